Source: an optimization exercise on an open RTL-to-GDS flow (aim: small area and a short achievable clock period). Production flows keep margins and buffers that such runs may drop.
Where RTL was checked, it was by simulation tests only, not by an equivalence proof against the original.
Runs are listed by start time; runs that overlapped did not see each other's results, and the first one shown may already differ from the original design.
Not every run is shown, and edits may drop behaviour that the tests do not exercise.
For runs 2 to 10, 16 to 19, 21, 23, 24, 26 and 37 to 45, only the layout was checked, not whether the RTL still works.
Power figures rest on the tool's default switching activity, not on a simulated workload.

--- design/flow/design.v ---
`timescale 1ns / 1ps
module RISCuva0 ( clk, reset,
 				  progAddress, progData, progReset,
 				  dataIn, dataOut,
				  portAddress, portRead, portWrite,
 				  intReq, intAck );
	input 	clk, reset; 		 
	output [9:0] progAddress; 	 
	input [13:0] progData; 		 
	output progReset; 			 
	input [7:0] dataIn; 		 
	output [7:0] dataOut; 		 
	output [7:0] portAddress; 	 
	output portRead; 			 
	output portWrite; 			 
	input intReq; 				 
	output intAck; 				 
    logic [7:0] dataBus; 					 
	logic [2+9:0] stackValue; 				 
	logic zeroFlag, carryFlag; 				 
	logic [13:0] opCode; 	
	logic [1:0] opA; 
	logic [1:0] opB;
	logic [1:0] opC;
	logic [3:0] rM;
	logic [3:0] rN;
	logic [9:0] immAddr;
	logic [7:0] immData;
	logic [4:0] immPort;
	assign opCode = progData; 	 
	assign opA = opCode[13:12];  
	assign opB = opCode[11:10];  
	assign opC = opCode[ 9: 8];  
	assign rM = opCode[ 7: 4]; 	 
	assign rN = opCode[ 3: 0]; 	 
	assign immAddr = opCode[ 9:0];  
	assign immData = opCode[11:4];  
	assign immPort = opCode[ 8:4];  
    logic MISC, JP, LOAD, ALU, CALL, GOTO, RETS, MOVOUT, RETN, RETI;
	logic DI, EI, FLAG_Z, FLAG_NZ, FLAG_C, FLAG_NC, LOGIX, ARITH;
	logic SHIFT, MOVIN, MOV, XNOR, OR, AND, ADD, ADC, SUB, SBC, ASR;
	logic RRC, ROR, ROL, IND, SEQ, DIR; 
    assign MISC = (opA == 2'b00);
	assign JP = (opA == 2'b01);
	assign LOAD = (opA == 2'b10);
	assign ALU = (opA == 2'b11);
	assign CALL = (opB == 2'b00);
	assign GOTO = (opB == 2'b01);
	assign RETS = (opB == 2'b10);
	assign MOVOUT = (opB == 2'b11);
	assign RETN = (opC == 2'b00);
	assign RETI = (opC == 2'b01);
	assign DI = (opC == 2'b10);
	assign EI = (opC == 2'b11);
	assign FLAG_Z = (opB == 2'b00);
	assign FLAG_NZ = (opB == 2'b01);
	assign FLAG_C = (opB == 2'b10);
	assign FLAG_NC = (opB == 2'b11);
	assign LOGIX = (opB == 2'b00);
	assign ARITH = (opB == 2'b01);
	assign SHIFT = (opB == 2'b10);
	assign MOVIN = (opB == 2'b11);
	assign MOV = (opC == 2'b00);
	assign XNOR = (opC == 2'b01);
	assign OR = (opC == 2'b10);
	assign AND = (opC == 2'b11);
	assign ADD = (opC == 2'b00);
	assign ADC = (opC == 2'b01);
	assign SUB = (opC == 2'b10);
	assign SBC = (opC == 2'b11);
	assign ASR = (opC == 2'b00);
	assign RRC = (opC == 2'b01);
	assign ROR = (opC == 2'b10);
	assign ROL = (opC == 2'b11);
	assign IND = (opC == 2'b00);
	assign SEQ = (opC == 2'b01);
	assign DIR = (opC >= 2'b10); 	
	logic [7:0] registerFile[0:15]; 			 
	always@(posedge clk)
	begin
	    if (reset)
	    begin
	       registerFile[0] <= 0;
	       registerFile[1] <= 1;
	    end   
		else if (LOAD | ALU)
			registerFile[rN] <= dataBus; 	 
	end
	logic [7:0] busN;
	assign busN = registerFile[rN]; 	 
	logic [7:0] busM;
	assign busM = registerFile[rM]; 	 
	logic [7:0] nextPort;
	always@(posedge clk)
	begin
        if (reset)
            nextPort <= 0;
        else if (portRead | portWrite)
            nextPort <= portAddress + 1; 	 
    end
	assign dataOut = busN; 					 
	assign portRead = ALU & MOVIN; 			 
	assign portWrite = MISC & MOVOUT; 		 
	assign portAddress = IND ? busM : 		 
						 SEQ ? nextPort :	 
							   {3'b111,immPort};  
	logic logicCarry;
	assign logicCarry = AND ? 1'b1 : OR ? 1'b0 : carryFlag;
	logic [7:0] logicALU;
	assign logicALU = AND ? busN & busM :
						  OR ?  busN | busM :
						  XNOR ? busN ~^ busM :
									 	 busM ; 
	logic [7:0] arithALU, altM;
	logic arithCarry, x, y, z;
	assign x = ADD ? 1'b0 : ADC ? carryFlag :
			   SUB ? 1'b1 : ~carryFlag;
	assign altM = (SUB | SBC) ? ~busM : busM;
	assign {z, arithALU, y} = {busN, 1'b1} + {altM, x};
	assign arithCarry = (SUB | SBC) ? ~z : z; 
	logic [7:0] shiftALU;
	logic shiftCarry;
	assign {shiftALU, shiftCarry} =
						ASR ? {busN[7], busN} :
						RRC ? {carryFlag, busN} :
						ROR ? {busN[0], busN} :
							  {busN[6:0], busN[7], busN[7]};
	always_comb
	begin
        dataBus = 8'b0;
        dataBus = ((LOAD | MISC) == 1)          ? immData   : dataBus;
        dataBus = (((ALU | JP) & LOGIX) == 1)   ? logicALU  : dataBus;
        dataBus = (((ALU | JP) & ARITH) == 1)   ? arithALU  : dataBus;
        dataBus = (((ALU | JP) & SHIFT) == 1)   ? shiftALU  : dataBus;
        dataBus = (((ALU | JP) & MOVIN) == 1)   ? dataIn    : dataBus;         
	end
	logic userEI, callingIRQ, intAck;
	logic mayIRQ;
	assign mayIRQ = ! (MISC & RETS
				  | MISC & MOVOUT
				  | ALU & MOVIN);
	logic validIRQ;
	assign validIRQ = intReq & ~intAck & userEI & mayIRQ;
	logic [9:0] destIRQ;
	assign destIRQ = callingIRQ ? 10'h001 : 10'h000;
	always@(posedge clk)
	begin
		if (reset) 					 userEI <= 0;
		else if (MISC & RETS & DI)   userEI <= 0;
		else if (MISC & RETS & EI)   userEI <= 1;
		if (reset) 					 intAck <= 0;
		else if (validIRQ) 			 intAck <= 1;
		else if (MISC & RETS & RETI) intAck <= 0;
		if (reset) 					 callingIRQ <= 0;
		else 						 callingIRQ <= validIRQ;
	end
	always@(posedge clk)
	begin
		if (MISC & RETS & RETI) 	 
			{carryFlag,zeroFlag} <= stackValue[11:10];
		else begin
			if (LOAD | ALU)  
				zeroFlag <= (dataBus == 8'h00);
			if (ALU & ~MOVIN)  
				carryFlag <= LOGIX ? logicCarry :
							 SHIFT ? shiftCarry :
									 arithCarry ;
		end
	end
	logic [9:0] PC;
	logic [9:0] nextPC, incrPC;
    logic validFlag;
	assign validFlag = FLAG_Z ?   zeroFlag :
				 	 FLAG_NZ ? ~zeroFlag :
					 FLAG_C ?  carryFlag :
							  ~carryFlag ; 	
	logic onRet;
	assign onRet = MISC & RETS & (RETN | RETI);
	logic onJump;
	assign onJump = MISC & (GOTO | CALL) | JP & validFlag;
	assign incrPC = PC + (callingIRQ ? 0 : 1);
	always_comb
	begin
	   nextPC = 10'b0;
	   nextPC = (!(onRet == 1) | !(onJump == 1))      ? incrPC : nextPC;
	   nextPC = (onRet == 1)                          ? stackValue[9:0]    : nextPC;
       nextPC = (onJump == 1)                         ? immAddr | destIRQ : nextPC;
	end
	always@(posedge clk)
	begin
        if (reset)
            PC <= 0;
        else
            PC <= nextPC;
    end
	assign progAddress = nextPC;
	assign progReset = (reset == 1) ? 1 : validIRQ; 
	logic [3:0] SP;  
	always@(posedge clk)
	begin
		if (reset) 							SP <= 0;
		else if (MISC & CALL) 				SP <= SP + 1;
		else if (MISC & RETS & (RETN|RETI)) SP <= SP - 1;
	end
	logic [3:0] mySP;
	assign mySP = (CALL | GOTO) ? SP : SP - 1;
	logic [2+9:0] stackMem[0:15]; 		 
	always@(posedge clk)
	begin
		if (MISC & CALL)  
			stackMem [mySP] <= {carryFlag, zeroFlag, incrPC};
	end
	assign stackValue = stackMem[mySP]; 
endmodule 	 
--- design/flow/run.sh ---
#!/bin/bash
# synth_recipe.tcl (not shown) runs the flow's synth.tcl, then flattens the netlist and writes it again
# the make line also repeats each setting of config.mk as NAME=value (left out here)
make -C /OpenROAD-flow-scripts/flow DESIGN_CONFIG=/design/flow/config.mk WORK_HOME=/design/flow/orfs CLKGATE_MAP_FILE= SYNTH_SCRIPT=/design/flow/synth_recipe.tcl finish
--- design/flow/config.mk ---
export PLATFORM = sky130hd
export DESIGN_NAME = RISCuva0
export DESIGN_NICKNAME = RISCuva0
export VERILOG_FILES = /design/flow/design.v
export SDC_FILE = /design/flow/constraint.sdc
export NUM_CORES = 4
export LEC_CHECK = 0
export CAP_MARGIN = 20
export CORE_MARGIN = 2
export CORE_UTILIZATION = 40
export SLEW_MARGIN = 20
--- design/flow/constraint.sdc ---
create_clock -name core_clock -period 7.0 [get_ports {clk}]
set_input_delay 1.4000 -clock core_clock [delete_from_list [all_inputs] [get_ports {clk}]]
set_output_delay 1.4000 -clock core_clock [all_outputs]
set_load 0.01 [all_outputs]
==> results.rst, run 1 <==
.. list-table::
   :header-rows: 1

   * - Metric
     - Value
   * - Initial antenna violation count
     - 0
   * - Via density
     - 5.96
   * - Remaining global-route overflow
     - 0
   * - Placement row count
     - 75
   * - FMAX
     - 151 MHz
   * - Number of I/O pins
     - 55
   * - Most common library cells after synthesis
     - 322 x sky130_fd_sc_hd__edfxtp_1, 114 x sky130_fd_sc_hd__mux4_2, 79 x sky130_fd_sc_hd__nor2_1
   * - Routed length per placed instance
     - 26.6 µm
   * - Area overhead of the layout relative to synthesis
     - 17.0%
   * - Largest net degree at the start of global routing
     - 29
   * - Critical register-to-register path startpoint
     - registerFile[12][2]$_DFFE_PP_
   * - Arrival time at the worst endpoint
     - 5.23 ns
   * - Final standard cell count with taps included and fillers excluded
     - 1766
   * - Final hold slack
     - 0.459 ns
   * - Sequential area share after synthesis
     - 60.2%
   * - Post-cts gate resize count
     - 0
   * - WHS Path Cells
     - 2
   * - Nature of the critical path startpoint
     - input pin
   * - Data required time of the worst path
     - 5.60 ns
   * - Yosys reg bits
     - 347
   * - Flop2flop setup slack
     - 2.54 ns
   * - Logic depth of the worst register-to-register path
     - 14
   * - Minimum clock period
     - 6.63 ns
   * - Critical path cell sequence
     - clkdlybuf4s50_1 > xnor2_4 > buf_4 > mux4_2 > mux4_2 > mux2i_1 > mux2i_1 > clkdlybuf4s50_1
   * - Reg-to-reg critical path endpoint
     - zeroFlag$_DFFE_PP_
   * - Worst IR drop on VDD
     - 0.000170 V
   * - Via count of the first global-routing pass
     - 10597
   * - Instance count of the mapped netlist
     - 1103
   * - Number of buffers inserted for hold repair after clock tree synthesis
     - 0
   * - Number of DRC markers after the initial detailed-route iteration
     - 1281
   * - Clock tree from TritonCTS
     - yes
   * - Post-CTS setup buffers
     - 0
   * - Width of the chip
     - 210 µm
   * - Die area
     - 0.0439 mm²
   * - Final layout net count
     - 1252
   * - Share of the clock period used by the worst path after layout
     - 94.7%
   * - Clock Tree Root
     - sky130_fd_sc_hd__clkbuf_16
   * - First-pass GRT wire length
     - 69600 µm
   * - Fin. max-slew vios
     - 0
   * - Clock Tree Buf Depth
     - 3
   * - Starting utilization of the core area
     - 40.4%
   * - Synthesized area
     - 0.0169 mm²
   * - Worst path buffer plus inverter count
     - 3
   * - CP Capture Point
     - progAddress[9]
   * - Kind of cell adding the most delay to the critical path
     - buffers and inverters
   * - Count of input and output buffers
     - 54
   * - Slowest cell on the critical path
     - sky130_fd_sc_hd__xnor2_4
   * - Max_cap viols
     - 0
   * - Number of synthesis warnings
     - 1
   * - Final Routed Wirelength
     - 46900 µm
   * - Clock buffers created by TritonCTS
     - 38
   * - Layout filler cell count
     - 3543
   * - Detailed placement HPWL
     - 31800 µm
   * - Final cell area excluding filler cells
     - 0.0198 mm²
   * - Total cell area at the placement stage
     - 0.0183 mm²
   * - Post-synth EDFFs
     - 322
   * - Clk Latency, worst-skew pair
     - 0.56 ns
   * - Detailed-route via count
     - 10532
   * - Yosys top cell by area
     - sky130_fd_sc_hd__edfxtp_1
   * - Setup CP Type
     - input pin to primary output
   * - Placed cell count
     - 1694
   * - Setup repair after global routing missed its margin
     - false
   * - Count of distinct cell types in the synthesized netlist
     - 71
   * - Classification of the worst-slack hold path
     - flop to flop
   * - Clk sink count
     - 347
   * - Final RePlAce weighted congestion
     - 0.916
   * - Residual DRC
     - 0
   * - Clock transition at path regs
     - 0.06 ns
   * - Top cells by area, synth
     - sky130_fd_sc_hd__edfxtp_1 57%, sky130_fd_sc_hd__mux4_2 15%, sky130_fd_sc_hd__dfxtp_1 3.0%
   * - Slowest cell delay on critical path
     - 0.78 ns
   * - Status
     - complete, no violations
   * - Average size of a mapped cell
     - 15.3 µm²
   * - Die height
     - 210 µm
   * - Number of detailed-route iterations in the first pass
     - 5
   * - Global Route Usage Sum
     - 21.7%
   * - Antenna-violating nets left
     - 0
   * - CTS H-tree depth
     - 2
   * - Actual slew at the worst max-slew pin
     - 1.17 ns
   * - Async S/R FF share, synth
     - 0%
   * - Total area of multi-input combinational cells
     - 0.00637 mm²
   * - CP max FO
     - 21
   * - Setup TNS Final
     - 0 ns
   * - Static power due to leakage
     - 0.00668 µW
   * - Critical path origin
     - progData[11]
   * - Core area
     - 0.0419 mm²
   * - Path length in cells of the critical path
     - 8
   * - Main synth FF type
     - sky130_fd_sc_hd__edfxtp_1
   * - Share of final-layout standard cells stronger than drive strength 1
     - 23.4%
   * - Final Setup Violations
     - 0
   * - Synthesized net count
     - 1159
   * - Power density over the cells
     - 267 mW/mm²
   * - Hold Fails Final Rpt
     - 0
   * - Relative slew slack
     - 21.9%
   * - Most frequently used cell type in the post-synthesis netlist
     - sky130_fd_sc_hd__edfxtp_1
   * - Clock Skew
     - 0.0341 ns
   * - Proportion of netlist area held by the largest area contributor
     - 57.2%
   * - Sequential cell area
     - 0.0102 mm²
   * - Worst setup EP type
     - primary output
==> per-stage QoR <==
| stage | worst slack, ns | power (µW) | utilization (%) |
|---|---|---|---|
| floorplan | 1.77 | 2850 | - |
| global placement | 0.401 | 3080 | 43.7 |
| detailed placement | 0.353 | 3080 | 43.7 |
| CTS | 0.350 | 5300 | 47.1 |
| global route | 0.171 | 5440 | 47.2 |
| finish | 0.373 | 5270 | 47.3 |
==> worst register-to-register path: cells and delay by family, from the launching register on <==
| kind | cells | cell delay [ns] |
|---|---|---|
| muxes | 2 | 0.61 |
| adders and majority gates | 1 | 0.30 |
| and+or+nand+nor | 3 | 0.97 |
| buffers and inverters | 1 | 0.12 |
| DFF | 1 | 0.40 |
| AOI/OAI and AO/OA | 7 | 1.85 |
==> area by class of cell <==
type / count / share of cell area [%]
multi-input combinational: 658 / 32.2
clock inverter: 29 / 2.23
timing repair buffer: 114 / 5.12
tap: 539 / 3.41
inverter: 37 / 0.702
clock buffer: 41 / 4.92
sequential: 347 / 51.4
antenna: 1 / 0.0127
==> cell usage in the layout, fill, tap and decap left out, types with 8 or more instances in the layout <==
cell	synthesis	routed
sky130_fd_sc_hd__a211oi_1	15	15
sky130_fd_sc_hd__ha_1	30	30
sky130_fd_sc_hd__clkbuf_16	0	38
sky130_fd_sc_hd__a22oi_1	16	16
sky130_fd_sc_hd__o22ai_1	8	8
sky130_fd_sc_hd__buf_4	7	56
sky130_fd_sc_hd__mux2i_1	47	47
sky130_fd_sc_hd__a21oi_1	39	38
sky130_fd_sc_hd__mux2_2	13	13
sky130_fd_sc_hd__xnor2_1	22	18
sky130_fd_sc_hd__inv_1	34	34
sky130_fd_sc_hd__o21ai_0	18	18
sky130_fd_sc_hd__a221oi_1	9	9
sky130_fd_sc_hd__edfxtp_1	322	322
sky130_fd_sc_hd__dfxtp_1	25	25
sky130_fd_sc_hd__nor3_1	16	15
sky130_fd_sc_hd__mux4_2	114	114
sky130_fd_sc_hd__nand2_1	58	58
sky130_fd_sc_hd__nand2b_1	16	16
sky130_fd_sc_hd__nor2b_1	26	26
sky130_fd_sc_hd__bufinv_16	0	9
sky130_fd_sc_hd__clkdlybuf4s50_1	0	50
sky130_fd_sc_hd__nand3_1	18	18
sky130_fd_sc_hd__o211ai_1	9	9
sky130_fd_sc_hd__nor2_1	79	74
==> routing by layer <==
metal | up-vias | GRT usage [%] | share of wire, %
li1 | 4569 | - | -
met4 | 0 | 7.68 | 3.2
met5 | - | 0 | 0
met3 | 92 | 4.65 | 7.7
met2 | 476 | 34.4 | 47
met1 | 5395 | 29.8 | 42
==> sequential cells by signal, summed over array words and instances (netlist names) <==
| register | cells |
|---|---|
| PC | 10 |
| SP | 4 |
| callingIRQ | 1 |
| carryFlag | 1 |
| intAck | 1 |
| nextPort | 8 |
| registerFile | 128 |
| stackMem | 192 |
| userEI | 1 |
| zeroFlag | 1 |
==> power by group <==
| part | internal, µW | switching, µW | leakage, µW |
|---|---|---|---|
| Sequential | 2330 | 17.1 | 0.00313 |
| Clock | 1360 | 866 | 0.000663 |
| Combinational | 297 | 405 | 0.00289 |
| Total | 3980 | 1290 | 0.00668 |
==> worst min-delay path by stage <==
stage / start / to
5_1_grt: nextPort[0]$_SDFFE_PP0P_ / nextPort[0]$_SDFFE_PP0P_
2_1_floorplan: nextPort[1]$_SDFFE_PP0P_ / nextPort[1]$_SDFFE_PP0P_
6_report: nextPort[0]$_SDFFE_PP0P_ / nextPort[0]$_SDFFE_PP0P_
3_5_place_dp: nextPort[0]$_SDFFE_PP0P_ / nextPort[0]$_SDFFE_PP0P_
4_1_cts: nextPort[0]$_SDFFE_PP0P_ / nextPort[0]$_SDFFE_PP0P_
3_3_place_gp: nextPort[0]$_SDFFE_PP0P_ / nextPort[0]$_SDFFE_PP0P_
==> cell families after synthesis <==
kind of cell	share of synthesized area, %
AOI/OAI and AO/OA	6.17
xor gates and xnor gates	1.80
adders and majority gates	2.34
buffers and inverters	2.77
DFF	60.2
muxes	19.0
and+or+nand+nor	7.73
==> run 2: changes to the inputs <==
==> design/flow/design.v (replaced) <==
`timescale 1ns / 1ps
module RISCuva0 ( clk, reset,
                  progAddress, progData, progReset,
                  dataIn, dataOut,
                  portAddress, portRead, portWrite,
                  intReq, intAck );
    input        clk, reset;
    output [9:0] progAddress;
    input [13:0] progData;
    output       progReset;
    input  [7:0] dataIn;
    output [7:0] dataOut;
    output [7:0] portAddress;
    output       portRead;
    output       portWrite;
    input        intReq;
    output       intAck;
    wire [1:0] opA = progData[13:12];
    wire [1:0] opB = progData[11:10];
    wire [1:0] opC = progData[9:8];
    wire [3:0] rM  = progData[7:4];
    wire [3:0] rN  = progData[3:0];
    wire [9:0] immAddr = progData[9:0];
    wire [7:0] immData = progData[11:4];
    wire MISC = (opA == 2'b00);
    wire JP   = (opA == 2'b01);
    wire LOAD = (opA == 2'b10);
    wire ALU  = (opA == 2'b11);
    wire rets    = MISC & (opB == 2'b10);
    wire onRet   = rets & ~opC[1];               
    wire isRETI  = rets & (opC == 2'b01);
    wire isDI    = rets & (opC == 2'b10);
    wire isEI    = rets & (opC == 2'b11);
    wire isCALL  = MISC & (opB == 2'b00);
    wire writeRF = opA[1];                       
    logic [7:0]  rf [0:15];
    logic [11:0] stackMem [0:15];
    logic [3:0]  SP;
    logic [9:0]  PC;
    logic [7:0]  nextPort;
    logic        zeroFlag, carryFlag;
    logic        userEI, intAckR, callingIRQ;
    wire [7:0] busN = rf[rN];
    wire [7:0] busM = rf[rM];
    assign portRead  = ALU & (opB == 2'b11);
    assign portWrite = MISC & (opB == 2'b11);
    assign dataOut   = busN;
    assign portAddress = (opC == 2'b00) ? busM :
                         (opC == 2'b01) ? nextPort : {3'b111, progData[8:4]};
    assign intAck = intAckR;
    logic [7:0] logicALU;
    logic       logicCarry;
    always_comb
        case (opC)
            2'b00: begin logicALU = busM;           logicCarry = carryFlag; end
            2'b01: begin logicALU = busN ~^ busM;   logicCarry = carryFlag; end
            2'b10: begin logicALU = busN | busM;    logicCarry = 1'b0;      end
            default: begin logicALU = busN & busM;  logicCarry = 1'b1;      end
        endcase
    wire       isSub = opC[1];
    wire [7:0] altM  = isSub ? ~busM : busM;
    wire       cin   = opC[0] ? (isSub ? ~carryFlag : carryFlag) : isSub;
    wire [8:0] sum   = {1'b0, busN} + {1'b0, altM} + {8'b0, cin};
    wire [7:0] arithALU   = sum[7:0];
    wire       arithCarry = isSub ? ~sum[8] : sum[8];
    wire [7:0] hx = busN ^ altM;
    wire [7:0] ho = busN | altM;
    wire       arithZero = ~(hx[0] ^ cin) & ((hx[7:1] ^ ho[6:0]) == 7'b0);
    logic [7:0] shiftALU;
    logic       shiftCarry;
    always_comb
        case (opC)
            2'b00: {shiftALU, shiftCarry} = {busN[7], busN};
            2'b01: {shiftALU, shiftCarry} = {carryFlag, busN};
            2'b10: {shiftALU, shiftCarry} = {busN[0], busN};
            default: {shiftALU, shiftCarry} = {busN[6:0], busN[7], busN[7]};
        endcase
    logic [7:0] aluRes;
    logic       aluZero;
    always_comb
        case (opB)
            2'b00: begin aluRes = logicALU; aluZero = (logicALU == 8'h00); end
            2'b01: begin aluRes = arithALU; aluZero = arithZero;            end
            2'b10: begin aluRes = shiftALU; aluZero = (shiftALU == 8'h00); end
            default: begin aluRes = dataIn; aluZero = (dataIn == 8'h00);    end
        endcase
    wire [7:0] dataBus  = opA[0] ? aluRes  : immData;
    wire       dataZero = opA[0] ? aluZero : (immData == 8'h00);
    always @(posedge clk)
        for (int i = 0; i < 16; i++)
            if (reset && i < 2)
                rf[i] <= (i == 1) ? 8'd1 : 8'd0;
            else if (~reset && writeRF && rN == i)
                rf[i] <= dataBus;
    always @(posedge clk)
        if (reset)
            nextPort <= 8'd0;
        else if (portRead | portWrite)
            nextPort <= portAddress + 8'd1;
    wire mayIRQ   = ~(rets | portWrite | portRead);
    wire validIRQ = intReq & ~intAckR & userEI & mayIRQ;
    always @(posedge clk) begin
        if (reset)     userEI <= 1'b0;
        else if (isDI) userEI <= 1'b0;
        else if (isEI) userEI <= 1'b1;
        if (reset)         intAckR <= 1'b0;
        else if (validIRQ) intAckR <= 1'b1;
        else if (isRETI)   intAckR <= 1'b0;
        if (reset) callingIRQ <= 1'b0;
        else       callingIRQ <= validIRQ;
    end
    wire [3:0]  SPm1     = SP - 4'd1;
    wire [11:0] stackTop = stackMem[SPm1];
    always @(posedge clk)
        if (isRETI)
            {carryFlag, zeroFlag} <= stackTop[11:10];
        else begin
            if (writeRF)
                zeroFlag <= dataZero;
            if (ALU & (opB != 2'b11))
                carryFlag <= (opB == 2'b00) ? logicCarry :
                             (opB == 2'b10) ? shiftCarry : arithCarry;
        end
    logic validFlag;
    always_comb
        case (opB)
            2'b00: validFlag =  zeroFlag;
            2'b01: validFlag = ~zeroFlag;
            2'b10: validFlag =  carryFlag;
            default: validFlag = ~carryFlag;
        endcase
    wire       onJump = (MISC & ~opB[1]) | (JP & validFlag);
    wire [9:0] incrPC = callingIRQ ? PC : PC + 10'd1;
    wire [9:0] nextPC = onJump ? {immAddr[9:1], immAddr[0] | callingIRQ} :
                        onRet  ? stackTop[9:0] : incrPC;
    always @(posedge clk)
        if (reset) PC <= 10'd0;
        else       PC <= nextPC;
    assign progAddress = nextPC;
    assign progReset   = reset | validIRQ;
    always @(posedge clk)
        if (reset)       SP <= 4'd0;
        else if (isCALL) SP <= SP + 4'd1;
        else if (onRet)  SP <= SPm1;
    always @(posedge clk)
        if (isCALL)
            stackMem[SP] <= {carryFlag, zeroFlag, incrPC};
endmodule
--- a/design/flow/config.mk
+++ b/design/flow/config.mk
@@ -9,3 +9,4 @@
 export CORE_MARGIN = 2
 export CORE_UTILIZATION = 40
+export SETUP_SLACK_MARGIN = 3.0
 export SLEW_MARGIN = 20
==> run 2 against run 1 <==
Synthesized area up 4.9%; final area up 26%; total power up 5.1%; still clean; global-route usage up 6.1 points.
==> results.rst, run 2 <==
.. list-table::
   :header-rows: 1

   * - Metric
     - Value
   * - Status
     - complete, no violations
   * - Number of I/O pins
     - 55 (unchanged)
   * - Layout filler cell count
     - 3504 (-1.1%)
   * - Count of input and output buffers
     - 54 (unchanged)
   * - Placed cell count
     - 1977 (+17%)
   * - Routed length per placed instance
     - 28.7 µm (+8.0%)
   * - Leading cell type in the layout, fill and taps excluded
     - sky130_fd_sc_hd__edfxtp_1
   * - Count of distinct cell types in the synthesized netlist
     - 100 (+41%)
   * - Sequential cell area
     - 0.0100 mm² (-1.5%)
   * - Most common library cells after synthesis
     - 306 x sky130_fd_sc_hd__edfxtp_1, 99 x sky130_fd_sc_hd__nor2_1, 75 x sky130_fd_sc_hd__nand2_1
   * - Share of final-layout standard cells stronger than drive strength 1
     - 44.4% (+21 points)
   * - Starting utilization of the core area
     - 40.3% (-0.044 points)
   * - Worst path buffer plus inverter count
     - 5 (+2)
   * - Final Setup Violations
     - 0 (unchanged)
   * - Sequential area share after synthesis
     - 56.5% (-3.7 points)
   * - Sequential fraction of design power
     - 42.1% (-2.4 points)
   * - Die height
     - 215 µm (+2.4%)
   * - Antenna-violating nets left
     - 0 (unchanged)
   * - Max_cap viols
     - 0 (unchanged)
   * - Count of antenna diodes in the layout
     - 0 (-1)
   * - CTS H-tree depth
     - 2 (unchanged)
   * - Number of synthesis warnings
     - 2 (+1)
   * - Average size of a mapped cell
     - 12.9 µm² (-16%)
   * - Classification of the worst-slack hold path
     - flop to flop
   * - Basic-gate share of the synthesized area counting and, or, nand and nor cells
     - 11.0% (+3.3 points)
   * - Clock Tree Buf Depth
     - 3 (unchanged)
   * - Area overhead of the layout relative to synthesis
     - 41.0%
   * - Number of buffers inserted for hold repair after clock tree synthesis
     - 0 (unchanged)
   * - Die area
     - 0.0460 mm² (+4.8%)
   * - Fraction of power spent switching nets
     - 27.8% (+3.4 points)
   * - Yosys reg bits
     - 347 (unchanged)
   * - Final Routed Wirelength
     - 65800 µm (+40%)
   * - Internal power component
     - 4000 µW (+0.32%)
   * - Register ranked first by flip-flop count
     - stackMem
   * - Via count of the first global-routing pass
     - 14385 (+36%)
   * - Number of DRC markers after the initial detailed-route iteration
     - 1703 (+33%)
   * - Share of the clock period used by the worst path after layout
     - 66.6% (-28 points)
   * - Main synth FF type
     - sky130_fd_sc_hd__edfxtp_1
   * - Critical path cell sequence
     - buf_12 > clkinvlp_4 > buf_6 > buf_6 > o21ai_2 > a21o_1 > a21oi_2 > o32a_4 > xnor2_4 > fa_2 > fa_2 > nor2b_4 > o21a_1 > nand2_2 > o31ai_4 > mux2_4 > a2111oi_4 > buf_6 > nor3_4
   * - Kind of cell adding the most delay to the critical path
     - compound AO/OA/AOI/OAI gates
   * - Clock Skew
     - 0.0377 ns (+0.00357 ns)
   * - Residual DRC
     - 0 (unchanged)
   * - Setup CP Type
     - input pin to flop
   * - Post-synth EDFFs
     - 306 (-5.0%)
   * - Instance count of the mapped netlist
     - 1369 (+24%)
   * - Placement Setup Slack
     - 0.666 ns (+0.314 ns)
   * - Net load switching power
     - 1540 µW (+20%)
   * - Compound-gate portion of the synthesized area
     - 11.6% (+5.4 points)
   * - Combinational family with the most area after synthesis
     - multiplexers
   * - Largest register FFs
     - 192 (unchanged)
   * - Final layout net count
     - 1737 (+39%)
   * - Final standard cell count with taps included and fillers excluded
     - 2294 (+30%)
   * - Share of power burned in the clock network
     - 34.6% (-7.6 points)
   * - Worst setup EP type
     - flop
   * - FMAX
     - 214 MHz (+42%)
   * - Total area of multi-input combinational cells
     - 0.00879 mm² (+38%)
   * - Core area
     - 0.0439 mm² (+5.0%)
   * - Actual slew at the worst max-slew pin
     - 1.30 ns (+0.130 ns)
   * - Combinational share of power
     - 23.3% (+10 points)
   * - Final core utilization
     - 56.9% (+9.7 points)
   * - Largest net degree at the start of global routing
     - 40 (+38%)
   * - Arrival time at the worst endpoint
     - 4.91 ns (-0.32 ns)
   * - Clock tree from TritonCTS
     - yes
   * - Fraction of synthesized area in multiplexers
     - 12.4% (-6.7 points)
   * - Initial antenna violation count
     - 0 (unchanged)
   * - Most frequently used cell type in the post-synthesis netlist
     - sky130_fd_sc_hd__edfxtp_1
   * - Detailed-route via count
     - 14347 (+36%)
   * - Placement row count
     - 77 (+2.7%)
   * - Adder-Cell Fraction of Synth Area
     - 2.63% (+0.29 points)
   * - Clock Tree Root
     - sky130_fd_sc_hd__clkbuf_16
   * - Width of the chip
     - 215 µm (+2.4%)
   * - Slowest cell on the critical path
     - sky130_fd_sc_hd__fa_2
   * - Most used cell along the critical path
     - sky130_fd_sc_hd__buf_6
   * - Synthesized area
     - 0.0177 mm² (+4.9%)
   * - Async S/R FF share, synth
     - 0% (unchanged)
   * - Top cells by area, synth
     - sky130_fd_sc_hd__edfxtp_1 52%, sky130_fd_sc_hd__mux4_2 8.8%, sky130_fd_sc_hd__dfxtp_1 4.6%
   * - Power density over the cells
     - 222 mW/mm² (-17%)
   * - Clk sink count
     - 347 (unchanged)
   * - Static power due to leakage
     - 0.00888 µW (+33%)
   * - XOR/XNOR share of the synthesized area
     - 2.05% (+0.26 points)
   * - Detailed placement HPWL
     - 37900 µm (+19%)
   * - Clock buffers created by TritonCTS
     - 38 (unchanged)
   * - Clk Latency, worst-skew pair
     - 0.57 ns (about the same)
   * - Global Route Usage Sum
     - 27.8% (+6.1 points)
   * - Worst IR drop on VDD
     - 0.000242 V (+42%)
   * - Setup repair after global routing missed its margin
     - true
   * - Relative slew slack
     - 13.2% (-8.7 points)
   * - Via density
     - 6.25 (+4.9%)
   * - Setup TNS Final
     - 0 ns (unchanged)
   * - Registers with the most flip-flops
     - stackMem: 192 flops, rf: 128 flops, PC: 10 flops
   * - Yosys top cell by area
     - sky130_fd_sc_hd__edfxtp_1
   * - Highest-count cells in the layout ignoring fill and taps
     - 306 x sky130_fd_sc_hd__edfxtp_1, 196 x sky130_fd_sc_hd__buf_4, 76 x sky130_fd_sc_hd__nor2_1, 69 x sky130_fd_sc_hd__mux4_2, 65 x sky130_fd_sc_hd__nand2_1
   * - Synthesized net count
     - 1430 (+23%)
   * - Slowest cell delay on critical path
     - 0.43 ns (-0.35 ns)
   * - Number of detailed-route iterations in the first pass
     - 5 (unchanged)
   * - Clock transition at path regs
     - 0.06 ns (about the same)
   * - First-pass GRT wire length
     - 94700 µm (+36%)
   * - Final setup slack of the worst path
     - 2.34 ns (+1.96 ns)
   * - Final RePlAce weighted congestion
     - 0.982 (+7.3%)
   * - Nature of the critical path startpoint
     - input pin
   * - Data required time of the worst path
     - 7.24 ns (+1.64 ns)
   * - CP max FO
     - 7 (-67%)
   * - Fin. max-slew vios
     - 0 (unchanged)
   * - Remaining global-route overflow
     - 0 (unchanged)
   * - Proportion of netlist area held by the largest area contributor
     - 51.8% (-5.4 points)
   * - Minimum clock period
     - 4.66 ns (-1.96 ns)
   * - Hold Fails Final Rpt
     - 0 (unchanged)
run 2: timing repair:
item,in CTS,in global routing
pin swaps,102,66
buffers inserted,185,41
endpoints found under the setup margin,162,155
gates resized for setup,522,89
cloned,24,1
run 2: path summary, 6_finish.rpt:
| path | start | to | slack (ns) | cells after the start |
|---|---|---|---|---|
| min reg2reg | nextPort[1]$_SDFFE_PP0P_ | nextPort[1]$_SDFFE_PP0P_ | 0.47 | 2 |
| max | progData[6] | rf[8][6]$_DFFE_PP_ | 2.34 | 19 |
| min | nextPort[1]$_SDFFE_PP0P_ | nextPort[1]$_SDFFE_PP0P_ | 0.47 | 2 |
| max reg2reg | rf[2][0]$_DFFE_PP_ | rf[8][6]$_DFFE_PP_ | 2.89 | 15 |
run 2: cell type report:
cell class	count	share of cell area, %
timing repair buffer	359	15.9
timing repair inverter	3	0.0851
sequential	347	40.1
clock inverter	20	0.701
multi-input combinational	872	35.2
inverter	55	1.14
tap	592	2.96
clock buffer	46	4.00
run 2: layer usage:
metal	routed length, µm	vias to the layer above	GRT usage, %	share of wire, %
met5	0	-	0	0
met4	4620	0	17.3	7.0
met3	5500	280	5.83	8.4
met2	30700	856	44.6	47
met1	25000	7245	34.6	38
li1	-	5966	-	-
run 2: stage by stage:
step	hold WS (ns)	power (µW)	area [µm²]
after floorplan	0.432	2930	18300
after global placement	0.446	3180	19300
after detailed placement	0.454	3180	19400
after CTS	0.463	5450	24200
after global routing	0.499	5710	25000
final	0.466	5540	25000
run 2: worst min-delay path: stages (launching register included):
cell	delay, ns
sky130_fd_sc_hd__dfxtp_1	0.31
sky130_fd_sc_hd__nand2_1	0.05
sky130_fd_sc_hd__a21oi_1	0.05
run 2: cell families (layout without fill, tap and decap cells):
group / Yosys count / in the layout
compound gates: 280 / 281
xor+xnor: 39 / 39
fa+ha+maj: 36 / 36
buf+inv: 154 / 483
flops: 347 / 347
mux: 131 / 131
simple gates: 382 / 385
run 2: power groups by stage:
stage / Combinational (µW) / Clock, µW / Sequential (µW)
after floorplan: 564 / 0 / 2370
after global placement: 804 / 0 / 2370
after detailed placement: 810 / 0 / 2370
after CTS: 1180 / 1940 / 2330
after global routing: 1350 / 2020 / 2330
final: 1290 / 1910 / 2330
==> run 3: changes to the inputs <==
--- a/design/flow/config.mk
+++ b/design/flow/config.mk
@@ -9,4 +9,3 @@
 export CORE_MARGIN = 2
 export CORE_UTILIZATION = 40
-export SETUP_SLACK_MARGIN = 3.0
 export SLEW_MARGIN = 20
==> run 3 against run 2 <==
Sequential share of layout area is 9.0 points higher; clock power is 2% higher; synthesized cell count stayed put; routed wire length is 17% lower.
==> results.rst, run 3 <==
.. list-table::
   :header-rows: 1

   * - Metric
     - Value
   * - Status
     - complete, no violations
   * - Yosys top cell by area
     - sky130_fd_sc_hd__edfxtp_1
   * - Async S/R FF share, synth
     - 0% (unchanged)
   * - Final setup slack of the worst path
     - 1.08 ns (-1.25 ns)
   * - Count of input and output buffers
     - 54 (unchanged)
   * - CP max FO
     - 20 (+13)
   * - Slowest cell delay on critical path
     - 0.58 ns (+0.15 ns)
   * - Leading cell type in the layout, fill and taps excluded
     - sky130_fd_sc_hd__edfxtp_1
   * - Startpoint of the lowest-slack hold path
     - nextPort[1]$_SDFFE_PP0P_
   * - Main synth FF type
     - sky130_fd_sc_hd__edfxtp_1
   * - Setup TNS Final
     - 0 ns (unchanged)
   * - Placement Setup Slack
     - 0.803 ns (+0.136 ns)
   * - Fraction of synthesized area in multiplexers
     - 12.4% (unchanged)
   * - Combinational family with the most area after synthesis
     - multiplexers
   * - Number of synthesis warnings
     - 2 (unchanged)
   * - Post-CTS setup buffers
     - 0 (-100%)
   * - Clk sink count
     - 347 (unchanged)
   * - Flop2flop setup slack
     - 2.44 ns (-0.45 ns)
   * - Instance count of the mapped netlist
     - 1369 (unchanged)
   * - Clock Skew
     - 0.0304 ns (-0.00726 ns)
   * - Number of DRC markers after the initial detailed-route iteration
     - 1557 (-8.6%)
   * - Actual slew at the worst max-slew pin
     - 1.07 ns (-0.226 ns)
   * - Clock buffers created by TritonCTS
     - 39 (+2.6%)
   * - Final core utilization
     - 46.5% (-10 points)
   * - Antenna-violating nets left
     - 0 (unchanged)
   * - Final layout net count
     - 1500 (-14%)
   * - Max_cap viols
     - 0 (unchanged)
   * - Clk Latency, worst-skew pair
     - 0.57 ns (about the same)
   * - Residual DRC
     - 0 (unchanged)
   * - Final Setup Violations
     - 0 (unchanged)
   * - Nature of the critical path startpoint
     - input pin
   * - Largest net degree at the start of global routing
     - 53 (+33%)
   * - Final hold slack
     - 0.465 ns (-0.00147 ns)
   * - Worst path buffer plus inverter count
     - 4 (-1)
   * - Slowest cell on the critical path
     - sky130_fd_sc_hd__clkdlybuf4s50_1
   * - Final Routed Wirelength
     - 54900 µm (-17%)
   * - Area overhead of the layout relative to synthesis
     - 15.1%
   * - Setup CP Type
     - input pin to primary output
   * - Static power due to leakage
     - 0.00694 µW (-22%)
   * - Global Route Usage Sum
     - 23.7% (-4.2 points)
   * - WHS Path Cells
     - 2 (unchanged)
   * - Adder-Cell Fraction of Synth Area
     - 2.63% (unchanged)
   * - Layout filler cell count
     - 3959 (+13%)
   * - Most frequently used cell type in the post-synthesis netlist
     - sky130_fd_sc_hd__edfxtp_1
   * - Post-synth EDFFs
     - 306 (unchanged)
   * - Basic-gate share of the synthesized area counting and, or, nand and nor cells
     - 11.0% (unchanged)
   * - Synthesized area
     - 0.0177 mm² (unchanged)
   * - Detailed placement HPWL
     - 37100 µm (-2.2%)
   * - Clock Tree Root
     - sky130_fd_sc_hd__clkbuf_16
   * - Remaining global-route overflow
     - 0 (unchanged)
   * - Compound-gate portion of the synthesized area
     - 11.6% (unchanged)
   * - Width of the chip
     - 215 µm (unchanged)
   * - Logic depth of the worst register-to-register path
     - 15 (unchanged)
   * - Number of buffers inserted for hold repair after clock tree synthesis
     - 0 (unchanged)
   * - Register ranked first by flip-flop count
     - stackMem
   * - Via density
     - 6.10 (-2.5%)
   * - Worst IR drop on VDD
     - 0.000202 V (-16%)
   * - Highest-count cells in the layout ignoring fill and taps
     - 306 x sky130_fd_sc_hd__edfxtp_1, 92 x sky130_fd_sc_hd__nor2_1, 75 x sky130_fd_sc_hd__nand2_1, 72 x sky130_fd_sc_hd__buf_4, 69 x sky130_fd_sc_hd__mux4_2
   * - XOR/XNOR share of the synthesized area
     - 2.05% (unchanged)
   * - Core area
     - 0.0439 mm² (unchanged)
   * - Minimum clock period
     - 5.92 ns (+1.25 ns)
   * - Top cells by area, synth
     - sky130_fd_sc_hd__edfxtp_1 52%, sky130_fd_sc_hd__mux4_2 8.8%, sky130_fd_sc_hd__dfxtp_1 4.6%
   * - Clock transition at path regs
     - 0.06 ns (about the same)
   * - Critical path origin
     - progData[6]
   * - Final RePlAce weighted congestion
     - 0.987 (+0.53%)
   * - Count of antenna diodes in the layout
     - 0 (unchanged)
   * - Number of detailed-route iterations in the first pass
     - 5 (unchanged)
   * - Critical register-to-register path startpoint
     - rf[13][1]$_DFFE_PP_
   * - Starting utilization of the core area
     - 40.3% (unchanged)
   * - Share of final-layout standard cells stronger than drive strength 1
     - 18.4% (-26 points)
   * - Hold Path End
     - nextPort[1]$_SDFFE_PP0P_
   * - Count of distinct cell types in the synthesized netlist
     - 100 (unchanged)
   * - Worst setup EP type
     - primary output
   * - Data required time of the worst path
     - 5.60 ns (-1.64 ns)
   * - Fin. max-slew vios
     - 0 (unchanged)
   * - Clock tree from TritonCTS
     - yes
   * - Post-cts gate resize count
     - 0 (-100%)
   * - Reg-to-reg critical path endpoint
     - rf[5][7]$_DFFE_PP_
   * - Detailed-route via count
     - 12560 (-12%)
   * - Share of the clock period used by the worst path after layout
     - 84.5% (+18 points)
   * - Critical path cell sequence
     - buf_2 > buf_4 > or3b_2 > o22ai_1 > nor4_1 > a31o_2 > o21a_1 > inv_1 > clkdlybuf4s50_1
   * - Relative slew slack
     - 28.2% (+15 points)
   * - Power density over the cells
     - 249 mW/mm² (+12%)
   * - Setup repair after global routing missed its margin
     - false
   * - Die area
     - 0.0460 mm² (unchanged)
   * - Hold Fails Final Rpt
     - 0 (unchanged)
   * - Average size of a mapped cell
     - 12.9 µm² (unchanged)
   * - Registers with the most flip-flops
     - stackMem: 192 flops, rf: 128 flops, PC: 10 flops
   * - Largest register FFs
     - 192 (unchanged)
   * - Placement row count
     - 77 (unchanged)
   * - Routed length per placed instance
     - 26.7 µm (-7.1%)
   * - Synthesized net count
     - 1430 (unchanged)
   * - First-pass GRT wire length
     - 80700 µm (-15%)
   * - Kind of cell adding the most delay to the critical path
     - buffers and inverters
   * - Via count of the first global-routing pass
     - 12226 (-15%)
   * - Arrival time at the worst endpoint
     - 4.52 ns (-0.39 ns)
   * - Clock Tree Buf Depth
     - 3 (unchanged)
   * - Die height
     - 215 µm (unchanged)
   * - Classification of the worst-slack hold path
     - flop to flop
   * - Yosys reg bits
     - 347 (unchanged)
   * - CTS H-tree depth
     - 2 (unchanged)
   * - Proportion of netlist area held by the largest area contributor
     - 51.8% (unchanged)
   * - Sequential area share after synthesis
     - 56.5% (unchanged)
   * - Initial antenna violation count
     - 0 (unchanged)
   * - Number of I/O pins
     - 55 (unchanged)
   * - FMAX
     - 169 MHz (-21%)
   * - Most common library cells after synthesis
     - 306 x sky130_fd_sc_hd__edfxtp_1, 99 x sky130_fd_sc_hd__nor2_1, 75 x sky130_fd_sc_hd__nand2_1
-- run 3: final cells by class --
cell class,instances,area [µm²],area share [%]
repair buffers,128,1100,5.38
clock inverters,22,179,0.877
well taps,592,741,3.63
clock buffers,47,1020,4.98
flip-flops and latches,347,10000,49.1
inverters,55,206,1.01
multi-input cells,868,7160,35.1
-- run 3: how the worst max path moves through the flow --
stage,endpoint,cells past startpoint,slack (ns)
floorplan,rf[10][6]$_DFFE_PP_,16,1.52
global placement,rf[11][6]$_DFFE_PP_,17,0.87
detailed placement,rf[5][7]$_DFFE_PP_,17,0.80
CTS,portAddress[4],9,1.12
global route,rf[15][7]$_DFFE_PP_,17,0.99
finish,portAddress[4],9,1.08
-- run 3: through the flow --
stage                     std cells  instance area [µm²]  total power (µW)
after floorplan                1369                17700              2880
after global placement         1989                19100              3150
after detailed placement       1989                19100              3150
after CTS                      2058                20300              5100
after global routing           2059                20400              5260
final                          2059                20400              5080
-- run 3: kinds of logic after synthesis --
kind of cell             count (synthesis)
AO/OA/AOI/OAI                          280
buffers and inverters                  154
multiplexers                           131
AND/OR/NAND/NOR                        382
flip-flops                             347
adder cells (fa/ha/maj)                 36
XOR/XNOR                                39
-- run 3: worst min-delay path: cells and delay by family, from the launching register on --
kind	cells	cell delay, ns
AO/OA/AOI/OAI	1	0.05
AND/OR/NAND/NOR	1	0.05
flip-flops	1	0.31
-- run 3: layer usage --
metal | routed length, µm | share of wire (%) | global-route usage (%) | vias up
met3 | 4220 | 7.7 | 3.94 | 143
met5 | 0 | 0 | 0 | -
li1 | - | - | - | 5456
met4 | 2690 | 4.9 | 11.4 | 0
met1 | 22600 | 41 | 31.8 | 6341
met2 | 25400 | 46 | 37.4 | 620
-- run 3: report_power, final --
part	internal (µW)	switching, µW
Combinational	315	479
Clock	1110	840
Sequential	2310	17.9
Total	3740	1340
==> run 4: changes to the inputs <==
--- a/design/flow/design.v
+++ b/design/flow/design.v
@@ -61,9 +61,21 @@
     wire [7:0] altM  = isSub ? ~busM : busM;
     wire       cin   = opC[0] ? (isSub ? ~carryFlag : carryFlag) : isSub;
-    wire [8:0] sum   = {1'b0, busN} + {1'b0, altM} + {8'b0, cin};
-    wire [7:0] arithALU   = sum[7:0];
-    wire       arithCarry = isSub ? ~sum[8] : sum[8];
     wire [7:0] hx = busN ^ altM;
     wire [7:0] ho = busN | altM;
+    wire [7:0] g0 = busN & altM;
+    wire [7:0] p0 = hx;
+    wire [7:0] g1, p1, g2, p2, g3, p3;
+    assign g1[0] = g0[0];              assign p1[0] = p0[0];
+    assign g1[7:1] = g0[7:1] | (p0[7:1] & g0[6:0]);
+    assign p1[7:1] = p0[7:1] & p0[6:0];
+    assign g2[1:0] = g1[1:0];          assign p2[1:0] = p1[1:0];
+    assign g2[7:2] = g1[7:2] | (p1[7:2] & g1[5:0]);
+    assign p2[7:2] = p1[7:2] & p1[5:0];
+    assign g3[3:0] = g2[3:0];          assign p3[3:0] = p2[3:0];
+    assign g3[7:4] = g2[7:4] | (p2[7:4] & g2[3:0]);
+    assign p3[7:4] = p2[7:4] & p2[3:0];
+    wire [8:1] c = g3 | (p3 & {8{cin}});
+    wire [7:0] arithALU   = hx ^ {c[7:1], cin};
+    wire       arithCarry = isSub ? ~c[8] : c[8];
     wire       arithZero = ~(hx[0] ^ cin) & ((hx[7:1] ^ ho[6:0]) == 7'b0);
     logic [7:0] shiftALU;
@@ -110,6 +122,6 @@
         else       callingIRQ <= validIRQ;
     end
-    wire [3:0]  SPm1     = SP - 4'd1;
-    wire [11:0] stackTop = stackMem[SPm1];
+    wire [3:0]  SPp1     = SP + 4'd1;
+    wire [11:0] stackTop = stackMem[SP];
     always @(posedge clk)
         if (isRETI)
@@ -140,9 +152,9 @@
     assign progReset   = reset | validIRQ;
     always @(posedge clk)
-        if (reset)       SP <= 4'd0;
-        else if (isCALL) SP <= SP + 4'd1;
-        else if (onRet)  SP <= SPm1;
+        if (reset)       SP <= 4'd15;
+        else if (isCALL) SP <= SPp1;
+        else if (onRet)  SP <= SP - 4'd1;
     always @(posedge clk)
         if (isCALL)
-            stackMem[SP] <= {carryFlag, zeroFlag, incrPC};
+            stackMem[SPp1] <= {carryFlag, zeroFlag, incrPC};
 endmodule
--- a/design/flow/config.mk
+++ b/design/flow/config.mk
@@ -9,3 +9,4 @@
 export CORE_MARGIN = 2
 export CORE_UTILIZATION = 40
+export SETUP_SLACK_MARGIN = 2.6
 export SLEW_MARGIN = 20
==> run 4 against run 3 <==
Register-to-register slack better by 0.65 ns; combinational power up 36%; flip-flop and latch count up 4; sequential share of layout area down 7.0 points; maximum frequency up 28%; clock power up 4%; critical path type unchanged; critical endpoint is now portAddress[2]; largest power group unchanged; highest routed layer unchanged.
==> results.rst, run 4 <==
.. list-table::
   :header-rows: 1

   * - Metric
     - Value
   * - Remaining global-route overflow
     - 0 (unchanged)
   * - Antenna-violating nets left
     - 0 (unchanged)
   * - Hold Fails Final Rpt
     - 0 (unchanged)
   * - Status
     - complete, no violations
   * - Sequential fraction of design power
     - 43.3% (-2.6 points)
   * - Critical path origin
     - progData[5]
   * - Average size of a mapped cell
     - 12.7 µm² (-2.0%)
   * - Synthesized area
     - 0.0178 mm² (+0.47%)
   * - Placement row count
     - 77 (unchanged)
   * - Final Routed Wirelength
     - 65000 µm (+18%)
   * - Setup repair after global routing missed its margin
     - true
   * - Logic depth of the worst register-to-register path
     - 15 (unchanged)
   * - Clock Skew
     - 0.0356 ns (+0.00512 ns)
   * - Overall Power
     - 5480 µW (+7.9%)
   * - Routed length per placed instance
     - 28.7 µm (+7.7%)
   * - Minimum clock period
     - 4.62 ns (-1.30 ns)
   * - Clk Latency, worst-skew pair
     - 0.57 ns (about the same)
   * - Count of distinct cell types in the synthesized netlist
     - 84 (-16%)
   * - Clock Tree Root
     - sky130_fd_sc_hd__clkbuf_16
   * - Setup CP Type
     - input pin to primary output
   * - Nature of the critical path startpoint
     - input pin
   * - Flop2flop setup slack
     - 3.09 ns (+0.65 ns)
   * - Met3 track utilization from global routing
     - 4.59% (+0.64 points)
   * - Combinational share of power
     - 19.7% (+4.1 points)
   * - Synthesized net count
     - 1469 (+2.7%)
   * - CTS H-tree depth
     - 2 (unchanged)
   * - Starting utilization of the core area
     - 40.4% (about the same)
   * - Most common library cells after synthesis
     - 306 x sky130_fd_sc_hd__edfxtp_1, 98 x sky130_fd_sc_hd__nor2_1, 86 x sky130_fd_sc_hd__nand2_1
   * - Fin. max-slew vios
     - 0 (unchanged)
   * - Share of final-layout standard cells stronger than drive strength 1
     - 36.8% (+18 points)
   * - Via count of the first global-routing pass
     - 13671 (+12%)
   * - Met1 usage
     - 36.3% (+4.5 points)
   * - Worst setup EP type
     - primary output
   * - CP max FO
     - 10 (-50%)
   * - Number of I/O pins
     - 55 (unchanged)
   * - Worst IR drop on VDD
     - 0.000212 V (+4.9%)
   * - Final RePlAce weighted congestion
     - 0.972 (-1.5%)
   * - Actual slew at the worst max-slew pin
     - 0.993 ns (-0.0775 ns)
   * - Setup TNS Final
     - 0 ns (unchanged)
   * - Clock transition at path regs
     - 0.06 ns (about the same)
   * - Number of DRC markers after the initial detailed-route iteration
     - 2065 (+33%)
   * - Critical register-to-register path startpoint
     - rf[12][2]$_DFFE_PP_
   * - Yosys top cell by area
     - sky130_fd_sc_hd__edfxtp_1
   * - Count of antenna diodes in the layout
     - 0 (unchanged)
   * - Sequential area share after synthesis
     - 56.7% (+0.19 points)
   * - Largest net degree at the start of global routing
     - 38 (-28%)
   * - Power density over the cells
     - 228 mW/mm² (-8.3%)
   * - Register ranked first by flip-flop count
     - stackMem
   * - Width of the chip
     - 215 µm (+0.23%)
   * - Initial antenna violation count
     - 0 (unchanged)
   * - Global Route Usage Sum
     - 26.4% (+2.8 points)
   * - Via density
     - 6.34 (+4.0%)
   * - Proportion of netlist area held by the largest area contributor
     - 51.6% (-0.24 points)
   * - Highest-count cells in the layout ignoring fill and taps
     - 306 x sky130_fd_sc_hd__edfxtp_1, 162 x sky130_fd_sc_hd__buf_4, 78 x sky130_fd_sc_hd__nand2_1, 74 x sky130_fd_sc_hd__nor2_1, 63 x sky130_fd_sc_hd__mux4_2
   * - Relative slew slack
     - 33.7% (+5.5 points)
   * - Clock Tree Buf Depth
     - 3 (unchanged)
   * - Fraction of met2 tracks used by global routing
     - 40.9% (+3.5 points)
   * - FMAX
     - 217 MHz (+28%)
   * - Clock tree from TritonCTS
     - yes
   * - Instance count of the mapped netlist
     - 1403 (+2.5%)
   * - Number of detailed-route iterations in the first pass
     - 8 (+3)
   * - Die height
     - 215 µm (+0.23%)
   * - Leading cell type in the layout, fill and taps excluded
     - sky130_fd_sc_hd__edfxtp_1
   * - Detailed placement HPWL
     - 37800 µm (+1.8%)
   * - First-pass GRT wire length
     - 91100 µm (+13%)
   * - Final layout net count
     - 1706 (+14%)
   * - Top cells by area, synth
     - sky130_fd_sc_hd__edfxtp_1 52%, sky130_fd_sc_hd__mux4_2 8.0%, sky130_fd_sc_hd__dfxtp_1 5.1%
   * - Async S/R FF share, synth
     - 0% (unchanged)
   * - Data required time of the worst path
     - 5.60 ns (about the same)
   * - Share of the clock period used by the worst path after layout
     - 65.9% (-19 points)
   * - Number of synthesis warnings
     - 2 (unchanged)
   * - Post-synth EDFFs
     - 306 (unchanged)
   * - Internal power component
     - 3950 µW (+5.6%)
   * - Global routing's busiest layer
     - met2
   * - Share of power burned in the clock network
     - 37.0% (-1.4 points)
   * - CP Capture Point
     - portAddress[2]
   * - Detailed-route via count
     - 14345 (+14%)
   * - Net load switching power
     - 1530 µW (+14%)
   * - Largest register FFs
     - 192 (unchanged)
   * - Most frequently used cell type in the post-synthesis netlist
     - sky130_fd_sc_hd__edfxtp_1
   * - Residual DRC
     - 0 (unchanged)
   * - Clk sink count
     - 351 (+1.2%)
   * - Core area
     - 0.0441 mm² (+0.44%)
   * - Static power due to leakage
     - 0.00878 µW (+27%)
   * - Arrival time at the worst endpoint
     - 3.22 ns (-1.30 ns)
   * - Clock buffers created by TritonCTS
     - 39 (unchanged)
   * - Registers with the most flip-flops
     - stackMem: 192 flops, rf: 128 flops, PC: 10 flops
   * - Area overhead of the layout relative to synthesis
     - 34.8%
   * - Classification of the worst-slack hold path
     - flop to flop
   * - Fraction of power spent switching nets
     - 27.9% (+1.5 points)
   * - Max_cap viols
     - 0 (unchanged)
   * - Final Setup Violations
     - 0 (unchanged)
   * - Yosys reg bits
     - 351 (+1.2%)
   * - Count of input and output buffers
     - 54 (unchanged)
   * - Die area
     - 0.0462 mm² (+0.46%)
   * - Final hold slack
     - 0.475 ns (+0.0107 ns)
   * - Main synth FF type
     - sky130_fd_sc_hd__edfxtp_1
   * - Reg-to-reg critical path endpoint
     - rf[0][4]$_SDFFE_PP0P_
-- run 4: cells by family after synthesis --
logic type / after synthesis / synth area share (%)
simple gates: 407 / 12.2
flops: 351 / 56.7
compound gates: 287 / 11.1
buf+inv: 159 / 3.91
mux: 117 / 11.1
xor+xnor: 41 / 2.02
fa+ha+maj: 41 / 2.92
-- run 4: worst max-delay path, cell delays in order --
cell and delay (ns):
sky130_fd_sc_hd__buf_16 0.14, sky130_fd_sc_hd__mux2_2 0.36, sky130_fd_sc_hd__a32o_1 0.26, sky130_fd_sc_hd__nor4_4 0.37, sky130_fd_sc_hd__a21oi_4 0.15, sky130_fd_sc_hd__a221oi_4 0.30, sky130_fd_sc_hd__inv_1 0.09, sky130_fd_sc_hd__buf_6 0.13
-- run 4: power by group through the flow --
stage                     registers (µW)  logic, µW  clock network (µW)
after floorplan                     2400        496                   0
after global placement              2420        722                   0
after detailed placement            2420        723                   0
after CTS                           2370        934                2050
after global routing                2370       1130                2140
final                               2370       1080                2030
-- run 4: final cells by class --
| class | count | area (µm²) |
|---|---|---|
| flip-flops and latches | 351 | 10100 |
| repair inverters | 2 | 15.0 |
| repair buffers | 286 | 3280 |
| fillers | 3630 | 20100 |
| clock inverters | 24 | 213 |
| inverters | 65 | 273 |
| multi-input cells | 895 | 8340 |
| well taps | 592 | 741 |
| clock buffers | 47 | 1050 |
-- run 4: per-stage QoR --
stage	setup WS [ns]	area (µm²)	utilization [%]	instances
floorplan	2.12	18000	-	1403
global placement	1.05	19200	43.4	2010
detailed placement	1.09	19200	43.5	2010
CTS	2.46	22800	51.7	2198
global route	2.35	24000	54.4	2262
finish	2.38	24000	54.4	2262
-- run 4: worst min-delay path by stage --
stage                                   from                  endpoint  slack (ns)  cells past startpoint
finish                  intAckR$_SDFFE_PP0P_      intAckR$_SDFFE_PP0P_        0.48                      2
detailed placement  nextPort[5]$_SDFFE_PP0P_  nextPort[5]$_SDFFE_PP0P_        0.48                      2
CTS                     intAckR$_SDFFE_PP0P_      intAckR$_SDFFE_PP0P_        0.49                      2
floorplan           nextPort[5]$_SDFFE_PP0P_  nextPort[5]$_SDFFE_PP0P_        0.45                      2
global route            intAckR$_SDFFE_PP0P_      intAckR$_SDFFE_PP0P_        0.52                      2
global placement    nextPort[5]$_SDFFE_PP0P_  nextPort[5]$_SDFFE_PP0P_        0.47                      2
-- run 4: routing by layer --
layer	vias to the layer above	wire length, µm
li1	5945	-
met1	7142	25600
met2	990	29100
met3	268	6610
met4	0	3640
met5	-	0
-- run 4: timing repair --
item,in CTS,in global routing
hold endpoints to repair,0,0
hold buffers,0,0
cloned,21,8
resized for setup,379,112
buffers inserted,96,56
pin swaps,59,52
endpoints found under the setup margin,159,128
==> run 5: changes to the inputs <==
--- a/design/flow/config.mk
+++ b/design/flow/config.mk
@@ -9,4 +9,4 @@
 export CORE_MARGIN = 2
 export CORE_UTILIZATION = 40
-export SETUP_SLACK_MARGIN = 2.6
+export SETUP_SLACK_MARGIN = 2.0
 export SLEW_MARGIN = 20
==> run 5 against run 4 <==
Synthesized area is the same; clock power is essentially flat; utilization decreased by 5.9 points; register-to-register slack got worse by 0.30 ns; combinational power shrank 25%; critical path type unchanged.
==> results.rst, run 5 <==
.. list-table::
   :header-rows: 1

   * - Metric
     - Value
   * - Final standard cell count with taps included and fillers excluded
     - 2143 (-5.3%)
   * - Final hold slack
     - 0.475 ns (+0.000113 ns)
   * - Setup repair after global routing missed its margin
     - true
   * - Clock Tree Root
     - sky130_fd_sc_hd__clkbuf_16
   * - Hold Fails Final Rpt
     - 0 (unchanged)
   * - Synthesized net count
     - 1469 (unchanged)
   * - Placed cell count
     - 2026 (+0.80%)
   * - Power density over the cells
     - 244 mW/mm² (+6.8%)
   * - Routed length per placed instance
     - 26.7 µm (-7.1%)
   * - Actual slew at the worst max-slew pin
     - 0.966 ns (-0.0272 ns)
   * - Main synth FF type
     - sky130_fd_sc_hd__edfxtp_1
   * - Share of the clock period used by the worst path after layout
     - 71.5% (+5.5 points)
   * - Detailed placement HPWL
     - 37800 µm (about the same)
   * - Leading cell type in the layout, fill and taps excluded
     - sky130_fd_sc_hd__edfxtp_1
   * - Count of distinct cell types in the synthesized netlist
     - 84 (unchanged)
   * - Final layout net count
     - 1587 (-7.0%)
   * - CP max FO
     - 20 (+10)
   * - Number of I/O pins
     - 55 (unchanged)
   * - Status
     - complete, no violations
   * - Minimum clock period
     - 5.00 ns (+0.387 ns)
   * - Layout filler cell count
     - 3958 (+9.0%)
   * - Global Route Usage Sum
     - 24.4% (-2.1 points)
   * - Share of final-layout standard cells stronger than drive strength 1
     - 22.6% (-14 points)
   * - Final Setup Violations
     - 0 (unchanged)
   * - Yosys top cell by area
     - sky130_fd_sc_hd__edfxtp_1
   * - Async S/R FF share, synth
     - 0% (unchanged)
   * - Total area of multi-input combinational cells
     - 0.00742 mm² (-11%)
   * - Kind of cell adding the most delay to the critical path
     - buffers and inverters
   * - Yosys reg bits
     - 351 (unchanged)
   * - Worst path buffer plus inverter count
     - 4 (+1)
   * - First-pass GRT wire length
     - 84600 µm (-7.2%)
   * - Detailed-route via count
     - 13026 (-9.2%)
   * - Starting utilization of the core area
     - 40.4% (unchanged)
   * - Final RePlAce weighted congestion
     - 0.988 (+1.6%)
   * - Highest-count cells in the layout ignoring fill and taps
     - 306 x sky130_fd_sc_hd__edfxtp_1, 97 x sky130_fd_sc_hd__buf_4, 94 x sky130_fd_sc_hd__nor2_1, 85 x sky130_fd_sc_hd__nand2_1, 63 x sky130_fd_sc_hd__mux4_2
   * - Number of buffers inserted for hold repair after clock tree synthesis
     - 0 (unchanged)
   * - Setup TNS Final
     - 0 ns (unchanged)
   * - Synthesized area
     - 0.0178 mm² (unchanged)
   * - Critical path cell sequence
     - buf_12 > buf_8 > nor2_1 > a21oi_1 > o32a_1 > a31oi_4 > o21ai_2 > inv_1 > clkdlybuf4s50_1
   * - Registers with the most flip-flops
     - stackMem: 192 flops, rf: 128 flops, PC: 10 flops
   * - Max_cap viols
     - 0 (unchanged)
   * - Post-synth EDFFs
     - 306 (unchanged)
   * - Slowest cell delay on critical path
     - 0.55 ns (+0.18 ns)
   * - Nature of the critical path startpoint
     - input pin
   * - Clock Tree Buf Depth
     - 3 (unchanged)
   * - Width of the chip
     - 215 µm (unchanged)
   * - Count of antenna diodes in the layout
     - 0 (unchanged)
   * - Clock tree from TritonCTS
     - yes
   * - Number of detailed-route iterations in the first pass
     - 5 (-3)
   * - Static power due to leakage
     - 0.00763 µW (-13%)
   * - Placement row count
     - 77 (unchanged)
   * - FMAX
     - 200 MHz (-7.7%)
   * - Remaining global-route overflow
     - 0 (unchanged)
   * - Setup CP Type
     - input pin to primary output
   * - Initial antenna violation count
     - 2 (+2)
   * - Clk Latency, worst-skew pair
     - 0.56 ns (about the same)
   * - Die area
     - 0.0462 mm² (unchanged)
   * - Area overhead of the layout relative to synthesis
     - 20.1%
   * - Via density
     - 6.08 (-4.2%)
   * - Classification of the worst-slack hold path
     - flop to flop
   * - Relative slew slack
     - 35.5% (+1.8 points)
   * - Core area
     - 0.0441 mm² (unchanged)
   * - Antenna-violating nets left
     - 0 (unchanged)
   * - Clk sink count
     - 351 (unchanged)
   * - Average size of a mapped cell
     - 12.7 µm² (unchanged)
   * - Most common library cells after synthesis
     - 306 x sky130_fd_sc_hd__edfxtp_1, 98 x sky130_fd_sc_hd__nor2_1, 86 x sky130_fd_sc_hd__nand2_1
   * - Number of DRC markers after the initial detailed-route iteration
     - 1360 (-34%)
   * - Instance count of the mapped netlist
     - 1403 (unchanged)
   * - Most frequently used cell type in the post-synthesis netlist
     - sky130_fd_sc_hd__edfxtp_1
   * - Worst IR drop on VDD
     - 0.000204 V (-3.6%)
   * - Die height
     - 215 µm (unchanged)
   * - Top cells by area, synth
     - sky130_fd_sc_hd__edfxtp_1 52%, sky130_fd_sc_hd__mux4_2 8.0%, sky130_fd_sc_hd__dfxtp_1 5.1%
   * - Slowest cell on the critical path
     - sky130_fd_sc_hd__clkdlybuf4s50_1
   * - Number of synthesis warnings
     - 2 (unchanged)
   * - Data required time of the worst path
     - 5.60 ns (about the same)
   * - Register ranked first by flip-flop count
     - stackMem
   * - Arrival time at the worst endpoint
     - 3.60 ns (+0.38 ns)
   * - Clock transition at path regs
     - 0.05 ns (about the same)
   * - Final Routed Wirelength
     - 57200 µm (-12%)
   * - Largest net degree at the start of global routing
     - 38 (unchanged)
   * - Clock Skew
     - 0.0239 ns (-0.0117 ns)
   * - Sequential cell area
     - 0.0101 mm² (about the same)
   * - Proportion of netlist area held by the largest area contributor
     - 51.6% (unchanged)
   * - Via count of the first global-routing pass
     - 12971 (-5.1%)
   * - Clock buffers created by TritonCTS
     - 38 (-2.6%)
   * - Count of input and output buffers
     - 54 (unchanged)
   * - Residual DRC
     - 0 (unchanged)
   * - Worst setup EP type
     - primary output
   * - CTS H-tree depth
     - 2 (unchanged)
   * - Fin. max-slew vios
     - 0 (unchanged)
   * - Largest register FFs
     - 192 (unchanged)
   * - Sequential area share after synthesis
     - 56.7% (unchanged)
[run 5: cell counts after synthesis]
No cell type changed its count.
[run 5: cells by family after synthesis]
logic type	synth area share (%)
XOR/XNOR	2.02
flip-flops	56.7
AO/OA/AOI/OAI	11.1
buffers and inverters	3.91
AND/OR/NAND/NOR	12.2
multiplexers	11.1
adder cells (fa/ha/maj)	2.92
[run 5: layer usage]
| layer | vias to the layer above | share of wire [%] | track usage (%) |
|---|---|---|---|
| met4 | 2 | 3.9 | 9.36 |
| met1 | 6618 | 42 | 33.1 |
| li1 | 5668 | - | - |
| met5 | - | 0.026 | 0 |
| met3 | 130 | 7.1 | 3.84 |
| met2 | 608 | 47 | 39.6 |
[run 5: repair_timing]
action                                  CTS  global route
endpoints found under the setup margin  121            73
gates resized for setup                 123            48
buffers inserted                         39             3
endpoints found under the hold margin     0             0
cloned                                    4             1
pin swaps                                14             2
[run 5: cell type report]
class	instances	share of cell area (%)
Clock inverter	15	0.947
Clock buffer	55	4.88
Inverter	65	1.24
Timing Repair Buffer	170	7.57
Tap cell	592	3.46
Multi-Input combinational cell	895	34.7
Sequential cell	351	47.2
[run 5: worst min-delay path: stages (launching register included)]
cell and delay, ns:
sky130_fd_sc_hd__dfxtp_1 0.30, sky130_fd_sc_hd__o21ai_0 0.06, sky130_fd_sc_hd__a21oi_1 0.06
[run 5: final timing paths]
| check | depth (start not counted) | slack [ns] | startpoint | endpoint |
|---|---|---|---|---|
| setup / recovery | 9 | 2.00 | progData[5] | portAddress[3] |
| hold reg to reg | 2 | 0.48 | userEI$_SDFFE_PP0P_ | userEI$_SDFFE_PP0P_ |
| setup reg to reg | 15 | 2.79 | rf[4][5]$_DFFE_PP_ | rf[14][7]$_DFFE_PP_ |
| hold / removal | 2 | 0.48 | userEI$_SDFFE_PP0P_ | userEI$_SDFFE_PP0P_ |
[run 5: stage by stage]
stage / cell area, µm² / utilization [%] / total power, µW / setup slack (ns)
finish: 21400 / 48.5 / 5220 / 2.00
global route: 21400 / 48.5 / 5380 / 1.91
CTS: 21100 / 47.9 / 5200 / 1.96
detailed placement: 19200 / 43.5 / 3140 / 0.714
global placement: 19200 / 43.5 / 3140 / 0.746
floorplan: 17900 / - / 2880 / 2.01
[run 5: power breakdown]
part | switching, µW | total, µW | internal (µW)
logic | 490 | 815 | 325
registers | 32.1 | 2370 | 2340
clock network | 861 | 2030 | 1170
total | 1380 | 5220 | 3830
==> run 6: changes to the inputs <==
--- a/design/flow/config.mk
+++ b/design/flow/config.mk
@@ -6,4 +6,5 @@
 export NUM_CORES = 4
 export LEC_CHECK = 0
+export ABC_AREA = 1
 export CAP_MARGIN = 20
 export CORE_MARGIN = 2
==> run 6 against run 5 <==
Sequential power hardly changed; first-iteration DRC count is 6.4% higher; clock skew is 0.011 ns lower; synthesized cell count is 37% higher; critical path depth is 4 higher; critical path type unchanged; largest cell class unchanged; largest power group unchanged.
==> results.rst, run 6 <==
.. list-table::
   :header-rows: 1

   * - Metric
     - Value
   * - Data required time of the worst path
     - 5.60 ns (about the same)
   * - Largest register FFs
     - 192 (unchanged)
   * - Combinational family with the most area after synthesis
     - simple AND/OR/NAND/NOR gates
   * - Via count of the first global-routing pass
     - 14146 (+9.1%)
   * - Sequential cell area
     - 0.0101 mm² (about the same)
   * - Leading cell type in the layout, fill and taps excluded
     - sky130_fd_sc_hd__nand2_1
   * - Initial antenna violation count
     - 0 (-2)
   * - Instance count of the mapped netlist
     - 1925 (+37%)
   * - Worst setup EP type
     - primary output
   * - Global Route Usage Sum
     - 25.3% (+0.88 points)
   * - CTS H-tree depth
     - 2 (unchanged)
   * - Antenna-violating nets left
     - 0 (unchanged)
   * - Overall Power
     - 5070 µW (-2.8%)
   * - Async S/R FF share, synth
     - 0% (unchanged)
   * - Yosys top cell by area
     - sky130_fd_sc_hd__edfxtp_1
   * - Fraction of synthesized area in multiplexers
     - 0% (-11 points)
   * - Clk Latency, worst-skew pair
     - 0.54 ns (-0.02 ns)
   * - Share of the clock period used by the worst path after layout
     - 70.9% (-0.55 points)
   * - Adder-Cell Fraction of Synth Area
     - 2.96% (+0.040 points)
   * - Via density
     - 5.49 (-9.6%)
   * - Kind of cell adding the most delay to the critical path
     - simple AND/OR/NAND/NOR gates
   * - Nature of the critical path startpoint
     - input pin
   * - Arrival time at the worst endpoint
     - 3.56 ns (-0.04 ns)
   * - Proportion of netlist area held by the largest area contributor
     - 52.3% (+0.70 points)
   * - Final standard cell count with taps included and fillers excluded
     - 2646 (+23%)
   * - Critical path cell sequence
     - buf_2 > inv_4 > nand2_2 > nor2_4 > nand2_1 > nand2_1 > nor2_1 > nand2_1 > inv_1 > nand2_1 > nand2_1 > inv_2 > clkdlybuf4s50_1
   * - Reg-to-reg critical path endpoint
     - rf[2][4]$_DFFE_PP_
   * - Sequential area share after synthesis
     - 57.4% (+0.77 points)
   * - Critical register-to-register path startpoint
     - rf[9][1]$_DFFE_PP_
   * - Largest net degree at the start of global routing
     - 97 (+160%)
   * - Routed length per placed instance
     - 21.7 µm (-19%)
   * - Share of final-layout standard cells stronger than drive strength 1
     - 13.6% (-9.0 points)
   * - Core area
     - 0.0432 mm² (-2.2%)
   * - Count of distinct cell types in the synthesized netlist
     - 45 (-46%)
   * - Number of detailed-route iterations in the first pass
     - 7 (+2)
   * - Most common library cells after synthesis
     - 540 x sky130_fd_sc_hd__nand2_1, 306 x sky130_fd_sc_hd__edfxtp_1, 241 x sky130_fd_sc_hd__nor2_1
   * - Status
     - complete, no violations
   * - Clock Tree Root
     - sky130_fd_sc_hd__clkbuf_16
   * - Number of buffers inserted for hold repair after clock tree synthesis
     - 0 (unchanged)
   * - Number of DRC markers after the initial detailed-route iteration
     - 1447 (+6.4%)
   * - Setup repair after global routing missed its margin
     - true
   * - Die height
     - 214 µm (-0.66%)
   * - Flop2flop setup slack
     - 3.44 ns (+0.65 ns)
   * - Hold Path End
     - rf[0][7]$_SDFFE_PP0P_
   * - WHS Path Cells
     - 2 (unchanged)
   * - Setup TNS Final
     - 0 ns (unchanged)
   * - Detailed placement HPWL
     - 39800 µm (+5.5%)
   * - Clk sink count
     - 351 (unchanged)
   * - Post-synth EDFFs
     - 306 (unchanged)
   * - Final RePlAce weighted congestion
     - 1.02 (+3.2%)
   * - Placed cell count
     - 2537 (+25%)
   * - Final Setup Violations
     - 0 (unchanged)
   * - Number of synthesis warnings
     - 2 (unchanged)
   * - Slowest cell delay on critical path
     - 0.54 ns (about the same)
   * - Average size of a mapped cell
     - 9.13 µm² (-28%)
   * - Worst path buffer plus inverter count
     - 5 (+1)
   * - Classification of the worst-slack hold path
     - flop to flop
   * - Registers with the most flip-flops
     - stackMem: 192 flops, rf: 128 flops, PC: 10 flops
   * - Final layout net count
     - 2098 (+32%)
   * - Clock transition at path regs
     - 0.05 ns (about the same)
   * - Final cell area excluding filler cells
     - 0.0209 mm² (-2.4%)
   * - Detailed-route via count
     - 14534 (+12%)
   * - Die area
     - 0.0456 mm² (-1.3%)
   * - First-pass GRT wire length
     - 86000 µm (+1.6%)
   * - Clock Tree Buf Depth
     - 3 (unchanged)
   * - Area overhead of the layout relative to synthesis
     - 18.8%
   * - FMAX
     - 201 MHz (+0.77%)
   * - Max_cap viols
     - 0 (unchanged)
   * - Setup CP Type
     - input pin to primary output
   * - Startpoint of the lowest-slack hold path
     - rf[0][7]$_SDFFE_PP0P_
   * - Count of antenna diodes in the layout
     - 0 (unchanged)
   * - Total cell area at the placement stage
     - 0.0189 mm² (-1.3%)
   * - Layout filler cell count
     - 4126 (+4.2%)
   * - Total area of multi-input combinational cells
     - 0.00710 mm² (-4.4%)
   * - Starting utilization of the core area
     - 40.7% (+0.34 points)
   * - Worst IR drop on VDD
     - 0.000169 V (-17%)
   * - Static power due to leakage
     - 0.00829 µW (+8.7%)
   * - Final Routed Wirelength
     - 57400 µm (+0.42%)
   * - Count of input and output buffers
     - 54 (unchanged)
   * - Top cells by area, synth
     - sky130_fd_sc_hd__edfxtp_1 52%, sky130_fd_sc_hd__nand2_1 12%, sky130_fd_sc_hd__nor2_1 5.1%
   * - Most used cell along the critical path
     - sky130_fd_sc_hd__nand2_1
   * - Clock tree from TritonCTS
     - yes
   * - Number of I/O pins
     - 55 (unchanged)
   * - Compound-gate portion of the synthesized area
     - 9.52% (-1.6 points)
   * - Slowest cell on the critical path
     - sky130_fd_sc_hd__clkdlybuf4s50_1
   * - Placement row count
     - 76 (-1.3%)
   * - XOR/XNOR share of the synthesized area
     - 1.35% (-0.67 points)
   * - Residual DRC
     - 0 (unchanged)
   * - Register ranked first by flip-flop count
     - stackMem
   * - Remaining global-route overflow
     - 0 (unchanged)
   * - Basic-gate share of the synthesized area counting and, or, nand and nor cells
     - 23.8% (+12 points)
   * - Most frequently used cell type in the post-synthesis netlist
     - sky130_fd_sc_hd__nand2_1
   * - Clock buffers created by TritonCTS
     - 38 (unchanged)
   * - Minimum clock period
     - 4.96 ns (-0.0383 ns)
   * - Hold Fails Final Rpt
     - 0 (unchanged)
   * - CP max FO
     - 6 (-70%)
   * - Width of the chip
     - 214 µm (-0.66%)
   * - Fin. max-slew vios
     - 0 (unchanged)
   * - Clock Skew
     - 0.0128 ns (-0.0110 ns)
   * - Main synth FF type
     - sky130_fd_sc_hd__edfxtp_1
   * - Logic depth of the worst register-to-register path
     - 16 (+1)
   * - Actual slew at the worst max-slew pin
     - 1.18 ns (+0.214 ns)
   * - Final core utilization
     - 48.4% (-0.13 points)
   * - Yosys reg bits
     - 351 (unchanged)
   * - Synthesized area
     - 0.0176 mm² (-1.3%)
   * - Highest-count cells in the layout ignoring fill and taps
     - 522 x sky130_fd_sc_hd__nand2_1, 306 x sky130_fd_sc_hd__edfxtp_1, 221 x sky130_fd_sc_hd__nor2_1, 133 x sky130_fd_sc_hd__nand3_1, 131 x sky130_fd_sc_hd__o21ai_0
   * - Power density over the cells
     - 243 mW/mm² (-0.34%)
   * - Relative slew slack
     - 20.9% (-15 points)
   * - Synthesized net count
     - 1991 (+36%)
-- run 6: cell types whose count changed in the layout (fill, tap and decap cells not counted), moves of 17 or more --
cell and delta:
sky130_fd_sc_hd__mux4_2 -63, sky130_fd_sc_hd__nor2_1 +127, sky130_fd_sc_hd__nand2_1 +437, sky130_fd_sc_hd__o22ai_1 +24, sky130_fd_sc_hd__mux2i_1 -36, sky130_fd_sc_hd__xnor2_1 -22
sky130_fd_sc_hd__nor2_4 +35, sky130_fd_sc_hd__nand2_2 +17, sky130_fd_sc_hd__buf_4 -19, sky130_fd_sc_hd__o221ai_1 +20, sky130_fd_sc_hd__o21ai_0 +75, sky130_fd_sc_hd__nand3_1 +97
sky130_fd_sc_hd__inv_1 +72
-- run 6: logic make-up after synthesis --
family | count (synthesis)
xor gates and xnor gates | 27
and+or+nand+nor | 1007
AOI/OAI and AO/OA | 281
adders and majority gates | 41
buffers and inverters | 218
DFF | 351
-- run 6: worst max path at each step --
stage,startpoint,endpoint,slack [ns],cells past startpoint
detailed placement,progData[11],progAddress[6],0.68,12
CTS,progData[7],portAddress[4],1.92,12
finish,progData[2],dataOut[7],2.04,13
global placement,progData[11],progAddress[6],0.71,12
global route,progData[6],portAddress[3],1.97,12
floorplan,progData[2],rf[10][6]$_DFFE_PP_,2.74,22
-- run 6: worst reg2reg max path, cell delays in order, from the launching register on --
cell and delay (ns):
sky130_fd_sc_hd__edfxtp_1 0.43, sky130_fd_sc_hd__nand2_1 0.09, sky130_fd_sc_hd__nand2_1 0.05, sky130_fd_sc_hd__nor2_1 0.29, sky130_fd_sc_hd__nand2_1 0.11, sky130_fd_sc_hd__o21ai_2 0.26, sky130_fd_sc_hd__inv_1 0.15, sky130_fd_sc_hd__ha_1 0.38
sky130_fd_sc_hd__a21o_1 0.18, sky130_fd_sc_hd__inv_1 0.06, sky130_fd_sc_hd__o21a_1 0.10, sky130_fd_sc_hd__nand2_1 0.07, sky130_fd_sc_hd__or2_2 0.27, sky130_fd_sc_hd__nand3_1 0.09, sky130_fd_sc_hd__o2111ai_1 0.12, sky130_fd_sc_hd__nand2_1 0.11
sky130_fd_sc_hd__nand2_1 0.38
-- run 6: metal layers --
metal | wire, µm | global-route usage [%]
met1 | 23400 | 32.2
met2 | 27500 | 42.2
met3 | 3880 | 4.23
met4 | 2660 | 11.6
met5 | 0 | 0
-- run 6: timing repair --
item                       in CTS  in global routing
setup buffers                  29                 11
setup endpoints to repair     139                 86
resized for setup             141                 41
cloned                          0                  0
pin swaps                      20                 17
-- run 6: power breakdown --
group | switching, µW | leakage (µW) | internal, µW
logic | 496 | 0.00455 | 226
registers | 18.8 | 0.00313 | 2330
clock network | 839 | 0.000612 | 1160
-- run 6: per-stage QoR --
step	hold slack [ns]	worst slack (ns)
CTS	0.474	1.92
floorplan	0.450	2.74
global route	0.487	1.97
detailed placement	0.465	0.680
global placement	0.458	0.714
finish	0.473	2.04
-- run 6: final cells by class --
| type | count | share of cell area [%] |
|---|---|---|
| Timing Repair Buffer | 136 | 5.36 |
| Clock buffer | 45 | 4.93 |
| Sequential cell | 351 | 48.3 |
| Clock inverter | 24 | 1.02 |
| Tap cell | 585 | 3.51 |
| Multi-Input combinational cell | 1356 | 34.0 |
| Inverter | 149 | 2.84 |
==> run 7: changes to the inputs <==
==> design/flow/flow/run.sh (new file) <==
#!/bin/bash
# Standard layout, with plain buffers on the ports instead of the delay cells
# buffer_ports picks by default.
set -euo pipefail
bash standard.sh "BUFFER_PORTS_ARGS=-buffer_cell sky130_fd_sc_hd__buf_1" finish > standard.log 2>&1
==> design/flow/standard.sh (new file) <==
#!/bin/bash
# synth_recipe.tcl (not shown) runs the flow's synth.tcl, then flattens the netlist and writes it again
# the make line also repeats each setting of config.mk as NAME=value (left out here)
make -C /OpenROAD-flow-scripts/flow DESIGN_CONFIG=/design/flow/config.mk WORK_HOME=/design/flow/orfs CLKGATE_MAP_FILE= SYNTH_SCRIPT=/design/flow/synth_recipe.tcl "${@:-finish}"
--- a/design/flow/config.mk
+++ b/design/flow/config.mk
@@ -9,5 +9,5 @@
 export CAP_MARGIN = 20
 export CORE_MARGIN = 2
-export CORE_UTILIZATION = 40
+export CORE_UTILIZATION = 50
 export SETUP_SLACK_MARGIN = 2.0
 export SLEW_MARGIN = 20
removed: design/flow/run.sh
==> run 7 against run 6 <==
Still clean on timing, DRC and antenna; critical path type unchanged; first-iteration DRC count shrank 2.2%; sequential share of layout area increased by 2.3 points; register-to-register slack improved by 0.07 ns; critical endpoint is now dataOut[6]; highest routed layer is now met5.
==> results.rst, run 7 <==
.. list-table::
   :header-rows: 1

   * - Metric
     - Value
   * - Antenna-violating nets left
     - 0 (unchanged)
   * - Remaining global-route overflow
     - 0 (unchanged)
   * - Setup repair after global routing missed its margin
     - true
   * - Clock tree from TritonCTS
     - yes
   * - Power density over the cells
     - 251 mW/mm² (+3.4%)
   * - FMAX
     - 196 MHz (-2.7%)
   * - Reg-to-reg critical path endpoint
     - rf[7][5]$_DFFE_PP_
   * - Worst path buffer plus inverter count
     - 4 (-1)
   * - Leading cell type in the layout, fill and taps excluded
     - sky130_fd_sc_hd__nand2_1
   * - Data required time of the worst path
     - 5.60 ns (about the same)
   * - Layout filler cell count
     - 3121 (-24%)
   * - Yosys reg bits
     - 351 (unchanged)
   * - Critical path origin
     - progData[1]
   * - Average size of a mapped cell
     - 9.13 µm² (unchanged)
   * - Relative slew slack
     - 27.4% (+6.6 points)
   * - Clk Latency, worst-skew pair
     - 0.53 ns (about the same)
   * - Status
     - complete, no violations
   * - Routed length per placed instance
     - 23.1 µm (+6.4%)
   * - Registers with the most flip-flops
     - stackMem: 192 flops, rf: 128 flops, PC: 10 flops
   * - Placed cell count
     - 2404 (-5.2%)
   * - Kind of cell adding the most delay to the critical path
     - simple AND/OR/NAND/NOR gates
   * - Largest net degree at the start of global routing
     - 54 (-44%)
   * - Count of input and output buffers
     - 54 (unchanged)
   * - Max_cap viols
     - 0 (unchanged)
   * - Minimum clock period
     - 5.10 ns (+0.138 ns)
   * - Share of final-layout standard cells stronger than drive strength 1
     - 10.4% (-3.2 points)
   * - Logic depth of the worst register-to-register path
     - 19 (+3)
   * - Largest register FFs
     - 192 (unchanged)
   * - Clock Tree Root
     - sky130_fd_sc_hd__clkbuf_16
   * - Number of buffers inserted for hold repair after clock tree synthesis
     - 0 (unchanged)
   * - Final layout net count
     - 2066 (-1.5%)
   * - Highest-count cells in the layout ignoring fill and taps
     - 533 x sky130_fd_sc_hd__nand2_1, 306 x sky130_fd_sc_hd__edfxtp_1, 228 x sky130_fd_sc_hd__nor2_1, 136 x sky130_fd_sc_hd__nand3_1, 134 x sky130_fd_sc_hd__inv_1
   * - Die height
     - 191 µm (-10%)
   * - Async S/R FF share, synth
     - 0% (unchanged)
   * - Placement row count
     - 68 (-11%)
   * - Residual DRC
     - 0 (unchanged)
   * - Path length in cells of the critical path
     - 12 (-1)
   * - Via count of the first global-routing pass
     - 13678 (-3.3%)
   * - Count of distinct cell types in the synthesized netlist
     - 45 (unchanged)
   * - CTS H-tree depth
     - 2 (unchanged)
   * - Post-synth EDFFs
     - 306 (unchanged)
   * - Count of antenna diodes in the layout
     - 0 (unchanged)
   * - Share of the clock period used by the worst path after layout
     - 72.9% (+2.0 points)
   * - Core area
     - 0.0345 mm² (-20%)
   * - Yosys top cell by area
     - sky130_fd_sc_hd__edfxtp_1
   * - Detailed-route via count
     - 14439 (-0.65%)
   * - Classification of the worst-slack hold path
     - flop to flop
   * - Number of synthesis warnings
     - 2 (unchanged)
   * - Synthesized net count
     - 1991 (unchanged)
   * - Top cells by area, synth
     - sky130_fd_sc_hd__edfxtp_1 52%, sky130_fd_sc_hd__nand2_1 12%, sky130_fd_sc_hd__nor2_1 5.1%
   * - Clk sink count
     - 351 (unchanged)
   * - Setup CP Type
     - input pin to primary output
   * - Sequential cell area
     - 0.0101 mm² (about the same)
   * - Area overhead of the layout relative to synthesis
     - 13.4%
   * - Final hold slack
     - 0.472 ns (-0.00132 ns)
   * - Number of I/O pins
     - 55 (unchanged)
   * - Overall Power
     - 5000 µW (-1.4%)
   * - Most used cell along the critical path
     - sky130_fd_sc_hd__nand2_1
   * - Most common library cells after synthesis
     - 540 x sky130_fd_sc_hd__nand2_1, 306 x sky130_fd_sc_hd__edfxtp_1, 241 x sky130_fd_sc_hd__nor2_1
   * - Actual slew at the worst max-slew pin
     - 1.08 ns (-0.0983 ns)
   * - Clock Tree Buf Depth
     - 3 (unchanged)
   * - Clock Skew
     - 0.0137 ns (+0.000863 ns)
   * - Slowest cell delay on critical path
     - 0.41 ns (-0.13 ns)
   * - Static power due to leakage
     - 0.00786 µW (-5.2%)
   * - Worst IR drop on VDD
     - 0.000290 V (+72%)
   * - Fin. max-slew vios
     - 0 (unchanged)
   * - Arrival time at the worst endpoint
     - 3.70 ns (+0.14 ns)
   * - Slowest cell on the critical path
     - sky130_fd_sc_hd__nor2_2
   * - CP Capture Point
     - dataOut[6]
   * - Final Routed Wirelength
     - 57300 µm (-0.11%)
   * - Clock buffers created by TritonCTS
     - 37 (-2.6%)
   * - Flop2flop setup slack
     - 3.51 ns (+0.07 ns)
   * - Hold Fails Final Rpt
     - 0 (unchanged)
   * - Most frequently used cell type in the post-synthesis netlist
     - sky130_fd_sc_hd__nand2_1
   * - Sequential area share after synthesis
     - 57.4% (unchanged)
   * - Setup TNS Final
     - 0 ns (unchanged)
   * - Critical register-to-register path startpoint
     - rf[8][2]$_DFFE_PP_
   * - Final Setup Violations
     - 0 (unchanged)
   * - Die area
     - 0.0367 mm² (-20%)
   * - Via density
     - 5.81 (+5.8%)
   * - Number of detailed-route iterations in the first pass
     - 6 (-1)
   * - CP max FO
     - 9 (+3)
   * - Critical path cell sequence
     - buf_1 > nand2_2 > nor2_2 > nand2_1 > nand2_1 > inv_1 > nand2_1 > nor2_1 > nand2_1 > nand2_1 > inv_1 > buf_1
   * - Number of DRC markers after the initial detailed-route iteration
     - 1415 (-2.2%)
   * - Final standard cell count with taps included and fillers excluded
     - 2484 (-6.1%)
   * - Clock transition at path regs
     - 0.06 ns (about the same)
   * - Detailed placement HPWL
     - 40000 µm (+0.53%)
   * - Total area of multi-input combinational cells
     - 0.00685 mm² (-3.5%)
   * - Starting utilization of the core area
     - 50.9% (+10 points)
   * - Final core utilization
     - 57.7% (+9.3 points)
   * - Global Route Usage Sum
     - 31.2% (+5.9 points)
   * - Register ranked first by flip-flop count
     - stackMem
   * - Main synth FF type
     - sky130_fd_sc_hd__edfxtp_1
   * - Worst setup EP type
     - primary output
   * - Width of the chip
     - 191 µm (-10%)
   * - Synthesized area
     - 0.0176 mm² (unchanged)
   * - Initial antenna violation count
     - 1 (+1)
   * - Instance count of the mapped netlist
     - 1925 (unchanged)
   * - Proportion of netlist area held by the largest area contributor
     - 52.3% (unchanged)
   * - Final RePlAce weighted congestion
     - 1.02 (+0.50%)
   * - First-pass GRT wire length
     - 83400 µm (-2.9%)
   * - Nature of the critical path startpoint
     - input pin
run 7: layer usage:
layer  GRT usage, %  routed length [µm]
met5              0                  12
met4           15.1                2860
met3           4.02                3870
met2           53.6               28000
met1           38.9               22600
run 7: report_power, final:
part / total, µW / leakage, µW / switching (µW) / internal [µW]
Combinational: 673 / 0.00414 / 482 / 191
Sequential: 2350 / 0.00313 / 21.0 / 2330
Clock: 1980 / 0.000592 / 820 / 1160
Total: 5000 / 0.00786 / 1320 / 3680
run 7: worst min-delay path by stage:
| stage | slack [ns] | end | cells past startpoint | from |
|---|---|---|---|---|
| global placement | 0.46 | rf[0][4]$_SDFFE_PP0P_ | 2 | rf[0][4]$_SDFFE_PP0P_ |
| finish | 0.47 | rf[0][1]$_SDFFE_PP0P_ | 2 | rf[0][1]$_SDFFE_PP0P_ |
| floorplan | 0.45 | rf[0][1]$_SDFFE_PP0P_ | 2 | rf[0][1]$_SDFFE_PP0P_ |
| global route | 0.49 | rf[0][5]$_SDFFE_PP0P_ | 2 | rf[0][5]$_SDFFE_PP0P_ |
| CTS | 0.47 | rf[0][1]$_SDFFE_PP0P_ | 2 | rf[0][1]$_SDFFE_PP0P_ |
| detailed placement | 0.46 | rf[0][5]$_SDFFE_PP0P_ | 2 | rf[0][5]$_SDFFE_PP0P_ |
run 7: final cells by class:
class	instances	area share, %
multi-input cells	1357	34.4
repair buffers	104	3.06
well taps	455	2.86
flip-flops and latches	351	50.7
inverters	149	2.87
clock buffers	47	4.99
clock inverters	21	1.12
run 7: metrics by stage:
stage / area (µm²) / worst slack [ns]
after CTS: 19700 / 1.98
after floorplan: 17600 / 2.74
after global placement: 18400 / 1.27
after global routing: 19900 / 1.88
final: 19900 / 1.90
after detailed placement: 18400 / 1.13
run 7: cells by family after synthesis:
family / after synthesis / synth area share [%]
AO/OA/AOI/OAI: 281 / 9.52
AND/OR/NAND/NOR: 1007 / 23.8
buffers and inverters: 218 / 4.91
adder cells (fa/ha/maj): 41 / 2.96
flip-flops: 351 / 57.4
XOR/XNOR: 27 / 1.35
run 7: worst reg2reg max path: stages (launching register included):
cell and delay, ns:
sky130_fd_sc_hd__edfxtp_1 0.45, sky130_fd_sc_hd__o211ai_1 0.24, sky130_fd_sc_hd__nand3_1 0.13, sky130_fd_sc_hd__nor2_1 0.16
sky130_fd_sc_hd__nand2_1 0.14, sky130_fd_sc_hd__nand2_2 0.18, sky130_fd_sc_hd__inv_1 0.11, sky130_fd_sc_hd__ha_1 0.39
sky130_fd_sc_hd__nand2_1 0.11, sky130_fd_sc_hd__inv_1 0.06, sky130_fd_sc_hd__nand2_1 0.05, sky130_fd_sc_hd__nand2_1 0.04
sky130_fd_sc_hd__nor2_1 0.11, sky130_fd_sc_hd__o21ai_1 0.12, sky130_fd_sc_hd__a31oi_1 0.20, sky130_fd_sc_hd__nand2_1 0.07
sky130_fd_sc_hd__nand2_1 0.06, sky130_fd_sc_hd__o21ai_0 0.08, sky130_fd_sc_hd__o21ai_1 0.19, sky130_fd_sc_hd__nand2_2 0.26
run 7: timing repair:
action	CTS	global route
pin swaps	1	0
resized for setup	22	21
setup buffers	3	8
cloned	1	0
endpoints found under the setup margin	101	131
==> run 8: changes to the inputs <==
--- a/design/flow/config.mk
+++ b/design/flow/config.mk
@@ -10,4 +10,6 @@
 export CORE_MARGIN = 2
 export CORE_UTILIZATION = 50
+export CTS_BUF_LIST = sky130_fd_sc_hd__clkbuf_4 sky130_fd_sc_hd__clkbuf_8
+export CTS_CLUSTER_SIZE = 20
 export SETUP_SLACK_MARGIN = 2.0
 export SLEW_MARGIN = 20
==> run 8 against run 7 <==
Critical path depth is 1 higher; setup slack improved by 0.16 ns; first-iteration DRC count increased by 1.3%; critical endpoint unchanged; maximum frequency grew 3.3%; highest routed layer is now met4; final area grew 0.32%; register-to-register slack lost 0.05 ns; total power down 1.1%; global-route usage rose by 0.40 points.
==> results.rst, run 8 <==
.. list-table::
   :header-rows: 1

   * - Metric
     - Value
   * - Fin. max-slew vios
     - 0 (unchanged)
   * - Synthesized net count
     - 1991 (unchanged)
   * - Relative slew slack
     - 26.9% (-0.51 points)
   * - Remaining global-route overflow
     - 0 (unchanged)
   * - Main synth FF type
     - sky130_fd_sc_hd__edfxtp_1
   * - Worst setup EP type
     - primary output
   * - Count of input and output buffers
     - 54 (unchanged)
   * - Initial antenna violation count
     - 0 (-1)
   * - Synthesized area
     - 0.0176 mm² (unchanged)
   * - Clock buffers created by TritonCTS
     - 57 (+54%)
   * - Placement row count
     - 68 (unchanged)
   * - Basic-gate share of the synthesized area counting and, or, nand and nor cells
     - 23.8% (unchanged)
   * - Net load switching power
     - 1330 µW (+0.74%)
   * - Logic depth of the worst register-to-register path
     - 19 (unchanged)
   * - Die height
     - 191 µm (unchanged)
   * - Via count of the first global-routing pass
     - 13756 (+0.57%)
   * - Static power due to leakage
     - 0.00796 µW (+1.3%)
   * - CTS H-tree depth
     - 2 (unchanged)
   * - Slowest cell delay on critical path
     - 0.32 ns (-0.09 ns)
   * - Nature of the critical path startpoint
     - input pin
   * - Registers with the most flip-flops
     - stackMem: 192 flops, rf: 128 flops, PC: 10 flops
   * - Core area
     - 0.0345 mm² (unchanged)
   * - Critical path origin
     - progData[3]
   * - Yosys top cell by area
     - sky130_fd_sc_hd__edfxtp_1
   * - Total cell area at the placement stage
     - 0.0184 mm² (unchanged)
   * - Antenna-violating nets left
     - 0 (unchanged)
   * - Count of distinct cell types in the synthesized netlist
     - 45 (unchanged)
   * - Critical path cell sequence
     - buf_1 > inv_2 > nand2_2 > nor2_2 > nand2_1 > nand2_1 > inv_1 > nand2_1 > nor2_1 > nand2_1 > nand2_1 > inv_1 > buf_1
   * - Clk Latency, worst-skew pair
     - 0.65 ns (+0.12 ns)
   * - Clock Skew
     - 0.0165 ns (+0.00285 ns)
   * - Average size of a mapped cell
     - 9.13 µm² (unchanged)
   * - Width of the chip
     - 191 µm (unchanged)
   * - Largest register FFs
     - 192 (unchanged)
   * - Number of I/O pins
     - 55 (unchanged)
   * - Hold Fails Final Rpt
     - 0 (unchanged)
   * - Final Setup Violations
     - 0 (unchanged)
   * - Number of buffers inserted for hold repair after clock tree synthesis
     - 0 (unchanged)
   * - Instance count of the mapped netlist
     - 1925 (unchanged)
   * - Combinational family with the most area after synthesis
     - simple AND/OR/NAND/NOR gates
   * - Final RePlAce weighted congestion
     - 1.02 (unchanged)
   * - Register ranked first by flip-flop count
     - stackMem
   * - Leading cell type in the layout, fill and taps excluded
     - sky130_fd_sc_hd__nand2_1
   * - Reg-to-reg critical path endpoint
     - rf[4][5]$_DFFE_PP_
   * - Fraction of synthesized area in multiplexers
     - 0% (unchanged)
   * - XOR/XNOR share of the synthesized area
     - 1.35% (unchanged)
   * - Data required time of the worst path
     - 5.60 ns (about the same)
   * - Via density
     - 5.78 (-0.62%)
   * - Die area
     - 0.0367 mm² (unchanged)
   * - Arrival time at the worst endpoint
     - 3.54 ns (-0.16 ns)
   * - Slowest cell on the critical path
     - sky130_fd_sc_hd__nand2_1
   * - Adder-Cell Fraction of Synth Area
     - 2.96% (unchanged)
   * - Residual DRC
     - 0 (unchanged)
   * - Compound-gate portion of the synthesized area
     - 9.52% (unchanged)
   * - Worst IR drop on VDD
     - 0.000164 V (-43%)
   * - Detailed-route via count
     - 14569 (+0.90%)
   * - Routed length per placed instance
     - 22.9 µm (-1.0%)
   * - Classification of the worst-slack hold path
     - flop to flop
   * - Share of final-layout standard cells stronger than drive strength 1
     - 12.8% (+2.4 points)
   * - Top cells by area, synth
     - sky130_fd_sc_hd__edfxtp_1 52%, sky130_fd_sc_hd__nand2_1 12%, sky130_fd_sc_hd__nor2_1 5.1%
   * - Clock Tree Buf Depth
     - 3 (unchanged)
   * - Clock tree from TritonCTS
     - yes
   * - Detailed placement HPWL
     - 40000 µm (unchanged)
   * - Post-synth EDFFs
     - 306 (unchanged)
   * - Largest net degree at the start of global routing
     - 54 (unchanged)
   * - Highest-count cells in the layout ignoring fill and taps
     - 532 x sky130_fd_sc_hd__nand2_1, 306 x sky130_fd_sc_hd__edfxtp_1, 229 x sky130_fd_sc_hd__nor2_1, 136 x sky130_fd_sc_hd__nand3_1, 133 x sky130_fd_sc_hd__inv_1
   * - Clock transition at path regs
     - 0.06 ns (about the same)
   * - Most frequently used cell type in the post-synthesis netlist
     - sky130_fd_sc_hd__nand2_1
   * - Final cell area excluding filler cells
     - 0.0200 mm² (+0.32%)
   * - Max_cap viols
     - 0 (unchanged)
   * - Fraction of power spent switching nets
     - 26.9% (+0.49 points)
   * - First-pass GRT wire length
     - 83800 µm (+0.46%)
   * - Starting utilization of the core area
     - 50.9% (unchanged)
   * - Yosys reg bits
     - 351 (unchanged)
   * - Critical register-to-register path startpoint
     - rf[8][2]$_DFFE_PP_
   * - Minimum clock period
     - 4.94 ns (-0.163 ns)
   * - Share of the clock period used by the worst path after layout
     - 70.6% (-2.3 points)
   * - Startpoint of the lowest-slack hold path
     - rf[0][6]$_SDFFE_PP0P_
   * - Combinational share of power
     - 13.6% (+0.2 points)
   * - Final Routed Wirelength
     - 57600 µm (+0.51%)
   * - Number of DRC markers after the initial detailed-route iteration
     - 1433 (+1.3%)
   * - Proportion of netlist area held by the largest area contributor
     - 52.3% (unchanged)
   * - Async S/R FF share, synth
     - 0% (unchanged)
   * - Status
     - complete, no violations
   * - Area overhead of the layout relative to synthesis
     - 13.7%
   * - Clk sink count
     - 351 (unchanged)
   * - Setup TNS Final
     - 0 ns (unchanged)
   * - Number of synthesis warnings
     - 2 (unchanged)
   * - Power density over the cells
     - 248 mW/mm² (-1.4%)
   * - Number of detailed-route iterations in the first pass
     - 5 (-1)
   * - Flop2flop setup slack
     - 3.46 ns (-0.05 ns)
   * - Most common library cells after synthesis
     - 540 x sky130_fd_sc_hd__nand2_1, 306 x sky130_fd_sc_hd__edfxtp_1, 241 x sky130_fd_sc_hd__nor2_1
   * - Setup CP Type
     - input pin to primary output
   * - Sequential fraction of design power
     - 47.5% (+0.6 points)
   * - Hold Path End
     - rf[0][6]$_SDFFE_PP0P_
   * - Sequential area share after synthesis
     - 57.4% (unchanged)
   * - Setup repair after global routing missed its margin
     - false
   * - Most used cell along the critical path
     - sky130_fd_sc_hd__nand2_1
   * - FMAX
     - 202 MHz (+3.3%)
   * - CP max FO
     - 6 (-3)
   * - Share of power burned in the clock network
     - 38.9% (-0.7 points)
   * - Internal power component
     - 3610 µW (-1.8%)
   * - Clock Tree Root
     - sky130_fd_sc_hd__clkbuf_8
   * - Final hold slack
     - 0.478 ns (+0.00558 ns)
   * - WHS Path Cells
     - 2 (unchanged)
   * - Global Route Usage Sum
     - 31.6% (+0.40 points)
   * - Actual slew at the worst max-slew pin
     - 1.09 ns (+0.00753 ns)
   * - Final layout net count
     - 2085 (+0.92%)
## run 8: cell counts after synthesis
No cell type changed its count.
## run 8: layout make-up
class                           instances  area (µm²)
Fill cell                            3155       14600
Sequential cell                       351       10100
Multi-Input combinational cell       1357        6900
Clock buffer                           90        1090
Timing Repair Buffer                  103         594
Inverter                              149         572
Tap cell                              455         569
Clock inverter                         16         163
Antenna cell                            1        2.50
## run 8: power by group through the flow
stage	registers (µW)	clock network, µW	logic, µW
2_1_floorplan	2380	0	435
3_3_place_gp	2390	0	645
3_5_place_dp	2390	0	648
4_1_cts	2350	1950	654
5_1_grt	2350	2030	741
6_report	2350	1920	673
## run 8: cell families after synthesis
logic type / Yosys count
fa+ha+maj: 41
compound gates: 281
simple gates: 1007
buf+inv: 218
flops: 351
xor+xnor: 27
## run 8: worst max path at each step
stage / to / slack, ns
6_report: dataOut[6] / 2.06
3_5_place_dp: rf[10][5]$_DFFE_PP_ / 1.13
5_1_grt: progAddress[5] / 2.00
2_1_floorplan: rf[10][6]$_DFFE_PP_ / 2.74
3_3_place_gp: rf[4][5]$_DFFE_PP_ / 1.27
4_1_cts: progAddress[5] / 1.98
## run 8: layer usage
layer	vias up	track usage (%)	wire length (µm)
met5	-	0	0
met4	0	17.3	3290
met3	173	4.98	4080
met2	648	53.7	28000
met1	6982	38.5	22300
li1	6766	-	-
## run 8: per-stage QoR
stage | total power, µW | std cells | util (%) | worst slack (ns)
2_1_floorplan | 2820 | 1925 | - | 2.74
3_3_place_gp | 3040 | 2404 | 53.3 | 1.27
3_5_place_dp | 3040 | 2404 | 53.3 | 1.13
4_1_cts | 4950 | 2514 | 57.2 | 1.98
5_1_grt | 5120 | 2521 | 57.8 | 2.00
6_report | 4950 | 2522 | 57.8 | 2.06
## run 8: worst max-delay path: cells and delay by family
kind          cells  cell delay (ns)
buf+inv           5             0.82
simple gates      8             1.30
## run 8: timing repair
action                     CTS  global route
setup buffers                3             7
cloned                       1             0
setup endpoints to repair   98           118
pin swaps                    1             5
gates resized for setup     17            39
==> run 9: changes to the inputs <==
==> design/flow/flow/run.sh (replaced) <==
#!/bin/bash
# Standard layout, except that the ports get plain buffers of a chosen size
# (inputs and outputs separately) instead of the delay cells buffer_ports
# picks by default.
set -euo pipefail
here=$(pwd)
res=$here/orfs/results/sky130hd/RISCuva0/base
bash standard.sh synth floorplan > standard_floorplan.log 2>&1
cat > buffer_ports.tcl <<EOT
read_liberty \$::env(FLOW_HOME)/platforms/sky130hd/lib/sky130_fd_sc_hd__tt_025C_1v80.lib
read_db $res/2_floorplan.odb
read_sdc $res/2_floorplan.sdc
remove_buffers
buffer_ports -inputs -buffer_cell sky130_fd_sc_hd__buf_4
buffer_ports -outputs -buffer_cell sky130_fd_sc_hd__buf_2
write_db $res/2_floorplan.odb
EOT
openroad -no_init -exit buffer_ports.tcl > buffer_ports.log 2>&1
bash standard.sh DONT_BUFFER_PORTS=1 finish > standard_finish.log 2>&1
--- a/design/flow/config.mk
+++ b/design/flow/config.mk
@@ -10,6 +10,4 @@
 export CORE_MARGIN = 2
 export CORE_UTILIZATION = 50
-export CTS_BUF_LIST = sky130_fd_sc_hd__clkbuf_4 sky130_fd_sc_hd__clkbuf_8
-export CTS_CLUSTER_SIZE = 20
 export SETUP_SLACK_MARGIN = 2.0
 export SLEW_MARGIN = 20
==> run 9 against run 8 <==
Critical path type unchanged; still clean on timing, DRC and antenna; combinational power shrank 6.1%; flip-flop and latch count unchanged; total power up 0.67%; critical endpoint is now progAddress[1]; maximum frequency rose by 0.13%; routed wire length down 0.54%; hold slack got worse by 0.0021 ns; critical path depth shrank 5; clock-buffer cell count is 35 lower; register-to-register slack worse by 0.31 ns.
==> results.rst, run 9 <==
.. list-table::
   :header-rows: 1

   * - Metric
     - Value
   * - Final Setup Violations
     - 0 (unchanged)
   * - Hold Fails Final Rpt
     - 0 (unchanged)
   * - Via count of the first global-routing pass
     - 13527 (-1.7%)
   * - Total cell area at the placement stage
     - 0.0182 mm² (-1.2%)
   * - Most used cell along the critical path
     - sky130_fd_sc_hd__inv_1
   * - Most common library cells after synthesis
     - 540 x sky130_fd_sc_hd__nand2_1, 306 x sky130_fd_sc_hd__edfxtp_1, 241 x sky130_fd_sc_hd__nor2_1
   * - Width of the chip
     - 191 µm (unchanged)
   * - Detailed-route via count
     - 14132 (-3.0%)
   * - Leading cell type in the layout, fill and taps excluded
     - sky130_fd_sc_hd__nand2_1
   * - Registers with the most flip-flops
     - stackMem: 192 flops, rf: 128 flops, PC: 10 flops
   * - Number of I/O pins
     - 55 (unchanged)
   * - CP max FO
     - 11 (+5)
   * - Overall Power
     - 4980 µW (+0.67%)
   * - Classification of the worst-slack hold path
     - flop to flop
   * - Yosys top cell by area
     - sky130_fd_sc_hd__edfxtp_1
   * - Static power due to leakage
     - 0.00773 µW (-2.9%)
   * - Antenna-violating nets left
     - 0 (unchanged)
   * - Remaining global-route overflow
     - 0 (unchanged)
   * - Flop2flop setup slack
     - 3.15 ns (-0.31 ns)
   * - Synthesized area
     - 0.0176 mm² (unchanged)
   * - Post-synth EDFFs
     - 306 (unchanged)
   * - Register ranked first by flip-flop count
     - stackMem
   * - Yosys reg bits
     - 351 (unchanged)
   * - Clock transition at path regs
     - 0.06 ns (about the same)
   * - Clk Latency, worst-skew pair
     - 0.57 ns (-0.08 ns)
   * - Final cell area excluding filler cells
     - 0.0195 mm² (-2.6%)
   * - Setup TNS Final
     - 0 ns (unchanged)
   * - Clock Skew
     - 0.0220 ns (+0.00542 ns)
   * - Share of final-layout standard cells stronger than drive strength 1
     - 8.51% (-4.3 points)
   * - Nature of the critical path startpoint
     - input pin
   * - Final setup slack of the worst path
     - 2.07 ns (+0.00653 ns)
   * - Routed length per placed instance
     - 23.7 µm (+3.8%)
   * - Async S/R FF share, synth
     - 0% (unchanged)
   * - Status
     - complete, no violations
   * - Relative slew slack
     - 15.6% (-11 points)
   * - Worst setup EP type
     - primary output
   * - Final layout net count
     - 1998 (-4.2%)
   * - Core area
     - 0.0345 mm² (unchanged)
   * - Data required time of the worst path
     - 5.60 ns (about the same)
   * - Count of antenna diodes in the layout
     - 0 (-1)
   * - Detailed placement HPWL
     - 39000 µm (-2.5%)
   * - Clock buffers created by TritonCTS
     - 38 (-33%)
   * - Clock tree from TritonCTS
     - yes
   * - Max_cap viols
     - 0 (unchanged)
   * - Top cells by area, synth
     - sky130_fd_sc_hd__edfxtp_1 52%, sky130_fd_sc_hd__nand2_1 12%, sky130_fd_sc_hd__nor2_1 5.1%
   * - Count of distinct cell types in the synthesized netlist
     - 45 (unchanged)
   * - Number of DRC markers after the initial detailed-route iteration
     - 1472 (+2.7%)
   * - Initial antenna violation count
     - 0 (unchanged)
   * - Average size of a mapped cell
     - 9.13 µm² (unchanged)
   * - Placement row count
     - 68 (unchanged)
   * - Instance count of the mapped netlist
     - 1925 (unchanged)
   * - Critical path cell sequence
     - inv_1 > nor2_2 > inv_1 > nor2_1 > inv_1 > nor2_2 > o211ai_1 > nand2_1
   * - Number of detailed-route iterations in the first pass
     - 7 (+2)
   * - Clock Tree Root
     - sky130_fd_sc_hd__clkbuf_16
   * - Number of synthesis warnings
     - 2 (unchanged)
   * - Proportion of netlist area held by the largest area contributor
     - 52.3% (unchanged)
   * - Area overhead of the layout relative to synthesis
     - 10.8%
   * - Via density
     - 5.85 (+1.2%)
   * - Actual slew at the worst max-slew pin
     - 1.26 ns (+0.169 ns)
   * - Most frequently used cell type in the post-synthesis netlist
     - sky130_fd_sc_hd__nand2_1
   * - Placement Setup Slack
     - 1.76 ns (+0.632 ns)
   * - Clk sink count
     - 351 (unchanged)
   * - Final Routed Wirelength
     - 57300 µm (-0.54%)
   * - Share of the clock period used by the worst path after layout
     - 70.5% (-0.093 points)
   * - Final hold slack
     - 0.476 ns (-0.00206 ns)
   * - Largest register FFs
     - 192 (unchanged)
   * - Highest-count cells in the layout ignoring fill and taps
     - 540 x sky130_fd_sc_hd__nand2_1, 306 x sky130_fd_sc_hd__edfxtp_1, 239 x sky130_fd_sc_hd__nor2_1, 137 x sky130_fd_sc_hd__inv_1, 136 x sky130_fd_sc_hd__nand3_1
   * - Main synth FF type
     - sky130_fd_sc_hd__edfxtp_1
   * - Residual DRC
     - 0 (unchanged)
   * - Arrival time at the worst endpoint
     - 3.53 ns (about the same)
   * - Synthesized net count
     - 1991 (unchanged)
   * - Power density over the cells
     - 256 mW/mm² (+3.3%)
   * - CTS H-tree depth
     - 2 (unchanged)
   * - Minimum clock period
     - 4.93 ns (-0.00653 ns)
   * - Sequential area share after synthesis
     - 57.4% (unchanged)
   * - Setup CP Type
     - input pin to primary output
   * - Die height
     - 191 µm (unchanged)
   * - Slowest cell on the critical path
     - sky130_fd_sc_hd__nor2_2
   * - Setup repair after global routing missed its margin
     - false
   * - Worst IR drop on VDD
     - 0.000236 V (+43%)
   * - Slowest cell delay on critical path
     - 0.57 ns (+0.25 ns)
   * - Die area
     - 0.0367 mm² (unchanged)
   * - FMAX
     - 203 MHz (+0.13%)
   * - Starting utilization of the core area
     - 50.9% (unchanged)
   * - Count of input and output buffers
     - 0 (-100%)
   * - Global Route Usage Sum
     - 31.3% (-0.23 points)
   * - Fin. max-slew vios
     - 0 (unchanged)
   * - First-pass GRT wire length
     - 83700 µm (-0.17%)
   * - Final RePlAce weighted congestion
     - 0.997 (-2.7%)
   * - Clock Tree Buf Depth
     - 3 (unchanged)
   * - Largest net degree at the start of global routing
     - 65 (+20%)
run 9: cell count changes in the layout (fill, tap and decap cells not counted), moves of 6 or more:
cell / before / now
sky130_fd_sc_hd__nor2_1: 229 / 239
sky130_fd_sc_hd__clkbuf_1: 0 / 13
sky130_fd_sc_hd__clkbuf_2: 6 / 0
sky130_fd_sc_hd__nor2_2: 18 / 25
sky130_fd_sc_hd__buf_4: 48 / 34
sky130_fd_sc_hd__buf_1: 45 / 0
sky130_fd_sc_hd__clkbuf_8: 66 / 3
sky130_fd_sc_hd__nor2_4: 19 / 2
sky130_fd_sc_hd__clkbuf_16: 0 / 39
sky130_fd_sc_hd__nand2_1: 532 / 540
sky130_fd_sc_hd__clkbuf_4: 24 / 1
run 9: cell families (layout without fill, tap and decap cells):
logic type / Yosys count / count (layout) / synth area share [%]
AOI/OAI and AO/OA: 281 / 281 / 9.52
and+or+nand+nor: 1007 / 1008 / 23.8
adders and majority gates: 41 / 41 / 2.96
buffers and inverters: 218 / 254 / 4.91
xor gates and xnor gates: 27 / 27 / 1.35
DFF: 351 / 351 / 57.4
run 9: what timing repair did:
action | CTS | global route
cloned | 0 | 1
setup buffers | 0 | 0
hold endpoints to repair | 0 | 0
setup endpoints to repair | 9 | 30
hold buffers | 0 | 0
gates resized for setup | 1 | 1
pin swaps | 0 | 1
run 9: stage by stage:
step	std cells	util [%]
after floorplan	1925	-
after global placement	2344	52.6
after detailed placement	2344	52.7
after CTS	2414	56.2
after global routing	2417	56.3
final	2417	56.3
run 9: final timing paths:
check,from,to,depth (start not counted)
worst min register to register,userEI$_SDFFE_PP0P_,userEI$_SDFFE_PP0P_,2
worst min-delay path,userEI$_SDFFE_PP0P_,userEI$_SDFFE_PP0P_,2
worst max register to register,rf[8][3]$_DFFE_PP_,rf[15][4]$_DFFE_PP_,15
worst max-delay path,progData[11],progAddress[1],8
run 9: layout make-up:
class,count,area (µm²)
Clock buffer,55,1070
Inverter,149,562
Multi-Input combinational cell,1357,6750
Sequential cell,351,10100
Tap cell,455,569
Timing Repair Buffer,35,263
Fill cell,3139,15100
Clock inverter,15,161
run 9: routing by layer:
layer / up-vias / routed length (µm) / GRT usage, %
met4: 0 / 2850 / 15.0
met3: 173 / 5120 / 6.43
met2: 713 / 26700 / 51.5
met5: - / 0 / 0
met1: 6674 / 22600 / 39.6
li1: 6572 / - / -
run 9: power by group:
part | leakage, µW | switching (µW) | internal, µW
combinational | 0.00400 | 458 | 174
sequential | 0.00313 | 20.5 | 2330
clock | 0.000599 | 824 | 1170
total | 0.00773 | 1300 | 3680
run 9: critical path: cells and delay by family:
| kind | cells | cell delay [ns] |
|---|---|---|
| AO/OA/AOI/OAI | 1 | 0.22 |
| buffers and inverters | 3 | 0.50 |
| AND/OR/NAND/NOR | 4 | 1.42 |
==> run 10: changes to the inputs <==
--- a/design/flow/config.mk
+++ b/design/flow/config.mk
@@ -10,4 +10,7 @@
 export CORE_MARGIN = 2
 export CORE_UTILIZATION = 50
+export CTS_BUF_LIST = sky130_fd_sc_hd__clkbuf_8
+export CTS_CLUSTER_DIAMETER = 50
+export CTS_CLUSTER_SIZE = 16
 export SETUP_SLACK_MARGIN = 2.0
 export SLEW_MARGIN = 20
==> run 10 against run 9 <==
Still clean on timing, DRC and antenna; cell count decreased by 0.41%; register-to-register slack got worse by 0.02 ns; total power shrank 9.9%; utilization down 1.2 points; maximum frequency increased by 0.42%; clock skew rose by 0.016 ns; first-iteration DRC count fell by 0.68%; synthesized cell count is the same; flip-flop and latch count stayed put; critical path type unchanged; largest cell class unchanged; largest power group unchanged.
==> results.rst, run 10 <==
.. list-table::
   :header-rows: 1

   * - Metric
     - Value
   * - Status
     - complete, no violations
   * - Share of the clock period used by the worst path after layout
     - 70.2% (-0.29 points)
   * - Antenna-violating nets left
     - 0 (unchanged)
   * - Hold Path End
     - userEI$_SDFFE_PP0P_
   * - Clock buffers created by TritonCTS
     - 35 (-7.9%)
   * - Critical register-to-register path startpoint
     - rf[8][3]$_DFFE_PP_
   * - FMAX
     - 204 MHz (+0.42%)
   * - WHS Path Cells
     - 2 (unchanged)
   * - Routed length per placed instance
     - 23.8 µm (+0.30%)
   * - Synthesized net count
     - 1991 (unchanged)
   * - Starting utilization of the core area
     - 50.9% (unchanged)
   * - Via count of the first global-routing pass
     - 13458 (-0.51%)
   * - Average size of a mapped cell
     - 9.13 µm² (unchanged)
   * - Setup CP Type
     - input pin to primary output
   * - Flop2flop setup slack
     - 3.13 ns (-0.02 ns)
   * - Setup repair after global routing missed its margin
     - false
   * - Count of antenna diodes in the layout
     - 0 (unchanged)
   * - Leading cell type in the layout, fill and taps excluded
     - sky130_fd_sc_hd__nand2_1
   * - Register ranked first by flip-flop count
     - stackMem
   * - Main synth FF type
     - sky130_fd_sc_hd__edfxtp_1
   * - CTS H-tree depth
     - 2 (unchanged)
   * - Number of detailed-route iterations in the first pass
     - 6 (-1)
   * - Initial antenna violation count
     - 0 (unchanged)
   * - Instance count of the mapped netlist
     - 1925 (unchanged)
   * - Most common library cells after synthesis
     - 540 x sky130_fd_sc_hd__nand2_1, 306 x sky130_fd_sc_hd__edfxtp_1, 241 x sky130_fd_sc_hd__nor2_1
   * - Worst setup EP type
     - primary output
   * - Basic-gate share of the synthesized area counting and, or, nand and nor cells
     - 23.8% (unchanged)
   * - Hold Fails Final Rpt
     - 0 (unchanged)
   * - Arrival time at the worst endpoint
     - 3.51 ns (-0.02 ns)
   * - Post-synth EDFFs
     - 306 (unchanged)
   * - Post-CTS setup buffers
     - 0 (unchanged)
   * - Nature of the critical path startpoint
     - input pin
   * - Number of I/O pins
     - 55 (unchanged)
   * - Highest-count cells in the layout ignoring fill and taps
     - 540 x sky130_fd_sc_hd__nand2_1, 306 x sky130_fd_sc_hd__edfxtp_1, 240 x sky130_fd_sc_hd__nor2_1, 140 x sky130_fd_sc_hd__inv_1, 136 x sky130_fd_sc_hd__nand3_1
   * - Minimum clock period
     - 4.91 ns (-0.0204 ns)
   * - Largest register FFs
     - 192 (unchanged)
   * - Remaining global-route overflow
     - 0 (unchanged)
   * - Synthesized area
     - 0.0176 mm² (unchanged)
   * - Proportion of netlist area held by the largest area contributor
     - 52.3% (unchanged)
   * - Static power due to leakage
     - 0.00752 µW (-2.6%)
   * - Reg-to-reg critical path endpoint
     - rf[15][4]$_DFFE_PP_
   * - Number of DRC markers after the initial detailed-route iteration
     - 1462 (-0.68%)
   * - Top cells by area, synth
     - sky130_fd_sc_hd__edfxtp_1 52%, sky130_fd_sc_hd__nand2_1 12%, sky130_fd_sc_hd__nor2_1 5.1%
   * - Total area of multi-input combinational cells
     - 0.00676 mm² (+0.13%)
   * - Setup TNS Final
     - 0 ns (unchanged)
   * - Clock transition at path regs
     - 0.08 ns (+0.02 ns)
   * - Startpoint of the lowest-slack hold path
     - userEI$_SDFFE_PP0P_
   * - Core area
     - 0.0345 mm² (unchanged)
   * - Number of synthesis warnings
     - 2 (unchanged)
   * - Worst IR drop on VDD
     - 0.000206 V (-13%)
   * - Total cell area at the placement stage
     - 0.0182 mm² (unchanged)
   * - Clk Latency, worst-skew pair
     - 0.59 ns (+0.02 ns)
   * - Die height
     - 191 µm (unchanged)
   * - Classification of the worst-slack hold path
     - flop to flop
   * - Clock Tree Buf Depth
     - 3 (unchanged)
   * - Clock Tree Root
     - sky130_fd_sc_hd__clkbuf_8
   * - Area overhead of the layout relative to synthesis
     - 8.41%
   * - Most frequently used cell type in the post-synthesis netlist
     - sky130_fd_sc_hd__nand2_1
   * - Yosys reg bits
     - 351 (unchanged)
   * - Final hold slack
     - 0.481 ns (+0.00562 ns)
   * - Count of distinct cell types in the synthesized netlist
     - 45 (unchanged)
   * - Overall Power
     - 4490 µW (-9.9%)
   * - Layout filler cell count
     - 3196 (+1.8%)
   * - Placement row count
     - 68 (unchanged)
   * - Data required time of the worst path
     - 5.60 ns (about the same)
   * - Global Route Usage Sum
     - 31.2% (-0.19 points)
   * - Final layout net count
     - 1993 (-0.25%)
   * - Die area
     - 0.0367 mm² (unchanged)
   * - Width of the chip
     - 191 µm (unchanged)
   * - First-pass GRT wire length
     - 83400 µm (-0.35%)
   * - Fraction of synthesized area in multiplexers
     - 0% (unchanged)
   * - Sequential cell area
     - 0.0101 mm² (unchanged)
   * - Detailed-route via count
     - 14081 (-0.36%)
   * - Registers with the most flip-flops
     - stackMem: 192 flops, rf: 128 flops, PC: 10 flops
   * - Clock tree from TritonCTS
     - yes
   * - Power density over the cells
     - 236 mW/mm² (-7.9%)
   * - CP max FO
     - 11 (unchanged)
   * - Clock Skew
     - 0.0384 ns (+0.0165 ns)
   * - Clk sink count
     - 351 (unchanged)
   * - Adder-Cell Fraction of Synth Area
     - 2.96% (unchanged)
   * - Sequential area share after synthesis
     - 57.4% (unchanged)
   * - Fin. max-slew vios
     - 0 (unchanged)
   * - Detailed placement HPWL
     - 39000 µm (unchanged)
   * - Final Routed Wirelength
     - 57200 µm (-0.12%)
   * - Max_cap viols
     - 0 (unchanged)
   * - Yosys top cell by area
     - sky130_fd_sc_hd__edfxtp_1
   * - Combinational family with the most area after synthesis
     - simple AND/OR/NAND/NOR gates
   * - Logic depth of the worst register-to-register path
     - 15 (unchanged)
   * - Relative slew slack
     - 21.2% (+5.5 points)
   * - Async S/R FF share, synth
     - 0% (unchanged)
   * - Number of buffers inserted for hold repair after clock tree synthesis
     - 0 (unchanged)
   * - Final RePlAce weighted congestion
     - 0.997 (unchanged)
   * - Via density
     - 5.85 (about the same)
   * - Residual DRC
     - 0 (unchanged)
   * - Largest net degree at the start of global routing
     - 65 (unchanged)
   * - Actual slew at the worst max-slew pin
     - 1.18 ns (-0.0827 ns)
   * - Final cell area excluding filler cells
     - 0.0190 mm² (-2.1%)
   * - Count of input and output buffers
     - 0 (unchanged)
   * - Share of final-layout standard cells stronger than drive strength 1
     - 8.71% (+0.20 points)
   * - Final Setup Violations
     - 0 (unchanged)
   * - Compound-gate portion of the synthesized area
     - 9.52% (unchanged)
   * - XOR/XNOR share of the synthesized area
     - 1.35% (unchanged)
run 10: changes by cell type in the layout (fill, tap and decap cells not counted), sizes merged:
cell,before,now
clkbuf,56,35
buf,34,33
bufinv,3,7
inv,149,153
clkinvlp,0,6
clkinv,12,10
run 10: area by class of cell:
type                       count  area share [%]
sequential                   351            53.0
multi-input combinational   1357            35.5
clock inverter                27            1.77
tap                          455            2.99
timing repair buffer          33            1.30
clock buffer                  35            2.53
inverter                     149            2.95
run 10: per-stage QoR:
step                      utilization [%]  worst slack [ns]  std cells
after detailed placement             52.7              1.76       2344
final                                55.1              2.09       2407
after floorplan                         -              2.74       1925
after global routing                 55.1              2.01       2407
after CTS                            55.0              2.18       2406
after global placement               52.6              1.73       2344
run 10: what timing repair did:
action                                  in CTS  in global routing
endpoints found under the setup margin       8                  2
gates resized for setup                      1                  0
pin swaps                                    0                  1
gates cloned                                 0                  1
run 10: worst max-delay path, stage by stage:
cell and delay, ns:
sky130_fd_sc_hd__inv_1 0.10, sky130_fd_sc_hd__nor2_2 0.36, sky130_fd_sc_hd__inv_1 0.20, sky130_fd_sc_hd__nor2_1 0.20, sky130_fd_sc_hd__inv_1 0.18, sky130_fd_sc_hd__nor2_2 0.58, sky130_fd_sc_hd__o211ai_1 0.22, sky130_fd_sc_hd__nand2_1 0.25
run 10: logic make-up (layout without fill, tap and decap cells):
logic type,after synthesis,in the layout
XOR/XNOR,27,27
AO/OA/AOI/OAI,281,281
flip-flops,351,351
adder cells (fa/ha/maj),41,41
buffers and inverters,218,244
AND/OR/NAND/NOR,1007,1008
run 10: routing by layer:
metal / share of wire, % / global-route usage, % / vias up
met4: 4.8 / 14.0 / 0
met5: 0 / 0 / -
met3: 8.5 / 5.71 / 147
met1: 40 / 39.8 / 6717
li1: - / - / 6546
met2: 47 / 51.7 / 671
run 10: worst max path at each step:
stage | startpoint | endpoint | cells after the start
final | progData[11] | progAddress[1] | 8
after global routing | progData[0] | rf[4][7]$_DFFE_PP_ | 25
after CTS | progData[11] | progAddress[4] | 9
after detailed placement | progData[1] | rf[15][4]$_DFFE_PP_ | 16
after global placement | progData[1] | rf[12][4]$_DFFE_PP_ | 17
after floorplan | progData[2] | rf[10][6]$_DFFE_PP_ | 22
run 10: power breakdown:
group / internal, µW / switching, µW / leakage (µW)
Clock: 749 / 764 / 0.000405
Sequential: 2320 / 20.5 / 0.00313
Combinational: 173 / 457 / 0.00399
Total: 3250 / 1240 / 0.00752
==> run 11: changes to the inputs <==
--- a/design/flow/design.v
+++ b/design/flow/design.v
@@ -41,6 +41,11 @@
     logic        zeroFlag, carryFlag;
     logic        userEI, intAckR, callingIRQ;
-    wire [7:0] busN = rf[rN];
-    wire [7:0] busM = rf[rM];
+    wire [7:0] busN, busM;
+    RISCuva0_mux16 #(8) muxN (.sel(rN), .d0(rf[0]), .d1(rf[1]), .d2(rf[2]), .d3(rf[3]),
+        .d4(rf[4]), .d5(rf[5]), .d6(rf[6]), .d7(rf[7]), .d8(rf[8]), .d9(rf[9]),
+        .d10(rf[10]), .d11(rf[11]), .d12(rf[12]), .d13(rf[13]), .d14(rf[14]), .d15(rf[15]), .q(busN));
+    RISCuva0_mux16 #(8) muxM (.sel(rM), .d0(rf[0]), .d1(rf[1]), .d2(rf[2]), .d3(rf[3]),
+        .d4(rf[4]), .d5(rf[5]), .d6(rf[6]), .d7(rf[7]), .d8(rf[8]), .d9(rf[9]),
+        .d10(rf[10]), .d11(rf[11]), .d12(rf[12]), .d13(rf[13]), .d14(rf[14]), .d15(rf[15]), .q(busM));
     assign portRead  = ALU & (opB == 2'b11);
     assign portWrite = MISC & (opB == 2'b11);
@@ -88,15 +93,15 @@
             default: {shiftALU, shiftCarry} = {busN[6:0], busN[7], busN[7]};
         endcase
-    logic [7:0] aluRes;
-    logic       aluZero;
+    logic [7:0] otherRes;
     always_comb
-        case (opB)
-            2'b00: begin aluRes = logicALU; aluZero = (logicALU == 8'h00); end
-            2'b01: begin aluRes = arithALU; aluZero = arithZero;            end
-            2'b10: begin aluRes = shiftALU; aluZero = (shiftALU == 8'h00); end
-            default: begin aluRes = dataIn; aluZero = (dataIn == 8'h00);    end
+        case ({opA[0], opB})
+            3'b100:  otherRes = logicALU;
+            3'b110:  otherRes = shiftALU;
+            3'b111:  otherRes = dataIn;
+            default: otherRes = immData;
         endcase
-    wire [7:0] dataBus  = opA[0] ? aluRes  : immData;
-    wire       dataZero = opA[0] ? aluZero : (immData == 8'h00);
+    wire       isArith  = opA[0] & (opB == 2'b01);
+    wire [7:0] dataBus  = isArith ? arithALU  : otherRes;
+    wire       dataZero = isArith ? arithZero : (otherRes == 8'h00);
     always @(posedge clk)
         for (int i = 0; i < 16; i++)
@@ -123,5 +128,9 @@
     end
     wire [3:0]  SPp1     = SP + 4'd1;
-    wire [11:0] stackTop = stackMem[SP];
+    wire [11:0] stackTop;
+    RISCuva0_mux16 #(12) muxS (.sel(SP), .d0(stackMem[0]), .d1(stackMem[1]), .d2(stackMem[2]),
+        .d3(stackMem[3]), .d4(stackMem[4]), .d5(stackMem[5]), .d6(stackMem[6]), .d7(stackMem[7]),
+        .d8(stackMem[8]), .d9(stackMem[9]), .d10(stackMem[10]), .d11(stackMem[11]),
+        .d12(stackMem[12]), .d13(stackMem[13]), .d14(stackMem[14]), .d15(stackMem[15]), .q(stackTop));
     always @(posedge clk)
         if (isRETI)
@@ -159,2 +168,12 @@
             stackMem[SPp1] <= {carryFlag, zeroFlag, incrPC};
 endmodule
+module RISCuva0_mux16 #(parameter W = 8) (
+    input  [3:0]   sel,
+    input  [W-1:0] d0, d1, d2, d3, d4, d5, d6, d7, d8, d9, d10, d11, d12, d13, d14, d15,
+    output [W-1:0] q);
+    wire [W-1:0] a = sel[1] ? (sel[0] ? d3  : d2)  : (sel[0] ? d1  : d0);
+    wire [W-1:0] b = sel[1] ? (sel[0] ? d7  : d6)  : (sel[0] ? d5  : d4);
+    wire [W-1:0] c = sel[1] ? (sel[0] ? d11 : d10) : (sel[0] ? d9  : d8);
+    wire [W-1:0] d = sel[1] ? (sel[0] ? d15 : d14) : (sel[0] ? d13 : d12);
+    assign q = sel[3] ? (sel[2] ? d : c) : (sel[2] ? b : a);
+endmodule
==> run 11 against run 10 <==
Setup slack better by 0.020 ns; clock power is 3% lower; synthesized cell count is 2.1% lower; final area is 2.1% lower; first-iteration DRC count is 20% lower; global-route usage is 2.4 points lower; flip-flop and latch count is 4 lower; sequential power hardly changed; hold slack better by 0.0063 ns; critical endpoint is now portAddress[3]; highest routed layer unchanged.
==> results.rst, run 11 <==
.. list-table::
   :header-rows: 1

   * - Metric
     - Value
   * - Main synth FF type
     - sky130_fd_sc_hd__edfxtp_1
   * - Setup repair after global routing missed its margin
     - false
   * - Share of final-layout standard cells stronger than drive strength 1
     - 7.39% (-1.3 points)
   * - FMAX
     - 204 MHz (+0.42%)
   * - Yosys reg bits
     - 347 (-1.1%)
   * - Minimum clock period
     - 4.89 ns (-0.0203 ns)
   * - Initial antenna violation count
     - 0 (unchanged)
   * - Number of synthesis warnings
     - 3 (+1)
   * - Placement Setup Slack
     - 1.89 ns (+0.126 ns)
   * - Global Route Usage Sum
     - 28.8% (-2.4 points)
   * - Clk sink count
     - 347 (-1.1%)
   * - Clock Tree Root
     - sky130_fd_sc_hd__clkbuf_8
   * - Placement row count
     - 68 (unchanged)
   * - Most frequently used cell type in the post-synthesis netlist
     - sky130_fd_sc_hd__nand2_1
   * - Classification of the worst-slack hold path
     - flop to flop
   * - Area overhead of the layout relative to synthesis
     - 6.64%
   * - Largest net degree at the start of global routing
     - 104 (+60%)
   * - Post-CTS setup buffers
     - 0 (unchanged)
   * - Worst path buffer plus inverter count
     - 1 (-2)
   * - Async S/R FF share, synth
     - 0% (unchanged)
   * - Arrival time at the worst endpoint
     - 3.49 ns (-0.02 ns)
   * - Static power due to leakage
     - 0.00718 µW (-4.6%)
   * - Share of the clock period used by the worst path after layout
     - 69.9% (-0.29 points)
   * - CTS H-tree depth
     - 2 (unchanged)
   * - Count of antenna diodes in the layout
     - 0 (unchanged)
   * - Kind of cell adding the most delay to the critical path
     - simple AND/OR/NAND/NOR gates
   * - First-pass GRT wire length
     - 78300 µm (-6.1%)
   * - Die height
     - 191 µm (-0.23%)
   * - Via density
     - 5.80 (-0.93%)
   * - Top cells by area, synth
     - sky130_fd_sc_hd__edfxtp_1 53%, sky130_fd_sc_hd__nand2_1 9.6%, sky130_fd_sc_hd__nor2_1 5.2%
   * - Sequential area share after synthesis
     - 57.2% (-0.19 points)
   * - Remaining global-route overflow
     - 0 (unchanged)
   * - Synthesized net count
     - 1948 (-2.2%)
   * - Clock Tree Buf Depth
     - 3 (unchanged)
   * - Setup CP Type
     - input pin to primary output
   * - Highest-count cells in the layout ignoring fill and taps
     - 448 x sky130_fd_sc_hd__nand2_1, 306 x sky130_fd_sc_hd__edfxtp_1, 237 x sky130_fd_sc_hd__nor2_1, 161 x sky130_fd_sc_hd__o21ai_0, 147 x sky130_fd_sc_hd__inv_1
   * - Data required time of the worst path
     - 5.60 ns (about the same)
   * - Worst setup EP type
     - primary output
   * - Residual DRC
     - 0 (unchanged)
   * - Detailed-route via count
     - 13539 (-3.8%)
   * - Clock buffers created by TritonCTS
     - 36 (+2.9%)
   * - Instance count of the mapped netlist
     - 1884 (-2.1%)
   * - Number of detailed-route iterations in the first pass
     - 6 (unchanged)
   * - Worst IR drop on VDD
     - 0.000166 V (-20%)
   * - Number of I/O pins
     - 55 (unchanged)
   * - Clock tree from TritonCTS
     - yes
   * - Final layout net count
     - 1917 (-3.8%)
   * - Proportion of netlist area held by the largest area contributor
     - 52.5% (+0.25 points)
   * - Slowest cell on the critical path
     - sky130_fd_sc_hd__inv_1
   * - Most used cell along the critical path
     - sky130_fd_sc_hd__nand2_1
   * - Number of buffers inserted for hold repair after clock tree synthesis
     - 0 (unchanged)
   * - Register ranked first by flip-flop count
     - stackMem
   * - Clk Latency, worst-skew pair
     - 0.59 ns (about the same)
   * - CP max FO
     - 103 (+92)
   * - Final Routed Wirelength
     - 52000 µm (-9.1%)
   * - Critical path cell sequence
     - inv_1 > nand2_1 > nand2_1 > nand2_1 > nand3_1 > nand3_1 > nand2_1 > nand2_1 > nand3_2
   * - Registers with the most flip-flops
     - stackMem: 192 flops, rf: 128 flops, PC: 10 flops
   * - Status
     - complete, no violations
   * - Antenna-violating nets left
     - 0 (unchanged)
   * - Synthesized area
     - 0.0175 mm² (-0.47%)
   * - Largest register FFs
     - 192 (unchanged)
   * - Clock transition at path regs
     - 0.09 ns (about the same)
   * - Width of the chip
     - 191 µm (-0.23%)
   * - Final hold slack
     - 0.487 ns (+0.00626 ns)
   * - Average size of a mapped cell
     - 9.28 µm² (+1.7%)
   * - Relative slew slack
     - 21.2% (+0.088 points)
   * - Post-cts gate resize count
     - 1 (unchanged)
   * - Detailed placement HPWL
     - 33300 µm (-15%)
   * - Power density over the cells
     - 233 mW/mm² (-1.1%)
   * - Count of distinct cell types in the synthesized netlist
     - 45 (unchanged)
   * - Count of input and output buffers
     - 0 (unchanged)
   * - Leading cell type in the layout, fill and taps excluded
     - sky130_fd_sc_hd__nand2_1
   * - Via count of the first global-routing pass
     - 12818 (-4.8%)
   * - Flop2flop setup slack
     - 3.51 ns (+0.38 ns)
   * - Placed cell count
     - 2270 (-3.2%)
   * - Nature of the critical path startpoint
     - input pin
   * - Most common library cells after synthesis
     - 448 x sky130_fd_sc_hd__nand2_1, 306 x sky130_fd_sc_hd__edfxtp_1, 241 x sky130_fd_sc_hd__nor2_1
   * - Layout filler cell count
     - 3125 (-2.2%)
   * - Die area
     - 0.0365 mm² (-0.46%)
   * - Fin. max-slew vios
     - 0 (unchanged)
   * - Clock Skew
     - 0.0318 ns (-0.00665 ns)
   * - Core area
     - 0.0345 mm² (-0.25%)
   * - Final Setup Violations
     - 0 (unchanged)
   * - Final RePlAce weighted congestion
     - 0.912 (-8.5%)
   * - Routed length per placed instance
     - 22.3 µm (-6.3%)
   * - Post-synth EDFFs
     - 306 (unchanged)
   * - Slowest cell delay on critical path
     - 0.85 ns (+0.27 ns)
   * - Final standard cell count with taps included and fillers excluded
     - 2336 (-2.9%)
   * - Number of DRC markers after the initial detailed-route iteration
     - 1170 (-20%)
   * - Final setup slack of the worst path
     - 2.11 ns (+0.0203 ns)
   * - Starting utilization of the core area
     - 50.7% (-0.11 points)
   * - Overall Power
     - 4350 µW (-3.1%)
   * - Actual slew at the worst max-slew pin
     - 1.18 ns (+0.000738 ns)
   * - Max_cap viols
     - 0 (unchanged)
   * - Setup TNS Final
     - 0 ns (unchanged)
   * - Yosys top cell by area
     - sky130_fd_sc_hd__edfxtp_1
   * - Hold Fails Final Rpt
     - 0 (unchanged)
[run 11: cell types whose count changed in the layout (fill, tap and decap cells not counted), moves of 14 or more]
cell / previous run / this run
sky130_fd_sc_hd__o21ai_0: 132 / 161
sky130_fd_sc_hd__o22ai_1: 30 / 16
sky130_fd_sc_hd__nand2_1: 540 / 448
sky130_fd_sc_hd__a21oi_1: 31 / 64
sky130_fd_sc_hd__nand3_1: 136 / 116
sky130_fd_sc_hd__o211ai_1: 27 / 57
[run 11: metal layers]
layer / GRT usage, % / routed length (µm) / up-vias
li1: - / - / 6402
met1: 37.9 / 21400 / 6480
met2: 47.7 / 24800 / 535
met3: 3.56 / 3460 / 122
met4: 13.0 / 2410 / 0
met5: 0 / 0 / -
[run 11: cells by family after synthesis]
| family | after synthesis | synth area share (%) |
|---|---|---|
| and+or+nand+nor | 847 | 19.7 |
| AOI/OAI and AO/OA | 373 | 12.8 |
| DFF | 347 | 57.2 |
| buffers and inverters | 251 | 6.10 |
| adders and majority gates | 39 | 2.83 |
| xor gates and xnor gates | 27 | 1.35 |
[run 11: report_power, final]
| part | leakage (µW) | switching [µW] | total (µW) | internal [µW] |
|---|---|---|---|---|
| logic | 0.00370 | 402 | 561 | 159 |
| clock network | 0.000424 | 774 | 1470 | 693 |
| registers | 0.00306 | 14.8 | 2320 | 2300 |
| total | 0.00718 | 1190 | 4350 | 3150 |
[run 11: worst reg2reg max path: stages (launching register included)]
cell                       delay [ns]
sky130_fd_sc_hd__edfxtp_1        0.39
sky130_fd_sc_hd__nand2_1         0.07
sky130_fd_sc_hd__o21ai_0         0.08
sky130_fd_sc_hd__nand2_1         0.06
sky130_fd_sc_hd__nand3_1         0.21
sky130_fd_sc_hd__nand3_1         0.18
sky130_fd_sc_hd__nand2_1         0.21
sky130_fd_sc_hd__xor2_1          0.21
sky130_fd_sc_hd__ha_1            0.42
sky130_fd_sc_hd__nand4_1         0.16
sky130_fd_sc_hd__or3_1           0.39
sky130_fd_sc_hd__nand2_1         0.14
sky130_fd_sc_hd__nand2_1         0.07
sky130_fd_sc_hd__nand3_1         0.08
sky130_fd_sc_hd__nand3_1         0.21
sky130_fd_sc_hd__inv_1           0.38
[run 11: final timing paths]
kind,startpoint,endpoint,depth (start not counted)
max,progData[4],portAddress[3],9
min,userEI$_SDFFE_PP0P_,userEI$_SDFFE_PP0P_,2
max reg2reg,rf[5][3]$_DFFE_PP_,rf[9][6]$_DFFE_PP_,15
min reg2reg,userEI$_SDFFE_PP0P_,userEI$_SDFFE_PP0P_,2
[run 11: through the flow]
stage	cell area, µm²	util (%)
floorplan	17500	-
global placement	17800	51.6
detailed placement	17800	51.7
CTS	18600	54.1
global route	18600	54.1
finish	18600	54.1
[run 11: area by class of cell]
type	instances	area, µm²	share of cell area [%]
sequential	347	10000	53.7
multi-input combinational	1286	6460	34.7
inverter	154	578	3.10
tap	455	569	3.05
clock buffer	39	537	2.88
clock inverter	27	279	1.50
timing repair buffer	28	210	1.13
==> run 12: changes to the inputs <==
--- a/design/flow/config.mk
+++ b/design/flow/config.mk
@@ -6,5 +6,4 @@
 export NUM_CORES = 4
 export LEC_CHECK = 0
-export ABC_AREA = 1
 export CAP_MARGIN = 20
 export CORE_MARGIN = 2
==> run 12 against run 11 <==
Critical path depth decreased by 4; largest power group unchanged; routed wire length decreased by 20%; cell count fell by 33%; critical path type is now flop to primary output; hold slack gained 0.0077 ns; die area decreased by 3.8%; flip-flop and latch count did not move; utilization unchanged.
==> results.rst, run 12 <==
.. list-table::
   :header-rows: 1

   * - Metric
     - Value
   * - Status
     - complete, no violations
   * - Data required time of the worst path
     - 5.60 ns (about the same)
   * - Reg-to-reg critical path endpoint
     - rf[6][7]$_DFFE_PP_
   * - Final RePlAce weighted congestion
     - 0.857 (-6.0%)
   * - Largest register FFs
     - 192 (unchanged)
   * - Clock transition at path regs
     - 0.08 ns (about the same)
   * - CP Capture Point
     - progAddress[0]
   * - Clk Latency, worst-skew pair
     - 0.56 ns (-0.03 ns)
   * - Async S/R FF share, synth
     - 0% (unchanged)
   * - Die area
     - 0.0351 mm² (-3.8%)
   * - Clk sink count
     - 347 (unchanged)
   * - Final layout net count
     - 1166 (-39%)
   * - Clock Tree Root
     - sky130_fd_sc_hd__clkbuf_8
   * - Share of final-layout standard cells stronger than drive strength 1
     - 22.7% (+15 points)
   * - Minimum clock period
     - 4.70 ns (-0.196 ns)
   * - Final Routed Wirelength
     - 41500 µm (-20%)
   * - CTS H-tree depth
     - 2 (unchanged)
   * - Worst IR drop on VDD
     - 0.000115 V (-31%)
   * - Fin. max-slew vios
     - 0 (unchanged)
   * - Antenna-violating nets left
     - 0 (unchanged)
   * - Nature of the critical path startpoint
     - flop
   * - Most frequently used cell type in the post-synthesis netlist
     - sky130_fd_sc_hd__edfxtp_1
   * - Clock Skew
     - 0.0260 ns (-0.00579 ns)
   * - Leading cell type in the layout, fill and taps excluded
     - sky130_fd_sc_hd__edfxtp_1
   * - Core area
     - 0.0334 mm² (-3.2%)
   * - Setup TNS Final
     - 0 ns (unchanged)
   * - Registers with the most flip-flops
     - stackMem: 192 flops, rf: 128 flops, PC: 10 flops
   * - Synthesized area
     - 0.0168 mm² (-3.8%)
   * - Global Route Usage Sum
     - 24.0% (-4.8 points)
   * - FMAX
     - 213 MHz (+4.2%)
   * - Most common library cells after synthesis
     - 306 x sky130_fd_sc_hd__edfxtp_1, 125 x sky130_fd_sc_hd__mux4_2, 93 x sky130_fd_sc_hd__nor2_1
   * - Placement row count
     - 67 (-1.5%)
   * - First-pass GRT wire length
     - 62700 µm (-20%)
   * - Die height
     - 187 µm (-1.9%)
   * - Top cells by area, synth
     - sky130_fd_sc_hd__edfxtp_1 55%, sky130_fd_sc_hd__mux4_2 17%, sky130_fd_sc_hd__dfxtp_1 4.9%
   * - Width of the chip
     - 187 µm (-1.9%)
   * - Synthesized net count
     - 1170 (-40%)
   * - Instance count of the mapped netlist
     - 1106 (-41%)
   * - Number of detailed-route iterations in the first pass
     - 5 (-1)
   * - Static power due to leakage
     - 0.00606 µW (-16%)
   * - Remaining global-route overflow
     - 0 (unchanged)
   * - Starting utilization of the core area
     - 50.4% (-0.35 points)
   * - Average size of a mapped cell
     - 15.2 µm² (+64%)
   * - Number of buffers inserted for hold repair after clock tree synthesis
     - 0 (unchanged)
   * - Sequential cell area
     - 0.0100 mm² (about the same)
   * - Register ranked first by flip-flop count
     - stackMem
   * - Total area of multi-input combinational cells
     - 0.00635 mm² (-1.8%)
   * - Power density over the cells
     - 229 mW/mm² (-1.7%)
   * - Max_cap viols
     - 0 (unchanged)
   * - Residual DRC
     - 0 (unchanged)
   * - Number of DRC markers after the initial detailed-route iteration
     - 895 (-24%)
   * - Critical register-to-register path startpoint
     - rf[15][2]$_DFFE_PP_
   * - Critical path origin
     - SP[0]$_SDFFE_PP1P_
   * - Post-CTS setup buffers
     - 0 (unchanged)
   * - Flop2flop setup slack
     - 3.04 ns (-0.47 ns)
   * - Highest-count cells in the layout ignoring fill and taps
     - 306 x sky130_fd_sc_hd__edfxtp_1, 125 x sky130_fd_sc_hd__mux4_2, 93 x sky130_fd_sc_hd__nor2_1, 61 x sky130_fd_sc_hd__nand2_1, 48 x sky130_fd_sc_hd__inv_1
   * - Clock tree from TritonCTS
     - yes
   * - Via count of the first global-routing pass
     - 9739 (-24%)
   * - Number of I/O pins
     - 55 (unchanged)
   * - Post-cts gate resize count
     - 0 (-1)
   * - Detailed placement HPWL
     - 27000 µm (-19%)
   * - Post-synth EDFFs
     - 306 (unchanged)
   * - Worst setup EP type
     - primary output
   * - Routed length per placed instance
     - 26.4 µm (+19%)
   * - Setup CP Type
     - flop to primary output
   * - Share of the clock period used by the worst path after layout
     - 67.1% (-2.8 points)
   * - Area overhead of the layout relative to synthesis
     - 7.37%
   * - Detailed-route via count
     - 9786 (-28%)
   * - Setup repair after global routing missed its margin
     - false
   * - Yosys top cell by area
     - sky130_fd_sc_hd__edfxtp_1
   * - Clock Tree Buf Depth
     - 3 (unchanged)
   * - Hold Fails Final Rpt
     - 0 (unchanged)
   * - Count of antenna diodes in the layout
     - 0 (unchanged)
   * - Yosys reg bits
     - 347 (unchanged)
   * - Final hold slack
     - 0.495 ns (+0.00773 ns)
   * - Sequential area share after synthesis
     - 59.5% (+2.3 points)
   * - Arrival time at the worst endpoint
     - 3.30 ns (-0.19 ns)
   * - Clock buffers created by TritonCTS
     - 34 (-5.6%)
   * - Final Setup Violations
     - 0 (unchanged)
   * - Actual slew at the worst max-slew pin
     - 1.15 ns (-0.0273 ns)
   * - Largest net degree at the start of global routing
     - 47 (-55%)
   * - Count of input and output buffers
     - 0 (unchanged)
   * - Number of synthesis warnings
     - 3 (unchanged)
   * - Logic depth of the worst register-to-register path
     - 13 (-2)
   * - Layout filler cell count
     - 2736 (-12%)
   * - Classification of the worst-slack hold path
     - flop to flop
   * - Proportion of netlist area held by the largest area contributor
     - 54.6% (+2.1 points)
   * - Relative slew slack
     - 23.1% (+1.8 points)
   * - Initial antenna violation count
     - 0 (unchanged)
   * - Count of distinct cell types in the synthesized netlist
     - 76 (+69%)
   * - Via density
     - 6.23 (+7.4%)
   * - CP max FO
     - 43 (-58%)
   * - Main synth FF type
     - sky130_fd_sc_hd__edfxtp_1
run 12: cell count changes in the layout (fill, tap and decap cells not counted), sizes merged, moves of 22 or more:
cell / change
nor2: -157
a21oi: -32
a211oi: +22
nand3: -105
nand2: -397
inv: -102
o221ai: -35
o211ai: -53
o21ai: -161
mux4: +127
run 12: report_power, final:
group | internal, µW | switching [µW] | total, µW | leakage [µW]
clock | 577 | 747 | 1320 | 0.000369
sequential | 2310 | 24.5 | 2330 | 0.00312
combinational | 192 | 288 | 480 | 0.00258
total | 3080 | 1060 | 4140 | 0.00606
run 12: how the worst min path moves through the flow:
stage	depth (start not counted)	slack, ns	to	from
final	2	0.50	nextPort[6]$_SDFFE_PP0P_	nextPort[6]$_SDFFE_PP0P_
after global routing	2	0.53	rf[1][4]$_SDFFE_PP0P_	rf[1][4]$_SDFFE_PP0P_
after CTS	2	0.50	nextPort[6]$_SDFFE_PP0P_	nextPort[6]$_SDFFE_PP0P_
after detailed placement	2	0.48	nextPort[6]$_SDFFE_PP0P_	nextPort[6]$_SDFFE_PP0P_
after global placement	2	0.47	nextPort[6]$_SDFFE_PP0P_	nextPort[6]$_SDFFE_PP0P_
after floorplan	2	0.45	nextPort[1]$_SDFFE_PP0P_	nextPort[1]$_SDFFE_PP0P_
run 12: final cells by class:
type | instances | area share [%]
Clock buffer | 35 | 2.67
Multi-Input combinational cell | 640 | 35.1
Inverter | 48 | 0.998
Sequential cell | 347 | 55.5
Clock inverter | 23 | 1.31
Timing Repair Buffer | 31 | 1.31
Tap cell | 448 | 3.10
run 12: through the flow:
step / total power (µW) / cells / util, % / setup slack (ns) / instance area (µm²)
5_1_grt: 4300 / 1572 / 54.1 / 2.02 / 18100
3_3_place_gp: 2850 / 1512 / 51.8 / 2.13 / 17300
6_report: 4140 / 1572 / 54.1 / 2.30 / 18100
4_1_cts: 4170 / 1570 / 53.9 / 2.20 / 18000
2_1_floorplan: 2760 / 1106 / - / 2.28 / 16800
3_5_place_dp: 2860 / 1512 / 51.8 / 2.02 / 17300
run 12: routing by layer:
metal | global-route usage, % | routed length, µm
met1 | 35.4 | 18700
met3 | 4.07 | 2510
met4 | 5.21 | 715
met2 | 37.9 | 19600
met5 | 0 | 0
run 12: cell families (layout without fill, tap and decap cells):
logic type,after synthesis,in the layout,synth area share [%]
compound gates,154,154,6.67
xor+xnor,38,38,1.98
fa+ha+maj,39,39,2.95
buf+inv,119,137,3.17
flops,347,347,59.5
mux,147,147,18.3
simple gates,262,262,7.44
run 12: critical path, stage by stage, from the launching register on:
cell	delay (ns)
sky130_fd_sc_hd__dfxtp_4	0.88
sky130_fd_sc_hd__buf_4	0.45
sky130_fd_sc_hd__mux4_2	0.56
sky130_fd_sc_hd__mux4_2	0.48
sky130_fd_sc_hd__o21ai_0	0.17
sky130_fd_sc_hd__a21oi_1	0.18
==> run 13: changes to the inputs <==
--- a/design/flow/config.mk
+++ b/design/flow/config.mk
@@ -12,4 +12,4 @@
 export CTS_CLUSTER_DIAMETER = 50
 export CTS_CLUSTER_SIZE = 16
-export SETUP_SLACK_MARGIN = 2.0
+export SETUP_SLACK_MARGIN = 2.5
 export SLEW_MARGIN = 20
==> run 13 against run 12 <==
Still clean; routed wire length increased by 2.7%; register-to-register slack improved by 0.04 ns; sequential share of layout area decreased by 0.83 points; global-route usage increased by 0.79 points; total power increased by 4.1%; setup slack improved by 0.25 ns; synthesized area unchanged; first-iteration DRC count decreased by 4.8%; synthesized cell count unchanged; clock skew increased by 0.013 ns; largest power group unchanged.
==> results.rst, run 13 <==
.. list-table::
   :header-rows: 1

   * - Metric
     - Value
   * - Synthesized net count
     - 1170 (unchanged)
   * - Critical path cell sequence
     - mux4_2 > mux4_2 > a211o_1 > o21a_1
   * - Instance count of the mapped netlist
     - 1106 (unchanged)
   * - Synthesized area
     - 0.0168 mm² (unchanged)
   * - Yosys reg bits
     - 347 (unchanged)
   * - Core area
     - 0.0334 mm² (unchanged)
   * - Most used cell along the critical path
     - sky130_fd_sc_hd__mux4_2
   * - Reg-to-reg critical path endpoint
     - rf[7][6]$_DFFE_PP_
   * - Clock Tree Buf Depth
     - 3 (unchanged)
   * - Detailed-route via count
     - 9872 (+0.88%)
   * - Final Setup Violations
     - 0 (unchanged)
   * - Initial antenna violation count
     - 1 (+1)
   * - Clock buffers created by TritonCTS
     - 37 (+8.8%)
   * - Critical path origin
     - progData[4]
   * - Nature of the critical path startpoint
     - input pin
   * - Via count of the first global-routing pass
     - 9812 (+0.75%)
   * - Main synth FF type
     - sky130_fd_sc_hd__edfxtp_1
   * - Via density
     - 6.22 (-0.14%)
   * - Worst path buffer plus inverter count
     - 0 (-1)
   * - Static power due to leakage
     - 0.00618 µW (+1.9%)
   * - Clock Tree Root
     - sky130_fd_sc_hd__clkbuf_8
   * - Number of detailed-route iterations in the first pass
     - 5 (unchanged)
   * - Count of distinct cell types in the synthesized netlist
     - 76 (unchanged)
   * - Net load switching power
     - 1120 µW (+5.3%)
   * - Global Route Usage Sum
     - 24.8% (+0.79 points)
   * - Register ranked first by flip-flop count
     - stackMem
   * - Clock tree from TritonCTS
     - yes
   * - Yosys top cell by area
     - sky130_fd_sc_hd__edfxtp_1
   * - Overall Power
     - 4310 µW (+4.1%)
   * - Antenna-violating nets left
     - 0 (unchanged)
   * - Clock Skew
     - 0.0390 ns (+0.0130 ns)
   * - Setup TNS Final
     - 0 ns (unchanged)
   * - Clk sink count
     - 347 (unchanged)
   * - Compound-gate portion of the synthesized area
     - 6.67% (unchanged)
   * - Leading cell type in the layout, fill and taps excluded
     - sky130_fd_sc_hd__edfxtp_1
   * - Number of buffers inserted for hold repair after clock tree synthesis
     - 0 (unchanged)
   * - Fraction of synthesized area in multiplexers
     - 18.3% (unchanged)
   * - Starting utilization of the core area
     - 50.4% (unchanged)
   * - Minimum clock period
     - 4.45 ns (-0.247 ns)
   * - Largest net degree at the start of global routing
     - 49 (+4.3%)
   * - Placement row count
     - 67 (unchanged)
   * - Fin. max-slew vios
     - 0 (unchanged)
   * - First-pass GRT wire length
     - 63700 µm (+1.6%)
   * - Actual slew at the worst max-slew pin
     - 1.13 ns (-0.0201 ns)
   * - Sequential area share after synthesis
     - 59.5% (unchanged)
   * - Width of the chip
     - 187 µm (unchanged)
   * - Number of DRC markers after the initial detailed-route iteration
     - 852 (-4.8%)
   * - Area overhead of the layout relative to synthesis
     - 9.00%
   * - Relative slew slack
     - 24.4% (+1.3 points)
   * - Post-synth EDFFs
     - 306 (unchanged)
   * - Max_cap viols
     - 0 (unchanged)
   * - Most frequently used cell type in the post-synthesis netlist
     - sky130_fd_sc_hd__edfxtp_1
   * - Combinational share of power
     - 11.7% (about the same)
   * - Flop2flop setup slack
     - 3.08 ns (+0.04 ns)
   * - Classification of the worst-slack hold path
     - flop to flop
   * - Final RePlAce weighted congestion
     - 0.833 (-2.8%)
   * - Adder-Cell Fraction of Synth Area
     - 2.95% (unchanged)
   * - Kind of cell adding the most delay to the critical path
     - multiplexers
   * - Share of power burned in the clock network
     - 34.3% (+2.3 points)
   * - Final Routed Wirelength
     - 42600 µm (+2.7%)
   * - Share of the clock period used by the worst path after layout
     - 63.6% (-3.5 points)
   * - Clk Latency, worst-skew pair
     - 0.60 ns (+0.04 ns)
   * - Setup CP Type
     - input pin to primary output
   * - Logic depth of the worst register-to-register path
     - 12 (-1)
   * - Final layout net count
     - 1175 (+0.77%)
   * - Clock transition at path regs
     - 0.07 ns (about the same)
   * - Number of I/O pins
     - 55 (unchanged)
   * - Share of final-layout standard cells stronger than drive strength 1
     - 25.3% (+2.6 points)
   * - Largest register FFs
     - 192 (unchanged)
   * - Die area
     - 0.0351 mm² (unchanged)
   * - Combinational family with the most area after synthesis
     - multiplexers
   * - Slowest cell on the critical path
     - sky130_fd_sc_hd__mux4_2
   * - CTS H-tree depth
     - 2 (unchanged)
   * - Slowest cell delay on critical path
     - 0.59 ns (-0.29 ns)
   * - Die height
     - 187 µm (unchanged)
   * - Highest-count cells in the layout ignoring fill and taps
     - 306 x sky130_fd_sc_hd__edfxtp_1, 125 x sky130_fd_sc_hd__mux4_2, 91 x sky130_fd_sc_hd__nor2_1, 60 x sky130_fd_sc_hd__nand2_1, 46 x sky130_fd_sc_hd__inv_1
   * - Basic-gate share of the synthesized area counting and, or, nand and nor cells
     - 7.44% (unchanged)
   * - Hold Fails Final Rpt
     - 0 (unchanged)
   * - CP max FO
     - 36 (-16%)
   * - Sequential fraction of design power
     - 54.0% (-2.4 points)
   * - Routed length per placed instance
     - 26.9 µm (+1.6%)
   * - Power density over the cells
     - 235 mW/mm² (+2.5%)
   * - Registers with the most flip-flops
     - stackMem: 192 flops, rf: 128 flops, PC: 10 flops
   * - Async S/R FF share, synth
     - 0% (unchanged)
   * - Top cells by area, synth
     - sky130_fd_sc_hd__edfxtp_1 55%, sky130_fd_sc_hd__mux4_2 17%, sky130_fd_sc_hd__dfxtp_1 4.9%
   * - Internal power component
     - 3190 µW (+3.7%)
   * - Status
     - complete, no violations
   * - Critical register-to-register path startpoint
     - rf[7][0]$_DFFE_PP_
   * - CP Capture Point
     - portAddress[0]
   * - Fraction of power spent switching nets
     - 25.9% (+0.30 points)
   * - Worst IR drop on VDD
     - 0.000144 V (+25%)
   * - Worst setup EP type
     - primary output
   * - Count of input and output buffers
     - 0 (unchanged)
   * - Most common library cells after synthesis
     - 306 x sky130_fd_sc_hd__edfxtp_1, 125 x sky130_fd_sc_hd__mux4_2, 93 x sky130_fd_sc_hd__nor2_1
   * - XOR/XNOR share of the synthesized area
     - 1.98% (unchanged)
   * - Final core utilization
     - 54.9% (+0.82 points)
   * - Average size of a mapped cell
     - 15.2 µm² (unchanged)
   * - Path length in cells of the critical path
     - 4 (-1)
   * - Number of synthesis warnings
     - 3 (unchanged)
   * - Residual DRC
     - 0 (unchanged)
   * - FMAX
     - 225 MHz (+5.5%)
   * - Detailed placement HPWL
     - 27100 µm (+0.43%)
   * - Setup repair after global routing missed its margin
     - false
   * - Arrival time at the worst endpoint
     - 3.05 ns (-0.25 ns)
   * - Proportion of netlist area held by the largest area contributor
     - 54.6% (unchanged)
   * - Data required time of the worst path
     - 5.60 ns (about the same)
   * - Remaining global-route overflow
     - 0 (unchanged)
[run 13: cell counts after synthesis]
Identical to the previous run, type by type.
[run 13: routing by layer]
| metal | share of wire (%) | global-route usage (%) |
|---|---|---|
| met1 | 44 | 36.6 |
| met2 | 46 | 37.9 |
| met3 | 7.4 | 5.08 |
| met4 | 1.9 | 6.48 |
| met5 | 0 | 0 |
[run 13: power by group through the flow]
stage / combinational, µW / clock [µW] / sequential, µW
after floorplan: 406 / 0 / 2370
after global placement: 486 / 0 / 2380
after detailed placement: 491 / 0 / 2380
after CTS: 498 / 1510 / 2330
after global routing: 554 / 1590 / 2330
final: 505 / 1480 / 2320
[run 13: cell type report]
class                           count  area (µm²)
Fill cell                        2735       15000
Sequential cell                   347       10000
Multi-Input combinational cell    640        6420
Tap cell                          448         561
Clock buffer                       40         551
Timing Repair Buffer               37         314
Clock inverter                     27         278
Inverter                           48         185
Antenna cell                        1        2.50
[run 13: through the flow]
stage	setup slack [ns]	area [µm²]	std cells	hold WS [ns]
2_1_floorplan	2.50	16900	1106	0.452
3_3_place_gp	2.21	17400	1515	0.474
3_5_place_dp	2.13	17400	1516	0.486
4_1_cts	2.50	18300	1584	0.502
5_1_grt	2.50	18300	1588	0.517
6_report	2.55	18300	1588	0.495
[run 13: tightest hold or removal path, stage by stage, from the launching register on]
cell	delay [ns]
sky130_fd_sc_hd__dfxtp_1	0.32
sky130_fd_sc_hd__mux2i_1	0.06
sky130_fd_sc_hd__nor2_1	0.08
[run 13: cell families (layout without fill, tap and decap cells)]
kind of cell	count (synthesis)	in the layout
compound gates	154	154
xor+xnor	38	38
fa+ha+maj	39	39
buf+inv	119	152
flops	347	347
mux	147	147
other cells	0	1
simple gates	262	262
[run 13: worst min-delay path by stage]
stage | from | cells after the start | to | slack, ns
2_1_floorplan | nextPort[1]$_SDFFE_PP0P_ | 2 | nextPort[1]$_SDFFE_PP0P_ | 0.45
3_3_place_gp | nextPort[1]$_SDFFE_PP0P_ | 2 | nextPort[1]$_SDFFE_PP0P_ | 0.47
6_report | nextPort[1]$_SDFFE_PP0P_ | 2 | nextPort[1]$_SDFFE_PP0P_ | 0.49
5_1_grt | nextPort[3]$_SDFFE_PP0P_ | 2 | nextPort[3]$_SDFFE_PP0P_ | 0.52
3_5_place_dp | nextPort[6]$_SDFFE_PP0P_ | 2 | nextPort[6]$_SDFFE_PP0P_ | 0.49
4_1_cts | nextPort[6]$_SDFFE_PP0P_ | 2 | nextPort[6]$_SDFFE_PP0P_ | 0.50
[run 13: what timing repair did]
action | in CTS | in global routing
pin swaps | 0 | 0
endpoints found under the setup margin | 10 | 20
resized for setup | 4 | 3
buffers inserted | 1 | 3
==> run 14: changes to the inputs <==
==> design/flow/flow/run.sh (replaced) <==
#!/bin/bash
# The standard layout, with plain buf_2 cells as the port buffers instead of
# the delay cells that buffer_ports picks by default. Each tool's output is
# in standard.log and orfs/logs/.
set -euo pipefail
bash standard.sh "BUFFER_PORTS_ARGS=-buffer_cell sky130_fd_sc_hd__buf_2" finish > standard.log 2>&1
--- a/design/flow/config.mk
+++ b/design/flow/config.mk
@@ -12,4 +12,4 @@
 export CTS_CLUSTER_DIAMETER = 50
 export CTS_CLUSTER_SIZE = 16
-export SETUP_SLACK_MARGIN = 2.5
+export SETUP_SLACK_MARGIN = 2.8
 export SLEW_MARGIN = 20
==> run 14 against run 13 <==
Final area up 12%; global-route usage up 1.7 points; flip-flop and latch count unchanged; cell count up 10%; synthesized cell count unchanged; setup slack worse by 0.17 ns; first-iteration DRC count up 35%; clock-buffer cell count down 2; clock power about the same; routed wire length up 8.9%; non-clock buffer count up 160; critical path type unchanged; critical endpoint is now portAddress[5]; highest routed layer unchanged.
==> results.rst, run 14 <==
.. list-table::
   :header-rows: 1

   * - Metric
     - Value
   * - Status
     - complete, no violations
   * - Placement row count
     - 67 (unchanged)
   * - Fraction of power spent switching nets
     - 27.0% (+1.1 points)
   * - Sequential area share after synthesis
     - 59.5% (unchanged)
   * - Final Setup Violations
     - 0 (unchanged)
   * - Top cells by area, synth
     - sky130_fd_sc_hd__edfxtp_1 55%, sky130_fd_sc_hd__mux4_2 17%, sky130_fd_sc_hd__dfxtp_1 4.9%
   * - Final layout net count
     - 1337 (+14%)
   * - Worst IR drop on VDD
     - 0.000168 V (+17%)
   * - Nature of the critical path startpoint
     - input pin
   * - Final standard cell count with taps included and fillers excluded
     - 1749 (+10%)
   * - Layout filler cell count
     - 2499 (-8.6%)
   * - FMAX
     - 216 MHz (-3.7%)
   * - Relative slew slack
     - 27.7% (+3.3 points)
   * - Setup TNS Final
     - 0 ns (unchanged)
   * - Number of detailed-route iterations in the first pass
     - 5 (unchanged)
   * - Clock tree from TritonCTS
     - yes
   * - Final Routed Wirelength
     - 46400 µm (+8.9%)
   * - Actual slew at the worst max-slew pin
     - 1.08 ns (-0.0486 ns)
   * - Net load switching power
     - 1240 µW (+11%)
   * - Global Route Usage Sum
     - 26.5% (+1.7 points)
   * - Sequential fraction of design power
     - 50.8% (-3.2 points)
   * - Antenna-violating nets left
     - 0 (unchanged)
   * - Overall Power
     - 4580 µW (+6.4%)
   * - Synthesized area
     - 0.0168 mm² (unchanged)
   * - Detailed placement HPWL
     - 28100 µm (+3.5%)
   * - Final cell area excluding filler cells
     - 0.0205 mm² (+12%)
   * - Async S/R FF share, synth
     - 0% (unchanged)
   * - Remaining global-route overflow
     - 0 (unchanged)
   * - Highest-count cells in the layout ignoring fill and taps
     - 306 x sky130_fd_sc_hd__edfxtp_1, 127 x sky130_fd_sc_hd__mux4_2, 109 x sky130_fd_sc_hd__buf_4, 87 x sky130_fd_sc_hd__nor2_1, 54 x sky130_fd_sc_hd__nand2_1
   * - Width of the chip
     - 187 µm (unchanged)
   * - Registers with the most flip-flops
     - stackMem: 192 flops, rf: 128 flops, PC: 10 flops
   * - Setup repair after global routing missed its margin
     - true
   * - Logic depth of the worst register-to-register path
     - 22 (+10)
   * - Classification of the worst-slack hold path
     - flop to flop
   * - Most common library cells after synthesis
     - 306 x sky130_fd_sc_hd__edfxtp_1, 125 x sky130_fd_sc_hd__mux4_2, 93 x sky130_fd_sc_hd__nor2_1
   * - Die height
     - 187 µm (unchanged)
   * - Clock transition at path regs
     - 0.08 ns (about the same)
   * - Initial antenna violation count
     - 0 (-1)
   * - Number of buffers inserted for hold repair after clock tree synthesis
     - 0 (unchanged)
   * - Static power due to leakage
     - 0.00724 µW (+17%)
   * - Yosys top cell by area
     - sky130_fd_sc_hd__edfxtp_1
   * - Starting utilization of the core area
     - 50.4% (unchanged)
   * - Clock Tree Buf Depth
     - 3 (unchanged)
   * - Flop2flop setup slack
     - 3.16 ns (+0.08 ns)
   * - Instance count of the mapped netlist
     - 1106 (unchanged)
   * - Clk Latency, worst-skew pair
     - 0.58 ns (-0.02 ns)
   * - Via count of the first global-routing pass
     - 10830 (+10%)
   * - Via density
     - 6.22 (about the same)
   * - Count of antenna diodes in the layout
     - 0 (-1)
   * - First-pass GRT wire length
     - 68800 µm (+8.0%)
   * - Share of power burned in the clock network
     - 32.5% (-1.8 points)
   * - Number of DRC markers after the initial detailed-route iteration
     - 1149 (+35%)
   * - Largest net degree at the start of global routing
     - 46 (-6.1%)
   * - Post-synth EDFFs
     - 306 (unchanged)
   * - Count of input and output buffers
     - 54 (+54)
   * - Number of synthesis warnings
     - 3 (unchanged)
   * - Data required time of the worst path
     - 5.60 ns (about the same)
   * - CTS H-tree depth
     - 2 (unchanged)
   * - Clock buffers created by TritonCTS
     - 37 (unchanged)
   * - Register ranked first by flip-flop count
     - stackMem
   * - Arrival time at the worst endpoint
     - 3.22 ns (+0.17 ns)
   * - Setup CP Type
     - input pin to primary output
   * - Clock Skew
     - 0.0352 ns (-0.00381 ns)
   * - Area overhead of the layout relative to synthesis
     - 21.8%
   * - Fin. max-slew vios
     - 0 (unchanged)
   * - Synthesized net count
     - 1170 (unchanged)
   * - Die area
     - 0.0351 mm² (unchanged)
   * - Share of final-layout standard cells stronger than drive strength 1
     - 39.4% (+14 points)
   * - Hold Fails Final Rpt
     - 0 (unchanged)
   * - Max_cap viols
     - 0 (unchanged)
   * - Residual DRC
     - 0 (unchanged)
   * - Average size of a mapped cell
     - 15.2 µm² (unchanged)
   * - CP max FO
     - 7 (-81%)
   * - Share of the clock period used by the worst path after layout
     - 66.0% (+2.5 points)
   * - WHS Path Cells
     - 2 (unchanged)
   * - Placed cell count
     - 1567 (+3.4%)
   * - Final core utilization
     - 61.4% (+6.5 points)
   * - Internal power component
     - 3350 µW (+4.9%)
   * - Largest register FFs
     - 192 (unchanged)
   * - Worst setup EP type
     - primary output
   * - Detailed-route via count
     - 10878 (+10%)
   * - Main synth FF type
     - sky130_fd_sc_hd__edfxtp_1
   * - Combinational share of power
     - 16.7% (+5.0 points)
   * - Yosys reg bits
     - 347 (unchanged)
   * - Proportion of netlist area held by the largest area contributor
     - 54.6% (unchanged)
   * - Power density over the cells
     - 224 mW/mm² (-4.8%)
   * - Leading cell type in the layout, fill and taps excluded
     - sky130_fd_sc_hd__edfxtp_1
   * - Minimum clock period
     - 4.62 ns (+0.173 ns)
   * - Clk sink count
     - 347 (unchanged)
   * - Most frequently used cell type in the post-synthesis netlist
     - sky130_fd_sc_hd__edfxtp_1
   * - Total cell area at the placement stage
     - 0.0177 mm² (+1.6%)
   * - Core area
     - 0.0334 mm² (unchanged)
   * - Final RePlAce weighted congestion
     - 0.877 (+5.2%)
   * - Number of I/O pins
     - 55 (unchanged)
   * - Clock Tree Root
     - sky130_fd_sc_hd__clkbuf_8
   * - Routed length per placed instance
     - 26.6 µm (-1.1%)
   * - Count of distinct cell types in the synthesized netlist
     - 76 (unchanged)
[run 14: cell count changes in the layout (fill, tap and decap cells not counted), moves of 6 or more]
cell | before | now
sky130_fd_sc_hd__nand2_1 | 60 | 54
sky130_fd_sc_hd__buf_16 | 0 | 8
sky130_fd_sc_hd__buf_6 | 3 | 24
sky130_fd_sc_hd__buf_4 | 32 | 109
sky130_fd_sc_hd__buf_12 | 2 | 10
sky130_fd_sc_hd__buf_2 | 0 | 35
[run 14: kinds of logic after synthesis]
| logic type | after synthesis | synth area share [%] |
|---|---|---|
| xor+xnor | 38 | 1.98 |
| simple gates | 262 | 7.44 |
| flops | 347 | 59.5 |
| mux | 147 | 18.3 |
| buf+inv | 119 | 3.17 |
| compound gates | 154 | 6.67 |
| fa+ha+maj | 39 | 2.95 |
[run 14: worst paths after layout]
| kind | endpoint | startpoint |
|---|---|---|
| worst min-delay path | intAckR$_SDFFE_PP0P_ | intAckR$_SDFFE_PP0P_ |
| worst max register to register | nextPort[5]$_SDFFE_PP0P_ | rf[10][3]$_DFFE_PP_ |
| worst max-delay path | portAddress[5] | progData[4] |
| worst min register to register | intAckR$_SDFFE_PP0P_ | intAckR$_SDFFE_PP0P_ |
[run 14: layer usage]
metal / part of all wire [%] / GRT usage (%) / vias to the layer above
met2: 45 / 40.3 / 435
met4: 2.4 / 7.30 / 0
met5: 0 / 0 / -
met3: 7.4 / 4.88 / 74
met1: 45 / 39.6 / 5694
li1: - / - / 4675
[run 14: worst max-delay path: stages]
cell and delay, ns:
sky130_fd_sc_hd__buf_16 0.11, sky130_fd_sc_hd__buf_4 0.11, sky130_fd_sc_hd__buf_6 0.08, sky130_fd_sc_hd__mux4_2 0.52, sky130_fd_sc_hd__mux4_2 0.60, sky130_fd_sc_hd__a21oi_4 0.19
sky130_fd_sc_hd__inv_2 0.08, sky130_fd_sc_hd__buf_6 0.12
[run 14: what timing repair did]
| item | in CTS | in global routing |
|---|---|---|
| setup endpoints to repair | 157 | 134 |
| pin swaps | 31 | 27 |
| cloned | 8 | 4 |
| gates resized for setup | 123 | 56 |
| buffers inserted | 72 | 31 |
[run 14: power by group through the flow]
| stage | Combinational, µW | Clock (µW) | Sequential [µW] |
|---|---|---|---|
| 2_1_floorplan | 411 | 0 | 2360 |
| 3_3_place_gp | 557 | 0 | 2380 |
| 3_5_place_dp | 564 | 0 | 2380 |
| 4_1_cts | 698 | 1510 | 2330 |
| 5_1_grt | 818 | 1590 | 2330 |
| 6_report | 765 | 1490 | 2330 |
[run 14: cell type report]
cell class / instances / area [µm²] / area share, %
sequential: 347 / 10000 / 48.9
multi-input combinational: 641 / 6920 / 33.8
tap: 448 / 561 / 2.74
clock inverter: 29 / 319 / 1.56
timing repair buffer: 197 / 1940 / 9.48
inverter: 48 / 205 / 1.00
clock buffer: 38 / 523 / 2.55
timing repair inverter: 1 / 6.26 / 0.0305
[run 14: stage by stage]
step	setup slack, ns	hold WS, ns
3_5_place_dp	1.38	0.467
2_1_floorplan	2.50	0.452
4_1_cts	2.40	0.479
3_3_place_gp	1.48	0.462
6_report	2.38	0.480
5_1_grt	2.34	0.530
==> run 15: changes to the inputs <==
--- a/design/flow/config.mk
+++ b/design/flow/config.mk
@@ -12,4 +12,4 @@
 export CTS_CLUSTER_DIAMETER = 50
 export CTS_CLUSTER_SIZE = 16
-export SETUP_SLACK_MARGIN = 2.8
+export SETUP_SLACK_MARGIN = 2.5
 export SLEW_MARGIN = 20
==> run 15 against run 14 <==
Non-clock buffer count fell by 53; critical endpoint is now portAddress[0]; utilization decreased by 3.3 points; critical path depth down 2; combinational power shrank 15%; highest routed layer unchanged; final area fell by 5.3%; sequential power hardly changed; largest cell class unchanged; clock power is essentially flat; global-route usage is 0.49 points lower.
==> results.rst, run 15 <==
.. list-table::
   :header-rows: 1

   * - Metric
     - Value
   * - Top cells by area, synth
     - sky130_fd_sc_hd__edfxtp_1 55%, sky130_fd_sc_hd__mux4_2 17%, sky130_fd_sc_hd__dfxtp_1 4.9%
   * - Global routing's busiest layer
     - met2
   * - Met3 track utilization from global routing
     - 5.40% (+0.53 points)
   * - Clock tree from TritonCTS
     - yes
   * - Yosys top cell by area
     - sky130_fd_sc_hd__edfxtp_1
   * - Clock buffers created by TritonCTS
     - 39 (+5.4%)
   * - Detailed-route via count
     - 10471 (-3.7%)
   * - Die height
     - 187 µm (unchanged)
   * - Final setup slack of the worst path
     - 2.40 ns (+0.0269 ns)
   * - Critical register-to-register path startpoint
     - rf[15][0]$_DFFE_PP_
   * - Residual DRC
     - 0 (unchanged)
   * - Final Routed Wirelength
     - 45400 µm (-2.3%)
   * - Routed length per placed instance
     - 26.7 µm (+0.62%)
   * - Logic depth of the worst register-to-register path
     - 14 (-36%)
   * - Proportion of netlist area held by the largest area contributor
     - 54.6% (unchanged)
   * - Async S/R FF share, synth
     - 0% (unchanged)
   * - Critical path origin
     - progData[4]
   * - Share of the clock period used by the worst path after layout
     - 65.7% (-0.38 points)
   * - Area overhead of the layout relative to synthesis
     - 15.3%
   * - Sequential cell area
     - 0.0100 mm² (unchanged)
   * - Total area of multi-input combinational cells
     - 0.00657 mm² (-5.0%)
   * - Critical path cell sequence
     - buf_16 > mux4_2 > mux4_2 > a211o_1 > o21a_1 > buf_2
   * - Flop2flop setup slack
     - 3.14 ns (-0.02 ns)
   * - Overall Power
     - 4450 µW (-2.8%)
   * - Via density
     - 6.16 (-0.91%)
   * - Largest net degree at the start of global routing
     - 37 (-20%)
   * - Setup repair after global routing missed its margin
     - true
   * - Classification of the worst-slack hold path
     - flop to flop
   * - Clock Skew
     - 0.0443 ns (+0.00906 ns)
   * - Relative slew slack
     - 29.2% (+1.6 points)
   * - Hold Fails Final Rpt
     - 0 (unchanged)
   * - Max_cap viols
     - 0 (unchanged)
   * - Clock Tree Root
     - sky130_fd_sc_hd__clkbuf_8
   * - Number of DRC markers after the initial detailed-route iteration
     - 1246 (+8.4%)
   * - Setup TNS Final
     - 0 ns (unchanged)
   * - Actual slew at the worst max-slew pin
     - 1.06 ns (-0.0251 ns)
   * - Nature of the critical path startpoint
     - input pin
   * - Remaining global-route overflow
     - 0 (unchanged)
   * - Antenna-violating nets left
     - 0 (unchanged)
   * - Share of final-layout standard cells stronger than drive strength 1
     - 33.1% (-6.3 points)
   * - Count of distinct cell types in the synthesized netlist
     - 76 (unchanged)
   * - Minimum clock period
     - 4.60 ns (-0.0269 ns)
   * - Data required time of the worst path
     - 5.60 ns (about the same)
   * - Core area
     - 0.0334 mm² (unchanged)
   * - Average size of a mapped cell
     - 15.2 µm² (unchanged)
   * - Clock Tree Buf Depth
     - 3 (unchanged)
   * - Power density over the cells
     - 230 mW/mm² (+2.6%)
   * - Count of input and output buffers
     - 54 (unchanged)
   * - Largest register FFs
     - 192 (unchanged)
   * - Slowest cell on the critical path
     - sky130_fd_sc_hd__mux4_2
   * - Final RePlAce weighted congestion
     - 0.902 (+3.0%)
   * - Clk Latency, worst-skew pair
     - 0.59 ns (about the same)
   * - Most frequently used cell type in the post-synthesis netlist
     - sky130_fd_sc_hd__edfxtp_1
   * - Post-synth EDFFs
     - 306 (unchanged)
   * - Count of antenna diodes in the layout
     - 0 (unchanged)
   * - Clk sink count
     - 347 (unchanged)
   * - Arrival time at the worst endpoint
     - 3.20 ns (-0.02 ns)
   * - Number of I/O pins
     - 55 (unchanged)
   * - Status
     - complete, no violations
   * - Placement Setup Slack
     - 1.37 ns (-0.00286 ns)
   * - Clock transition at path regs
     - 0.07 ns (about the same)
   * - Via count of the first global-routing pass
     - 10301 (-4.9%)
   * - Die area
     - 0.0351 mm² (unchanged)
   * - Most used cell along the critical path
     - sky130_fd_sc_hd__mux4_2
   * - First-pass GRT wire length
     - 66600 µm (-3.2%)
   * - Met1 usage
     - 38.9% (-0.72 points)
   * - Synthesized net count
     - 1170 (unchanged)
   * - Sequential area share after synthesis
     - 59.5% (unchanged)
   * - Placement row count
     - 67 (unchanged)
   * - Synthesized area
     - 0.0168 mm² (unchanged)
   * - Initial antenna violation count
     - 0 (unchanged)
   * - Static power due to leakage
     - 0.00677 µW (-6.5%)
   * - CP max FO
     - 5 (-2)
   * - Fraction of met2 tracks used by global routing
     - 39.3% (-1.1 points)
   * - Main synth FF type
     - sky130_fd_sc_hd__edfxtp_1
   * - Most common library cells after synthesis
     - 306 x sky130_fd_sc_hd__edfxtp_1, 125 x sky130_fd_sc_hd__mux4_2, 93 x sky130_fd_sc_hd__nor2_1
   * - Slowest cell delay on critical path
     - 0.57 ns (-0.03 ns)
   * - CP Capture Point
     - portAddress[0]
   * - Placed cell count
     - 1582 (+0.96%)
   * - Highest-count cells in the layout ignoring fill and taps
     - 306 x sky130_fd_sc_hd__edfxtp_1, 125 x sky130_fd_sc_hd__mux4_2, 92 x sky130_fd_sc_hd__nor2_1, 78 x sky130_fd_sc_hd__buf_4, 58 x sky130_fd_sc_hd__nand2_1
   * - Instance count of the mapped netlist
     - 1106 (unchanged)
   * - Final standard cell count with taps included and fillers excluded
     - 1699 (-2.9%)
   * - Width of the chip
     - 187 µm (unchanged)
   * - Yosys reg bits
     - 347 (unchanged)
   * - Worst setup EP type
     - primary output
   * - Register ranked first by flip-flop count
     - stackMem
   * - Final Setup Violations
     - 0 (unchanged)
   * - FMAX
     - 218 MHz (+0.58%)
   * - Reg-to-reg critical path endpoint
     - rf[1][7]$_SDFFE_PP0P_
   * - Leading cell type in the layout, fill and taps excluded
     - sky130_fd_sc_hd__edfxtp_1
   * - Number of detailed-route iterations in the first pass
     - 6 (+1)
   * - Registers with the most flip-flops
     - stackMem: 192 flops, rf: 128 flops, PC: 10 flops
   * - Final layout net count
     - 1285 (-3.9%)
   * - Layout filler cell count
     - 2694 (+7.8%)
   * - Worst IR drop on VDD
     - 0.000174 V (+3.3%)
   * - Starting utilization of the core area
     - 50.4% (unchanged)
   * - Global Route Usage Sum
     - 26.0% (-0.49 points)
   * - Detailed placement HPWL
     - 29700 µm (+5.8%)
   * - Fin. max-slew vios
     - 0 (unchanged)
   * - Setup CP Type
     - input pin to primary output
   * - CTS H-tree depth
     - 2 (unchanged)
   * - Number of synthesis warnings
     - 3 (unchanged)
## run 15: area by class of cell
| type | instances | area share, % |
|---|---|---|
| Sequential cell | 347 | 51.6 |
| Multi-Input combinational cell | 640 | 33.9 |
| Timing Repair Buffer | 144 | 6.10 |
| Tap cell | 448 | 2.89 |
| Clock buffer | 40 | 2.84 |
| Clock inverter | 31 | 1.62 |
| Inverter | 48 | 0.968 |
| Timing Repair inverter | 1 | 0.0387 |
## run 15: critical path: cells and delay by family
family	cells	cell delay, ns
buf+inv	2	0.26
compound gates	2	0.47
mux	2	1.07
## run 15: power by group
part	internal (µW)	leakage (µW)	total [µW]	switching, µW
clock network	663	0.000430	1470	811
logic	266	0.00323	650	384
registers	2310	0.00312	2330	19.4
## run 15: logic make-up after synthesis
kind of cell | count (synthesis) | synth area share (%)
AO/OA/AOI/OAI | 154 | 6.67
XOR/XNOR | 38 | 1.98
adder cells (fa/ha/maj) | 39 | 2.95
buffers and inverters | 119 | 3.17
flip-flops | 347 | 59.5
multiplexers | 147 | 18.3
AND/OR/NAND/NOR | 262 | 7.44
## run 15: how the worst min path moves through the flow
stage          depth (start not counted)                  endpoint                     start
2_1_floorplan                          2  nextPort[1]$_SDFFE_PP0P_  nextPort[1]$_SDFFE_PP0P_
3_3_place_gp                           2  nextPort[1]$_SDFFE_PP0P_  nextPort[1]$_SDFFE_PP0P_
3_5_place_dp                           2      intAckR$_SDFFE_PP0P_      intAckR$_SDFFE_PP0P_
4_1_cts                                2      intAckR$_SDFFE_PP0P_      intAckR$_SDFFE_PP0P_
5_1_grt                                2  nextPort[0]$_SDFFE_PP0P_  nextPort[0]$_SDFFE_PP0P_
6_report                               2  nextPort[6]$_SDFFE_PP0P_  nextPort[6]$_SDFFE_PP0P_
## run 15: what timing repair did
item / CTS / global route
pin swaps: 5 / 10
setup endpoints to repair: 131 / 62
hold buffers: 0 / 0
resized for setup: 57 / 22
gates cloned: 2 / 2
setup buffers: 28 / 14
## run 15: layer usage
metal / vias up / wire length, µm
li1: 4564 / -
met1: 5378 / 20000
met2: 461 / 20600
met3: 68 / 3830
met4: 0 / 995
met5: - / 0
## run 15: stage by stage
step	util [%]	hold slack, ns	area [µm²]
4_1_cts	57.3	0.484	19100
5_1_grt	58.1	0.529	19400
3_5_place_dp	53.1	0.473	17700
2_1_floorplan	-	0.452	16900
6_report	58.1	0.487	19400
3_3_place_gp	53.1	0.465	17700
==> run 16: changes to the inputs <==
--- a/design/flow/design.v
+++ b/design/flow/design.v
@@ -38,12 +38,14 @@
     logic [3:0]  SP;
     logic [9:0]  PC;
-    logic [7:0]  nextPort;
+    logic [7:0]  lastPort;      
     logic        zeroFlag, carryFlag;
     logic        userEI, intAckR, callingIRQ;
+    wire [15:0] selN = 16'd1 << rN;
+    wire [15:0] selM = 16'd1 << rM;
     wire [7:0] busN, busM;
-    RISCuva0_mux16 #(8) muxN (.sel(rN), .d0(rf[0]), .d1(rf[1]), .d2(rf[2]), .d3(rf[3]),
+    RISCuva0_read16 readN (.sel(selN), .d0(rf[0]), .d1(rf[1]), .d2(rf[2]), .d3(rf[3]),
         .d4(rf[4]), .d5(rf[5]), .d6(rf[6]), .d7(rf[7]), .d8(rf[8]), .d9(rf[9]),
         .d10(rf[10]), .d11(rf[11]), .d12(rf[12]), .d13(rf[13]), .d14(rf[14]), .d15(rf[15]), .q(busN));
-    RISCuva0_mux16 #(8) muxM (.sel(rM), .d0(rf[0]), .d1(rf[1]), .d2(rf[2]), .d3(rf[3]),
+    RISCuva0_read16 readM (.sel(selM), .d0(rf[0]), .d1(rf[1]), .d2(rf[2]), .d3(rf[3]),
         .d4(rf[4]), .d5(rf[5]), .d6(rf[6]), .d7(rf[7]), .d8(rf[8]), .d9(rf[9]),
         .d10(rf[10]), .d11(rf[11]), .d12(rf[12]), .d13(rf[13]), .d14(rf[14]), .d15(rf[15]), .q(busM));
@@ -51,4 +53,5 @@
     assign portWrite = MISC & (opB == 2'b11);
     assign dataOut   = busN;
+    wire [7:0] nextPort = lastPort + 8'd1;
     assign portAddress = (opC == 2'b00) ? busM :
                          (opC == 2'b01) ? nextPort : {3'b111, progData[8:4]};
@@ -112,7 +115,7 @@
     always @(posedge clk)
         if (reset)
-            nextPort <= 8'd0;
+            lastPort <= 8'hFF;
         else if (portRead | portWrite)
-            nextPort <= portAddress + 8'd1;
+            lastPort <= portAddress;
     wire mayIRQ   = ~(rets | portWrite | portRead);
     wire validIRQ = intReq & ~intAckR & userEI & mayIRQ;
@@ -178,2 +181,11 @@
     assign q = sel[3] ? (sel[2] ? d : c) : (sel[2] ? b : a);
 endmodule
+module RISCuva0_read16 (
+    input  [15:0] sel,
+    input  [7:0]  d0, d1, d2, d3, d4, d5, d6, d7, d8, d9, d10, d11, d12, d13, d14, d15,
+    output [7:0]  q);
+    assign q = ({8{sel[0]}}  & d0)  | ({8{sel[1]}}  & d1)  | ({8{sel[2]}}  & d2)  | ({8{sel[3]}}  & d3)
+             | ({8{sel[4]}}  & d4)  | ({8{sel[5]}}  & d5)  | ({8{sel[6]}}  & d6)  | ({8{sel[7]}}  & d7)
+             | ({8{sel[8]}}  & d8)  | ({8{sel[9]}}  & d9)  | ({8{sel[10]}} & d10) | ({8{sel[11]}} & d11)
+             | ({8{sel[12]}} & d12) | ({8{sel[13]}} & d13) | ({8{sel[14]}} & d14) | ({8{sel[15]}} & d15);
+endmodule
--- a/design/flow/config.mk
+++ b/design/flow/config.mk
@@ -14,2 +14,4 @@
 export SETUP_SLACK_MARGIN = 2.5
 export SLEW_MARGIN = 20
+export SYNTH_HIERARCHICAL = 1
+export SYNTH_MINIMUM_KEEP_SIZE = 0
==> run 16 against run 15 <==
Setup slack better by 0.043 ns; critical path depth is 5 higher; critical endpoint is now portAddress[3]; sequential power hardly changed; still clean on timing, DRC and antenna; hold slack worse by 0.024 ns; utilization is 0.56 points higher.
==> results.rst, run 16 <==
.. list-table::
   :header-rows: 1

   * - Metric
     - Value
   * - Number of DRC markers after the initial detailed-route iteration
     - 1423 (+14%)
   * - Setup repair after global routing missed its margin
     - true
   * - Sequential area share after synthesis
     - 59.7% (+0.22 points)
   * - Residual DRC
     - 0 (unchanged)
   * - Most used cell along the critical path
     - sky130_fd_sc_hd__buf_12
   * - Antenna-violating nets left
     - 0 (unchanged)
   * - Detailed placement HPWL
     - 31200 µm (+5.0%)
   * - Minimum clock period
     - 4.55 ns (-0.0425 ns)
   * - Status
     - complete, no violations
   * - Setup CP Type
     - input pin to primary output
   * - Largest register FFs
     - 192 (unchanged)
   * - Average size of a mapped cell
     - 13.9 µm² (-8.6%)
   * - Width of the chip
     - 187 µm (-0.18%)
   * - Synthesized net count
     - 1270 (+8.5%)
   * - Number of synthesis warnings
     - 9 (+6)
   * - Via count of the first global-routing pass
     - 10936 (+6.2%)
   * - Slowest cell delay on critical path
     - 0.38 ns (-0.19 ns)
   * - Worst setup EP type
     - primary output
   * - Count of distinct cell types in the synthesized netlist
     - 70 (-7.9%)
   * - Proportion of netlist area held by the largest area contributor
     - 54.8% (+0.20 points)
   * - Setup TNS Final
     - 0 ns (unchanged)
   * - Yosys reg bits
     - 347 (unchanged)
   * - Final Setup Violations
     - 0 (unchanged)
   * - Area overhead of the layout relative to synthesis
     - 16.6%
   * - Critical register-to-register path startpoint
     - rf[4][4]$_DFFE_PP_
   * - Final hold slack
     - 0.463 ns (-0.0237 ns)
   * - Synthesized area
     - 0.0168 mm² (-0.37%)
   * - Instance count of the mapped netlist
     - 1205 (+9.0%)
   * - Nature of the critical path startpoint
     - input pin
   * - Most frequently used cell type in the post-synthesis netlist
     - sky130_fd_sc_hd__edfxtp_1
   * - Overall Power
     - 4500 µW (+1.2%)
   * - Placement Setup Slack
     - 1.25 ns (-0.119 ns)
   * - Via density
     - 6.34 (+2.9%)
   * - Slowest cell on the critical path
     - sky130_fd_sc_hd__nor3_4
   * - Hold Fails Final Rpt
     - 0 (unchanged)
   * - Initial antenna violation count
     - 0 (unchanged)
   * - Count of antenna diodes in the layout
     - 0 (unchanged)
   * - Global Route Usage Sum
     - 26.7% (+0.66 points)
   * - Clock Skew
     - 0.0458 ns (+0.00157 ns)
   * - Actual slew at the worst max-slew pin
     - 1.01 ns (-0.0424 ns)
   * - Clock tree from TritonCTS
     - yes
   * - Placement row count
     - 67 (unchanged)
   * - Final layout net count
     - 1374 (+6.9%)
   * - Share of the clock period used by the worst path after layout
     - 65.0% (-0.61 points)
   * - Highest-count cells in the layout ignoring fill and taps
     - 306 x sky130_fd_sc_hd__edfxtp_1, 91 x sky130_fd_sc_hd__buf_4, 64 x sky130_fd_sc_hd__a22o_1, 63 x sky130_fd_sc_hd__nor2_1, 55 x sky130_fd_sc_hd__nand2_1
   * - Clock buffers created by TritonCTS
     - 37 (-5.1%)
   * - Kind of cell adding the most delay to the critical path
     - simple AND/OR/NAND/NOR gates
   * - Clk sink count
     - 347 (unchanged)
   * - First-pass GRT wire length
     - 69900 µm (+5.0%)
   * - Final setup slack of the worst path
     - 2.45 ns (+0.0425 ns)
   * - Final RePlAce weighted congestion
     - 0.993 (+10%)
   * - Number of I/O pins
     - 55 (unchanged)
   * - FMAX
     - 220 MHz (+0.93%)
   * - Number of buffers inserted for hold repair after clock tree synthesis
     - 0 (unchanged)
   * - Classification of the worst-slack hold path
     - flop to flop
   * - Main synth FF type
     - sky130_fd_sc_hd__edfxtp_1
   * - Largest net degree at the start of global routing
     - 44 (+19%)
   * - Register ranked first by flip-flop count
     - stackMem
   * - Top cells by area, synth
     - sky130_fd_sc_hd__edfxtp_1 55%, sky130_fd_sc_hd__mux4_2 5.4%, sky130_fd_sc_hd__dfxtp_1 4.9%
   * - Post-synth EDFFs
     - 306 (unchanged)
   * - Routed length per placed instance
     - 26.5 µm (-0.88%)
   * - Count of input and output buffers
     - 54 (unchanged)
   * - Die height
     - 187 µm (-0.18%)
   * - Core area
     - 0.0333 mm² (-0.25%)
   * - Leading cell type in the layout, fill and taps excluded
     - sky130_fd_sc_hd__edfxtp_1
   * - Max_cap viols
     - 0 (unchanged)
   * - Worst IR drop on VDD
     - 0.000112 V (-36%)
   * - CP max FO
     - 8 (+3)
   * - Die area
     - 0.0350 mm² (-0.36%)
   * - Arrival time at the worst endpoint
     - 3.15 ns (-0.05 ns)
   * - Most common library cells after synthesis
     - 306 x sky130_fd_sc_hd__edfxtp_1, 92 x sky130_fd_sc_hd__nor2_1, 64 x sky130_fd_sc_hd__a22o_1
   * - Clk Latency, worst-skew pair
     - 0.57 ns (-0.02 ns)
   * - Fin. max-slew vios
     - 0 (unchanged)
   * - Static power due to leakage
     - 0.00700 µW (+3.4%)
   * - CTS H-tree depth
     - 2 (unchanged)
   * - Registers with the most flip-flops
     - stackMem: 192 flops, rf: 128 flops, PC: 10 flops
   * - Clock Tree Buf Depth
     - 3 (unchanged)
   * - Data required time of the worst path
     - 5.60 ns (about the same)
   * - Critical path cell sequence
     - buf_12 > buf_12 > nor3_4 > a22o_1 > a221oi_2 > nand4_1 > nor2_2 > a21oi_1 > nor2_1 > a21oi_2 > buf_2
   * - Async S/R FF share, synth
     - 0% (unchanged)
   * - Clock Tree Root
     - sky130_fd_sc_hd__clkbuf_8
   * - Startpoint of the lowest-slack hold path
     - userEI$_SDFFE_PP0P_
   * - Detailed-route via count
     - 11306 (+8.0%)
   * - Remaining global-route overflow
     - 0 (unchanged)
   * - Worst path buffer plus inverter count
     - 3 (+1)
   * - Power density over the cells
     - 231 mW/mm² (+0.45%)
   * - Number of detailed-route iterations in the first pass
     - 5 (-1)
   * - Starting utilization of the core area
     - 50.3% (-0.061 points)
   * - Relative slew slack
     - 32.4% (+3.1 points)
   * - Share of final-layout standard cells stronger than drive strength 1
     - 30.1% (-3.0 points)
   * - Critical path origin
     - progData[5]
   * - Final Routed Wirelength
     - 47200 µm (+4.0%)
   * - Yosys top cell by area
     - sky130_fd_sc_hd__edfxtp_1
   * - Clock transition at path regs
     - 0.08 ns (about the same)
## run 16: cell type report
class / instances / area, µm²
inverter: 50 / 213
sequential: 347 / 10000
clock buffer: 39 / 537
fill: 2645 / 13700
timing repair buffer: 153 / 1210
clock inverter: 25 / 249
tap: 448 / 561
multi-input combinational: 720 / 6740
## run 16: through the flow
step | util (%) | instance area [µm²] | cells
after floorplan | - | 16900 | 1205
after global placement | 52.1 | 17300 | 1651
after detailed placement | 52.1 | 17400 | 1652
after CTS | 57.4 | 19100 | 1763
after global routing | 58.7 | 19500 | 1782
final | 58.7 | 19500 | 1782
## run 16: worst reg2reg max path: stages, from the launching register on
cell	delay (ns)
sky130_fd_sc_hd__edfxtp_1	0.46
sky130_fd_sc_hd__a22o_1	0.27
sky130_fd_sc_hd__a221oi_1	0.27
sky130_fd_sc_hd__nand4_1	0.13
sky130_fd_sc_hd__buf_4	0.18
sky130_fd_sc_hd__xor2_1	0.26
sky130_fd_sc_hd__inv_1	0.07
sky130_fd_sc_hd__ha_1	0.38
sky130_fd_sc_hd__a21o_1	0.24
sky130_fd_sc_hd__a211oi_2	0.29
sky130_fd_sc_hd__a21oi_4	0.12
sky130_fd_sc_hd__a221oi_4	0.34
sky130_fd_sc_hd__xnor2_1	0.12
sky130_fd_sc_hd__a221o_1	0.30
## run 16: final timing paths
check | endpoint | slack, ns | cells past startpoint
worst max-delay path | portAddress[3] | 2.45 | 11
worst min-delay path | userEI$_SDFFE_PP0P_ | 0.46 | 2
worst max register to register | carryFlag$_DFFE_PP_ | 3.27 | 13
worst min register to register | userEI$_SDFFE_PP0P_ | 0.46 | 2
## run 16: report_power, final
| group | switching (µW) | total [µW] | internal (µW) | leakage (µW) |
|---|---|---|---|---|
| sequential | 26.3 | 2340 | 2310 | 0.00311 |
| clock | 749 | 1400 | 655 | 0.000409 |
| combinational | 458 | 760 | 302 | 0.00348 |
| total | 1230 | 4500 | 3270 | 0.00700 |
## run 16: repair_timing
action                                  in CTS  in global routing
resized for setup                          119                 49
setup buffers                               45                 18
gates cloned                                 2                  1
endpoints found under the setup margin     152                133
pin swaps                                   27                 12
## run 16: cells by family (layout without fill, tap and decap cells)
group / count (synthesis) / in the layout / share of synthesized area, %
AO/OA/AOI/OAI: 270 / 271 / 12.8
flip-flops: 347 / 347 / 59.7
adder cells (fa/ha/maj): 40 / 40 / 3.03
buffers and inverters: 139 / 267 / 4.69
multiplexers: 78 / 78 / 9.13
XOR/XNOR: 41 / 41 / 2.14
AND/OR/NAND/NOR: 290 / 290 / 8.44
## run 16: metal layers
layer	vias up	part of all wire [%]	track usage [%]
met1	5702	45	39.8
met2	531	44	40.4
met4	0	3.4	8.21
met5	-	0	0
li1	4956	-	-
met3	117	7.7	4.32
## run 16: per-module statistics from Yosys, one instance, submodules excluded, a selection
module           cell area, µm²  cells inside
RISCuva0                  13700           927
RISCuva0_read16             778            88
==> run 17: changes to the inputs <==
--- a/design/flow/design.v
+++ b/design/flow/design.v
@@ -132,5 +132,6 @@
     wire [3:0]  SPp1     = SP + 4'd1;
     wire [11:0] stackTop;
-    RISCuva0_mux16 #(12) muxS (.sel(SP), .d0(stackMem[0]), .d1(stackMem[1]), .d2(stackMem[2]),
+    wire [15:0] selS = 16'd1 << SP;
+    RISCuva0_read16 #(12) readS (.sel(selS), .d0(stackMem[0]), .d1(stackMem[1]), .d2(stackMem[2]),
         .d3(stackMem[3]), .d4(stackMem[4]), .d5(stackMem[5]), .d6(stackMem[6]), .d7(stackMem[7]),
         .d8(stackMem[8]), .d9(stackMem[9]), .d10(stackMem[10]), .d11(stackMem[11]),
@@ -171,21 +172,11 @@
             stackMem[SPp1] <= {carryFlag, zeroFlag, incrPC};
 endmodule
-module RISCuva0_mux16 #(parameter W = 8) (
-    input  [3:0]   sel,
+module RISCuva0_read16 #(parameter W = 8) (
+    input  [15:0]  sel,
     input  [W-1:0] d0, d1, d2, d3, d4, d5, d6, d7, d8, d9, d10, d11, d12, d13, d14, d15,
     output [W-1:0] q);
-    wire [W-1:0] a = sel[1] ? (sel[0] ? d3  : d2)  : (sel[0] ? d1  : d0);
-    wire [W-1:0] b = sel[1] ? (sel[0] ? d7  : d6)  : (sel[0] ? d5  : d4);
-    wire [W-1:0] c = sel[1] ? (sel[0] ? d11 : d10) : (sel[0] ? d9  : d8);
-    wire [W-1:0] d = sel[1] ? (sel[0] ? d15 : d14) : (sel[0] ? d13 : d12);
-    assign q = sel[3] ? (sel[2] ? d : c) : (sel[2] ? b : a);
+    assign q = ({W{sel[0]}}  & d0)  | ({W{sel[1]}}  & d1)  | ({W{sel[2]}}  & d2)  | ({W{sel[3]}}  & d3)
+             | ({W{sel[4]}}  & d4)  | ({W{sel[5]}}  & d5)  | ({W{sel[6]}}  & d6)  | ({W{sel[7]}}  & d7)
+             | ({W{sel[8]}}  & d8)  | ({W{sel[9]}}  & d9)  | ({W{sel[10]}} & d10) | ({W{sel[11]}} & d11)
+             | ({W{sel[12]}} & d12) | ({W{sel[13]}} & d13) | ({W{sel[14]}} & d14) | ({W{sel[15]}} & d15);
 endmodule
-module RISCuva0_read16 (
-    input  [15:0] sel,
-    input  [7:0]  d0, d1, d2, d3, d4, d5, d6, d7, d8, d9, d10, d11, d12, d13, d14, d15,
-    output [7:0]  q);
-    assign q = ({8{sel[0]}}  & d0)  | ({8{sel[1]}}  & d1)  | ({8{sel[2]}}  & d2)  | ({8{sel[3]}}  & d3)
-             | ({8{sel[4]}}  & d4)  | ({8{sel[5]}}  & d5)  | ({8{sel[6]}}  & d6)  | ({8{sel[7]}}  & d7)
-             | ({8{sel[8]}}  & d8)  | ({8{sel[9]}}  & d9)  | ({8{sel[10]}} & d10) | ({8{sel[11]}} & d11)
-             | ({8{sel[12]}} & d12) | ({8{sel[13]}} & d13) | ({8{sel[14]}} & d14) | ({8{sel[15]}} & d15);
-endmodule
==> run 17 against run 16 <==
Register-to-register slack improved by 0.10 ns; routed wire length fell by 0.74%; utilization rose by 0.17 points; still clean; global-route usage rose by 0.39 points; synthesized cell count rose by 4.1%; hold slack got worse by 0.0039 ns; non-clock buffer count did not move; sequential share of layout area rose by 1.3 points; maximum frequency fell by 1.6%; clock skew rose by 0.014 ns.
==> results.rst, run 17 <==
.. list-table::
   :header-rows: 1

   * - Metric
     - Value
   * - Status
     - complete, no violations
   * - WHS Path Cells
     - 2 (unchanged)
   * - CP Capture Point
     - portAddress[1]
   * - Basic-gate share of the synthesized area counting and, or, nand and nor cells
     - 9.04% (+0.60 points)
   * - Highest-count cells in the layout ignoring fill and taps
     - 306 x sky130_fd_sc_hd__edfxtp_1, 112 x sky130_fd_sc_hd__a22o_1, 93 x sky130_fd_sc_hd__buf_4, 61 x sky130_fd_sc_hd__nand2_1
   * - Antenna-violating nets left
     - 0 (unchanged)
   * - Critical path origin
     - progData[7]
   * - Number of DRC markers after the initial detailed-route iteration
     - 1305 (-8.3%)
   * - Max_cap viols
     - 0 (unchanged)
   * - Final layout net count
     - 1424 (+3.6%)
   * - Core area
     - 0.0324 mm² (-2.7%)
   * - Clock Tree Root
     - sky130_fd_sc_hd__clkbuf_8
   * - Most used cell along the critical path
     - sky130_fd_sc_hd__buf_4
   * - Clock tree from TritonCTS
     - yes
   * - Internal power component
     - 3190 µW (-2.5%)
   * - Via density
     - 6.36 (+0.23%)
   * - Minimum clock period
     - 4.63 ns (+0.0739 ns)
   * - Nature of the critical path startpoint
     - input pin
   * - Fraction of power spent switching nets
     - 27.7% (+0.34 points)
   * - Die area
     - 0.0341 mm² (-2.4%)
   * - Synthesized net count
     - 1321 (+4.0%)
   * - Via count of the first global-routing pass
     - 11017 (+0.74%)
   * - CP max FO
     - 8 (unchanged)
   * - Detailed-route via count
     - 11618 (+2.8%)
   * - Number of I/O pins
     - 55 (unchanged)
   * - Reg-to-reg critical path endpoint
     - rf[7][6]$_DFFE_PP_
   * - Final Setup Violations
     - 0 (unchanged)
   * - Critical path cell sequence
     - buf_12 > buf_4 > nand2_8 > buf_4 > nor2_4 > a221oi_1 > nand4_1 > buf_4 > mux2i_1 > o21ai_1 > buf_2
   * - Slowest cell delay on critical path
     - 0.38 ns (about the same)
   * - Post-synth EDFFs
     - 306 (unchanged)
   * - Largest register FFs
     - 192 (unchanged)
   * - Yosys reg bits
     - 347 (unchanged)
   * - Remaining global-route overflow
     - 0 (unchanged)
   * - Logic depth of the worst register-to-register path
     - 14 (+1)
   * - First-pass GRT wire length
     - 68100 µm (-2.6%)
   * - Power density over the cells
     - 232 mW/mm² (+0.47%)
   * - Clock buffers created by TritonCTS
     - 37 (unchanged)
   * - Combinational family with the most area after synthesis
     - compound AO/OA/AOI/OAI gates
   * - Classification of the worst-slack hold path
     - flop to flop
   * - Leading cell type in the layout, fill and taps excluded
     - sky130_fd_sc_hd__edfxtp_1
   * - Area overhead of the layout relative to synthesis
     - 16.6% (about the same)
   * - Static power due to leakage
     - 0.00683 µW (-2.4%)
   * - Net load switching power
     - 1220 µW (-0.77%)
   * - Relative slew slack
     - 25.3% (-7.0 points)
   * - Average size of a mapped cell
     - 13.0 µm² (-6.3%)
   * - Most common library cells after synthesis
     - 306 x sky130_fd_sc_hd__edfxtp_1, 112 x sky130_fd_sc_hd__a22o_1, 99 x sky130_fd_sc_hd__a221oi_1
   * - Clk sink count
     - 347 (unchanged)
   * - Final setup slack of the worst path
     - 2.37 ns (-0.0739 ns)
   * - Fin. max-slew vios
     - 0 (unchanged)
   * - Die height
     - 185 µm (-1.2%)
   * - Setup TNS Final
     - 0 ns (unchanged)
   * - Instance count of the mapped netlist
     - 1254 (+4.1%)
   * - Arrival time at the worst endpoint
     - 3.23 ns (+0.08 ns)
   * - Registers with the most flip-flops
     - stackMem: 192 flops, rf: 128 flops, PC: 10 flops
   * - Worst IR drop on VDD
     - 0.000155 V (+39%)
   * - Worst setup EP type
     - primary output
   * - Proportion of netlist area held by the largest area contributor
     - 56.2% (+1.4 points)
   * - Placement Setup Slack
     - 1.37 ns (+0.111 ns)
   * - Number of synthesis warnings
     - 9 (unchanged)
   * - Detailed placement HPWL
     - 31100 µm (-0.23%)
   * - Share of power burned in the clock network
     - 31.6% (+0.4 points)
   * - Setup repair after global routing missed its margin
     - true
   * - Synthesized area
     - 0.0163 mm² (-2.5%)
   * - Clk Latency, worst-skew pair
     - 0.59 ns (+0.02 ns)
   * - Routed length per placed instance
     - 25.6 µm (-3.2%)
   * - Sequential fraction of design power
     - 52.7% (+0.8 points)
   * - Async S/R FF share, synth
     - 0% (unchanged)
   * - Combinational share of power
     - 15.7% (-1.2 points)
   * - Width of the chip
     - 185 µm (-1.2%)
   * - Actual slew at the worst max-slew pin
     - 1.12 ns (+0.102 ns)
   * - Clock transition at path regs
     - 0.08 ns (about the same)
   * - Layout filler cell count
     - 2608 (-1.4%)
   * - Yosys top cell by area
     - sky130_fd_sc_hd__edfxtp_1
   * - Data required time of the worst path
     - 5.60 ns (about the same)
   * - Sequential cell area
     - 0.0100 mm² (about the same)
   * - Clock Tree Buf Depth
     - 3 (unchanged)
   * - Register ranked first by flip-flop count
     - stackMem
   * - Final Routed Wirelength
     - 46900 µm (-0.74%)
   * - Share of final-layout standard cells stronger than drive strength 1
     - 27.1% (-2.9 points)
   * - Path length in cells of the critical path
     - 11 (unchanged)
   * - Count of distinct cell types in the synthesized netlist
     - 64 (-8.6%)
   * - Final hold slack
     - 0.459 ns (-0.00388 ns)
   * - Number of detailed-route iterations in the first pass
     - 5 (unchanged)
   * - Worst path buffer plus inverter count
     - 5 (+2)
   * - Fraction of synthesized area in multiplexers
     - 1.74% (-7.4 points)
   * - Sequential area share after synthesis
     - 61.3% (+1.5 points)
   * - Largest net degree at the start of global routing
     - 50 (+14%)
   * - Total area of multi-input combinational cells
     - 0.00634 mm² (-6.0%)
   * - Setup CP Type
     - input pin to primary output
   * - CTS H-tree depth
     - 2 (unchanged)
   * - Top cells by area, synth
     - sky130_fd_sc_hd__edfxtp_1 56%, sky130_fd_sc_hd__a22o_1 6.0%, sky130_fd_sc_hd__a221oi_1 5.3%
   * - Kind of cell adding the most delay to the critical path
     - buffers and inverters
   * - Slowest cell on the critical path
     - sky130_fd_sc_hd__nor2_4
   * - Compound-gate portion of the synthesized area
     - 17.7% (+4.9 points)
   * - Final RePlAce weighted congestion
     - 0.905 (-8.9%)
   * - Placement row count
     - 66 (-1.5%)
   * - Most frequently used cell type in the post-synthesis netlist
     - sky130_fd_sc_hd__edfxtp_1
   * - Initial antenna violation count
     - 2 (+2)
   * - Hold Fails Final Rpt
     - 0 (unchanged)
   * - XOR/XNOR share of the synthesized area
     - 2.14% (about the same)
   * - Global Route Usage Sum
     - 27.0% (+0.39 points)
   * - Critical register-to-register path startpoint
     - rf[5][2]$_DFFE_PP_
   * - Share of the clock period used by the worst path after layout
     - 66.1% (+1.1 points)
   * - Count of antenna diodes in the layout
     - 0 (unchanged)
   * - FMAX
     - 216 MHz (-1.6%)
   * - Adder-Cell Fraction of Synth Area
     - 3.26% (+0.23 points)
   * - Starting utilization of the core area
     - 50.5% (+0.14 points)
   * - Residual DRC
     - 0 (unchanged)
   * - Main synth FF type
     - sky130_fd_sc_hd__edfxtp_1
   * - Count of input and output buffers
     - 54 (unchanged)
   * - Clock Skew
     - 0.0597 ns (+0.0138 ns)
   * - Flop2flop setup slack
     - 3.37 ns (+0.10 ns)
## run 17: kinds of logic after synthesis
family | Yosys count
AOI/OAI and AO/OA | 358
adders and majority gates | 42
buffers and inverters | 137
DFF | 347
xor gates and xnor gates | 40
and+or+nand+nor | 306
muxes | 24
## run 17: worst reg2reg max path, stage by stage, from the launching register on
cell and delay, ns:
sky130_fd_sc_hd__edfxtp_1 0.40, sky130_fd_sc_hd__a22o_1 0.27, sky130_fd_sc_hd__a221oi_4 0.27, sky130_fd_sc_hd__nand4_1 0.20, sky130_fd_sc_hd__buf_4 0.20, sky130_fd_sc_hd__xor2_1 0.21, sky130_fd_sc_hd__inv_1 0.07, sky130_fd_sc_hd__ha_1 0.34
sky130_fd_sc_hd__a21oi_1 0.21, sky130_fd_sc_hd__a21boi_1 0.13, sky130_fd_sc_hd__a21oi_1 0.26, sky130_fd_sc_hd__nor2_1 0.10, sky130_fd_sc_hd__xnor2_1 0.14, sky130_fd_sc_hd__a21o_2 0.27, sky130_fd_sc_hd__clkinvlp_4 0.25
## run 17: timing repair
item                                    in CTS  in global routing
hold buffers                                 0                  0
setup buffers                               47                 19
endpoints found under the setup margin     149                104
resized for setup                          138                 81
pin swaps                                   26                 32
cloned                                       0                  2
## run 17: area by class of cell
type                       instances  area share, %
inverter                          47           1.02
clock inverter                    29           1.33
timing repair inverter             1         0.0394
timing repair buffer             153           6.13
tap                              442           2.90
multi-input combinational        770           33.3
clock buffer                      38           2.74
sequential                       347           52.6
## run 17: how the worst min path moves through the flow
| stage | from | slack (ns) | endpoint |
|---|---|---|---|
| after detailed placement | userEI$_SDFFE_PP0P_ | 0.45 | userEI$_SDFFE_PP0P_ |
| after floorplan | userEI$_SDFFE_PP0P_ | 0.44 | userEI$_SDFFE_PP0P_ |
| after global placement | userEI$_SDFFE_PP0P_ | 0.45 | userEI$_SDFFE_PP0P_ |
| after global routing | userEI$_SDFFE_PP0P_ | 0.50 | userEI$_SDFFE_PP0P_ |
| after CTS | userEI$_SDFFE_PP0P_ | 0.46 | userEI$_SDFFE_PP0P_ |
| final | userEI$_SDFFE_PP0P_ | 0.46 | userEI$_SDFFE_PP0P_ |
## run 17: modules after synthesis, one instance, submodules excluded, a selection
| module | flip-flops and latches | cell area (µm²) | cells |
|---|---|---|---|
| RISCuva0 | 347 | 13700 | 954 |
| RISCuva0_read16 | 0 | 778 | 88 |
## run 17: power by group through the flow
| stage | Clock, µW | Sequential (µW) | Combinational [µW] |
|---|---|---|---|
| after global placement | 0 | 2370 | 560 |
| final | 1400 | 2330 | 691 |
| after global routing | 1500 | 2330 | 742 |
| after CTS | 1420 | 2330 | 633 |
| after detailed placement | 0 | 2370 | 562 |
| after floorplan | 0 | 2360 | 384 |
## run 17: per-stage QoR
step	cells	power, µW	utilization, %	area, µm²
after floorplan	1254	2750	-	16400
after global placement	1691	2930	51.9	16800
after detailed placement	1692	2930	51.9	16800
after CTS	1806	4380	57.1	18500
after global routing	1827	4570	58.9	19100
final	1827	4410	58.9	19100
## run 17: metal layers
layer	vias up	share of wire (%)	track usage, %
li1	5139	-	-
met3	106	9.2	4.68
met1	5741	45	41.2
met2	630	43	39.2
met4	2	3.0	9.05
met5	-	0.028	0
==> run 18: changes to the inputs <==
--- a/design/flow/config.mk
+++ b/design/flow/config.mk
@@ -6,5 +6,5 @@
 export NUM_CORES = 4
 export LEC_CHECK = 0
-export CAP_MARGIN = 20
+export CAP_MARGIN = 10
 export CORE_MARGIN = 2
 export CORE_UTILIZATION = 50
@@ -12,6 +12,7 @@
 export CTS_CLUSTER_DIAMETER = 50
 export CTS_CLUSTER_SIZE = 16
+export GPL_TIMING_DRIVEN = 0
 export SETUP_SLACK_MARGIN = 2.5
-export SLEW_MARGIN = 20
+export SLEW_MARGIN = 10
 export SYNTH_HIERARCHICAL = 1
 export SYNTH_MINIMUM_KEEP_SIZE = 0
==> run 18 against run 17 <==
Still clean on timing, DRC and antenna; non-clock buffer count grew 63; maximum frequency shrank 2.2%; first-iteration DRC count grew 2.0%; hold slack gained 0.0025 ns; highest routed layer unchanged.
==> results.rst, run 18 <==
.. list-table::
   :header-rows: 1

   * - Metric
     - Value
   * - Antenna-violating nets left
     - 0 (unchanged)
   * - Most frequently used cell type in the post-synthesis netlist
     - sky130_fd_sc_hd__edfxtp_1
   * - Register ranked first by flip-flop count
     - stackMem
   * - Largest register FFs
     - 192 (unchanged)
   * - Count of antenna diodes in the layout
     - 0 (unchanged)
   * - Logic depth of the worst register-to-register path
     - 16 (+2)
   * - Clk Latency, worst-skew pair
     - 0.57 ns (-0.02 ns)
   * - Clock transition at path regs
     - 0.06 ns (-0.02 ns)
   * - Yosys reg bits
     - 347 (unchanged)
   * - Placement row count
     - 66 (unchanged)
   * - Compound-gate portion of the synthesized area
     - 17.7% (unchanged)
   * - First-pass GRT wire length
     - 69200 µm (+1.6%)
   * - Average size of a mapped cell
     - 13.0 µm² (unchanged)
   * - Power density over the cells
     - 224 mW/mm² (-3.2%)
   * - Final RePlAce weighted congestion
     - 0.927 (+2.5%)
   * - Leading cell type in the layout, fill and taps excluded
     - sky130_fd_sc_hd__edfxtp_1
   * - Critical path cell sequence
     - clkbuf_16 > buf_4 > nor3_4 > buf_6 > a22o_1 > a221oi_4 > nand4_1 > nor2_2 > a21oi_2 > or2_4 > buf_6
   * - Starting utilization of the core area
     - 50.5% (unchanged)
   * - Top cells by area, synth
     - sky130_fd_sc_hd__edfxtp_1 56%, sky130_fd_sc_hd__a22o_1 6.0%, sky130_fd_sc_hd__a221oi_1 5.3%
   * - CTS H-tree depth
     - 2 (unchanged)
   * - Slowest cell on the critical path
     - sky130_fd_sc_hd__nand4_1
   * - Global Route Usage Sum
     - 27.3% (+0.24 points)
   * - Final layout net count
     - 1486 (+4.4%)
   * - Clock Skew
     - 0.0427 ns (-0.0170 ns)
   * - Adder-Cell Fraction of Synth Area
     - 3.26% (unchanged)
   * - Main synth FF type
     - sky130_fd_sc_hd__edfxtp_1
   * - Routed length per placed instance
     - 25.0 µm (-2.5%)
   * - Critical register-to-register path startpoint
     - rf[4][0]$_DFFE_PP_
   * - CP max FO
     - 8 (unchanged)
   * - Highest-count cells in the layout ignoring fill and taps
     - 306 x sky130_fd_sc_hd__edfxtp_1, 110 x sky130_fd_sc_hd__a22o_1, 86 x sky130_fd_sc_hd__buf_4, 66 x sky130_fd_sc_hd__nor2_1, 61 x sky130_fd_sc_hd__nand2_1
   * - Count of distinct cell types in the synthesized netlist
     - 64 (unchanged)
   * - Reg-to-reg critical path endpoint
     - rf[10][6]$_DFFE_PP_
   * - Status
     - complete, no violations
   * - Startpoint of the lowest-slack hold path
     - userEI$_SDFFE_PP0P_
   * - Setup TNS Final
     - 0 ns (unchanged)
   * - Proportion of netlist area held by the largest area contributor
     - 56.2% (unchanged)
   * - Sequential area share after synthesis
     - 61.3% (unchanged)
   * - Setup CP Type
     - input pin to primary output
   * - Detailed-route via count
     - 11888 (+2.3%)
   * - Number of buffers inserted for hold repair after clock tree synthesis
     - 0 (unchanged)
   * - Arrival time at the worst endpoint
     - 3.33 ns (+0.10 ns)
   * - Clock Tree Root
     - sky130_fd_sc_hd__clkbuf_8
   * - Fin. max-slew vios
     - 0 (unchanged)
   * - Share of the clock period used by the worst path after layout
     - 67.6% (+1.5 points)
   * - Die height
     - 185 µm (unchanged)
   * - Registers with the most flip-flops
     - stackMem: 192 flops, rf: 128 flops, PC: 10 flops
   * - Core area
     - 0.0324 mm² (unchanged)
   * - Clock tree from TritonCTS
     - yes
   * - Minimum clock period
     - 4.73 ns (+0.104 ns)
   * - Initial antenna violation count
     - 1 (-1)
   * - Clock buffers created by TritonCTS
     - 36 (-2.7%)
   * - Slowest cell delay on critical path
     - 0.29 ns (-0.09 ns)
   * - Clk sink count
     - 347 (unchanged)
   * - Nature of the critical path startpoint
     - input pin
   * - Most used cell along the critical path
     - sky130_fd_sc_hd__buf_6
   * - Number of DRC markers after the initial detailed-route iteration
     - 1331 (+2.0%)
   * - Detailed placement HPWL
     - 32600 µm (+4.9%)
   * - Worst setup EP type
     - primary output
   * - Async S/R FF share, synth
     - 0% (unchanged)
   * - Final Routed Wirelength
     - 47200 µm (+0.68%)
   * - Via count of the first global-routing pass
     - 11241 (+2.0%)
   * - Combinational family with the most area after synthesis
     - compound AO/OA/AOI/OAI gates
   * - Worst IR drop on VDD
     - 0.000177 V (+14%)
   * - Via density
     - 6.30 (-0.93%)
   * - Actual slew at the worst max-slew pin
     - 1.12 ns (+0.00635 ns)
   * - Final standard cell count with taps included and fillers excluded
     - 1887 (+3.3%)
   * - Yosys top cell by area
     - sky130_fd_sc_hd__edfxtp_1
   * - Remaining global-route overflow
     - 0 (unchanged)
   * - Count of input and output buffers
     - 44 (-19%)
   * - Classification of the worst-slack hold path
     - flop to flop
   * - Post-synth EDFFs
     - 306 (unchanged)
   * - Residual DRC
     - 0 (unchanged)
   * - Hold Fails Final Rpt
     - 0 (unchanged)
   * - XOR/XNOR share of the synthesized area
     - 2.14% (unchanged)
   * - Area overhead of the layout relative to synthesis
     - 20.6%
   * - WHS Path Cells
     - 2 (unchanged)
   * - Flop2flop setup slack
     - 3.43 ns (+0.06 ns)
   * - FMAX
     - 211 MHz (-2.2%)
   * - Share of final-layout standard cells stronger than drive strength 1
     - 30.7% (+3.6 points)
   * - Number of synthesis warnings
     - 9 (unchanged)
   * - Largest net degree at the start of global routing
     - 22 (-56%)
   * - Basic-gate share of the synthesized area counting and, or, nand and nor cells
     - 9.04% (unchanged)
   * - Placed cell count
     - 1741 (+2.9%)
   * - Hold Path End
     - userEI$_SDFFE_PP0P_
   * - Most common library cells after synthesis
     - 306 x sky130_fd_sc_hd__edfxtp_1, 112 x sky130_fd_sc_hd__a22o_1, 99 x sky130_fd_sc_hd__a221oi_1
   * - Number of detailed-route iterations in the first pass
     - 6 (+1)
   * - Max_cap viols
     - 0 (unchanged)
   * - Width of the chip
     - 185 µm (unchanged)
   * - Data required time of the worst path
     - 5.60 ns (about the same)
   * - Clock Tree Buf Depth
     - 3 (unchanged)
   * - Relative slew slack
     - 24.9% (-0.43 points)
   * - Setup repair after global routing missed its margin
     - true
   * - Static power due to leakage
     - 0.00722 µW (+5.7%)
   * - Synthesized area
     - 0.0163 mm² (unchanged)
   * - Fraction of synthesized area in multiplexers
     - 1.74% (unchanged)
   * - Synthesized net count
     - 1321 (unchanged)
   * - Number of I/O pins
     - 55 (unchanged)
   * - Instance count of the mapped netlist
     - 1254 (unchanged)
   * - Final Setup Violations
     - 0 (unchanged)
   * - Die area
     - 0.0341 mm² (unchanged)
==> run 18: cell types whose count changed in the layout (fill, tap and decap cells not counted), moves of 8 or more <==
cell	before	now
sky130_fd_sc_hd__a221oi_2	41	59
sky130_fd_sc_hd__and2_1	15	23
sky130_fd_sc_hd__nor2_1	58	66
sky130_fd_sc_hd__clkbuf_1	0	10
sky130_fd_sc_hd__and2_2	9	1
sky130_fd_sc_hd__buf_6	9	43
sky130_fd_sc_hd__a221oi_1	58	41
sky130_fd_sc_hd__buf_2	41	56
sky130_fd_sc_hd__nor2_4	18	3
==> run 18: power breakdown <==
group          switching (µW)  internal, µW
clock network             755           596
logic                     447           297
registers                21.0          2310
total                    1220          3200
==> run 18: per-module statistics from Yosys, one instance, submodules excluded, a selection <==
module	cell area, µm²	flip-flops and latches
RISCuva0_read16	778	0
RISCuva0	13700	347
==> run 18: repair_timing <==
| item | in CTS | in global routing |
|---|---|---|
| setup buffers | 57 | 22 |
| pin swaps | 28 | 28 |
| setup endpoints to repair | 152 | 112 |
| cloned | 1 | 1 |
| resized for setup | 137 | 118 |
==> run 18: worst max path at each step <==
stage                startpoint                   to  slack (ns)  cells after the start
floorplan           progData[7]  carryFlag$_DFFE_PP_        2.52                     18
global placement    progData[7]   rf[6][7]$_DFFE_PP_        0.98                     18
detailed placement  progData[7]   rf[6][7]$_DFFE_PP_        0.93                     18
CTS                 progData[5]       portAddress[0]        2.32                     13
global route        progData[6]       portAddress[0]        2.25                     13
finish              progData[5]       portAddress[7]        2.27                     11
==> run 18: kinds of logic (layout without fill, tap and decap cells) <==
group | count (synthesis) | count (layout)
buffers and inverters | 137 | 328
AND/OR/NAND/NOR | 306 | 306
adder cells (fa/ha/maj) | 42 | 42
flip-flops | 347 | 347
XOR/XNOR | 40 | 40
AO/OA/AOI/OAI | 358 | 358
multiplexers | 24 | 24
==> run 18: layout make-up <==
type	instances	area, µm²
buffer	90	782
clock buffer	37	509
clock inverter	27	229
fill	2569	12700
inverter	47	195
multi-input combinational	770	6510
sequential	347	10000
tap	442	553
timing repair buffer	126	910
timing repair inverter	1	7.51
==> run 18: layer usage <==
| layer | wire (µm) | vias to the layer above | track usage [%] |
|---|---|---|---|
| li1 | - | 5254 | - |
| met1 | 21200 | 5980 | 41.5 |
| met2 | 20600 | 572 | 40.2 |
| met3 | 4110 | 80 | 5.15 |
| met4 | 1240 | 2 | 7.33 |
| met5 | 11 | - | 0 |
==> run 18: per-stage QoR <==
| stage | setup slack [ns] | area (µm²) | util, % | power, µW | hold WS [ns] |
|---|---|---|---|---|---|
| global route | 2.25 | 19700 | 60.9 | 4580 | 0.496 |
| global placement | 0.981 | 17100 | 52.9 | 2940 | 0.450 |
| floorplan | 2.52 | 16400 | - | 2750 | 0.437 |
| detailed placement | 0.933 | 17200 | 53.0 | 2950 | 0.455 |
| CTS | 2.32 | 19000 | 58.6 | 4370 | 0.463 |
| finish | 2.27 | 19700 | 60.9 | 4420 | 0.462 |
==> run 18: worst max-delay path, delay by kind of cell <==
kind | cells | cell delay (ns)
and+or+nand+nor | 4 | 0.81
AOI/OAI and AO/OA | 3 | 0.59
buffers and inverters | 4 | 0.52
==> run 19: changes to the inputs <==
==> design/flow/run.sh (new file) <==
#!/bin/bash
# synth_recipe.tcl (not shown) runs the flow's synth.tcl, then flattens the netlist and writes it again
# the make line also repeats each setting of config.mk as NAME=value (left out here)
make -C /OpenROAD-flow-scripts/flow DESIGN_CONFIG=/design/flow/config.mk WORK_HOME=/design/flow/orfs CLKGATE_MAP_FILE= SYNTH_SCRIPT=/design/flow/synth_recipe.tcl finish
--- a/design/flow/config.mk
+++ b/design/flow/config.mk
@@ -6,5 +6,5 @@
 export NUM_CORES = 4
 export LEC_CHECK = 0
-export CAP_MARGIN = 10
+export CAP_MARGIN = 20
 export CORE_MARGIN = 2
 export CORE_UTILIZATION = 50
@@ -12,7 +12,6 @@
 export CTS_CLUSTER_DIAMETER = 50
 export CTS_CLUSTER_SIZE = 16
-export GPL_TIMING_DRIVEN = 0
 export SETUP_SLACK_MARGIN = 2.5
-export SLEW_MARGIN = 10
+export SLEW_MARGIN = 20
 export SYNTH_HIERARCHICAL = 1
 export SYNTH_MINIMUM_KEEP_SIZE = 0
removed: design/flow/flow/run.sh
removed: design/flow/standard.sh
==> run 19 against run 18 <==
Final area increased by 1.4%; maximum frequency rose by 0.82%; setup slack improved by 0.038 ns; largest power group unchanged; still clean on timing, DRC and antenna; total power rose by 3.9%; utilization up 0.82 points; hold slack gained 0.0024 ns; largest cell class unchanged.
==> results.rst, run 19 <==
.. list-table::
   :header-rows: 1

   * - Metric
     - Value
   * - Area overhead of the layout relative to synthesis
     - 22.3%
   * - Clk Latency, worst-skew pair
     - 0.57 ns (about the same)
   * - Setup TNS Final
     - 0 ns (unchanged)
   * - Hold Fails Final Rpt
     - 0 (unchanged)
   * - Setup CP Type
     - input pin to primary output
   * - Count of distinct cell types in the synthesized netlist
     - 64 (unchanged)
   * - Critical register-to-register path startpoint
     - rf[4][0]$_DFFE_PP_
   * - Fraction of synthesized area in multiplexers
     - 1.74% (unchanged)
   * - Most frequently used cell type in the post-synthesis netlist
     - sky130_fd_sc_hd__edfxtp_1
   * - Adder-Cell Fraction of Synth Area
     - 3.26% (unchanged)
   * - Via count of the first global-routing pass
     - 11212 (-0.26%)
   * - WHS Path Cells
     - 2 (unchanged)
   * - Highest-count cells in the layout ignoring fill and taps
     - 306 x sky130_fd_sc_hd__edfxtp_1, 112 x sky130_fd_sc_hd__a22o_1, 107 x sky130_fd_sc_hd__buf_4, 59 x sky130_fd_sc_hd__nor2_1, 59 x sky130_fd_sc_hd__a221oi_2
   * - Sequential area share after synthesis
     - 61.3% (unchanged)
   * - Sequential fraction of design power
     - 50.7% (-1.9 points)
   * - Largest net degree at the start of global routing
     - 50 (+130%)
   * - Basic-gate share of the synthesized area counting and, or, nand and nor cells
     - 9.04% (unchanged)
   * - Share of final-layout standard cells stronger than drive strength 1
     - 30.1% (-0.66 points)
   * - CP max FO
     - 10 (+2)
   * - Final standard cell count with taps included and fillers excluded
     - 1863 (-1.3%)
   * - Clock Tree Buf Depth
     - 3 (unchanged)
   * - Clock tree from TritonCTS
     - yes
   * - Die area
     - 0.0341 mm² (unchanged)
   * - Synthesized net count
     - 1321 (unchanged)
   * - Share of power burned in the clock network
     - 32.5% (+1.9 points)
   * - Average size of a mapped cell
     - 13.0 µm² (unchanged)
   * - Power density over the cells
     - 230 mW/mm² (+2.5%)
   * - Placed cell count
     - 1703 (-2.2%)
   * - Async S/R FF share, synth
     - 0% (unchanged)
   * - Classification of the worst-slack hold path
     - flop to flop
   * - CTS H-tree depth
     - 2 (unchanged)
   * - Data required time of the worst path
     - 5.60 ns (about the same)
   * - Number of I/O pins
     - 55 (unchanged)
   * - Global Route Usage Sum
     - 28.2% (+0.92 points)
   * - FMAX
     - 213 MHz (+0.82%)
   * - Minimum clock period
     - 4.69 ns (-0.0383 ns)
   * - Detailed placement HPWL
     - 32600 µm (about the same)
   * - Synthesized area
     - 0.0163 mm² (unchanged)
   * - Residual DRC
     - 0 (unchanged)
   * - Net load switching power
     - 1250 µW (+2.4%)
   * - Count of input and output buffers
     - 54 (+23%)
   * - Compound-gate portion of the synthesized area
     - 17.7% (unchanged)
   * - Nature of the critical path startpoint
     - input pin
   * - Fraction of power spent switching nets
     - 27.3% (-0.39 points)
   * - Number of synthesis warnings
     - 9 (unchanged)
   * - Internal power component
     - 3340 µW (+4.4%)
   * - Die height
     - 185 µm (unchanged)
   * - Final RePlAce weighted congestion
     - 0.959 (+3.4%)
   * - Detailed-route via count
     - 12015 (+1.1%)
   * - Final layout net count
     - 1459 (-1.8%)
   * - Static power due to leakage
     - 0.00720 µW (-0.27%)
   * - Worst IR drop on VDD
     - 0.000164 V (-7.6%)
   * - Final Routed Wirelength
     - 48800 µm (+3.6%)
   * - Core area
     - 0.0324 mm² (unchanged)
   * - Logic depth of the worst register-to-register path
     - 15 (-1)
   * - Largest register FFs
     - 192 (unchanged)
   * - Layout filler cell count
     - 2550 (-0.74%)
   * - Clock Tree Root
     - sky130_fd_sc_hd__clkbuf_8
   * - Final setup slack of the worst path
     - 2.31 ns (+0.0383 ns)
   * - Starting utilization of the core area
     - 50.5% (unchanged)
   * - Share of the clock period used by the worst path after layout
     - 67.0% (-0.55 points)
   * - Antenna-violating nets left
     - 0 (unchanged)
   * - Combinational family with the most area after synthesis
     - compound AO/OA/AOI/OAI gates
   * - Yosys reg bits
     - 347 (unchanged)
   * - XOR/XNOR share of the synthesized area
     - 2.14% (unchanged)
   * - Actual slew at the worst max-slew pin
     - 1.07 ns (-0.0533 ns)
   * - Clock buffers created by TritonCTS
     - 36 (unchanged)
   * - Status
     - complete, no violations
   * - Reg-to-reg critical path endpoint
     - rf[4][5]$_DFFE_PP_
   * - Number of DRC markers after the initial detailed-route iteration
     - 1541 (+16%)
   * - Routed length per placed instance
     - 26.2 µm (+4.9%)
   * - Clk sink count
     - 347 (unchanged)
   * - Placement Setup Slack
     - 0.448 ns (-0.484 ns)
   * - Worst setup EP type
     - primary output
   * - Clock Skew
     - 0.0308 ns (-0.0119 ns)
   * - Initial antenna violation count
     - 1 (unchanged)
   * - Width of the chip
     - 185 µm (unchanged)
   * - Final Setup Violations
     - 0 (unchanged)
   * - Proportion of netlist area held by the largest area contributor
     - 56.2% (unchanged)
   * - Clock transition at path regs
     - 0.09 ns (+0.03 ns)
   * - Register ranked first by flip-flop count
     - stackMem
   * - Remaining global-route overflow
     - 0 (unchanged)
   * - Relative slew slack
     - 28.5% (+3.6 points)
   * - Placement row count
     - 66 (unchanged)
   * - Registers with the most flip-flops
     - stackMem: 192 flops, rf: 128 flops, PC: 10 flops
   * - Instance count of the mapped netlist
     - 1254 (unchanged)
   * - Via density
     - 6.45 (+2.4%)
   * - Yosys top cell by area
     - sky130_fd_sc_hd__edfxtp_1
   * - Number of detailed-route iterations in the first pass
     - 6 (unchanged)
   * - Leading cell type in the layout, fill and taps excluded
     - sky130_fd_sc_hd__edfxtp_1
   * - Flop2flop setup slack
     - 3.39 ns (-0.04 ns)
   * - Setup repair after global routing missed its margin
     - true
   * - Max_cap viols
     - 0 (unchanged)
   * - Combinational share of power
     - 16.8% (about the same)
   * - Most common library cells after synthesis
     - 306 x sky130_fd_sc_hd__edfxtp_1, 112 x sky130_fd_sc_hd__a22o_1, 99 x sky130_fd_sc_hd__a221oi_1
   * - Post-synth EDFFs
     - 306 (unchanged)
   * - Fin. max-slew vios
     - 0 (unchanged)
   * - CP Capture Point
     - portAddress[7]
   * - Main synth FF type
     - sky130_fd_sc_hd__edfxtp_1
   * - Critical path origin
     - progData[6]
   * - First-pass GRT wire length
     - 70900 µm (+2.6%)
   * - Top cells by area, synth
     - sky130_fd_sc_hd__edfxtp_1 56%, sky130_fd_sc_hd__a22o_1 6.0%, sky130_fd_sc_hd__a221oi_1 5.3%
   * - Arrival time at the worst endpoint
     - 3.29 ns (-0.04 ns)
[run 19: worst min-delay path by stage]
stage,from,end,slack (ns)
floorplan,userEI$_SDFFE_PP0P_,userEI$_SDFFE_PP0P_,0.44
global placement,userEI$_SDFFE_PP0P_,userEI$_SDFFE_PP0P_,0.45
detailed placement,userEI$_SDFFE_PP0P_,userEI$_SDFFE_PP0P_,0.45
CTS,userEI$_SDFFE_PP0P_,userEI$_SDFFE_PP0P_,0.47
global route,userEI$_SDFFE_PP0P_,userEI$_SDFFE_PP0P_,0.53
finish,userEI$_SDFFE_PP0P_,userEI$_SDFFE_PP0P_,0.46
[run 19: logic make-up (layout without fill, tap and decap cells)]
group | Yosys count | count (layout)
fa+ha+maj | 42 | 42
flops | 347 | 347
xor+xnor | 40 | 40
compound gates | 358 | 358
buf+inv | 137 | 302
other cells | 0 | 1
mux | 24 | 24
simple gates | 306 | 307
[run 19: timing repair]
action / CTS / global route
gates resized for setup: 369 / 80
setup buffers: 64 / 27
setup endpoints to repair: 157 / 99
endpoints found under the hold margin: 0 / 0
pin swaps: 53 / 33
hold buffers: 0 / 0
gates cloned: 2 / 0
[run 19: power groups by stage]
stage	registers [µW]	logic, µW	clock network, µW
detailed placement	2370	608	0
finish	2330	772	1490
floorplan	2360	384	0
global placement	2370	603	0
CTS	2330	713	1510
global route	2330	823	1600
[run 19: per-stage QoR]
stage | hold slack, ns | power (µW) | instance area, µm² | util [%]
finish | 0.464 | 4590 | 20000 | 61.7
global route | 0.528 | 4760 | 20000 | 61.7
CTS | 0.467 | 4550 | 19500 | 60.1
detailed placement | 0.454 | 2980 | 17100 | 53.0
global placement | 0.447 | 2980 | 17100 | 52.9
floorplan | 0.437 | 2750 | 16400 | -
[run 19: final cells by class]
| class | count | area (µm²) | share of cell area (%) |
|---|---|---|---|
| repair buffers | 189 | 1710 | 8.55 |
| clock buffers | 38 | 523 | 2.62 |
| well taps | 442 | 553 | 2.77 |
| flip-flops and latches | 347 | 10000 | 50.1 |
| clock inverters | 28 | 325 | 1.63 |
| diodes | 1 | 2.50 | 0.0125 |
| multi-input cells | 771 | 6640 | 33.3 |
| inverters | 47 | 209 | 1.05 |
[run 19: metal layers]
| layer | part of all wire (%) | routed length (µm) | GRT usage [%] | up-vias |
|---|---|---|---|---|
| met4 | 3.0 | 1470 | 8.60 | 0 |
| met3 | 11 | 5140 | 4.97 | 89 |
| met1 | 44 | 21400 | 43.6 | 5993 |
| met5 | 0 | 0 | 0 | - |
| met2 | 43 | 20800 | 40.5 | 715 |
| li1 | - | - | - | 5218 |
[run 19: per-module statistics from Yosys, one instance, submodules excluded, a selection]
module	flip-flops and latches	area, µm²	cells	copies in the design
RISCuva0_read16	0	778	88	2
RISCuva0	347	13700	954	1
[run 19: critical path: stages]
cell                       delay, ns
sky130_fd_sc_hd__buf_16         0.14
sky130_fd_sc_hd__nand2_4        0.14
sky130_fd_sc_hd__nor2_4         0.09
sky130_fd_sc_hd__a22o_1         0.21
sky130_fd_sc_hd__a221oi_2       0.31
sky130_fd_sc_hd__nand4_1        0.31
sky130_fd_sc_hd__nor2_2         0.23
sky130_fd_sc_hd__a21oi_2        0.06
sky130_fd_sc_hd__or2_4          0.26
sky130_fd_sc_hd__buf_6          0.12
==> run 20: changes to the inputs <==
--- a/design/flow/design.v
+++ b/design/flow/design.v
@@ -38,5 +38,5 @@
     logic [3:0]  SP;
     logic [9:0]  PC;
-    logic [7:0]  lastPort;      
+    logic [7:0]  nextPort;
     logic        zeroFlag, carryFlag;
     logic        userEI, intAckR, callingIRQ;
@@ -53,5 +53,4 @@
     assign portWrite = MISC & (opB == 2'b11);
     assign dataOut   = busN;
-    wire [7:0] nextPort = lastPort + 8'd1;
     assign portAddress = (opC == 2'b00) ? busM :
                          (opC == 2'b01) ? nextPort : {3'b111, progData[8:4]};
@@ -115,7 +114,7 @@
     always @(posedge clk)
         if (reset)
-            lastPort <= 8'hFF;
+            nextPort <= 8'd0;
         else if (portRead | portWrite)
-            lastPort <= portAddress;
+            nextPort <= portAddress + 8'd1;
     wire mayIRQ   = ~(rets | portWrite | portRead);
     wire validIRQ = intReq & ~intAckR & userEI & mayIRQ;
@@ -132,6 +131,5 @@
     wire [3:0]  SPp1     = SP + 4'd1;
     wire [11:0] stackTop;
-    wire [15:0] selS = 16'd1 << SP;
-    RISCuva0_read16 #(12) readS (.sel(selS), .d0(stackMem[0]), .d1(stackMem[1]), .d2(stackMem[2]),
+    RISCuva0_mux16 #(12) muxS (.sel(SP), .d0(stackMem[0]), .d1(stackMem[1]), .d2(stackMem[2]),
         .d3(stackMem[3]), .d4(stackMem[4]), .d5(stackMem[5]), .d6(stackMem[6]), .d7(stackMem[7]),
         .d8(stackMem[8]), .d9(stackMem[9]), .d10(stackMem[10]), .d11(stackMem[11]),
@@ -172,11 +170,21 @@
             stackMem[SPp1] <= {carryFlag, zeroFlag, incrPC};
 endmodule
-module RISCuva0_read16 #(parameter W = 8) (
-    input  [15:0]  sel,
+module RISCuva0_mux16 #(parameter W = 8) (
+    input  [3:0]   sel,
     input  [W-1:0] d0, d1, d2, d3, d4, d5, d6, d7, d8, d9, d10, d11, d12, d13, d14, d15,
     output [W-1:0] q);
-    assign q = ({W{sel[0]}}  & d0)  | ({W{sel[1]}}  & d1)  | ({W{sel[2]}}  & d2)  | ({W{sel[3]}}  & d3)
-             | ({W{sel[4]}}  & d4)  | ({W{sel[5]}}  & d5)  | ({W{sel[6]}}  & d6)  | ({W{sel[7]}}  & d7)
-             | ({W{sel[8]}}  & d8)  | ({W{sel[9]}}  & d9)  | ({W{sel[10]}} & d10) | ({W{sel[11]}} & d11)
-             | ({W{sel[12]}} & d12) | ({W{sel[13]}} & d13) | ({W{sel[14]}} & d14) | ({W{sel[15]}} & d15);
+    wire [W-1:0] a = sel[1] ? (sel[0] ? d3  : d2)  : (sel[0] ? d1  : d0);
+    wire [W-1:0] b = sel[1] ? (sel[0] ? d7  : d6)  : (sel[0] ? d5  : d4);
+    wire [W-1:0] c = sel[1] ? (sel[0] ? d11 : d10) : (sel[0] ? d9  : d8);
+    wire [W-1:0] d = sel[1] ? (sel[0] ? d15 : d14) : (sel[0] ? d13 : d12);
+    assign q = sel[3] ? (sel[2] ? d : c) : (sel[2] ? b : a);
 endmodule
+module RISCuva0_read16 (
+    input  [15:0] sel,
+    input  [7:0]  d0, d1, d2, d3, d4, d5, d6, d7, d8, d9, d10, d11, d12, d13, d14, d15,
+    output [7:0]  q);
+    assign q = ({8{sel[0]}}  & d0)  | ({8{sel[1]}}  & d1)  | ({8{sel[2]}}  & d2)  | ({8{sel[3]}}  & d3)
+             | ({8{sel[4]}}  & d4)  | ({8{sel[5]}}  & d5)  | ({8{sel[6]}}  & d6)  | ({8{sel[7]}}  & d7)
+             | ({8{sel[8]}}  & d8)  | ({8{sel[9]}}  & d9)  | ({8{sel[10]}} & d10) | ({8{sel[11]}} & d11)
+             | ({8{sel[12]}} & d12) | ({8{sel[13]}} & d13) | ({8{sel[14]}} & d14) | ({8{sel[15]}} & d15);
+endmodule
==> design/flow/flow/run.sh (new file) <==
#!/bin/bash
# The standard layout, with plain buf_2 cells as the port buffers instead of
# the delay cells that buffer_ports picks by default. Each tool's output is
# in standard.log and orfs/logs/.
set -euo pipefail
bash standard.sh "BUFFER_PORTS_ARGS=-buffer_cell sky130_fd_sc_hd__buf_2" finish > standard.log 2>&1
==> design/flow/standard.sh (new file) <==
#!/bin/bash
# synth_recipe.tcl (not shown) runs the flow's synth.tcl, then flattens the netlist and writes it again
# the make line also repeats each setting of config.mk as NAME=value (left out here)
make -C /OpenROAD-flow-scripts/flow DESIGN_CONFIG=/design/flow/config.mk WORK_HOME=/design/flow/orfs CLKGATE_MAP_FILE= SYNTH_SCRIPT=/design/flow/synth_recipe.tcl "${@:-finish}"
removed: design/flow/run.sh
==> run 20 against run 19 <==
Total power shrank 3.8%; flip-flop and latch count is the same; first-iteration DRC count is 15% lower; routed wire length fell by 6.0%; critical path type unchanged.
==> results.rst, run 20 <==
.. list-table::
   :header-rows: 1

   * - Metric
     - Value
   * - Highest-count cells in the layout ignoring fill and taps
     - 306 x sky130_fd_sc_hd__edfxtp_1, 97 x sky130_fd_sc_hd__buf_4, 84 x sky130_fd_sc_hd__nor2_1, 64 x sky130_fd_sc_hd__a22o_1, 55 x sky130_fd_sc_hd__nand2_1
   * - Fraction of synthesized area in multiplexers
     - 8.99% (+7.3 points)
   * - Internal power component
     - 3190 µW (-4.7%)
   * - Clock transition at path regs
     - 0.07 ns (-0.02 ns)
   * - Routed length per placed instance
     - 25.6 µm (-2.2%)
   * - Share of power burned in the clock network
     - 31.2% (-1.3 points)
   * - Synthesized net count
     - 1273 (-3.6%)
   * - Worst setup EP type
     - primary output
   * - Yosys reg bits
     - 347 (unchanged)
   * - First-pass GRT wire length
     - 68700 µm (-3.2%)
   * - Adder-Cell Fraction of Synth Area
     - 3.04% (-0.22 points)
   * - Yosys top cell by area
     - sky130_fd_sc_hd__edfxtp_1
   * - Registers with the most flip-flops
     - stackMem: 192 flops, rf: 128 flops, PC: 10 flops
   * - Setup TNS Final
     - 0 ns (unchanged)
   * - Setup CP Type
     - input pin to primary output
   * - Basic-gate share of the synthesized area counting and, or, nand and nor cells
     - 8.24% (-0.81 points)
   * - Combinational share of power
     - 16.0% (-0.8 points)
   * - Initial antenna violation count
     - 1 (unchanged)
   * - Number of synthesis warnings
     - 9 (unchanged)
   * - Clock tree from TritonCTS
     - yes
   * - Die height
     - 187 µm (+1.1%)
   * - Largest register FFs
     - 192 (unchanged)
   * - Most common library cells after synthesis
     - 306 x sky130_fd_sc_hd__edfxtp_1, 92 x sky130_fd_sc_hd__nor2_1, 65 x sky130_fd_sc_hd__a22o_1
   * - Data required time of the worst path
     - 5.60 ns (about the same)
   * - Classification of the worst-slack hold path
     - flop to flop
   * - Sequential area share after synthesis
     - 59.9% (-1.3 points)
   * - Most frequently used cell type in the post-synthesis netlist
     - sky130_fd_sc_hd__edfxtp_1
   * - Register ranked first by flip-flop count
     - stackMem
   * - Synthesized area
     - 0.0167 mm² (+2.3%)
   * - Global Route Usage Sum
     - 26.1% (-2.1 points)
   * - Residual DRC
     - 0 (unchanged)
   * - Nature of the critical path startpoint
     - input pin
   * - Main synth FF type
     - sky130_fd_sc_hd__edfxtp_1
   * - Net load switching power
     - 1230 µW (-1.5%)
   * - Async S/R FF share, synth
     - 0% (unchanged)
   * - Max_cap viols
     - 0 (unchanged)
   * - Number of DRC markers after the initial detailed-route iteration
     - 1314 (-15%)
   * - Area overhead of the layout relative to synthesis
     - 16.0%
   * - Final layout net count
     - 1387 (-4.9%)
   * - Starting utilization of the core area
     - 51.1% (+0.61 points)
   * - Detailed placement HPWL
     - 30400 µm (-6.8%)
   * - Instance count of the mapped netlist
     - 1208 (-3.7%)
   * - Die area
     - 0.0349 mm² (+2.2%)
   * - Count of distinct cell types in the synthesized netlist
     - 76 (+19%)
   * - Placement Setup Slack
     - 1.28 ns (+0.830 ns)
   * - Proportion of netlist area held by the largest area contributor
     - 55.0% (-1.2 points)
   * - Minimum clock period
     - 4.50 ns (-0.192 ns)
   * - Static power due to leakage
     - 0.00697 µW (-3.2%)
   * - Hold Fails Final Rpt
     - 0 (unchanged)
   * - Clock Tree Root
     - sky130_fd_sc_hd__clkbuf_8
   * - Average size of a mapped cell
     - 13.8 µm² (+6.1%)
   * - Power density over the cells
     - 228 mW/mm² (-0.81%)
   * - Setup repair after global routing missed its margin
     - true
   * - Final RePlAce weighted congestion
     - 0.896 (-6.6%)
   * - Detailed-route via count
     - 11303 (-5.9%)
   * - Remaining global-route overflow
     - 0 (unchanged)
   * - Share of the clock period used by the worst path after layout
     - 64.3% (-2.7 points)
   * - Share of final-layout standard cells stronger than drive strength 1
     - 27.8% (-2.2 points)
   * - Antenna-violating nets left
     - 0 (unchanged)
   * - Relative slew slack
     - 27.6% (-0.91 points)
   * - Leading cell type in the layout, fill and taps excluded
     - sky130_fd_sc_hd__edfxtp_1
   * - Via count of the first global-routing pass
     - 10933 (-2.5%)
   * - CTS H-tree depth
     - 2 (unchanged)
   * - Compound-gate portion of the synthesized area
     - 13.2% (-4.5 points)
   * - CP max FO
     - 9 (-1)
   * - XOR/XNOR share of the synthesized area
     - 2.04% (-0.10 points)
   * - Post-synth EDFFs
     - 306 (unchanged)
   * - Count of input and output buffers
     - 54 (unchanged)
   * - FMAX
     - 222 MHz (+4.3%)
   * - Clock Tree Buf Depth
     - 3 (unchanged)
   * - Clock Skew
     - 0.0355 ns (+0.00466 ns)
   * - Worst IR drop on VDD
     - 0.000131 V (-20%)
   * - Number of I/O pins
     - 55 (unchanged)
   * - Placement row count
     - 66 (unchanged)
   * - Final setup slack of the worst path
     - 2.50 ns (+0.192 ns)
   * - Layout filler cell count
     - 2601 (+2.0%)
   * - Number of detailed-route iterations in the first pass
     - 5 (-1)
   * - Clk Latency, worst-skew pair
     - 0.57 ns (about the same)
   * - Via density
     - 6.31 (-2.1%)
   * - Combinational family with the most area after synthesis
     - compound AO/OA/AOI/OAI gates
   * - Final hold slack
     - 0.471 ns (+0.00709 ns)
   * - Total area of multi-input combinational cells
     - 0.00660 mm² (-0.64%)
   * - Fin. max-slew vios
     - 0 (unchanged)
   * - Actual slew at the worst max-slew pin
     - 1.09 ns (+0.0164 ns)
   * - Final Routed Wirelength
     - 45900 µm (-6.0%)
   * - Clk sink count
     - 347 (unchanged)
   * - Largest net degree at the start of global routing
     - 49 (-2.0%)
   * - Clock buffers created by TritonCTS
     - 37 (+2.8%)
   * - Core area
     - 0.0327 mm² (+1.0%)
   * - Final Setup Violations
     - 0 (unchanged)
   * - Sequential cell area
     - 0.0100 mm² (about the same)
   * - Status
     - complete, no violations
   * - Top cells by area, synth
     - sky130_fd_sc_hd__edfxtp_1 55%, sky130_fd_sc_hd__dfxtp_1 4.9%, sky130_fd_sc_hd__mux4_2 4.9%
   * - Arrival time at the worst endpoint
     - 3.10 ns (-0.19 ns)
   * - Fraction of power spent switching nets
     - 27.9% (+0.65 points)
   * - Sequential fraction of design power
     - 52.8% (+2.1 points)
   * - Width of the chip
     - 187 µm (+1.1%)
[run 20: changes by cell type in the layout (fill, tap and decap cells not counted), sizes merged, moves of 8 or more]
cell / change
mux4: +52
a221oi: -48
a22o: -47
a22oi: +23
and2: -13
clkdlybuf4s50: -13
inv: +11
nand4: -11
o21ai: -9
a21oi: +8
dlygate4sd2: -8
[run 20: cells by family after synthesis]
logic type,count (synthesis)
DFF,347
and+or+nand+nor,284
xor gates and xnor gates,39
AOI/OAI and AO/OA,285
muxes,74
adders and majority gates,40
buffers and inverters,139
[run 20: final cells by class]
| type | instances | area share [%] |
|---|---|---|
| sequential | 347 | 51.7 |
| multi-input combinational | 722 | 34.1 |
| timing repair buffer | 161 | 6.32 |
| tap | 442 | 2.85 |
| clock buffer | 38 | 2.70 |
| clock inverter | 26 | 1.23 |
| inverter | 53 | 1.11 |
| antenna | 1 | 0.0129 |
[run 20: power groups by stage]
stage | clock network (µW) | logic [µW] | registers [µW]
global route | 1480 | 762 | 2340
CTS | 1400 | 674 | 2330
finish | 1380 | 708 | 2330
detailed placement | 0 | 599 | 2390
global placement | 0 | 592 | 2380
floorplan | 0 | 420 | 2370
[run 20: final timing paths]
check	slack, ns	end	startpoint	cells past startpoint
min reg2reg	0.47	nextPort[6]$_SDFFE_PP0P_	nextPort[6]$_SDFFE_PP0P_	2
min	0.47	nextPort[6]$_SDFFE_PP0P_	nextPort[6]$_SDFFE_PP0P_	2
max reg2reg	3.36	rf[11][7]$_DFFE_PP_	rf[5][4]$_DFFE_PP_	14
max	2.50	portAddress[0]	progData[6]	12
[run 20: through the flow]
step                      area, µm²  total power, µW  instances  utilization [%]
after global routing          19400             4580       1789             59.2
after detailed placement      17500             2980       1673             53.5
after CTS                     19100             4410       1780             58.3
after floorplan               16900             2790       1208                -
final                         19400             4420       1790             59.3
after global placement        17500             2980       1673             53.5
[run 20: Yosys stat by module (local to each module, per instance), a selection]
module	flops+latches	cells	area, µm²
RISCuva0	347	930	13700
RISCuva0_read16	0	88	778
[run 20: critical path, stage by stage]
cell	delay, ns
sky130_fd_sc_hd__buf_12	0.12
sky130_fd_sc_hd__nand2_2	0.14
sky130_fd_sc_hd__nor2_1	0.07
sky130_fd_sc_hd__buf_4	0.18
sky130_fd_sc_hd__a22o_1	0.21
sky130_fd_sc_hd__a221oi_2	0.19
sky130_fd_sc_hd__nand4_1	0.15
sky130_fd_sc_hd__buf_6	0.17
sky130_fd_sc_hd__mux2i_1	0.12
sky130_fd_sc_hd__o21ai_1	0.07
sky130_fd_sc_hd__buf_4	0.15
sky130_fd_sc_hd__buf_6	0.11
[run 20: repair_timing]
item / CTS / global route
pin swaps: 25 / 14
hold buffers: 0 / 0
setup endpoints to repair: 152 / 109
gates resized for setup: 98 / 49
setup buffers: 43 / 8
[run 20: metal layers]
metal	GRT usage, %	part of all wire, %	vias to the layer above
met1	39.2	45	5752
met5	0	0	-
met2	39.6	45	479
met3	4.80	8.0	69
li1	-	-	5003
met4	5.95	1.9	0
==> run 21: changes to the inputs <==
==> design/flow/design.v: back to that of run 17 <==
--- a/design/flow/config.mk
+++ b/design/flow/config.mk
@@ -12,5 +12,5 @@
 export CTS_CLUSTER_DIAMETER = 50
 export CTS_CLUSTER_SIZE = 16
-export SETUP_SLACK_MARGIN = 2.5
+export SETUP_SLACK_MARGIN = 2.2
 export SLEW_MARGIN = 20
 export SYNTH_HIERARCHICAL = 1
==> run 21 against run 20 <==
Clock power fell by 3%; hold slack got worse by 0.013 ns; routed wire length rose by 1.4%; critical path type unchanged; combinational power fell by 9.6%; highest routed layer unchanged; global-route usage rose by 1.1 points; flip-flop and latch count did not move; critical endpoint is now portAddress[2]; cell count rose by 0.45%; utilization fell by 2.9 points; register-to-register slack got worse by 0.09 ns.
==> results.rst, run 21 <==
.. list-table::
   :header-rows: 1

   * - Metric
     - Value
   * - Critical path origin
     - progData[7]
   * - Yosys reg bits
     - 347 (unchanged)
   * - Synthesized net count
     - 1321 (+3.8%)
   * - Setup TNS Final
     - 0 ns (unchanged)
   * - Flop2flop setup slack
     - 3.27 ns (-0.09 ns)
   * - Final RePlAce weighted congestion
     - 0.905 (+1.0%)
   * - Actual slew at the worst max-slew pin
     - 1.02 ns (-0.0610 ns)
   * - Placement Setup Slack
     - 1.36 ns (+0.0834 ns)
   * - Number of synthesis warnings
     - 9 (unchanged)
   * - Number of detailed-route iterations in the first pass
     - 6 (+1)
   * - Critical register-to-register path startpoint
     - rf[5][0]$_DFFE_PP_
   * - Share of power burned in the clock network
     - 31.2% (about the same)
   * - Count of distinct cell types in the synthesized netlist
     - 64 (-16%)
   * - Max_cap viols
     - 0 (unchanged)
   * - Internal power component
     - 3120 µW (-2.0%)
   * - Sequential cell area
     - 0.0100 mm² (about the same)
   * - Initial antenna violation count
     - 1 (unchanged)
   * - Worst setup EP type
     - primary output
   * - CP max FO
     - 10 (+1)
   * - Clk sink count
     - 347 (unchanged)
   * - Number of DRC markers after the initial detailed-route iteration
     - 1776 (+35%)
   * - First-pass GRT wire length
     - 68300 µm (-0.52%)
   * - Setup CP Type
     - input pin to primary output
   * - Placement row count
     - 66 (unchanged)
   * - Sequential fraction of design power
     - 54.0% (+1.2 points)
   * - Clock tree from TritonCTS
     - yes
   * - Via count of the first global-routing pass
     - 10758 (-1.6%)
   * - Startpoint of the lowest-slack hold path
     - userEI$_SDFFE_PP0P_
   * - Synthesized area
     - 0.0163 mm² (-2.2%)
   * - Average size of a mapped cell
     - 13.0 µm² (-5.8%)
   * - Hold Fails Final Rpt
     - 0 (unchanged)
   * - Clock Tree Root
     - sky130_fd_sc_hd__clkbuf_8
   * - Area overhead of the layout relative to synthesis
     - 11.7%
   * - Instance count of the mapped netlist
     - 1254 (+3.8%)
   * - Core area
     - 0.0324 mm² (-1.0%)
   * - Most frequently used cell type in the post-synthesis netlist
     - sky130_fd_sc_hd__edfxtp_1
   * - Nature of the critical path startpoint
     - input pin
   * - Slowest cell on the critical path
     - sky130_fd_sc_hd__nor2_2
   * - Clock Tree Buf Depth
     - 3 (unchanged)
   * - Final setup slack of the worst path
     - 2.15 ns (-0.348 ns)
   * - Arrival time at the worst endpoint
     - 3.45 ns (+0.35 ns)
   * - Largest register FFs
     - 192 (unchanged)
   * - Yosys top cell by area
     - sky130_fd_sc_hd__edfxtp_1
   * - Antenna-violating nets left
     - 0 (unchanged)
   * - Clock buffers created by TritonCTS
     - 35 (-5.4%)
   * - Net load switching power
     - 1180 µW (-4.0%)
   * - Reg-to-reg critical path endpoint
     - rf[5][6]$_DFFE_PP_
   * - Final hold slack
     - 0.458 ns (-0.0132 ns)
   * - Main synth FF type
     - sky130_fd_sc_hd__edfxtp_1
   * - Power density over the cells
     - 236 mW/mm² (+3.5%)
   * - Placed cell count
     - 1695 (+1.3%)
   * - Residual DRC
     - 0 (unchanged)
   * - Post-synth EDFFs
     - 306 (unchanged)
   * - Static power due to leakage
     - 0.00654 µW (-6.1%)
   * - Sequential area share after synthesis
     - 61.3% (+1.3 points)
   * - Minimum clock period
     - 4.85 ns (+0.348 ns)
   * - Largest net degree at the start of global routing
     - 46 (-6.1%)
   * - Remaining global-route overflow
     - 0 (unchanged)
   * - Clk Latency, worst-skew pair
     - 0.57 ns (about the same)
   * - Worst IR drop on VDD
     - 0.000152 V (+16%)
   * - Classification of the worst-slack hold path
     - flop to flop
   * - Global Route Usage Sum
     - 27.2% (+1.1 points)
   * - CP Capture Point
     - portAddress[2]
   * - Final Routed Wirelength
     - 46600 µm (+1.4%)
   * - Fin. max-slew vios
     - 0 (unchanged)
   * - CTS H-tree depth
     - 2 (unchanged)
   * - Via density
     - 6.42 (+1.6%)
   * - Top cells by area, synth
     - sky130_fd_sc_hd__edfxtp_1 56%, sky130_fd_sc_hd__a22o_1 6.0%, sky130_fd_sc_hd__a221oi_1 5.3%
   * - Async S/R FF share, synth
     - 0% (unchanged)
   * - Most common library cells after synthesis
     - 306 x sky130_fd_sc_hd__edfxtp_1, 112 x sky130_fd_sc_hd__a22o_1, 99 x sky130_fd_sc_hd__a221oi_1
   * - Detailed-route via count
     - 11537 (+2.1%)
   * - Share of the clock period used by the worst path after layout
     - 69.3% (+5.0 points)
   * - Data required time of the worst path
     - 5.60 ns (about the same)
   * - Starting utilization of the core area
     - 50.5% (-0.61 points)
   * - Total area of multi-input combinational cells
     - 0.00588 mm² (-11%)
   * - Routed length per placed instance
     - 25.9 µm (+0.99%)
   * - Clock Skew
     - 0.0346 ns (-0.000879 ns)
   * - Combinational share of power
     - 14.9% (-1.1 points)
   * - Proportion of netlist area held by the largest area contributor
     - 56.2% (+1.2 points)
   * - Clock transition at path regs
     - 0.09 ns (+0.02 ns)
   * - Count of input and output buffers
     - 54 (unchanged)
   * - Status
     - complete, no violations
   * - Layout filler cell count
     - 2747 (+5.6%)
   * - Register ranked first by flip-flop count
     - stackMem
   * - Final standard cell count with taps included and fillers excluded
     - 1798 (+0.45%)
   * - Relative slew slack
     - 31.5% (+3.9 points)
   * - Logic depth of the worst register-to-register path
     - 14 (unchanged)
   * - Die area
     - 0.0341 mm² (-2.2%)
   * - Setup repair after global routing missed its margin
     - true
   * - Registers with the most flip-flops
     - stackMem: 192 flops, rf: 128 flops, PC: 10 flops
   * - Number of I/O pins
     - 55 (unchanged)
   * - Share of final-layout standard cells stronger than drive strength 1
     - 21.2% (-6.6 points)
   * - Critical path cell sequence
     - buf_12 > inv_2 > nand2_4 > nor2_2 > a221oi_2 > nand4_1 > o21ai_1 > o21ai_0 > buf_2
   * - Count of antenna diodes in the layout
     - 0 (-1)
   * - Leading cell type in the layout, fill and taps excluded
     - sky130_fd_sc_hd__edfxtp_1
   * - Final Setup Violations
     - 0 (unchanged)
   * - Highest-count cells in the layout ignoring fill and taps
     - 306 x sky130_fd_sc_hd__edfxtp_1, 112 x sky130_fd_sc_hd__a22o_1, 77 x sky130_fd_sc_hd__buf_4, 76 x sky130_fd_sc_hd__a221oi_1, 66 x sky130_fd_sc_hd__nor2_1
   * - Width of the chip
     - 185 µm (-1.1%)
   * - Die height
     - 185 µm (-1.1%)
   * - Fraction of power spent switching nets
     - 27.5% (-0.42 points)
   * - Final layout net count
     - 1400 (+0.94%)
   * - Slowest cell delay on critical path
     - 0.55 ns (+0.34 ns)
   * - FMAX
     - 206 MHz (-7.2%)
   * - Detailed placement HPWL
     - 31700 µm (+4.2%)
run 21: power groups by stage:
stage / Combinational, µW / Sequential (µW) / Clock, µW
2_1_floorplan: 382 / 2360 / 0
3_3_place_gp: 558 / 2370 / 0
3_5_place_dp: 564 / 2370 / 0
4_1_cts: 603 / 2320 / 1370
5_1_grt: 690 / 2330 / 1440
6_report: 640 / 2330 / 1340
run 21: timing repair:
| action | CTS | global route |
|---|---|---|
| endpoints found under the hold margin | 0 | 0 |
| buffers inserted | 26 | 16 |
| setup endpoints to repair | 80 | 98 |
| gates resized for setup | 54 | 43 |
| pin swaps | 15 | 9 |
| hold buffers | 0 | 0 |
run 21: how the worst min path moves through the flow:
| stage | slack, ns | cells after the start | end |
|---|---|---|---|
| global route | 0.49 | 2 | userEI$_SDFFE_PP0P_ |
| global placement | 0.45 | 2 | userEI$_SDFFE_PP0P_ |
| floorplan | 0.44 | 2 | userEI$_SDFFE_PP0P_ |
| finish | 0.46 | 2 | userEI$_SDFFE_PP0P_ |
| detailed placement | 0.45 | 2 | userEI$_SDFFE_PP0P_ |
| CTS | 0.46 | 2 | userEI$_SDFFE_PP0P_ |
run 21: worst max-delay path: cells and delay by family:
| kind | cells | cell delay [ns] |
|---|---|---|
| compound gates | 3 | 0.72 |
| buf+inv | 3 | 0.47 |
| simple gates | 3 | 0.85 |
run 21: cell families after synthesis:
| group | count (synthesis) | share of synthesized area (%) |
|---|---|---|
| AO/OA/AOI/OAI | 358 | 17.7 |
| XOR/XNOR | 40 | 2.14 |
| adder cells (fa/ha/maj) | 42 | 3.26 |
| buffers and inverters | 137 | 4.82 |
| flip-flops | 347 | 61.3 |
| multiplexers | 24 | 1.74 |
| AND/OR/NAND/NOR | 306 | 9.04 |
run 21: cell type report:
cell class,count,area share [%]
multi-input cells,770,32.2
clock buffers,36,2.72
well taps,442,3.03
repair buffers,132,4.95
flip-flops and latches,347,54.9
inverters,47,0.967
clock inverters,24,1.25
run 21: per-module statistics from Yosys, one instance, submodules excluded, a selection:
module	flops+latches	copies in the design
RISCuva0	347	1
RISCuva0_read16	0	2
run 21: per-layer routing:
metal | routed length [µm] | global-route usage (%) | part of all wire (%) | vias to the layer above
li1 | - | - | - | 5073
met1 | 20900 | 42.3 | 45 | 5773
met2 | 19600 | 38.7 | 42 | 608
met3 | 4890 | 5.19 | 10 | 83
met4 | 1160 | 7.59 | 2.5 | 0
met5 | 0 | 0 | 0 | -
run 21: metrics by stage:
stage	power [µW]	utilization, %	instance area (µm²)
floorplan	2750	-	16300
global placement	2930	52.0	16800
detailed placement	2940	52.0	16800
CTS	4300	55.5	18000
global route	4460	56.4	18200
finish	4310	56.4	18200
==> run 22: changes to the inputs <==
--- a/design/flow/design.v
+++ b/design/flow/design.v
@@ -41,4 +41,6 @@
     logic        zeroFlag, carryFlag;
     logic        userEI, intAckR, callingIRQ;
+    wire [7:0] nextPort = lastPort + 8'd1;
+    wire [7:0] otherPort = (opC == 2'b01) ? nextPort : {3'b111, progData[8:4]};
     wire [15:0] selN = 16'd1 << rN;
     wire [15:0] selM = 16'd1 << rM;
@@ -47,13 +49,11 @@
         .d4(rf[4]), .d5(rf[5]), .d6(rf[6]), .d7(rf[7]), .d8(rf[8]), .d9(rf[9]),
         .d10(rf[10]), .d11(rf[11]), .d12(rf[12]), .d13(rf[13]), .d14(rf[14]), .d15(rf[15]), .q(busN));
-    RISCuva0_read16 readM (.sel(selM), .d0(rf[0]), .d1(rf[1]), .d2(rf[2]), .d3(rf[3]),
+    RISCuva0_read16p readM (.sel(selM), .d0(rf[0]), .d1(rf[1]), .d2(rf[2]), .d3(rf[3]),
         .d4(rf[4]), .d5(rf[5]), .d6(rf[6]), .d7(rf[7]), .d8(rf[8]), .d9(rf[9]),
-        .d10(rf[10]), .d11(rf[11]), .d12(rf[12]), .d13(rf[13]), .d14(rf[14]), .d15(rf[15]), .q(busM));
+        .d10(rf[10]), .d11(rf[11]), .d12(rf[12]), .d13(rf[13]), .d14(rf[14]), .d15(rf[15]), .q(busM),
+        .pass(opC == 2'b00), .other(otherPort), .qp(portAddress));
     assign portRead  = ALU & (opB == 2'b11);
     assign portWrite = MISC & (opB == 2'b11);
     assign dataOut   = busN;
-    wire [7:0] nextPort = lastPort + 8'd1;
-    assign portAddress = (opC == 2'b00) ? busM :
-                         (opC == 2'b01) ? nextPort : {3'b111, progData[8:4]};
     assign intAck = intAckR;
     logic [7:0] logicALU;
@@ -181,2 +181,15 @@
              | ({W{sel[12]}} & d12) | ({W{sel[13]}} & d13) | ({W{sel[14]}} & d14) | ({W{sel[15]}} & d15);
 endmodule
+module RISCuva0_read16p (
+    input  [15:0] sel,
+    input  [7:0]  d0, d1, d2, d3, d4, d5, d6, d7, d8, d9, d10, d11, d12, d13, d14, d15,
+    input         pass,
+    input  [7:0]  other,
+    output [7:0]  q,
+    output [7:0]  qp);
+    assign q = ({8{sel[0]}}  & d0)  | ({8{sel[1]}}  & d1)  | ({8{sel[2]}}  & d2)  | ({8{sel[3]}}  & d3)
+             | ({8{sel[4]}}  & d4)  | ({8{sel[5]}}  & d5)  | ({8{sel[6]}}  & d6)  | ({8{sel[7]}}  & d7)
+             | ({8{sel[8]}}  & d8)  | ({8{sel[9]}}  & d9)  | ({8{sel[10]}} & d10) | ({8{sel[11]}} & d11)
+             | ({8{sel[12]}} & d12) | ({8{sel[13]}} & d13) | ({8{sel[14]}} & d14) | ({8{sel[15]}} & d15);
+    assign qp = pass ? q : other;
+endmodule
--- a/design/flow/config.mk
+++ b/design/flow/config.mk
@@ -12,5 +12,5 @@
 export CTS_CLUSTER_DIAMETER = 50
 export CTS_CLUSTER_SIZE = 16
-export SETUP_SLACK_MARGIN = 2.2
+export SETUP_SLACK_MARGIN = 2.5
 export SLEW_MARGIN = 20
 export SYNTH_HIERARCHICAL = 1
==> run 22 against run 21 <==
Via count is 0.81% higher; global-route usage is 0.94 points higher; hold slack better by 0.0045 ns; clock skew is 0.0034 ns lower; routed wire length is 5.4% higher; synthesized cell count is 1.6% lower; total power is 5.1% higher; first-iteration DRC count is 21% lower; largest cell class unchanged; largest power group unchanged.
==> results.rst, run 22 <==
.. list-table::
   :header-rows: 1

   * - Metric
     - Value
   * - Status
     - complete, no violations
   * - Worst IR drop on VDD
     - 0.000134 V (-12%)
   * - Share of final-layout standard cells stronger than drive strength 1
     - 29.1% (+7.9 points)
   * - Die height
     - 186 µm (+0.58%)
   * - Yosys reg bits
     - 347 (unchanged)
   * - Async S/R FF share, synth
     - 0% (unchanged)
   * - Setup repair after global routing missed its margin
     - true
   * - Flop2flop setup slack
     - 3.42 ns (+0.15 ns)
   * - Data required time of the worst path
     - 5.60 ns (about the same)
   * - Actual slew at the worst max-slew pin
     - 0.943 ns (-0.0810 ns)
   * - Average size of a mapped cell
     - 13.4 µm² (+2.8%)
   * - Main synth FF type
     - sky130_fd_sc_hd__edfxtp_1
   * - Classification of the worst-slack hold path
     - flop to flop
   * - Clk sink count
     - 347 (unchanged)
   * - Placed cell count
     - 1683 (-0.71%)
   * - Final layout net count
     - 1412 (+0.86%)
   * - Proportion of netlist area held by the largest area contributor
     - 55.6% (-0.66 points)
   * - CP Capture Point
     - portAddress[7]
   * - Starting utilization of the core area
     - 50.8% (+0.34 points)
   * - Power density over the cells
     - 234 mW/mm² (-0.96%)
   * - Critical register-to-register path startpoint
     - rf[4][1]$_DFFE_PP_
   * - Number of buffers inserted for hold repair after clock tree synthesis
     - 0 (unchanged)
   * - Initial antenna violation count
     - 0 (-1)
   * - Clk Latency, worst-skew pair
     - 0.59 ns (+0.02 ns)
   * - Setup TNS Final
     - 0 ns (unchanged)
   * - Hold Fails Final Rpt
     - 0 (unchanged)
   * - Number of I/O pins
     - 55 (unchanged)
   * - Minimum clock period
     - 4.59 ns (-0.261 ns)
   * - Registers with the most flip-flops
     - stackMem: 192 flops, rf: 128 flops, PC: 10 flops
   * - Fin. max-slew vios
     - 0 (unchanged)
   * - CP max FO
     - 8 (-2)
   * - Final setup slack of the worst path
     - 2.41 ns (+0.261 ns)
   * - Post-synth EDFFs
     - 306 (unchanged)
   * - Top cells by area, synth
     - sky130_fd_sc_hd__edfxtp_1 56%, sky130_fd_sc_hd__a22o_1 5.9%, sky130_fd_sc_hd__a221oi_1 5.2%
   * - Most frequently used cell type in the post-synthesis netlist
     - sky130_fd_sc_hd__edfxtp_1
   * - Synthesized area
     - 0.0165 mm² (+1.2%)
   * - Worst setup EP type
     - primary output
   * - Register ranked first by flip-flop count
     - stackMem
   * - Antenna-violating nets left
     - 0 (unchanged)
   * - Most common library cells after synthesis
     - 306 x sky130_fd_sc_hd__edfxtp_1, 111 x sky130_fd_sc_hd__a22o_1, 98 x sky130_fd_sc_hd__a221oi_1
   * - Synthesized net count
     - 1301 (-1.5%)
   * - Clock tree from TritonCTS
     - yes
   * - Share of the clock period used by the worst path after layout
     - 65.5% (-3.7 points)
   * - Clock buffers created by TritonCTS
     - 37 (+5.7%)
   * - Placement row count
     - 66 (unchanged)
   * - Number of DRC markers after the initial detailed-route iteration
     - 1399 (-21%)
   * - Count of distinct cell types in the synthesized netlist
     - 78 (+22%)
   * - Largest net degree at the start of global routing
     - 37 (-20%)
   * - Relative slew slack
     - 36.9% (+5.4 points)
   * - CTS H-tree depth
     - 2 (unchanged)
   * - Logic depth of the worst register-to-register path
     - 14 (unchanged)
   * - Critical path origin
     - progData[7]
   * - Nature of the critical path startpoint
     - input pin
   * - Static power due to leakage
     - 0.00690 µW (+5.4%)
   * - Final Setup Violations
     - 0 (unchanged)
   * - Core area
     - 0.0325 mm² (+0.51%)
   * - Setup CP Type
     - input pin to primary output
   * - Area overhead of the layout relative to synthesis
     - 17.1%
   * - Remaining global-route overflow
     - 0 (unchanged)
   * - Residual DRC
     - 0 (unchanged)
   * - Detailed placement HPWL
     - 33500 µm (+5.6%)
   * - FMAX
     - 218 MHz (+5.7%)
   * - Count of input and output buffers
     - 54 (unchanged)
   * - Layout filler cell count
     - 2641 (-3.9%)
   * - Number of synthesis warnings
     - 9 (unchanged)
   * - Instance count of the mapped netlist
     - 1234 (-1.6%)
   * - Final standard cell count with taps included and fillers excluded
     - 1812 (+0.78%)
   * - Final RePlAce weighted congestion
     - 0.964 (+6.6%)
   * - Placement Setup Slack
     - 1.13 ns (-0.234 ns)
   * - Number of detailed-route iterations in the first pass
     - 7 (+1)
   * - Final core utilization
     - 59.5% (+3.1 points)
   * - First-pass GRT wire length
     - 70200 µm (+2.8%)
   * - Via density
     - 6.42 (about the same)
   * - Final Routed Wirelength
     - 49000 µm (+5.4%)
   * - Arrival time at the worst endpoint
     - 3.19 ns (-0.26 ns)
   * - Highest-count cells in the layout ignoring fill and taps
     - 306 x sky130_fd_sc_hd__edfxtp_1, 110 x sky130_fd_sc_hd__a22o_1, 96 x sky130_fd_sc_hd__buf_4, 57 x sky130_fd_sc_hd__nor2_1, 57 x sky130_fd_sc_hd__a221oi_1
   * - Detailed-route via count
     - 11631 (+0.81%)
   * - Max_cap viols
     - 0 (unchanged)
   * - Clock Skew
     - 0.0312 ns (-0.00339 ns)
   * - Count of antenna diodes in the layout
     - 0 (unchanged)
   * - Largest register FFs
     - 192 (unchanged)
   * - Clock Tree Buf Depth
     - 3 (unchanged)
   * - Clock transition at path regs
     - 0.10 ns (about the same)
   * - Global Route Usage Sum
     - 28.1% (+0.94 points)
   * - Sequential area share after synthesis
     - 60.5% (-0.72 points)
   * - Leading cell type in the layout, fill and taps excluded
     - sky130_fd_sc_hd__edfxtp_1
   * - Die area
     - 0.0345 mm² (+1.2%)
   * - Overall Power
     - 4530 µW (+5.1%)
   * - Yosys top cell by area
     - sky130_fd_sc_hd__edfxtp_1
   * - Reg-to-reg critical path endpoint
     - rf[4][6]$_DFFE_PP_
   * - Width of the chip
     - 186 µm (+0.58%)
   * - Via count of the first global-routing pass
     - 10820 (+0.58%)
   * - Clock Tree Root
     - sky130_fd_sc_hd__clkbuf_8
   * - Routed length per placed instance
     - 27.1 µm (+4.5%)
[run 22: cell types whose count changed in the layout (fill, tap and decap cells not counted), moves of 8 or more]
cell                       before  now
sky130_fd_sc_hd__a221oi_1      76   57
sky130_fd_sc_hd__a221oi_4       1   18
sky130_fd_sc_hd__and2_1        24   12
sky130_fd_sc_hd__and2_4         0    8
sky130_fd_sc_hd__buf_2         49   41
sky130_fd_sc_hd__buf_4         77   96
sky130_fd_sc_hd__buf_6          2   11
sky130_fd_sc_hd__mux2_4         0    8
sky130_fd_sc_hd__nand2_1       63   48
sky130_fd_sc_hd__nand3_1       33   25
sky130_fd_sc_hd__nor2_1        66   57
sky130_fd_sc_hd__o211ai_1      11    2
sky130_fd_sc_hd__o21ai_0       40   11
[run 22: worst max-delay path, cell delays in order]
cell,delay (ns)
sky130_fd_sc_hd__buf_12,0.11
sky130_fd_sc_hd__inv_4,0.04
sky130_fd_sc_hd__nand2_4,0.05
sky130_fd_sc_hd__nor3_2,0.04
sky130_fd_sc_hd__buf_6,0.15
sky130_fd_sc_hd__a22o_1,0.27
sky130_fd_sc_hd__a221oi_4,0.26
sky130_fd_sc_hd__nand4_1,0.34
sky130_fd_sc_hd__mux2_4,0.39
sky130_fd_sc_hd__buf_6,0.13
[run 22: repair_timing]
| action | 4_1_cts | 5_1_grt |
|---|---|---|
| buffers inserted | 44 | 20 |
| setup endpoints to repair | 137 | 126 |
| pin swaps | 22 | 20 |
| gates cloned | 1 | 0 |
| gates resized for setup | 126 | 86 |
[run 22: per-stage QoR]
stage / hold slack, ns / area [µm²]
6_report: 0.463 / 19400
5_1_grt: 0.490 / 19400
4_1_cts: 0.466 / 18800
3_5_place_dp: 0.452 / 17100
3_3_place_gp: 0.448 / 17100
2_1_floorplan: 0.431 / 16600
[run 22: final cells by class]
| cell class | count | area [µm²] | share of cell area [%] |
|---|---|---|---|
| Sequential cell | 347 | 10000 | 51.7 |
| Multi-Input combinational cell | 750 | 6600 | 34.1 |
| Timing Repair Buffer | 155 | 1160 | 5.99 |
| Tap cell | 442 | 553 | 2.86 |
| Clock buffer | 39 | 537 | 2.77 |
| Clock inverter | 25 | 264 | 1.36 |
| Inverter | 54 | 231 | 1.20 |
[run 22: Yosys stat by module (local to each module, per instance), a selection]
module	cell area, µm²	flip-flops and latches
RISCuva0	13800	347
RISCuva0_read16p	915	0
RISCuva0_read16	778	0
[run 22: cell families (layout without fill, tap and decap cells)]
family                     count (synthesis)  count (layout)  share of synthesized area, %
xor gates and xnor gates                  40              40                          2.12
muxes                                     40              40                          3.34
buffers and inverters                    138             273                          4.77
DFF                                      347             347                          60.5
and+or+nand+nor                          292             292                          9.00
adders and majority gates                 42              42                          3.22
AOI/OAI and AO/OA                        335             336                          17.0
[run 22: where the power goes]
part	switching [µW]	internal (µW)	total, µW
Sequential	19.8	2310	2330
Clock	797	634	1430
Combinational	468	296	765
Total	1280	3240	4530
[run 22: worst min path at each step]
stage / start / endpoint / slack (ns) / cells past startpoint
6_report: userEI$_SDFFE_PP0P_ / userEI$_SDFFE_PP0P_ / 0.46 / 2
5_1_grt: userEI$_SDFFE_PP0P_ / userEI$_SDFFE_PP0P_ / 0.49 / 2
4_1_cts: userEI$_SDFFE_PP0P_ / userEI$_SDFFE_PP0P_ / 0.47 / 2
3_5_place_dp: userEI$_SDFFE_PP0P_ / userEI$_SDFFE_PP0P_ / 0.45 / 2
3_3_place_gp: userEI$_SDFFE_PP0P_ / userEI$_SDFFE_PP0P_ / 0.45 / 2
2_1_floorplan: userEI$_SDFFE_PP0P_ / userEI$_SDFFE_PP0P_ / 0.43 / 2
[run 22: per-layer routing]
layer	wire, µm	vias to the layer above	GRT usage (%)
met3	4500	103	6.22
li1	-	5093	-
met1	22000	5890	42.0
met2	21300	545	41.4
met5	0	-	0
met4	1280	0	7.46
==> run 23: changes to the inputs <==
--- a/design/flow/design.v
+++ b/design/flow/design.v
@@ -41,6 +41,4 @@
     logic        zeroFlag, carryFlag;
     logic        userEI, intAckR, callingIRQ;
-    wire [7:0] nextPort = lastPort + 8'd1;
-    wire [7:0] otherPort = (opC == 2'b01) ? nextPort : {3'b111, progData[8:4]};
     wire [15:0] selN = 16'd1 << rN;
     wire [15:0] selM = 16'd1 << rM;
@@ -49,11 +47,13 @@
         .d4(rf[4]), .d5(rf[5]), .d6(rf[6]), .d7(rf[7]), .d8(rf[8]), .d9(rf[9]),
         .d10(rf[10]), .d11(rf[11]), .d12(rf[12]), .d13(rf[13]), .d14(rf[14]), .d15(rf[15]), .q(busN));
-    RISCuva0_read16p readM (.sel(selM), .d0(rf[0]), .d1(rf[1]), .d2(rf[2]), .d3(rf[3]),
+    RISCuva0_read16 readM (.sel(selM), .d0(rf[0]), .d1(rf[1]), .d2(rf[2]), .d3(rf[3]),
         .d4(rf[4]), .d5(rf[5]), .d6(rf[6]), .d7(rf[7]), .d8(rf[8]), .d9(rf[9]),
-        .d10(rf[10]), .d11(rf[11]), .d12(rf[12]), .d13(rf[13]), .d14(rf[14]), .d15(rf[15]), .q(busM),
-        .pass(opC == 2'b00), .other(otherPort), .qp(portAddress));
+        .d10(rf[10]), .d11(rf[11]), .d12(rf[12]), .d13(rf[13]), .d14(rf[14]), .d15(rf[15]), .q(busM));
     assign portRead  = ALU & (opB == 2'b11);
     assign portWrite = MISC & (opB == 2'b11);
     assign dataOut   = busN;
+    wire [7:0] nextPort = lastPort + 8'd1;
+    assign portAddress = (opC == 2'b00) ? busM :
+                         (opC == 2'b01) ? nextPort : {3'b111, progData[8:4]};
     assign intAck = intAckR;
     logic [7:0] logicALU;
@@ -181,15 +181,2 @@
              | ({W{sel[12]}} & d12) | ({W{sel[13]}} & d13) | ({W{sel[14]}} & d14) | ({W{sel[15]}} & d15);
 endmodule
-module RISCuva0_read16p (
-    input  [15:0] sel,
-    input  [7:0]  d0, d1, d2, d3, d4, d5, d6, d7, d8, d9, d10, d11, d12, d13, d14, d15,
-    input         pass,
-    input  [7:0]  other,
-    output [7:0]  q,
-    output [7:0]  qp);
-    assign q = ({8{sel[0]}}  & d0)  | ({8{sel[1]}}  & d1)  | ({8{sel[2]}}  & d2)  | ({8{sel[3]}}  & d3)
-             | ({8{sel[4]}}  & d4)  | ({8{sel[5]}}  & d5)  | ({8{sel[6]}}  & d6)  | ({8{sel[7]}}  & d7)
-             | ({8{sel[8]}}  & d8)  | ({8{sel[9]}}  & d9)  | ({8{sel[10]}} & d10) | ({8{sel[11]}} & d11)
-             | ({8{sel[12]}} & d12) | ({8{sel[13]}} & d13) | ({8{sel[14]}} & d14) | ({8{sel[15]}} & d15);
-    assign qp = pass ? q : other;
-endmodule
--- a/design/flow/config.mk
+++ b/design/flow/config.mk
@@ -10,6 +10,6 @@
 export CORE_UTILIZATION = 50
 export CTS_BUF_LIST = sky130_fd_sc_hd__clkbuf_8
-export CTS_CLUSTER_DIAMETER = 50
-export CTS_CLUSTER_SIZE = 16
+export CTS_CLUSTER_DIAMETER = 40
+export CTS_CLUSTER_SIZE = 24
 export SETUP_SLACK_MARGIN = 2.5
 export SLEW_MARGIN = 20
==> run 23 against run 22 <==
Still clean on timing, DRC and antenna; via count increased by 0.10%; utilization up 0.40 points; first-iteration DRC count fell by 6.3%; non-clock buffer count did not move; flip-flop and latch count unchanged; cell count grew 1.9%; critical path depth up 1; combinational power fell by 9.3%; synthesized area fell by 1.2%; maximum frequency is 0.88% lower; critical path type unchanged; largest cell class unchanged; largest power group unchanged.
==> results.rst, run 23 <==
.. list-table::
   :header-rows: 1

   * - Metric
     - Value
   * - Status
     - complete, no violations
   * - Setup CP Type
     - input pin to primary output
   * - Starting utilization of the core area
     - 50.5% (-0.34 points)
   * - CP Capture Point
     - portAddress[4]
   * - Setup TNS Final
     - 0 ns (unchanged)
   * - CTS H-tree depth
     - 2 (unchanged)
   * - Reg-to-reg critical path endpoint
     - rf[13][6]$_DFFE_PP_
   * - Final Setup Violations
     - 0 (unchanged)
   * - Static power due to leakage
     - 0.00697 µW (+1.0%)
   * - Path length in cells of the critical path
     - 11 (+1)
   * - Clock transition at path regs
     - 0.08 ns (-0.02 ns)
   * - Detailed-route via count
     - 11643 (+0.10%)
   * - Critical path origin
     - progData[7]
   * - Flop2flop setup slack
     - 3.42 ns (about the same)
   * - Power density over the cells
     - 247 mW/mm² (+5.4%)
   * - Placed cell count
     - 1692 (+0.53%)
   * - FMAX
     - 216 MHz (-0.88%)
   * - Clk Latency, worst-skew pair
     - 0.58 ns (about the same)
   * - Clock buffers created by TritonCTS
     - 46 (+24%)
   * - Count of distinct cell types in the synthesized netlist
     - 64 (-18%)
   * - Nature of the critical path startpoint
     - input pin
   * - Width of the chip
     - 185 µm (-0.58%)
   * - Final cell area excluding filler cells
     - 0.0194 mm² (+0.15%)
   * - Share of the clock period used by the worst path after layout
     - 66.1% (+0.58 points)
   * - Minimum clock period
     - 4.63 ns (+0.0408 ns)
   * - Async S/R FF share, synth
     - 0% (unchanged)
   * - Yosys reg bits
     - 347 (unchanged)
   * - Clock Tree Buf Depth
     - 3 (unchanged)
   * - Hold Fails Final Rpt
     - 0 (unchanged)
   * - Setup repair after global routing missed its margin
     - true
   * - Sequential area share after synthesis
     - 61.3% (+0.72 points)
   * - Routed length per placed instance
     - 25.5 µm (-5.7%)
   * - Count of input and output buffers
     - 54 (unchanged)
   * - Final standard cell count with taps included and fillers excluded
     - 1846 (+1.9%)
   * - Remaining global-route overflow
     - 0 (unchanged)
   * - Relative slew slack
     - 21.9% (-15 points)
   * - Clk sink count
     - 347 (unchanged)
   * - Total cell area at the placement stage
     - 0.0168 mm² (-1.6%)
   * - Core area
     - 0.0324 mm² (-0.51%)
   * - Clock tree from TritonCTS
     - yes
   * - Worst setup EP type
     - primary output
   * - Antenna-violating nets left
     - 0 (unchanged)
   * - First-pass GRT wire length
     - 68800 µm (-2.0%)
   * - Classification of the worst-slack hold path
     - flop to flop
   * - Number of detailed-route iterations in the first pass
     - 6 (-1)
   * - Proportion of netlist area held by the largest area contributor
     - 56.2% (+0.66 points)
   * - Highest-count cells in the layout ignoring fill and taps
     - 306 x sky130_fd_sc_hd__edfxtp_1, 112 x sky130_fd_sc_hd__a22o_1, 90 x sky130_fd_sc_hd__buf_4, 61 x sky130_fd_sc_hd__nand2_1, 61 x sky130_fd_sc_hd__a221oi_1
   * - Average size of a mapped cell
     - 13.0 µm² (-2.7%)
   * - Synthesized area
     - 0.0163 mm² (-1.2%)
   * - Number of synthesis warnings
     - 9 (unchanged)
   * - Via count of the first global-routing pass
     - 11091 (+2.5%)
   * - Main synth FF type
     - sky130_fd_sc_hd__edfxtp_1
   * - Kind of cell adding the most delay to the critical path
     - simple AND/OR/NAND/NOR gates
   * - Post-synth EDFFs
     - 306 (unchanged)
   * - Arrival time at the worst endpoint
     - 3.23 ns (+0.04 ns)
   * - Most common library cells after synthesis
     - 306 x sky130_fd_sc_hd__edfxtp_1, 112 x sky130_fd_sc_hd__a22o_1, 99 x sky130_fd_sc_hd__a221oi_1
   * - Critical register-to-register path startpoint
     - rf[5][2]$_DFFE_PP_
   * - Yosys top cell by area
     - sky130_fd_sc_hd__edfxtp_1
   * - Final Routed Wirelength
     - 47100 µm (-3.9%)
   * - Placement row count
     - 66 (unchanged)
   * - Critical path cell sequence
     - buf_12 > buf_6 > nand2_8 > nor2_4 > buf_4 > a22o_1 > a221oi_2 > nand4_1 > nand2b_1 > a22oi_2 > buf_2
   * - Share of final-layout standard cells stronger than drive strength 1
     - 28.3% (-0.83 points)
   * - Die height
     - 185 µm (-0.58%)
   * - Final RePlAce weighted congestion
     - 0.905 (-6.2%)
   * - Die area
     - 0.0341 mm² (-1.1%)
   * - Largest net degree at the start of global routing
     - 50 (+35%)
   * - Global Route Usage Sum
     - 27.3% (-0.82 points)
   * - CP max FO
     - 8 (unchanged)
   * - Synthesized net count
     - 1321 (+1.5%)
   * - Actual slew at the worst max-slew pin
     - 1.17 ns (+0.223 ns)
   * - Most frequently used cell type in the post-synthesis netlist
     - sky130_fd_sc_hd__edfxtp_1
   * - Detailed placement HPWL
     - 31100 µm (-7.2%)
   * - Register ranked first by flip-flop count
     - stackMem
   * - Via density
     - 6.31 (-1.7%)
   * - Number of DRC markers after the initial detailed-route iteration
     - 1311 (-6.3%)
   * - Clock Skew
     - 0.0350 ns (+0.00378 ns)
   * - Residual DRC
     - 0 (unchanged)
   * - Clock Tree Root
     - sky130_fd_sc_hd__clkbuf_8
   * - Final layout net count
     - 1435 (+1.6%)
   * - Data required time of the worst path
     - 5.60 ns (about the same)
   * - Area overhead of the layout relative to synthesis
     - 18.6%
   * - Max_cap viols
     - 0 (unchanged)
   * - Fin. max-slew vios
     - 0 (unchanged)
   * - Instance count of the mapped netlist
     - 1254 (+1.6%)
   * - Worst IR drop on VDD
     - 0.000151 V (+13%)
   * - Slowest cell delay on critical path
     - 0.33 ns (-0.06 ns)
   * - Registers with the most flip-flops
     - stackMem: 192 flops, rf: 128 flops, PC: 10 flops
   * - Leading cell type in the layout, fill and taps excluded
     - sky130_fd_sc_hd__edfxtp_1
   * - Slowest cell on the critical path
     - sky130_fd_sc_hd__a221oi_2
   * - Layout filler cell count
     - 2572 (-2.6%)
   * - Initial antenna violation count
     - 2 (+2)
   * - Largest register FFs
     - 192 (unchanged)
   * - Worst path buffer plus inverter count
     - 4 (unchanged)
   * - Logic depth of the worst register-to-register path
     - 14 (unchanged)
   * - Top cells by area, synth
     - sky130_fd_sc_hd__edfxtp_1 56%, sky130_fd_sc_hd__a22o_1 6.0%, sky130_fd_sc_hd__a221oi_1 5.3%
   * - Number of I/O pins
     - 55 (unchanged)
run 23: cell count changes in the layout (fill, tap and decap cells not counted), moves of 8 or more:
cell,change
sky130_fd_sc_hd__o21ai_1,-9
sky130_fd_sc_hd__nor2_4,+9
sky130_fd_sc_hd__nand3_1,+8
sky130_fd_sc_hd__o21ai_0,+26
sky130_fd_sc_hd__clkbuf_8,+8
sky130_fd_sc_hd__and2_4,-8
sky130_fd_sc_hd__o211ai_1,+9
sky130_fd_sc_hd__inv_1,-8
sky130_fd_sc_hd__nand2_1,+13
run 23: report_power, final:
group / switching, µW / internal, µW
logic: 428 / 266
clock network: 859 / 901
registers: 20.4 / 2310
run 23: kinds of logic after synthesis:
group | synth area share (%)
adders and majority gates | 3.26
AOI/OAI and AO/OA | 17.7
xor gates and xnor gates | 2.14
and+or+nand+nor | 9.04
DFF | 61.3
muxes | 1.74
buffers and inverters | 4.82
run 23: layout make-up:
cell class              instances  area (µm²)  area share, %
diodes                          1        2.50         0.0129
clock inverters                36         425           2.19
inverters                      47         203           1.05
multi-input cells             770        6340           32.7
repair inverters                1        7.51         0.0387
clock buffers                  47         647           3.34
repair buffers                155        1200           6.18
well taps                     442         553           2.85
flip-flops and latches        347       10000           51.6
run 23: routing by layer:
| metal | GRT usage (%) | share of wire (%) | vias to the layer above |
|---|---|---|---|
| met4 | 9.17 | 2.9 | 0 |
| met2 | 40.0 | 43 | 613 |
| li1 | - | - | 5165 |
| met5 | 0 | 0 | - |
| met1 | 41.3 | 44 | 5762 |
| met3 | 4.66 | 9.4 | 103 |
run 23: modules after synthesis (local to each module, per instance), a selection:
module	flip-flops and latches	cell area (µm²)
RISCuva0_read16	0	778
RISCuva0	347	13700
run 23: worst min path at each step:
| stage | from | to | depth (start not counted) |
|---|---|---|---|
| 2_1_floorplan | userEI$_SDFFE_PP0P_ | userEI$_SDFFE_PP0P_ | 2 |
| 3_3_place_gp | userEI$_SDFFE_PP0P_ | userEI$_SDFFE_PP0P_ | 2 |
| 3_5_place_dp | userEI$_SDFFE_PP0P_ | userEI$_SDFFE_PP0P_ | 2 |
| 4_1_cts | userEI$_SDFFE_PP0P_ | userEI$_SDFFE_PP0P_ | 2 |
| 5_1_grt | userEI$_SDFFE_PP0P_ | userEI$_SDFFE_PP0P_ | 2 |
| 6_report | userEI$_SDFFE_PP0P_ | userEI$_SDFFE_PP0P_ | 2 |
run 23: through the flow:
stage	power, µW	hold WS [ns]	setup slack [ns]	util (%)
floorplan	2750	0.437	2.52	-
global placement	2930	0.446	1.47	51.9
detailed placement	2930	0.450	1.37	51.9
CTS	4750	0.462	2.37	58.4
global route	4930	0.496	2.35	59.9
finish	4780	0.459	2.37	59.9
run 23: repair_timing:
| item | 4_1_cts | 5_1_grt |
|---|---|---|
| pin swaps | 32 | 30 |
| endpoints found under the setup margin | 149 | 102 |
| gates cloned | 0 | 2 |
| resized for setup | 154 | 72 |
| setup buffers | 52 | 16 |
| hold buffers | 0 | 0 |
run 23: worst register-to-register path, cell delays in order (launching register included):
cell and delay [ns]:
sky130_fd_sc_hd__edfxtp_1 0.39, sky130_fd_sc_hd__a22o_1 0.25, sky130_fd_sc_hd__a221oi_2 0.31, sky130_fd_sc_hd__nand4_1 0.23, sky130_fd_sc_hd__buf_4 0.21, sky130_fd_sc_hd__xor2_1 0.21, sky130_fd_sc_hd__inv_1 0.07, sky130_fd_sc_hd__ha_1 0.38
sky130_fd_sc_hd__o211ai_1 0.14, sky130_fd_sc_hd__a21boi_1 0.20, sky130_fd_sc_hd__a21oi_1 0.13, sky130_fd_sc_hd__nor2_1 0.15, sky130_fd_sc_hd__xnor2_1 0.13, sky130_fd_sc_hd__a21o_2 0.27, sky130_fd_sc_hd__clkinvlp_4 0.22
==> run 24: changes to the inputs <==
--- a/design/flow/config.mk
+++ b/design/flow/config.mk
@@ -8,8 +8,8 @@
 export CAP_MARGIN = 20
 export CORE_MARGIN = 2
-export CORE_UTILIZATION = 50
+export CORE_UTILIZATION = 60
 export CTS_BUF_LIST = sky130_fd_sc_hd__clkbuf_8
-export CTS_CLUSTER_DIAMETER = 40
-export CTS_CLUSTER_SIZE = 24
+export CTS_CLUSTER_DIAMETER = 50
+export CTS_CLUSTER_SIZE = 16
 export SETUP_SLACK_MARGIN = 2.5
 export SLEW_MARGIN = 20
==> run 24 against run 23 <==
Non-clock buffer count is 3 lower; final area is 2.0% lower; cell count is 7.0% lower; clock skew is 0.0053 ns lower; synthesized area stayed put; setup slack worse by 0.013 ns; critical endpoint is now portAddress[3]; largest cell class unchanged; highest routed layer unchanged.
==> results.rst, run 24 <==
.. list-table::
   :header-rows: 1

   * - Metric
     - Value
   * - Most used cell along the critical path
     - sky130_fd_sc_hd__nor2_1
   * - Share of the clock period used by the worst path after layout
     - 66.3% (+0.19 points)
   * - Width of the chip
     - 169 µm (-8.5%)
   * - Worst path buffer plus inverter count
     - 4 (unchanged)
   * - First-pass GRT wire length
     - 69500 µm (+0.96%)
   * - Combinational share of power
     - 16.2% (+1.7 points)
   * - Synthesized area
     - 0.0163 mm² (unchanged)
   * - Detailed placement HPWL
     - 31200 µm (+0.30%)
   * - Register ranked first by flip-flop count
     - stackMem
   * - Via density
     - 6.85 (+8.6%)
   * - Largest net degree at the start of global routing
     - 50 (unchanged)
   * - Core area
     - 0.0269 mm² (-17%)
   * - Detailed-route via count
     - 11758 (+0.99%)
   * - Critical register-to-register path startpoint
     - rf[4][1]$_DFFE_PP_
   * - Power density over the cells
     - 230 mW/mm² (-6.8%)
   * - Final Routed Wirelength
     - 47400 µm (+0.62%)
   * - Placement row count
     - 60 (-9.1%)
   * - Area overhead of the layout relative to synthesis
     - 16.3%
   * - Most common library cells after synthesis
     - 306 x sky130_fd_sc_hd__edfxtp_1, 112 x sky130_fd_sc_hd__a22o_1, 99 x sky130_fd_sc_hd__a221oi_1
   * - Clock Tree Root
     - sky130_fd_sc_hd__clkbuf_8
   * - Relative slew slack
     - 21.3% (-0.61 points)
   * - Remaining global-route overflow
     - 0 (unchanged)
   * - Critical path cell sequence
     - buf_12 > inv_8 > nand2_8 > nor3_4 > buf_6 > a22o_1 > a221oi_2 > nand4_1 > nor2_1 > a21oi_1 > nor2_1 > a21oi_2 > buf_2
   * - Placement Setup Slack
     - 1.52 ns (+0.158 ns)
   * - Kind of cell adding the most delay to the critical path
     - simple AND/OR/NAND/NOR gates
   * - Most frequently used cell type in the post-synthesis netlist
     - sky130_fd_sc_hd__edfxtp_1
   * - Sequential fraction of design power
     - 53.3% (+4.6 points)
   * - Count of antenna diodes in the layout
     - 0 (-1)
   * - Critical path origin
     - progData[7]
   * - Residual DRC
     - 0 (unchanged)
   * - Clock transition at path regs
     - 0.06 ns (-0.02 ns)
   * - Layout filler cell count
     - 1869 (-27%)
   * - Actual slew at the worst max-slew pin
     - 1.18 ns (+0.00915 ns)
   * - Fin. max-slew vios
     - 0 (unchanged)
   * - Number of synthesis warnings
     - 9 (unchanged)
   * - Final setup slack of the worst path
     - 2.36 ns (-0.0130 ns)
   * - Clock buffers created by TritonCTS
     - 35 (-24%)
   * - CTS H-tree depth
     - 2 (unchanged)
   * - Main synth FF type
     - sky130_fd_sc_hd__edfxtp_1
   * - Net load switching power
     - 1210 µW (-7.7%)
   * - Leading cell type in the layout, fill and taps excluded
     - sky130_fd_sc_hd__edfxtp_1
   * - Worst setup EP type
     - primary output
   * - Clock Skew
     - 0.0297 ns (-0.00527 ns)
   * - Count of distinct cell types in the synthesized netlist
     - 64 (unchanged)
   * - Overall Power
     - 4370 µW (-8.6%)
   * - Status
     - complete, no violations
   * - Slowest cell delay on critical path
     - 0.28 ns (-0.05 ns)
   * - Clk sink count
     - 347 (unchanged)
   * - Proportion of netlist area held by the largest area contributor
     - 56.2% (unchanged)
   * - Final cell area excluding filler cells
     - 0.0190 mm² (-2.0%)
   * - Clock Tree Buf Depth
     - 3 (unchanged)
   * - Startpoint of the lowest-slack hold path
     - userEI$_SDFFE_PP0P_
   * - Setup repair after global routing missed its margin
     - true
   * - Top cells by area, synth
     - sky130_fd_sc_hd__edfxtp_1 56%, sky130_fd_sc_hd__a22o_1 6.0%, sky130_fd_sc_hd__a221oi_1 5.3%
   * - FMAX
     - 215 MHz (-0.28%)
   * - Share of power burned in the clock network
     - 30.5% (-6.3 points)
   * - Yosys top cell by area
     - sky130_fd_sc_hd__edfxtp_1
   * - Data required time of the worst path
     - 5.60 ns (about the same)
   * - Internal power component
     - 3160 µW (-9.0%)
   * - Number of buffers inserted for hold repair after clock tree synthesis
     - 0 (unchanged)
   * - Highest-count cells in the layout ignoring fill and taps
     - 306 x sky130_fd_sc_hd__edfxtp_1, 112 x sky130_fd_sc_hd__a22o_1, 89 x sky130_fd_sc_hd__buf_4, 61 x sky130_fd_sc_hd__nand2_1, 59 x sky130_fd_sc_hd__a221oi_2
   * - Share of final-layout standard cells stronger than drive strength 1
     - 28.5% (+0.19 points)
   * - Initial antenna violation count
     - 0 (-2)
   * - Average size of a mapped cell
     - 13.0 µm² (unchanged)
   * - Registers with the most flip-flops
     - stackMem: 192 flops, rf: 128 flops, PC: 10 flops
   * - Number of detailed-route iterations in the first pass
     - 6 (unchanged)
   * - Classification of the worst-slack hold path
     - flop to flop
   * - Yosys reg bits
     - 347 (unchanged)
   * - Number of DRC markers after the initial detailed-route iteration
     - 1630 (+24%)
   * - Worst IR drop on VDD
     - 0.000178 V (+18%)
   * - Routed length per placed instance
     - 27.6 µm (+8.2%)
   * - Die area
     - 0.0286 mm² (-16%)
   * - Nature of the critical path startpoint
     - input pin
   * - Largest register FFs
     - 192 (unchanged)
   * - Starting utilization of the core area
     - 60.8% (+10 points)
   * - Setup TNS Final
     - 0 ns (unchanged)
   * - Static power due to leakage
     - 0.00683 µW (-2.1%)
   * - Fraction of power spent switching nets
     - 27.6% (+0.29 points)
   * - Hold Fails Final Rpt
     - 0 (unchanged)
   * - Final layout net count
     - 1421 (-0.98%)
   * - Via count of the first global-routing pass
     - 11043 (-0.43%)
   * - Clock tree from TritonCTS
     - yes
   * - Setup CP Type
     - input pin to primary output
   * - CP max FO
     - 8 (unchanged)
   * - Post-synth EDFFs
     - 306 (unchanged)
   * - Total cell area at the placement stage
     - 0.0167 mm² (-0.77%)
   * - Async S/R FF share, synth
     - 0% (unchanged)
   * - Slowest cell on the critical path
     - sky130_fd_sc_hd__a221oi_2
   * - Arrival time at the worst endpoint
     - 3.24 ns (about the same)
   * - Die height
     - 169 µm (-8.5%)
   * - Count of input and output buffers
     - 54 (unchanged)
   * - Final hold slack
     - 0.470 ns (+0.0105 ns)
   * - Number of I/O pins
     - 55 (unchanged)
   * - Antenna-violating nets left
     - 0 (unchanged)
   * - Synthesized net count
     - 1321 (unchanged)
   * - Final RePlAce weighted congestion
     - 0.938 (+3.6%)
   * - Max_cap viols
     - 0 (unchanged)
   * - Minimum clock period
     - 4.64 ns (+0.0130 ns)
   * - Clk Latency, worst-skew pair
     - 0.57 ns (about the same)
   * - Global Route Usage Sum
     - 32.8% (+5.5 points)
   * - Instance count of the mapped netlist
     - 1254 (unchanged)
   * - Sequential area share after synthesis
     - 61.3% (unchanged)
   * - Final Setup Violations
     - 0 (unchanged)
-- run 24: cell types whose count changed in the layout (fill, tap and decap cells not counted), sizes merged --
cell,previous run,this run
clkbuf,51,37
inv,61,53
bufinv,6,2
clkinvlp,7,6
diode,1,0
-- run 24: metal layers --
metal,track usage [%],vias to the layer above,wire length [µm]
met4,7.51,0,920
met2,47.6,661,20700
met5,0,-,0
li1,-,5126,-
met3,7.69,69,5300
met1,50.4,5902,20500
-- run 24: timing repair --
item                                    in CTS  in global routing
pin swaps                                   32                 25
buffers inserted                            48                 19
resized for setup                          163                 75
endpoints found under the setup margin     102                114
gates cloned                                 0                  1
-- run 24: cell families after synthesis --
| kind of cell | after synthesis | share of synthesized area (%) |
|---|---|---|
| AO/OA/AOI/OAI | 358 | 17.7 |
| XOR/XNOR | 40 | 2.14 |
| flip-flops | 347 | 61.3 |
| buffers and inverters | 137 | 4.82 |
| adder cells (fa/ha/maj) | 42 | 3.26 |
| AND/OR/NAND/NOR | 306 | 9.04 |
| multiplexers | 24 | 1.74 |
-- run 24: final timing paths --
path                         endpoint  slack, ns  depth (start not counted)
setup reg to reg  rf[11][6]$_DFFE_PP_       3.41                         15
hold / removal    userEI$_SDFFE_PP0P_       0.47                          2
setup / recovery       portAddress[3]       2.36                         13
hold reg to reg   userEI$_SDFFE_PP0P_       0.47                          2
-- run 24: power groups by stage --
stage / registers [µW] / logic (µW) / clock network [µW]
global placement: 2370 / 557 / 0
CTS: 2320 / 647 / 1360
finish: 2330 / 708 / 1330
floorplan: 2360 / 384 / 0
detailed placement: 2370 / 565 / 0
global route: 2330 / 756 / 1420
-- run 24: per-module statistics from Yosys, one instance, submodules excluded, excerpt --
module	cell area, µm²	flops+latches	copies in the design	cells
RISCuva0	13700	347	1	954
RISCuva0_read16	778	0	2	88
-- run 24: worst min-delay path, delay by kind of cell (launching register included) --
family / cells / cell delay (ns)
flip-flops: 1 / 0.31
AND/OR/NAND/NOR: 1 / 0.05
AO/OA/AOI/OAI: 1 / 0.06
-- run 24: final cells by class --
cell class	count	area (µm²)	area share, %
multi-input combinational	770	6460	34.0
clock buffer	36	495	2.61
timing repair inverter	1	7.51	0.0395
inverter	47	198	1.04
clock inverter	23	224	1.18
timing repair buffer	152	1180	6.19
sequential	347	10000	52.7
tap	341	427	2.25
-- run 24: stage by stage --
step / utilization, % / cells
3_5_place_dp: 62.1 / 1590
2_1_floorplan: - / 1254
3_3_place_gp: 62.0 / 1589
6_report: 70.7 / 1717
5_1_grt: 70.7 / 1717
4_1_cts: 68.8 / 1697
==> run 25: changes to the inputs <==
--- a/design/flow/design.v
+++ b/design/flow/design.v
@@ -41,4 +41,6 @@
     logic        zeroFlag, carryFlag;
     logic        userEI, intAckR, callingIRQ;
+    wire [7:0] nextPort = lastPort + 8'd1;
+    wire [7:0] otherPort = (opC == 2'b01) ? nextPort : {3'b111, progData[8:4]};
     wire [15:0] selN = 16'd1 << rN;
     wire [15:0] selM = 16'd1 << rM;
@@ -47,13 +49,11 @@
         .d4(rf[4]), .d5(rf[5]), .d6(rf[6]), .d7(rf[7]), .d8(rf[8]), .d9(rf[9]),
         .d10(rf[10]), .d11(rf[11]), .d12(rf[12]), .d13(rf[13]), .d14(rf[14]), .d15(rf[15]), .q(busN));
-    RISCuva0_read16 readM (.sel(selM), .d0(rf[0]), .d1(rf[1]), .d2(rf[2]), .d3(rf[3]),
+    RISCuva0_read16p readM (.sel(selM), .d0(rf[0]), .d1(rf[1]), .d2(rf[2]), .d3(rf[3]),
         .d4(rf[4]), .d5(rf[5]), .d6(rf[6]), .d7(rf[7]), .d8(rf[8]), .d9(rf[9]),
-        .d10(rf[10]), .d11(rf[11]), .d12(rf[12]), .d13(rf[13]), .d14(rf[14]), .d15(rf[15]), .q(busM));
+        .d10(rf[10]), .d11(rf[11]), .d12(rf[12]), .d13(rf[13]), .d14(rf[14]), .d15(rf[15]), .q(busM),
+        .pass(opC == 2'b00), .other(otherPort), .qp(portAddress));
     assign portRead  = ALU & (opB == 2'b11);
     assign portWrite = MISC & (opB == 2'b11);
     assign dataOut   = busN;
-    wire [7:0] nextPort = lastPort + 8'd1;
-    assign portAddress = (opC == 2'b00) ? busM :
-                         (opC == 2'b01) ? nextPort : {3'b111, progData[8:4]};
     assign intAck = intAckR;
     logic [7:0] logicALU;
@@ -181,2 +181,15 @@
              | ({W{sel[12]}} & d12) | ({W{sel[13]}} & d13) | ({W{sel[14]}} & d14) | ({W{sel[15]}} & d15);
 endmodule
+module RISCuva0_read16p (
+    input  [15:0] sel,
+    input  [7:0]  d0, d1, d2, d3, d4, d5, d6, d7, d8, d9, d10, d11, d12, d13, d14, d15,
+    input         pass,
+    input  [7:0]  other,
+    output [7:0]  q,
+    output [7:0]  qp);
+    assign q = ({8{sel[0]}}  & d0)  | ({8{sel[1]}}  & d1)  | ({8{sel[2]}}  & d2)  | ({8{sel[3]}}  & d3)
+             | ({8{sel[4]}}  & d4)  | ({8{sel[5]}}  & d5)  | ({8{sel[6]}}  & d6)  | ({8{sel[7]}}  & d7)
+             | ({8{sel[8]}}  & d8)  | ({8{sel[9]}}  & d9)  | ({8{sel[10]}} & d10) | ({8{sel[11]}} & d11)
+             | ({8{sel[12]}} & d12) | ({8{sel[13]}} & d13) | ({8{sel[14]}} & d14) | ({8{sel[15]}} & d15);
+    assign qp = pass ? q : other;
+endmodule
--- a/design/flow/config.mk
+++ b/design/flow/config.mk
@@ -8,9 +8,9 @@
 export CAP_MARGIN = 20
 export CORE_MARGIN = 2
-export CORE_UTILIZATION = 60
+export CORE_UTILIZATION = 50
 export CTS_BUF_LIST = sky130_fd_sc_hd__clkbuf_8
 export CTS_CLUSTER_DIAMETER = 50
 export CTS_CLUSTER_SIZE = 16
-export SETUP_SLACK_MARGIN = 2.5
+export SETUP_SLACK_MARGIN = 2.3
 export SLEW_MARGIN = 20
 export SYNTH_HIERARCHICAL = 1
==> run 25 against run 24 <==
Sequential power barely moved; critical path depth fell by 5; sequential share of layout area rose by 1.4 points; total power about the same; die area grew 21%; flip-flop and latch count is the same; utilization is 14 points lower; via count is 1.4% lower; first-iteration DRC count down 8.7%; non-clock buffer count shrank 18.
==> results.rst, run 25 <==
.. list-table::
   :header-rows: 1

   * - Metric
     - Value
   * - Status
     - complete, no violations
   * - First-pass GRT wire length
     - 70500 µm (+1.5%)
   * - Power density over the cells
     - 236 mW/mm² (+2.8%)
   * - Final layout net count
     - 1388 (-2.3%)
   * - Registers with the most flip-flops
     - stackMem: 192 flops, rf: 128 flops, PC: 10 flops
   * - CP max FO
     - 10 (+2)
   * - Clk Latency, worst-skew pair
     - 0.57 ns (about the same)
   * - Final Setup Violations
     - 0 (unchanged)
   * - Critical path origin
     - progData[1]
   * - Placement row count
     - 66 (+10%)
   * - Leading cell type in the layout, fill and taps excluded
     - sky130_fd_sc_hd__edfxtp_1
   * - Area overhead of the layout relative to synthesis
     - 11.8%
   * - Worst setup EP type
     - primary output
   * - Width of the chip
     - 186 µm (+10%)
   * - Async S/R FF share, synth
     - 0% (unchanged)
   * - CP Capture Point
     - dataOut[7]
   * - Number of buffers inserted for hold repair after clock tree synthesis
     - 0 (unchanged)
   * - Starting utilization of the core area
     - 50.8% (-10 points)
   * - Register ranked first by flip-flop count
     - stackMem
   * - Instance count of the mapped netlist
     - 1234 (-1.6%)
   * - Number of synthesis warnings
     - 9 (unchanged)
   * - Static power due to leakage
     - 0.00661 µW (-3.2%)
   * - Setup repair after global routing missed its margin
     - true
   * - Synthesized area
     - 0.0165 mm² (+1.2%)
   * - Nature of the critical path startpoint
     - input pin
   * - Number of detailed-route iterations in the first pass
     - 5 (-1)
   * - Die height
     - 186 µm (+10%)
   * - Setup TNS Final
     - 0 ns (unchanged)
   * - Share of final-layout standard cells stronger than drive strength 1
     - 24.1% (-4.4 points)
   * - Largest net degree at the start of global routing
     - 37 (-26%)
   * - Relative slew slack
     - 28.6% (+7.3 points)
   * - Highest-count cells in the layout ignoring fill and taps
     - 306 x sky130_fd_sc_hd__edfxtp_1, 111 x sky130_fd_sc_hd__a22o_1, 79 x sky130_fd_sc_hd__buf_4, 76 x sky130_fd_sc_hd__a221oi_1, 60 x sky130_fd_sc_hd__nor2_1
   * - CTS H-tree depth
     - 2 (unchanged)
   * - Clock Tree Root
     - sky130_fd_sc_hd__clkbuf_8
   * - Fin. max-slew vios
     - 0 (unchanged)
   * - Clock tree from TritonCTS
     - yes
   * - Yosys reg bits
     - 347 (unchanged)
   * - Average size of a mapped cell
     - 13.4 µm² (+2.8%)
   * - Setup CP Type
     - input pin to primary output
   * - Classification of the worst-slack hold path
     - flop to flop
   * - Share of the clock period used by the worst path after layout
     - 66.7% (+0.38 points)
   * - Clock Tree Buf Depth
     - 3 (unchanged)
   * - Proportion of netlist area held by the largest area contributor
     - 55.6% (-0.66 points)
   * - Die area
     - 0.0345 mm² (+21%)
   * - FMAX
     - 214 MHz (-0.57%)
   * - Via count of the first global-routing pass
     - 10735 (-2.8%)
   * - Most common library cells after synthesis
     - 306 x sky130_fd_sc_hd__edfxtp_1, 111 x sky130_fd_sc_hd__a22o_1, 98 x sky130_fd_sc_hd__a221oi_1
   * - Count of distinct cell types in the synthesized netlist
     - 78 (+22%)
   * - Initial antenna violation count
     - 1 (+1)
   * - Global Route Usage Sum
     - 28.1% (-4.6 points)
   * - Layout filler cell count
     - 2698 (+44%)
   * - Core area
     - 0.0325 mm² (+21%)
   * - Count of input and output buffers
     - 54 (unchanged)
   * - Final standard cell count with taps included and fillers excluded
     - 1782 (+3.8%)
   * - Largest register FFs
     - 192 (unchanged)
   * - Clock transition at path regs
     - 0.09 ns (+0.03 ns)
   * - Main synth FF type
     - sky130_fd_sc_hd__edfxtp_1
   * - Final Routed Wirelength
     - 49000 µm (+3.4%)
   * - Logic depth of the worst register-to-register path
     - 14 (-1)
   * - Clk sink count
     - 347 (unchanged)
   * - Synthesized net count
     - 1301 (-1.5%)
   * - Yosys top cell by area
     - sky130_fd_sc_hd__edfxtp_1
   * - Detailed placement HPWL
     - 33300 µm (+6.9%)
   * - Via density
     - 6.51 (-5.0%)
   * - Number of DRC markers after the initial detailed-route iteration
     - 1489 (-8.7%)
   * - Residual DRC
     - 0 (unchanged)
   * - Flop2flop setup slack
     - 3.32 ns (-0.09 ns)
   * - Antenna-violating nets left
     - 0 (unchanged)
   * - Placement Setup Slack
     - 1.25 ns (-0.276 ns)
   * - Data required time of the worst path
     - 5.60 ns (about the same)
   * - Routed length per placed instance
     - 27.5 µm (-0.35%)
   * - Final core utilization
     - 56.8% (-14 points)
   * - Minimum clock period
     - 4.67 ns (+0.0265 ns)
   * - Remaining global-route overflow
     - 0 (unchanged)
   * - Sequential area share after synthesis
     - 60.5% (-0.72 points)
   * - Count of antenna diodes in the layout
     - 0 (unchanged)
   * - Arrival time at the worst endpoint
     - 3.27 ns (+0.03 ns)
   * - Clock buffers created by TritonCTS
     - 34 (-2.9%)
   * - Placed cell count
     - 1685 (+6.0%)
   * - Actual slew at the worst max-slew pin
     - 1.07 ns (-0.109 ns)
   * - Number of I/O pins
     - 55 (unchanged)
   * - Final RePlAce weighted congestion
     - 0.959 (+2.2%)
   * - Reg-to-reg critical path endpoint
     - rf[8][2]$_DFFE_PP_
   * - Hold Fails Final Rpt
     - 0 (unchanged)
   * - Clock Skew
     - 0.0445 ns (+0.0148 ns)
   * - Most frequently used cell type in the post-synthesis netlist
     - sky130_fd_sc_hd__edfxtp_1
   * - Final setup slack of the worst path
     - 2.33 ns (-0.0265 ns)
   * - Critical register-to-register path startpoint
     - rf[15][0]$_DFFE_PP_
   * - Post-synth EDFFs
     - 306 (unchanged)
   * - Worst IR drop on VDD
     - 0.000105 V (-41%)
   * - Top cells by area, synth
     - sky130_fd_sc_hd__edfxtp_1 56%, sky130_fd_sc_hd__a22o_1 5.9%, sky130_fd_sc_hd__a221oi_1 5.2%
   * - Max_cap viols
     - 0 (unchanged)
   * - Detailed-route via count
     - 11597 (-1.4%)
run 25: cell count changes in the layout (fill, tap and decap cells not counted), sizes merged, moves of 3 or more:
cell / delta
inv: +6
o211ai: -9
a21oi: +3
nand3: -8
clkinv: -3
a31oi: +3
buf: -19
o21ai: -21
nand2: -12
mux2: +8
and3: +7
nor2: -4
mux4: +6
run 25: power by group:
group          switching [µW]  internal, µW  total [µW]  leakage (µW)
clock network             722           598        1320      0.000363
registers                17.9          2310        2330       0.00312
logic                     452           266         718       0.00312
total                    1190          3180        4370       0.00661
run 25: timing repair:
| action | in CTS | in global routing |
|---|---|---|
| pin swaps | 16 | 6 |
| gates cloned | 0 | 1 |
| buffers inserted | 33 | 8 |
| resized for setup | 46 | 44 |
| setup endpoints to repair | 121 | 126 |
run 25: logic make-up after synthesis:
kind of cell	count (synthesis)	synth area share, %
compound gates	335	17.0
flops	347	60.5
buf+inv	138	4.77
mux	40	3.34
xor+xnor	40	2.12
simple gates	292	9.00
fa+ha+maj	42	3.22
run 25: worst min-delay path by stage:
stage	from	end	slack, ns	cells after the start
floorplan	userEI$_SDFFE_PP0P_	userEI$_SDFFE_PP0P_	0.43	2
global placement	userEI$_SDFFE_PP0P_	userEI$_SDFFE_PP0P_	0.45	2
detailed placement	userEI$_SDFFE_PP0P_	userEI$_SDFFE_PP0P_	0.46	2
CTS	userEI$_SDFFE_PP0P_	userEI$_SDFFE_PP0P_	0.48	2
global route	userEI$_SDFFE_PP0P_	userEI$_SDFFE_PP0P_	0.51	2
finish	userEI$_SDFFE_PP0P_	userEI$_SDFFE_PP0P_	0.47	2
run 25: layer usage:
metal / part of all wire (%) / vias to the layer above / track usage, %
met4: 3.1 / 0 / 8.28
met1: 44 / 5843 / 43.3
met3: 10 / 90 / 5.42
li1: - / 5036 / -
met2: 42 / 628 / 40.3
met5: 0 / - / 0
run 25: final cells by class:
cell class | instances | area, µm² | area share (%)
Multi-Input combinational cell | 750 | 6100 | 33.0
Inverter | 54 | 221 | 1.20
Clock buffer | 35 | 482 | 2.61
Clock inverter | 20 | 209 | 1.13
Tap cell | 442 | 553 | 2.99
Sequential cell | 347 | 10000 | 54.1
Timing Repair Buffer | 134 | 916 | 4.95
run 25: worst max-delay path, cell delays in order:
cell	delay [ns]
sky130_fd_sc_hd__buf_2	0.19
sky130_fd_sc_hd__nand2b_1	0.22
sky130_fd_sc_hd__nor2_1	0.09
sky130_fd_sc_hd__buf_4	0.19
sky130_fd_sc_hd__a22o_1	0.23
sky130_fd_sc_hd__a221oi_1	0.32
sky130_fd_sc_hd__nand4_1	0.35
sky130_fd_sc_hd__buf_2	0.27
run 25: per-module statistics from Yosys (local to each module, per instance), excerpt:
| module | times used | cell area [µm²] | cells |
|---|---|---|---|
| RISCuva0_read16p | 1 | 915 | 97 |
| RISCuva0_read16 | 1 | 778 | 88 |
| RISCuva0 | 1 | 13800 | 925 |
run 25: stage by stage:
stage               cell area, µm²  hold slack [ns]  power, µW
floorplan                    16500            0.431       2780
global placement             17100            0.449       3000
detailed placement           17100            0.463       3000
CTS                          18200            0.475       4350
global route                 18500            0.508       4520
finish                       18500            0.475       4370
==> run 26: changes to the inputs <==
--- a/design/flow/design.v
+++ b/design/flow/design.v
@@ -71,18 +71,7 @@
     wire [7:0] hx = busN ^ altM;
     wire [7:0] ho = busN | altM;
-    wire [7:0] g0 = busN & altM;
-    wire [7:0] p0 = hx;
-    wire [7:0] g1, p1, g2, p2, g3, p3;
-    assign g1[0] = g0[0];              assign p1[0] = p0[0];
-    assign g1[7:1] = g0[7:1] | (p0[7:1] & g0[6:0]);
-    assign p1[7:1] = p0[7:1] & p0[6:0];
-    assign g2[1:0] = g1[1:0];          assign p2[1:0] = p1[1:0];
-    assign g2[7:2] = g1[7:2] | (p1[7:2] & g1[5:0]);
-    assign p2[7:2] = p1[7:2] & p1[5:0];
-    assign g3[3:0] = g2[3:0];          assign p3[3:0] = p2[3:0];
-    assign g3[7:4] = g2[7:4] | (p2[7:4] & g2[3:0]);
-    assign p3[7:4] = p2[7:4] & p2[3:0];
-    wire [8:1] c = g3 | (p3 & {8{cin}});
-    wire [7:0] arithALU   = hx ^ {c[7:1], cin};
+    wire [7:0] arithALU;
+    wire [8:1] c;
+    RISCuva0_add8 add (.a(busN), .b(altM), .cin(cin), .s(arithALU), .cout(c[8]));
     wire       arithCarry = isSub ? ~c[8] : c[8];
     wire       arithZero = ~(hx[0] ^ cin) & ((hx[7:1] ^ ho[6:0]) == 7'b0);
@@ -194,2 +183,23 @@
     assign qp = pass ? q : other;
 endmodule
+module RISCuva0_add8 (
+    input  [7:0] a, b,
+    input        cin,
+    output [7:0] s,
+    output       cout);
+    wire [7:0] p0 = a ^ b;
+    wire [7:0] g0 = a & b;
+    wire [7:0] g1, p1, g2, p2, g3, p3;
+    assign g1[0] = g0[0];              assign p1[0] = p0[0];
+    assign g1[7:1] = g0[7:1] | (p0[7:1] & g0[6:0]);
+    assign p1[7:1] = p0[7:1] & p0[6:0];
+    assign g2[1:0] = g1[1:0];          assign p2[1:0] = p1[1:0];
+    assign g2[7:2] = g1[7:2] | (p1[7:2] & g1[5:0]);
+    assign p2[7:2] = p1[7:2] & p1[5:0];
+    assign g3[3:0] = g2[3:0];          assign p3[3:0] = p2[3:0];
+    assign g3[7:4] = g2[7:4] | (p2[7:4] & g2[3:0]);
+    assign p3[7:4] = p2[7:4] & p2[3:0];
+    wire [8:1] c = g3 | (p3 & {8{cin}});
+    assign s = p0 ^ {c[7:1], cin};
+    assign cout = c[8];
+endmodule
--- a/design/flow/config.mk
+++ b/design/flow/config.mk
@@ -12,5 +12,5 @@
 export CTS_CLUSTER_DIAMETER = 50
 export CTS_CLUSTER_SIZE = 16
-export SETUP_SLACK_MARGIN = 2.3
+export SETUP_SLACK_MARGIN = 2.5
 export SLEW_MARGIN = 20
 export SYNTH_HIERARCHICAL = 1
==> run 26 against run 25 <==
Critical path depth is 2 higher; synthesized area is 0.26% lower; non-clock buffer count is 9 higher; largest cell class unchanged; setup slack better by 0.13 ns; utilization is 2.8 points higher; total power is 2.3% higher; maximum frequency is 3.0% higher; routed wire length is 1.3% higher; hold slack better by 0.012 ns; still clean; global-route usage is 0.33 points higher; clock-buffer cell count is 3 higher; cell count is 1.7% higher.
==> results.rst, run 26 <==
.. list-table::
   :header-rows: 1

   * - Metric
     - Value
   * - CP max FO
     - 8 (-2)
   * - Most used cell along the critical path
     - sky130_fd_sc_hd__buf_6
   * - Hold Path End
     - userEI$_SDFFE_PP0P_
   * - Flop2flop setup slack
     - 3.46 ns (+0.14 ns)
   * - Yosys top cell by area
     - sky130_fd_sc_hd__edfxtp_1
   * - Largest register FFs
     - 192 (unchanged)
   * - Placed cell count
     - 1687 (+0.12%)
   * - Main synth FF type
     - sky130_fd_sc_hd__edfxtp_1
   * - Final cell area excluding filler cells
     - 0.0194 mm² (+4.9%)
   * - Relative slew slack
     - 26.7% (-1.9 points)
   * - Setup CP Type
     - input pin to primary output
   * - Placement row count
     - 66 (unchanged)
   * - Setup TNS Final
     - 0 ns (unchanged)
   * - CTS H-tree depth
     - 2 (unchanged)
   * - Leading cell type in the layout, fill and taps excluded
     - sky130_fd_sc_hd__edfxtp_1
   * - Highest-count cells in the layout ignoring fill and taps
     - 306 x sky130_fd_sc_hd__edfxtp_1, 111 x sky130_fd_sc_hd__a22o_1, 81 x sky130_fd_sc_hd__buf_4, 58 x sky130_fd_sc_hd__nor2_1, 55 x sky130_fd_sc_hd__a221oi_2
   * - Nature of the critical path startpoint
     - input pin
   * - Slowest cell on the critical path
     - sky130_fd_sc_hd__mux2_4
   * - Kind of cell adding the most delay to the critical path
     - buffers and inverters
   * - Initial antenna violation count
     - 1 (unchanged)
   * - Logic depth of the worst register-to-register path
     - 13 (-1)
   * - Critical path cell sequence
     - buf_16 > nand2_8 > nor3_4 > buf_6 > a22o_1 > a221oi_4 > nand4_1 > buf_4 > mux2_4 > buf_6
   * - Layout filler cell count
     - 2618 (-3.0%)
   * - Overall Power
     - 4470 µW (+2.3%)
   * - Share of final-layout standard cells stronger than drive strength 1
     - 29.6% (+5.5 points)
   * - Number of detailed-route iterations in the first pass
     - 7 (+2)
   * - Setup repair after global routing missed its margin
     - true
   * - Arrival time at the worst endpoint
     - 3.13 ns (-0.14 ns)
   * - Max_cap viols
     - 0 (unchanged)
   * - Clk sink count
     - 347 (unchanged)
   * - Slowest cell delay on critical path
     - 0.28 ns (-0.07 ns)
   * - Clock Tree Buf Depth
     - 3 (unchanged)
   * - Synthesized net count
     - 1318 (+1.3%)
   * - Data required time of the worst path
     - 5.60 ns (about the same)
   * - Number of synthesis warnings
     - 9 (unchanged)
   * - Classification of the worst-slack hold path
     - flop to flop
   * - Clk Latency, worst-skew pair
     - 0.56 ns (about the same)
   * - Clock buffers created by TritonCTS
     - 37 (+8.8%)
   * - Status
     - complete, no violations
   * - Clock Skew
     - 0.0440 ns (-0.000533 ns)
   * - Instance count of the mapped netlist
     - 1251 (+1.4%)
   * - Area overhead of the layout relative to synthesis
     - 17.6%
   * - Count of antenna diodes in the layout
     - 0 (unchanged)
   * - Yosys reg bits
     - 347 (unchanged)
   * - Async S/R FF share, synth
     - 0% (unchanged)
   * - Synthesized area
     - 0.0165 mm² (-0.26%)
   * - Critical register-to-register path startpoint
     - rf[5][3]$_DFFE_PP_
   * - Final standard cell count with taps included and fillers excluded
     - 1812 (+1.7%)
   * - Core area
     - 0.0325 mm² (unchanged)
   * - Count of input and output buffers
     - 54 (unchanged)
   * - Largest net degree at the start of global routing
     - 37 (unchanged)
   * - Power density over the cells
     - 230 mW/mm² (-2.4%)
   * - Clock Tree Root
     - sky130_fd_sc_hd__clkbuf_8
   * - Top cells by area, synth
     - sky130_fd_sc_hd__edfxtp_1 56%, sky130_fd_sc_hd__a22o_1 5.9%, sky130_fd_sc_hd__a221oi_1 5.3%
   * - Average size of a mapped cell
     - 13.2 µm² (-1.6%)
   * - Via density
     - 6.47 (-0.60%)
   * - Register ranked first by flip-flop count
     - stackMem
   * - Minimum clock period
     - 4.53 ns (-0.134 ns)
   * - Worst IR drop on VDD
     - 0.000166 V (+58%)
   * - Final layout net count
     - 1415 (+1.9%)
   * - Die height
     - 186 µm (-0.13%)
   * - Detailed placement HPWL
     - 33100 µm (-0.63%)
   * - Share of the clock period used by the worst path after layout
     - 64.8% (-1.9 points)
   * - Total cell area at the placement stage
     - 0.0170 mm² (-0.39%)
   * - Worst setup EP type
     - primary output
   * - Via count of the first global-routing pass
     - 10959 (+2.1%)
   * - Most frequently used cell type in the post-synthesis netlist
     - sky130_fd_sc_hd__edfxtp_1
   * - Antenna-violating nets left
     - 0 (unchanged)
   * - First-pass GRT wire length
     - 71100 µm (+0.78%)
   * - Final Routed Wirelength
     - 49700 µm (+1.3%)
   * - Clock transition at path regs
     - 0.09 ns (about the same)
   * - Post-synth EDFFs
     - 306 (unchanged)
   * - Global Route Usage Sum
     - 28.5% (+0.33 points)
   * - Fin. max-slew vios
     - 0 (unchanged)
   * - Width of the chip
     - 186 µm (-0.13%)
   * - Sequential area share after synthesis
     - 60.7% (+0.16 points)
   * - Most common library cells after synthesis
     - 306 x sky130_fd_sc_hd__edfxtp_1, 112 x sky130_fd_sc_hd__a22o_1, 100 x sky130_fd_sc_hd__a221oi_1
   * - Final RePlAce weighted congestion
     - 0.900 (-6.1%)
   * - Final Setup Violations
     - 0 (unchanged)
   * - Final hold slack
     - 0.486 ns (+0.0115 ns)
   * - Number of buffers inserted for hold repair after clock tree synthesis
     - 0 (unchanged)
   * - Number of I/O pins
     - 55 (unchanged)
   * - Clock tree from TritonCTS
     - yes
   * - Detailed-route via count
     - 11722 (+1.1%)
   * - Count of distinct cell types in the synthesized netlist
     - 70 (-10%)
   * - Sequential cell area
     - 0.0100 mm² (about the same)
   * - Starting utilization of the core area
     - 50.7% (-0.13 points)
   * - Startpoint of the lowest-slack hold path
     - userEI$_SDFFE_PP0P_
   * - FMAX
     - 221 MHz (+3.0%)
   * - Die area
     - 0.0345 mm² (-0.26%)
   * - Residual DRC
     - 0 (unchanged)
   * - Static power due to leakage
     - 0.00685 µW (+3.7%)
   * - Total area of multi-input combinational cells
     - 0.00674 mm² (+11%)
   * - Worst path buffer plus inverter count
     - 4 (+1)
   * - Number of DRC markers after the initial detailed-route iteration
     - 1325 (-11%)
   * - Registers with the most flip-flops
     - stackMem: 192 flops, rf: 128 flops, PC: 10 flops
   * - Remaining global-route overflow
     - 0 (unchanged)
   * - Hold Fails Final Rpt
     - 0 (unchanged)
   * - Proportion of netlist area held by the largest area contributor
     - 55.7% (+0.15 points)
   * - Routed length per placed instance
     - 27.4 µm (-0.42%)
   * - WHS Path Cells
     - 2 (unchanged)
   * - Actual slew at the worst max-slew pin
     - 1.09 ns (+0.0283 ns)
   * - Reg-to-reg critical path endpoint
     - rf[8][6]$_DFFE_PP_
## run 26: cell types whose count changed after synthesis, moves of 4 or more
cell	previous run	this run
sky130_fd_sc_hd__a21o_1	7	3
sky130_fd_sc_hd__a21oi_1	30	37
sky130_fd_sc_hd__clkbuf_1	24	33
sky130_fd_sc_hd__inv_1	51	43
sky130_fd_sc_hd__inv_2	1	5
sky130_fd_sc_hd__mux4_2	9	5
sky130_fd_sc_hd__nand2_1	55	60
sky130_fd_sc_hd__nand3_1	25	31
sky130_fd_sc_hd__nor2_1	82	87
sky130_fd_sc_hd__o21ai_1	15	21
## run 26: per-layer routing
metal	part of all wire (%)	wire (µm)	global-route usage [%]	vias up
met5	0.026	13	0	-
met4	2.4	1200	7.59	2
met3	10	4990	6.79	82
met2	43	21200	40.9	612
met1	45	22300	43.2	5889
li1	-	-	-	5137
## run 26: cell type report
cell class / instances / area share, %
clock inverter: 23 / 1.18
inverter: 49 / 1.05
timing repair inverter: 1 / 0.0323
multi-input combinational: 769 / 34.8
timing repair buffer: 143 / 5.80
clock buffer: 38 / 2.70
sequential: 347 / 51.6
tap: 442 / 2.85
## run 26: stage by stage
stage               setup slack (ns)  utilization (%)
CTS                             2.39             57.5
global route                    2.43             59.6
finish                          2.47             59.6
detailed placement              1.44             52.3
global placement                1.39             52.2
floorplan                       2.51                -
## run 26: power by group
group | leakage [µW] | total (µW) | switching [µW] | internal, µW
combinational | 0.00335 | 763 | 467 | 296
sequential | 0.00311 | 2330 | 22.1 | 2310
clock | 0.000391 | 1380 | 736 | 639
## run 26: kinds of logic (layout without fill, tap and decap cells)
| kind of cell | Yosys count | after routing | synth area share [%] |
|---|---|---|---|
| adder cells (fa/ha/maj) | 42 | 42 | 3.23 |
| buffers and inverters | 137 | 254 | 4.64 |
| multiplexers | 38 | 38 | 2.93 |
| XOR/XNOR | 44 | 44 | 2.43 |
| AO/OA/AOI/OAI | 340 | 341 | 17.0 |
| flip-flops | 347 | 347 | 60.7 |
| AND/OR/NAND/NOR | 303 | 304 | 9.06 |
## run 26: worst max-delay path by stage
stage                             startpoint                   to  depth (start not counted)
after floorplan                  progData[6]  carryFlag$_DFFE_PP_                         17
after global placement           progData[7]   rf[6][5]$_DFFE_PP_                         17
after detailed placement         progData[5]   rf[6][2]$_DFFE_PP_                         16
after CTS                 SP[0]$_SDFFE_PP1P_       progAddress[4]                          8
after global routing             progData[6]       portAddress[3]                         10
final                            progData[6]       portAddress[3]                         10
## run 26: modules after synthesis (local to each module, per instance), a selection
module / cells inside / copies in the design / area, µm² / flops+latches
RISCuva0: 906 / 1 / 13400 / 347
RISCuva0_read16p: 97 / 1 / 915 / 0
RISCuva0_read16: 88 / 1 / 778 / 0
RISCuva0_add8: 36 / 1 / 305 / 0
## run 26: worst min-delay path, delay by kind of cell (launching register included)
kind,cells,cell delay (ns)
flops,1,0.32
compound gates,2,0.12
## run 26: what timing repair did
item / 4_1_cts / 5_1_grt
gates resized for setup: 140 / 86
gates cloned: 1 / 4
pin swaps: 20 / 21
buffers inserted: 40 / 19
setup endpoints to repair: 151 / 131
==> run 27: changes to the inputs <==
--- a/design/flow/design.v
+++ b/design/flow/design.v
@@ -71,7 +71,18 @@
     wire [7:0] hx = busN ^ altM;
     wire [7:0] ho = busN | altM;
-    wire [7:0] arithALU;
-    wire [8:1] c;
-    RISCuva0_add8 add (.a(busN), .b(altM), .cin(cin), .s(arithALU), .cout(c[8]));
+    wire [7:0] g0 = busN & altM;
+    wire [7:0] p0 = hx;
+    wire [7:0] g1, p1, g2, p2, g3, p3;
+    assign g1[0] = g0[0];              assign p1[0] = p0[0];
+    assign g1[7:1] = g0[7:1] | (p0[7:1] & g0[6:0]);
+    assign p1[7:1] = p0[7:1] & p0[6:0];
+    assign g2[1:0] = g1[1:0];          assign p2[1:0] = p1[1:0];
+    assign g2[7:2] = g1[7:2] | (p1[7:2] & g1[5:0]);
+    assign p2[7:2] = p1[7:2] & p1[5:0];
+    assign g3[3:0] = g2[3:0];          assign p3[3:0] = p2[3:0];
+    assign g3[7:4] = g2[7:4] | (p2[7:4] & g2[3:0]);
+    assign p3[7:4] = p2[7:4] & p2[3:0];
+    wire [8:1] c = g3 | (p3 & {8{cin}});
+    wire [7:0] arithALU   = hx ^ {c[7:1], cin};
     wire       arithCarry = isSub ? ~c[8] : c[8];
     wire       arithZero = ~(hx[0] ^ cin) & ((hx[7:1] ^ ho[6:0]) == 7'b0);
@@ -183,23 +194,2 @@
     assign qp = pass ? q : other;
 endmodule
-module RISCuva0_add8 (
-    input  [7:0] a, b,
-    input        cin,
-    output [7:0] s,
-    output       cout);
-    wire [7:0] p0 = a ^ b;
-    wire [7:0] g0 = a & b;
-    wire [7:0] g1, p1, g2, p2, g3, p3;
-    assign g1[0] = g0[0];              assign p1[0] = p0[0];
-    assign g1[7:1] = g0[7:1] | (p0[7:1] & g0[6:0]);
-    assign p1[7:1] = p0[7:1] & p0[6:0];
-    assign g2[1:0] = g1[1:0];          assign p2[1:0] = p1[1:0];
-    assign g2[7:2] = g1[7:2] | (p1[7:2] & g1[5:0]);
-    assign p2[7:2] = p1[7:2] & p1[5:0];
-    assign g3[3:0] = g2[3:0];          assign p3[3:0] = p2[3:0];
-    assign g3[7:4] = g2[7:4] | (p2[7:4] & g2[3:0]);
-    assign p3[7:4] = p2[7:4] & p2[3:0];
-    wire [8:1] c = g3 | (p3 & {8{cin}});
-    assign s = p0 ^ {c[7:1], cin};
-    assign cout = c[8];
-endmodule
==> design/flow/flow/run.sh (replaced) <==
#!/bin/bash
# The standard layout with two changes: plain buf_2 cells as the port buffers
# (instead of the delay cells that buffer_ports picks by default), and clock
# tree synthesis without dummy loads at the clock tree's leaves. Each tool's
# output is in standard.log and orfs/logs/.
set -euo pipefail
bash standard.sh \
  "BUFFER_PORTS_ARGS=-buffer_cell sky130_fd_sc_hd__buf_2" \
  "CTS_ARGS=-sink_clustering_enable -repair_clock_nets -buf_list sky130_fd_sc_hd__clkbuf_8 -sink_clustering_size 16 -sink_clustering_max_diameter 50 -dont_use_dummy_load" \
  finish > standard.log 2>&1
==> run 27 against run 26 <==
Utilization shrank 0.83 points; global-route usage shrank 0.48 points; maximum frequency shrank 0.14%; critical path type unchanged; still clean on timing, DRC and antenna; flip-flop and latch count is the same; largest cell class unchanged.
==> results.rst, run 27 <==
.. list-table::
   :header-rows: 1

   * - Metric
     - Value
   * - Detailed-route via count
     - 11630 (-0.78%)
   * - Proportion of netlist area held by the largest area contributor
     - 55.6% (-0.15 points)
   * - Final Setup Violations
     - 0 (unchanged)
   * - Final layout net count
     - 1417 (+0.14%)
   * - CP max FO
     - 7 (-1)
   * - Average size of a mapped cell
     - 13.4 µm² (+1.6%)
   * - Kind of cell adding the most delay to the critical path
     - buffers and inverters
   * - Number of I/O pins
     - 55 (unchanged)
   * - Number of buffers inserted for hold repair after clock tree synthesis
     - 0 (unchanged)
   * - Fin. max-slew vios
     - 0 (unchanged)
   * - Placement row count
     - 66 (unchanged)
   * - Via count of the first global-routing pass
     - 10793 (-1.5%)
   * - Async S/R FF share, synth
     - 0% (unchanged)
   * - Max_cap viols
     - 0 (unchanged)
   * - Actual slew at the worst max-slew pin
     - 0.947 ns (-0.148 ns)
   * - Highest-count cells in the layout ignoring fill and taps
     - 306 x sky130_fd_sc_hd__edfxtp_1, 111 x sky130_fd_sc_hd__a22o_1, 98 x sky130_fd_sc_hd__buf_4, 58 x sky130_fd_sc_hd__a221oi_1, 57 x sky130_fd_sc_hd__nor2_1
   * - Slowest cell on the critical path
     - sky130_fd_sc_hd__a221oi_2
   * - Classification of the worst-slack hold path
     - flop to flop
   * - Setup CP Type
     - input pin to primary output
   * - Top cells by area, synth
     - sky130_fd_sc_hd__edfxtp_1 56%, sky130_fd_sc_hd__a22o_1 5.9%, sky130_fd_sc_hd__a221oi_1 5.2%
   * - Setup repair after global routing missed its margin
     - true
   * - Clk Latency, worst-skew pair
     - 0.59 ns (+0.03 ns)
   * - Detailed placement HPWL
     - 33500 µm (+1.1%)
   * - First-pass GRT wire length
     - 69900 µm (-1.7%)
   * - Registers with the most flip-flops
     - stackMem: 192 flops, rf: 128 flops, PC: 10 flops
   * - Initial antenna violation count
     - 0 (-1)
   * - Share of final-layout standard cells stronger than drive strength 1
     - 28.4% (-1.1 points)
   * - Slowest cell delay on critical path
     - 0.35 ns (+0.07 ns)
   * - Register ranked first by flip-flop count
     - stackMem
   * - Most used cell along the critical path
     - sky130_fd_sc_hd__buf_4
   * - Count of distinct cell types in the synthesized netlist
     - 78 (+11%)
   * - Setup TNS Final
     - 0 ns (unchanged)
   * - CTS H-tree depth
     - 2 (unchanged)
   * - Relative slew slack
     - 36.6% (+9.9 points)
   * - Layout filler cell count
     - 2645 (+1.0%)
   * - Residual DRC
     - 0 (unchanged)
   * - Leading cell type in the layout, fill and taps excluded
     - sky130_fd_sc_hd__edfxtp_1
   * - Arrival time at the worst endpoint
     - 3.14 ns (about the same)
   * - Clock Tree Buf Depth
     - 3 (unchanged)
   * - Most common library cells after synthesis
     - 306 x sky130_fd_sc_hd__edfxtp_1, 111 x sky130_fd_sc_hd__a22o_1, 98 x sky130_fd_sc_hd__a221oi_1
   * - Routed length per placed instance
     - 27.4 µm (about the same)
   * - Sequential area share after synthesis
     - 60.5% (-0.16 points)
   * - Clock Skew
     - 0.0622 ns (+0.0182 ns)
   * - Yosys top cell by area
     - sky130_fd_sc_hd__edfxtp_1
   * - Power density over the cells
     - 221 mW/mm² (-4.0%)
   * - Minimum clock period
     - 4.54 ns (+0.00616 ns)
   * - Via density
     - 6.50 (+0.43%)
   * - Yosys reg bits
     - 347 (unchanged)
   * - Hold Fails Final Rpt
     - 0 (unchanged)
   * - Clock Tree Root
     - sky130_fd_sc_hd__clkbuf_8
   * - Die height
     - 186 µm (+0.13%)
   * - Most frequently used cell type in the post-synthesis netlist
     - sky130_fd_sc_hd__edfxtp_1
   * - Count of antenna diodes in the layout
     - 0 (unchanged)
   * - Clock transition at path regs
     - 0.09 ns (about the same)
   * - Starting utilization of the core area
     - 50.8% (+0.13 points)
   * - Antenna-violating nets left
     - 0 (unchanged)
   * - Die area
     - 0.0345 mm² (+0.26%)
   * - Critical path cell sequence
     - buf_12 > nand2b_4 > nor3_1 > buf_4 > buf_4 > a221oi_2 > nand4_1 > buf_4 > mux2_4 > buf_2
   * - Number of DRC markers after the initial detailed-route iteration
     - 1161 (-12%)
   * - Global Route Usage Sum
     - 28.0% (-0.48 points)
   * - Core area
     - 0.0325 mm² (unchanged)
   * - Data required time of the worst path
     - 5.60 ns (about the same)
   * - Clock tree from TritonCTS
     - yes
   * - Width of the chip
     - 186 µm (+0.13%)
   * - Remaining global-route overflow
     - 0 (unchanged)
   * - Instance count of the mapped netlist
     - 1234 (-1.4%)
   * - Worst path buffer plus inverter count
     - 5 (+1)
   * - Final Routed Wirelength
     - 49100 µm (-1.2%)
   * - Area overhead of the layout relative to synthesis
     - 15.7%
   * - Count of input and output buffers
     - 54 (unchanged)
   * - Synthesized area
     - 0.0165 mm² (+0.27%)
   * - Number of synthesis warnings
     - 9 (unchanged)
   * - Largest register FFs
     - 192 (unchanged)
   * - Nature of the critical path startpoint
     - input pin
   * - Post-synth EDFFs
     - 306 (unchanged)
   * - Main synth FF type
     - sky130_fd_sc_hd__edfxtp_1
   * - Largest net degree at the start of global routing
     - 37 (unchanged)
   * - Static power due to leakage
     - 0.00678 µW (-1.0%)
   * - Worst setup EP type
     - primary output
   * - Synthesized net count
     - 1301 (-1.3%)
   * - Number of detailed-route iterations in the first pass
     - 5 (-2)
   * - FMAX
     - 220 MHz (-0.14%)
   * - Final hold slack
     - 0.468 ns (-0.0180 ns)
   * - Final RePlAce weighted congestion
     - 0.964 (+7.2%)
   * - Worst IR drop on VDD
     - 0.000119 V (-28%)
   * - Clock buffers created by TritonCTS
     - 37 (unchanged)
   * - Status
     - complete, no violations
   * - Clk sink count
     - 347 (unchanged)
   * - Share of the clock period used by the worst path after layout
     - 64.9% (+0.088 points)
run 27: layer usage:
layer  part of all wire (%)  global-route usage, %  vias to the layer above
li1                       -                      -                     5082
met1                     45                   41.7                     5913
met2                     44                   41.6                      549
met3                    8.6                   5.71                       86
met4                    2.4                   7.91                        0
met5                      0                      0                        -
run 27: cell families (layout without fill, tap and decap cells):
group           Yosys count  count (layout)  share of synthesized area [%]
mux                      40              40                           3.34
compound gates          335             336                           17.0
flops                   347             347                           60.5
simple gates            292             292                           9.00
xor+xnor                 40              40                           2.12
fa+ha+maj                42              42                           3.22
buf+inv                 138             251                           4.77
run 27: final cells by class:
class	count	area, µm²	area share [%]
Clock buffer	37	509	2.66
Inverter	54	231	1.21
Multi-Input combinational cell	750	6570	34.3
Sequential cell	347	10000	52.4
Tap cell	442	553	2.89
Timing Repair Buffer	160	1250	6.53
run 27: worst register-to-register path, delay by kind of cell (launching register included):
family	cells	cell delay, ns
AOI/OAI and AO/OA	7	1.71
DFF	1	0.39
buffers and inverters	4	0.59
xor gates and xnor gates	1	0.20
adders and majority gates	1	0.25
and+or+nand+nor	1	0.17
run 27: modules after synthesis, one instance, submodules excluded, a selection:
module	times used	area, µm²	cells inside	flip-flops and latches
RISCuva0	1	13800	925	347
RISCuva0_read16	1	778	88	0
RISCuva0_read16p	1	915	97	0
run 27: through the flow:
| stage | total power (µW) | setup WS (ns) | area [µm²] | util (%) | instances |
|---|---|---|---|---|---|
| 5_1_grt | 4370 | 2.41 | 19100 | 58.8 | 1790 |
| 6_report | 4230 | 2.46 | 19100 | 58.8 | 1790 |
| 3_3_place_gp | 3010 | 1.16 | 17100 | 52.5 | 1683 |
| 4_1_cts | 4190 | 2.50 | 18500 | 56.9 | 1767 |
| 3_5_place_dp | 3010 | 1.13 | 17100 | 52.5 | 1683 |
| 2_1_floorplan | 2790 | 2.54 | 16600 | - | 1234 |
run 27: power breakdown:
group	total (µW)	switching [µW]	leakage [µW]	internal, µW
sequential	2330	19.8	0.00312	2310
combinational	769	469	0.00340	300
clock	1130	659	0.000266	471
total	4230	1150	0.00678	3080
run 27: path summary, 6_finish.rpt:
| path | endpoint | slack [ns] | cells after the start | from |
|---|---|---|---|---|
| hold reg to reg | userEI$_SDFFE_PP0P_ | 0.47 | 2 | userEI$_SDFFE_PP0P_ |
| setup reg to reg | rf[3][6]$_DFFE_PP_ | 3.44 | 14 | rf[4][1]$_DFFE_PP_ |
| hold / removal | userEI$_SDFFE_PP0P_ | 0.47 | 2 | userEI$_SDFFE_PP0P_ |
| setup / recovery | portAddress[5] | 2.46 | 10 | progData[4] |
run 27: timing repair:
action | CTS | global route
pin swaps | 24 | 20
buffers inserted | 46 | 23
cloned | 1 | 0
endpoints found under the hold margin | 0 | 0
resized for setup | 128 | 82
setup endpoints to repair | 140 | 127
==> run 28: changes to the inputs <==
--- a/design/flow/config.mk
+++ b/design/flow/config.mk
@@ -12,5 +12,5 @@
 export CTS_CLUSTER_DIAMETER = 50
 export CTS_CLUSTER_SIZE = 16
-export SETUP_SLACK_MARGIN = 2.5
+export SETUP_SLACK_MARGIN = 2.4
 export SLEW_MARGIN = 20
 export SYNTH_HIERARCHICAL = 1
==> run 28 against run 27 <==
Synthesized cell count is the same; flip-flop and latch count unchanged; register-to-register slack lost 0.05 ns; routed wire length up 0.48%; synthesized area did not move; maximum frequency shrank 2.5%; global-route usage grew 0.53 points; die area did not move; clock skew increased by 0.0087 ns.
==> results.rst, run 28 <==
.. list-table::
   :header-rows: 1

   * - Metric
     - Value
   * - Critical register-to-register path startpoint
     - rf[4][5]$_DFFE_PP_
   * - Initial antenna violation count
     - 0 (unchanged)
   * - Largest net degree at the start of global routing
     - 37 (unchanged)
   * - XOR/XNOR share of the synthesized area
     - 2.12% (unchanged)
   * - Number of synthesis warnings
     - 9 (unchanged)
   * - Area overhead of the layout relative to synthesis
     - 14.1%
   * - Fraction of synthesized area in multiplexers
     - 3.34% (unchanged)
   * - Data required time of the worst path
     - 5.60 ns (about the same)
   * - Setup repair after global routing missed its margin
     - true
   * - Sequential cell area
     - 0.0100 mm² (about the same)
   * - Routed length per placed instance
     - 27.7 µm (+1.0%)
   * - Number of detailed-route iterations in the first pass
     - 5 (unchanged)
   * - Count of antenna diodes in the layout
     - 0 (unchanged)
   * - FMAX
     - 215 MHz (-2.5%)
   * - Instance count of the mapped netlist
     - 1234 (unchanged)
   * - Residual DRC
     - 0 (unchanged)
   * - Main synth FF type
     - sky130_fd_sc_hd__edfxtp_1
   * - Status
     - complete, no violations
   * - Relative slew slack
     - 31.9% (-4.7 points)
   * - Final Routed Wirelength
     - 49300 µm (+0.48%)
   * - Logic depth of the worst register-to-register path
     - 13 (-1)
   * - Worst path buffer plus inverter count
     - 2 (-3)
   * - Async S/R FF share, synth
     - 0% (unchanged)
   * - Flop2flop setup slack
     - 3.39 ns (-0.05 ns)
   * - Final core utilization
     - 58.0% (-0.78 points)
   * - Global Route Usage Sum
     - 28.5% (+0.53 points)
   * - Clock tree from TritonCTS
     - yes
   * - Arrival time at the worst endpoint
     - 3.26 ns (+0.12 ns)
   * - Slowest cell delay on critical path
     - 0.47 ns (+0.12 ns)
   * - Starting utilization of the core area
     - 50.8% (unchanged)
   * - Actual slew at the worst max-slew pin
     - 1.02 ns (+0.0705 ns)
   * - Registers with the most flip-flops
     - stackMem: 192 flops, rf: 128 flops, PC: 10 flops
   * - Setup CP Type
     - input pin to primary output
   * - Worst setup EP type
     - primary output
   * - Remaining global-route overflow
     - 0 (unchanged)
   * - Final Setup Violations
     - 0 (unchanged)
   * - Synthesized area
     - 0.0165 mm² (unchanged)
   * - Compound-gate portion of the synthesized area
     - 17.0% (unchanged)
   * - WHS Path Cells
     - 2 (unchanged)
   * - Count of distinct cell types in the synthesized netlist
     - 78 (unchanged)
   * - Minimum clock period
     - 4.66 ns (+0.116 ns)
   * - First-pass GRT wire length
     - 70900 µm (+1.5%)
   * - Setup TNS Final
     - 0 ns (unchanged)
   * - Register ranked first by flip-flop count
     - stackMem
   * - Number of I/O pins
     - 55 (unchanged)
   * - Clock buffers created by TritonCTS
     - 38 (+2.7%)
   * - Detailed placement HPWL
     - 34000 µm (+1.5%)
   * - Via density
     - 6.45 (-0.72%)
   * - Path length in cells of the critical path
     - 8 (-2)
   * - Width of the chip
     - 186 µm (unchanged)
   * - Count of input and output buffers
     - 54 (unchanged)
   * - Highest-count cells in the layout ignoring fill and taps
     - 306 x sky130_fd_sc_hd__edfxtp_1, 111 x sky130_fd_sc_hd__a22o_1, 91 x sky130_fd_sc_hd__buf_4, 58 x sky130_fd_sc_hd__a221oi_2, 56 x sky130_fd_sc_hd__nor2_1
   * - Kind of cell adding the most delay to the critical path
     - compound AO/OA/AOI/OAI gates
   * - Power density over the cells
     - 224 mW/mm² (+1.4%)
   * - Share of the clock period used by the worst path after layout
     - 66.5% (+1.7 points)
   * - Proportion of netlist area held by the largest area contributor
     - 55.6% (unchanged)
   * - Static power due to leakage
     - 0.00674 µW (-0.67%)
   * - Clock Tree Buf Depth
     - 3 (unchanged)
   * - Fin. max-slew vios
     - 0 (unchanged)
   * - Adder-Cell Fraction of Synth Area
     - 3.22% (unchanged)
   * - Most used cell along the critical path
     - sky130_fd_sc_hd__a21oi_1
   * - Synthesized net count
     - 1301 (unchanged)
   * - Most frequently used cell type in the post-synthesis netlist
     - sky130_fd_sc_hd__edfxtp_1
   * - Die height
     - 186 µm (unchanged)
   * - Most common library cells after synthesis
     - 306 x sky130_fd_sc_hd__edfxtp_1, 111 x sky130_fd_sc_hd__a22o_1, 98 x sky130_fd_sc_hd__a221oi_1
   * - Final layout net count
     - 1407 (-0.71%)
   * - Detailed-route via count
     - 11482 (-1.3%)
   * - Critical path cell sequence
     - buf_4 > xnor2_1 > a21oi_1 > o21bai_4 > mux2i_2 > nor2b_1 > a21oi_1 > buf_2
   * - Share of final-layout standard cells stronger than drive strength 1
     - 28.0% (-0.39 points)
   * - Via count of the first global-routing pass
     - 10726 (-0.62%)
   * - Clk sink count
     - 347 (unchanged)
   * - Clock transition at path regs
     - 0.07 ns (-0.02 ns)
   * - Largest register FFs
     - 192 (unchanged)
   * - CP max FO
     - 23 (+16)
   * - Basic-gate share of the synthesized area counting and, or, nand and nor cells
     - 9.00% (unchanged)
   * - Leading cell type in the layout, fill and taps excluded
     - sky130_fd_sc_hd__edfxtp_1
   * - Final RePlAce weighted congestion
     - 0.972 (+0.80%)
   * - Clock Tree Root
     - sky130_fd_sc_hd__clkbuf_8
   * - Startpoint of the lowest-slack hold path
     - userEI$_SDFFE_PP0P_
   * - Clk Latency, worst-skew pair
     - 0.58 ns (about the same)
   * - Classification of the worst-slack hold path
     - flop to flop
   * - Reg-to-reg critical path endpoint
     - rf[15][6]$_DFFE_PP_
   * - Placement row count
     - 66 (unchanged)
   * - Slowest cell on the critical path
     - sky130_fd_sc_hd__a21oi_1
   * - Layout filler cell count
     - 2678 (+1.2%)
   * - Max_cap viols
     - 0 (unchanged)
   * - Average size of a mapped cell
     - 13.4 µm² (unchanged)
   * - Hold Fails Final Rpt
     - 0 (unchanged)
   * - Worst IR drop on VDD
     - 0.000118 V (-0.88%)
   * - Total area of multi-input combinational cells
     - 0.00646 mm² (-1.6%)
   * - Yosys reg bits
     - 347 (unchanged)
   * - Clock Skew
     - 0.0709 ns (+0.00872 ns)
   * - Nature of the critical path startpoint
     - input pin
   * - Antenna-violating nets left
     - 0 (unchanged)
   * - Core area
     - 0.0325 mm² (unchanged)
   * - Sequential area share after synthesis
     - 60.5% (unchanged)
   * - CTS H-tree depth
     - 2 (unchanged)
   * - Number of DRC markers after the initial detailed-route iteration
     - 1314 (+13%)
   * - Combinational family with the most area after synthesis
     - compound AO/OA/AOI/OAI gates
   * - Die area
     - 0.0345 mm² (unchanged)
   * - Post-synth EDFFs
     - 306 (unchanged)
   * - Yosys top cell by area
     - sky130_fd_sc_hd__edfxtp_1
   * - Top cells by area, synth
     - sky130_fd_sc_hd__edfxtp_1 56%, sky130_fd_sc_hd__a22o_1 5.9%, sky130_fd_sc_hd__a221oi_1 5.2%
   * - Hold Path End
     - userEI$_SDFFE_PP0P_
## run 28: cell counts after synthesis
Identical to the previous run, type by type.
## run 28: power by group
part           total [µW]  leakage [µW]  switching, µW  internal (µW)
sequential           2330       0.00312           22.0           2310
clock                1140      0.000273            656            483
combinational         760       0.00334            466            294
## run 28: how the worst max path moves through the flow
stage	startpoint	endpoint	slack [ns]
4_1_cts	progData[1]	dataOut[7]	2.38
2_1_floorplan	progData[5]	rf[10][4]$_DFFE_PP_	2.41
3_3_place_gp	progData[5]	rf[11][5]$_DFFE_PP_	1.12
5_1_grt	progData[10]	progAddress[0]	2.25
3_5_place_dp	progData[5]	rf[11][5]$_DFFE_PP_	1.15
6_report	progData[10]	progAddress[0]	2.34
## run 28: logic make-up (layout without fill, tap and decap cells)
family / Yosys count / after routing
adders and majority gates: 42 / 42
DFF: 347 / 347
buffers and inverters: 138 / 241
and+or+nand+nor: 292 / 292
muxes: 40 / 40
xor gates and xnor gates: 40 / 40
AOI/OAI and AO/OA: 335 / 336
## run 28: tightest hold or removal path, stage by stage (launching register included)
cell	delay, ns
sky130_fd_sc_hd__dfxtp_1	0.32
sky130_fd_sc_hd__nand2_1	0.05
sky130_fd_sc_hd__a21oi_1	0.06
## run 28: per-layer routing
layer	part of all wire, %	global-route usage (%)
met3	9.3	6.46
met1	45	43.5
met4	2.2	7.31
met2	43	41.1
met5	0	0
## run 28: Yosys stat by module, one instance, submodules excluded, excerpt
module            flip-flops and latches  times used  cells
RISCuva0                             347           1    925
RISCuva0_read16                        0           1     88
RISCuva0_read16p                       0           1     97
## run 28: timing repair
item | 4_1_cts | 5_1_grt
resized for setup | 116 | 68
endpoints found under the setup margin | 136 | 131
pin swaps | 22 | 26
gates cloned | 1 | 0
buffers inserted | 39 | 21
hold buffers | 0 | 0
## run 28: metrics by stage
step,cells,hold WS (ns),power [µW],cell area (µm²),setup WS [ns]
after floorplan,1234,0.431,2790,16500,2.41
after global placement,1680,0.448,3010,17000,1.12
after detailed placement,1680,0.470,3010,17000,1.15
after CTS,1758,0.479,4200,18400,2.38
after global routing,1780,0.491,4390,18900,2.25
final,1780,0.475,4230,18900,2.34
## run 28: cell type report
cell class | instances | area share [%]
flip-flops and latches | 347 | 53.1
multi-input cells | 750 | 34.2
repair buffers | 149 | 5.82
well taps | 442 | 2.93
clock buffers | 38 | 2.77
inverters | 54 | 1.18
==> run 29: changes to the inputs <==
--- a/design/flow/config.mk
+++ b/design/flow/config.mk
@@ -12,5 +12,5 @@
 export CTS_CLUSTER_DIAMETER = 50
 export CTS_CLUSTER_SIZE = 16
-export SETUP_SLACK_MARGIN = 2.4
+export SETUP_SLACK_MARGIN = 2.3
 export SLEW_MARGIN = 20
 export SYNTH_HIERARCHICAL = 1
==> run 29 against run 28 <==
Still clean; routed wire length down 0.96%; final area down 2.7%; non-clock buffer count down 15; sequential share of layout area up 1.4 points; clock-buffer cell count down 4; maximum frequency down 0.28%; die area unchanged; setup slack worse by 0.013 ns; via count down 0.77%; global-route usage down 0.24 points; hold slack worse by 0.0034 ns.
==> results.rst, run 29 <==
.. list-table::
   :header-rows: 1

   * - Metric
     - Value
   * - Final layout net count
     - 1389 (-1.3%)
   * - Top cells by area, synth
     - sky130_fd_sc_hd__edfxtp_1 56%, sky130_fd_sc_hd__a22o_1 5.9%, sky130_fd_sc_hd__a221oi_1 5.2%
   * - Synthesized net count
     - 1301 (unchanged)
   * - Largest register FFs
     - 192 (unchanged)
   * - Count of antenna diodes in the layout
     - 0 (unchanged)
   * - Residual DRC
     - 0 (unchanged)
   * - CTS H-tree depth
     - 2 (unchanged)
   * - Sequential area share after synthesis
     - 60.5% (unchanged)
   * - Yosys top cell by area
     - sky130_fd_sc_hd__edfxtp_1
   * - Routed met1 length
     - 21800 µm (-2.2%)
   * - Largest net degree at the start of global routing
     - 37 (unchanged)
   * - Clk sink count
     - 347 (unchanged)
   * - Setup CP Type
     - flop to primary output
   * - Slowest cell on the critical path
     - sky130_fd_sc_hd__a221oi_1
   * - Number of I/O pins
     - 55 (unchanged)
   * - Yosys reg bits
     - 347 (unchanged)
   * - Arrival time at the worst endpoint
     - 3.27 ns (about the same)
   * - Clock buffers created by TritonCTS
     - 34 (-11%)
   * - Number of detailed-route iterations in the first pass
     - 6 (+1)
   * - Most common library cells after synthesis
     - 306 x sky130_fd_sc_hd__edfxtp_1, 111 x sky130_fd_sc_hd__a22o_1, 98 x sky130_fd_sc_hd__a221oi_1
   * - Setup TNS Final
     - 0 ns (unchanged)
   * - Static power due to leakage
     - 0.00654 µW (-2.9%)
   * - Clk Latency, worst-skew pair
     - 0.55 ns (-0.03 ns)
   * - Final RePlAce weighted congestion
     - 0.959 (-1.4%)
   * - Length of routed met2 wiring
     - 20600 µm (-3.2%)
   * - FMAX
     - 214 MHz (-0.28%)
   * - Data required time of the worst path
     - 5.60 ns (about the same)
   * - Average size of a mapped cell
     - 13.4 µm² (unchanged)
   * - Status
     - complete, no violations
   * - Amount of wire on met3 after detailed routing
     - 4960 µm (+7.9%)
   * - Worst path buffer plus inverter count
     - 2 (unchanged)
   * - Area overhead of the layout relative to synthesis
     - 11.1%
   * - Share of final-layout standard cells stronger than drive strength 1
     - 23.6% (-4.4 points)
   * - Most frequently used cell type in the post-synthesis netlist
     - sky130_fd_sc_hd__edfxtp_1
   * - Post-synth EDFFs
     - 306 (unchanged)
   * - Setup repair after global routing missed its margin
     - true
   * - Final Setup Violations
     - 0 (unchanged)
   * - Worst setup EP type
     - primary output
   * - Final standard cell count with taps included and fillers excluded
     - 1762 (-1.0%)
   * - Core area
     - 0.0325 mm² (unchanged)
   * - Count of distinct cell types in the synthesized netlist
     - 78 (unchanged)
   * - Starting utilization of the core area
     - 50.8% (unchanged)
   * - Registers with the most flip-flops
     - stackMem: 192 flops, rf: 128 flops, PC: 10 flops
   * - Clock transition at path regs
     - 0.10 ns (+0.03 ns)
   * - Detailed-route via count
     - 11394 (-0.77%)
   * - Die height
     - 186 µm (unchanged)
   * - Overall Power
     - 4120 µW (-2.6%)
   * - Global Route Usage Sum
     - 28.3% (-0.24 points)
   * - Clock tree from TritonCTS
     - yes
   * - Highest routed layer
     - met4
   * - Via density
     - 6.47 (+0.25%)
   * - Async S/R FF share, synth
     - 0% (unchanged)
   * - Proportion of netlist area held by the largest area contributor
     - 55.6% (unchanged)
   * - Share of the clock period used by the worst path after layout
     - 66.7% (+0.18 points)
   * - Remaining global-route overflow
     - 0 (unchanged)
   * - Clock Tree Buf Depth
     - 3 (unchanged)
   * - Synthesized area
     - 0.0165 mm² (unchanged)
   * - Worst IR drop on VDD
     - 0.0000954 V (-19%)
   * - Classification of the worst-slack hold path
     - flop to flop
   * - Register ranked first by flip-flop count
     - stackMem
   * - Detailed placement HPWL
     - 33300 µm (-1.9%)
   * - Placed cell count
     - 1685 (+0.30%)
   * - Number of DRC markers after the initial detailed-route iteration
     - 1549 (+18%)
   * - Instance count of the mapped netlist
     - 1234 (unchanged)
   * - Flop2flop setup slack
     - 3.42 ns (+0.03 ns)
   * - Slowest cell delay on critical path
     - 0.47 ns (about the same)
   * - Relative slew slack
     - 31.7% (-0.26 points)
   * - CP max FO
     - 12 (-48%)
   * - Final Routed Wirelength
     - 48800 µm (-0.96%)
   * - Kind of cell adding the most delay to the critical path
     - simple AND/OR/NAND/NOR gates
   * - Hold Fails Final Rpt
     - 0 (unchanged)
   * - Clock Skew
     - 0.0781 ns (+0.00720 ns)
   * - Initial antenna violation count
     - 0 (unchanged)
   * - Nature of the critical path startpoint
     - flop
   * - Count of input and output buffers
     - 54 (unchanged)
   * - Via count of the first global-routing pass
     - 10700 (-0.24%)
   * - Die area
     - 0.0345 mm² (unchanged)
   * - Highest-count cells in the layout ignoring fill and taps
     - 306 x sky130_fd_sc_hd__edfxtp_1, 111 x sky130_fd_sc_hd__a22o_1, 81 x sky130_fd_sc_hd__buf_4, 74 x sky130_fd_sc_hd__a221oi_1, 60 x sky130_fd_sc_hd__nor2_1
   * - Routed length per placed instance
     - 27.7 µm (about the same)
   * - Power density over the cells
     - 225 mW/mm² (about the same)
   * - Actual slew at the worst max-slew pin
     - 1.02 ns (+0.00382 ns)
   * - Max_cap viols
     - 0 (unchanged)
   * - Antenna-violating nets left
     - 0 (unchanged)
   * - Clock Tree Root
     - sky130_fd_sc_hd__clkbuf_8
   * - Main synth FF type
     - sky130_fd_sc_hd__edfxtp_1
   * - First-pass GRT wire length
     - 70700 µm (-0.26%)
   * - Minimum clock period
     - 4.67 ns (+0.0129 ns)
   * - Number of synthesis warnings
     - 9 (unchanged)
   * - Width of the chip
     - 186 µm (unchanged)
   * - Fin. max-slew vios
     - 0 (unchanged)
   * - Critical path cell sequence
     - inv_1 > ha_1 > and3_1 > a221oi_1 > nand4_1 > nand2b_1 > a21oi_1 > a31oi_1 > buf_2
   * - Leading cell type in the layout, fill and taps excluded
     - sky130_fd_sc_hd__edfxtp_1
   * - Placement row count
     - 66 (unchanged)
run 29: cell types whose count changed in the layout (fill, tap and decap cells not counted), moves of 3 or more:
cell | before | now
sky130_fd_sc_hd__nor2_1 | 56 | 60
sky130_fd_sc_hd__buf_4 | 91 | 81
sky130_fd_sc_hd__and2_1 | 13 | 17
sky130_fd_sc_hd__clkbuf_8 | 38 | 34
sky130_fd_sc_hd__a21oi_2 | 8 | 5
sky130_fd_sc_hd__nand2b_4 | 4 | 1
sky130_fd_sc_hd__a221oi_1 | 50 | 74
sky130_fd_sc_hd__a221oi_2 | 58 | 36
sky130_fd_sc_hd__buf_6 | 9 | 1
sky130_fd_sc_hd__a21oi_1 | 24 | 27
sky130_fd_sc_hd__nor2_4 | 7 | 3
sky130_fd_sc_hd__buf_2 | 42 | 47
run 29: per-layer routing:
metal | GRT usage, % | vias to the layer above
li1 | - | 5015
met1 | 43.3 | 5666
met2 | 40.2 | 620
met3 | 6.34 | 93
met4 | 8.13 | 0
met5 | 0 | -
run 29: power by group:
| group | switching, µW | leakage, µW | internal (µW) | total, µW |
|---|---|---|---|---|
| Sequential | 18.0 | 0.00312 | 2310 | 2330 |
| Clock | 632 | 0.000244 | 435 | 1070 |
| Combinational | 457 | 0.00318 | 270 | 726 |
| Total | 1110 | 0.00654 | 3020 | 4120 |
run 29: final timing paths:
path                        from                  end  cells past startpoint
min          userEI$_SDFFE_PP0P_  userEI$_SDFFE_PP0P_                      2
min reg2reg  userEI$_SDFFE_PP0P_  userEI$_SDFFE_PP0P_                      2
max           SP[0]$_SDFFE_PP1P_       progAddress[9]                      9
max reg2reg   rf[5][2]$_DFFE_PP_   rf[8][7]$_DFFE_PP_                     12
run 29: cell families after synthesis:
group / synth area share (%)
flip-flops: 60.5
AO/OA/AOI/OAI: 17.0
AND/OR/NAND/NOR: 9.00
buffers and inverters: 4.77
adder cells (fa/ha/maj): 3.22
XOR/XNOR: 2.12
multiplexers: 3.34
run 29: area by class of cell:
class | instances | area [µm²]
fill | 2707 | 14200
sequential | 347 | 10000
multi-input combinational | 751 | 6180
timing repair buffer | 134 | 937
tap | 442 | 553
clock buffer | 34 | 468
inverter | 54 | 215
run 29: worst reg2reg max path: cells and delay by family (launching register included):
kind            cells  cell delay, ns
compound gates      5            1.43
xor+xnor            1            0.16
fa+ha+maj           1            0.41
buf+inv             3            0.46
flops               1            0.41
mux                 1            0.18
simple gates        1            0.23
run 29: per-module statistics from Yosys, one instance, submodules excluded, a selection:
module            area [µm²]  times used  cells  flip-flops and latches
RISCuva0               13800           1    925                     347
RISCuva0_read16p         915           1     97                       0
RISCuva0_read16          778           1     88                       0
run 29: timing repair:
action                                  CTS  global route
endpoints found under the setup margin  121           131
resized for setup                        52            61
endpoints found under the hold margin     0             0
setup buffers                            28            13
gates cloned                              2             0
hold buffers                              0             0
pin swaps                                19            12
run 29: through the flow:
stage / setup slack (ns) / hold WS (ns) / instance area (µm²) / util, %
2_1_floorplan: 2.31 / 0.431 / 16500 / -
4_1_cts: 2.29 / 0.473 / 18000 / 55.4
3_5_place_dp: 1.25 / 0.463 / 17100 / 52.5
5_1_grt: 2.23 / 0.506 / 18400 / 56.4
6_report: 2.33 / 0.472 / 18400 / 56.4
3_3_place_gp: 1.21 / 0.449 / 17100 / 52.5
==> run 30: changes to the inputs <==
--- a/design/flow/flow/run.sh
+++ b/design/flow/flow/run.sh
@@ -7,4 +7,4 @@
 bash standard.sh \
   "BUFFER_PORTS_ARGS=-buffer_cell sky130_fd_sc_hd__buf_2" \
-  "CTS_ARGS=-sink_clustering_enable -repair_clock_nets -buf_list sky130_fd_sc_hd__clkbuf_8 -sink_clustering_size 16 -sink_clustering_max_diameter 50 -dont_use_dummy_load" \
+  "CTS_ARGS=-sink_clustering_enable -repair_clock_nets -buf_list sky130_fd_sc_hd__clkbuf_8 -sink_clustering_size 16 -sink_clustering_max_diameter 80 -dont_use_dummy_load" \
   finish > standard.log 2>&1
==> run 30 against run 29 <==
Via count fell by 0.12%; clock skew fell by 0.018 ns; flip-flop and latch count did not move; combinational power fell by 2%; die area did not move; clock power fell by 11%; hold slack improved by 0.0065 ns; first-iteration DRC count rose by 2.3%; critical endpoint is now progAddress[0]; highest routed layer unchanged.
==> results.rst, run 30 <==
.. list-table::
   :header-rows: 1

   * - Metric
     - Value
   * - Status
     - complete, no violations
   * - Remaining global-route overflow
     - 0 (unchanged)
   * - Global routing's busiest layer
     - met1
   * - Synthesized net count
     - 1301 (unchanged)
   * - Classification of the worst-slack hold path
     - flop to flop
   * - Synthesized area
     - 0.0165 mm² (unchanged)
   * - Clk Latency, worst-skew pair
     - 0.62 ns (+0.07 ns)
   * - Largest register FFs
     - 192 (unchanged)
   * - Initial antenna violation count
     - 1 (+1)
   * - Antenna-violating nets left
     - 0 (unchanged)
   * - Post-synth EDFFs
     - 306 (unchanged)
   * - Final RePlAce weighted congestion
     - 0.959 (unchanged)
   * - Largest net degree at the start of global routing
     - 37 (unchanged)
   * - Count of distinct cell types in the synthesized netlist
     - 78 (unchanged)
   * - Detailed placement HPWL
     - 33300 µm (unchanged)
   * - Arrival time at the worst endpoint
     - 3.33 ns (+0.06 ns)
   * - Sequential area share after synthesis
     - 60.5% (unchanged)
   * - Met3 track utilization from global routing
     - 5.42% (-0.92 points)
   * - Setup CP Type
     - input pin to primary output
   * - Met1 usage
     - 43.0% (-0.30 points)
   * - Net load switching power
     - 1080 µW (-2.2%)
   * - Internal power component
     - 2900 µW (-3.7%)
   * - Clock buffers created by TritonCTS
     - 26 (-24%)
   * - Number of detailed-route iterations in the first pass
     - 6 (unchanged)
   * - Setup repair after global routing missed its margin
     - true
   * - Worst IR drop on VDD
     - 0.000126 V (+32%)
   * - Clock Skew
     - 0.0600 ns (-0.0181 ns)
   * - Most common library cells after synthesis
     - 306 x sky130_fd_sc_hd__edfxtp_1, 111 x sky130_fd_sc_hd__a22o_1, 98 x sky130_fd_sc_hd__a221oi_1
   * - Final layout net count
     - 1375 (-1.0%)
   * - Global Route Usage Sum
     - 27.9% (-0.34 points)
   * - Share of power burned in the clock network
     - 23.8% (-2.1 points)
   * - Worst setup EP type
     - primary output
   * - Number of DRC markers after the initial detailed-route iteration
     - 1585 (+2.3%)
   * - First-pass GRT wire length
     - 70100 µm (-0.84%)
   * - Core area
     - 0.0325 mm² (unchanged)
   * - Data required time of the worst path
     - 5.60 ns (about the same)
   * - Top cells by area, synth
     - sky130_fd_sc_hd__edfxtp_1 56%, sky130_fd_sc_hd__a22o_1 5.9%, sky130_fd_sc_hd__a221oi_1 5.2%
   * - Fin. max-slew vios
     - 0 (unchanged)
   * - Via density
     - 6.51 (+0.68%)
   * - Routed length per placed instance
     - 27.8 µm (+0.17%)
   * - Flop2flop setup slack
     - 3.26 ns (-0.16 ns)
   * - Overall Power
     - 3990 µW (-3.3%)
   * - Hold Fails Final Rpt
     - 0 (unchanged)
   * - Logic depth of the worst register-to-register path
     - 13 (+1)
   * - Final Routed Wirelength
     - 48500 µm (-0.63%)
   * - Yosys reg bits
     - 347 (unchanged)
   * - Die height
     - 186 µm (unchanged)
   * - Number of synthesis warnings
     - 9 (unchanged)
   * - Count of input and output buffers
     - 54 (unchanged)
   * - Register ranked first by flip-flop count
     - stackMem
   * - Share of the clock period used by the worst path after layout
     - 67.6% (+0.90 points)
   * - Power density over the cells
     - 219 mW/mm² (-2.3%)
   * - Fraction of power spent switching nets
     - 27.1% (+0.30 points)
   * - Detailed-route via count
     - 11380 (-0.12%)
   * - Most frequently used cell type in the post-synthesis netlist
     - sky130_fd_sc_hd__edfxtp_1
   * - Count of antenna diodes in the layout
     - 0 (unchanged)
   * - Max_cap viols
     - 0 (unchanged)
   * - Share of final-layout standard cells stronger than drive strength 1
     - 22.3% (-1.4 points)
   * - WHS Path Cells
     - 2 (unchanged)
   * - Clock tree from TritonCTS
     - yes
   * - CP max FO
     - 23 (+11)
   * - Die area
     - 0.0345 mm² (unchanged)
   * - Via count of the first global-routing pass
     - 10631 (-0.64%)
   * - Average size of a mapped cell
     - 13.4 µm² (unchanged)
   * - Registers with the most flip-flops
     - stackMem: 192 flops, rf: 128 flops, PC: 10 flops
   * - Final standard cell count with taps included and fillers excluded
     - 1748 (-0.79%)
   * - Relative slew slack
     - 29.1% (-2.6 points)
   * - Static power due to leakage
     - 0.00644 µW (-1.6%)
   * - Fraction of met2 tracks used by global routing
     - 40.3% (+0.12 points)
   * - Clock Tree Root
     - sky130_fd_sc_hd__clkbuf_8
   * - Number of buffers inserted for hold repair after clock tree synthesis
     - 0 (unchanged)
   * - Minimum clock period
     - 4.73 ns (+0.0632 ns)
   * - Placement row count
     - 66 (unchanged)
   * - Final Setup Violations
     - 0 (unchanged)
   * - Width of the chip
     - 186 µm (unchanged)
   * - Clk sink count
     - 347 (unchanged)
   * - FMAX
     - 211 MHz (-1.3%)
   * - Combinational share of power
     - 17.8% (+0.2 points)
   * - Clock Tree Buf Depth
     - 3 (unchanged)
   * - Clock transition at path regs
     - 0.10 ns (about the same)
   * - CTS H-tree depth
     - 1 (-1)
   * - Nature of the critical path startpoint
     - input pin
   * - Placed cell count
     - 1685 (unchanged)
   * - Residual DRC
     - 0 (unchanged)
   * - Area overhead of the layout relative to synthesis
     - 9.94%
   * - Starting utilization of the core area
     - 50.8% (unchanged)
   * - Main synth FF type
     - sky130_fd_sc_hd__edfxtp_1
   * - Leading cell type in the layout, fill and taps excluded
     - sky130_fd_sc_hd__edfxtp_1
   * - Yosys top cell by area
     - sky130_fd_sc_hd__edfxtp_1
   * - Proportion of netlist area held by the largest area contributor
     - 55.6% (unchanged)
   * - Sequential fraction of design power
     - 58.4% (+1.9 points)
   * - Number of I/O pins
     - 55 (unchanged)
   * - Setup TNS Final
     - 0 ns (unchanged)
   * - Instance count of the mapped netlist
     - 1234 (unchanged)
   * - Actual slew at the worst max-slew pin
     - 1.06 ns (+0.0386 ns)
   * - Highest-count cells in the layout ignoring fill and taps
     - 306 x sky130_fd_sc_hd__edfxtp_1, 111 x sky130_fd_sc_hd__a22o_1, 77 x sky130_fd_sc_hd__a221oi_1, 73 x sky130_fd_sc_hd__buf_4, 60 x sky130_fd_sc_hd__nor2_1
   * - Async S/R FF share, synth
     - 0% (unchanged)
[run 30: changes by cell type in the layout (fill, tap and decap cells not counted), sizes merged]
cell / before / now
clkbuf: 35 / 27
buf: 133 / 128
nand2: 58 / 57
[run 30: power groups by stage]
stage | Sequential, µW | Clock (µW) | Combinational, µW
global route | 2330 | 1030 | 764
finish | 2330 | 949 | 709
detailed placement | 2380 | 0 | 627
CTS | 2330 | 958 | 672
floorplan | 2370 | 0 | 414
global placement | 2380 | 0 | 624
[run 30: critical path, stage by stage]
cell	delay, ns
sky130_fd_sc_hd__clkbuf_4	0.24
sky130_fd_sc_hd__xnor2_1	0.19
sky130_fd_sc_hd__a21oi_1	0.44
sky130_fd_sc_hd__o21bai_4	0.20
sky130_fd_sc_hd__mux2i_2	0.22
sky130_fd_sc_hd__nor2b_1	0.17
sky130_fd_sc_hd__a21oi_1	0.27
sky130_fd_sc_hd__buf_2	0.20
[run 30: what timing repair did]
action                                  CTS  global route
gates resized for setup                  52            50
buffers inserted                         28             8
cloned                                    1             0
pin swaps                                18             6
endpoints found under the setup margin  119           127
[run 30: cell type report]
| type | count | area (µm²) |
|---|---|---|
| clock buffer | 26 | 358 |
| fill | 2714 | 14400 |
| inverter | 54 | 215 |
| multi-input combinational | 750 | 6150 |
| sequential | 347 | 10000 |
| tap | 442 | 553 |
| timing repair buffer | 129 | 890 |
[run 30: routing by layer]
layer  wire [µm]  part of all wire [%]
met2       20500                    42
met5           0                     0
met1       21800                    45
met4        1390                   2.9
met3        4800                   9.9
[run 30: cells by family (layout without fill, tap and decap cells)]
family / after synthesis / count (layout) / share of synthesized area (%)
muxes: 40 / 40 / 3.34
adders and majority gates: 42 / 42 / 3.22
AOI/OAI and AO/OA: 335 / 336 / 17.0
xor gates and xnor gates: 40 / 40 / 2.12
buffers and inverters: 138 / 209 / 4.77
and+or+nand+nor: 292 / 292 / 9.00
DFF: 347 / 347 / 60.5
[run 30: final timing paths]
| kind | endpoint | start |
|---|---|---|
| setup / recovery | progAddress[0] | progData[10] |
| hold / removal | userEI$_SDFFE_PP0P_ | userEI$_SDFFE_PP0P_ |
| setup reg to reg | carryFlag$_DFFE_PP_ | rf[0][3]$_SDFFE_PP0P_ |
| hold reg to reg | userEI$_SDFFE_PP0P_ | userEI$_SDFFE_PP0P_ |
[run 30: modules after synthesis, one instance, submodules excluded, excerpt]
module	flip-flops and latches	cells	times used	area, µm²
RISCuva0_read16	0	88	1	778
RISCuva0	347	925	1	13800
RISCuva0_read16p	0	97	1	915
[run 30: through the flow]
stage	util, %	hold WS [ns]	instance area (µm²)	setup WS (ns)
6_report	55.9	0.479	18200	2.27
5_1_grt	55.9	0.511	18200	2.22
4_1_cts	55.0	0.477	17900	2.14
3_5_place_dp	52.5	0.463	17100	1.25
3_3_place_gp	52.5	0.449	17100	1.21
2_1_floorplan	-	0.431	16500	2.31
==> run 31: changes to the inputs <==
--- a/design/flow/config.mk
+++ b/design/flow/config.mk
@@ -12,5 +12,5 @@
 export CTS_CLUSTER_DIAMETER = 50
 export CTS_CLUSTER_SIZE = 16
-export SETUP_SLACK_MARGIN = 2.3
+export SETUP_SLACK_MARGIN = 2.4
 export SLEW_MARGIN = 20
 export SYNTH_HIERARCHICAL = 1
==> run 31 against run 30 <==
Flip-flop and latch count unchanged; via count increased by 1.0%; die area unchanged; critical path depth unchanged; final area increased by 2.9%; setup slack improved by 0.088 ns; largest cell class unchanged; critical path type unchanged.
==> results.rst, run 31 <==
.. list-table::
   :header-rows: 1

   * - Metric
     - Value
   * - Adder-Cell Fraction of Synth Area
     - 3.22% (unchanged)
   * - Final RePlAce weighted congestion
     - 0.972 (+1.4%)
   * - Async S/R FF share, synth
     - 0% (unchanged)
   * - Number of I/O pins
     - 55 (unchanged)
   * - Fraction of synthesized area in multiplexers
     - 3.34% (unchanged)
   * - Clock buffers created by TritonCTS
     - 26 (unchanged)
   * - FMAX
     - 215 MHz (+1.9%)
   * - Most common library cells after synthesis
     - 306 x sky130_fd_sc_hd__edfxtp_1, 111 x sky130_fd_sc_hd__a22o_1, 98 x sky130_fd_sc_hd__a221oi_1
   * - Width of the chip
     - 186 µm (unchanged)
   * - Max_cap viols
     - 0 (unchanged)
   * - Largest register FFs
     - 192 (unchanged)
   * - Final hold slack
     - 0.477 ns (-0.00167 ns)
   * - Yosys top cell by area
     - sky130_fd_sc_hd__edfxtp_1
   * - Leading cell type in the layout, fill and taps excluded
     - sky130_fd_sc_hd__edfxtp_1
   * - Kind of cell adding the most delay to the critical path
     - compound AO/OA/AOI/OAI gates
   * - Yosys reg bits
     - 347 (unchanged)
   * - Final core utilization
     - 57.5% (+1.6 points)
   * - Combinational family with the most area after synthesis
     - compound AO/OA/AOI/OAI gates
   * - Final Setup Violations
     - 0 (unchanged)
   * - Sequential cell area
     - 0.0100 mm² (about the same)
   * - Most frequently used cell type in the post-synthesis netlist
     - sky130_fd_sc_hd__edfxtp_1
   * - Synthesized net count
     - 1301 (unchanged)
   * - Synthesized area
     - 0.0165 mm² (unchanged)
   * - Number of buffers inserted for hold repair after clock tree synthesis
     - 0 (unchanged)
   * - Starting utilization of the core area
     - 50.8% (unchanged)
   * - Setup CP Type
     - input pin to primary output
   * - Count of antenna diodes in the layout
     - 0 (unchanged)
   * - Detailed placement HPWL
     - 34000 µm (+1.9%)
   * - Via count of the first global-routing pass
     - 10733 (+0.96%)
   * - Via density
     - 6.52 (+0.14%)
   * - Status
     - complete, no violations
   * - Instance count of the mapped netlist
     - 1234 (unchanged)
   * - Minimum clock period
     - 4.64 ns (-0.0880 ns)
   * - Antenna-violating nets left
     - 0 (unchanged)
   * - Clock tree from TritonCTS
     - yes
   * - Data required time of the worst path
     - 5.60 ns (about the same)
   * - Overall Power
     - 4040 µW (+1.2%)
   * - Hold Fails Final Rpt
     - 0 (unchanged)
   * - Share of final-layout standard cells stronger than drive strength 1
     - 26.9% (+4.7 points)
   * - Global Route Usage Sum
     - 28.2% (+0.22 points)
   * - Setup repair after global routing missed its margin
     - true
   * - Clock Tree Root
     - sky130_fd_sc_hd__clkbuf_8
   * - Core area
     - 0.0325 mm² (unchanged)
   * - Final layout net count
     - 1390 (+1.1%)
   * - Most used cell along the critical path
     - sky130_fd_sc_hd__a21oi_1
   * - Number of DRC markers after the initial detailed-route iteration
     - 1344 (-15%)
   * - Largest net degree at the start of global routing
     - 37 (unchanged)
   * - First-pass GRT wire length
     - 70700 µm (+0.84%)
   * - Sequential area share after synthesis
     - 60.5% (unchanged)
   * - Slowest cell delay on critical path
     - 0.49 ns (+0.05 ns)
   * - Compound-gate portion of the synthesized area
     - 17.0% (unchanged)
   * - Worst path buffer plus inverter count
     - 2 (unchanged)
   * - Total area of multi-input combinational cells
     - 0.00649 mm² (+5.5%)
   * - Final Routed Wirelength
     - 49200 µm (+1.4%)
   * - Number of synthesis warnings
     - 9 (unchanged)
   * - Main synth FF type
     - sky130_fd_sc_hd__edfxtp_1
   * - Highest-count cells in the layout ignoring fill and taps
     - 306 x sky130_fd_sc_hd__edfxtp_1, 111 x sky130_fd_sc_hd__a22o_1, 87 x sky130_fd_sc_hd__buf_4, 55 x sky130_fd_sc_hd__nor2_1, 52 x sky130_fd_sc_hd__a221oi_1
   * - Proportion of netlist area held by the largest area contributor
     - 55.6% (unchanged)
   * - Slowest cell on the critical path
     - sky130_fd_sc_hd__a21oi_1
   * - Clock Tree Buf Depth
     - 3 (unchanged)
   * - Remaining global-route overflow
     - 0 (unchanged)
   * - CP max FO
     - 23 (unchanged)
   * - Count of input and output buffers
     - 54 (unchanged)
   * - Count of distinct cell types in the synthesized netlist
     - 78 (unchanged)
   * - Worst setup EP type
     - primary output
   * - Classification of the worst-slack hold path
     - flop to flop
   * - Post-synth EDFFs
     - 306 (unchanged)
   * - Residual DRC
     - 0 (unchanged)
   * - Top cells by area, synth
     - sky130_fd_sc_hd__edfxtp_1 56%, sky130_fd_sc_hd__a22o_1 5.9%, sky130_fd_sc_hd__a221oi_1 5.2%
   * - Average size of a mapped cell
     - 13.4 µm² (unchanged)
   * - Routed length per placed instance
     - 27.9 µm (+0.57%)
   * - Number of detailed-route iterations in the first pass
     - 6 (unchanged)
   * - Register ranked first by flip-flop count
     - stackMem
   * - Fin. max-slew vios
     - 0 (unchanged)
   * - Final cell area excluding filler cells
     - 0.0187 mm² (+2.9%)
   * - CTS H-tree depth
     - 1 (unchanged)
   * - Basic-gate share of the synthesized area counting and, or, nand and nor cells
     - 9.00% (unchanged)
   * - Clock Skew
     - 0.0564 ns (-0.00363 ns)
   * - Clk sink count
     - 347 (unchanged)
   * - Setup TNS Final
     - 0 ns (unchanged)
   * - Share of the clock period used by the worst path after layout
     - 66.3% (-1.3 points)
   * - Initial antenna violation count
     - 0 (-1)
   * - Detailed-route via count
     - 11494 (+1.0%)
   * - XOR/XNOR share of the synthesized area
     - 2.12% (unchanged)
   * - Critical path cell sequence
     - buf_4 > xnor2_1 > a21oi_1 > o21bai_4 > mux2i_2 > nor2b_1 > a21oi_1 > buf_2
   * - Total cell area at the placement stage
     - 0.0170 mm² (-0.25%)
   * - Worst IR drop on VDD
     - 0.000133 V (+5.8%)
   * - Power density over the cells
     - 216 mW/mm² (-1.6%)
   * - Area overhead of the layout relative to synthesis
     - 13.1%
   * - Placement row count
     - 66 (unchanged)
   * - Layout filler cell count
     - 2714 (unchanged)
   * - Nature of the critical path startpoint
     - input pin
   * - Clock transition at path regs
     - 0.10 ns (about the same)
   * - Actual slew at the worst max-slew pin
     - 1.03 ns (-0.0313 ns)
   * - Arrival time at the worst endpoint
     - 3.24 ns (-0.09 ns)
   * - Die area
     - 0.0345 mm² (unchanged)
   * - Die height
     - 186 µm (unchanged)
   * - Relative slew slack
     - 31.2% (+2.1 points)
   * - Static power due to leakage
     - 0.00662 µW (+2.8%)
   * - Registers with the most flip-flops
     - stackMem: 192 flops, rf: 128 flops, PC: 10 flops
   * - Clk Latency, worst-skew pair
     - 0.61 ns (about the same)
run 31: cell counts after synthesis:
No cell type changed its count.
run 31: stage by stage:
step,setup WS [ns],std cells
3_3_place_gp,1.12,1680
3_5_place_dp,1.15,1680
5_1_grt,2.29,1763
2_1_floorplan,2.41,1234
4_1_cts,2.37,1746
6_report,2.36,1763
run 31: final cells by class:
cell class	instances	area share [%]
Sequential cell	347	53.5
Inverter	54	1.20
Clock buffer	26	1.91
Timing Repair Buffer	144	5.69
Multi-Input combinational cell	750	34.7
Tap cell	442	2.96
run 31: worst paths after layout:
path	from	endpoint	slack, ns	cells past startpoint
min	userEI$_SDFFE_PP0P_	userEI$_SDFFE_PP0P_	0.48	2
min reg2reg	userEI$_SDFFE_PP0P_	userEI$_SDFFE_PP0P_	0.48	2
max	progData[10]	progAddress[0]	2.36	8
max reg2reg	rf[5][0]$_DFFE_PP_	rf[14][2]$_DFFE_PP_	3.31	13
run 31: power by group:
| group | switching [µW] | total [µW] | internal, µW |
|---|---|---|---|
| Sequential | 22.1 | 2330 | 2310 |
| Clock | 615 | 947 | 332 |
| Combinational | 465 | 755 | 290 |
| Total | 1100 | 4040 | 2930 |
run 31: cells by family (layout without fill, tap and decap cells):
| family | after synthesis | in the layout |
|---|---|---|
| compound gates | 335 | 336 |
| flops | 347 | 347 |
| simple gates | 292 | 292 |
| mux | 40 | 40 |
| fa+ha+maj | 42 | 42 |
| xor+xnor | 40 | 40 |
| buf+inv | 138 | 224 |
run 31: per-layer routing:
metal  vias up  track usage [%]  wire [µm]
met5         -                0          0
met4         0             5.73        975
li1       5020                -          -
met2       587             41.3      21300
met1      5819             44.4      22400
met3        68             4.27       4590
run 31: timing repair:
item | CTS | global route
gates resized for setup | 127 | 60
buffers inserted | 39 | 16
pin swaps | 21 | 17
setup endpoints to repair | 133 | 122
cloned | 1 | 0
run 31: modules after synthesis (local to each module, per instance), excerpt:
module | copies in the design | cells inside
RISCuva0 | 1 | 925
RISCuva0_read16p | 1 | 97
RISCuva0_read16 | 1 | 88
run 31: worst min-delay path, delay by kind of cell (launching register included):
family             cells  cell delay (ns)
AOI/OAI and AO/OA      1             0.06
DFF                    1             0.33
and+or+nand+nor        1             0.05
==> run 32: changes to the inputs <==
--- a/design/flow/config.mk
+++ b/design/flow/config.mk
@@ -12,5 +12,6 @@
 export CTS_CLUSTER_DIAMETER = 50
 export CTS_CLUSTER_SIZE = 16
-export SETUP_SLACK_MARGIN = 2.4
+export PLACE_DENSITY = 0.72
+export SETUP_SLACK_MARGIN = 2.3
 export SLEW_MARGIN = 20
 export SYNTH_HIERARCHICAL = 1
==> run 32 against run 31 <==
Clock skew increased by 0.047 ns; largest power group unchanged; clock-buffer cell count rose by 1; die area unchanged; routed wire length down 3.3%; combinational power down 2.6%; first-iteration DRC count increased by 7.4%; global-route usage shrank 0.98 points; final area down 2.2%.
==> results.rst, run 32 <==
.. list-table::
   :header-rows: 1

   * - Metric
     - Value
   * - Count of antenna diodes in the layout
     - 0 (unchanged)
   * - Nature of the critical path startpoint
     - input pin
   * - Starting utilization of the core area
     - 50.8% (unchanged)
   * - Area overhead of the layout relative to synthesis
     - 10.6%
   * - WHS Path Cells
     - 2 (unchanged)
   * - Clock Tree Root
     - sky130_fd_sc_hd__clkbuf_8
   * - Sequential area share after synthesis
     - 60.5% (unchanged)
   * - Async S/R FF share, synth
     - 0% (unchanged)
   * - Antenna-violating nets left
     - 0 (unchanged)
   * - Die height
     - 186 µm (unchanged)
   * - Power density over the cells
     - 220 mW/mm² (+1.9%)
   * - Clk Latency, worst-skew pair
     - 0.61 ns (about the same)
   * - Number of DRC markers after the initial detailed-route iteration
     - 1443 (+7.4%)
   * - Path length in cells of the critical path
     - 9 (+1)
   * - CP max FO
     - 8 (-65%)
   * - Critical path cell sequence
     - buf_2 > nand2b_2 > nor3_1 > buf_4 > a22o_1 > a221oi_2 > nand4_1 > buf_4 > buf_2
   * - Layout filler cell count
     - 2692 (-0.81%)
   * - Number of buffers inserted for hold repair after clock tree synthesis
     - 0 (unchanged)
   * - Worst IR drop on VDD
     - 0.000144 V (+8.1%)
   * - Clock transition at path regs
     - 0.11 ns (about the same)
   * - Leading cell type in the layout, fill and taps excluded
     - sky130_fd_sc_hd__edfxtp_1
   * - Core area
     - 0.0325 mm² (unchanged)
   * - Number of synthesis warnings
     - 9 (unchanged)
   * - Relative slew slack
     - 23.4% (-7.8 points)
   * - Setup CP Type
     - input pin to primary output
   * - Register ranked first by flip-flop count
     - stackMem
   * - Max_cap viols
     - 0 (unchanged)
   * - Hold Fails Final Rpt
     - 0 (unchanged)
   * - Clock Tree Buf Depth
     - 3 (unchanged)
   * - Number of detailed-route iterations in the first pass
     - 6 (unchanged)
   * - Worst setup EP type
     - primary output
   * - Status
     - complete, no violations
   * - Clock buffers created by TritonCTS
     - 27 (+3.8%)
   * - Slowest cell on the critical path
     - sky130_fd_sc_hd__a221oi_2
   * - Share of the clock period used by the worst path after layout
     - 67.4% (+1.0 points)
   * - Count of distinct cell types in the synthesized netlist
     - 78 (unchanged)
   * - Static power due to leakage
     - 0.00643 µW (-2.8%)
   * - Final setup slack of the worst path
     - 2.28 ns (-0.0715 ns)
   * - Detailed-route via count
     - 11472 (-0.19%)
   * - Number of I/O pins
     - 55 (unchanged)
   * - Clock Skew
     - 0.104 ns (+0.0471 ns)
   * - Remaining global-route overflow
     - 0 (unchanged)
   * - Top cells by area, synth
     - sky130_fd_sc_hd__edfxtp_1 56%, sky130_fd_sc_hd__a22o_1 5.9%, sky130_fd_sc_hd__a221oi_1 5.2%
   * - Share of final-layout standard cells stronger than drive strength 1
     - 24.5% (-2.5 points)
   * - Main synth FF type
     - sky130_fd_sc_hd__edfxtp_1
   * - Global Route Usage Sum
     - 27.2% (-0.98 points)
   * - Fin. max-slew vios
     - 0 (unchanged)
   * - First-pass GRT wire length
     - 69000 µm (-2.5%)
   * - Most frequently used cell type in the post-synthesis netlist
     - sky130_fd_sc_hd__edfxtp_1
   * - Die area
     - 0.0345 mm² (unchanged)
   * - Synthesized area
     - 0.0165 mm² (unchanged)
   * - Most common library cells after synthesis
     - 306 x sky130_fd_sc_hd__edfxtp_1, 111 x sky130_fd_sc_hd__a22o_1, 98 x sky130_fd_sc_hd__a221oi_1
   * - Via count of the first global-routing pass
     - 10839 (+0.99%)
   * - Routed length per placed instance
     - 27.4 µm (-1.9%)
   * - Final Setup Violations
     - 0 (unchanged)
   * - Final Routed Wirelength
     - 47600 µm (-3.3%)
   * - Residual DRC
     - 0 (unchanged)
   * - Placement Setup Slack
     - 1.03 ns (-0.115 ns)
   * - Yosys top cell by area
     - sky130_fd_sc_hd__edfxtp_1
   * - Detailed placement HPWL
     - 32500 µm (-4.4%)
   * - Kind of cell adding the most delay to the critical path
     - buffers and inverters
   * - Clk sink count
     - 347 (unchanged)
   * - Worst path buffer plus inverter count
     - 4 (+2)
   * - Highest-count cells in the layout ignoring fill and taps
     - 306 x sky130_fd_sc_hd__edfxtp_1, 110 x sky130_fd_sc_hd__a22o_1, 64 x sky130_fd_sc_hd__buf_4, 56 x sky130_fd_sc_hd__a221oi_1, 53 x sky130_fd_sc_hd__a221oi_2
   * - Instance count of the mapped netlist
     - 1234 (unchanged)
   * - Slowest cell delay on critical path
     - 0.37 ns (-0.12 ns)
   * - Setup repair after global routing missed its margin
     - true
   * - Yosys reg bits
     - 347 (unchanged)
   * - Synthesized net count
     - 1301 (unchanged)
   * - Clock tree from TritonCTS
     - yes
   * - Minimum clock period
     - 4.72 ns (+0.0715 ns)
   * - Initial antenna violation count
     - 0 (unchanged)
   * - Count of input and output buffers
     - 54 (unchanged)
   * - Via density
     - 6.60 (+1.3%)
   * - Registers with the most flip-flops
     - stackMem: 192 flops, rf: 128 flops, PC: 10 flops
   * - Post-synth EDFFs
     - 306 (unchanged)
   * - Width of the chip
     - 186 µm (unchanged)
   * - Largest register FFs
     - 192 (unchanged)
   * - Data required time of the worst path
     - 5.60 ns (about the same)
   * - FMAX
     - 212 MHz (-1.5%)
   * - Actual slew at the worst max-slew pin
     - 1.14 ns (+0.116 ns)
   * - Placement row count
     - 66 (unchanged)
   * - Final RePlAce weighted congestion
     - 0.975 (+0.34%)
   * - Final layout net count
     - 1364 (-1.9%)
   * - Arrival time at the worst endpoint
     - 3.32 ns (+0.08 ns)
   * - Largest net degree at the start of global routing
     - 37 (unchanged)
   * - Logic depth of the worst register-to-register path
     - 14 (+1)
   * - CTS H-tree depth
     - 1 (unchanged)
   * - Classification of the worst-slack hold path
     - flop to flop
   * - Proportion of netlist area held by the largest area contributor
     - 55.6% (unchanged)
   * - Final hold slack
     - 0.469 ns (-0.00751 ns)
   * - Setup TNS Final
     - 0 ns (unchanged)
   * - Average size of a mapped cell
     - 13.4 µm² (unchanged)
[run 32: logic make-up after synthesis]
group,Yosys count,share of synthesized area (%)
AOI/OAI and AO/OA,335,17.0
and+or+nand+nor,292,9.00
adders and majority gates,42,3.22
buffers and inverters,138,4.77
xor gates and xnor gates,40,2.12
muxes,40,3.34
DFF,347,60.5
[run 32: final cells by class]
cell class / count / area, µm² / area share, %
inverters: 54 / 224 / 1.22
multi-input cells: 749 / 6340 / 34.6
clock buffers: 27 / 372 / 2.03
repair buffers: 118 / 795 / 4.34
flip-flops and latches: 347 / 10000 / 54.7
well taps: 442 / 553 / 3.02
[run 32: metal layers]
metal | wire length [µm] | part of all wire [%] | up-vias | GRT usage [%]
li1 | - | - | 4968 | -
met1 | 19700 | 41 | 5736 | 39.4
met2 | 21100 | 44 | 662 | 40.8
met3 | 5120 | 11 | 106 | 6.22
met4 | 1690 | 3.5 | 0 | 8.31
met5 | 0 | 0 | - | 0
[run 32: final timing paths]
kind / slack [ns] / end / startpoint
max: 2.28 / dataOut[0] / progData[3]
min: 0.47 / userEI$_SDFFE_PP0P_ / userEI$_SDFFE_PP0P_
max reg2reg: 3.35 / rf[7][2]$_DFFE_PP_ / rf[4][0]$_DFFE_PP_
min reg2reg: 0.47 / userEI$_SDFFE_PP0P_ / userEI$_SDFFE_PP0P_
[run 32: report_power, final]
group | leakage [µW] | internal (µW) | switching (µW)
combinational | 0.00312 | 273 | 462
sequential | 0.00312 | 2310 | 21.8
clock | 0.000194 | 343 | 610
[run 32: repair_timing]
item	4_1_cts	5_1_grt
gates resized for setup	61	74
buffers inserted	29	10
pin swaps	17	14
endpoints found under the setup margin	135	129
[run 32: tightest hold or removal path, cell delays in order (launching register included)]
cell and delay [ns]:
sky130_fd_sc_hd__dfxtp_1 0.33, sky130_fd_sc_hd__nand2_1 0.05, sky130_fd_sc_hd__a21oi_1 0.05
[run 32: stage by stage]
stage	cells	util [%]	area [µm²]	power, µW
after global placement	1669	52.1	17000	3000
after detailed placement	1670	52.2	17000	3010
after floorplan	1234	-	16500	2780
after CTS	1726	54.8	17800	3980
final	1737	56.2	18300	4020
after global routing	1737	56.2	18300	4150
[run 32: modules after synthesis, one instance, submodules excluded, excerpt]
module            times used  flip-flops and latches
RISCuva0_read16            1                       0
RISCuva0                   1                     347
RISCuva0_read16p           1                       0
==> run 33: changes to the inputs <==
--- a/design/flow/design.v
+++ b/design/flow/design.v
@@ -157,6 +157,8 @@
     wire       onJump = (MISC & ~opB[1]) | (JP & validFlag);
     wire [9:0] incrPC = callingIRQ ? PC : PC + 10'd1;
-    wire [9:0] nextPC = onJump ? {immAddr[9:1], immAddr[0] | callingIRQ} :
-                        onRet  ? stackTop[9:0] : incrPC;
+    wire [9:0] nextPC;
+    RISCuva0_pcmux pcmux (.jump(onJump), .ret(onRet),
+        .target({immAddr[9:1], immAddr[0] | callingIRQ}), .retAddr(stackTop[9:0]),
+        .incr(incrPC), .q(nextPC));
     always @(posedge clk)
         if (reset) PC <= 10'd0;
@@ -194,2 +196,8 @@
     assign qp = pass ? q : other;
 endmodule
+module RISCuva0_pcmux (
+    input        jump, ret,
+    input  [9:0] target, retAddr, incr,
+    output [9:0] q);
+    assign q = jump ? target : ret ? retAddr : incr;
+endmodule
--- a/design/flow/config.mk
+++ b/design/flow/config.mk
@@ -12,5 +12,4 @@
 export CTS_CLUSTER_DIAMETER = 50
 export CTS_CLUSTER_SIZE = 16
-export PLACE_DENSITY = 0.72
 export SETUP_SLACK_MARGIN = 2.3
 export SLEW_MARGIN = 20
==> run 33 against run 32 <==
Flip-flop and latch count unchanged; hold slack lost 0.0037 ns; largest cell class unchanged; utilization down 0.30 points; critical path type unchanged; largest power group unchanged.
==> results.rst, run 33 <==
.. list-table::
   :header-rows: 1

   * - Metric
     - Value
   * - Core area
     - 0.0325 mm² (unchanged)
   * - Global Route Usage Sum
     - 26.3% (-0.85 points)
   * - Routed length per placed instance
     - 26.3 µm (-3.9%)
   * - Number of detailed-route iterations in the first pass
     - 5 (-1)
   * - Starting utilization of the core area
     - 50.8% (about the same)
   * - Nature of the critical path startpoint
     - input pin
   * - Worst IR drop on VDD
     - 0.000164 V (+14%)
   * - Final RePlAce weighted congestion
     - 0.935 (-4.2%)
   * - Clock Skew
     - 0.0879 ns (-0.0156 ns)
   * - Data required time of the worst path
     - 5.60 ns (about the same)
   * - Fraction of synthesized area in multiplexers
     - 3.34% (+0.0071 points)
   * - Async S/R FF share, synth
     - 0% (unchanged)
   * - Arrival time at the worst endpoint
     - 3.27 ns (-0.05 ns)
   * - Most used cell along the critical path
     - sky130_fd_sc_hd__buf_2
   * - Internal power component
     - 2900 µW (-1.1%)
   * - Actual slew at the worst max-slew pin
     - 1.07 ns (-0.0764 ns)
   * - Synthesized area
     - 0.0165 mm² (about the same)
   * - Slowest cell on the critical path
     - sky130_fd_sc_hd__a221oi_1
   * - Remaining global-route overflow
     - 0 (unchanged)
   * - Highest-count cells in the layout ignoring fill and taps
     - 306 x sky130_fd_sc_hd__edfxtp_1, 111 x sky130_fd_sc_hd__a22o_1, 66 x sky130_fd_sc_hd__a221oi_1, 62 x sky130_fd_sc_hd__buf_4, 55 x sky130_fd_sc_hd__nand2_1
   * - Residual DRC
     - 0 (unchanged)
   * - Detailed placement HPWL
     - 32100 µm (-1.2%)
   * - Clock transition at path regs
     - 0.10 ns (about the same)
   * - Final Setup Violations
     - 0 (unchanged)
   * - Share of power burned in the clock network
     - 23.8% (about the same)
   * - Net load switching power
     - 1040 µW (-4.9%)
   * - Clk Latency, worst-skew pair
     - 0.60 ns (about the same)
   * - Die height
     - 186 µm (about the same)
   * - Combinational share of power
     - 17.2% (-1.1 points)
   * - Overall Power
     - 3940 µW (-2.1%)
   * - Die area
     - 0.0345 mm² (about the same)
   * - Setup TNS Final
     - 0 ns (unchanged)
   * - Detailed-route via count
     - 11028 (-3.9%)
   * - Final layout net count
     - 1364 (unchanged)
   * - CP max FO
     - 8 (unchanged)
   * - Clock tree from TritonCTS
     - yes
   * - Post-synth EDFFs
     - 306 (unchanged)
   * - Registers with the most flip-flops
     - stackMem: 192 flops, rf: 128 flops, PC: 10 flops
   * - Via density
     - 6.35 (-3.9%)
   * - Width of the chip
     - 186 µm (about the same)
   * - Number of I/O pins
     - 55 (unchanged)
   * - Sequential fraction of design power
     - 59.1% (+1.1 points)
   * - Clock Tree Buf Depth
     - 3 (unchanged)
   * - First-pass GRT wire length
     - 67100 µm (-2.7%)
   * - Placement row count
     - 66 (unchanged)
   * - Area overhead of the layout relative to synthesis
     - 10.0%
   * - Basic-gate share of the synthesized area counting and, or, nand and nor cells
     - 9.31% (+0.32 points)
   * - Instance count of the mapped netlist
     - 1237 (+0.24%)
   * - Critical register-to-register path startpoint
     - rf[4][1]$_DFFE_PP_
   * - Placed cell count
     - 1672 (+0.12%)
   * - XOR/XNOR share of the synthesized area
     - 2.12% (about the same)
   * - Yosys reg bits
     - 347 (unchanged)
   * - Number of synthesis warnings
     - 9 (unchanged)
   * - Final core utilization
     - 55.9% (-0.30 points)
   * - Combinational family with the most area after synthesis
     - compound AO/OA/AOI/OAI gates
   * - Fraction of power spent switching nets
     - 26.4% (-0.77 points)
   * - CTS H-tree depth
     - 1 (unchanged)
   * - FMAX
     - 214 MHz (+0.90%)
   * - Leading cell type in the layout, fill and taps excluded
     - sky130_fd_sc_hd__edfxtp_1
   * - Setup repair after global routing missed its margin
     - true
   * - Adder-Cell Fraction of Synth Area
     - 3.22% (about the same)
   * - Sequential area share after synthesis
     - 60.5% (about the same)
   * - Minimum clock period
     - 4.67 ns (-0.0423 ns)
   * - Main synth FF type
     - sky130_fd_sc_hd__edfxtp_1
   * - Relative slew slack
     - 28.5% (+5.1 points)
   * - Register ranked first by flip-flop count
     - stackMem
   * - Initial antenna violation count
     - 1 (+1)
   * - WHS Path Cells
     - 2 (unchanged)
   * - Power density over the cells
     - 216 mW/mm² (-1.6%)
   * - Max_cap viols
     - 0 (unchanged)
   * - Static power due to leakage
     - 0.00631 µW (-1.9%)
   * - Worst setup EP type
     - primary output
   * - Average size of a mapped cell
     - 13.4 µm² (-0.23%)
   * - Largest net degree at the start of global routing
     - 44 (+19%)
   * - Classification of the worst-slack hold path
     - flop to flop
   * - Clock buffers created by TritonCTS
     - 26 (-3.7%)
   * - Layout filler cell count
     - 2726 (+1.3%)
   * - Final standard cell count with taps included and fillers excluded
     - 1738 (+0.058%)
   * - Critical path cell sequence
     - buf_2 > nand2b_1 > nor2_2 > a22o_1 > a221oi_1 > nand4_1 > buf_4 > buf_2
   * - Most common library cells after synthesis
     - 306 x sky130_fd_sc_hd__edfxtp_1, 111 x sky130_fd_sc_hd__a22o_1, 99 x sky130_fd_sc_hd__a221oi_1
   * - Status
     - complete, no violations
   * - Count of input and output buffers
     - 54 (unchanged)
   * - Number of DRC markers after the initial detailed-route iteration
     - 958 (-34%)
   * - Hold Fails Final Rpt
     - 0 (unchanged)
   * - Startpoint of the lowest-slack hold path
     - userEI$_SDFFE_PP0P_
   * - Slowest cell delay on critical path
     - 0.47 ns (+0.10 ns)
   * - Logic depth of the worst register-to-register path
     - 14 (unchanged)
   * - Most frequently used cell type in the post-synthesis netlist
     - sky130_fd_sc_hd__edfxtp_1
   * - Setup CP Type
     - input pin to primary output
   * - Largest register FFs
     - 192 (unchanged)
   * - Compound-gate portion of the synthesized area
     - 16.7% (-0.27 points)
   * - Fin. max-slew vios
     - 0 (unchanged)
   * - Count of distinct cell types in the synthesized netlist
     - 67 (-14%)
   * - Proportion of netlist area held by the largest area contributor
     - 55.6% (about the same)
   * - Antenna-violating nets left
     - 0 (unchanged)
   * - Yosys top cell by area
     - sky130_fd_sc_hd__edfxtp_1
   * - Clk sink count
     - 347 (unchanged)
   * - Share of final-layout standard cells stronger than drive strength 1
     - 22.9% (-1.6 points)
   * - Clock Tree Root
     - sky130_fd_sc_hd__clkbuf_8
   * - Top cells by area, synth
     - sky130_fd_sc_hd__edfxtp_1 56%, sky130_fd_sc_hd__a22o_1 5.9%, sky130_fd_sc_hd__a221oi_1 5.2%
   * - Critical path origin
     - progData[2]
   * - Share of the clock period used by the worst path after layout
     - 66.8% (-0.60 points)
   * - Synthesized net count
     - 1304 (+0.23%)
   * - Final Routed Wirelength
     - 45800 µm (-3.8%)
   * - Via count of the first global-routing pass
     - 10505 (-3.1%)
[run 33: cell types whose count changed after synthesis, moves of 8 or more]
cell and delta:
sky130_fd_sc_hd__a211o_1 +8, sky130_fd_sc_hd__a21oi_1 -15, sky130_fd_sc_hd__clkbuf_1 +10, sky130_fd_sc_hd__nand3_1 -9, sky130_fd_sc_hd__nand3b_1 +11, sky130_fd_sc_hd__nor2_1 -9
sky130_fd_sc_hd__nor2b_1 +22, sky130_fd_sc_hd__o21ai_0 +21
[run 33: path summary, 6_finish.rpt]
kind,to,slack [ns]
max reg2reg,rf[3][5]$_DFFE_PP_,3.35
max,dataOut[0],2.33
min reg2reg,userEI$_SDFFE_PP0P_,0.47
min,userEI$_SDFFE_PP0P_,0.47
[run 33: per-layer routing]
| layer | vias to the layer above | GRT usage (%) | routed length (µm) |
|---|---|---|---|
| met5 | - | 0 | 0 |
| met4 | 0 | 8.35 | 1710 |
| met3 | 97 | 2.47 | 2240 |
| met2 | 388 | 46.6 | 23300 |
| met1 | 5590 | 34.2 | 18500 |
| li1 | 4953 | - | - |
[run 33: area by class of cell]
cell class / instances / area, µm² / area share, %
sequential: 347 / 10000 / 55.0
multi-input combinational: 753 / 6250 / 34.3
timing repair buffer: 120 / 832 / 4.57
tap: 442 / 553 / 3.04
clock buffer: 26 / 358 / 1.97
inverter: 48 / 180 / 0.990
timing repair inverter: 1 / 7.51 / 0.0413
antenna: 1 / 2.50 / 0.0138
[run 33: kinds of logic after synthesis]
group | after synthesis
adders and majority gates | 42
and+or+nand+nor | 298
muxes | 41
xor gates and xnor gates | 40
buffers and inverters | 137
AOI/OAI and AO/OA | 332
DFF | 347
[run 33: power groups by stage]
stage | sequential [µW] | combinational [µW] | clock, µW
final | 2330 | 675 | 935
after global routing | 2330 | 727 | 1020
after CTS | 2330 | 645 | 953
after detailed placement | 2370 | 592 | 0
after global placement | 2370 | 588 | 0
after floorplan | 2360 | 402 | 0
[run 33: repair_timing]
item / in CTS / in global routing
pin swaps: 19 / 3
buffers inserted: 33 / 5
hold buffers: 0 / 0
gates resized for setup: 52 / 60
cloned: 0 / 1
endpoints found under the setup margin: 146 / 112
[run 33: per-stage QoR]
step	hold slack [ns]	setup WS, ns	cell area, µm²
2_1_floorplan	0.437	2.32	16600
3_3_place_gp	0.447	1.02	17000
3_5_place_dp	0.450	1.08	17000
4_1_cts	0.465	2.18	17900
5_1_grt	0.494	2.28	18200
6_report	0.466	2.33	18200
[run 33: critical path, delay by kind of cell]
family          cells  cell delay [ns]
buf+inv             3             0.47
compound gates      2             0.70
simple gates        3             0.70
[run 33: Yosys stat by module (local to each module, per instance), excerpt]
module	area [µm²]	copies in the design	flip-flops and latches	cells inside
RISCuva0_read16p	915	1	0	97
RISCuva0	13600	1	347	895
RISCuva0_read16	778	1	0	88
RISCuva0_pcmux	213	1	0	33
==> run 34: changes to the inputs <==
--- a/design/flow/flow/run.sh
+++ b/design/flow/flow/run.sh
@@ -7,4 +7,4 @@
 bash standard.sh \
   "BUFFER_PORTS_ARGS=-buffer_cell sky130_fd_sc_hd__buf_2" \
-  "CTS_ARGS=-sink_clustering_enable -repair_clock_nets -buf_list sky130_fd_sc_hd__clkbuf_8 -sink_clustering_size 16 -sink_clustering_max_diameter 80 -dont_use_dummy_load" \
+  "CTS_ARGS=-sink_clustering_enable -repair_clock_nets -buf_list sky130_fd_sc_hd__clkbuf_8 -sink_clustering_size 16 -sink_clustering_max_diameter 50 -dont_use_dummy_load" \
   finish > standard.log 2>&1
==> run 34 against run 33 <==
Critical endpoint is now dataOut[5]; critical path type unchanged; hold slack got worse by 0.0085 ns; cell count increased by 0.46%; highest routed layer unchanged; combinational power decreased by 1%; flip-flop and latch count unchanged; still clean; sequential share of layout area decreased by 0.13 points; via count decreased by 0.23%.
==> results.rst, run 34 <==
.. list-table::
   :header-rows: 1

   * - Metric
     - Value
   * - Status
     - complete, no violations
   * - Fraction of met2 tracks used by global routing
     - 46.4% (-0.25 points)
   * - Average size of a mapped cell
     - 13.4 µm² (unchanged)
   * - Compound-gate portion of the synthesized area
     - 16.7% (unchanged)
   * - Number of buffers inserted for hold repair after clock tree synthesis
     - 0 (unchanged)
   * - Residual DRC
     - 0 (unchanged)
   * - Clock tree from TritonCTS
     - yes
   * - Met3 track utilization from global routing
     - 3.21% (+0.74 points)
   * - Relative slew slack
     - 31.2% (+2.7 points)
   * - Slowest cell delay on critical path
     - 0.49 ns (+0.02 ns)
   * - Met1 usage
     - 34.0% (-0.21 points)
   * - Placement row count
     - 66 (unchanged)
   * - Net load switching power
     - 1060 µW (+2.2%)
   * - Count of input and output buffers
     - 54 (unchanged)
   * - Slowest cell on the critical path
     - sky130_fd_sc_hd__a221oi_1
   * - Proportion of netlist area held by the largest area contributor
     - 55.6% (unchanged)
   * - First-pass GRT wire length
     - 67400 µm (+0.44%)
   * - Final layout net count
     - 1372 (+0.59%)
   * - Clock buffers created by TritonCTS
     - 36 (+38%)
   * - Sequential area share after synthesis
     - 60.5% (unchanged)
   * - Routed length per placed instance
     - 26.2 µm (-0.48%)
   * - Final Setup Violations
     - 0 (unchanged)
   * - Number of I/O pins
     - 55 (unchanged)
   * - Count of distinct cell types in the synthesized netlist
     - 67 (unchanged)
   * - Via count of the first global-routing pass
     - 10587 (+0.78%)
   * - Final core utilization
     - 56.0% (+0.13 points)
   * - Layout filler cell count
     - 2740 (+0.51%)
   * - Initial antenna violation count
     - 1 (unchanged)
   * - Sequential cell area
     - 0.0100 mm² (about the same)
   * - Kind of cell adding the most delay to the critical path
     - compound AO/OA/AOI/OAI gates
   * - Final hold slack
     - 0.457 ns (-0.00853 ns)
   * - Number of DRC markers after the initial detailed-route iteration
     - 841 (-12%)
   * - Total area of multi-input combinational cells
     - 0.00617 mm² (-1.3%)
   * - Combinational share of power
     - 16.4% (-0.8 points)
   * - Fraction of synthesized area in multiplexers
     - 3.34% (unchanged)
   * - Minimum clock period
     - 4.63 ns (-0.0400 ns)
   * - Static power due to leakage
     - 0.00634 µW (+0.50%)
   * - Share of power burned in the clock network
     - 26.7% (+2.9 points)
   * - Basic-gate share of the synthesized area counting and, or, nand and nor cells
     - 9.31% (unchanged)
   * - Instance count of the mapped netlist
     - 1237 (unchanged)
   * - Share of the clock period used by the worst path after layout
     - 66.2% (-0.57 points)
   * - Number of detailed-route iterations in the first pass
     - 5 (unchanged)
   * - Adder-Cell Fraction of Synth Area
     - 3.22% (unchanged)
   * - Detailed-route via count
     - 11003 (-0.23%)
   * - Clock Skew
     - 0.0978 ns (+0.00991 ns)
   * - Arrival time at the worst endpoint
     - 3.23 ns (-0.04 ns)
   * - Final RePlAce weighted congestion
     - 0.935 (unchanged)
   * - Most used cell along the critical path
     - sky130_fd_sc_hd__buf_2
   * - Clock Tree Buf Depth
     - 3 (unchanged)
   * - Most common library cells after synthesis
     - 306 x sky130_fd_sc_hd__edfxtp_1, 111 x sky130_fd_sc_hd__a22o_1, 99 x sky130_fd_sc_hd__a221oi_1
   * - Share of final-layout standard cells stronger than drive strength 1
     - 22.0% (-0.83 points)
   * - Most frequently used cell type in the post-synthesis netlist
     - sky130_fd_sc_hd__edfxtp_1
   * - Number of synthesis warnings
     - 9 (unchanged)
   * - Setup CP Type
     - input pin to primary output
   * - Clk Latency, worst-skew pair
     - 0.57 ns (-0.03 ns)
   * - Hold Fails Final Rpt
     - 0 (unchanged)
   * - Critical path cell sequence
     - buf_2 > nand2b_2 > nor2_2 > a22o_1 > a221oi_1 > nand4_1 > buf_4 > buf_2
   * - Power density over the cells
     - 224 mW/mm² (+3.5%)
   * - Detailed placement HPWL
     - 32100 µm (unchanged)
   * - Global routing's busiest layer
     - met2
   * - Actual slew at the worst max-slew pin
     - 1.03 ns (-0.0405 ns)
   * - Nature of the critical path startpoint
     - input pin
   * - Fraction of power spent switching nets
     - 26.0% (-0.39 points)
   * - Die area
     - 0.0345 mm² (unchanged)
   * - Clk sink count
     - 347 (unchanged)
   * - FMAX
     - 216 MHz (+0.86%)
   * - Setup repair after global routing missed its margin
     - true
   * - Worst path buffer plus inverter count
     - 3 (unchanged)
   * - Highest-count cells in the layout ignoring fill and taps
     - 306 x sky130_fd_sc_hd__edfxtp_1, 111 x sky130_fd_sc_hd__a22o_1, 70 x sky130_fd_sc_hd__a221oi_1, 60 x sky130_fd_sc_hd__buf_4, 55 x sky130_fd_sc_hd__nand2_1
   * - Area overhead of the layout relative to synthesis
     - 10.3%
   * - Worst setup EP type
     - primary output
   * - Post-synth EDFFs
     - 306 (unchanged)
   * - Internal power component
     - 3020 µW (+4.3%)
   * - Global Route Usage Sum
     - 26.6% (+0.23 points)
   * - Async S/R FF share, synth
     - 0% (unchanged)
   * - Classification of the worst-slack hold path
     - flop to flop
   * - Data required time of the worst path
     - 5.60 ns (about the same)
   * - Combinational family with the most area after synthesis
     - compound AO/OA/AOI/OAI gates
   * - Sequential fraction of design power
     - 57.0% (-2.1 points)
   * - Width of the chip
     - 186 µm (unchanged)
   * - Core area
     - 0.0325 mm² (unchanged)
   * - Fin. max-slew vios
     - 0 (unchanged)
   * - Antenna-violating nets left
     - 0 (unchanged)
   * - Setup TNS Final
     - 0 ns (unchanged)
   * - Final Routed Wirelength
     - 45800 µm (about the same)
   * - Clock Tree Root
     - sky130_fd_sc_hd__clkbuf_8
   * - XOR/XNOR share of the synthesized area
     - 2.12% (unchanged)
   * - Main synth FF type
     - sky130_fd_sc_hd__edfxtp_1
   * - Yosys top cell by area
     - sky130_fd_sc_hd__edfxtp_1
   * - Top cells by area, synth
     - sky130_fd_sc_hd__edfxtp_1 56%, sky130_fd_sc_hd__a22o_1 5.9%, sky130_fd_sc_hd__a221oi_1 5.2%
   * - Leading cell type in the layout, fill and taps excluded
     - sky130_fd_sc_hd__edfxtp_1
   * - Synthesized net count
     - 1304 (unchanged)
   * - Largest register FFs
     - 192 (unchanged)
   * - Yosys reg bits
     - 347 (unchanged)
   * - Worst IR drop on VDD
     - 0.000177 V (+7.9%)
   * - Registers with the most flip-flops
     - stackMem: 192 flops, rf: 128 flops, PC: 10 flops
   * - Clock transition at path regs
     - 0.04 ns (-0.06 ns)
   * - Synthesized area
     - 0.0165 mm² (unchanged)
   * - Register ranked first by flip-flop count
     - stackMem
   * - CP max FO
     - 10 (+2)
   * - Largest net degree at the start of global routing
     - 44 (unchanged)
   * - CTS H-tree depth
     - 2 (+1)
   * - Remaining global-route overflow
     - 0 (unchanged)
   * - Via density
     - 6.30 (-0.68%)
   * - Starting utilization of the core area
     - 50.8% (unchanged)
   * - Die height
     - 186 µm (unchanged)
   * - Max_cap viols
     - 0 (unchanged)
run 34: logic make-up (layout without fill, tap and decap cells):
family                   after synthesis  in the layout
flip-flops                           347            347
other                                  0              1
AND/OR/NAND/NOR                      298            298
multiplexers                          41             41
XOR/XNOR                              40             40
AO/OA/AOI/OAI                        332            332
adder cells (fa/ha/maj)               42             42
buffers and inverters                137            203
run 34: worst register-to-register path: cells and delay by family, from the launching register on:
family                   cells  cell delay [ns]
buffers and inverters        2             0.23
XOR/XNOR                     1             0.29
AND/OR/NAND/NOR              2             0.51
AO/OA/AOI/OAI                7             1.55
adder cells (fa/ha/maj)      1             0.37
flip-flops                   1             0.43
run 34: power by group through the flow:
stage	clock network, µW	logic (µW)	registers [µW]
after global routing	1190	720	2330
after CTS	1120	641	2330
after global placement	0	588	2370
final	1090	668	2330
after detailed placement	0	592	2370
after floorplan	0	402	2360
run 34: cell type report:
class                      count  share of cell area, %
inverter                      48                  0.988
multi-input combinational    753                   33.8
timing repair buffer         118                   4.48
timing repair inverter         1                 0.0412
antenna                        1                 0.0137
clock buffer                  36                   2.72
sequential                   347                   54.9
tap                          442                   3.03
run 34: what timing repair did:
| item | CTS | global route |
|---|---|---|
| setup endpoints to repair | 150 | 110 |
| gates cloned | 0 | 1 |
| gates resized for setup | 53 | 37 |
| pin swaps | 17 | 5 |
| setup buffers | 30 | 6 |
run 34: final timing paths:
kind                       startpoint             endpoint  slack [ns]  cells after the start
setup reg to reg   rf[4][1]$_DFFE_PP_   rf[2][5]$_DFFE_PP_        3.34                     13
hold reg to reg   userEI$_SDFFE_PP0P_  userEI$_SDFFE_PP0P_        0.46                      2
setup / recovery          progData[1]           dataOut[5]        2.37                      8
hold / removal    userEI$_SDFFE_PP0P_  userEI$_SDFFE_PP0P_        0.46                      2
run 34: layer usage:
metal,vias up,share of wire (%)
li1,4965,-
met1,5562,40
met2,371,51
met3,105,5.2
met4,0,3.8
met5,-,0
run 34: Yosys stat by module, one instance, submodules excluded, excerpt:
module            times used  cells  area [µm²]  flip-flops and latches
RISCuva0_pcmux             1     33         213                       0
RISCuva0_read16p           1     97         915                       0
RISCuva0                   1    895       13600                     347
RISCuva0_read16            1     88         778                       0
run 34: metrics by stage:
| stage | std cells | setup WS (ns) | total power [µW] | cell area, µm² |
|---|---|---|---|---|
| 2_1_floorplan | 1237 | 2.32 | 2770 | 16600 |
| 3_3_place_gp | 1671 | 1.02 | 2960 | 17000 |
| 3_5_place_dp | 1672 | 1.08 | 2960 | 17000 |
| 4_1_cts | 1738 | 2.30 | 4080 | 18000 |
| 5_1_grt | 1746 | 2.24 | 4240 | 18200 |
| 6_report | 1746 | 2.37 | 4080 | 18200 |
==> run 35: changes to the inputs <==
==> design/flow/flow/run.sh (replaced) <==
#!/bin/bash
# The standard layout with two changes: plain buf_2 cells as the port buffers
# (instead of the delay cells that buffer_ports picks by default), and clock
# tree synthesis without dummy loads at the clock tree's leaves. Adders are
# left to abc (no half/full adder cells). Each tool's
# output is in standard.log and orfs/logs/.
set -euo pipefail
bash standard.sh \
  "ADDER_MAP_FILE=" \
  "BUFFER_PORTS_ARGS=-buffer_cell sky130_fd_sc_hd__buf_2" \
  "CTS_ARGS=-sink_clustering_enable -repair_clock_nets -buf_list sky130_fd_sc_hd__clkbuf_8 -sink_clustering_size 16 -sink_clustering_max_diameter 80 -dont_use_dummy_load" \
  finish > standard.log 2>&1
==> run 35 against run 34 <==
Synthesized cell count up 3.0%; via count up 6.1%; highest routed layer unchanged; largest cell class unchanged; routed wire length up 5.9%; still clean on timing, DRC and antenna; utilization up 0.34 points; register-to-register slack worse by 0.20 ns; final area up 0.10%; clock-buffer cell count down 10; combinational power up 9.7%; maximum frequency down 2.4%; sequential share of layout area about the same.
==> results.rst, run 35 <==
.. list-table::
   :header-rows: 1

   * - Metric
     - Value
   * - Setup CP Type
     - input pin to flop
   * - Proportion of netlist area held by the largest area contributor
     - 56.2% (+0.64 points)
   * - Worst setup EP type
     - flop
   * - Relative slew slack
     - 41.0% (+9.7 points)
   * - Layout filler cell count
     - 2720 (-0.73%)
   * - Antenna-violating nets left
     - 0 (unchanged)
   * - Share of final-layout standard cells stronger than drive strength 1
     - 23.7% (+1.7 points)
   * - Registers with the most flip-flops
     - stackMem: 192 flops, rf: 128 flops, PC: 10 flops
   * - Worst IR drop on VDD
     - 0.000150 V (-15%)
   * - Final Routed Wirelength
     - 48500 µm (+5.9%)
   * - Via count of the first global-routing pass
     - 11070 (+4.6%)
   * - Die height
     - 185 µm (-0.56%)
   * - Setup TNS Final
     - 0 ns (unchanged)
   * - Clock Tree Root
     - sky130_fd_sc_hd__clkbuf_8
   * - Arrival time at the worst endpoint
     - 5.07 ns (+1.84 ns)
   * - First-pass GRT wire length
     - 70300 µm (+4.4%)
   * - Final setup slack of the worst path
     - 2.25 ns (-0.113 ns)
   * - Post-synth EDFFs
     - 306 (unchanged)
   * - Sequential area share after synthesis
     - 61.2% (+0.69 points)
   * - CTS H-tree depth
     - 1 (-1)
   * - Minimum clock period
     - 4.75 ns (+0.113 ns)
   * - Final core utilization
     - 56.4% (+0.34 points)
   * - Classification of the worst-slack hold path
     - flop to flop
   * - CP max FO
     - 8 (-2)
   * - Data required time of the worst path
     - 7.33 ns (+1.73 ns)
   * - Die area
     - 0.0342 mm² (-1.1%)
   * - Highest-count cells in the layout ignoring fill and taps
     - 306 x sky130_fd_sc_hd__edfxtp_1, 111 x sky130_fd_sc_hd__a22o_1, 83 x sky130_fd_sc_hd__buf_4, 69 x sky130_fd_sc_hd__a221oi_1, 63 x sky130_fd_sc_hd__nand2_1
   * - Share of the clock period used by the worst path after layout
     - 67.8% (+1.6 points)
   * - Routed length per placed instance
     - 27.2 µm (+3.6%)
   * - Initial antenna violation count
     - 0 (-1)
   * - Detailed-route via count
     - 11672 (+6.1%)
   * - Instance count of the mapped netlist
     - 1274 (+3.0%)
   * - Clk sink count
     - 347 (unchanged)
   * - Max_cap viols
     - 0 (unchanged)
   * - Clock transition at path regs
     - 0.09 ns (+0.05 ns)
   * - Async S/R FF share, synth
     - 0% (unchanged)
   * - Hold Fails Final Rpt
     - 0 (unchanged)
   * - Final cell area excluding filler cells
     - 0.0183 mm² (+0.10%)
   * - Static power due to leakage
     - 0.00612 µW (-3.4%)
   * - Placement Setup Slack
     - 0.774 ns (-0.311 ns)
   * - Fin. max-slew vios
     - 0 (unchanged)
   * - Top cells by area, synth
     - sky130_fd_sc_hd__edfxtp_1 56%, sky130_fd_sc_hd__a22o_1 5.9%, sky130_fd_sc_hd__a221oi_1 5.4%
   * - Count of distinct cell types in the synthesized netlist
     - 68 (+1.5%)
   * - Status
     - complete, no violations
   * - Starting utilization of the core area
     - 50.5% (-0.32 points)
   * - Core area
     - 0.0324 mm² (-0.51%)
   * - Main synth FF type
     - sky130_fd_sc_hd__edfxtp_1
   * - Power density over the cells
     - 219 mW/mm² (-2.2%)
   * - Yosys top cell by area
     - sky130_fd_sc_hd__edfxtp_1
   * - Clock buffers created by TritonCTS
     - 26 (-28%)
   * - Final layout net count
     - 1368 (-0.29%)
   * - FMAX
     - 211 MHz (-2.4%)
   * - Total cell area at the placement stage
     - 0.0170 mm² (-0.47%)
   * - Register ranked first by flip-flop count
     - stackMem
   * - Via density
     - 6.54 (+3.8%)
   * - Leading cell type in the layout, fill and taps excluded
     - sky130_fd_sc_hd__edfxtp_1
   * - Count of input and output buffers
     - 54 (unchanged)
   * - Final Setup Violations
     - 0 (unchanged)
   * - Number of detailed-route iterations in the first pass
     - 5 (unchanged)
   * - Detailed placement HPWL
     - 32500 µm (+1.5%)
   * - Placed cell count
     - 1713 (+2.5%)
   * - Setup repair after global routing missed its margin
     - true
   * - Residual DRC
     - 0 (unchanged)
   * - Most frequently used cell type in the post-synthesis netlist
     - sky130_fd_sc_hd__edfxtp_1
   * - Remaining global-route overflow
     - 0 (unchanged)
   * - Number of I/O pins
     - 55 (unchanged)
   * - Placement row count
     - 66 (unchanged)
   * - Clock Skew
     - 0.0733 ns (-0.0245 ns)
   * - Number of buffers inserted for hold repair after clock tree synthesis
     - 0 (unchanged)
   * - Global Route Usage Sum
     - 27.9% (+1.4 points)
   * - Largest net degree at the start of global routing
     - 44 (unchanged)
   * - Synthesized area
     - 0.0163 mm² (-1.1%)
   * - Final RePlAce weighted congestion
     - 0.997 (+6.7%)
   * - Clock tree from TritonCTS
     - yes
   * - Number of synthesis warnings
     - 9 (unchanged)
   * - Final standard cell count with taps included and fillers excluded
     - 1784 (+2.2%)
   * - Width of the chip
     - 185 µm (-0.56%)
   * - Area overhead of the layout relative to synthesis
     - 11.7%
   * - Average size of a mapped cell
     - 12.8 µm² (-4.0%)
   * - Yosys reg bits
     - 347 (unchanged)
   * - Clock Tree Buf Depth
     - 3 (unchanged)
   * - Number of DRC markers after the initial detailed-route iteration
     - 1209 (+44%)
   * - Most common library cells after synthesis
     - 306 x sky130_fd_sc_hd__edfxtp_1, 111 x sky130_fd_sc_hd__a22o_1, 100 x sky130_fd_sc_hd__a221oi_1
   * - Nature of the critical path startpoint
     - input pin
   * - Actual slew at the worst max-slew pin
     - 0.879 ns (-0.149 ns)
   * - Largest register FFs
     - 192 (unchanged)
   * - Synthesized net count
     - 1299 (-0.38%)
   * - Clk Latency, worst-skew pair
     - 0.61 ns (+0.04 ns)
-- run 35: cell types whose count changed in the layout (fill, tap and decap cells not counted), moves of 11 or more --
cell and delta:
sky130_fd_sc_hd__inv_1 -21, sky130_fd_sc_hd__a21oi_1 +18, sky130_fd_sc_hd__buf_4 +23, sky130_fd_sc_hd__xnor2_1 +11, sky130_fd_sc_hd__and3_1 +11, sky130_fd_sc_hd__ha_1 -40
-- run 35: power by group --
group | total, µW | switching [µW] | leakage [µW] | internal, µW
Sequential | 2320 | 21.3 | 0.00310 | 2300
Clock | 942 | 610 | 0.000187 | 332
Combinational | 733 | 456 | 0.00284 | 277
-- run 35: routing by layer --
| layer | track usage, % | vias up | share of wire (%) |
|---|---|---|---|
| li1 | - | 5161 | - |
| met1 | 37.0 | 5871 | 41 |
| met2 | 46.1 | 524 | 48 |
| met3 | 4.64 | 116 | 6.8 |
| met4 | 11.1 | 0 | 3.9 |
| met5 | 0 | - | 0 |
-- run 35: layout make-up --
type	instances	area, µm²	area share [%]
tap	442	553	3.03
inverter	27	113	0.617
timing repair buffer	141	1010	5.51
antenna	1	2.50	0.0137
timing repair inverter	1	6.26	0.0343
multi-input combinational	799	6200	34.0
clock buffer	26	358	1.96
sequential	347	10000	54.9
-- run 35: worst paths after layout --
check                                          from                   to  slack, ns  cells after the start
worst max register to register   rf[5][3]$_DFFE_PP_  rf[13][7]$_DFFE_PP_       3.14                     14
worst max-delay path                    progData[3]  rf[13][7]$_DFFE_PP_       2.25                     18
worst min-delay path            userEI$_SDFFE_PP0P_  userEI$_SDFFE_PP0P_       0.47                      2
worst min register to register  userEI$_SDFFE_PP0P_  userEI$_SDFFE_PP0P_       0.47                      2
-- run 35: timing repair --
action | in CTS | in global routing
pin swaps | 13 | 9
buffers inserted | 35 | 8
gates resized for setup | 55 | 82
cloned | 0 | 1
endpoints found under the setup margin | 106 | 86
-- run 35: metrics by stage --
step	power, µW	hold WS, ns
floorplan	2790	0.437
global placement	2990	0.446
detailed placement	3000	0.453
CTS	3970	0.466
global route	4140	0.496
finish	4000	0.473
-- run 35: modules after synthesis, one instance, submodules excluded, excerpt --
module,cell area [µm²],flops+latches,times used
RISCuva0,13400,347,1
RISCuva0_pcmux,213,0,1
RISCuva0_read16p,915,0,1
RISCuva0_read16,778,0,1
-- run 35: logic make-up after synthesis --
family	count (synthesis)	share of synthesized area, %
buf+inv	128	4.52
simple gates	338	10.6
flops	347	61.2
compound gates	379	18.7
xor+xnor	45	2.41
mux	30	2.14
fa+ha+maj	7	0.429
-- run 35: critical path: stages --
cell,delay (ns)
sky130_fd_sc_hd__clkbuf_4,0.17
sky130_fd_sc_hd__or2_4,0.20
sky130_fd_sc_hd__nor3_1,0.06
sky130_fd_sc_hd__buf_4,0.17
sky130_fd_sc_hd__a22o_1,0.21
sky130_fd_sc_hd__a221oi_2,0.24
sky130_fd_sc_hd__nand4_1,0.25
sky130_fd_sc_hd__buf_4,0.23
sky130_fd_sc_hd__xnor2_4,0.16
sky130_fd_sc_hd__or3_4,0.38
sky130_fd_sc_hd__a222oi_1,0.30
sky130_fd_sc_hd__buf_4,0.19
sky130_fd_sc_hd__nor3_2,0.06
sky130_fd_sc_hd__o311ai_2,0.33
sky130_fd_sc_hd__nor3_2,0.10
sky130_fd_sc_hd__o31ai_4,0.36
sky130_fd_sc_hd__buf_6,0.17
sky130_fd_sc_hd__clkinv_4,0.07
==> run 36: changes to the inputs <==
==> design/flow/flow/run.sh (replaced) <==
#!/bin/bash
# The standard layout with two changes: plain buf_2 cells as the port buffers
# (instead of the delay cells that buffer_ports picks by default), and clock
# tree synthesis without dummy loads at the clock tree's leaves. Each tool's
# output is in standard.log and orfs/logs/.
set -euo pipefail
bash standard.sh \
  "BUFFER_PORTS_ARGS=-buffer_cell sky130_fd_sc_hd__buf_2" \
  "CTS_ARGS=-sink_clustering_enable -repair_clock_nets -buf_list sky130_fd_sc_hd__clkbuf_8 -sink_clustering_size 16 -sink_clustering_max_diameter 80 -dont_use_dummy_load" \
  finish > standard.log 2>&1
--- a/design/flow/config.mk
+++ b/design/flow/config.mk
@@ -12,5 +12,5 @@
 export CTS_CLUSTER_DIAMETER = 50
 export CTS_CLUSTER_SIZE = 16
-export SETUP_SLACK_MARGIN = 2.3
+export SETUP_SLACK_MARGIN = 2.2
 export SLEW_MARGIN = 20
 export SYNTH_HIERARCHICAL = 1
==> run 36 against run 35 <==
Still clean on timing, DRC and antenna; clock skew increased by 0.032 ns; total power decreased by 1.2%; sequential power about the same; non-clock buffer count decreased by 27; utilization decreased by 0.77 points; synthesized area increased by 1.1%; first-iteration DRC count decreased by 6.2%; clock-buffer cell count increased by 1; sequential share of layout area increased by 0.46 points.
==> results.rst, run 36 <==
.. list-table::
   :header-rows: 1

   * - Metric
     - Value
   * - Hold Fails Final Rpt
     - 0 (unchanged)
   * - Most common library cells after synthesis
     - 306 x sky130_fd_sc_hd__edfxtp_1, 111 x sky130_fd_sc_hd__a22o_1, 99 x sky130_fd_sc_hd__a221oi_1
   * - FMAX
     - 208 MHz (-1.3%)
   * - Share of the clock period used by the worst path after layout
     - 68.7% (+0.92 points)
   * - Final standard cell count with taps included and fillers excluded
     - 1733 (-2.9%)
   * - Worst IR drop on VDD
     - 0.000176 V (+17%)
   * - Average size of a mapped cell
     - 13.4 µm² (+4.2%)
   * - Clock buffers created by TritonCTS
     - 27 (+3.8%)
   * - Most used cell along the critical path
     - sky130_fd_sc_hd__buf_2
   * - Clock tree from TritonCTS
     - yes
   * - Count of input and output buffers
     - 54 (unchanged)
   * - Top cells by area, synth
     - sky130_fd_sc_hd__edfxtp_1 56%, sky130_fd_sc_hd__a22o_1 5.9%, sky130_fd_sc_hd__a221oi_1 5.2%
   * - Worst setup EP type
     - primary output
   * - Detailed placement HPWL
     - 32200 µm (-1.0%)
   * - Sequential area share after synthesis
     - 60.5% (-0.69 points)
   * - Largest net degree at the start of global routing
     - 44 (unchanged)
   * - First-pass GRT wire length
     - 68700 µm (-2.3%)
   * - Setup repair after global routing missed its margin
     - false
   * - Registers with the most flip-flops
     - stackMem: 192 flops, rf: 128 flops, PC: 10 flops
   * - Share of final-layout standard cells stronger than drive strength 1
     - 21.6% (-2.2 points)
   * - Main synth FF type
     - sky130_fd_sc_hd__edfxtp_1
   * - Most frequently used cell type in the post-synthesis netlist
     - sky130_fd_sc_hd__edfxtp_1
   * - Post-synth EDFFs
     - 306 (unchanged)
   * - Number of detailed-route iterations in the first pass
     - 5 (unchanged)
   * - Data required time of the worst path
     - 5.60 ns (-1.73 ns)
   * - Slowest cell on the critical path
     - sky130_fd_sc_hd__nor2_1
   * - Power density over the cells
     - 218 mW/mm² (-0.29%)
   * - Critical path cell sequence
     - buf_2 > nand2b_1 > nor2_1 > a221oi_1 > nand4_1 > buf_4 > buf_2
   * - Final Setup Violations
     - 0 (unchanged)
   * - Highest-count cells in the layout ignoring fill and taps
     - 306 x sky130_fd_sc_hd__edfxtp_1, 111 x sky130_fd_sc_hd__a22o_1, 65 x sky130_fd_sc_hd__a221oi_1, 58 x sky130_fd_sc_hd__buf_4, 55 x sky130_fd_sc_hd__nand2_1
   * - Largest register FFs
     - 192 (unchanged)
   * - Antenna-violating nets left
     - 0 (unchanged)
   * - Number of DRC markers after the initial detailed-route iteration
     - 1134 (-6.2%)
   * - Width of the chip
     - 186 µm (+0.56%)
   * - Clock Skew
     - 0.105 ns (+0.0321 ns)
   * - Clock transition at path regs
     - 0.10 ns (about the same)
   * - Instance count of the mapped netlist
     - 1237 (-2.9%)
   * - Startpoint of the lowest-slack hold path
     - userEI$_SDFFE_PP0P_
   * - Initial antenna violation count
     - 1 (+1)
   * - Final setup slack of the worst path
     - 2.19 ns (-0.0643 ns)
   * - Clk sink count
     - 347 (unchanged)
   * - CP max FO
     - 8 (unchanged)
   * - Residual DRC
     - 0 (unchanged)
   * - Register ranked first by flip-flop count
     - stackMem
   * - Yosys top cell by area
     - sky130_fd_sc_hd__edfxtp_1
   * - Actual slew at the worst max-slew pin
     - 1.08 ns (+0.204 ns)
   * - Adder-Cell Fraction of Synth Area
     - 3.22% (+2.8 points)
   * - Critical register-to-register path startpoint
     - rf[4][4]$_DFFE_PP_
   * - Arrival time at the worst endpoint
     - 3.41 ns (-1.66 ns)
   * - Die area
     - 0.0345 mm² (+1.1%)
   * - Setup CP Type
     - input pin to primary output
   * - Synthesized net count
     - 1304 (+0.38%)
   * - Die height
     - 186 µm (+0.56%)
   * - Classification of the worst-slack hold path
     - flop to flop
   * - CTS H-tree depth
     - 1 (unchanged)
   * - Relative slew slack
     - 27.5% (-13 points)
   * - Synthesized area
     - 0.0165 mm² (+1.1%)
   * - Yosys reg bits
     - 347 (unchanged)
   * - Slowest cell delay on critical path
     - 0.76 ns (+0.38 ns)
   * - Compound-gate portion of the synthesized area
     - 16.7% (-1.9 points)
   * - Placement Setup Slack
     - 1.18 ns (+0.401 ns)
   * - Area overhead of the layout relative to synthesis
     - 9.43%
   * - Clock Tree Buf Depth
     - 3 (unchanged)
   * - Count of distinct cell types in the synthesized netlist
     - 67 (-1.5%)
   * - Final layout net count
     - 1359 (-0.66%)
   * - Basic-gate share of the synthesized area counting and, or, nand and nor cells
     - 9.31% (-1.3 points)
   * - XOR/XNOR share of the synthesized area
     - 2.12% (-0.29 points)
   * - Placement row count
     - 66 (unchanged)
   * - Max_cap viols
     - 0 (unchanged)
   * - Via count of the first global-routing pass
     - 10701 (-3.3%)
   * - Global Route Usage Sum
     - 27.1% (-0.84 points)
   * - Final RePlAce weighted congestion
     - 0.912 (-8.5%)
   * - Number of synthesis warnings
     - 9 (unchanged)
   * - Nature of the critical path startpoint
     - input pin
   * - Fraction of synthesized area in multiplexers
     - 3.34% (+1.2 points)
   * - Kind of cell adding the most delay to the critical path
     - simple AND/OR/NAND/NOR gates
   * - Remaining global-route overflow
     - 0 (unchanged)
   * - Static power due to leakage
     - 0.00625 µW (+2.0%)
   * - Setup TNS Final
     - 0 ns (unchanged)
   * - Combinational family with the most area after synthesis
     - compound AO/OA/AOI/OAI gates
   * - Worst path buffer plus inverter count
     - 3 (-3)
   * - Clk Latency, worst-skew pair
     - 0.62 ns (about the same)
   * - Status
     - complete, no violations
   * - Via density
     - 6.37 (-2.6%)
   * - Minimum clock period
     - 4.81 ns (+0.0643 ns)
   * - Leading cell type in the layout, fill and taps excluded
     - sky130_fd_sc_hd__edfxtp_1
   * - Fin. max-slew vios
     - 0 (unchanged)
   * - Layout filler cell count
     - 2749 (+1.1%)
   * - Detailed-route via count
     - 11046 (-5.4%)
   * - Proportion of netlist area held by the largest area contributor
     - 55.6% (-0.64 points)
   * - Starting utilization of the core area
     - 50.8% (+0.32 points)
   * - Placed cell count
     - 1672 (-2.4%)
   * - Routed length per placed instance
     - 27.0 µm (-0.70%)
   * - Async S/R FF share, synth
     - 0% (unchanged)
   * - Number of I/O pins
     - 55 (unchanged)
   * - Core area
     - 0.0325 mm² (+0.51%)
   * - Final Routed Wirelength
     - 46700 µm (-3.5%)
   * - Critical path origin
     - progData[2]
   * - Clock Tree Root
     - sky130_fd_sc_hd__clkbuf_8
-- run 36: worst min-delay path, stage by stage, from the launching register on --
cell                      delay (ns)
sky130_fd_sc_hd__dfxtp_1        0.33
sky130_fd_sc_hd__nand2_1        0.05
sky130_fd_sc_hd__a21oi_1        0.05
-- run 36: routing by layer --
metal / track usage (%) / part of all wire, % / vias to the layer above
met5: 0 / 0 / -
met4: 11.0 / 4.3 / 0
met3: 2.37 / 5.0 / 101
met2: 46.1 / 50 / 421
met1: 35.9 / 41 / 5592
li1: - / - / 4932
-- run 36: Yosys stat by module (local to each module, per instance), excerpt --
| module | copies in the design | cell area, µm² |
|---|---|---|
| RISCuva0_read16p | 1 | 915 |
| RISCuva0_pcmux | 1 | 213 |
| RISCuva0_read16 | 1 | 778 |
| RISCuva0 | 1 | 13600 |
-- run 36: final cells by class --
type	instances	area [µm²]	area share (%)
Tap cell	442	553	3.06
Sequential cell	347	10000	55.3
Multi-Input combinational cell	753	6210	34.3
Timing Repair Buffer	114	767	4.24
Timing Repair inverter	1	5.00	0.0277
Inverter	48	180	0.996
Antenna cell	1	2.50	0.0138
Clock buffer	27	372	2.05
-- run 36: final timing paths --
| check | end | slack (ns) | depth (start not counted) |
|---|---|---|---|
| max | dataOut[0] | 2.19 | 7 |
| min | userEI$_SDFFE_PP0P_ | 0.48 | 2 |
| min reg2reg | userEI$_SDFFE_PP0P_ | 0.48 | 2 |
| max reg2reg | rf[12][4]$_DFFE_PP_ | 3.37 | 12 |
-- run 36: per-stage QoR --
| stage | area, µm² | hold slack (ns) | total power (µW) | util, % |
|---|---|---|---|---|
| global route | 18100 | 0.489 | 4090 | 55.6 |
| global placement | 17000 | 0.447 | 2950 | 52.1 |
| detailed placement | 17000 | 0.466 | 2960 | 52.2 |
| finish | 18100 | 0.476 | 3950 | 55.6 |
| floorplan | 16500 | 0.437 | 2760 | - |
| CTS | 17700 | 0.481 | 3930 | 54.5 |
-- run 36: what timing repair did --
item / 4_1_cts / 5_1_grt
hold buffers: 0 / 0
setup endpoints to repair: 116 / 129
gates resized for setup: 39 / 59
cloned: 0 / 1
pin swaps: 11 / 7
setup buffers: 22 / 9
-- run 36: power breakdown --
group,internal [µW],switching (µW)
clock network,344,621
registers,2310,19.4
logic,252,411
-- run 36: kinds of logic (layout without fill, tap and decap cells) --
logic type	Yosys count	count (layout)
buffers and inverters	137	190
muxes	41	41
other	0	1
xor gates and xnor gates	40	40
AOI/OAI and AO/OA	332	332
DFF	347	347
adders and majority gates	42	42
and+or+nand+nor	298	298
==> run 37: changes to the inputs <==
--- a/design/flow/design.v
+++ b/design/flow/design.v
@@ -105,5 +105,7 @@
         endcase
     wire       isArith  = opA[0] & (opB == 2'b01);
-    wire [7:0] dataBus  = isArith ? arithALU  : otherRes;
+    wire [7:0] dataBusLo, dataBusHi;
+    RISCuva0_resmux resLo (.arith(isArith), .a(arithALU), .b(otherRes), .q(dataBusLo));
+    RISCuva0_resmux resHi (.arith(isArith), .a(arithALU), .b(otherRes), .q(dataBusHi));
     wire       dataZero = isArith ? arithZero : (otherRes == 8'h00);
     always @(posedge clk)
@@ -112,5 +114,5 @@
                 rf[i] <= (i == 1) ? 8'd1 : 8'd0;
             else if (~reset && writeRF && rN == i)
-                rf[i] <= dataBus;
+                rf[i] <= (i < 8) ? dataBusLo : dataBusHi;
     always @(posedge clk)
         if (reset)
@@ -202,2 +204,8 @@
     assign q = jump ? target : ret ? retAddr : incr;
 endmodule
+module RISCuva0_resmux (
+    input        arith,
+    input  [7:0] a, b,
+    output [7:0] q);
+    assign q = arith ? a : b;
+endmodule
--- a/design/flow/config.mk
+++ b/design/flow/config.mk
@@ -12,5 +12,5 @@
 export CTS_CLUSTER_DIAMETER = 50
 export CTS_CLUSTER_SIZE = 16
-export SETUP_SLACK_MARGIN = 2.2
+export SETUP_SLACK_MARGIN = 2.3
 export SLEW_MARGIN = 20
 export SYNTH_HIERARCHICAL = 1
==> run 37 against run 36 <==
Critical path type unchanged; hold slack worse by 0.0063 ns; flip-flop and latch count stayed put; non-clock buffer count up 14; routed wire length up 7.4%; maximum frequency is 2.8% higher; global-route usage grew 0.84 points; highest routed layer unchanged; clock skew down 0.034 ns; synthesized area is 1.1% higher; still clean on timing, DRC and antenna.
==> results.rst, run 37 <==
.. list-table::
   :header-rows: 1

   * - Metric
     - Value
   * - Starting utilization of the core area
     - 51.1% (+0.31 points)
   * - Yosys top cell by area
     - sky130_fd_sc_hd__edfxtp_1
   * - Most frequently used cell type in the post-synthesis netlist
     - sky130_fd_sc_hd__edfxtp_1
   * - Count of input and output buffers
     - 54 (unchanged)
   * - Registers with the most flip-flops
     - stackMem: 192 flops, rf: 128 flops, PC: 10 flops
   * - Number of detailed-route iterations in the first pass
     - 5 (unchanged)
   * - Core area
     - 0.0327 mm² (+0.51%)
   * - Actual slew at the worst max-slew pin
     - 1.19 ns (+0.110 ns)
   * - Share of the clock period used by the worst path after layout
     - 66.8% (-1.9 points)
   * - FMAX
     - 214 MHz (+2.8%)
   * - Layout filler cell count
     - 2744 (-0.18%)
   * - Sequential cell area
     - 0.0100 mm² (unchanged)
   * - Combinational family with the most area after synthesis
     - compound AO/OA/AOI/OAI gates
   * - Placement row count
     - 66 (unchanged)
   * - Area overhead of the layout relative to synthesis
     - 9.87%
   * - Async S/R FF share, synth
     - 0% (unchanged)
   * - Clock transition at path regs
     - 0.09 ns (about the same)
   * - Remaining global-route overflow
     - 0 (unchanged)
   * - Detailed placement HPWL
     - 34100 µm (+5.8%)
   * - Via count of the first global-routing pass
     - 10861 (+1.5%)
   * - Clk Latency, worst-skew pair
     - 0.61 ns (about the same)
   * - Slowest cell delay on critical path
     - 0.34 ns (-0.42 ns)
   * - Relative slew slack
     - 20.2% (-7.4 points)
   * - Proportion of netlist area held by the largest area contributor
     - 55.0% (-0.61 points)
   * - Final layout net count
     - 1398 (+2.9%)
   * - Top cells by area, synth
     - sky130_fd_sc_hd__edfxtp_1 55%, sky130_fd_sc_hd__a22o_1 5.8%, sky130_fd_sc_hd__a221oi_1 5.1%
   * - Total area of multi-input combinational cells
     - 0.00644 mm² (+3.7%)
   * - XOR/XNOR share of the synthesized area
     - 2.20% (+0.081 points)
   * - Highest-count cells in the layout ignoring fill and taps
     - 306 x sky130_fd_sc_hd__edfxtp_1, 111 x sky130_fd_sc_hd__a22o_1, 84 x sky130_fd_sc_hd__nand2_1, 73 x sky130_fd_sc_hd__buf_4, 63 x sky130_fd_sc_hd__a221oi_1
   * - Initial antenna violation count
     - 0 (-1)
   * - Number of I/O pins
     - 55 (unchanged)
   * - Arrival time at the worst endpoint
     - 3.28 ns (-0.13 ns)
   * - Fraction of synthesized area in multiplexers
     - 4.06% (+0.71 points)
   * - Average size of a mapped cell
     - 13.2 µm² (-0.97%)
   * - Count of antenna diodes in the layout
     - 0 (-1)
   * - First-pass GRT wire length
     - 72700 µm (+5.8%)
   * - Number of synthesis warnings
     - 9 (unchanged)
   * - Count of distinct cell types in the synthesized netlist
     - 66 (-1.5%)
   * - Slowest cell on the critical path
     - sky130_fd_sc_hd__a221oi_1
   * - Antenna-violating nets left
     - 0 (unchanged)
   * - Number of buffers inserted for hold repair after clock tree synthesis
     - 0 (unchanged)
   * - Max_cap viols
     - 0 (unchanged)
   * - Compound-gate portion of the synthesized area
     - 16.5% (-0.27 points)
   * - Data required time of the worst path
     - 5.60 ns (about the same)
   * - Detailed-route via count
     - 11570 (+4.7%)
   * - Die area
     - 0.0349 mm² (+1.1%)
   * - Minimum clock period
     - 4.68 ns (-0.133 ns)
   * - Static power due to leakage
     - 0.00641 µW (+2.5%)
   * - Setup CP Type
     - input pin to primary output
   * - Basic-gate share of the synthesized area counting and, or, nand and nor cells
     - 9.68% (+0.36 points)
   * - Final Routed Wirelength
     - 50200 µm (+7.4%)
   * - Hold Fails Final Rpt
     - 0 (unchanged)
   * - Critical path cell sequence
     - buf_2 > nand2b_1 > nor2_2 > a22o_1 > a221oi_1 > nand4_1 > buf_2
   * - Worst setup EP type
     - primary output
   * - Main synth FF type
     - sky130_fd_sc_hd__edfxtp_1
   * - Adder-Cell Fraction of Synth Area
     - 3.19% (-0.035 points)
   * - Synthesized net count
     - 1330 (+2.0%)
   * - Die height
     - 187 µm (+0.54%)
   * - Most used cell along the critical path
     - sky130_fd_sc_hd__buf_2
   * - Worst IR drop on VDD
     - 0.000165 V (-6.3%)
   * - Final core utilization
     - 56.2% (+0.56 points)
   * - CTS H-tree depth
     - 1 (unchanged)
   * - Largest register FFs
     - 192 (unchanged)
   * - Width of the chip
     - 187 µm (+0.54%)
   * - Fin. max-slew vios
     - 0 (unchanged)
   * - Clock Tree Buf Depth
     - 3 (unchanged)
   * - Yosys reg bits
     - 347 (unchanged)
   * - Leading cell type in the layout, fill and taps excluded
     - sky130_fd_sc_hd__edfxtp_1
   * - Sequential area share after synthesis
     - 59.9% (-0.67 points)
   * - Post-synth EDFFs
     - 306 (unchanged)
   * - Final hold slack
     - 0.470 ns (-0.00629 ns)
   * - Power density over the cells
     - 218 mW/mm² (-0.34%)
   * - Share of final-layout standard cells stronger than drive strength 1
     - 22.9% (+1.3 points)
   * - Most common library cells after synthesis
     - 306 x sky130_fd_sc_hd__edfxtp_1, 111 x sky130_fd_sc_hd__a22o_1, 98 x sky130_fd_sc_hd__a221oi_1
   * - Status
     - complete, no violations
   * - Routed length per placed instance
     - 28.3 µm (+5.1%)
   * - Largest net degree at the start of global routing
     - 44 (unchanged)
   * - Final RePlAce weighted congestion
     - 0.958 (+5.0%)
   * - Clock tree from TritonCTS
     - yes
   * - Register ranked first by flip-flop count
     - stackMem
   * - Clock Skew
     - 0.0712 ns (-0.0341 ns)
   * - Global Route Usage Sum
     - 27.9% (+0.84 points)
   * - Number of DRC markers after the initial detailed-route iteration
     - 1574 (+39%)
   * - CP max FO
     - 10 (+2)
   * - Setup TNS Final
     - 0 ns (unchanged)
   * - Residual DRC
     - 0 (unchanged)
   * - Classification of the worst-slack hold path
     - flop to flop
   * - Setup repair after global routing missed its margin
     - true
   * - Final Setup Violations
     - 0 (unchanged)
   * - Clock buffers created by TritonCTS
     - 26 (-3.7%)
   * - Clk sink count
     - 347 (unchanged)
   * - Instance count of the mapped netlist
     - 1263 (+2.1%)
   * - Clock Tree Root
     - sky130_fd_sc_hd__clkbuf_8
   * - Synthesized area
     - 0.0167 mm² (+1.1%)
   * - Nature of the critical path startpoint
     - input pin
   * - Via density
     - 6.53 (+2.5%)
run 37: cell count changes in the layout (fill, tap and decap cells not counted), sizes merged, moves of 5 or more:
| cell | delta |
|---|---|
| nand2 | +30 |
| buf | +13 |
| mux2 | +16 |
| inv | -9 |
| nand3b | -5 |
| nand2b | +7 |
| nor2b | -5 |
run 37: Yosys stat by module (local to each module, per instance), excerpt:
module / cells / flip-flops and latches / times used / area (µm²)
RISCuva0_read16p: 97 / 0 / 1 / 915
RISCuva0_read16: 88 / 0 / 1 / 778
RISCuva0: 903 / 347 / 1 / 13500
RISCuva0_resmux: 9 / 0 / 2 / 131
RISCuva0_pcmux: 33 / 0 / 1 / 213
run 37: area by class of cell:
class                   instances  share of cell area (%)
flip-flops and latches        347                    54.5
well taps                     442                    3.01
multi-input cells             788                    35.0
inverters                      40                   0.838
repair buffers                128                    4.68
clock buffers                  26                    1.95
run 37: critical path: cells and delay by family:
| kind | cells | cell delay, ns |
|---|---|---|
| and+or+nand+nor | 3 | 0.80 |
| AOI/OAI and AO/OA | 2 | 0.58 |
| buffers and inverters | 2 | 0.49 |
run 37: power by group:
group          switching [µW]  internal (µW)  total (µW)
clock                     618            332         950
combinational             456            264         720
sequential               19.8           2310        2330
run 37: through the flow:
stage	setup slack (ns)	power (µW)	instances	instance area, µm²
6_report	2.32	4000	1771	18400
5_1_grt	2.26	4130	1771	18400
4_1_cts	2.22	3980	1761	18100
3_5_place_dp	1.41	3020	1710	17200
3_3_place_gp	1.42	3010	1709	17200
2_1_floorplan	2.34	2790	1263	16700
run 37: final timing paths:
kind                                     startpoint                    end  slack, ns  depth (start not counted)
worst max-delay path                    progData[1]             dataOut[2]       2.32                          7
worst min-delay path            userEI$_SDFFE_PP0P_    userEI$_SDFFE_PP0P_       0.47                          2
worst max register to register   rf[5][0]$_DFFE_PP_  rf[0][7]$_SDFFE_PP0P_       3.42                         17
worst min register to register  userEI$_SDFFE_PP0P_    userEI$_SDFFE_PP0P_       0.47                          2
run 37: routing by layer:
layer / global-route usage [%] / wire, µm / vias to the layer above
met5: 0 / 0 / -
met4: 5.56 / 1040 / 0
met3: 7.28 / 5470 / 86
met2: 41.4 / 21900 / 643
met1: 41.7 / 21700 / 5800
li1: - / - / 5041
run 37: cell families after synthesis:
logic type | count (synthesis)
AO/OA/AOI/OAI | 333
XOR/XNOR | 42
adder cells (fa/ha/maj) | 42
buffers and inverters | 128
flip-flops | 347
multiplexers | 52
AND/OR/NAND/NOR | 319
run 37: timing repair:
item                       CTS  global route
setup buffers               25            10
gates resized for setup     57            51
pin swaps                   15             6
setup endpoints to repair   79            79
==> run 38: changes to the inputs <==
--- a/design/flow/design.v
+++ b/design/flow/design.v
@@ -43,14 +43,20 @@
     wire [7:0] nextPort = lastPort + 8'd1;
     wire [7:0] otherPort = (opC == 2'b01) ? nextPort : {3'b111, progData[8:4]};
-    wire [15:0] selN = 16'd1 << rN;
-    wire [15:0] selM = 16'd1 << rM;
+    wire [15:0] selNlo, selNhi, selMlo, selMhi;
+    RISCuva0_dec16 decNlo (.a(rN), .y(selNlo));
+    RISCuva0_dec16 decNhi (.a(rN), .y(selNhi));
+    RISCuva0_dec16 decMlo (.a(rM), .y(selMlo));
+    RISCuva0_dec16 decMhi (.a(rM), .y(selMhi));
     wire [7:0] busN, busM;
-    RISCuva0_read16 readN (.sel(selN), .d0(rf[0]), .d1(rf[1]), .d2(rf[2]), .d3(rf[3]),
-        .d4(rf[4]), .d5(rf[5]), .d6(rf[6]), .d7(rf[7]), .d8(rf[8]), .d9(rf[9]),
-        .d10(rf[10]), .d11(rf[11]), .d12(rf[12]), .d13(rf[13]), .d14(rf[14]), .d15(rf[15]), .q(busN));
-    RISCuva0_read16p readM (.sel(selM), .d0(rf[0]), .d1(rf[1]), .d2(rf[2]), .d3(rf[3]),
-        .d4(rf[4]), .d5(rf[5]), .d6(rf[6]), .d7(rf[7]), .d8(rf[8]), .d9(rf[9]),
-        .d10(rf[10]), .d11(rf[11]), .d12(rf[12]), .d13(rf[13]), .d14(rf[14]), .d15(rf[15]), .q(busM),
-        .pass(opC == 2'b00), .other(otherPort), .qp(portAddress));
+    RISCuva0_read16 #(4) readNlo (.sel(selNlo), .d0(rf[0][3:0]), .d1(rf[1][3:0]), .d2(rf[2][3:0]), .d3(rf[3][3:0]), .d4(rf[4][3:0]), .d5(rf[5][3:0]), .d6(rf[6][3:0]), .d7(rf[7][3:0]), .d8(rf[8][3:0]), .d9(rf[9][3:0]), .d10(rf[10][3:0]), .d11(rf[11][3:0]), .d12(rf[12][3:0]), .d13(rf[13][3:0]), .d14(rf[14][3:0]), .d15(rf[15][3:0]),
+        .q(busN[3:0]));
+    RISCuva0_read16 #(4) readNhi (.sel(selNhi), .d0(rf[0][7:4]), .d1(rf[1][7:4]), .d2(rf[2][7:4]), .d3(rf[3][7:4]), .d4(rf[4][7:4]), .d5(rf[5][7:4]), .d6(rf[6][7:4]), .d7(rf[7][7:4]), .d8(rf[8][7:4]), .d9(rf[9][7:4]), .d10(rf[10][7:4]), .d11(rf[11][7:4]), .d12(rf[12][7:4]), .d13(rf[13][7:4]), .d14(rf[14][7:4]), .d15(rf[15][7:4]),
+        .q(busN[7:4]));
+    RISCuva0_read16p #(4) readMlo (.sel(selMlo), .d0(rf[0][3:0]), .d1(rf[1][3:0]), .d2(rf[2][3:0]), .d3(rf[3][3:0]), .d4(rf[4][3:0]), .d5(rf[5][3:0]), .d6(rf[6][3:0]), .d7(rf[7][3:0]), .d8(rf[8][3:0]), .d9(rf[9][3:0]), .d10(rf[10][3:0]), .d11(rf[11][3:0]), .d12(rf[12][3:0]), .d13(rf[13][3:0]), .d14(rf[14][3:0]), .d15(rf[15][3:0]),
+        .pass(opC == 2'b00), .other(otherPort[3:0]), .qp(portAddress[3:0]),
+        .q(busM[3:0]));
+    RISCuva0_read16p #(4) readMhi (.sel(selMhi), .d0(rf[0][7:4]), .d1(rf[1][7:4]), .d2(rf[2][7:4]), .d3(rf[3][7:4]), .d4(rf[4][7:4]), .d5(rf[5][7:4]), .d6(rf[6][7:4]), .d7(rf[7][7:4]), .d8(rf[8][7:4]), .d9(rf[9][7:4]), .d10(rf[10][7:4]), .d11(rf[11][7:4]), .d12(rf[12][7:4]), .d13(rf[13][7:4]), .d14(rf[14][7:4]), .d15(rf[15][7:4]),
+        .pass(opC == 2'b00), .other(otherPort[7:4]), .qp(portAddress[7:4]),
+        .q(busM[7:4]));
     assign portRead  = ALU & (opB == 2'b11);
     assign portWrite = MISC & (opB == 2'b11);
@@ -105,7 +111,5 @@
         endcase
     wire       isArith  = opA[0] & (opB == 2'b01);
-    wire [7:0] dataBusLo, dataBusHi;
-    RISCuva0_resmux resLo (.arith(isArith), .a(arithALU), .b(otherRes), .q(dataBusLo));
-    RISCuva0_resmux resHi (.arith(isArith), .a(arithALU), .b(otherRes), .q(dataBusHi));
+    wire [7:0] dataBus  = isArith ? arithALU  : otherRes;
     wire       dataZero = isArith ? arithZero : (otherRes == 8'h00);
     always @(posedge clk)
@@ -114,5 +118,5 @@
                 rf[i] <= (i == 1) ? 8'd1 : 8'd0;
             else if (~reset && writeRF && rN == i)
-                rf[i] <= (i < 8) ? dataBusLo : dataBusHi;
+                rf[i] <= dataBus;
     always @(posedge clk)
         if (reset)
@@ -185,15 +189,15 @@
              | ({W{sel[12]}} & d12) | ({W{sel[13]}} & d13) | ({W{sel[14]}} & d14) | ({W{sel[15]}} & d15);
 endmodule
-module RISCuva0_read16p (
-    input  [15:0] sel,
-    input  [7:0]  d0, d1, d2, d3, d4, d5, d6, d7, d8, d9, d10, d11, d12, d13, d14, d15,
-    input         pass,
-    input  [7:0]  other,
-    output [7:0]  q,
-    output [7:0]  qp);
-    assign q = ({8{sel[0]}}  & d0)  | ({8{sel[1]}}  & d1)  | ({8{sel[2]}}  & d2)  | ({8{sel[3]}}  & d3)
-             | ({8{sel[4]}}  & d4)  | ({8{sel[5]}}  & d5)  | ({8{sel[6]}}  & d6)  | ({8{sel[7]}}  & d7)
-             | ({8{sel[8]}}  & d8)  | ({8{sel[9]}}  & d9)  | ({8{sel[10]}} & d10) | ({8{sel[11]}} & d11)
-             | ({8{sel[12]}} & d12) | ({8{sel[13]}} & d13) | ({8{sel[14]}} & d14) | ({8{sel[15]}} & d15);
+module RISCuva0_read16p #(parameter W = 8) (
+    input  [15:0]  sel,
+    input  [W-1:0] d0, d1, d2, d3, d4, d5, d6, d7, d8, d9, d10, d11, d12, d13, d14, d15,
+    input          pass,
+    input  [W-1:0] other,
+    output [W-1:0] q,
+    output [W-1:0] qp);
+    assign q = ({W{sel[0]}}  & d0)  | ({W{sel[1]}}  & d1)  | ({W{sel[2]}}  & d2)  | ({W{sel[3]}}  & d3)
+             | ({W{sel[4]}}  & d4)  | ({W{sel[5]}}  & d5)  | ({W{sel[6]}}  & d6)  | ({W{sel[7]}}  & d7)
+             | ({W{sel[8]}}  & d8)  | ({W{sel[9]}}  & d9)  | ({W{sel[10]}} & d10) | ({W{sel[11]}} & d11)
+             | ({W{sel[12]}} & d12) | ({W{sel[13]}} & d13) | ({W{sel[14]}} & d14) | ({W{sel[15]}} & d15);
     assign qp = pass ? q : other;
 endmodule
@@ -204,8 +208,7 @@
     assign q = jump ? target : ret ? retAddr : incr;
 endmodule
-module RISCuva0_resmux (
-    input        arith,
-    input  [7:0] a, b,
-    output [7:0] q);
-    assign q = arith ? a : b;
-endmodule
+module RISCuva0_dec16 (
+    input  [3:0]  a,
+    output [15:0] y);
+    assign y = 16'd1 << a;
+endmodule
==> run 38 against run 37 <==
Largest cell class unchanged; still clean on timing, DRC and antenna; final area rose by 0.57%; global-route usage decreased by 1.4 points; clock-buffer cell count did not move; via count down 1.6%; total power is 1.8% lower.
==> results.rst, run 38 <==
.. list-table::
   :header-rows: 1

   * - Metric
     - Value
   * - Status
     - complete, no violations
   * - Clock transition at path regs
     - 0.10 ns (about the same)
   * - Arrival time at the worst endpoint
     - 3.21 ns (-0.07 ns)
   * - Yosys reg bits
     - 347 (unchanged)
   * - Placement Setup Slack
     - 0.953 ns (-0.455 ns)
   * - Remaining global-route overflow
     - 0 (unchanged)
   * - Power density over the cells
     - 213 mW/mm² (-2.4%)
   * - Worst IR drop on VDD
     - 0.000165 V (-0.11%)
   * - Width of the chip
     - 189 µm (+1.1%)
   * - Synthesized area
     - 0.0171 mm² (+2.2%)
   * - Hold Fails Final Rpt
     - 0 (unchanged)
   * - Classification of the worst-slack hold path
     - flop to flop
   * - Number of I/O pins
     - 55 (unchanged)
   * - Starting utilization of the core area
     - 50.8% (-0.30 points)
   * - Global routing's busiest layer
     - met2
   * - Area overhead of the layout relative to synthesis
     - 8.13%
   * - Worst setup EP type
     - primary output
   * - Kind of cell adding the most delay to the critical path
     - buffers and inverters
   * - Highest-count cells in the layout ignoring fill and taps
     - 306 x sky130_fd_sc_hd__edfxtp_1, 112 x sky130_fd_sc_hd__a22o_1, 82 x sky130_fd_sc_hd__a221oi_1, 62 x sky130_fd_sc_hd__nor2_1
   * - Count of antenna diodes in the layout
     - 0 (unchanged)
   * - Count of input and output buffers
     - 54 (unchanged)
   * - Overall Power
     - 3930 µW (-1.8%)
   * - Register ranked first by flip-flop count
     - stackMem
   * - Main synth FF type
     - sky130_fd_sc_hd__edfxtp_1
   * - Number of DRC markers after the initial detailed-route iteration
     - 1071 (-32%)
   * - Antenna-violating nets left
     - 0 (unchanged)
   * - Path length in cells of the critical path
     - 8 (+1)
   * - Setup CP Type
     - input pin to primary output
   * - Number of detailed-route iterations in the first pass
     - 5 (unchanged)
   * - First-pass GRT wire length
     - 70800 µm (-2.6%)
   * - Critical path cell sequence
     - buf_12 > and4b_1 > a22o_1 > a221oi_1 > nand4_1 > buf_4 > mux2_2 > buf_2
   * - Static power due to leakage
     - 0.00641 µW (about the same)
   * - Share of final-layout standard cells stronger than drive strength 1
     - 18.3% (-4.5 points)
   * - Average size of a mapped cell
     - 13.9 µm² (+4.8%)
   * - CP max FO
     - 35 (+25)
   * - Worst path buffer plus inverter count
     - 3 (+1)
   * - Yosys top cell by area
     - sky130_fd_sc_hd__edfxtp_1
   * - Clk sink count
     - 347 (unchanged)
   * - Largest register FFs
     - 192 (unchanged)
   * - Count of distinct cell types in the synthesized netlist
     - 71 (+7.6%)
   * - Logic depth of the worst register-to-register path
     - 14 (-3)
   * - Placement row count
     - 67 (+1.5%)
   * - Final Setup Violations
     - 0 (unchanged)
   * - Clock Tree Buf Depth
     - 3 (unchanged)
   * - Detailed-route via count
     - 11381 (-1.6%)
   * - Registers with the most flip-flops
     - stackMem: 192 flops, rf: 128 flops, PC: 10 flops
   * - Post-synth EDFFs
     - 306 (unchanged)
   * - CTS H-tree depth
     - 1 (unchanged)
   * - Initial antenna violation count
     - 0 (unchanged)
   * - Instance count of the mapped netlist
     - 1232 (-2.5%)
   * - Top cells by area, synth
     - sky130_fd_sc_hd__edfxtp_1 54%, sky130_fd_sc_hd__a22o_1 5.7%, sky130_fd_sc_hd__a221oi_1 5.0%
   * - Detailed placement HPWL
     - 32900 µm (-3.5%)
   * - Setup TNS Final
     - 0 ns (unchanged)
   * - Clock buffers created by TritonCTS
     - 26 (unchanged)
   * - Final layout net count
     - 1372 (-1.9%)
   * - Final setup slack of the worst path
     - 2.39 ns (+0.0671 ns)
   * - Core area
     - 0.0336 mm² (+2.8%)
   * - Relative slew slack
     - 30.1% (+9.9 points)
   * - Sequential area share after synthesis
     - 58.6% (-1.3 points)
   * - Clock Skew
     - 0.0356 ns (-0.0356 ns)
   * - Async S/R FF share, synth
     - 0% (unchanged)
   * - Synthesized net count
     - 1299 (-2.3%)
   * - Layout filler cell count
     - 2843 (+3.6%)
   * - Data required time of the worst path
     - 5.60 ns (about the same)
   * - Final RePlAce weighted congestion
     - 0.914 (-4.7%)
   * - Final Routed Wirelength
     - 47200 µm (-5.9%)
   * - Die area
     - 0.0357 mm² (+2.1%)
   * - Clock tree from TritonCTS
     - yes
   * - Share of the clock period used by the worst path after layout
     - 65.9% (-0.96 points)
   * - Max_cap viols
     - 0 (unchanged)
   * - Most frequently used cell type in the post-synthesis netlist
     - sky130_fd_sc_hd__edfxtp_1
   * - Slowest cell delay on critical path
     - 0.31 ns (-0.03 ns)
   * - Number of synthesis warnings
     - 9 (unchanged)
   * - Die height
     - 189 µm (+1.1%)
   * - Routed length per placed instance
     - 27.0 µm (-4.9%)
   * - Met3 track utilization from global routing
     - 2.87% (-4.4 points)
   * - Fin. max-slew vios
     - 0 (unchanged)
   * - Clk Latency, worst-skew pair
     - 0.61 ns (about the same)
   * - Via density
     - 6.50 (-0.51%)
   * - Slowest cell on the critical path
     - sky130_fd_sc_hd__a221oi_1
   * - Proportion of netlist area held by the largest area contributor
     - 53.8% (-1.2 points)
   * - Actual slew at the worst max-slew pin
     - 1.04 ns (-0.148 ns)
   * - FMAX
     - 217 MHz (+1.5%)
   * - Fraction of met2 tracks used by global routing
     - 48.8% (+7.3 points)
   * - Largest net degree at the start of global routing
     - 41 (-6.8%)
   * - WHS Path Cells
     - 2 (unchanged)
   * - Most common library cells after synthesis
     - 306 x sky130_fd_sc_hd__edfxtp_1, 112 x sky130_fd_sc_hd__a22o_1, 97 x sky130_fd_sc_hd__a221oi_1
   * - Global Route Usage Sum
     - 26.5% (-1.4 points)
   * - Clock Tree Root
     - sky130_fd_sc_hd__clkbuf_8
   * - Residual DRC
     - 0 (unchanged)
   * - Nature of the critical path startpoint
     - input pin
   * - Minimum clock period
     - 4.61 ns (-0.0671 ns)
   * - Leading cell type in the layout, fill and taps excluded
     - sky130_fd_sc_hd__edfxtp_1
   * - Setup repair after global routing missed its margin
     - false
   * - Via count of the first global-routing pass
     - 11381 (+4.8%)
   * - Met1 usage
     - 32.1% (-9.6 points)
## run 38: cell count changes in the layout (fill, tap and decap cells not counted), moves of 19 or more
cell                       delta
sky130_fd_sc_hd__nand2_1     -33
sky130_fd_sc_hd__nor2_2      -20
sky130_fd_sc_hd__buf_4       -22
sky130_fd_sc_hd__and4bb_1    +20
sky130_fd_sc_hd__mux2_4      -20
sky130_fd_sc_hd__a221oi_1    +19
## run 38: cell families after synthesis
logic type / share of synthesized area [%]
flops: 58.6
compound gates: 16.4
simple gates: 13.2
buf+inv: 3.71
fa+ha+maj: 3.12
xor+xnor: 2.00
mux: 2.92
## run 38: what timing repair did
action,in CTS,in global routing
buffers inserted,22,3
resized for setup,32,32
hold buffers,0,0
pin swaps,12,3
setup endpoints to repair,156,106
gates cloned,0,0
## run 38: cell type report
cell class / count / area [µm²] / share of cell area [%]
Clock buffer: 26 / 358 / 1.94
Sequential cell: 347 / 10000 / 54.2
Multi-Input combinational cell: 774 / 6590 / 35.6
Tap cell: 448 / 561 / 3.03
Timing Repair Buffer: 107 / 772 / 4.18
Inverter: 49 / 188 / 1.02
## run 38: tightest hold or removal path, cell delays in order (launching register included)
cell	delay (ns)
sky130_fd_sc_hd__dfxtp_1	0.32
sky130_fd_sc_hd__nand2_1	0.05
sky130_fd_sc_hd__a21oi_1	0.06
## run 38: metal layers
| metal | share of wire [%] | vias up |
|---|---|---|
| met5 | 0 | - |
| met4 | 4.2 | 0 |
| met3 | 5.0 | 102 |
| met2 | 53 | 423 |
| met1 | 38 | 5737 |
| li1 | - | 5119 |
## run 38: worst paths after layout
kind	start	endpoint	slack, ns
max	progData[5]	portAddress[0]	2.39
min	userEI$_SDFFE_PP0P_	userEI$_SDFFE_PP0P_	0.47
max reg2reg	rf[2][2]$_DFFE_PP_	rf[5][5]$_DFFE_PP_	3.39
min reg2reg	userEI$_SDFFE_PP0P_	userEI$_SDFFE_PP0P_	0.47
## run 38: stage by stage
stage | instances | hold WS [ns] | utilization (%) | cell area [µm²]
after detailed placement | 1700 | 0.460 | 52.6 | 17700
final | 1751 | 0.469 | 55.0 | 18500
after CTS | 1748 | 0.474 | 54.6 | 18300
after floorplan | 1232 | 0.436 | - | 17100
after global placement | 1699 | 0.446 | 52.6 | 17700
after global routing | 1751 | 0.500 | 55.0 | 18500
## run 38: per-module statistics from Yosys (local to each module, per instance), excerpt
| module | cells inside | cell area (µm²) |
|---|---|---|
| RISCuva0_pcmux | 33 | 213 |
| RISCuva0_dec16 | 20 | 277 |
| RISCuva0 | 843 | 13300 |
## run 38: power breakdown
part	switching (µW)	internal (µW)
sequential	19.3	2310
clock	612	332
combinational	413	244
==> run 39: changes to the inputs <==
--- a/design/flow/flow/run.sh
+++ b/design/flow/flow/run.sh
@@ -7,4 +7,4 @@
 bash standard.sh \
   "BUFFER_PORTS_ARGS=-buffer_cell sky130_fd_sc_hd__buf_2" \
-  "CTS_ARGS=-sink_clustering_enable -repair_clock_nets -buf_list sky130_fd_sc_hd__clkbuf_8 -sink_clustering_size 16 -sink_clustering_max_diameter 80 -dont_use_dummy_load" \
+  "CTS_ARGS=-sink_clustering_enable -repair_clock_nets -buf_list sky130_fd_sc_hd__clkbuf_8 -sink_clustering_size 16 -sink_clustering_max_diameter 50 -dont_use_dummy_load" \
   finish > standard.log 2>&1
==> run 39 against run 38 <==
Global-route usage grew 0.063 points; first-iteration DRC count grew 0.56%; sequential share of layout area shrank 0.31 points; register-to-register slack gained 0.06 ns; clock-buffer cell count grew 10; clock skew grew 0.019 ns; synthesized cell count is the same.
==> results.rst, run 39 <==
.. list-table::
   :header-rows: 1

   * - Metric
     - Value
   * - Number of I/O pins
     - 55 (unchanged)
   * - Reg-to-reg critical path endpoint
     - rf[13][7]$_DFFE_PP_
   * - Clock Tree Buf Depth
     - 3 (unchanged)
   * - Yosys top cell by area
     - sky130_fd_sc_hd__edfxtp_1
   * - Synthesized area
     - 0.0171 mm² (unchanged)
   * - Largest register FFs
     - 192 (unchanged)
   * - Final hold slack
     - 0.467 ns (-0.00197 ns)
   * - Fin. max-slew vios
     - 0 (unchanged)
   * - Clock buffers created by TritonCTS
     - 36 (+38%)
   * - Data required time of the worst path
     - 5.60 ns (about the same)
   * - Register ranked first by flip-flop count
     - stackMem
   * - Combinational share of power
     - 16.0% (-0.7 points)
   * - Main synth FF type
     - sky130_fd_sc_hd__edfxtp_1
   * - Initial antenna violation count
     - 0 (unchanged)
   * - Synthesized net count
     - 1299 (unchanged)
   * - Critical register-to-register path startpoint
     - rf[2][6]$_DFFE_PP_
   * - Placement Setup Slack
     - 0.953 ns (unchanged)
   * - First-pass GRT wire length
     - 71000 µm (+0.24%)
   * - Internal power component
     - 3010 µW (+4.4%)
   * - Worst IR drop on VDD
     - 0.000143 V (-13%)
   * - Starting utilization of the core area
     - 50.8% (unchanged)
   * - Count of distinct cell types in the synthesized netlist
     - 71 (unchanged)
   * - Share of the clock period used by the worst path after layout
     - 66.3% (+0.47 points)
   * - FMAX
     - 215 MHz (-0.71%)
   * - Clock Tree Root
     - sky130_fd_sc_hd__clkbuf_8
   * - CP max FO
     - 40 (+14%)
   * - Setup TNS Final
     - 0 ns (unchanged)
   * - Flop2flop setup slack
     - 3.45 ns (+0.06 ns)
   * - Max_cap viols
     - 0 (unchanged)
   * - Count of input and output buffers
     - 54 (unchanged)
   * - Final Routed Wirelength
     - 47200 µm (about the same)
   * - Clk Latency, worst-skew pair
     - 0.56 ns (-0.05 ns)
   * - Classification of the worst-slack hold path
     - flop to flop
   * - Via count of the first global-routing pass
     - 11495 (+1.0%)
   * - Fraction of power spent switching nets
     - 26.3% (-0.36 points)
   * - Final Setup Violations
     - 0 (unchanged)
   * - Worst setup EP type
     - primary output
   * - Detailed placement HPWL
     - 32900 µm (unchanged)
   * - Static power due to leakage
     - 0.00647 µW (+0.90%)
   * - Critical path cell sequence
     - buf_6 > and4bb_1 > a22o_1 > a221oi_1 > nand4_1 > buf_4 > buf_2
   * - Minimum clock period
     - 4.64 ns (+0.0332 ns)
   * - Final layout net count
     - 1380 (+0.58%)
   * - Number of buffers inserted for hold repair after clock tree synthesis
     - 0 (unchanged)
   * - Final RePlAce weighted congestion
     - 0.914 (unchanged)
   * - Hold Fails Final Rpt
     - 0 (unchanged)
   * - Net load switching power
     - 1070 µW (+2.5%)
   * - Setup repair after global routing missed its margin
     - false
   * - Share of final-layout standard cells stronger than drive strength 1
     - 18.5% (+0.19 points)
   * - Share of power burned in the clock network
     - 27.0% (+3.0 points)
   * - Relative slew slack
     - 29.3% (-0.79 points)
   * - Detailed-route via count
     - 11438 (+0.50%)
   * - Registers with the most flip-flops
     - stackMem: 192 flops, rf: 128 flops, PC: 10 flops
   * - Area overhead of the layout relative to synthesis
     - 8.74%
   * - Yosys reg bits
     - 347 (unchanged)
   * - Number of DRC markers after the initial detailed-route iteration
     - 1077 (+0.56%)
   * - Nature of the critical path startpoint
     - input pin
   * - Number of synthesis warnings
     - 9 (unchanged)
   * - Async S/R FF share, synth
     - 0% (unchanged)
   * - Highest-count cells in the layout ignoring fill and taps
     - 306 x sky130_fd_sc_hd__edfxtp_1, 112 x sky130_fd_sc_hd__a22o_1, 84 x sky130_fd_sc_hd__a221oi_1, 62 x sky130_fd_sc_hd__nor2_1, 51 x sky130_fd_sc_hd__nand2_1
   * - Proportion of netlist area held by the largest area contributor
     - 53.8% (unchanged)
   * - CTS H-tree depth
     - 2 (+1)
   * - Setup CP Type
     - input pin to primary output
   * - Top cells by area, synth
     - sky130_fd_sc_hd__edfxtp_1 54%, sky130_fd_sc_hd__a22o_1 5.7%, sky130_fd_sc_hd__a221oi_1 5.0%
   * - Most frequently used cell type in the post-synthesis netlist
     - sky130_fd_sc_hd__edfxtp_1
   * - Placement row count
     - 67 (unchanged)
   * - Final standard cell count with taps included and fillers excluded
     - 1759 (+0.46%)
   * - Routed length per placed instance
     - 26.8 µm (-0.42%)
   * - Number of detailed-route iterations in the first pass
     - 5 (unchanged)
   * - Final setup slack of the worst path
     - 2.36 ns (-0.0332 ns)
   * - Clock Skew
     - 0.0546 ns (+0.0189 ns)
   * - Leading cell type in the layout, fill and taps excluded
     - sky130_fd_sc_hd__edfxtp_1
   * - Die height
     - 189 µm (unchanged)
   * - Remaining global-route overflow
     - 0 (unchanged)
   * - Arrival time at the worst endpoint
     - 3.24 ns (+0.03 ns)
   * - Slowest cell delay on critical path
     - 0.36 ns (+0.05 ns)
   * - Critical path origin
     - progData[3]
   * - Clock tree from TritonCTS
     - yes
   * - Global Route Usage Sum
     - 26.6% (+0.063 points)
   * - Die area
     - 0.0357 mm² (unchanged)
   * - Count of antenna diodes in the layout
     - 0 (unchanged)
   * - Final core utilization
     - 55.3% (+0.31 points)
   * - Residual DRC
     - 0 (unchanged)
   * - CP Capture Point
     - dataOut[1]
   * - Instance count of the mapped netlist
     - 1232 (unchanged)
   * - Width of the chip
     - 189 µm (unchanged)
   * - Most common library cells after synthesis
     - 306 x sky130_fd_sc_hd__edfxtp_1, 112 x sky130_fd_sc_hd__a22o_1, 97 x sky130_fd_sc_hd__a221oi_1
   * - Clk sink count
     - 347 (unchanged)
   * - Post-synth EDFFs
     - 306 (unchanged)
   * - Antenna-violating nets left
     - 0 (unchanged)
   * - Logic depth of the worst register-to-register path
     - 12 (-2)
   * - Power density over the cells
     - 220 mW/mm² (+3.3%)
   * - Average size of a mapped cell
     - 13.9 µm² (unchanged)
   * - Core area
     - 0.0336 mm² (unchanged)
   * - Actual slew at the worst max-slew pin
     - 1.06 ns (+0.0118 ns)
   * - Via density
     - 6.50 (about the same)
   * - Sequential area share after synthesis
     - 58.6% (unchanged)
   * - Sequential fraction of design power
     - 57.0% (-2.2 points)
   * - Clock transition at path regs
     - 0.07 ns (-0.03 ns)
   * - Status
     - complete, no violations
   * - Slowest cell on the critical path
     - sky130_fd_sc_hd__a221oi_1
   * - Placed cell count
     - 1700 (unchanged)
   * - Largest net degree at the start of global routing
     - 41 (unchanged)
[run 39: cell counts after synthesis]
No cell type changed its count.
[run 39: final cells by class]
type	count	area, µm²
clock buffer	36	495
fill	2841	15000
inverter	49	188
multi-input combinational	774	6570
sequential	347	10000
tap	448	561
timing repair buffer	105	759
[run 39: worst min path at each step]
stage | from | end | slack (ns) | cells after the start
2_1_floorplan | userEI$_SDFFE_PP0P_ | userEI$_SDFFE_PP0P_ | 0.44 | 2
3_3_place_gp | userEI$_SDFFE_PP0P_ | userEI$_SDFFE_PP0P_ | 0.45 | 2
3_5_place_dp | userEI$_SDFFE_PP0P_ | userEI$_SDFFE_PP0P_ | 0.46 | 2
4_1_cts | userEI$_SDFFE_PP0P_ | userEI$_SDFFE_PP0P_ | 0.47 | 2
5_1_grt | userEI$_SDFFE_PP0P_ | userEI$_SDFFE_PP0P_ | 0.49 | 2
6_report | userEI$_SDFFE_PP0P_ | userEI$_SDFFE_PP0P_ | 0.47 | 2
[run 39: logic make-up (layout without fill, tap and decap cells)]
group / Yosys count / count (layout) / synth area share (%)
DFF: 347 / 347 / 58.6
and+or+nand+nor: 319 / 319 / 13.2
AOI/OAI and AO/OA: 336 / 336 / 16.4
adders and majority gates: 42 / 42 / 3.12
xor gates and xnor gates: 39 / 39 / 2.00
buffers and inverters: 111 / 190 / 3.71
muxes: 38 / 38 / 2.92
[run 39: modules after synthesis, one instance, submodules excluded, a selection]
module,flops+latches,cells
RISCuva0,347,843
RISCuva0_dec16,0,20
RISCuva0_pcmux,0,33
[run 39: through the flow]
stage | total power, µW | area (µm²)
6_report | 4080 | 18600
5_1_grt | 4240 | 18600
2_1_floorplan | 2780 | 17100
4_1_cts | 4090 | 18500
3_5_place_dp | 2990 | 17700
3_3_place_gp | 2980 | 17700
[run 39: repair_timing]
item                                    4_1_cts  5_1_grt
endpoints found under the setup margin      156       89
resized for setup                            33       28
setup buffers                                19        4
pin swaps                                    11        4
[run 39: layer usage]
metal / routed length, µm / track usage, %
met5: 0 / 0
met2: 24600 / 48.6
met4: 2170 / 10.8
met3: 2580 / 3.24
met1: 17900 / 31.7
[run 39: critical path: cells and delay by family]
family                 cells  cell delay [ns]
and+or+nand+nor            2             0.57
AOI/OAI and AO/OA          2             0.59
buffers and inverters      3             0.67
[run 39: power groups by stage]
stage | Sequential [µW] | Combinational [µW] | Clock, µW
global route | 2330 | 710 | 1200
global placement | 2370 | 611 | 0
finish | 2330 | 653 | 1100
floorplan | 2360 | 420 | 0
CTS | 2330 | 644 | 1120
detailed placement | 2370 | 618 | 0
==> run 40: changes to the inputs <==
--- a/design/flow/flow/run.sh
+++ b/design/flow/flow/run.sh
@@ -7,4 +7,4 @@
 bash standard.sh \
   "BUFFER_PORTS_ARGS=-buffer_cell sky130_fd_sc_hd__buf_2" \
-  "CTS_ARGS=-sink_clustering_enable -repair_clock_nets -buf_list sky130_fd_sc_hd__clkbuf_8 -sink_clustering_size 16 -sink_clustering_max_diameter 50 -dont_use_dummy_load" \
+  "CTS_ARGS=-sink_clustering_enable -repair_clock_nets -buf_list sky130_fd_sc_hd__clkbuf_8 -sink_clustering_size 16 -sink_clustering_max_diameter 80 -dont_use_dummy_load" \
   finish > standard.log 2>&1
--- a/design/flow/config.mk
+++ b/design/flow/config.mk
@@ -12,5 +12,5 @@
 export CTS_CLUSTER_DIAMETER = 50
 export CTS_CLUSTER_SIZE = 16
-export SETUP_SLACK_MARGIN = 2.3
+export SETUP_SLACK_MARGIN = 2.5
 export SLEW_MARGIN = 20
 export SYNTH_HIERARCHICAL = 1
==> run 40 against run 39 <==
Clock-buffer cell count down 10; routed wire length grew 3.8%; clock skew down 0.020 ns; first-iteration DRC count fell by 7.9%; synthesized cell count unchanged; die area did not move; highest routed layer unchanged; final area is 2.6% higher; utilization up 1.4 points; global-route usage up 0.32 points; non-clock buffer count is 29 higher; sequential power is essentially flat.
==> results.rst, run 40 <==
.. list-table::
   :header-rows: 1

   * - Metric
     - Value
   * - Status
     - complete, no violations
   * - Worst path buffer plus inverter count
     - 3 (unchanged)
   * - Largest net degree at the start of global routing
     - 41 (unchanged)
   * - Most frequently used cell type in the post-synthesis netlist
     - sky130_fd_sc_hd__edfxtp_1
   * - Registers with the most flip-flops
     - stackMem: 192 flops, rf: 128 flops, PC: 10 flops
   * - First-pass GRT wire length
     - 71600 µm (+0.85%)
   * - Die height
     - 189 µm (unchanged)
   * - CP max FO
     - 40 (unchanged)
   * - Average size of a mapped cell
     - 13.9 µm² (unchanged)
   * - Data required time of the worst path
     - 5.60 ns (about the same)
   * - Combinational share of power
     - 17.7% (+1.7 points)
   * - Via density
     - 6.52 (+0.26%)
   * - Final Setup Violations
     - 0 (unchanged)
   * - Count of distinct cell types in the synthesized netlist
     - 71 (unchanged)
   * - Slowest cell delay on critical path
     - 0.34 ns (-0.02 ns)
   * - Number of DRC markers after the initial detailed-route iteration
     - 992 (-7.9%)
   * - Starting utilization of the core area
     - 50.8% (unchanged)
   * - Slowest cell on the critical path
     - sky130_fd_sc_hd__a221oi_1
   * - Critical path cell sequence
     - clkbuf_8 > and4b_1 > a22o_1 > a221oi_1 > nand4_1 > buf_4 > buf_2
   * - Classification of the worst-slack hold path
     - flop to flop
   * - Instance count of the mapped netlist
     - 1232 (unchanged)
   * - Detailed-route via count
     - 11592 (+1.3%)
   * - Main synth FF type
     - sky130_fd_sc_hd__edfxtp_1
   * - Worst IR drop on VDD
     - 0.000166 V (+16%)
   * - Total cell area at the placement stage
     - 0.0177 mm² (unchanged)
   * - Final Routed Wirelength
     - 49000 µm (+3.8%)
   * - Setup TNS Final
     - 0 ns (unchanged)
   * - Static power due to leakage
     - 0.00668 µW (+3.3%)
   * - Count of input and output buffers
     - 54 (unchanged)
   * - Top cells by area, synth
     - sky130_fd_sc_hd__edfxtp_1 54%, sky130_fd_sc_hd__a22o_1 5.7%, sky130_fd_sc_hd__a221oi_1 5.0%
   * - Internal power component
     - 2910 µW (-3.2%)
   * - Via count of the first global-routing pass
     - 11504 (+0.078%)
   * - Clock buffers created by TritonCTS
     - 26 (-28%)
   * - Fraction of power spent switching nets
     - 26.7% (+0.43 points)
   * - Post-synth EDFFs
     - 306 (unchanged)
   * - Kind of cell adding the most delay to the critical path
     - buffers and inverters
   * - Final cell area excluding filler cells
     - 0.0191 mm² (+2.6%)
   * - Highest-count cells in the layout ignoring fill and taps
     - 306 x sky130_fd_sc_hd__edfxtp_1, 112 x sky130_fd_sc_hd__a22o_1, 73 x sky130_fd_sc_hd__buf_4, 62 x sky130_fd_sc_hd__a221oi_1, 61 x sky130_fd_sc_hd__nor2_1
   * - Final RePlAce weighted congestion
     - 0.914 (unchanged)
   * - Share of final-layout standard cells stronger than drive strength 1
     - 23.1% (+4.5 points)
   * - Width of the chip
     - 189 µm (unchanged)
   * - Yosys top cell by area
     - sky130_fd_sc_hd__edfxtp_1
   * - Number of synthesis warnings
     - 9 (unchanged)
   * - Initial antenna violation count
     - 0 (unchanged)
   * - Max_cap viols
     - 0 (unchanged)
   * - Most common library cells after synthesis
     - 306 x sky130_fd_sc_hd__edfxtp_1, 112 x sky130_fd_sc_hd__a22o_1, 97 x sky130_fd_sc_hd__a221oi_1
   * - Core area
     - 0.0336 mm² (unchanged)
   * - Final layout net count
     - 1399 (+1.4%)
   * - Relative slew slack
     - 27.8% (-1.5 points)
   * - Synthesized area
     - 0.0171 mm² (unchanged)
   * - Minimum clock period
     - 4.49 ns (-0.156 ns)
   * - Die area
     - 0.0357 mm² (unchanged)
   * - Async S/R FF share, synth
     - 0% (unchanged)
   * - Clock Tree Buf Depth
     - 3 (unchanged)
   * - Setup CP Type
     - input pin to primary output
   * - Clock tree from TritonCTS
     - yes
   * - Yosys reg bits
     - 347 (unchanged)
   * - FMAX
     - 223 MHz (+3.5%)
   * - Routed length per placed instance
     - 27.6 µm (+2.7%)
   * - Clock Tree Root
     - sky130_fd_sc_hd__clkbuf_8
   * - Actual slew at the worst max-slew pin
     - 1.08 ns (+0.0229 ns)
   * - Clk Latency, worst-skew pair
     - 0.61 ns (+0.05 ns)
   * - Proportion of netlist area held by the largest area contributor
     - 53.8% (unchanged)
   * - Fin. max-slew vios
     - 0 (unchanged)
   * - Share of power burned in the clock network
     - 23.8% (-3.2 points)
   * - Remaining global-route overflow
     - 0 (unchanged)
   * - Clock transition at path regs
     - 0.10 ns (+0.03 ns)
   * - Worst setup EP type
     - primary output
   * - Number of I/O pins
     - 55 (unchanged)
   * - Nature of the critical path startpoint
     - input pin
   * - Largest register FFs
     - 192 (unchanged)
   * - Share of the clock period used by the worst path after layout
     - 64.1% (-2.2 points)
   * - Sequential area share after synthesis
     - 58.6% (unchanged)
   * - Placement row count
     - 67 (unchanged)
   * - Register ranked first by flip-flop count
     - stackMem
   * - Clk sink count
     - 347 (unchanged)
   * - Power density over the cells
     - 208 mW/mm² (-5.0%)
   * - Number of detailed-route iterations in the first pass
     - 5 (unchanged)
   * - Count of antenna diodes in the layout
     - 0 (unchanged)
   * - Sequential fraction of design power
     - 58.6% (+1.6 points)
   * - CTS H-tree depth
     - 1 (-1)
   * - Leading cell type in the layout, fill and taps excluded
     - sky130_fd_sc_hd__edfxtp_1
   * - Antenna-violating nets left
     - 0 (unchanged)
   * - Detailed placement HPWL
     - 32900 µm (unchanged)
   * - Net load switching power
     - 1060 µW (-1.0%)
   * - Area overhead of the layout relative to synthesis
     - 11.5%
   * - Setup repair after global routing missed its margin
     - true
   * - Global Route Usage Sum
     - 26.9% (+0.32 points)
   * - Residual DRC
     - 0 (unchanged)
   * - Clock Skew
     - 0.0343 ns (-0.0202 ns)
   * - Hold Fails Final Rpt
     - 0 (unchanged)
   * - Synthesized net count
     - 1299 (unchanged)
   * - Arrival time at the worst endpoint
     - 3.09 ns (-0.15 ns)
   * - Layout filler cell count
     - 2809 (-1.1%)
[run 40: cell counts after synthesis]
No cell type changed its count.
[run 40: per-module statistics from Yosys, one instance, submodules excluded, a selection]
module | cell area, µm² | cells inside | copies in the design | flops+latches
RISCuva0_pcmux | 213 | 33 | 1 | 0
RISCuva0_dec16 | 277 | 20 | 4 | 0
RISCuva0 | 13300 | 843 | 1 | 347
[run 40: logic make-up after synthesis]
group,Yosys count,share of synthesized area (%)
flip-flops,347,58.6
AO/OA/AOI/OAI,336,16.4
AND/OR/NAND/NOR,319,13.2
buffers and inverters,111,3.71
adder cells (fa/ha/maj),42,3.12
XOR/XNOR,39,2.00
multiplexers,38,2.92
[run 40: power groups by stage]
stage               Sequential (µW)  Combinational [µW]  Clock, µW
floorplan                      2360                 420          0
global placement               2370                 611          0
finish                         2330                 703        944
detailed placement             2370                 618          0
CTS                            2330                 666        972
global route                   2330                 758       1040
[run 40: worst paths after layout]
| path | slack (ns) | depth (start not counted) | from | endpoint |
|---|---|---|---|---|
| hold / removal | 0.47 | 2 | userEI$_SDFFE_PP0P_ | userEI$_SDFFE_PP0P_ |
| setup reg to reg | 3.41 | 13 | rf[2][2]$_DFFE_PP_ | rf[5][5]$_DFFE_PP_ |
| hold reg to reg | 0.47 | 2 | userEI$_SDFFE_PP0P_ | userEI$_SDFFE_PP0P_ |
| setup / recovery | 2.51 | 7 | progData[2] | dataOut[1] |
[run 40: worst min-delay path, cell delays in order (launching register included)]
cell and delay (ns):
sky130_fd_sc_hd__dfxtp_1 0.32, sky130_fd_sc_hd__nand2_1 0.05, sky130_fd_sc_hd__a21oi_1 0.06
[run 40: final cells by class]
class / instances / area [µm²] / share of cell area, %
multi-input cells: 774 / 6820 / 35.8
flip-flops and latches: 347 / 10000 / 52.6
repair buffers: 134 / 1110 / 5.84
clock buffers: 26 / 358 / 1.88
well taps: 448 / 561 / 2.94
inverters: 49 / 190 / 0.998
[run 40: routing by layer]
layer / wire [µm] / GRT usage [%] / share of wire, %
met5: 0 / 0 / 0
met4: 2520 / 11.1 / 5.1
met3: 2560 / 3.04 / 5.2
met2: 25300 / 49.2 / 52
met1: 18600 / 32.3 / 38
[run 40: through the flow]
step	std cells	utilization (%)	hold WS, ns	total power (µW)	worst slack [ns]
global placement	1699	52.6	0.446	2980	0.973
finish	1778	56.7	0.472	3970	2.51
detailed placement	1700	52.6	0.460	2990	0.953
global route	1778	56.7	0.500	4130	2.44
floorplan	1232	-	0.436	2780	2.51
CTS	1753	55.5	0.474	3960	2.37
[run 40: repair_timing]
item,CTS,global route
pin swaps,18,14
endpoints found under the setup margin,156,119
setup buffers,26,22
hold buffers,0,0
cloned,1,3
gates resized for setup,89,47
==> run 41: changes to the inputs <==
--- a/design/flow/config.mk
+++ b/design/flow/config.mk
@@ -12,5 +12,5 @@
 export CTS_CLUSTER_DIAMETER = 50
 export CTS_CLUSTER_SIZE = 16
-export SETUP_SLACK_MARGIN = 2.5
+export SETUP_SLACK_MARGIN = 2.7
 export SLEW_MARGIN = 20
 export SYNTH_HIERARCHICAL = 1
==> run 41 against run 40 <==
Largest power group unchanged; sequential power hardly changed; setup slack improved by 0.013 ns; non-clock buffer count up 55; utilization up 4.1 points; critical path depth rose by 1; sequential share of layout area is 3.5 points lower; clock power is essentially flat; first-iteration DRC count rose by 36%; synthesized area unchanged; routed wire length rose by 7.1%; hold slack worse by 0.0020 ns; still clean; synthesized cell count unchanged.
==> results.rst, run 41 <==
.. list-table::
   :header-rows: 1

   * - Metric
     - Value
   * - Register ranked first by flip-flop count
     - stackMem
   * - Total area of multi-input combinational cells
     - 0.00737 mm² (+8.1%)
   * - Post-synth EDFFs
     - 306 (unchanged)
   * - Share of the clock period used by the worst path after layout
     - 63.9% (-0.18 points)
   * - Overall Power
     - 4080 µW (+2.7%)
   * - Clock tree from TritonCTS
     - yes
   * - Number of DRC markers after the initial detailed-route iteration
     - 1354 (+36%)
   * - Antenna-violating nets left
     - 0 (unchanged)
   * - Synthesized area
     - 0.0171 mm² (unchanged)
   * - Number of buffers inserted for hold repair after clock tree synthesis
     - 0 (unchanged)
   * - Largest net degree at the start of global routing
     - 41 (unchanged)
   * - Final Routed Wirelength
     - 52500 µm (+7.1%)
   * - Die height
     - 189 µm (unchanged)
   * - Clock buffers created by TritonCTS
     - 25 (-3.8%)
   * - Remaining global-route overflow
     - 0 (unchanged)
   * - CTS H-tree depth
     - 1 (unchanged)
   * - Yosys reg bits
     - 347 (unchanged)
   * - Instance count of the mapped netlist
     - 1232 (unchanged)
   * - Met3 track utilization from global routing
     - 3.67% (+0.63 points)
   * - Clock Tree Root
     - sky130_fd_sc_hd__clkbuf_8
   * - Core area
     - 0.0336 mm² (unchanged)
   * - Residual DRC
     - 0 (unchanged)
   * - Setup CP Type
     - input pin to primary output
   * - Fin. max-slew vios
     - 0 (unchanged)
   * - Relative slew slack
     - 17.4% (-10 points)
   * - Count of input and output buffers
     - 54 (unchanged)
   * - Synthesized net count
     - 1299 (unchanged)
   * - Arrival time at the worst endpoint
     - 3.07 ns (-0.02 ns)
   * - Number of I/O pins
     - 55 (unchanged)
   * - Yosys top cell by area
     - sky130_fd_sc_hd__edfxtp_1
   * - Width of the chip
     - 189 µm (unchanged)
   * - Global routing's busiest layer
     - met2
   * - Global Route Usage Sum
     - 28.5% (+1.6 points)
   * - Layout filler cell count
     - 2594 (-7.7%)
   * - Most common library cells after synthesis
     - 306 x sky130_fd_sc_hd__edfxtp_1, 112 x sky130_fd_sc_hd__a22o_1, 97 x sky130_fd_sc_hd__a221oi_1
   * - Worst setup EP type
     - primary output
   * - Static power due to leakage
     - 0.00721 µW (+8.0%)
   * - Actual slew at the worst max-slew pin
     - 1.23 ns (+0.154 ns)
   * - Routed length per placed instance
     - 28.6 µm (+3.7%)
   * - Hold Fails Final Rpt
     - 0 (unchanged)
   * - Number of synthesis warnings
     - 9 (unchanged)
   * - Final core utilization
     - 60.8% (+4.1 points)
   * - Count of distinct cell types in the synthesized netlist
     - 71 (unchanged)
   * - Area overhead of the layout relative to synthesis
     - 19.5%
   * - Sequential area share after synthesis
     - 58.6% (unchanged)
   * - Share of final-layout standard cells stronger than drive strength 1
     - 30.6% (+7.5 points)
   * - Clk sink count
     - 347 (unchanged)
   * - Top cells by area, synth
     - sky130_fd_sc_hd__edfxtp_1 54%, sky130_fd_sc_hd__a22o_1 5.7%, sky130_fd_sc_hd__a221oi_1 5.0%
   * - Clock Skew
     - 0.0381 ns (+0.00380 ns)
   * - Highest-count cells in the layout ignoring fill and taps
     - 306 x sky130_fd_sc_hd__edfxtp_1, 112 x sky130_fd_sc_hd__a22o_1, 110 x sky130_fd_sc_hd__buf_4, 59 x sky130_fd_sc_hd__nor2_1, 59 x sky130_fd_sc_hd__a221oi_2
   * - FMAX
     - 223 MHz (+0.29%)
   * - Nature of the critical path startpoint
     - input pin
   * - Max_cap viols
     - 0 (unchanged)
   * - Sequential cell area
     - 0.0100 mm² (about the same)
   * - Power density over the cells
     - 200 mW/mm² (-4.2%)
   * - Initial antenna violation count
     - 0 (unchanged)
   * - CP max FO
     - 8 (-80%)
   * - Detailed-route via count
     - 12203 (+5.3%)
   * - Worst IR drop on VDD
     - 0.000161 V (-2.9%)
   * - Async S/R FF share, synth
     - 0% (unchanged)
   * - Clock Tree Buf Depth
     - 3 (unchanged)
   * - Proportion of netlist area held by the largest area contributor
     - 53.8% (unchanged)
   * - Number of detailed-route iterations in the first pass
     - 6 (+1)
   * - Clk Latency, worst-skew pair
     - 0.61 ns (about the same)
   * - Registers with the most flip-flops
     - stackMem: 192 flops, rf: 128 flops, PC: 10 flops
   * - Via count of the first global-routing pass
     - 11897 (+3.4%)
   * - Leading cell type in the layout, fill and taps excluded
     - sky130_fd_sc_hd__edfxtp_1
   * - Average size of a mapped cell
     - 13.9 µm² (unchanged)
   * - Final Setup Violations
     - 0 (unchanged)
   * - Final layout net count
     - 1457 (+4.1%)
   * - Die area
     - 0.0357 mm² (unchanged)
   * - Data required time of the worst path
     - 5.60 ns (about the same)
   * - Most frequently used cell type in the post-synthesis netlist
     - sky130_fd_sc_hd__edfxtp_1
   * - Minimum clock period
     - 4.47 ns (-0.0128 ns)
   * - Status
     - complete, no violations
   * - Setup TNS Final
     - 0 ns (unchanged)
   * - Detailed placement HPWL
     - 32800 µm (-0.40%)
   * - Main synth FF type
     - sky130_fd_sc_hd__edfxtp_1
   * - Via density
     - 6.64 (+1.9%)
   * - Placement row count
     - 67 (unchanged)
   * - Final RePlAce weighted congestion
     - 0.980 (+7.3%)
   * - Clock transition at path regs
     - 0.10 ns (about the same)
   * - Largest register FFs
     - 192 (unchanged)
   * - Setup repair after global routing missed its margin
     - true
   * - First-pass GRT wire length
     - 75700 µm (+5.7%)
   * - Starting utilization of the core area
     - 50.8% (unchanged)
   * - Classification of the worst-slack hold path
     - flop to flop
   * - Fraction of met2 tracks used by global routing
     - 51.7% (+2.5 points)
   * - Met1 usage
     - 33.4% (+1.1 points)
run 41: cell counts after synthesis:
No cell type changed its count.
run 41: cell type report:
cell class              instances  area share (%)
multi-input cells             778            36.1
well taps                     448            2.74
flip-flops and latches        347            49.1
diodes                          1          0.0123
repair buffers                189            9.44
inverters                      49           0.943
clock buffers                  25            1.68
run 41: cells by family after synthesis:
kind of cell / synth area share, %
adder cells (fa/ha/maj): 3.12
AO/OA/AOI/OAI: 16.4
AND/OR/NAND/NOR: 13.2
flip-flops: 58.6
XOR/XNOR: 2.00
buffers and inverters: 3.71
multiplexers: 2.92
run 41: routing by layer:
metal	wire length (µm)	up-vias
met4	3200	0
met1	19500	6091
met2	26800	592
met3	3070	191
met5	0	-
li1	-	5329
run 41: path summary, 6_finish.rpt:
kind	endpoint	slack, ns	cells past startpoint	startpoint
max reg2reg	rf[13][7]$_DFFE_PP_	3.60	14	rf[5][1]$_DFFE_PP_
min	userEI$_SDFFE_PP0P_	0.47	2	userEI$_SDFFE_PP0P_
max	portAddress[0]	2.53	8	progData[6]
min reg2reg	userEI$_SDFFE_PP0P_	0.47	2	userEI$_SDFFE_PP0P_
run 41: modules after synthesis (local to each module, per instance), excerpt:
module	cells inside	flip-flops and latches	copies in the design	cell area [µm²]
RISCuva0	843	347	1	13300
RISCuva0_dec16	20	0	4	277
RISCuva0_pcmux	33	0	1	213
run 41: power by group:
group	switching, µW	total [µW]	internal [µW]
logic	463	807	345
registers	20.5	2330	2310
clock network	626	946	320
total	1110	4080	2970
run 41: what timing repair did:
action | 4_1_cts | 5_1_grt
setup endpoints to repair | 157 | 118
gates resized for setup | 195 | 66
pin swaps | 46 | 32
cloned | 14 | 6
setup buffers | 70 | 22
run 41: worst max-delay path, stage by stage:
cell and delay (ns):
sky130_fd_sc_hd__buf_16 0.13, sky130_fd_sc_hd__and4bb_2 0.26, sky130_fd_sc_hd__a22o_1 0.27, sky130_fd_sc_hd__a221oi_2 0.26, sky130_fd_sc_hd__nand4_1 0.15, sky130_fd_sc_hd__buf_4 0.18, sky130_fd_sc_hd__mux2_4 0.28, sky130_fd_sc_hd__buf_6 0.13
run 41: per-stage QoR:
step           setup slack [ns]  std cells  instance area, µm²  hold slack (ns)
2_1_floorplan              2.69       1232               17100            0.436
3_3_place_gp               1.22       1697               17700            0.444
3_5_place_dp               1.20       1697               17700            0.454
4_1_cts                    2.59       1806               19800            0.470
5_1_grt                    2.52       1836               20400            0.512
6_report                   2.53       1837               20400            0.470
==> run 42: changes to the inputs <==
--- a/design/flow/design.v
+++ b/design/flow/design.v
@@ -211,4 +211,17 @@
     input  [3:0]  a,
     output [15:0] y);
-    assign y = 16'd1 << a;
-endmodule
+    wire [3:0] lo, hi;
+    RISCuva0_dec4 declo (.a(a[1:0]), .y(lo));
+    RISCuva0_dec4 dechi (.a(a[3:2]), .y(hi));
+    RISCuva0_and16 comb (.hi(hi), .lo(lo), .y(y));
+endmodule
+module RISCuva0_dec4 (
+    input  [1:0] a,
+    output [3:0] y);
+    assign y = 4'd1 << a;
+endmodule
+module RISCuva0_and16 (
+    input  [3:0]  hi, lo,
+    output [15:0] y);
+    assign y = {{4{hi[3]}} & lo, {4{hi[2]}} & lo, {4{hi[1]}} & lo, {4{hi[0]}} & lo};
+endmodule
--- a/design/flow/config.mk
+++ b/design/flow/config.mk
@@ -12,5 +12,5 @@
 export CTS_CLUSTER_DIAMETER = 50
 export CTS_CLUSTER_SIZE = 16
-export SETUP_SLACK_MARGIN = 2.7
+export SETUP_SLACK_MARGIN = 2.3
 export SLEW_MARGIN = 20
 export SYNTH_HIERARCHICAL = 1
==> run 42 against run 41 <==
Still clean on timing, DRC and antenna; final area shrank 9.6%; clock skew increased by 0.022 ns; hold slack improved by 0.0049 ns; synthesized cell count up 1.3%; critical path type unchanged; critical endpoint unchanged.
==> results.rst, run 42 <==
.. list-table::
   :header-rows: 1

   * - Metric
     - Value
   * - Status
     - complete, no violations
   * - Internal power component
     - 2890 µW (-2.7%)
   * - Clock Skew
     - 0.0604 ns (+0.0223 ns)
   * - Core area
     - 0.0326 mm² (-3.0%)
   * - Combinational share of power
     - 16.9% (-2.9 points)
   * - Number of DRC markers after the initial detailed-route iteration
     - 891 (-34%)
   * - Detailed-route via count
     - 11190 (-8.3%)
   * - Final core utilization
     - 56.6% (-4.2 points)
   * - Residual DRC
     - 0 (unchanged)
   * - Die area
     - 0.0347 mm² (-2.8%)
   * - Sequential area share after synthesis
     - 60.3% (+1.7 points)
   * - First-pass GRT wire length
     - 70600 µm (-6.7%)
   * - Final Setup Violations
     - 0 (unchanged)
   * - Global Route Usage Sum
     - 27.9% (-0.65 points)
   * - Largest register FFs
     - 192 (unchanged)
   * - Starting utilization of the core area
     - 50.9% (about the same)
   * - Leading cell type in the layout, fill and taps excluded
     - sky130_fd_sc_hd__edfxtp_1
   * - Clock buffers created by TritonCTS
     - 26 (+4.0%)
   * - Via count of the first global-routing pass
     - 11108 (-6.6%)
   * - Antenna-violating nets left
     - 0 (unchanged)
   * - Area overhead of the layout relative to synthesis
     - 11.3%
   * - Final RePlAce weighted congestion
     - 0.958 (-2.3%)
   * - Clock Tree Buf Depth
     - 3 (unchanged)
   * - Die height
     - 186 µm (-1.4%)
   * - Worst IR drop on VDD
     - 0.000145 V (-9.8%)
   * - Instance count of the mapped netlist
     - 1248 (+1.3%)
   * - Setup CP Type
     - input pin to primary output
   * - Hold Fails Final Rpt
     - 0 (unchanged)
   * - Data required time of the worst path
     - 5.60 ns (about the same)
   * - Setup TNS Final
     - 0 ns (unchanged)
   * - Average size of a mapped cell
     - 13.3 µm² (-4.1%)
   * - Placement row count
     - 66 (-1.5%)
   * - Synthesized net count
     - 1315 (+1.2%)
   * - Number of I/O pins
     - 55 (unchanged)
   * - Largest net degree at the start of global routing
     - 45 (+9.8%)
   * - Count of antenna diodes in the layout
     - 0 (-1)
   * - Clock tree from TritonCTS
     - yes
   * - Share of final-layout standard cells stronger than drive strength 1
     - 21.5% (-9.1 points)
   * - CP max FO
     - 11 (+3)
   * - Count of distinct cell types in the synthesized netlist
     - 68 (-4.2%)
   * - Registers with the most flip-flops
     - stackMem: 192 flops, rf: 128 flops, PC: 10 flops
   * - Fin. max-slew vios
     - 0 (unchanged)
   * - Initial antenna violation count
     - 0 (unchanged)
   * - Share of power burned in the clock network
     - 23.9% (+0.7 points)
   * - Number of synthesis warnings
     - 9 (unchanged)
   * - Top cells by area, synth
     - sky130_fd_sc_hd__edfxtp_1 55%, sky130_fd_sc_hd__a22o_1 5.9%, sky130_fd_sc_hd__a221oi_1 5.1%
   * - Power density over the cells
     - 213 mW/mm² (+6.6%)
   * - Proportion of netlist area held by the largest area contributor
     - 55.4% (+1.6 points)
   * - Routed length per placed instance
     - 26.7 µm (-6.6%)
   * - Arrival time at the worst endpoint
     - 3.26 ns (+0.19 ns)
   * - Relative slew slack
     - 29.7% (+12 points)
   * - Post-synth EDFFs
     - 306 (unchanged)
   * - Most frequently used cell type in the post-synthesis netlist
     - sky130_fd_sc_hd__edfxtp_1
   * - Via density
     - 6.25 (-5.9%)
   * - Worst setup EP type
     - primary output
   * - Total cell area at the placement stage
     - 0.0174 mm² (-1.9%)
   * - Main synth FF type
     - sky130_fd_sc_hd__edfxtp_1
   * - Net load switching power
     - 1040 µW (-6.0%)
   * - Minimum clock period
     - 4.66 ns (+0.185 ns)
   * - Sequential fraction of design power
     - 59.2% (+2.2 points)
   * - FMAX
     - 215 MHz (-4.0%)
   * - Share of the clock period used by the worst path after layout
     - 66.6% (+2.6 points)
   * - Setup repair after global routing missed its margin
     - true
   * - Actual slew at the worst max-slew pin
     - 1.05 ns (-0.183 ns)
   * - Clk sink count
     - 347 (unchanged)
   * - Max_cap viols
     - 0 (unchanged)
   * - Classification of the worst-slack hold path
     - flop to flop
   * - Count of input and output buffers
     - 54 (unchanged)
   * - Final cell area excluding filler cells
     - 0.0185 mm² (-9.6%)
   * - Static power due to leakage
     - 0.00647 µW (-10%)
   * - Clk Latency, worst-skew pair
     - 0.60 ns (about the same)
   * - Final Routed Wirelength
     - 47900 µm (-8.9%)
   * - Clock transition at path regs
     - 0.09 ns (about the same)
   * - Synthesized area
     - 0.0166 mm² (-2.9%)
   * - Detailed placement HPWL
     - 33700 µm (+2.8%)
   * - Register ranked first by flip-flop count
     - stackMem
   * - Final layout net count
     - 1418 (-2.7%)
   * - Remaining global-route overflow
     - 0 (unchanged)
   * - Yosys top cell by area
     - sky130_fd_sc_hd__edfxtp_1
   * - CTS H-tree depth
     - 1 (unchanged)
   * - Width of the chip
     - 186 µm (-1.4%)
   * - Fraction of power spent switching nets
     - 26.5% (-0.68 points)
   * - Nature of the critical path startpoint
     - input pin
   * - Async S/R FF share, synth
     - 0% (unchanged)
   * - Most common library cells after synthesis
     - 306 x sky130_fd_sc_hd__edfxtp_1, 112 x sky130_fd_sc_hd__a22o_1, 97 x sky130_fd_sc_hd__a221oi_1
   * - Yosys reg bits
     - 347 (unchanged)
   * - Highest-count cells in the layout ignoring fill and taps
     - 306 x sky130_fd_sc_hd__edfxtp_1, 112 x sky130_fd_sc_hd__a22o_1, 71 x sky130_fd_sc_hd__nor2_1, 70 x sky130_fd_sc_hd__buf_4, 62 x sky130_fd_sc_hd__and2_1
   * - Number of detailed-route iterations in the first pass
     - 5 (-1)
   * - Clock Tree Root
     - sky130_fd_sc_hd__clkbuf_8
run 42: changes by cell type in the layout (fill, tap and decap cells not counted), sizes merged, moves of 8 or more:
cell and delta:
and2 +70, and2b +8, and4b -16, and4bb -24, buf -60, nor2 +8
nor4b -16
run 42: stage by stage:
| step | cells | power (µW) | worst slack [ns] | hold slack [ns] |
|---|---|---|---|---|
| after detailed placement | 1727 | 2970 | 1.19 | 0.460 |
| after floorplan | 1248 | 2760 | 2.48 | 0.436 |
| after global routing | 1791 | 4090 | 2.29 | 0.508 |
| after CTS | 1789 | 3950 | 2.29 | 0.475 |
| after global placement | 1727 | 2970 | 1.17 | 0.451 |
| final | 1791 | 3930 | 2.34 | 0.475 |
run 42: power by group through the flow:
| stage | registers [µW] | clock network [µW] | logic [µW] |
|---|---|---|---|
| after floorplan | 2360 | 0 | 394 |
| after global placement | 2370 | 0 | 593 |
| after detailed placement | 2370 | 0 | 599 |
| after CTS | 2330 | 973 | 646 |
| after global routing | 2330 | 1040 | 723 |
| final | 2330 | 939 | 665 |
run 42: kinds of logic after synthesis:
| group | after synthesis | synth area share (%) |
|---|---|---|
| AND/OR/NAND/NOR | 351 | 11.7 |
| flip-flops | 347 | 60.3 |
| buffers and inverters | 95 | 2.74 |
| XOR/XNOR | 39 | 2.06 |
| AO/OA/AOI/OAI | 336 | 16.9 |
| adder cells (fa/ha/maj) | 42 | 3.21 |
| multiplexers | 38 | 3.01 |
run 42: Yosys stat by module (local to each module, per instance), a selection:
module | flops+latches | cells | area (µm²)
RISCuva0 | 347 | 843 | 13300
RISCuva0_and16 | 0 | 16 | 100
RISCuva0_dec4 | 0 | 4 | 26.3
RISCuva0_pcmux | 0 | 33 | 213
run 42: worst max-delay path, cell delays in order:
cell	delay [ns]
sky130_fd_sc_hd__buf_4	0.17
sky130_fd_sc_hd__and2b_2	0.23
sky130_fd_sc_hd__and2_4	0.19
sky130_fd_sc_hd__a22o_1	0.21
sky130_fd_sc_hd__a221oi_2	0.29
sky130_fd_sc_hd__nand4_1	0.25
sky130_fd_sc_hd__mux2_4	0.35
sky130_fd_sc_hd__buf_2	0.15
run 42: worst paths after layout:
| kind | from | cells after the start | slack, ns | to |
|---|---|---|---|---|
| worst min-delay path | userEI$_SDFFE_PP0P_ | 2 | 0.47 | userEI$_SDFFE_PP0P_ |
| worst max-delay path | progData[6] | 8 | 2.34 | portAddress[0] |
| worst max register to register | rf[4][4]$_DFFE_PP_ | 13 | 3.49 | rf[15][7]$_DFFE_PP_ |
| worst min register to register | userEI$_SDFFE_PP0P_ | 2 | 0.47 | userEI$_SDFFE_PP0P_ |
run 42: metal layers:
| metal | global-route usage, % | up-vias | part of all wire, % |
|---|---|---|---|
| met1 | 34.2 | 5622 | 39 |
| met5 | 0 | - | 0 |
| met4 | 11.1 | 0 | 4.0 |
| met3 | 3.19 | 94 | 5.0 |
| li1 | - | 5109 | - |
| met2 | 50.1 | 365 | 52 |
run 42: area by class of cell:
cell class | count | area [µm²]
well taps | 442 | 553
fillers | 2702 | 14200
clock buffers | 26 | 358
inverters | 49 | 190
repair buffers | 121 | 796
flip-flops and latches | 347 | 10000
multi-input cells | 806 | 6550
run 42: repair_timing:
item	in CTS	in global routing
setup endpoints to repair	136	93
gates resized for setup	54	53
setup buffers	36	1
hold buffers	0	0
pin swaps	16	4
==> run 43: changes to the inputs <==
--- a/design/flow/config.mk
+++ b/design/flow/config.mk
@@ -12,5 +12,5 @@
 export CTS_CLUSTER_DIAMETER = 50
 export CTS_CLUSTER_SIZE = 16
-export SETUP_SLACK_MARGIN = 2.3
+export SETUP_SLACK_MARGIN = 2.5
 export SLEW_MARGIN = 20
 export SYNTH_HIERARCHICAL = 1
==> run 43 against run 42 <==
Final area up 3.8%; non-clock buffer count increased by 17; combinational power increased by 9.0%; clock-buffer cell count did not move; critical path depth up 2; synthesized area unchanged; die area unchanged.
==> results.rst, run 43 <==
.. list-table::
   :header-rows: 1

   * - Metric
     - Value
   * - Die area
     - 0.0347 mm² (unchanged)
   * - Main synth FF type
     - sky130_fd_sc_hd__edfxtp_1
   * - Total cell area at the placement stage
     - 0.0173 mm² (-0.14%)
   * - CTS H-tree depth
     - 1 (unchanged)
   * - Slowest cell on the critical path
     - sky130_fd_sc_hd__a221oi_2
   * - Synthesized area
     - 0.0166 mm² (unchanged)
   * - Number of DRC markers after the initial detailed-route iteration
     - 926 (+3.9%)
   * - Hold Fails Final Rpt
     - 0 (unchanged)
   * - Number of detailed-route iterations in the first pass
     - 8 (+3)
   * - Kind of cell adding the most delay to the critical path
     - simple AND/OR/NAND/NOR gates
   * - Residual DRC
     - 0 (unchanged)
   * - Setup CP Type
     - input pin to primary output
   * - Proportion of netlist area held by the largest area contributor
     - 55.4% (unchanged)
   * - Clock Tree Buf Depth
     - 3 (unchanged)
   * - Most common library cells after synthesis
     - 306 x sky130_fd_sc_hd__edfxtp_1, 112 x sky130_fd_sc_hd__a22o_1, 97 x sky130_fd_sc_hd__a221oi_1
   * - Most frequently used cell type in the post-synthesis netlist
     - sky130_fd_sc_hd__edfxtp_1
   * - Most used cell along the critical path
     - sky130_fd_sc_hd__buf_6
   * - Share of final-layout standard cells stronger than drive strength 1
     - 26.5% (+5.0 points)
   * - Final Setup Violations
     - 0 (unchanged)
   * - Largest register FFs
     - 192 (unchanged)
   * - Remaining global-route overflow
     - 0 (unchanged)
   * - Fin. max-slew vios
     - 0 (unchanged)
   * - Sequential area share after synthesis
     - 60.3% (unchanged)
   * - Synthesized net count
     - 1315 (unchanged)
   * - Count of distinct cell types in the synthesized netlist
     - 68 (unchanged)
   * - Count of input and output buffers
     - 54 (unchanged)
   * - First-pass GRT wire length
     - 71500 µm (+1.2%)
   * - Flop2flop setup slack
     - 3.53 ns (+0.04 ns)
   * - Number of synthesis warnings
     - 9 (unchanged)
   * - Number of I/O pins
     - 55 (unchanged)
   * - Placement row count
     - 66 (unchanged)
   * - Die height
     - 186 µm (unchanged)
   * - Yosys top cell by area
     - sky130_fd_sc_hd__edfxtp_1
   * - Starting utilization of the core area
     - 50.9% (unchanged)
   * - Static power due to leakage
     - 0.00675 µW (+4.2%)
   * - Worst path buffer plus inverter count
     - 4 (+2)
   * - Highest-count cells in the layout ignoring fill and taps
     - 306 x sky130_fd_sc_hd__edfxtp_1, 112 x sky130_fd_sc_hd__a22o_1, 76 x sky130_fd_sc_hd__buf_4, 69 x sky130_fd_sc_hd__a221oi_2, 67 x sky130_fd_sc_hd__nor2_1
   * - Detailed placement HPWL
     - 33600 µm (-0.19%)
   * - Leading cell type in the layout, fill and taps excluded
     - sky130_fd_sc_hd__edfxtp_1
   * - Via count of the first global-routing pass
     - 11206 (+0.88%)
   * - Minimum clock period
     - 4.60 ns (-0.0601 ns)
   * - Core area
     - 0.0326 mm² (unchanged)
   * - Final RePlAce weighted congestion
     - 0.967 (+0.91%)
   * - Clock transition at path regs
     - 0.07 ns (-0.02 ns)
   * - Initial antenna violation count
     - 0 (unchanged)
   * - Instance count of the mapped netlist
     - 1248 (unchanged)
   * - Clk Latency, worst-skew pair
     - 0.60 ns (about the same)
   * - Registers with the most flip-flops
     - stackMem: 192 flops, rf: 128 flops, PC: 10 flops
   * - Critical path cell sequence
     - buf_12 > buf_6 > and2b_2 > and2_4 > a22o_1 > a221oi_2 > nand4_1 > buf_4 > mux2_4 > buf_6
   * - Clock Skew
     - 0.0356 ns (-0.0248 ns)
   * - Setup repair after global routing missed its margin
     - true
   * - Width of the chip
     - 186 µm (unchanged)
   * - Average size of a mapped cell
     - 13.3 µm² (unchanged)
   * - Largest net degree at the start of global routing
     - 45 (unchanged)
   * - Count of antenna diodes in the layout
     - 0 (unchanged)
   * - Area overhead of the layout relative to synthesis
     - 15.5%
   * - Clock buffers created by TritonCTS
     - 26 (unchanged)
   * - Antenna-violating nets left
     - 0 (unchanged)
   * - Slowest cell delay on critical path
     - 0.28 ns (-0.07 ns)
   * - Max_cap viols
     - 0 (unchanged)
   * - Clock Tree Root
     - sky130_fd_sc_hd__clkbuf_8
   * - Relative slew slack
     - 26.5% (-3.2 points)
   * - Final standard cell count with taps included and fillers excluded
     - 1809 (+1.0%)
   * - CP max FO
     - 4 (-7)
   * - Classification of the worst-slack hold path
     - flop to flop
   * - Worst IR drop on VDD
     - 0.000165 V (+13%)
   * - Setup TNS Final
     - 0 ns (unchanged)
   * - Async S/R FF share, synth
     - 0% (unchanged)
   * - FMAX
     - 217 MHz (+1.3%)
   * - Detailed-route via count
     - 11441 (+2.2%)
   * - Clock tree from TritonCTS
     - yes
   * - Status
     - complete, no violations
   * - Yosys reg bits
     - 347 (unchanged)
   * - Data required time of the worst path
     - 5.60 ns (about the same)
   * - Worst setup EP type
     - primary output
   * - Actual slew at the worst max-slew pin
     - 1.10 ns (+0.0475 ns)
   * - Via density
     - 6.32 (+1.2%)
   * - Arrival time at the worst endpoint
     - 3.20 ns (-0.06 ns)
   * - Global Route Usage Sum
     - 28.4% (+0.50 points)
   * - Nature of the critical path startpoint
     - input pin
   * - Placed cell count
     - 1724 (-0.17%)
   * - Power density over the cells
     - 209 mW/mm² (-1.8%)
   * - Final cell area excluding filler cells
     - 0.0192 mm² (+3.8%)
   * - Register ranked first by flip-flop count
     - stackMem
   * - Final layout net count
     - 1436 (+1.3%)
   * - Post-synth EDFFs
     - 306 (unchanged)
   * - Routed length per placed instance
     - 27.3 µm (+2.3%)
   * - Final Routed Wirelength
     - 49500 µm (+3.4%)
   * - Share of the clock period used by the worst path after layout
     - 65.7% (-0.86 points)
   * - Clk sink count
     - 347 (unchanged)
   * - Top cells by area, synth
     - sky130_fd_sc_hd__edfxtp_1 55%, sky130_fd_sc_hd__a22o_1 5.9%, sky130_fd_sc_hd__a221oi_1 5.1%
run 43: final timing paths:
| path | to | start | cells after the start |
|---|---|---|---|
| min | userEI$_SDFFE_PP0P_ | userEI$_SDFFE_PP0P_ | 2 |
| min reg2reg | userEI$_SDFFE_PP0P_ | userEI$_SDFFE_PP0P_ | 2 |
| max reg2reg | rf[6][3]$_DFFE_PP_ | rf[5][0]$_DFFE_PP_ | 13 |
| max | portAddress[5] | progData[7] | 10 |
run 43: final cells by class:
class                      count  area, µm²
inverter                      49        190
fill                        2653      13400
sequential                   347      10000
tap                          442        553
clock buffer                  26        358
multi-input combinational    807       6950
timing repair buffer         138       1100
run 43: routing by layer:
layer  global-route usage, %  share of wire, %  vias up
li1                        -                 -     5153
met5                       0                 0        -
met1                    35.0                39     5805
met2                    50.8                52      381
met4                    11.9               4.5        0
met3                    3.10               4.5      102
run 43: worst reg2reg max path, stage by stage (launching register included):
cell and delay [ns]:
sky130_fd_sc_hd__edfxtp_1 0.42, sky130_fd_sc_hd__a22o_1 0.25, sky130_fd_sc_hd__a221oi_2 0.29, sky130_fd_sc_hd__nand4_1 0.16
sky130_fd_sc_hd__buf_6 0.17, sky130_fd_sc_hd__buf_4 0.14, sky130_fd_sc_hd__xor2_1 0.19, sky130_fd_sc_hd__ha_1 0.26
sky130_fd_sc_hd__a21o_1 0.20, sky130_fd_sc_hd__a21oi_1 0.20, sky130_fd_sc_hd__nand2_1 0.11, sky130_fd_sc_hd__xor2_1 0.17
sky130_fd_sc_hd__mux2i_1 0.36, sky130_fd_sc_hd__inv_2 0.24
run 43: metrics by stage:
stage	util (%)	total power [µW]	setup WS, ns	hold WS [ns]
2_1_floorplan	-	2760	2.51	0.436
3_3_place_gp	53.1	2970	1.21	0.445
3_5_place_dp	53.2	2970	1.23	0.452
4_1_cts	57.5	3980	2.39	0.462
5_1_grt	58.8	4150	2.36	0.482
6_report	58.8	4010	2.40	0.465
run 43: modules after synthesis (local to each module, per instance), a selection:
module / cells / times used
RISCuva0_and16: 16 / 4
RISCuva0_pcmux: 33 / 1
RISCuva0: 843 / 1
RISCuva0_dec4: 4 / 8
run 43: repair_timing:
action	CTS	global route
pin swaps	26	18
gates resized for setup	154	73
hold buffers	0	0
setup endpoints to repair	155	98
cloned	2	1
buffers inserted	50	5
run 43: cell families after synthesis:
group	share of synthesized area, %
AND/OR/NAND/NOR	11.7
buffers and inverters	2.74
XOR/XNOR	2.06
multiplexers	3.01
adder cells (fa/ha/maj)	3.21
flip-flops	60.3
AO/OA/AOI/OAI	16.9
run 43: power breakdown:
| group | switching, µW | internal, µW | total (µW) |
|---|---|---|---|
| registers | 21.7 | 2310 | 2330 |
| clock network | 623 | 332 | 955 |
| logic | 433 | 292 | 725 |
| total | 1080 | 2930 | 4010 |
==> run 44: changes to the inputs <==
--- a/design/flow/design.v
+++ b/design/flow/design.v
@@ -48,18 +48,21 @@
     RISCuva0_dec16 decMlo (.a(rM), .y(selMlo));
     RISCuva0_dec16 decMhi (.a(rM), .y(selMhi));
+    wire [7:0] xN0, xN1, xN2, xN3, xM0, xM1, xM2, xM3;
+    RISCuva0_part16 #(4) partNlo (.sel(selNlo), .d0(rf[0][3:0]), .d1(rf[1][3:0]), .d2(rf[2][3:0]), .d3(rf[3][3:0]), .d4(rf[4][3:0]), .d5(rf[5][3:0]), .d6(rf[6][3:0]), .d7(rf[7][3:0]), .d8(rf[8][3:0]), .d9(rf[9][3:0]), .d10(rf[10][3:0]), .d11(rf[11][3:0]), .d12(rf[12][3:0]), .d13(rf[13][3:0]), .d14(rf[14][3:0]), .d15(rf[15][3:0]),
+        .x0(xN0[3:0]), .x1(xN1[3:0]), .x2(xN2[3:0]), .x3(xN3[3:0]));
+    RISCuva0_part16 #(4) partNhi (.sel(selNhi), .d0(rf[0][7:4]), .d1(rf[1][7:4]), .d2(rf[2][7:4]), .d3(rf[3][7:4]), .d4(rf[4][7:4]), .d5(rf[5][7:4]), .d6(rf[6][7:4]), .d7(rf[7][7:4]), .d8(rf[8][7:4]), .d9(rf[9][7:4]), .d10(rf[10][7:4]), .d11(rf[11][7:4]), .d12(rf[12][7:4]), .d13(rf[13][7:4]), .d14(rf[14][7:4]), .d15(rf[15][7:4]),
+        .x0(xN0[7:4]), .x1(xN1[7:4]), .x2(xN2[7:4]), .x3(xN3[7:4]));
+    RISCuva0_part16 #(4) partMlo (.sel(selMlo), .d0(rf[0][3:0]), .d1(rf[1][3:0]), .d2(rf[2][3:0]), .d3(rf[3][3:0]), .d4(rf[4][3:0]), .d5(rf[5][3:0]), .d6(rf[6][3:0]), .d7(rf[7][3:0]), .d8(rf[8][3:0]), .d9(rf[9][3:0]), .d10(rf[10][3:0]), .d11(rf[11][3:0]), .d12(rf[12][3:0]), .d13(rf[13][3:0]), .d14(rf[14][3:0]), .d15(rf[15][3:0]),
+        .x0(xM0[3:0]), .x1(xM1[3:0]), .x2(xM2[3:0]), .x3(xM3[3:0]));
+    RISCuva0_part16 #(4) partMhi (.sel(selMhi), .d0(rf[0][7:4]), .d1(rf[1][7:4]), .d2(rf[2][7:4]), .d3(rf[3][7:4]), .d4(rf[4][7:4]), .d5(rf[5][7:4]), .d6(rf[6][7:4]), .d7(rf[7][7:4]), .d8(rf[8][7:4]), .d9(rf[9][7:4]), .d10(rf[10][7:4]), .d11(rf[11][7:4]), .d12(rf[12][7:4]), .d13(rf[13][7:4]), .d14(rf[14][7:4]), .d15(rf[15][7:4]),
+        .x0(xM0[7:4]), .x1(xM1[7:4]), .x2(xM2[7:4]), .x3(xM3[7:4]));
     wire [7:0] busN, busM;
-    RISCuva0_read16 #(4) readNlo (.sel(selNlo), .d0(rf[0][3:0]), .d1(rf[1][3:0]), .d2(rf[2][3:0]), .d3(rf[3][3:0]), .d4(rf[4][3:0]), .d5(rf[5][3:0]), .d6(rf[6][3:0]), .d7(rf[7][3:0]), .d8(rf[8][3:0]), .d9(rf[9][3:0]), .d10(rf[10][3:0]), .d11(rf[11][3:0]), .d12(rf[12][3:0]), .d13(rf[13][3:0]), .d14(rf[14][3:0]), .d15(rf[15][3:0]),
-        .q(busN[3:0]));
-    RISCuva0_read16 #(4) readNhi (.sel(selNhi), .d0(rf[0][7:4]), .d1(rf[1][7:4]), .d2(rf[2][7:4]), .d3(rf[3][7:4]), .d4(rf[4][7:4]), .d5(rf[5][7:4]), .d6(rf[6][7:4]), .d7(rf[7][7:4]), .d8(rf[8][7:4]), .d9(rf[9][7:4]), .d10(rf[10][7:4]), .d11(rf[11][7:4]), .d12(rf[12][7:4]), .d13(rf[13][7:4]), .d14(rf[14][7:4]), .d15(rf[15][7:4]),
-        .q(busN[7:4]));
-    RISCuva0_read16p #(4) readMlo (.sel(selMlo), .d0(rf[0][3:0]), .d1(rf[1][3:0]), .d2(rf[2][3:0]), .d3(rf[3][3:0]), .d4(rf[4][3:0]), .d5(rf[5][3:0]), .d6(rf[6][3:0]), .d7(rf[7][3:0]), .d8(rf[8][3:0]), .d9(rf[9][3:0]), .d10(rf[10][3:0]), .d11(rf[11][3:0]), .d12(rf[12][3:0]), .d13(rf[13][3:0]), .d14(rf[14][3:0]), .d15(rf[15][3:0]),
-        .pass(opC == 2'b00), .other(otherPort[3:0]), .qp(portAddress[3:0]),
-        .q(busM[3:0]));
-    RISCuva0_read16p #(4) readMhi (.sel(selMhi), .d0(rf[0][7:4]), .d1(rf[1][7:4]), .d2(rf[2][7:4]), .d3(rf[3][7:4]), .d4(rf[4][7:4]), .d5(rf[5][7:4]), .d6(rf[6][7:4]), .d7(rf[7][7:4]), .d8(rf[8][7:4]), .d9(rf[9][7:4]), .d10(rf[10][7:4]), .d11(rf[11][7:4]), .d12(rf[12][7:4]), .d13(rf[13][7:4]), .d14(rf[14][7:4]), .d15(rf[15][7:4]),
-        .pass(opC == 2'b00), .other(otherPort[7:4]), .qp(portAddress[7:4]),
-        .q(busM[7:4]));
+    RISCuva0_join #(8) joinN (.x0(xN0), .x1(xN1), .x2(xN2), .x3(xN3), .q(busN));
+    RISCuva0_join #(8) joinD (.x0(xN0), .x1(xN1), .x2(xN2), .x3(xN3), .q(dataOut));
+    RISCuva0_join #(8) joinM (.x0(xM0), .x1(xM1), .x2(xM2), .x3(xM3), .q(busM));
+    RISCuva0_joinp #(8) joinP (.x0(xM0), .x1(xM1), .x2(xM2), .x3(xM3),
+        .pass(opC == 2'b00), .other(otherPort), .q(portAddress));
     assign portRead  = ALU & (opB == 2'b11);
     assign portWrite = MISC & (opB == 2'b11);
-    assign dataOut   = busN;
     assign intAck = intAckR;
     logic [7:0] logicALU;
@@ -189,16 +192,24 @@
              | ({W{sel[12]}} & d12) | ({W{sel[13]}} & d13) | ({W{sel[14]}} & d14) | ({W{sel[15]}} & d15);
 endmodule
-module RISCuva0_read16p #(parameter W = 8) (
+module RISCuva0_part16 #(parameter W = 8) (
     input  [15:0]  sel,
     input  [W-1:0] d0, d1, d2, d3, d4, d5, d6, d7, d8, d9, d10, d11, d12, d13, d14, d15,
+    output [W-1:0] x0, x1, x2, x3);
+    assign x0 = ~(({W{sel[0]}}  & d0)  | ({W{sel[1]}}  & d1)  | ({W{sel[2]}}  & d2)  | ({W{sel[3]}}  & d3));
+    assign x1 = ~(({W{sel[4]}}  & d4)  | ({W{sel[5]}}  & d5)  | ({W{sel[6]}}  & d6)  | ({W{sel[7]}}  & d7));
+    assign x2 = ~(({W{sel[8]}}  & d8)  | ({W{sel[9]}}  & d9)  | ({W{sel[10]}} & d10) | ({W{sel[11]}} & d11));
+    assign x3 = ~(({W{sel[12]}} & d12) | ({W{sel[13]}} & d13) | ({W{sel[14]}} & d14) | ({W{sel[15]}} & d15));
+endmodule
+module RISCuva0_join #(parameter W = 8) (
+    input  [W-1:0] x0, x1, x2, x3,
+    output [W-1:0] q);
+    assign q = ~(x0 & x1 & x2 & x3);
+endmodule
+module RISCuva0_joinp #(parameter W = 8) (
+    input  [W-1:0] x0, x1, x2, x3,
     input          pass,
     input  [W-1:0] other,
-    output [W-1:0] q,
-    output [W-1:0] qp);
-    assign q = ({W{sel[0]}}  & d0)  | ({W{sel[1]}}  & d1)  | ({W{sel[2]}}  & d2)  | ({W{sel[3]}}  & d3)
-             | ({W{sel[4]}}  & d4)  | ({W{sel[5]}}  & d5)  | ({W{sel[6]}}  & d6)  | ({W{sel[7]}}  & d7)
-             | ({W{sel[8]}}  & d8)  | ({W{sel[9]}}  & d9)  | ({W{sel[10]}} & d10) | ({W{sel[11]}} & d11)
-             | ({W{sel[12]}} & d12) | ({W{sel[13]}} & d13) | ({W{sel[14]}} & d14) | ({W{sel[15]}} & d15);
-    assign qp = pass ? q : other;
+    output [W-1:0] q);
+    assign q = pass ? ~(x0 & x1 & x2 & x3) : other;
 endmodule
 module RISCuva0_pcmux (
--- a/design/flow/config.mk
+++ b/design/flow/config.mk
@@ -12,5 +12,5 @@
 export CTS_CLUSTER_DIAMETER = 50
 export CTS_CLUSTER_SIZE = 16
-export SETUP_SLACK_MARGIN = 2.5
+export SETUP_SLACK_MARGIN = 2.3
 export SLEW_MARGIN = 20
 export SYNTH_HIERARCHICAL = 1
==> run 44 against run 43 <==
Still clean on timing, DRC and antenna; setup slack got worse by 0.089 ns; first-iteration DRC count rose by 34%; synthesized cell count rose by 2.0%; maximum frequency fell by 1.9%; global-route usage fell by 2.5 points; critical endpoint is now portAddress[3].
==> results.rst, run 44 <==
.. list-table::
   :header-rows: 1

   * - Metric
     - Value
   * - Status
     - complete, no violations
   * - Slowest cell on the critical path
     - sky130_fd_sc_hd__a221oi_2
   * - FMAX
     - 213 MHz (-1.9%)
   * - Count of antenna diodes in the layout
     - 0 (unchanged)
   * - Via count of the first global-routing pass
     - 11041 (-1.5%)
   * - Setup TNS Final
     - 0 ns (unchanged)
   * - Final standard cell count with taps included and fillers excluded
     - 1801 (-0.44%)
   * - CP max FO
     - 11 (+7)
   * - Core area
     - 0.0334 mm² (+2.3%)
   * - Max_cap viols
     - 0 (unchanged)
   * - Clk sink count
     - 347 (unchanged)
   * - Count of input and output buffers
     - 54 (unchanged)
   * - Largest register FFs
     - 192 (unchanged)
   * - Clock tree from TritonCTS
     - yes
   * - Total cell area at the placement stage
     - 0.0176 mm² (+1.8%)
   * - Hold Fails Final Rpt
     - 0 (unchanged)
   * - Initial antenna violation count
     - 1 (+1)
   * - Relative slew slack
     - 32.6% (+6.1 points)
   * - Sequential cell area
     - 0.0100 mm² (about the same)
   * - Fraction of power spent switching nets
     - 26.7% (-0.15 points)
   * - Worst IR drop on VDD
     - 0.000136 V (-18%)
   * - Clock Skew
     - 0.0373 ns (+0.00163 ns)
   * - Combinational share of power
     - 16.7% (-1.4 points)
   * - Setup CP Type
     - input pin to primary output
   * - Internal power component
     - 2870 µW (-2.2%)
   * - Clock transition at path regs
     - 0.09 ns (+0.02 ns)
   * - Share of final-layout standard cells stronger than drive strength 1
     - 20.9% (-5.6 points)
   * - Most frequently used cell type in the post-synthesis netlist
     - sky130_fd_sc_hd__edfxtp_1
   * - Width of the chip
     - 188 µm (+0.88%)
   * - Fin. max-slew vios
     - 0 (unchanged)
   * - Number of I/O pins
     - 55 (unchanged)
   * - Final RePlAce weighted congestion
     - 0.904 (-6.4%)
   * - Detailed placement HPWL
     - 33400 µm (-0.74%)
   * - Final setup slack of the worst path
     - 2.31 ns (-0.0887 ns)
   * - Net load switching power
     - 1050 µW (-3.0%)
   * - Placed cell count
     - 1756 (+1.9%)
   * - Power density over the cells
     - 213 mW/mm² (+1.7%)
   * - Total area of multi-input combinational cells
     - 0.00662 mm² (-4.8%)
   * - Registers with the most flip-flops
     - stackMem: 192 flops, rf: 128 flops, PC: 10 flops
   * - Async S/R FF share, synth
     - 0% (unchanged)
   * - Minimum clock period
     - 4.69 ns (+0.0887 ns)
   * - Classification of the worst-slack hold path
     - flop to flop
   * - Static power due to leakage
     - 0.00639 µW (-5.3%)
   * - Share of power burned in the clock network
     - 23.8% (about the same)
   * - Worst path buffer plus inverter count
     - 2 (-2)
   * - Kind of cell adding the most delay to the critical path
     - simple AND/OR/NAND/NOR gates
   * - Antenna-violating nets left
     - 0 (unchanged)
   * - Instance count of the mapped netlist
     - 1273 (+2.0%)
   * - Die area
     - 0.0353 mm² (+1.8%)
   * - Final Setup Violations
     - 0 (unchanged)
   * - Highest-count cells in the layout ignoring fill and taps
     - 306 x sky130_fd_sc_hd__edfxtp_1, 80 x sky130_fd_sc_hd__a22o_1, 73 x sky130_fd_sc_hd__nor2_1, 71 x sky130_fd_sc_hd__and2_1, 62 x sky130_fd_sc_hd__a221oi_1
   * - Synthesized net count
     - 1340 (+1.9%)
   * - Number of DRC markers after the initial detailed-route iteration
     - 1242 (+34%)
   * - Clk Latency, worst-skew pair
     - 0.60 ns (about the same)
   * - Setup repair after global routing missed its margin
     - false
   * - Detailed-route via count
     - 11444 (+0.026%)
   * - Arrival time at the worst endpoint
     - 3.29 ns (+0.09 ns)
   * - Post-synth EDFFs
     - 306 (unchanged)
   * - Sequential fraction of design power
     - 59.5% (+1.4 points)
   * - Placement Setup Slack
     - 1.28 ns (+0.0483 ns)
   * - Number of detailed-route iterations in the first pass
     - 5 (-3)
   * - Residual DRC
     - 0 (unchanged)
   * - Average size of a mapped cell
     - 13.3 µm² (-0.19%)
   * - Leading cell type in the layout, fill and taps excluded
     - sky130_fd_sc_hd__edfxtp_1
   * - Register ranked first by flip-flop count
     - stackMem
   * - Routed length per placed instance
     - 25.6 µm (-6.4%)
   * - Slowest cell delay on critical path
     - 0.34 ns (+0.06 ns)
   * - Nature of the critical path startpoint
     - input pin
   * - Most common library cells after synthesis
     - 306 x sky130_fd_sc_hd__edfxtp_1, 80 x sky130_fd_sc_hd__a22o_1, 78 x sky130_fd_sc_hd__and2_1
   * - Critical path cell sequence
     - clkbuf_4 > and2_2 > and2_1 > a22o_2 > a221oi_2 > and4_1 > a21oi_1 > buf_2
   * - Clock Tree Root
     - sky130_fd_sc_hd__clkbuf_8
   * - Final core utilization
     - 55.1% (-3.6 points)
   * - Via density
     - 6.35 (+0.47%)
   * - First-pass GRT wire length
     - 69000 µm (-3.5%)
   * - Clock buffers created by TritonCTS
     - 25 (-3.8%)
   * - Synthesized area
     - 0.0169 mm² (+1.8%)
   * - Final cell area excluding filler cells
     - 0.0184 mm² (-4.1%)
   * - Placement row count
     - 67 (+1.5%)
   * - Global Route Usage Sum
     - 25.8% (-2.5 points)
   * - Share of the clock period used by the worst path after layout
     - 67.0% (+1.3 points)
   * - Layout filler cell count
     - 2833 (+6.8%)
   * - Sequential area share after synthesis
     - 59.3% (-1.1 points)
   * - Worst setup EP type
     - primary output
   * - Number of synthesis warnings
     - 9 (unchanged)
   * - Main synth FF type
     - sky130_fd_sc_hd__edfxtp_1
   * - Area overhead of the layout relative to synthesis
     - 8.87%
   * - Yosys top cell by area
     - sky130_fd_sc_hd__edfxtp_1
   * - CTS H-tree depth
     - 1 (unchanged)
   * - Remaining global-route overflow
     - 0 (unchanged)
   * - Final layout net count
     - 1422 (-0.97%)
   * - Die height
     - 188 µm (+0.88%)
   * - Data required time of the worst path
     - 5.60 ns (about the same)
   * - Top cells by area, synth
     - sky130_fd_sc_hd__edfxtp_1 54%, sky130_fd_sc_hd__dfxtp_1 4.9%, sky130_fd_sc_hd__a22o_1 4.1%
   * - Largest net degree at the start of global routing
     - 45 (unchanged)
   * - Clock Tree Buf Depth
     - 3 (unchanged)
   * - Final Routed Wirelength
     - 46100 µm (-6.8%)
   * - Proportion of netlist area held by the largest area contributor
     - 54.4% (-0.98 points)
   * - Starting utilization of the core area
     - 50.6% (-0.24 points)
   * - Yosys reg bits
     - 347 (unchanged)
   * - Count of distinct cell types in the synthesized netlist
     - 71 (+4.4%)
   * - Actual slew at the worst max-slew pin
     - 1.01 ns (-0.0911 ns)
==> run 44: cell types whose count changed in the layout (fill, tap and decap cells not counted), moves of 8 or more <==
cell                       delta
sky130_fd_sc_hd__a221oi_2    -22
sky130_fd_sc_hd__buf_6       -12
sky130_fd_sc_hd__a221oi_1    +30
sky130_fd_sc_hd__buf_4       -25
sky130_fd_sc_hd__mux2_4       -8
sky130_fd_sc_hd__buf_2       +10
sky130_fd_sc_hd__a22o_2      +32
sky130_fd_sc_hd__and2_4      -29
sky130_fd_sc_hd__nand4_1      +8
sky130_fd_sc_hd__and2_1      +24
sky130_fd_sc_hd__a22o_1      -32
sky130_fd_sc_hd__a221oi_4     -8
==> run 44: tightest hold or removal path, cell delays in order (launching register included) <==
cell and delay (ns):
sky130_fd_sc_hd__dfxtp_1 0.32, sky130_fd_sc_hd__nand2_1 0.05, sky130_fd_sc_hd__a21oi_1 0.05
==> run 44: metrics by stage <==
stage               power [µW]  hold WS (ns)
CTS                       3910         0.468
global route              4070         0.500
global placement          2980         0.452
detailed placement        2980         0.456
floorplan                 2770         0.437
finish                    3910         0.465
==> run 44: logic make-up after synthesis <==
kind of cell             count (synthesis)  share of synthesized area, %
multiplexers                            30                          2.38
AND/OR/NAND/NOR                        373                          12.4
buffers and inverters                   97                          2.87
AO/OA/AOI/OAI                          345                          17.9
adder cells (fa/ha/maj)                 42                          3.16
flip-flops                             347                          59.3
XOR/XNOR                                39                          2.02
==> run 44: power by group through the flow <==
stage                     Combinational (µW)  Sequential [µW]  Clock [µW]
after global routing                     709             2330        1030
after floorplan                          406             2370           0
final                                    653             2330         931
after CTS                                629             2330         955
after global placement                   607             2370           0
after detailed placement                 610             2370           0
==> run 44: repair_timing <==
action                                  4_1_cts  5_1_grt
hold buffers                                  0        0
gates resized for setup                      33       29
buffers inserted                              9       11
pin swaps                                     8        7
endpoints found under the setup margin      104      104
==> run 44: Yosys stat by module, one instance, submodules excluded, excerpt <==
module          cell area, µm²  cells inside
RISCuva0                 13300           842
RISCuva0_dec4             26.3             4
RISCuva0_and16             100            16
RISCuva0_pcmux             213            33
==> run 44: layout make-up <==
type / instances / share of cell area, %
Clock buffer: 25 / 1.87
Sequential cell: 347 / 54.4
Multi-Input combinational cell: 829 / 36.0
Inverter: 49 / 1.02
Timing Repair Buffer: 103 / 3.64
Tap cell: 448 / 3.05
==> run 44: worst paths after layout <==
check | from | endpoint | slack [ns] | cells past startpoint
worst max register to register | rf[12][3]$_DFFE_PP_ | rf[12][7]$_DFFE_PP_ | 3.41 | 11
worst max-delay path | progData[6] | portAddress[3] | 2.31 | 8
worst min register to register | userEI$_SDFFE_PP0P_ | userEI$_SDFFE_PP0P_ | 0.47 | 2
worst min-delay path | userEI$_SDFFE_PP0P_ | userEI$_SDFFE_PP0P_ | 0.47 | 2
==> run 44: routing by layer <==
layer / global-route usage, % / routed length [µm] / vias up
li1: - / - / 5181
met1: 41.0 / 22200 / 5796
met2: 38.5 / 20100 / 418
met3: 3.09 / 3180 / 49
met4: 4.57 / 662 / 0
met5: 0 / 0 / -
==> run 45: changes to the inputs <==
--- a/design/flow/config.mk
+++ b/design/flow/config.mk
@@ -12,5 +12,5 @@
 export CTS_CLUSTER_DIAMETER = 50
 export CTS_CLUSTER_SIZE = 16
-export SETUP_SLACK_MARGIN = 2.3
+export SETUP_SLACK_MARGIN = 2.5
 export SLEW_MARGIN = 20
 export SYNTH_HIERARCHICAL = 1
==> run 45 against run 44 <==
Clock-buffer cell count is the same; critical path depth grew 1; setup slack gained 0.19 ns; synthesized cell count is the same.
==> results.rst, run 45 <==
.. list-table::
   :header-rows: 1

   * - Metric
     - Value
   * - Nature of the critical path startpoint
     - input pin
   * - Number of detailed-route iterations in the first pass
     - 5 (unchanged)
   * - Clock Skew
     - 0.0382 ns (+0.000928 ns)
   * - Setup repair after global routing missed its margin
     - true
   * - Via count of the first global-routing pass
     - 11009 (-0.29%)
   * - Total area of multi-input combinational cells
     - 0.00703 mm² (+6.2%)
   * - Proportion of netlist area held by the largest area contributor
     - 54.4% (unchanged)
   * - Final layout net count
     - 1433 (+0.77%)
   * - Sequential fraction of design power
     - 58.9% (-0.6 points)
   * - Via density
     - 6.48 (+2.0%)
   * - Registers with the most flip-flops
     - stackMem: 192 flops, rf: 128 flops, PC: 10 flops
   * - Number of DRC markers after the initial detailed-route iteration
     - 1252 (+0.81%)
   * - Yosys top cell by area
     - sky130_fd_sc_hd__edfxtp_1
   * - Register ranked first by flip-flop count
     - stackMem
   * - Final setup slack of the worst path
     - 2.50 ns (+0.186 ns)
   * - Core area
     - 0.0334 mm² (unchanged)
   * - Count of distinct cell types in the synthesized netlist
     - 71 (unchanged)
   * - Static power due to leakage
     - 0.00659 µW (+3.2%)
   * - XOR/XNOR share of the synthesized area
     - 2.02% (unchanged)
   * - Setup TNS Final
     - 0 ns (unchanged)
   * - Share of power burned in the clock network
     - 23.3% (-0.5 points)
   * - CP max FO
     - 23 (+12)
   * - Placed cell count
     - 1753 (-0.17%)
   * - Number of synthesis warnings
     - 9 (unchanged)
   * - Status
     - complete, no violations
   * - Placement Setup Slack
     - 1.48 ns (+0.201 ns)
   * - Largest net degree at the start of global routing
     - 45 (unchanged)
   * - Most common library cells after synthesis
     - 306 x sky130_fd_sc_hd__edfxtp_1, 80 x sky130_fd_sc_hd__a22o_1, 78 x sky130_fd_sc_hd__and2_1
   * - Final standard cell count with taps included and fillers excluded
     - 1813 (+0.67%)
   * - FMAX
     - 222 MHz (+4.1%)
   * - Worst IR drop on VDD
     - 0.000155 V (+14%)
   * - Placement row count
     - 67 (unchanged)
   * - Routed length per placed instance
     - 26.5 µm (+3.4%)
   * - Classification of the worst-slack hold path
     - flop to flop
[run 45: cell counts after synthesis]
No cell type changed its count.
[run 45: timing repair]
action / in CTS / in global routing
setup endpoints to repair: 124 / 111
gates resized for setup: 91 / 69
endpoints found under the hold margin: 0 / 0
hold buffers: 0 / 0
setup buffers: 20 / 14
pin swaps: 20 / 16
[run 45: layer usage]
metal | global-route usage (%) | part of all wire, % | routed length, µm | vias to the layer above
met5 | 0 | 0 | 0 | -
met4 | 4.63 | 1.8 | 853 | 0
met3 | 3.76 | 8.1 | 3880 | 67
met2 | 39.0 | 43 | 20500 | 540
met1 | 41.9 | 47 | 22800 | 5922
li1 | - | - | - | 5218
[run 45: per-module statistics from Yosys (local to each module, per instance), excerpt]
module,flops+latches,area [µm²],times used,cells inside
RISCuva0_pcmux,0,213,1,33
RISCuva0_and16,0,100,4,16
RISCuva0,347,13300,1,842
RISCuva0_dec4,0,26.3,8,4
[run 45: worst min-delay path: stages, from the launching register on]
cell                      delay (ns)
sky130_fd_sc_hd__dfxtp_1        0.33
sky130_fd_sc_hd__nand2_1        0.05
sky130_fd_sc_hd__a21oi_1        0.06
[run 45: logic make-up after synthesis]
logic type	after synthesis
simple gates	373
flops	347
compound gates	345
buf+inv	97
fa+ha+maj	42
xor+xnor	39
mux	30
[run 45: final timing paths]
kind	start	to	slack [ns]	cells after the start
setup / recovery	progData[10]	progAddress[4]	2.50	9
hold / removal	userEI$_SDFFE_PP0P_	userEI$_SDFFE_PP0P_	0.47	2
setup reg to reg	rf[8][4]$_DFFE_PP_	rf[13][7]$_DFFE_PP_	3.53	12
hold reg to reg	userEI$_SDFFE_PP0P_	userEI$_SDFFE_PP0P_	0.47	2
[run 45: through the flow]
step           power, µW  hold WS (ns)
6_report            3950         0.475
5_1_grt             4100         0.495
4_1_cts             3940         0.477
3_5_place_dp        2990         0.462
3_3_place_gp        2980         0.446
2_1_floorplan       2770         0.437
[run 45: layout make-up]
cell class	count	share of cell area [%]
Sequential cell	347	52.9
Multi-Input combinational cell	829	37.1
Timing Repair Buffer	114	4.15
Tap cell	448	2.96
Clock buffer	25	1.82
Inverter	49	1.01
Antenna cell	1	0.0132
[run 45: power groups by stage]
stage | clock network [µW] | registers (µW) | logic, µW
final | 922 | 2330 | 704
after global routing | 1010 | 2330 | 757
after CTS | 956 | 2330 | 656
after detailed placement | 0 | 2370 | 615
after global placement | 0 | 2370 | 610
after floorplan | 0 | 2360 | 407

## separate check: timing with driven ports
The results above use ideal ports. As a check the final layouts listed here were re-extracted and re-timed, cells and wires unchanged.
Step 1: set_driving_cell puts a clkbuf_16 on clk and a buf_2 on each other input, an assumption about the parent block.
Step 2 moves the port delays by t, midway between the first and last clock arrival at a register: inputs arrive t later, outputs are due t later. That takes back most of the time a late clock gives input paths.
a / b / c = no drivers / after step 1 / after step 2; a / b = the first two.
run | t (ns) | setup WS [ns] | worst data-port slew with drivers (ns) | max-slew violations | max-capacitance violations | cell pins on the clock port's net
run 1 | 0.599 | 0.373 / 0.342 / 0.342 | 0.05 | 0 / 0 | 0 / 0 | 1
run 2 | 0.607 | 2.335 / 2.106 / 1.499 | 0.30 | 0 / 0 | 0 / 0 | 1
run 3 | 0.608 | 1.082 / 1.062 / 0.659 | 0.05 | 0 / 0 | 0 / 0 | 1
run 4 | 0.607 | 2.385 / 2.108 / 1.684 | 0.35 | 0 / 0 | 0 / 0 | 1
run 5 | 0.603 | 1.998 / 1.949 / 1.438 | 0.07 | 0 / 0 | 0 / 0 | 1
run 6 | 0.590 | 2.036 / 2.012 / 1.783 | 0.04 | 0 / 0 | 0 / 0 | 1
run 7 | 0.581 | 1.898 / 1.875 / 1.627 | 0.06 | 0 / 0 | 0 / 0 | 1
run 8 | 0.698 | 2.061 / 2.037 / 1.710 | 0.07 | 0 / 0 | 0 / 0 | 1
run 9 | 0.612 | 2.067 / 1.837 / 1.492 | 0.55 | 0 / 0 | 0 / 0 | 1
run 10 | 0.615 | 2.088 / 1.855 / 1.529 | 0.54 | 0 / 0 | 0 / 0 | 1
run 11 | 0.623 | 2.108 / 0.362 / -0.120 | 1.91 | 0 / 104 | 0 / 1 | 1
run 12 | 0.599 | 2.304 / 1.605 / 1.005 | 1.25 | 0 / 0 | 0 / 0 | 1
run 13 | 0.634 | 2.550 / 1.545 / 1.033 | 1.27 | 0 / 0 | 0 / 0 | 1
run 14 | 0.616 | 2.377 / 2.149 / 1.678 | 0.24 | 0 / 0 | 0 / 0 | 1
run 15 | 0.622 | 2.404 / 2.223 / 1.789 | 0.18 | 0 / 0 | 0 / 0 | 1
run 16 | 0.598 | 2.447 / 2.319 / 1.847 | 0.18 | 0 / 0 | 0 / 0 | 1
run 17 | 0.609 | 2.373 / 2.254 / 1.846 | 0.17 | 0 / 0 | 0 / 0 | 1
run 18 | 0.597 | 2.269 / 2.138 / 1.849 | 0.13 | 0 / 0 | 0 / 0 | 1
run 19 | 0.601 | 2.307 / 2.240 / 1.881 | 0.09 | 0 / 0 | 0 / 0 | 1
run 20 | 0.605 | 2.499 / 2.427 / 1.941 | 0.07 | 0 / 0 | 0 / 0 | 1
run 21 | 0.599 | 2.152 / 2.099 / 1.709 | 0.07 | 0 / 0 | 0 / 0 | 1
run 22 | 0.623 | 2.413 / 2.346 / 1.955 | 0.09 | 0 / 0 | 0 / 0 | 1
run 23 | 0.617 | 2.372 / 2.271 / 1.931 | 0.13 | 0 / 0 | 0 / 0 | 1
run 24 | 0.603 | 2.359 / 2.286 / 1.967 | 0.07 | 0 / 0 | 0 / 0 | 1
run 25 | 0.597 | 2.333 / 2.284 / 1.763 | 0.05 | 0 / 0 | 0 / 0 | 1
run 26 | 0.595 | 2.466 / 2.325 / 1.934 | 0.20 | 0 / 0 | 0 / 0 | 1
run 27 | 0.607 | 2.460 / 2.393 / 1.969 | 0.09 | 0 / 0 | 0 / 0 | 1
run 28 | 0.596 | 2.345 / 2.316 / 1.958 | 0.08 | 0 / 0 | 0 / 0 | 1
run 29 | 0.576 | 2.332 / 2.279 / 1.845 | 0.07 | 0 / 0 | 0 / 0 | 1
run 30 | 0.640 | 2.268 / 2.243 / 1.778 | 0.06 | 0 / 0 | 0 / 0 | 1
run 31 | 0.629 | 2.356 / 2.328 / 1.801 | 0.08 | 0 / 0 | 0 / 0 | 1
run 32 | 0.613 | 2.285 / 2.233 / 1.778 | 0.07 | 0 / 0 | 0 / 0 | 1
run 33 | 0.607 | 2.327 / 2.287 / 1.857 | 0.11 | 0 / 0 | 0 / 0 | 1
run 34 | 0.576 | 2.367 / 2.316 / 1.788 | 0.11 | 0 / 0 | 0 / 0 | 1
run 35 | 0.625 | 2.255 / 2.262 / 1.637 | 0.10 | 0 / 0 | 0 / 0 | 1
run 36 | 0.612 | 2.190 / 2.131 / 1.665 | 0.12 | 0 / 0 | 0 / 0 | 1
run 37 | 0.623 | 2.323 / 2.298 / 1.760 | 0.05 | 0 / 0 | 0 / 0 | 1
run 38 | 0.639 | 2.390 / 2.324 / 1.862 | 0.06 | 0 / 0 | 0 / 0 | 1
run 39 | 0.578 | 2.357 / 2.316 / 1.903 | 0.06 | 0 / 0 | 0 / 0 | 1
run 40 | 0.644 | 2.513 / 2.307 / 1.846 | 0.23 | 0 / 0 | 0 / 0 | 1
run 41 | 0.639 | 2.526 / 2.175 / 1.846 | 0.50 | 0 / 0 | 0 / 0 | 1
run 42 | 0.623 | 2.341 / 2.315 / 1.889 | 0.05 | 0 / 0 | 0 / 0 | 1
run 43 | 0.634 | 2.401 / 2.289 / 1.914 | 0.17 | 0 / 0 | 0 / 0 | 1
run 44 | 0.629 | 2.312 / 2.276 / 1.757 | 0.04 | 0 / 0 | 0 / 0 | 1
run 45 | 0.615 | 2.498 / 2.438 / 1.966 | 0.08 | 0 / 0 | 0 / 0 | 1
Met with ideal ports but missed after step 2: setup timing in run 11. The drivers bring new slew violations in run 11. The drivers bring new capacitance violations in run 11. The setup slack of run 11, which loses most, moves by -1.746 ns with the drivers and by -2.228 ns with both steps.
